This is an optimization exercise on Yosys and OpenROAD, whose aim is small area, a short achievable clock period and few clock cycles per item, not a production implementation.
At most, simulation tests tie the RTL to the original design; equivalence was not proved.
Runs are listed by start time; runs that overlapped did not see each other's results, and the first one shown may already differ from the original design.
The series may have gaps, and a smaller design here may also do less where the tests do not look.
The RTL of runs 2 to 9, 13, 14, 16 to 18, 23 to 31 and 36 was laid out without a check of its function.
Power and IR drop assume default switching activity.

## design/flow/run.sh

```bash
#!/bin/bash
# synth_recipe.tcl (not shown) runs the flow's synth.tcl, then flattens the netlist and writes it again
# the make line also repeats each setting of config.mk as NAME=value (left out here)
make -C /OpenROAD-flow-scripts/flow DESIGN_CONFIG=/design/flow/config.mk WORK_HOME=/design/flow/orfs CLKGATE_MAP_FILE= SYNTH_SCRIPT=/design/flow/synth_recipe.tcl finish
```

## design/flow/config.mk

```make
export PLATFORM = sky130hd
export DESIGN_NAME = cordicTanh
export DESIGN_NICKNAME = cordicTanh
export VERILOG_FILES = /design/flow/design.v
export SDC_FILE = /design/flow/constraint.sdc
export NUM_CORES = 4
export LEC_CHECK = 0
export CAP_MARGIN = 20
export CORE_MARGIN = 2
export CORE_UTILIZATION = 40
export SLEW_MARGIN = 20
```

## design/flow/constraint.sdc

```tcl
create_clock -name core_clock -period 10.0 [get_ports {clk}]
set_input_delay 2.0000 -clock core_clock [delete_from_list [all_inputs] [get_ports {clk}]]
set_output_delay 2.0000 -clock core_clock [all_outputs]
set_load 0.01 [all_outputs]
```

## design/flow/design.v

```verilog
module cordicTanh(z0, clk, rst, out, flag);	
	input wire clk, rst;
	input wire signed [15:0] z0;
	output wire signed [15:0] out;
	output reg flag;
	reg [3:0] itr;
	reg signed [15:0] zj;
	wire signed [15:0] zn, zi, zval;
	reg signed [1:0] zsel;
	wire di;
	reg m;
	wire signed [15:0] tmpOut;
	reg [1:0] extreme;
	wire signed [15:0] extremeCheckN, extremeCheckP;
	reg signed [15:0] yj, xj;
	wire signed [15:0] yn, yi, yval, xn, xi, xval; 
	reg ysel, xsel;
	reg hold, clear;
	parameter [2:0] RST = 3'b000,
					TANH = 3'b001,
					REPEAT = 3'b010,
					DIVIDE = 3'b011,
					EXTR = 3'b100;
	reg [2:0] CS, NS;
	reg signed [15:0] ROM;
	always @(*)
		case(itr)
			4'b0001: ROM = 16'h08CA;
			4'b0010: ROM = 16'h0416;
			4'b0011: ROM = 16'h0203;
			4'b0100: ROM = 16'h0100;
			4'b0101: ROM = 16'h0080;
			4'b0110: ROM = 16'h0040;
			4'b0111: ROM = 16'h0020;
			4'b1000: ROM = 16'h0010;
			4'b1001: ROM = 16'h0008;
			4'b1010: ROM = 16'h0004;
			4'b1011: ROM = 16'h0002;
			4'b1100: ROM = 16'h0001;
			4'b1101: ROM = 16'h0001;
			default: ROM = 16'h0001;
		endcase
	assign zval = (zsel == 2'b00) ? z0 :  
				  (zsel == 2'b01) ? 16'h0000:
				  (zsel == 2'b10) ? zn : 16'h0000;
	always @(posedge clk) 
		if(rst)
			zj <= 16'h0000;
		else
			zj <= zval;
	assign di = (m == 1'b0) ? zj[15] : (~yj[15]);  
	assign zi = (m == 1'b0) ? ROM : (16'h1000 >>> itr);  
	assign zn = (di == 1'b0) ? zj - zi : zi + zj;
	assign yval = (ysel == 1'b0) ? 16'h0000 : yn;
	always @(posedge clk) 
		if(rst)
			yj <= 16'h0000;
		else
			yj <= yval;
	assign yi = xj >>> itr;
	assign yn = (di == 1'b0) ? yj + yi : yj - yi;
	assign xval = (xsel == 1'b0) ? 16'h1000 : xn;  
	always @(posedge clk) 
		if(rst)
			xj <= 16'h1000;
		else
			xj <= xval;
	assign xi = yj >>> itr;
	assign xn = ({di, m} == 2'b00) ? xj + xi : 
				({di, m} == 2'b10) ? xj - xi : xj;
	always@(posedge clk)
		if(clear || rst)
			itr <= 5'b0_0001;
		else if(~hold)
			itr <= itr + 5'b0_0001;
	assign extremeCheckP = z0 - 16'h4000;
	assign extremeCheckN = z0 - 16'hC000;
	always @(*)
	case(CS)
		RST:
		begin  
		if (extremeCheckP[15] == 1'b0 || extremeCheckN[15] == 1'b1) 
			begin
			extreme = 2'b00;
			m = 1'b0;
			ysel = 1'b0;
			xsel = 1'b0;
			zsel = 2'b00;
			hold = 1'b1;
			clear = 1'b1;
			flag = 1'b0;
			NS = EXTR;				
			end
		else 
			begin
			extreme = 2'b00;
			m = 1'b0;  
			ysel = 1'b0;
			xsel = 1'b0;
			zsel = 2'b00;
			hold = 1'b1;
			clear = 1'b1;
			flag = 1'b0;
			NS = TANH;
			end
		end
		EXTR:
			if(extremeCheckP[15] == 1'b0 && z0[15] == 1'b0)  
				begin
				extreme = 2'b01;
				m = 1'b0;		
				ysel = 1'b0;
				xsel = 1'b0;
				zsel = 2'b00;
				hold = 1'b1;
				clear = 1'b1;
				flag = 1'b1;
				NS = RST;
				end
			else if(extremeCheckN[15] == 1'b1 && z0[15] == 1'b1)  
				begin
				extreme = 2'b10;
				m = 1'b0;		
				ysel = 1'b0;
				xsel = 1'b0;
				zsel = 2'b00;
				hold = 1'b1;
				clear = 1'b1;
				flag = 1'b1;
				NS = RST;
				end
			else  
				begin
				extreme = 2'b00;
				m = 1'b0;
				ysel = 1'b0;
				xsel = 1'b0;
				zsel = 2'b00;
				hold = 1'b1;
				clear = 1'b1;
				flag = 1'b0;
				NS = RST;
				end
		TANH:
			if(itr == 5'b0_1110)  
				begin
				extreme = 2'b00;	
				m = 1'b1;
				ysel = 1'b1;
				xsel = 1'b1;
				zsel = 2'b01;
				hold = 1'b1;
				clear = 1'b1;
				NS = DIVIDE;
				flag = 1'b0;
				end
			else
				begin
				extreme = 2'b00;  
				m = 1'b0;
				ysel = 1'b1;
				xsel = 1'b1;
				zsel = 2'b10;
				hold = 1'b1;
				clear = 1'b0;
				NS = REPEAT;
				flag = 1'b0;
				end
		REPEAT:  
			begin
			extreme = 2'b00;	
			m = 1'b0;
			ysel = 1'b1;
			xsel = 1'b1;
			zsel = 2'b10;
			hold = 1'b0;
			clear = 1'b0;
			NS = TANH;
			flag = 1'b0;
			end
		DIVIDE: 
		if (itr == 5'b0_1110)  
			begin              
			extreme = 2'b00;
			m = 1'b0;
			ysel = 1'b0;
			xsel = 1'b0;
			zsel = 2'b00;
			hold = 1'b1;
			clear = 1'b1;
			NS = RST;
			flag = 1'b1;
			end
		else
			begin  
			extreme = 2'b00;
			m = 1'b1;
			ysel = 1'b1;
			xsel = 1'b1;
			zsel = 2'b10;
			hold = 1'b0;
			clear = 1'b0;
			flag = 1'b0;
			NS = DIVIDE;
			end
		default:  
			begin
			extreme = 2'b00;
			m = 1'b0;
			ysel = 1'b0;
			xsel = 1'b0;
			zsel = 2'b00;
			hold = 1'b1;
			clear = 1'b1;
			flag = 1'b0;
			NS = RST;
			end
	endcase 
	always@(posedge clk)  
		if(rst)
			CS <= RST;
		else
			CS <= NS;
	assign tmpOut = (extreme == 2'b00) ? zn : 
					(extreme == 2'b01) ? 16'h1000 :
					(extreme == 2'b10) ? 16'hF000 : zn;
	assign out = tmpOut;  
endmodule
```

==> run summary, run 1 <==
wire length per cell 17.1 µm; DR vias/cell 5.76; final routed wirelength across all metal layers 19700 µm; leading cell type in the layout, fill and taps excluded sky130_fd_sc_hd__nor2_1; power consumption 1230 µW; Hold Buf Count CTS 0; Yosys warnings 1; Clock Sinks 67; WP data required 8000 ps; most prevalent standard cell on the critical path sky130_fd_sc_hd__o21ai_0; net count reported at finish 997; leakage power of the design 0.00334 µW; final setup violating endpoints 0; RSZ-0062 raised after global routing no; sequential cell area fraction in the yosys report 0.185; most used flip-flop cell after synthesis sky130_fd_sc_hd__dfxtp_1; maximum ir drop on the vdd rail 0.104 mV; Slowest Stage Delay on Critical Path 1030 ps; series of cell instances along the critical path ha_1 > and3_1 > xor2_1 > nand2_1 > o21ai_2 > nor2_1 > xnor2_1 > ha_1 > nor2b_1 > o21ai_0 > a21o_1 > a21oi_1 > o21ai_0 > a21oi_1 > nor3_1 > nor4_1 > o21ai_0 > clkdlybuf4s50_1; post-synthesis average cell area 8.05 µm²; ys async rst share 0; Final Slew Violations 0; cells taking the most area after synthesis sky130_fd_sc_hd__dfxtp_1 18%, sky130_fd_sc_hd__ha_1 11%, sky130_fd_sc_hd__mux4_2 10%; antenna violations before repair 0; number of global-route vias before repair 6054; post-synthesis cell type count 77; Max Clock Freq 113 MHz; sum of net half-perimeters after detailed placement 15100 µm; post-route standard cell area excluding fillers 0.00805 mm²; top-level I/O count 35; Die Outline Area 0.0193 mm²; maximum number of pins on one net before global-route repair 43; width of the chip 139 µm; largest fanout of any net on the critical path 42; detailed-routing iteration count for the pre-antenna-repair pass 9; power per cell area 152 mW/mm²; DIE HEIGHT 139 µm; status no timing/DRC/antenna violations; maximum clock path buffer count 2; GRT Total Usage 0.203; Starting Density 0.406; total vias in the final route 6608; Final Critical Period 8860 ps; Max-slew headroom 0.352; CTS Root Cell sky130_fd_sc_hd__clkbuf_16; #FFs+latches synth 67; placed cell area 0.00776 mm²; synth-to-layout area growth 10.8%; top library cells by usage in the layout, fill and taps aside 94 x sky130_fd_sc_hd__nor2_1, 91 x sky130_fd_sc_hd__nand2_1, 68 x sky130_fd_sc_hd__a21oi_1, 65 x sky130_fd_sc_hd__dfxtp_1, 63 x sky130_fd_sc_hd__ha_1; number of nets with antenna violations after detailed routing 0; placement row count 49; remaining design rule violation count 0; register clock-pin slew on the reported worst setup and hold paths 50 ps; final core occ 0.450; transition time of the tightest slew-check pin 972 ps; final worst-path cycle share 0.886; summed negative setup slack over all endpoints 0 ps; dominant cell type by area after synthesis sky130_fd_sc_hd__dfxtp_1; Data arrival, critical path 6860 ps; Cell Count, Final, Fillers Out 1147; placeable core region 0.0179 mm²; post-CTS sizing 0; summed instance area of the synthesized netlist 0.00727 mm²; detailed router's first-iteration violation count 425; syn_nets 987; aggregate global routing overflow 0; H-tree depth 3; clock network latency to the later pin of the worst-skew pair 350 ps; Antenna diodes 0; area share of the largest cell type after synthesis 0.185; Placed Cells 1131; number of filler cells placed in the layout 1803; worst clock skew on the final layout 11.9 ps; total clock buffers created by CTS 9; buffer count from post-CTS setup fixing 0; number of instances in the synthesized netlist 903; wire length of the first global-routing pass 31800 µm; number of synthesized flops with an enable pin 0; clock tree from TritonCTS done; type of the worst setup path reg2out; internal reg-to-reg setup slack 3740 ps; Buf/Inv on CP 1; kind of cell with the highest combined delay on the critical path compound AO/OA/AOI/OAI gates; routability cong. 0.895; Critical Path Slowest Stage Cell sky130_fd_sc_hd__o21ai_2; Setup crit end kind output port; share of post-route cells with drive strength above 1 0.0937; number of hold violations in the final report 0; kind of start point of the critical path register; class of the most critical hold timing path reg2reg; total of max-cap violations 0; I/O Buffers 34
[logic make-up (layout without fill, tap and decap cells)]
family                     after synthesis  in the layout  synth area share
xor gates and xnor gates                74             74            0.0911
AOI/OAI and AO/OA                      237            237             0.212
buffers and inverters                   81             96            0.0477
and+or+nand+nor                        321            321             0.211
DFF                                     67             67             0.185
muxes                                   57             57             0.137
adders and majority gates               66             66             0.117
[per-stage QoR]
step	hold slack, ps	setup WS, ps
final	478	1140
after global routing	515	534
after CTS	477	1180
after detailed placement	469	1560
after global placement	465	1780
after floorplan	446	3190
[synth_stat cells, types with 9 or more instances]
library cell               count
sky130_fd_sc_hd__nor2_1       95
sky130_fd_sc_hd__xor2_1       32
sky130_fd_sc_hd__a21oi_1      68
sky130_fd_sc_hd__mux2i_1      15
sky130_fd_sc_hd__inv_1        36
sky130_fd_sc_hd__nand2b_1     12
sky130_fd_sc_hd__dfxtp_1      67
sky130_fd_sc_hd__xnor2_1      41
sky130_fd_sc_hd__a31oi_1      11
sky130_fd_sc_hd__nand2_1      91
sky130_fd_sc_hd__o21ai_0      46
sky130_fd_sc_hd__nor2b_1      25
sky130_fd_sc_hd__a22oi_1      13
sky130_fd_sc_hd__ha_1         63
sky130_fd_sc_hd__a211oi_1      9
sky130_fd_sc_hd__clkbuf_1     31
sky130_fd_sc_hd__mux4_2       33
sky130_fd_sc_hd__nand3_1      19
sky130_fd_sc_hd__and3_1       10
sky130_fd_sc_hd__and2_1       11
sky130_fd_sc_hd__nor3_1       26
sky130_fd_sc_hd__a21o_1       15
[routing by layer]
metal | wire length [µm] | vias up | global-route usage
met5 | 0 | - | 0
met4 | 345 | 0 | 0.0633
met3 | 942 | 22 | 0.0394
met2 | 8880 | 172 | 0.322
met1 | 9490 | 3121 | 0.281
li1 | - | 3293 | -
[cell type report]
class | count | area, µm² | share of cell area
inverter | 37 | 139 | 0.0172
tap | 229 | 287 | 0.0356
clock buffer | 11 | 233 | 0.0289
multi-input combinational | 755 | 5590 | 0.694
timing repair buffer | 43 | 408 | 0.0507
sequential | 67 | 1340 | 0.167
clock inverter | 5 | 53.8 | 0.00668
[state kept, by name (all words and copies together), names as in the netlist]
signal,count
yj,16
zj,16
itr,4
ROM,12
xj,16
CS,3
[worst min-delay path, stage by stage (launching register included)]
cell and delay [ps]:
sky130_fd_sc_hd__dfxtp_1 320, sky130_fd_sc_hd__nand2_1 60, sky130_fd_sc_hd__a21oi_1 50
[worst paths after layout]
check,startpoint,end,cells past startpoint
hold reg to reg,xj[0],xj[0],2
setup reg to reg,itr[1],yj[14],17
hold / removal,xj[0],xj[0],2
setup / recovery,itr[1],out[14],18
[where the power goes]
part	total [µW]	switching (µW)	internal, µW
sequential	306	20.9	285
combinational	600	316	284
clock	320	128	192
Testbench counts, summed over its fixed seeds: cycles 80,976, items 2,048.
==> inputs of run 2 (changes only) <==
==> design/flow/design.v (replaced) <==
module cordicTanh(z0, clk, rst, out, flag);
	input wire clk, rst;
	input wire signed [15:0] z0;
	output wire signed [15:0] out;
	output reg flag;
	reg [5:0] cnt;
	reg [3:0] sh;                
	reg rot;                     
	reg signed [14:0] z;         
	reg signed [14:0] y;
	reg [13:0] x;                
	wire ext = z0[15] ^ z0[14];            
	wire load = (cnt == 6'd0);
	wire last = (cnt == 6'd38);
	wire s = rot ? z[14] : ~y[14];
	reg [14:0] K;
	always @(*)
		if (rot)
			case (sh)
				4'd1:  K = 15'h08CA;
				4'd2:  K = 15'h0416;
				4'd3:  K = 15'h0203;
				4'd4:  K = 15'h0100;
				4'd5:  K = 15'h0080;
				4'd6:  K = 15'h0040;
				4'd7:  K = 15'h0020;
				4'd8:  K = 15'h0010;
				4'd9:  K = 15'h0008;
				4'd10: K = 15'h0004;
				4'd11: K = 15'h0002;
				default: K = 15'h0001;
			endcase
		else if (sh == 4'd12)
			K = (z[14] ^ y[14]) ? 15'h0002 : 15'h0000;
		else
			K = 15'h1000 >> sh;
	wire [13:0] xs = x >> sh;
	wire signed [14:0] ys = y >>> sh;
	wire [14:0] xs15 = {1'b0, xs};
	wire [14:0] zn = s ? z + K : z - K;
	wire [14:0] yn = s ? y - xs15 : y + xs15;
	wire [13:0] xn = s ? x - ys[13:0] : x + ys[13:0];
	reg [3:0] sh_n;
	always @(*)
		if (cnt <= 6'd25)
			sh_n = (cnt[4:0] + 5'd2) >> 1;
		else if (cnt <= 6'd37)
			sh_n = cnt - 6'd25;
		else
			sh_n = 4'd1;
	always @(posedge clk) begin
		if (rst) begin
			cnt <= 6'd0;
			flag <= 1'b0;
		end else if (load) begin
			cnt <= ext ? 6'd39 : 6'd1;
			flag <= ext;
		end else if (cnt == 6'd39) begin
			cnt <= 6'd0;
			flag <= 1'b0;
		end else begin
			cnt <= cnt + 6'd1;
			flag <= last;
		end
	end
	always @(posedge clk) begin
		sh <= sh_n;
		rot <= (cnt <= 6'd25);
		if (load) begin
			z <= ext ? (z0[15] ? 15'h7000 : 15'h1000) : z0[14:0];
			x <= 14'h1000;
			y <= 15'h0000;
		end else begin
			z <= (cnt == 6'd26) ? 15'h0000 : zn;
			y <= yn;
			if (rot)
				x <= xn;
		end
	end
	assign out = {z[14], z};
endmodule
==> run summary, run 2 <==
total vias in the final route 5583 (-16%); leading cell type in the layout, fill and taps excluded sky130_fd_sc_hd__nor2_1; detailed-routing iteration count for the pre-antenna-repair pass 5 (-4); post-synthesis average cell area 8.45 µm² (+5.0%); number of synthesized flops with an enable pin 0 (unchanged); Setup crit end kind register; #FFs+latches synth 68 (+1.5%); transition time of the tightest slew-check pin 1000 ps (+28.5 ps); syn_nets 842 (-15%); area share of the largest cell type after synthesis 0.211 (+0.0265); worst clock skew on the final layout 6.75 ps (-5.14 ps); type of the worst setup path reg2reg; most used flip-flop cell after synthesis sky130_fd_sc_hd__dfxtp_1; final routed wirelength across all metal layers 16000 µm (-19%); wire length of the first global-routing pass 25900 µm (-19%); summed negative setup slack over all endpoints 0 ps (unchanged); detailed router's first-iteration violation count 397 (-6.6%); remaining design rule violation count 0 (unchanged); final worst-path cycle share 0.528 (-0.358); share of post-route cells with drive strength above 1 0.0823 (-0.0114); Starting Density 0.407 (+0.00157); wire length per cell 16.1 µm (-6.0%); DR vias/cell 5.62 (-2.5%); Placed Cells 978 (-14%); H-tree depth 3 (unchanged); antenna violations before repair 0 (unchanged); summed instance area of the synthesized netlist 0.00645 mm² (-11%); Critical Path Slowest Stage Cell sky130_fd_sc_hd__dfxtp_2; net count reported at finish 852 (-15%); routability cong. 0.862 (-3.8%); RSZ-0062 raised after global routing no; Final Critical Period 5280 ps (-3580 ps); Clock Sinks 68 (+1.5%); number of hold violations in the final report 0 (unchanged); number of instances in the synthesized netlist 763 (-16%); I/O Buffers 34 (unchanged); Slowest Stage Delay on Critical Path 980 ps (-50 ps); clock network latency to the later pin of the worst-skew pair 350 ps (about the same); series of cell instances along the critical path mux4_2 > mux4_2 > inv_1 > ha_1 > a21oi_1 > ha_1 > nor2b_1 > o31a_1 > o41a_1 > o41ai_1 > o21ai_0 > a31oi_1 > xnor2_1 > a21oi_1 > a31o_1; buffer count from post-CTS setup fixing 0 (unchanged); top library cells by usage in the layout, fill and taps aside 76 x sky130_fd_sc_hd__nor2_1, 66 x sky130_fd_sc_hd__dfxtp_1, 65 x sky130_fd_sc_hd__nand2_1, 60 x sky130_fd_sc_hd__a21oi_1, 58 x sky130_fd_sc_hd__ha_1; Yosys warnings 1 (unchanged); placement row count 46 (-6.1%); Antenna diodes 0 (unchanged); Max-slew headroom 0.333 (-0.0189); dominant cell type by area after synthesis sky130_fd_sc_hd__dfxtp_1; clock tree from TritonCTS done; total clock buffers created by CTS 9 (unchanged); most numerous cell in the Yosys netlist sky130_fd_sc_hd__nor2_1; Data arrival, critical path 5520 ps (-1340 ps); Hold Buf Count CTS 0 (unchanged); sequential cell area fraction in the yosys report 0.211 (+0.0265); maximum clock path buffer count 2 (unchanged); number of global-route vias before repair 5202 (-14%); placeable core region 0.0158 mm² (-12%); synth-to-layout area growth 10.8% (about the same); cells taking the most area after synthesis sky130_fd_sc_hd__dfxtp_1 21%, sky130_fd_sc_hd__ha_1 11%, sky130_fd_sc_hd__mux4_2 8.4%; post-synthesis cell type count 72 (-6.5%); maximum number of pins on one net before global-route repair 52 (+21%); status no timing/DRC/antenna violations; GRT Total Usage 0.192 (-0.0106); class of the most critical hold timing path reg2reg; register clock-pin slew on the reported worst setup and hold paths 60 ps (about the same); largest fanout of any net on the critical path 40 (-4.8%); number of nets with antenna violations after detailed routing 0 (unchanged); top-level I/O count 35 (unchanged); final setup violating endpoints 0 (unchanged); CTS Root Cell sky130_fd_sc_hd__clkbuf_16; final core occ 0.451 (+0.00163); Die Outline Area 0.0172 mm² (-11%); post-CTS sizing 0 (unchanged); Buf/Inv on CP 1 (unchanged); minimum hold slack 529 ps (+50.8 ps); sum of net half-perimeters after detailed placement 12200 µm (-19%); kind of cell with the highest combined delay on the critical path compound AO/OA/AOI/OAI gates; Max Clock Freq 190 MHz (+68%); ys async rst share 0 (unchanged); Final Slew Violations 0 (unchanged); DIE HEIGHT 131 µm (-5.6%); total of max-cap violations 0 (unchanged); kind of start point of the critical path register; width of the chip 131 µm (-5.6%); Cell Count, Final, Fillers Out 994 (-13%); aggregate global routing overflow 0 (unchanged); top post-synthesis cells by count 76 x sky130_fd_sc_hd__nor2_1, 68 x sky130_fd_sc_hd__dfxtp_1, 65 x sky130_fd_sc_hd__nand2_1, 60 x sky130_fd_sc_hd__a21oi_1, 58 x sky130_fd_sc_hd__ha_1; WP data required 10240 ps (+2240 ps)
## run 2: cell types whose count changed after synthesis, moves of 10 or more
| cell | before | now |
|---|---|---|
| sky130_fd_sc_hd__clkbuf_1 | 31 | 21 |
| sky130_fd_sc_hd__nand2_1 | 91 | 65 |
| sky130_fd_sc_hd__a22oi_1 | 13 | 3 |
| sky130_fd_sc_hd__nor2_1 | 95 | 76 |
| sky130_fd_sc_hd__nand3_1 | 19 | 9 |
| sky130_fd_sc_hd__nor2b_1 | 25 | 7 |
## run 2: cell families (layout without fill, tap and decap cells)
family / after synthesis / after routing / synth area share
DFF: 68 / 68 / 0.211
muxes: 51 / 51 / 0.134
xor gates and xnor gates: 78 / 78 / 0.106
AOI/OAI and AO/OA: 193 / 193 / 0.192
buffers and inverters: 81 / 96 / 0.0648
adders and majority gates: 61 / 61 / 0.122
and+or+nand+nor: 231 / 231 / 0.171
## run 2: path summary, 6_finish.rpt
kind	start	end	slack (ps)	cells after the start
max	sh[0]	x[13]	4720	15
min	x[0]	x[0]	530	2
max reg2reg	sh[0]	x[13]	4720	15
min reg2reg	x[0]	x[0]	530	2
## run 2: tightest hold or removal path, delay by kind of cell (launching register included)
| kind | cells | cell delay (ps) |
|---|---|---|
| DFF | 1 | 340 |
| AOI/OAI and AO/OA | 1 | 50 |
| and+or+nand+nor | 1 | 90 |
## run 2: area by class of cell
cell class	count	area [µm²]
clock buffer	11	243
clock inverter	5	61.3
fill	1525	8680
inverter	41	154
multi-input combinational	614	4670
sequential	68	1360
tap	216	270
timing repair buffer	39	378
## run 2: metal layers
| metal | up-vias | GRT usage | share of wire | wire length (µm) |
|---|---|---|---|---|
| met1 | 2658 | 0.266 | 0.48 | 7710 |
| met4 | 0 | 0.0826 | 0.025 | 403 |
| met5 | - | 0 | 0 | 0 |
| met3 | 26 | 0.0212 | 0.045 | 724 |
| li1 | 2756 | - | - | - |
| met2 | 143 | 0.305 | 0.45 | 7180 |
## run 2: metrics by stage
stage                     setup slack, ps  instance area (µm²)
after CTS                            4680                 7140
final                                4720                 7140
after detailed placement             4680                 6840
after global placement               4900                 6840
after global routing                 4290                 7140
after floorplan                      5640                 6450
Power of run 2 is not shown: default switching activity piles up to over one toggle a cycle in this logic, so the estimate is an artifact.
==> inputs of run 3 (changes only) <==
--- a/design/flow/design.v
+++ b/design/flow/design.v
@@ -13,33 +13,28 @@
 	wire load = (cnt == 6'd0);
 	wire last = (cnt == 6'd38);
 	wire s = rot ? z[14] : ~y[14];
-	reg [14:0] K;
-	always @(*)
-		if (rot)
-			case (sh)
-				4'd1:  K = 15'h08CA;
-				4'd2:  K = 15'h0416;
-				4'd3:  K = 15'h0203;
-				4'd4:  K = 15'h0100;
-				4'd5:  K = 15'h0080;
-				4'd6:  K = 15'h0040;
-				4'd7:  K = 15'h0020;
-				4'd8:  K = 15'h0010;
-				4'd9:  K = 15'h0008;
-				4'd10: K = 15'h0004;
-				4'd11: K = 15'h0002;
-				default: K = 15'h0001;
-			endcase
-		else if (sh == 4'd12)
-			K = (z[14] ^ y[14]) ? 15'h0002 : 15'h0000;
-		else
-			K = 15'h1000 >> sh;
+	wire [14:0] K =
+		!rot ? ((sh == 4'd12) ? {13'd0, z[14] ^ y[14], 1'b0} : (15'h1000 >> sh)) :
+		(sh == 4'd1)  ? 15'h08CA :
+		(sh == 4'd2)  ? 15'h0416 :
+		(sh == 4'd3)  ? 15'h0203 :
+		(sh == 4'd4)  ? 15'h0100 :
+		(sh == 4'd5)  ? 15'h0080 :
+		(sh == 4'd6)  ? 15'h0040 :
+		(sh == 4'd7)  ? 15'h0020 :
+		(sh == 4'd8)  ? 15'h0010 :
+		(sh == 4'd9)  ? 15'h0008 :
+		(sh == 4'd10) ? 15'h0004 :
+		(sh == 4'd11) ? 15'h0002 : 15'h0001;
 	wire [13:0] xs = x >> sh;
 	wire signed [14:0] ys = y >>> sh;
 	wire [14:0] xs15 = {1'b0, xs};
-	wire [14:0] zn = s ? z + K : z - K;
-	wire [14:0] yn = s ? y - xs15 : y + xs15;
-	wire [13:0] xn = s ? x - ys[13:0] : x + ys[13:0];
+	wire [15:0] zsum = {z, 1'b1} + {K ^ {15{~s}}, ~s};
+	wire [15:0] ysum = {y, 1'b1} + {xs15 ^ {15{s}}, s};
+	wire [14:0] xsum = {x, 1'b1} + {ys[13:0] ^ {14{s}}, s};
+	wire [14:0] zn = zsum[15:1];
+	wire [14:0] yn = ysum[15:1];
+	wire [13:0] xn = xsum[14:1];
 	reg [3:0] sh_n;
 	always @(*)
 		if (cnt <= 6'd25)
--- a/design/flow/config.mk
+++ b/design/flow/config.mk
@@ -5,7 +5,9 @@
 export SDC_FILE = /design/flow/constraint.sdc
 export NUM_CORES = 4
 export LEC_CHECK = 0
+export ABC_CLOCK_PERIOD_IN_PS = 2500
 export CAP_MARGIN = 20
 export CORE_MARGIN = 2
 export CORE_UTILIZATION = 40
+export SETUP_SLACK_MARGIN = 5
 export SLEW_MARGIN = 20
==> run summary, run 3 <==
post-CTS sizing 0 (unchanged); post-synthesis cell type count 70 (-2.8%); Clock Sinks 56 (-18%); leading cell type in the layout, fill and taps excluded sky130_fd_sc_hd__nor2_1; RSZ-0062 raised after global routing no; placeable core region 0.0139 mm² (-12%); total of max-cap violations 0 (unchanged); class of the most critical hold timing path reg2reg; summed negative setup slack over all endpoints 0 ps (unchanged); placement row count 43 (-6.5%); Die Outline Area 0.0152 mm² (-11%); width of the chip 123 µm (-5.8%); synth-to-layout area growth 10.7% (about the same); syn_nets 768 (-8.8%); final routed wirelength across all metal layers 15400 µm (-3.9%); DIE HEIGHT 123 µm (-5.8%); Final Critical Period 4040 ps (-1230 ps); share of post-route cells with drive strength above 1 0.0831 (+0.000836); transition time of the tightest slew-check pin 759 ps (-242 ps); I/O Buffers 34 (unchanged); Max-slew headroom 0.492 (+0.159); Cell Count, Final, Fillers Out 890 (-10%); largest fanout of any net on the critical path 26 (-35%); net count reported at finish 777 (-8.8%); internal reg-to-reg setup slack 5960 ps (+1230 ps); dominant cell type by area after synthesis sky130_fd_sc_hd__dfxtp_1; DR vias/cell 5.80 (+3.2%); Data arrival, critical path 4230 ps (-1290 ps); cells taking the most area after synthesis sky130_fd_sc_hd__dfxtp_1 20%, sky130_fd_sc_hd__ha_1 11%, sky130_fd_sc_hd__xnor2_1 8.9%; Setup crit end kind register; final core occ 0.454 (+0.00310); top library cells by usage in the layout, fill and taps aside 65 x sky130_fd_sc_hd__nor2_1, 58 x sky130_fd_sc_hd__nand2_1, 58 x sky130_fd_sc_hd__xnor2_1, 56 x sky130_fd_sc_hd__dfxtp_1, 50 x sky130_fd_sc_hd__ha_1; detailed router's first-iteration violation count 358 (-9.8%); wire length of the first global-routing pass 24900 µm (-3.7%); post-synthesis average cell area 8.14 µm² (-3.7%); number of instances in the synthesized netlist 700 (-8.3%); Yosys warnings 1 (unchanged); most used flip-flop cell after synthesis sky130_fd_sc_hd__dfxtp_1; H-tree depth 2 (-1); ys async rst share 0 (unchanged); pre-CTS WS 5990 ps (+1310 ps); Final Slew Violations 0 (unchanged); Hold Buf Count CTS 0 (unchanged); clock tree from TritonCTS done; number of global-route vias before repair 4857 (-6.6%); GRT Total Usage 0.209 (+0.0170); Max Clock Freq 247 MHz (+31%); number of synthesized flops with an enable pin 0 (unchanged); number of hold violations in the final report 0 (unchanged); number of nets with antenna violations after detailed routing 0 (unchanged); maximum number of pins on one net before global-route repair 46 (-12%); maximum clock path buffer count 2 (unchanged); summed instance area of the synthesized netlist 0.00570 mm² (-12%); detailed-routing iteration count for the pre-antenna-repair pass 5 (unchanged); Placed Cells 882 (-9.8%); total vias in the final route 5161 (-7.6%); worst clock skew on the final layout 11.9 ps (+5.14 ps); Antenna diodes 0 (unchanged); buffer count from post-CTS setup fixing 0 (unchanged); final setup violating endpoints 0 (unchanged); aggregate global routing overflow 0 (unchanged); kind of start point of the critical path register; register clock-pin slew on the reported worst setup and hold paths 90 ps (+30 ps); Starting Density 0.410 (+0.00306); registers with the most flip-flops y x15, z x15, x x14; top post-synthesis cells by count 65 x sky130_fd_sc_hd__nor2_1, 58 x sky130_fd_sc_hd__nand2_1, 58 x sky130_fd_sc_hd__xnor2_1, 56 x sky130_fd_sc_hd__dfxtp_1, 50 x sky130_fd_sc_hd__ha_1; routability cong. 0.929 (+7.8%); wire length per cell 17.3 µm (+7.4%); top-level I/O count 35 (unchanged); #FFs+latches synth 56 (-18%); total clock buffers created by CTS 5 (-4); sequential cell area fraction in the yosys report 0.197 (-0.0143); final worst-path cycle share 0.404 (-0.123); minimum setup slack in the final design 5960 ps (+1230 ps); status no timing/DRC/antenna violations; sum of net half-perimeters after detailed placement 11500 µm (-5.9%); antenna violations before repair 0 (unchanged); WP data required 10190 ps (-50 ps); most numerous cell in the Yosys netlist sky130_fd_sc_hd__nor2_1; remaining design rule violation count 0 (unchanged); CTS Root Cell sky130_fd_sc_hd__clkbuf_16; type of the worst setup path reg2reg; clock network latency to the later pin of the worst-skew pair 310 ps (-40 ps); area share of the largest cell type after synthesis 0.197 (-0.0143)
## run 3: cell count changes in the layout (fill, tap and decap cells not counted), sizes merged, moves of 7 or more
cell / previous run / this run
a21oi: 60 / 48
dfxtp: 68 / 56
ha: 58 / 50
inv: 40 / 19
mux2i: 20 / 31
mux4: 27 / 14
nand2: 65 / 58
nand3: 10 / 18
nor2: 76 / 65
nor3: 24 / 16
o21bai: 8 / 1
xnor2: 50 / 58
## run 3: routing by layer
layer  vias up  share of wire  track usage  routed length [µm]
met5         -              0            0                   0
met4         0          0.012       0.0575                 184
met3        12          0.056       0.0277                 865
met2       143           0.46        0.335                7020
met1      2472           0.48        0.295                7320
li1       2534              -            -                   -
## run 3: cell type report
| class | instances | area, µm² |
|---|---|---|
| multi-input cells | 587 | 4340 |
| fillers | 1401 | 7570 |
| inverters | 16 | 60.1 |
| well taps | 180 | 225 |
| clock inverters | 3 | 28.8 |
| clock buffers | 5 | 125 |
| repair buffers | 43 | 408 |
| flip-flops and latches | 56 | 1120 |
## run 3: worst max-delay path: stages (launching register included)
cell and delay [ps]:
sky130_fd_sc_hd__dfxtp_1 320, sky130_fd_sc_hd__buf_4 310, sky130_fd_sc_hd__inv_1 290, sky130_fd_sc_hd__nor2_1 210
sky130_fd_sc_hd__mux2i_1 90, sky130_fd_sc_hd__or3_1 340, sky130_fd_sc_hd__xnor2_1 150, sky130_fd_sc_hd__ha_1 390
sky130_fd_sc_hd__a21o_1 150, sky130_fd_sc_hd__a21oi_1 70, sky130_fd_sc_hd__a21boi_0 220, sky130_fd_sc_hd__a31oi_2 100
sky130_fd_sc_hd__nor4b_2 210, sky130_fd_sc_hd__o41ai_1 610, sky130_fd_sc_hd__a21o_1 200, sky130_fd_sc_hd__a21oi_1 70
sky130_fd_sc_hd__xnor2_1 130, sky130_fd_sc_hd__o21ai_1 70
## run 3: final timing paths
kind / start / endpoint / depth (start not counted)
max: rot / z[14] / 17
min: cnt[0] / cnt[0] / 1
max reg2reg: rot / z[14] / 17
min reg2reg: cnt[0] / cnt[0] / 1
## run 3: stage by stage
stage | hold WS, ps | area, µm²
floorplan | 478 | 5700
global placement | 514 | 6150
detailed placement | 542 | 6150
CTS | 560 | 6310
global route | 595 | 6310
finish | 559 | 6310
## run 3: cell families after synthesis
logic type	share of synthesized area
AO/OA/AOI/OAI	0.208
XOR/XNOR	0.132
adder cells (fa/ha/maj)	0.110
buffers and inverters	0.0424
flip-flops	0.197
multiplexers	0.128
AND/OR/NAND/NOR	0.184
Power of run 3 is left out for the same reason.
==> inputs of run 4 (changes only) <==
==> design/flow/config.mk (replaced) <==
export PLATFORM = sky130hd
export DESIGN_NAME = cordicTanh
export DESIGN_NICKNAME = cordicTanh
export VERILOG_FILES = /design/flow/design.v
export SDC_FILE = /design/flow/constraint.sdc
export NUM_CORES = 4
export LEC_CHECK = 0
export CAP_MARGIN = 20
export CORE_MARGIN = 2
export CORE_UTILIZATION = 40
export SLEW_MARGIN = 20
==> run summary, run 4 <==
net count reported at finish 777 (unchanged); post-synthesis average cell area 8.14 µm² (unchanged); ys async rst share 0 (unchanged); Setup crit end kind register; number of global-route vias before repair 4857 (unchanged); sum of net half-perimeters after detailed placement 11500 µm (unchanged); final worst-path cycle share 0.404 (unchanged); kind of start point of the critical path register; Hold Buf Count CTS 0 (unchanged); class of the most critical hold timing path reg2reg; most used flip-flop cell after synthesis sky130_fd_sc_hd__dfxtp_1; final routed wirelength across all metal layers 15400 µm (unchanged); top-level I/O count 35 (unchanged); Yosys warnings 1 (unchanged); final setup violating endpoints 0 (unchanged); most numerous cell in the Yosys netlist sky130_fd_sc_hd__nor2_1; buffer count from post-CTS setup fixing 0 (unchanged); CTS Root Cell sky130_fd_sc_hd__clkbuf_16; summed instance area of the synthesized netlist 0.00570 mm² (unchanged); Antenna diodes 0 (unchanged); DR vias/cell 5.80 (unchanged); register clock-pin slew on the reported worst setup and hold paths 90 ps (about the same); detailed-routing iteration count for the pre-antenna-repair pass 5 (unchanged); number of synthesized flops with an enable pin 0 (unchanged); #FFs+latches synth 56 (unchanged); area share of the largest cell type after synthesis 0.197 (unchanged); Cell Count, Final, Fillers Out 890 (unchanged); maximum clock path buffer count 2 (unchanged); worst clock skew on the final layout 11.9 ps (unchanged); Starting Density 0.410 (unchanged); registers with the most flip-flops y x15, z x15, x x14; Final Critical Period 4040 ps (unchanged); synth-to-layout area growth 10.7% (unchanged); detailed router's first-iteration violation count 358 (unchanged); wire length of the first global-routing pass 24900 µm (unchanged); minimum setup slack in the final design 5960 ps (unchanged); syn_nets 768 (unchanged); top library cells by usage in the layout, fill and taps aside 65 x sky130_fd_sc_hd__nor2_1, 58 x sky130_fd_sc_hd__nand2_1, 58 x sky130_fd_sc_hd__xnor2_1, 56 x sky130_fd_sc_hd__dfxtp_1, 50 x sky130_fd_sc_hd__ha_1; leading cell type in the layout, fill and taps excluded sky130_fd_sc_hd__nor2_1; number of nets with antenna violations after detailed routing 0 (unchanged); Max Clock Freq 247 MHz (unchanged); status no timing/DRC/antenna violations; Data arrival, critical path 4230 ps (about the same); placeable core region 0.0139 mm² (unchanged); routability cong. 0.929 (unchanged); pre-CTS WS 5990 ps (unchanged); total clock buffers created by CTS 5 (unchanged); DIE HEIGHT 123 µm (unchanged); wire length per cell 17.3 µm (unchanged); number of hold violations in the final report 0 (unchanged); aggregate global routing overflow 0 (unchanged); GRT Total Usage 0.209 (unchanged); top post-synthesis cells by count 65 x sky130_fd_sc_hd__nor2_1, 58 x sky130_fd_sc_hd__nand2_1, 58 x sky130_fd_sc_hd__xnor2_1, 56 x sky130_fd_sc_hd__dfxtp_1, 50 x sky130_fd_sc_hd__ha_1; share of post-route cells with drive strength above 1 0.0831 (unchanged); H-tree depth 2 (unchanged); Placed Cells 882 (unchanged); Die Outline Area 0.0152 mm² (unchanged); antenna violations before repair 0 (unchanged); dominant cell type by area after synthesis sky130_fd_sc_hd__dfxtp_1; Max-slew headroom 0.492 (unchanged); post-synthesis cell type count 70 (unchanged); total of max-cap violations 0 (unchanged); width of the chip 123 µm (unchanged); Clock Sinks 56 (unchanged); sequential cell area fraction in the yosys report 0.197 (unchanged); clock tree from TritonCTS done; final core occ 0.454 (unchanged); largest fanout of any net on the critical path 26 (unchanged); placement row count 43 (unchanged); WP data required 10190 ps (about the same); summed negative setup slack over all endpoints 0 ps (unchanged); total vias in the final route 5161 (unchanged); Final Slew Violations 0 (unchanged); remaining design rule violation count 0 (unchanged); cells taking the most area after synthesis sky130_fd_sc_hd__dfxtp_1 20%, sky130_fd_sc_hd__ha_1 11%, sky130_fd_sc_hd__xnor2_1 8.9%; clock network latency to the later pin of the worst-skew pair 310 ps (about the same); post-CTS sizing 0 (unchanged); type of the worst setup path reg2reg; maximum number of pins on one net before global-route repair 46 (unchanged); RSZ-0062 raised after global routing no; transition time of the tightest slew-check pin 759 ps (unchanged); number of instances in the synthesized netlist 700 (unchanged); I/O Buffers 34 (unchanged)
-- run 4: worst max-delay path, cell delays in order (launching register included) --
cell	delay (ps)
sky130_fd_sc_hd__dfxtp_1	320
sky130_fd_sc_hd__buf_4	310
sky130_fd_sc_hd__inv_1	290
sky130_fd_sc_hd__nor2_1	210
sky130_fd_sc_hd__mux2i_1	90
sky130_fd_sc_hd__or3_1	340
sky130_fd_sc_hd__xnor2_1	150
sky130_fd_sc_hd__ha_1	390
sky130_fd_sc_hd__a21o_1	150
sky130_fd_sc_hd__a21oi_1	70
sky130_fd_sc_hd__a21boi_0	220
sky130_fd_sc_hd__a31oi_2	100
sky130_fd_sc_hd__nor4b_2	210
sky130_fd_sc_hd__o41ai_1	610
sky130_fd_sc_hd__a21o_1	200
sky130_fd_sc_hd__a21oi_1	70
sky130_fd_sc_hd__xnor2_1	130
sky130_fd_sc_hd__o21ai_1	70
-- run 4: path summary, 6_finish.rpt --
kind              cells past startpoint  slack, ps     end  startpoint
setup / recovery                     17       5960   z[14]         rot
hold / removal                        1        560  cnt[0]      cnt[0]
setup reg to reg                     17       5960   z[14]         rot
hold reg to reg                       1        560  cnt[0]      cnt[0]
-- run 4: logic make-up after synthesis --
family,count (synthesis),share of synthesized area
simple gates,219,0.184
compound gates,178,0.208
flops,56,0.197
mux,54,0.128
buf+inv,57,0.0424
xor+xnor,86,0.132
fa+ha+maj,50,0.110
-- run 4: layer usage --
layer | up-vias | share of wire | wire (µm) | GRT usage
li1 | 2534 | - | - | -
met4 | 0 | 0.012 | 184 | 0.0575
met2 | 143 | 0.46 | 7020 | 0.335
met5 | - | 0 | 0 | 0
met1 | 2472 | 0.48 | 7320 | 0.295
met3 | 12 | 0.056 | 865 | 0.0277
-- run 4: through the flow --
stage / instance area, µm² / hold WS [ps]
floorplan: 5700 / 478
global placement: 6150 / 514
detailed placement: 6150 / 542
CTS: 6310 / 560
global route: 6310 / 595
finish: 6310 / 559
-- run 4: layout make-up --
class,count,area (µm²)
fillers,1401,7570
multi-input cells,587,4340
flip-flops and latches,56,1120
repair buffers,43,408
well taps,180,225
clock buffers,5,125
inverters,16,60.1
clock inverters,3,28.8
Power of run 4 is left out for the same reason.
==> inputs of run 5 (changes only) <==
--- a/design/flow/config.mk
+++ b/design/flow/config.mk
@@ -5,6 +5,7 @@
 export SDC_FILE = /design/flow/constraint.sdc
 export NUM_CORES = 4
 export LEC_CHECK = 0
+export ABC_AREA = 1
 export CAP_MARGIN = 20
 export CORE_MARGIN = 2
 export CORE_UTILIZATION = 40
==> run summary, run 5 <==
status no timing/DRC/antenna violations; reg2reg end z[12]; Antenna diodes 0 (unchanged); Clock Sinks 56 (unchanged); met1 track demand over resource 0.292 (-0.00313); wire length per cell 14.4 µm (-17%); Data arrival, critical path 4220 ps (about the same); cells taking the most area after synthesis sky130_fd_sc_hd__dfxtp_1 20%, sky130_fd_sc_hd__nand2_1 17%, sky130_fd_sc_hd__ha_1 11%; global routing's busiest layer met2; summed instance area of the synthesized netlist 0.00563 mm² (-1.2%); CTS Root Cell sky130_fd_sc_hd__clkbuf_16; most numerous cell in the Yosys netlist sky130_fd_sc_hd__nand2_1; met2 Usage GRT 0.350 (+0.0148); top-level I/O count 35 (unchanged); aggregate global routing overflow 0 (unchanged); final setup violating endpoints 0 (unchanged); #FFs+latches synth 56 (unchanged); net count reported at finish 979 (+26%); number of instances in the synthesized netlist 897 (+28%); transition time of the tightest slew-check pin 1020 ps (+262 ps); DIE HEIGHT 123 µm (-0.60%); H-tree depth 2 (unchanged); ys async rst share 0 (unchanged); share of post-route cells with drive strength above 1 0.0395 (-0.0436); Max-slew headroom 0.318 (-0.174); top library cells by usage in the layout, fill and taps aside 254 x sky130_fd_sc_hd__nand2_1, 79 x sky130_fd_sc_hd__o21ai_0, 78 x sky130_fd_sc_hd__a21oi_1, 75 x sky130_fd_sc_hd__inv_1, 59 x sky130_fd_sc_hd__nand3_1; Starting Density 0.407 (-0.00347); number of hold violations in the final report 0 (unchanged); I/O Buffers 34 (unchanged); number of cell instances on the worst register-to-register path 17 (unchanged); syn_nets 965 (+26%); placeable core region 0.0138 mm² (-0.39%); area share of the largest cell type after synthesis 0.199 (+0.00245); clock network latency to the later pin of the worst-skew pair 320 ps (about the same); detailed router's first-iteration violation count 356 (-0.56%); end point of the most critical hold path x[13]; number of synthesized flops with an enable pin 0 (unchanged); GRT Total Usage 0.215 (+0.00551); buffer count from post-CTS setup fixing 0 (unchanged); antenna violations before repair 0 (unchanged); final worst-path cycle share 0.401 (-0.00319); RSZ-0062 raised after global routing no; maximum clock path buffer count 2 (unchanged); post-synthesis average cell area 6.27 µm² (-23%); width of the chip 123 µm (-0.60%); Final Slew Violations 0 (unchanged); total of max-cap violations 0 (unchanged); DR vias/cell 5.26 (-9.3%); post-CTS sizing 0 (unchanged); register clock-pin slew on the reported worst setup and hold paths 90 ps (about the same); most used flip-flop cell after synthesis sky130_fd_sc_hd__dfxtp_1; Setup crit end kind register; WP data required 10210 ps (+20 ps); Max Clock Freq 249 MHz (+0.80%); sequential cell area fraction in the yosys report 0.199 (+0.00245); type of the worst setup path reg2reg; leading cell type in the layout, fill and taps excluded sky130_fd_sc_hd__nand2_1; maximum number of pins on one net before global-route repair 29 (-37%); min-delay src x[13]; registers with the most flip-flops y x15, z x15, x x14; synth-to-layout area growth 10.6% (about the same); class of the most critical hold timing path reg2reg; total clock buffers created by CTS 5 (unchanged); remaining design rule violation count 0 (unchanged); Yosys warnings 1 (unchanged); post-synthesis cell type count 47 (-33%); detailed-routing iteration count for the pre-antenna-repair pass 5 (unchanged); top post-synthesis cells by count 254 x sky130_fd_sc_hd__nand2_1, 80 x sky130_fd_sc_hd__o21ai_0, 78 x sky130_fd_sc_hd__a21oi_1, 75 x sky130_fd_sc_hd__inv_1, 59 x sky130_fd_sc_hd__nand3_1; routability cong. 0.906 (-2.4%); number of global-route vias before repair 5317 (+9.5%); worst clock skew on the final layout 13.6 ps (+1.67 ps); clock tree from TritonCTS done; Die Outline Area 0.0150 mm² (-1.2%); total vias in the final route 5744 (+11%); largest fanout of any net on the critical path 26 (unchanged); Critical R2R Launch rot; number of nets with antenna violations after detailed routing 0 (unchanged); hold path depth 2 (+1); wire length of the first global-routing pass 25700 µm (+3.2%); Hold Buf Count CTS 0 (unchanged); final routed wirelength across all metal layers 15700 µm (+1.9%); met3 global-route usage 0.0349 (+0.00718); sum of net half-perimeters after detailed placement 12200 µm (+5.5%); dominant cell type by area after synthesis sky130_fd_sc_hd__dfxtp_1; Final Critical Period 4010 ps (-31.9 ps); placement row count 43 (unchanged); summed negative setup slack over all endpoints 0 ps (unchanged); internal reg-to-reg setup slack 5990 ps (+30 ps); kind of start point of the critical path register
==> run 5: cell count changes after synthesis, moves of 11 or more <==
| cell | previous run | this run |
|---|---|---|
| sky130_fd_sc_hd__nand2_1 | 58 | 254 |
| sky130_fd_sc_hd__inv_1 | 16 | 75 |
| sky130_fd_sc_hd__xnor2_1 | 58 | 6 |
| sky130_fd_sc_hd__o21ai_0 | 35 | 80 |
| sky130_fd_sc_hd__nand3_1 | 18 | 59 |
| sky130_fd_sc_hd__a21oi_1 | 48 | 78 |
| sky130_fd_sc_hd__mux2i_1 | 31 | 1 |
| sky130_fd_sc_hd__xor2_1 | 28 | 48 |
| sky130_fd_sc_hd__mux4_2 | 14 | 0 |
| sky130_fd_sc_hd__nand2b_1 | 14 | 0 |
| sky130_fd_sc_hd__a21o_1 | 17 | 5 |
| sky130_fd_sc_hd__nor3_1 | 16 | 5 |
==> run 5: critical path, cell delays in order, from the launching register on <==
cell                       delay, ps
sky130_fd_sc_hd__dfxtp_1        1000
sky130_fd_sc_hd__inv_2           350
sky130_fd_sc_hd__o21ai_2         510
sky130_fd_sc_hd__buf_4           320
sky130_fd_sc_hd__nand2_1          80
sky130_fd_sc_hd__nand2_1          50
sky130_fd_sc_hd__inv_1            40
sky130_fd_sc_hd__ha_1            290
sky130_fd_sc_hd__nand2_1          50
sky130_fd_sc_hd__o21bai_1        270
sky130_fd_sc_hd__a21o_1          230
sky130_fd_sc_hd__nand3_1         100
sky130_fd_sc_hd__o21bai_1        240
sky130_fd_sc_hd__nand3_1         130
sky130_fd_sc_hd__nand2_1          80
sky130_fd_sc_hd__nand2_1          40
sky130_fd_sc_hd__nand3_1          60
sky130_fd_sc_hd__nand2_1          50
==> run 5: cell type report <==
class                   instances  area (µm²)
fillers                      1500        7600
multi-input cells             727        4040
flip-flops and latches         56        1120
repair buffers                 39         378
inverters                      82         310
well taps                     180         225
clock buffers                   5         125
clock inverters                 3        27.5
==> run 5: cell families after synthesis <==
family,share of synthesized area
AO/OA/AOI/OAI,0.235
XOR/XNOR,0.0840
adder cells (fa/ha/maj),0.111
buffers and inverters,0.0838
flip-flops,0.199
multiplexers,0.00178
AND/OR/NAND/NOR,0.285
==> run 5: worst max path at each step <==
| stage | from | to | slack (ps) | depth (start not counted) |
|---|---|---|---|---|
| 6_report | rot | z[12] | 5990 | 17 |
| 5_1_grt | rot | z[12] | 5650 | 17 |
| 4_1_cts | rot | z[12] | 6010 | 17 |
| 3_5_place_dp | z0[14] | z[13] | 5970 | 7 |
| 3_3_place_gp | z0[14] | z[13] | 5980 | 7 |
| 2_1_floorplan | z0[14] | z[7] | 6920 | 7 |
==> run 5: metrics by stage <==
step	worst slack, ps	cells	hold slack (ps)	util	area [µm²]
2_1_floorplan	6920	897	472	-	5630
3_3_place_gp	5980	1084	525	0.439	6070
3_5_place_dp	5970	1084	519	0.439	6070
4_1_cts	6010	1092	533	0.450	6230
5_1_grt	5650	1092	557	0.450	6230
6_report	5990	1092	540	0.450	6230
==> run 5: layer usage <==
metal	vias to the layer above	routed length, µm
met4	0	298
met5	-	0
met3	20	645
li1	3042	-
met1	2557	7690
met2	125	7050
Power of run 5 is left out for the same reason.
==> inputs of run 6 (changes only) <==
--- a/design/flow/config.mk
+++ b/design/flow/config.mk
@@ -6,7 +6,7 @@
 export NUM_CORES = 4
 export LEC_CHECK = 0
 export ABC_AREA = 1
-export CAP_MARGIN = 20
+export CAP_MARGIN = 70
 export CORE_MARGIN = 2
 export CORE_UTILIZATION = 40
-export SLEW_MARGIN = 20
+export SLEW_MARGIN = 70
==> run summary, run 6 <==
detailed router's first-iteration violation count 421 (+18%); wire length of the first global-routing pass 25600 µm (-0.21%); WP data required 10250 ps (+40 ps); status no timing/DRC/antenna violations; detailed-routing iteration count for the pre-antenna-repair pass 6 (+1); buffer count from post-CTS setup fixing 0 (unchanged); I/O Buffers 34 (unchanged); top-level I/O count 35 (unchanged); net count reported at finish 982 (+0.31%); placed cell area 0.00611 mm² (+0.64%); reg2reg end y[8]; top library cells by usage in the layout, fill and taps aside 253 x sky130_fd_sc_hd__nand2_1, 78 x sky130_fd_sc_hd__a21oi_1, 78 x sky130_fd_sc_hd__o21ai_0, 75 x sky130_fd_sc_hd__inv_1, 59 x sky130_fd_sc_hd__nand3_1; clock network latency to the later pin of the worst-skew pair 320 ps (about the same); total vias in the final route 5819 (+1.3%); Antenna diodes 0 (unchanged); area share of the largest cell type after synthesis 0.199 (unchanged); synth-to-layout area growth 11.4%; aggregate global routing overflow 0 (unchanged); ys async rst share 0 (unchanged); Final Critical Period 3480 ps (-533 ps); Die Outline Area 0.0150 mm² (unchanged); Critical R2R Launch sh[0]; largest fanout of any net on the critical path 27 (+3.8%); class of the most critical hold timing path reg2reg; number of cell instances on the worst register-to-register path 19 (+2); Final Slew Violations 0 (unchanged); Max-slew headroom 0.697 (+0.378); dominant cell type by area after synthesis sky130_fd_sc_hd__dfxtp_1; Setup crit end kind register; syn_nets 965 (unchanged); H-tree depth 2 (unchanged); Max Clock Freq 288 MHz (+15%); kind of start point of the critical path register; sequential cell area fraction in the yosys report 0.199 (unchanged); summed instance area of the synthesized netlist 0.00563 mm² (unchanged); sum of net half-perimeters after detailed placement 12100 µm (-0.48%); Clock Sinks 56 (unchanged); routability cong. 0.906 (unchanged); register clock-pin slew on the reported worst setup and hold paths 90 ps (about the same); min-delay src x[13]; Critical Path Slowest Stage Cell sky130_fd_sc_hd__o21ai_0; number of instances in the synthesized netlist 897 (unchanged); final setup violating endpoints 0 (unchanged); post-synthesis average cell area 6.27 µm² (unchanged); total of max-cap violations 0 (unchanged); transition time of the tightest slew-check pin 455 ps (-566 ps); leading cell type in the layout, fill and taps excluded sky130_fd_sc_hd__nand2_1; number of hold violations in the final report 0 (unchanged); width of the chip 123 µm (unchanged); post-route standard cell area excluding fillers 0.00627 mm² (+0.74%); internal reg-to-reg setup slack 6520 ps (+530 ps); remaining design rule violation count 0 (unchanged); Yosys warnings 1 (unchanged); Hold Buf Count CTS 0 (unchanged); cells taking the most area after synthesis sky130_fd_sc_hd__dfxtp_1 20%, sky130_fd_sc_hd__nand2_1 17%, sky130_fd_sc_hd__ha_1 11%; maximum number of pins on one net before global-route repair 29 (unchanged); number of nets with antenna violations after detailed routing 0 (unchanged); final worst-path cycle share 0.348 (-0.0533); maximum clock path buffer count 2 (unchanged); most used flip-flop cell after synthesis sky130_fd_sc_hd__dfxtp_1; number of filler cells placed in the layout 1463 (-2.5%); most prevalent standard cell on the critical path sky130_fd_sc_hd__nand2_1; registers with the most flip-flops y x15, z x15, x x14; DR vias/cell 5.31 (+1.0%); GRT Total Usage 0.215 (-0.000411); #FFs+latches synth 56 (unchanged); summed negative setup slack over all endpoints 0 ps (unchanged); post-CTS sizing 0 (unchanged); antenna violations before repair 0 (unchanged); clock tree from TritonCTS done; share of post-route cells with drive strength above 1 0.0481 (+0.00861); Starting Density 0.407 (unchanged); number of global-route vias before repair 5290 (-0.51%); end point of the most critical hold path x[13]; hold path depth 2 (unchanged); final routed wirelength across all metal layers 15800 µm (+0.45%); wire length per cell 14.4 µm (+0.17%); number of synthesized flops with an enable pin 0 (unchanged); placement row count 43 (unchanged); Data arrival, critical path 3730 ps (-490 ps); CTS Root Cell sky130_fd_sc_hd__clkbuf_16; DIE HEIGHT 123 µm (unchanged); series of cell instances along the critical path buf_4 > inv_4 > nand2_1 > nand2_1 > o21ai_0 > o21ai_0 > nand2_1 > nand3_1 > xor2_1 > ha_1 > a21oi_1 > nand2_1 > nand2_1 > nand2_1 > a21oi_1 > o21ai_1 > a21boi_0 > o21ai_0 > a21oi_1; worst clock skew on the final layout 12.0 ps (-1.59 ps); post-synthesis cell type count 47 (unchanged); final core occ 0.454 (+0.00335); placeable core region 0.0138 mm² (unchanged); top post-synthesis cells by count 254 x sky130_fd_sc_hd__nand2_1, 80 x sky130_fd_sc_hd__o21ai_0, 78 x sky130_fd_sc_hd__a21oi_1, 75 x sky130_fd_sc_hd__inv_1, 59 x sky130_fd_sc_hd__nand3_1; most numerous cell in the Yosys netlist sky130_fd_sc_hd__nand2_1; type of the worst setup path reg2reg; RSZ-0062 raised after global routing no; Slowest Stage Delay on Critical Path 340 ps (-660 ps); total clock buffers created by CTS 5 (unchanged)
## run 6: logic make-up after synthesis
logic type	after synthesis	share of synthesized area
AO/OA/AOI/OAI	230	0.235
flip-flops	56	0.199
AND/OR/NAND/NOR	392	0.285
buffers and inverters	114	0.0838
XOR/XNOR	54	0.0840
adder cells (fa/ha/maj)	50	0.111
multiplexers	1	0.00178
## run 6: through the flow
| step | setup slack (ps) | instances | hold slack, ps |
|---|---|---|---|
| 6_report | 6520 | 1095 | 530 |
| 2_1_floorplan | 6920 | 897 | 472 |
| 3_5_place_dp | 6440 | 1086 | 512 |
| 5_1_grt | 6150 | 1095 | 556 |
| 4_1_cts | 6540 | 1094 | 526 |
| 3_3_place_gp | 5980 | 1084 | 525 |
## run 6: final cells by class
type | count | area [µm²] | area share
Multi-Input combinational cell | 727 | 4060 | 0.647
Sequential cell | 56 | 1130 | 0.180
Timing Repair Buffer | 42 | 400 | 0.0638
Inverter | 82 | 310 | 0.0495
Tap cell | 180 | 225 | 0.0359
Clock buffer | 5 | 125 | 0.0199
Clock inverter | 3 | 27.5 | 0.00439
## run 6: worst max-delay path by stage
stage,from,end,slack [ps],cells past startpoint
5_1_grt,sh[0],y[8],6150,19
6_report,sh[0],y[8],6520,19
3_5_place_dp,z0[14],z[13],6440,7
3_3_place_gp,z0[14],z[13],5980,7
2_1_floorplan,z0[14],z[7],6920,7
4_1_cts,z[14],out[15],6540,1
## run 6: metal layers
layer  wire [µm]  share of wire  GRT usage  vias up
met5           0              0          0        -
li1            -              -          -     3047
met1        7680           0.49      0.291     2597
met4         362          0.023     0.0733        0
met2        7020           0.45      0.345      141
met3         696          0.044     0.0335       34
## run 6: worst max-delay path: cells and delay by family (launching register included)
kind	cells	cell delay (ps)
flops	1	310
xor+xnor	1	160
buf+inv	2	460
compound gates	8	1510
simple gates	7	600
fa+ha+maj	1	340
Power of run 6 is left out for the same reason.
==> inputs of run 7 (changes only) <==
==> design/flow/design.v (replaced) <==
module cordicTanh(z0, clk, rst, out, flag);
	input wire clk, rst;
	input wire signed [15:0] z0;
	output wire signed [15:0] out;
	output reg flag;
	reg ld;                      
	reg rot;                     
	reg half;                    
	reg [3:0] sh;                
	reg signed [14:0] z;         
	reg signed [14:0] y;
	reg [13:0] x;                
	wire ext = z0[15] ^ z0[14];            
	wire div = ~(ld | rot | flag);
	wire rot_end = rot & half & (sh == 4'd13);
	wire s = rot ? z[14] : ~y[14];
	wire [14:0] K =
		!rot ? ((sh == 4'd12) ? {13'd0, z[14] ^ y[14], 1'b0} : (15'h1000 >> sh)) :
		(sh == 4'd1)  ? 15'h08CA :
		(sh == 4'd2)  ? 15'h0416 :
		(sh == 4'd3)  ? 15'h0203 :
		(sh == 4'd4)  ? 15'h0100 :
		(sh == 4'd5)  ? 15'h0080 :
		(sh == 4'd6)  ? 15'h0040 :
		(sh == 4'd7)  ? 15'h0020 :
		(sh == 4'd8)  ? 15'h0010 :
		(sh == 4'd9)  ? 15'h0008 :
		(sh == 4'd10) ? 15'h0004 :
		(sh == 4'd11) ? 15'h0002 : 15'h0001;
	wire [13:0] xs = x >> sh;
	wire signed [14:0] ys = y >>> sh;
	wire [15:0] zsum = {z, 1'b1} + {K ^ {15{~s}}, ~s};
	wire [15:0] ysum = {y, 1'b1} + {{1'b0, xs} ^ {15{s}}, s};
	wire [14:0] xsum = {x, 1'b1} + {ys[13:0] ^ {14{s}}, s};
	always @(posedge clk) begin
		if (rst) begin
			ld <= 1'b1;
			rot <= 1'b0;
			flag <= 1'b0;
		end else begin
			ld <= flag;
			rot <= (ld & ~ext) | (rot & ~rot_end);
			flag <= (ld & ext) | (div & (sh == 4'd12));
		end
	end
	always @(posedge clk) begin
		half <= rot & ~half;
		if (ld | rot_end)
			sh <= 4'd1;
		else if (~rot | half)
			sh <= sh + 4'd1;
	end
	always @(posedge clk) begin
		if (ld) begin
			z <= ext ? {z0[15], z0[15], 13'h1000} : z0[14:0];
			x <= 14'h1000;
			y <= 15'h0000;
		end else begin
			z <= rot_end ? 15'h0000 : zsum[15:1];
			y <= ysum[15:1];
			if (rot)
				x <= xsum[14:1];
		end
	end
	assign out = {z[14], z};
endmodule
==> run summary, run 7 <==
maximum number of pins on one net before global-route repair 44 (+52%); clock tree from TritonCTS done; Antenna diodes 0 (unchanged); internal reg-to-reg setup slack 6360 ps (-170 ps); DR vias/cell 5.34 (+0.49%); clock network latency to the later pin of the worst-skew pair 320 ps (about the same); synth-to-layout area growth 11.8%; final setup violating endpoints 0 (unchanged); top library cells by usage in the layout, fill and taps aside 229 x sky130_fd_sc_hd__nand2_1, 88 x sky130_fd_sc_hd__a21oi_1, 67 x sky130_fd_sc_hd__o21ai_0, 66 x sky130_fd_sc_hd__nand3_1, 62 x sky130_fd_sc_hd__inv_1; number of nets with antenna violations after detailed routing 0 (unchanged); Sequential cell area 0.00105 mm² (-6.8%); CTS Root Cell sky130_fd_sc_hd__clkbuf_16; RSZ-0062 raised after global routing no; buffer count from post-CTS setup fixing 0 (unchanged); Data arrival, critical path 3850 ps (+120 ps); status no timing/DRC/antenna violations; most used flip-flop cell after synthesis sky130_fd_sc_hd__dfxtp_1; sum of net half-perimeters after detailed placement 11700 µm (-3.1%); kind of start point of the critical path register; routability cong. 0.945 (+4.3%); Critical R2R Launch sh[1]; hold path depth 1 (-1); number of synthesized flops with an enable pin 0 (unchanged); largest fanout of any net on the critical path 32 (+19%); width of the chip 120 µm (-2.0%); series of cell instances along the critical path inv_4 > ha_1 > nand2_2 > nand2_1 > inv_2 > nand2_2 > o31ai_1 > xor2_1 > ha_1 > nand2_1 > o21bai_1 > a21o_1 > nand3_1 > o21bai_1 > nand3_1 > nand2_1 > nand2_1 > nand3_1 > nand2_1; Critical Path Slowest Stage Cell sky130_fd_sc_hd__dfxtp_4; number of filler cells placed in the layout 1418 (-3.1%); remaining design rule violation count 0 (unchanged); Max-slew headroom 0.706 (+0.00918); Final Slew Violations 0 (unchanged); end point of the most critical hold path ld; post-synthesis average cell area 6.24 µm² (-0.57%); dominant cell type by area after synthesis sky130_fd_sc_hd__dfxtp_1; number of cell instances on the worst register-to-register path 19 (unchanged); min-delay src flag; post-synthesis cell type count 47 (unchanged); leading cell type in the layout, fill and taps excluded sky130_fd_sc_hd__nand2_1; transition time of the tightest slew-check pin 437 ps (-18.4 ps); GRT Total Usage 0.225 (+0.0109); number of global-route vias before repair 5311 (+0.40%); reg2reg end z[12]; #FFs+latches synth 52 (-7.1%); maximum clock path buffer count 2 (unchanged); top-level I/O count 35 (unchanged); placeable core region 0.0132 mm² (-4.6%); most prevalent standard cell on the critical path sky130_fd_sc_hd__nand2_1; top post-synthesis cells by count 230 x sky130_fd_sc_hd__nand2_1, 88 x sky130_fd_sc_hd__a21oi_1, 71 x sky130_fd_sc_hd__o21ai_0, 66 x sky130_fd_sc_hd__inv_1, 66 x sky130_fd_sc_hd__nand3_1; Starting Density 0.409 (+0.00210); net count reported at finish 945 (-3.8%); Yosys warnings 1 (unchanged); H-tree depth 2 (unchanged); Setup crit end kind register; sequential cell area fraction in the yosys report 0.193 (-0.00629); final worst-path cycle share 0.364 (+0.0166); Cell Count, Final, Fillers Out 1055 (-3.7%); cells taking the most area after synthesis sky130_fd_sc_hd__dfxtp_1 19%, sky130_fd_sc_hd__nand2_1 16%, sky130_fd_sc_hd__ha_1 11%; wire length of the first global-routing pass 26200 µm (+2.2%); ys async rst share 0 (unchanged); total clock buffers created by CTS 5 (unchanged); I/O Buffers 34 (unchanged); Clock Sinks 52 (-7.1%); most numerous cell in the Yosys netlist sky130_fd_sc_hd__nand2_1; detailed-routing iteration count for the pre-antenna-repair pass 7 (+1); share of post-route cells with drive strength above 1 0.0592 (+0.0111); total vias in the final route 5634 (-3.2%); area share of the largest cell type after synthesis 0.193 (-0.00629); wire length per cell 14.8 µm (+3.2%); registers with the most flip-flops y x15, z x15, x x14; Slowest Stage Delay on Critical Path 570 ps (+230 ps); WP data required 10210 ps (-40 ps); summed negative setup slack over all endpoints 0 ps (unchanged); summed instance area of the synthesized netlist 0.00540 mm² (-4.1%); number of hold violations in the final report 0 (unchanged); Hold Buf Count CTS 0 (unchanged); syn_nets 932 (-3.4%); Final Critical Period 3640 ps (+166 ps); worst clock skew on the final layout 11.2 ps (-0.767 ps); class of the most critical hold timing path reg2reg; Max Clock Freq 274 MHz (-4.6%); final routed wirelength across all metal layers 15700 µm (-0.62%); total of max-cap violations 0 (unchanged); Placed Cells 1046 (-3.7%); number of instances in the synthesized netlist 865 (-3.6%); DIE HEIGHT 120 µm (-2.0%); detailed router's first-iteration violation count 466 (+11%); Die Outline Area 0.0144 mm² (-4.0%); aggregate global routing overflow 0 (unchanged); post-CTS sizing 0 (unchanged); placement row count 42 (-2.3%); antenna violations before repair 0 (unchanged); area of the multi-input gates 0.00394 mm² (-2.9%); type of the worst setup path reg2reg; register clock-pin slew on the reported worst setup and hold paths 80 ps (about the same)
==> run 7: kinds of logic (layout without fill, tap and decap cells) <==
logic type                 after synthesis  in the layout  synth area share
buffers and inverters                  108            122            0.0812
DFF                                     52             52             0.193
xor gates and xnor gates                46             46            0.0747
AOI/OAI and AO/OA                      223            223             0.230
and+or+nand+nor                        384            384             0.302
adders and majority gates               49             49             0.114
muxes                                    3              3           0.00556
==> run 7: final cells by class <==
class,count,share of cell area
multi-input combinational,705,0.653
clock buffer,6,0.0230
sequential,52,0.174
tap,176,0.0365
clock inverter,2,0.00166
timing repair buffer,39,0.0633
inverter,75,0.0483
==> run 7: routing by layer <==
metal	routed length, µm	track usage
met2	6550	0.352
met1	7880	0.322
met5	0	0
met4	263	0.0544
met3	964	0.0385
==> run 7: worst max-delay path by stage <==
stage | start | endpoint | slack, ps | cells past startpoint
floorplan | sh[1] | z[12] | 6370 | 22
CTS | sh[1] | z[12] | 6320 | 19
detailed placement | sh[1] | z[12] | 6330 | 19
global placement | sh[1] | z[12] | 5620 | 19
finish | sh[1] | z[12] | 6360 | 19
global route | sh[1] | z[12] | 6000 | 19
==> run 7: worst max-delay path, delay by kind of cell, from the launching register on <==
family,cells,cell delay [ps]
xor gates and xnor gates,1,110
buffers and inverters,2,310
adders and majority gates,2,690
DFF,1,570
AOI/OAI and AO/OA,4,1030
and+or+nand+nor,10,860
==> run 7: per-stage QoR <==
| step | setup slack [ps] | hold WS, ps | utilization | cell area [µm²] |
|---|---|---|---|---|
| after floorplan | 6370 | 444 | - | 5400 |
| after global placement | 5620 | 464 | 0.443 | 5850 |
| after detailed placement | 6330 | 465 | 0.445 | 5870 |
| after CTS | 6320 | 485 | 0.457 | 6020 |
| after global routing | 6000 | 520 | 0.457 | 6030 |
| final | 6360 | 481 | 0.457 | 6030 |
Power of run 7 is not shown: the default activity estimate is doubtful for this run.
==> inputs of run 8 (changes only) <==
==> design/flow/design.v (replaced) <==
module cordicTanh(z0, clk, rst, out, flag);
	input wire clk, rst;
	input wire signed [15:0] z0;
	output wire signed [15:0] out;
	output reg flag;
	reg [5:0] cnt;
	reg [3:0] sh;                
	reg rot;                     
	reg signed [14:0] z;         
	reg signed [14:0] y;
	reg [13:0] x;                
	wire ext = z0[15] ^ z0[14];            
	wire load = (cnt == 6'd0);
	wire last = (cnt == 6'd38);
	wire s = rot ? z[14] : ~y[14];
	wire [14:0] K =
		!rot ? ((sh == 4'd12) ? {13'd0, z[14] ^ y[14], 1'b0} : (15'h1000 >> sh)) :
		(sh == 4'd1)  ? 15'h08CA :
		(sh == 4'd2)  ? 15'h0416 :
		(sh == 4'd3)  ? 15'h0203 :
		(sh == 4'd4)  ? 15'h0100 :
		(sh == 4'd5)  ? 15'h0080 :
		(sh == 4'd6)  ? 15'h0040 :
		(sh == 4'd7)  ? 15'h0020 :
		(sh == 4'd8)  ? 15'h0010 :
		(sh == 4'd9)  ? 15'h0008 :
		(sh == 4'd10) ? 15'h0004 :
		(sh == 4'd11) ? 15'h0002 : 15'h0001;
	wire [13:0] xs = x >> sh;
	wire signed [14:0] ys = y >>> sh;
	wire [14:0] xs15 = {1'b0, xs};
	wire [15:0] zsum = {z, 1'b1} + {K ^ {15{~s}}, ~s};
	wire [15:0] ysum = {y, 1'b1} + {xs15 ^ {15{s}}, s};
	wire [14:0] xsum = {x, 1'b1} + {ys[13:0] ^ {14{s}}, s};
	wire [14:0] zn = zsum[15:1];
	wire [14:0] yn = ysum[15:1];
	wire [13:0] xn = xsum[14:1];
	reg [3:0] sh_n;
	always @(*)
		if (cnt <= 6'd25)
			sh_n = (cnt[4:0] + 5'd2) >> 1;
		else if (cnt <= 6'd37)
			sh_n = cnt - 6'd25;
		else
			sh_n = 4'd1;
	always @(posedge clk) begin
		if (rst) begin
			cnt <= 6'd0;
			flag <= 1'b0;
		end else if (load) begin
			cnt <= ext ? 6'd39 : 6'd1;
			flag <= ext;
		end else if (cnt == 6'd39) begin
			cnt <= 6'd0;
			flag <= 1'b0;
		end else begin
			cnt <= cnt + 6'd1;
			flag <= last;
		end
	end
	always @(posedge clk) begin
		sh <= sh_n;
		rot <= (cnt <= 6'd25);
		if (load) begin
			z <= ext ? (z0[15] ? 15'h7000 : 15'h1000) : z0[14:0];
			x <= 14'h1000;
			y <= 15'h0000;
		end else begin
			z <= (cnt == 6'd26) ? 15'h0000 : zn;
			y <= yn;
			if (rot)
				x <= xn;
		end
	end
	assign out = {z[14], z};
endmodule
--- a/design/flow/config.mk
+++ b/design/flow/config.mk
@@ -6,7 +6,7 @@
 export NUM_CORES = 4
 export LEC_CHECK = 0
 export ABC_AREA = 1
-export CAP_MARGIN = 70
+export CAP_MARGIN = 90
 export CORE_MARGIN = 2
 export CORE_UTILIZATION = 40
-export SLEW_MARGIN = 70
+export SLEW_MARGIN = 90
==> run summary, run 8 <==
status aborted with a tool error; stage reached global routing; Run Error [ERROR GRT-0232] Routing congestion too high. Check the congestion heatmap in the GUI.; area share of the largest cell type after synthesis 0.199 (+0.00629); most numerous cell in the Yosys netlist sky130_fd_sc_hd__nand2_1; maximum number of pins on one net before global-route repair 21; post-synthesis cell type count 47 (unchanged); H-tree depth 2 (unchanged); maximum clock path buffer count 2 (unchanged); sum of net half-perimeters after detailed placement 21200 µm (+81%); number of synthesized flops with an enable pin 0 (unchanged); summed instance area of the synthesized netlist 0.00563 mm² (+4.3%); sequential cell area fraction in the yosys report 0.199 (+0.00629); width of the chip 123 µm (+2.1%); Clock Sinks 56 (+7.7%); Hold Buf Count CTS 0 (unchanged); total clock buffers created by CTS 5 (unchanged); syn_nets 965 (+3.5%); aggregate global routing overflow 15; Starting Density 0.407 (-0.00210); post-synthesis average cell area 6.27 µm² (+0.57%); ys async rst share 0 (unchanged); DIE HEIGHT 123 µm (+2.1%); I/O Buffers 34 (unchanged); placement row count 43 (+2.4%); most used flip-flop cell after synthesis sky130_fd_sc_hd__dfxtp_1; Yosys warnings 1 (unchanged); #FFs+latches synth 56 (+7.7%); top post-synthesis cells by count 254 x sky130_fd_sc_hd__nand2_1, 80 x sky130_fd_sc_hd__o21ai_0, 78 x sky130_fd_sc_hd__a21oi_1, 75 x sky130_fd_sc_hd__inv_1, 59 x sky130_fd_sc_hd__nand3_1; cells taking the most area after synthesis sky130_fd_sc_hd__dfxtp_1 20%, sky130_fd_sc_hd__nand2_1 17%, sky130_fd_sc_hd__ha_1 11%; top-level I/O count 35 (unchanged); routability cong. 0.906 (-4.1%); number of instances in the synthesized netlist 897 (+3.7%); GRT Total Usage 0.706; dominant cell type by area after synthesis sky130_fd_sc_hd__dfxtp_1; CTS Root Cell sky130_fd_sc_hd__clkbuf_16; pre-CTS WS -2410 ps (-8750 ps)
## run 8: cell count changes after synthesis, sizes merged, moves of 4 or more
cell / delta
a21oi: -10
buf: +4
clkbuf: -5
dfxtp: +4
inv: +8
nand2: +17
nand3: -7
nor2: +6
o21bai: +4
o22ai: +4
xor2: +7
## run 8: worst max-delay path by stage
stage | start | to | slack (ps) | cells after the start
2_1_floorplan | z0[14] | z[7] | 6920 | 7
4_1_cts | sh[0] | x[13] | 140 | 37
3_5_place_dp | sh[2] | x[13] | -2410 | 45
3_3_place_gp | z0[14] | z[13] | 5980 | 7
## run 8: repair_timing
action / CTS
setup buffers: 1
pin swaps: 1
endpoints found under the setup margin: 12
resized for setup: 4
## run 8: cell families after synthesis
family	count (synthesis)	synth area share
DFF	56	0.199
buffers and inverters	114	0.0838
muxes	1	0.00178
xor gates and xnor gates	54	0.0840
and+or+nand+nor	392	0.285
AOI/OAI and AO/OA	230	0.235
adders and majority gates	50	0.111
## run 8: layer usage
layer / global-route usage / GRT overflow
met5: 0.153 / 0
met4: 0.742 / 6
met3: 0.539 / 0
met2: 0.908 / 9
met1: 0.674 / 0
## run 8: per-stage QoR
| stage | util | instances | cell area [µm²] |
|---|---|---|---|
| 2_1_floorplan | - | 897 | 5630 |
| 3_3_place_gp | 0.439 | 1084 | 6070 |
| 3_5_place_dp | 0.781 | 1332 | 10800 |
| 4_1_cts | 0.787 | 1328 | 10900 |
==> inputs of run 9 (changes only) <==
==> design/flow/flow/run.sh (new file) <==
#!/bin/bash
# Standard synthesis, then the standard layout steps with repair_timing
# asked for a larger setup margin (the SDC and clock period are unchanged).
set -eo pipefail
bash standard.sh synth > synth.log 2>&1
bash standard.sh SETUP_SLACK_MARGIN=7 finish > layout.log 2>&1
==> design/flow/standard.sh (new file) <==
#!/bin/bash
# synth_recipe.tcl (not shown) runs the flow's synth.tcl, then flattens the netlist and writes it again
# the make line also repeats each setting of config.mk as NAME=value (left out here)
make -C /OpenROAD-flow-scripts/flow DESIGN_CONFIG=/design/flow/config.mk WORK_HOME=/design/flow/orfs CLKGATE_MAP_FILE= SYNTH_SCRIPT=/design/flow/synth_recipe.tcl "${@:-finish}"
--- a/design/flow/config.mk
+++ b/design/flow/config.mk
@@ -6,7 +6,7 @@
 export NUM_CORES = 4
 export LEC_CHECK = 0
 export ABC_AREA = 1
-export CAP_MARGIN = 90
+export CAP_MARGIN = 70
 export CORE_MARGIN = 2
 export CORE_UTILIZATION = 40
-export SLEW_MARGIN = 90
+export SLEW_MARGIN = 70
removed: design/flow/run.sh
==> run summary, run 9 <==
type of the worst setup path reg2out; sum of net half-perimeters after detailed placement 12500 µm (-41%); dominant cell type by area after synthesis sky130_fd_sc_hd__dfxtp_1; antenna violations before repair 0; area share of the largest cell type after synthesis 0.199 (unchanged); top post-synthesis cells by count 254 x sky130_fd_sc_hd__nand2_1, 80 x sky130_fd_sc_hd__o21ai_0, 78 x sky130_fd_sc_hd__a21oi_1, 75 x sky130_fd_sc_hd__inv_1, 59 x sky130_fd_sc_hd__nand3_1; transition time of the tightest slew-check pin 410 ps; Routed met1 length 8260 µm; WP data required 8000 ps; post-synthesis average cell area 6.27 µm² (unchanged); end point of the most critical hold path x[13]; final setup violating endpoints 0; Final Critical Period 2960 ps; Placed Cells 1086 (-18%); DIE HEIGHT 123 µm (unchanged); Clock Sinks 56 (unchanged); sequential cell area fraction in the yosys report 0.199 (unchanged); clock tree from TritonCTS done; Max-slew headroom 0.726; min-delay src x[13]; GRT Total Usage 0.233; total of max-cap violations 0; Max Clock Freq 338 MHz; number of nets with antenna violations after detailed routing 0; share of the synthesized netlist area taken by xor and xnor gates 0.0840 (unchanged); DR vias/cell 5.39; remaining design rule violation count 0; number of filler cells placed in the layout 1383; wire length on met3 883 µm; detailed-routing iteration count for the pre-antenna-repair pass 5; Critical R2R Launch sh[0]; synth-to-layout area growth 26.8%; status no timing/DRC/antenna violations; reg2reg end x[13]; routability cong. 0.940 (+3.7%); synthesized-area fraction occupied by adder cells 0.111 (unchanged); top-level I/O count 35 (unchanged); number of global-route vias before repair 5588; Data arrival, critical path 960 ps; Hold Buf Count CTS 0 (unchanged); I/O Buffers 34 (unchanged); largest fanout of any net on the critical path 5; combinational family with the most area after synthesis simple AND/OR/NAND/NOR gates; Cell Count, Final, Fillers Out 1135; top library cells by usage in the layout, fill and taps aside 234 x sky130_fd_sc_hd__nand2_1, 72 x sky130_fd_sc_hd__inv_1, 61 x sky130_fd_sc_hd__a21oi_1, 59 x sky130_fd_sc_hd__o21ai_0; Die Outline Area 0.0150 mm²; summed negative setup slack over all endpoints 0 ps; #FFs+latches synth 56 (unchanged); class of the most critical hold timing path reg2reg; number of cell instances on the worst register-to-register path 19; wire length on met2 8220 µm; aggregate global routing overflow 0; total clock buffers created by CTS 5 (unchanged); number of hold violations in the final report 0; syn_nets 965 (unchanged); ys async rst share 0 (unchanged); series of cell instances along the critical path clkdlybuf4s15_1; placement row count 43 (unchanged); number of synthesized flops with an enable pin 0 (unchanged); uppermost layer routed met4; width of the chip 123 µm (unchanged); Final Slew Violations 0; most numerous cell in the Yosys netlist sky130_fd_sc_hd__nand2_1; final worst-path cycle share 0.296; Slowest Stage Delay on Critical Path 400 ps; kind of cell with the highest combined delay on the critical path flip-flops; multiplexer share of the synthesized area 0.00178 (unchanged); detailed router's first-iteration violation count 444; CTS Root Cell sky130_fd_sc_hd__clkbuf_16; leading cell type in the layout, fill and taps excluded sky130_fd_sc_hd__nand2_1; net count reported at finish 1022; post-synthesis share of cell area spent on and, or, nand and nor gates 0.285 (unchanged); final routed wirelength across all metal layers 17700 µm; Starting Density 0.407 (unchanged); summed instance area of the synthesized netlist 0.00563 mm² (unchanged); registers with the most flip-flops y x15, z x15, x x14; most used flip-flop cell after synthesis sky130_fd_sc_hd__dfxtp_1; share of post-route cells with drive strength above 1 0.184; hold path depth 2; maximum clock path buffer count 2 (unchanged); Setup crit end kind output port; total vias in the final route 6121; clock network latency to the later pin of the worst-skew pair 320 ps; post-synthesis cell type count 47 (unchanged); internal reg-to-reg setup slack 7090 ps; Critical Path Slowest Stage Cell sky130_fd_sc_hd__dfxtp_4; worst clock skew on the final layout 7.61 ps; cells taking the most area after synthesis sky130_fd_sc_hd__dfxtp_1 20%, sky130_fd_sc_hd__nand2_1 17%, sky130_fd_sc_hd__ha_1 11%; wire length per cell 15.6 µm; RSZ-0062 raised after global routing yes; number of instances in the synthesized netlist 897 (unchanged); maximum number of pins on one net before global-route repair 29; Buf/Inv on CP 1; placeable core region 0.0138 mm²; wire length of the first global-routing pass 27800 µm; H-tree depth 2 (unchanged); Antenna diodes 0; area fraction in compound gates after synthesis 0.235 (unchanged); kind of start point of the critical path register; register clock-pin slew on the reported worst setup and hold paths 80 ps; Yosys warnings 1 (unchanged)
## run 9: cell families (layout without fill, tap and decap cells)
group / after synthesis / count (layout)
simple gates: 392 / 392
buf+inv: 114 / 172
mux: 1 / 1
fa+ha+maj: 50 / 50
compound gates: 230 / 230
flops: 56 / 56
xor+xnor: 54 / 54
## run 9: timing repair
action | in CTS | in global routing
gates cloned | 2 | 1
resized for setup | 47 | 126
endpoints found under the setup margin | 48 | 28
setup buffers | 10 | 28
pin swaps | 8 | 51
## run 9: worst max path at each step
stage | startpoint | end | slack (ps) | cells after the start
CTS | z[14] | out[15] | 6990 | 1
finish | z[14] | out[14] | 7040 | 1
detailed placement | z0[14] | z[11] | 6450 | 7
global route | sh[0] | x[9] | 6900 | 16
global placement | rot | z[12] | 6000 | 17
floorplan | z0[14] | cnt[2] | 7070 | 6
## run 9: through the flow
step                hold slack (ps)  utilization  setup slack (ps)  instance area (µm²)
floorplan                       472            -              7070                 5630
global placement                503        0.439              6000                 6070
finish                          536        0.516              7040                 7130
detailed placement              509        0.443              6450                 6120
CTS                             521        0.469              6990                 6480
global route                    553        0.516              6900                 7130
## run 9: cell type report
type | instances | area [µm²] | share of cell area
Timing Repair Buffer | 81 | 795 | 0.111
Inverter | 82 | 339 | 0.0475
Clock buffer | 5 | 125 | 0.0175
Sequential cell | 56 | 1150 | 0.161
Tap cell | 180 | 225 | 0.0316
Clock inverter | 3 | 27.5 | 0.00386
Timing Repair inverter | 1 | 16.3 | 0.00228
Multi-Input combinational cell | 727 | 4460 | 0.625
## run 9: routing by layer
metal,vias up,track usage
li1,3138,-
met4,0,0.0611
met3,24,0.0362
met2,165,0.386
met1,2794,0.316
met5,-,0
Power of run 9 is left out: the tool's default activity adds up to more than one toggle a clock period on the data nets, which glitch-free logic cannot reach.
==> inputs of run 10 (changes only) <==
==> design/flow/design.v (replaced) <==
module cordicTanh(z0, clk, rst, out, flag);
	input wire clk, rst;
	input wire signed [15:0] z0;
	output wire signed [15:0] out;
	output reg flag;
	reg ld;                      
	reg rot;                     
	reg half;                    
	reg [3:0] sh;                
	reg signed [14:0] z;         
	reg signed [14:0] y;
	reg [13:0] x;                
	wire ext = z0[15] ^ z0[14];            
	wire div = ~(ld | rot | flag);
	wire rot_end = rot & half & (sh == 4'd13);
	wire s = rot ? z[14] : ~y[14];
	wire [13:1] d;
	genvar n;
	generate
		for (n = 1; n <= 13; n = n + 1) begin : dec
			assign d[n] = (sh == n);
		end
	endgenerate
	wire [14:0] K;
	assign K[14:12] = 3'b000;
	assign K[11] = d[1];
	assign K[10] = d[2];
	assign K[9]  = d[3];
	assign K[8]  = d[4];
	assign K[7]  = d[5] | (rot & d[1]);
	assign K[6]  = d[6] | (rot & d[1]);
	assign K[5]  = d[7];
	assign K[4]  = d[8] | (rot & d[2]);
	assign K[3]  = d[9] | (rot & d[1]);
	assign K[2]  = d[10] | (rot & d[2]);
	assign K[1]  = d[11] | (rot & (d[1] | d[2] | d[3])) | (~rot & d[12] & (z[14] ^ y[14]));
	assign K[0]  = rot & (d[3] | d[12] | d[13]);
	wire [13:0] xs = x >> sh;
	wire signed [14:0] ys = y >>> sh;
	wire [15:0] zsum = {z, 1'b1} + {K ^ {15{~s}}, ~s};
	wire [15:0] ysum = {y, 1'b1} + {{1'b0, xs} ^ {15{s}}, s};
	wire [14:0] xsum = {x, 1'b1} + {ys[13:0] ^ {14{s}}, s};
	always @(posedge clk) begin
		if (rst) begin
			ld <= 1'b1;
			rot <= 1'b0;
			flag <= 1'b0;
		end else begin
			ld <= flag;
			rot <= (ld & ~ext) | (rot & ~rot_end);
			flag <= (ld & ext) | (div & (sh == 4'd12));
		end
	end
	always @(posedge clk) begin
		half <= rot & ~half;
		if (ld | rot_end)
			sh <= 4'd1;
		else if (~rot | half)
			sh <= sh + 4'd1;
	end
	always @(posedge clk) begin
		if (ld) begin
			z <= ext ? {z0[15], z0[15], 13'h1000} : z0[14:0];
			x <= 14'h1000;
			y <= 15'h0000;
		end else begin
			z <= rot_end ? 15'h0000 : zsum[15:1];
			y <= ysum[15:1];
			if (rot)
				x <= xsum[14:1];
		end
	end
	assign out = {z[14], z};
endmodule
--- a/design/flow/config.mk
+++ b/design/flow/config.mk
@@ -5,7 +5,7 @@
 export SDC_FILE = /design/flow/constraint.sdc
 export NUM_CORES = 4
 export LEC_CHECK = 0
-export ABC_AREA = 1
+export ABC_AREA = 0
 export CAP_MARGIN = 70
 export CORE_MARGIN = 2
 export CORE_UTILIZATION = 40
==> run summary, run 10 <==
number of nets with antenna violations after detailed routing 0 (unchanged); hold path depth 1 (-1); final routed wirelength across all metal layers 18900 µm (+6.8%); routability cong. 0.848 (-9.7%); top-level I/O count 35 (unchanged); final worst-path cycle share 0.363 (+0.0665); series of cell instances along the critical path buf_12 > mux4_2 > mux4_2 > xnor2_2 > ha_4 > a21oi_2 > nor2b_2 > o31ai_4 > and2_4 > o21a_4 > o211ai_2 > mux2_4; clock network latency to the later pin of the worst-skew pair 320 ps (about the same); number of instances in the synthesized netlist 712 (-21%); most prevalent standard cell on the critical path sky130_fd_sc_hd__mux4_2; wire length per cell 19.5 µm (+25%); share of post-route cells with drive strength above 1 0.301 (+0.117); end point of the most critical hold path ld; #FFs+latches synth 52 (-7.1%); Yosys warnings 1 (unchanged); internal reg-to-reg setup slack 6370 ps (-720 ps); top library cells by usage in the layout, fill and taps aside 64 x sky130_fd_sc_hd__nand2_1, 55 x sky130_fd_sc_hd__nor2_1, 49 x sky130_fd_sc_hd__buf_4, 48 x sky130_fd_sc_hd__xnor2_1, 46 x sky130_fd_sc_hd__dfxtp_1; detailed router's first-iteration violation count 664 (+50%); GRT Total Usage 0.233 (-0.000716); dominant cell type by area after synthesis sky130_fd_sc_hd__dfxtp_1; maximum number of pins on one net before global-route repair 53 (+83%); area of the multi-input gates 0.00499 mm² (+12%); placeable core region 0.0137 mm² (-0.78%); number of cell instances on the worst register-to-register path 12 (-7); kind of start point of the critical path register; Max Clock Freq 276 MHz (-18%); aggregate global routing overflow 0 (unchanged); DIE HEIGHT 122 µm (-0.60%); Max-slew headroom 0.687 (-0.0392); DR vias/cell 6.02 (+12%); RSZ-0062 raised after global routing yes; number of synthesized flops with an enable pin 0 (unchanged); sequential cell area fraction in the yosys report 0.187 (-0.0119); type of the worst setup path reg2reg; Critical Path Slowest Stage Cell sky130_fd_sc_hd__mux4_2; Data arrival, critical path 3830 ps (+2870 ps); clock tree from TritonCTS done; summed negative setup slack over all endpoints 0 ps (unchanged); area share of the largest cell type after synthesis 0.187 (-0.0119); total clock buffers created by CTS 5 (unchanged); antenna violations before repair 0 (unchanged); Final Critical Period 3630 ps (+665 ps); I/O Buffers 34 (unchanged); most used flip-flop cell after synthesis sky130_fd_sc_hd__dfxtp_1; H-tree depth 2 (unchanged); reg2reg end x[13]; width of the chip 122 µm (-0.60%); Critical R2R Launch sh[0]; CTS Root Cell sky130_fd_sc_hd__clkbuf_16; Clock Sinks 52 (-7.1%); registers with the most flip-flops y x15, z x15, x x14; top post-synthesis cells by count 74 x sky130_fd_sc_hd__nand2_1, 65 x sky130_fd_sc_hd__nor2_1, 58 x sky130_fd_sc_hd__a21oi_1, 55 x sky130_fd_sc_hd__xnor2_1, 52 x sky130_fd_sc_hd__dfxtp_1; total vias in the final route 5842 (-4.6%); largest fanout of any net on the critical path 7 (+2); worst clock skew on the final layout 7.60 ps (-0.0150 ps); most numerous cell in the Yosys netlist sky130_fd_sc_hd__nand2_1; number of global-route vias before repair 5262 (-5.8%); syn_nets 777 (-19%); number of filler cells placed in the layout 1167 (-16%); ys async rst share 0 (unchanged); summed instance area of the synthesized netlist 0.00556 mm² (-1.2%); detailed-routing iteration count for the pre-antenna-repair pass 5 (unchanged); Slowest Stage Delay on Critical Path 560 ps (+160 ps); min-delay src flag; class of the most critical hold timing path reg2reg; cells taking the most area after synthesis sky130_fd_sc_hd__dfxtp_1 19%, sky130_fd_sc_hd__ha_1 11%, sky130_fd_sc_hd__xnor2_1 8.7%; sum of net half-perimeters after detailed placement 11200 µm (-10%); WP data required 10200 ps (+2200 ps); transition time of the tightest slew-check pin 465 ps (+54.4 ps); Starting Density 0.405 (-0.00191); status no timing/DRC/antenna violations; maximum clock path buffer count 2 (unchanged); wire length of the first global-routing pass 27400 µm (-1.5%); Die Outline Area 0.0149 mm² (-1.2%); Setup crit end kind register; total of max-cap violations 0 (unchanged); placement row count 43 (unchanged); leading cell type in the layout, fill and taps excluded sky130_fd_sc_hd__nand2_1; net count reported at finish 855 (-16%); post-synthesis average cell area 7.81 µm² (+24%); number of hold violations in the final report 0 (unchanged); final setup violating endpoints 0 (unchanged); register clock-pin slew on the reported worst setup and hold paths 80 ps (about the same); Final Slew Violations 0 (unchanged); Sequential cell area 0.00106 mm² (-7.6%); post-synthesis cell type count 71 (+51%); Antenna diodes 0 (unchanged); remaining design rule violation count 0 (unchanged); synth-to-layout area growth 38.4%
run 10: how the worst max path moves through the flow:
stage	from	endpoint	cells after the start
after detailed placement	sh[1]	x[12]	16
after floorplan	sh[0]	x[12]	15
final	sh[0]	x[13]	12
after global routing	sh[1]	x[12]	16
after global placement	y[14]	y[14]	13
after CTS	sh[0]	x[12]	14
run 10: cell type report:
type / instances / area share
clock buffer: 5 / 0.0163
clock inverter: 3 / 0.00277
inverter: 26 / 0.0159
multi-input combinational: 596 / 0.649
sequential: 52 / 0.138
tap: 180 / 0.0293
timing repair buffer: 109 / 0.150
run 10: logic make-up after synthesis:
| kind of cell | after synthesis | share of synthesized area |
|---|---|---|
| flip-flops | 52 | 0.187 |
| AND/OR/NAND/NOR | 235 | 0.198 |
| buffers and inverters | 65 | 0.0493 |
| adder cells (fa/ha/maj) | 47 | 0.106 |
| XOR/XNOR | 70 | 0.110 |
| multiplexers | 50 | 0.126 |
| AO/OA/AOI/OAI | 193 | 0.223 |
run 10: what timing repair did:
item,in CTS,in global routing
endpoints found under the setup margin,58,37
pin swaps,21,69
resized for setup,75,139
hold buffers,0,0
buffers inserted,26,37
cloned,5,2
run 10: metal layers:
| layer | track usage | up-vias | routed length, µm | part of all wire |
|---|---|---|---|---|
| li1 | - | 2727 | - | - |
| met4 | 0.0690 | 0 | 551 | 0.029 |
| met3 | 0.0389 | 45 | 1290 | 0.068 |
| met5 | 0 | - | 0 | 0 |
| met1 | 0.327 | 2834 | 8160 | 0.43 |
| met2 | 0.366 | 236 | 8930 | 0.47 |
run 10: metrics by stage:
stage / util / area (µm²) / std cells / hold slack, ps / worst slack (ps)
finish: 0.561 / 7690 / 971 / 496 / 6370
global route: 0.561 / 7690 / 971 / 528 / 6230
CTS: 0.491 / 6740 / 932 / 501 / 6410
detailed placement: 0.443 / 6080 / 893 / 487 / 6090
global placement: 0.439 / 6020 / 892 / 463 / 5730
floorplan: - / 5630 / 712 / 470 / 6410
run 10: worst max-delay path: cells and delay by family (launching register included):
| family | cells | cell delay, ps |
|---|---|---|
| muxes | 3 | 1430 |
| buffers and inverters | 1 | 150 |
| xor gates and xnor gates | 1 | 180 |
| DFF | 1 | 420 |
| adders and majority gates | 1 | 320 |
| AOI/OAI and AO/OA | 4 | 570 |
| and+or+nand+nor | 2 | 450 |
Testbench counts for the RTL of run 10, summed over its fixed seeds: cycles 77,132, items 2,048.
Power of run 10 is not shown: the default activity estimate is doubtful for this run.
==> inputs of run 11 (changes only) <==
--- a/design/flow/config.mk
+++ b/design/flow/config.mk
@@ -5,7 +5,7 @@
 export SDC_FILE = /design/flow/constraint.sdc
 export NUM_CORES = 4
 export LEC_CHECK = 0
-export ABC_AREA = 0
+export ABC_AREA = 1
 export CAP_MARGIN = 70
 export CORE_MARGIN = 2
 export CORE_UTILIZATION = 40
==> run summary, run 11 <==
detailed router's first-iteration violation count 437 (-34%); post-synthesis average cell area 6.46 µm² (-17%); most numerous cell in the Yosys netlist sky130_fd_sc_hd__nand2_1; DR vias/cell 5.44 (-9.5%); WP data required 8000 ps (-2200 ps); Buf/Inv on CP 1 (unchanged); area share of the largest cell type after synthesis 0.188 (+0.00106); final setup violating endpoints 0 (unchanged); H-tree depth 2 (unchanged); synth-to-layout area growth 23.1%; Max-slew headroom 0.743 (+0.0556); GRT Total Usage 0.232 (-0.000465); reg2reg end x[5]; sum of net half-perimeters after detailed placement 12300 µm (+10%); pre-CTS WS 6440 ps (+355 ps); Antenna diodes 0 (unchanged); remaining design rule violation count 0 (unchanged); placement row count 42 (-2.3%); registers with the most flip-flops y x15, z x15, x x14; Yosys warnings 1 (unchanged); ys async rst share 0 (unchanged); number of hold violations in the final report 0 (unchanged); maximum clock path buffer count 2 (unchanged); kind of start point of the critical path register; share of post-route cells with drive strength above 1 0.180 (-0.121); kind of cell with the highest combined delay on the critical path flip-flops; Max Clock Freq 336 MHz (+22%); Slowest Stage Delay on Critical Path 410 ps (-150 ps); top post-synthesis cells by count 196 x sky130_fd_sc_hd__nand2_1, 83 x sky130_fd_sc_hd__a21oi_1, 72 x sky130_fd_sc_hd__inv_1, 69 x sky130_fd_sc_hd__nor2_1, 59 x sky130_fd_sc_hd__nand3_1; cells taking the most area after synthesis sky130_fd_sc_hd__dfxtp_1 19%, sky130_fd_sc_hd__nand2_1 13%, sky130_fd_sc_hd__ha_1 11%; placeable core region 0.0133 mm² (-2.7%); total of max-cap violations 0 (unchanged); end point of the most critical hold path half; Data arrival, critical path 970 ps (-2860 ps); leading cell type in the layout, fill and taps excluded sky130_fd_sc_hd__nand2_1; width of the chip 122 µm (-0.27%); Clock Sinks 52 (unchanged); transition time of the tightest slew-check pin 384 ps (-80.9 ps); status no timing/DRC/antenna violations; wire length on met3 984 µm (-24%); largest fanout of any net on the critical path 5 (-2); sequential cell area fraction in the yosys report 0.188 (+0.00106); clock network latency to the later pin of the worst-skew pair 310 ps (about the same); min-delay src half; number of nets with antenna violations after detailed routing 0 (unchanged); clock tree from TritonCTS done; I/O Buffers 34 (unchanged); RSZ-0062 raised after global routing yes; net count reported at finish 972 (+14%); register clock-pin slew on the reported worst setup and hold paths 70 ps (about the same); uppermost layer routed met4; total clock buffers created by CTS 5 (unchanged); number of global-route vias before repair 5230 (-0.61%); total vias in the final route 5900 (+0.99%); most used flip-flop cell after synthesis sky130_fd_sc_hd__dfxtp_1; hold path depth 1 (unchanged); top-level I/O count 35 (unchanged); antenna violations before repair 0 (unchanged); Starting Density 0.414 (+0.00893); series of cell instances along the critical path clkdlybuf4s15_1; Critical R2R Launch sh[0]; top library cells by usage in the layout, fill and taps aside 191 x sky130_fd_sc_hd__nand2_1, 69 x sky130_fd_sc_hd__a21oi_1, 67 x sky130_fd_sc_hd__inv_1, 64 x sky130_fd_sc_hd__nor2_1, 57 x sky130_fd_sc_hd__nand3_1; worst clock skew on the final layout 5.79 ps (-1.81 ps); Critical Path Slowest Stage Cell sky130_fd_sc_hd__dfxtp_4; number of cell instances on the worst register-to-register path 17 (+5); wire length on met2 7380 µm (-17%); Routed met1 length 8870 µm (+8.7%); final routed wirelength across all metal layers 17600 µm (-7.2%); Final Critical Period 2970 ps (-652 ps); Hold Buf Count CTS 0 (unchanged); type of the worst setup path reg2out; post-synthesis cell type count 53 (-25%); summed negative setup slack over all endpoints 0 ps (unchanged); maximum number of pins on one net before global-route repair 32 (-40%); routability cong. 0.910 (+7.2%); number of filler cells placed in the layout 1370 (+17%); class of the most critical hold timing path reg2reg; dominant cell type by area after synthesis sky130_fd_sc_hd__dfxtp_1; Final Slew Violations 0 (unchanged); final worst-path cycle share 0.297 (-0.0652); syn_nets 921 (+19%); DIE HEIGHT 122 µm (-0.27%); Cell Count, Final, Fillers Out 1084 (+12%); summed instance area of the synthesized netlist 0.00553 mm² (-0.56%); Placed Cells 1040 (+16%); number of synthesized flops with an enable pin 0 (unchanged); #FFs+latches synth 52 (unchanged); aggregate global routing overflow 0 (unchanged); internal reg-to-reg setup slack 7040 ps (+670 ps); Setup crit end kind output port; CTS Root Cell sky130_fd_sc_hd__clkbuf_16; detailed-routing iteration count for the pre-antenna-repair pass 7 (+2); number of instances in the synthesized netlist 856 (+20%); Die Outline Area 0.0148 mm² (-0.54%); minimum setup slack in the final design 7030 ps (+652 ps); wire length of the first global-routing pass 27000 µm (-1.4%); wire length per cell 16.2 µm (-17%)
==> run 11: cell count changes after synthesis, sizes merged, moves of 23 or more <==
| cell | before | now |
|---|---|---|
| nand2 | 74 | 215 |
| nand3 | 11 | 69 |
| inv | 25 | 77 |
| xnor2 | 55 | 11 |
| a21oi | 58 | 84 |
| o21ai | 51 | 76 |
| mux2i | 28 | 4 |
| xor2 | 15 | 38 |
==> run 11: cell type report <==
class / count / area [µm²] / share of cell area
multi-input cells: 693 / 4270 / 0.628
flip-flops and latches: 52 / 1060 / 0.156
repair buffers: 72 / 702 / 0.103
inverters: 81 / 363 / 0.0533
well taps: 176 / 220 / 0.0324
clock buffers: 5 / 125 / 0.0184
clock inverters: 3 / 42.5 / 0.00625
repair inverters: 2 / 17.5 / 0.00257
==> run 11: repair_timing <==
item,4_1_cts,5_1_grt
endpoints found under the setup margin,50,34
gates resized for setup,53,69
pin swaps,3,24
gates cloned,2,3
setup buffers,11,20
==> run 11: stage by stage <==
step	hold slack, ps	util	instance area, µm²
5_1_grt	489	0.510	6800
3_5_place_dp	449	0.446	5960
6_report	459	0.510	6800
3_3_place_gp	444	0.445	5940
4_1_cts	459	0.475	6340
2_1_floorplan	427	-	5540
==> run 11: kinds of logic (layout without fill, tap and decap cells) <==
kind of cell | Yosys count | in the layout | share of synthesized area
AND/OR/NAND/NOR | 375 | 375 | 0.300
buffers and inverters | 111 | 163 | 0.0897
multiplexers | 4 | 4 | 0.00725
AO/OA/AOI/OAI | 218 | 218 | 0.231
adder cells (fa/ha/maj) | 47 | 47 | 0.106
XOR/XNOR | 49 | 49 | 0.0777
flip-flops | 52 | 52 | 0.188
==> run 11: worst max path at each step <==
stage                 from       to  cells after the start
floorplan            sh[0]    z[14]                     21
global placement     sh[1]    z[14]                     18
detailed placement   sh[1]    z[14]                     18
CTS                 z0[14]    z[13]                      7
global route         sh[0]    z[10]                     20
finish               z[14]  out[15]                      1
==> run 11: routing by layer <==
metal,GRT usage,up-vias
met1,0.355,2695
met5,0,-
met2,0.338,171
met3,0.0281,24
met4,0.0690,0
li1,-,3010
Power of run 11 is not shown: the default activity estimate is doubtful for this run.
==> inputs of run 12 (changes only) <==
==> design/flow/flow/run.sh (replaced) <==
#!/bin/bash
# Standard synthesis, then the standard layout steps with repair_timing
# asked for a larger setup margin and plain buffers on the ports (the SDC
# and clock period are unchanged).
set -eo pipefail
bash standard.sh synth > synth.log 2>&1
bash standard.sh SETUP_SLACK_MARGIN=7 "BUFFER_PORTS_ARGS=-buffer_cell sky130_fd_sc_hd__buf_1" finish > layout.log 2>&1
--- a/design/flow/config.mk
+++ b/design/flow/config.mk
@@ -8,5 +8,5 @@
 export ABC_AREA = 1
 export CAP_MARGIN = 70
 export CORE_MARGIN = 2
-export CORE_UTILIZATION = 40
+export CORE_UTILIZATION = 60
 export SLEW_MARGIN = 70
==> run summary, run 12 <==
dominant cell type by area after synthesis sky130_fd_sc_hd__dfxtp_1; worst clock skew on the final layout 12.4 ps (+6.64 ps); most prevalent standard cell on the critical path sky130_fd_sc_hd__o21ai_1; Max-slew headroom 0.666 (-0.0764); sequential cell area fraction in the yosys report 0.188 (unchanged); most numerous cell in the Yosys netlist sky130_fd_sc_hd__nand2_1; placeable core region 0.00906 mm² (-32%); area share of the largest cell type after synthesis 0.188 (unchanged); Antenna diodes 0 (unchanged); WP data required 10210 ps (+2210 ps); detailed-routing iteration count for the pre-antenna-repair pass 6 (-1); placement row count 35 (-17%); Final Slew Violations 0 (unchanged); largest fanout of any net on the critical path 25 (+20); wire length of the first global-routing pass 27300 µm (+1.1%); wire length per cell 17.4 µm (+7.7%); class of the most critical hold timing path reg2reg; Final Critical Period 3020 ps (+40.9 ps); cells taking the most area after synthesis sky130_fd_sc_hd__dfxtp_1 19%, sky130_fd_sc_hd__nand2_1 13%, sky130_fd_sc_hd__ha_1 11%; type of the worst setup path reg2reg; ys async rst share 0 (unchanged); CTS Root Cell sky130_fd_sc_hd__clkbuf_8; maximum number of pins on one net before global-route repair 33 (+3.1%); series of cell instances along the critical path buf_12 > inv_16 > nand2_2 > o21ai_4 > mux2i_2 > o21ai_2 > nand2_1 > nand3_1 > xor2_1 > ha_1 > a21oi_2 > o21ai_1 > a21oi_2 > buf_4 > o21ai_1 > xor2_1 > o21ai_1 > inv_1; number of nets with antenna violations after detailed routing 0 (unchanged); post-synthesis average cell area 6.46 µm² (unchanged); total of max-cap violations 0 (unchanged); remaining design rule violation count 0 (unchanged); total clock buffers created by CTS 5 (unchanged); top post-synthesis cells by count 196 x sky130_fd_sc_hd__nand2_1, 83 x sky130_fd_sc_hd__a21oi_1, 72 x sky130_fd_sc_hd__inv_1, 69 x sky130_fd_sc_hd__nor2_1, 59 x sky130_fd_sc_hd__nand3_1; number of hold violations in the final report 0 (unchanged); sum of net half-perimeters after detailed placement 12300 µm (-0.53%); most used flip-flop cell after synthesis sky130_fd_sc_hd__dfxtp_1; DIE HEIGHT 100 µm (-18%); summed instance area of the synthesized netlist 0.00553 mm² (unchanged); maximum clock path buffer count 2 (unchanged); number of filler cells placed in the layout 770 (-44%); Slowest Stage Delay on Critical Path 430 ps (+20 ps); GRT Total Usage 0.336 (+0.103); kind of start point of the critical path register; top library cells by usage in the layout, fill and taps aside 187 x sky130_fd_sc_hd__nand2_1, 72 x sky130_fd_sc_hd__a21oi_1, 67 x sky130_fd_sc_hd__inv_1, 65 x sky130_fd_sc_hd__nor2_1, 56 x sky130_fd_sc_hd__nand3_1; final worst-path cycle share 0.302 (+0.00409); Data arrival, critical path 3230 ps (+2260 ps); summed negative setup slack over all endpoints 0 ps (unchanged); kind of cell with the highest combined delay on the critical path compound AO/OA/AOI/OAI gates; leading cell type in the layout, fill and taps excluded sky130_fd_sc_hd__nand2_1; final routed wirelength across all metal layers 17700 µm (+0.92%); number of synthesized flops with an enable pin 0 (unchanged); aggregate global routing overflow 0 (unchanged); synth-to-layout area growth 17.5%; Starting Density 0.610 (+0.196); Hold Buf Count CTS 0 (unchanged); Max Clock Freq 332 MHz (-1.4%); register clock-pin slew on the reported worst setup and hold paths 110 ps (+40 ps); total vias in the final route 6195 (+5.0%); DR vias/cell 6.10 (+12%); clock tree from TritonCTS done; routability cong. 1.01 (+11%); RSZ-0062 raised after global routing yes; Critical Path Slowest Stage Cell sky130_fd_sc_hd__dfxtp_4; Buf/Inv on CP 4 (+3); final core occ 0.716 (+0.206); syn_nets 921 (unchanged); status no timing/DRC/antenna violations; minimum hold slack 492 ps (+33.2 ps); Clock Sinks 52 (unchanged); detailed router's first-iteration violation count 680 (+56%); final setup violating endpoints 0 (unchanged); transition time of the tightest slew-check pin 495 ps (+112 ps); share of post-route cells with drive strength above 1 0.183 (+0.00391); antenna violations before repair 0 (unchanged); clock network latency to the later pin of the worst-skew pair 320 ps (about the same); number of instances in the synthesized netlist 856 (unchanged); width of the chip 100 µm (-18%); post-synthesis cell type count 53 (unchanged); top-level I/O count 35 (unchanged); Yosys warnings 1 (unchanged); H-tree depth 2 (unchanged); I/O Buffers 34 (unchanged); Die Outline Area 0.0100 mm² (-32%); #FFs+latches synth 52 (unchanged); Setup crit end kind register; registers with the most flip-flops y x15, z x15, x x14; number of global-route vias before repair 5751 (+10%); net count reported at finish 969 (-0.31%)
[run 12: cell counts after synthesis]
Identical to the previous run, type by type.
[run 12: stage by stage]
stage | instances | setup slack [ps] | instance area [µm²]
2_1_floorplan | 856 | 7000 | 5540
3_3_place_gp | 975 | 6290 | 5650
3_5_place_dp | 975 | 6420 | 5660
4_1_cts | 992 | 6990 | 5960
5_1_grt | 1016 | 6840 | 6490
6_report | 1016 | 6980 | 6490
[run 12: timing repair]
item | 4_1_cts | 5_1_grt
endpoints found under the setup margin | 36 | 30
pin swaps | 3 | 24
cloned | 3 | 2
buffers inserted | 6 | 22
gates resized for setup | 28 | 82
[run 12: path summary, 6_finish.rpt]
kind	from	to	slack, ps	cells past startpoint
setup / recovery	sh[0]	x[6]	6980	18
hold / removal	half	half	490	1
setup reg to reg	sh[0]	x[6]	6980	18
hold reg to reg	half	half	490	1
[run 12: final cells by class]
| class | count | area [µm²] | area share |
|---|---|---|---|
| Multi-Input combinational cell | 693 | 4320 | 0.666 |
| Clock buffer | 5 | 68.8 | 0.0106 |
| Tap cell | 111 | 139 | 0.0214 |
| Timing Repair inverter | 1 | 7.51 | 0.00116 |
| Clock inverter | 3 | 21.3 | 0.00328 |
| Timing Repair Buffer | 70 | 523 | 0.0806 |
| Sequential cell | 52 | 1060 | 0.163 |
| Inverter | 81 | 350 | 0.0540 |
[run 12: metal layers]
| metal | global-route usage | vias to the layer above | share of wire |
|---|---|---|---|
| met3 | 0.0620 | 59 | 0.074 |
| met1 | 0.456 | 2838 | 0.44 |
| met2 | 0.552 | 296 | 0.46 |
| met4 | 0.0843 | 0 | 0.022 |
| met5 | 0 | - | 0 |
| li1 | - | 3002 | - |
[run 12: cells by family after synthesis]
group | count (synthesis) | synth area share
compound gates | 218 | 0.231
xor+xnor | 49 | 0.0777
fa+ha+maj | 47 | 0.106
buf+inv | 111 | 0.0897
flops | 52 | 0.188
mux | 4 | 0.00725
simple gates | 375 | 0.300
Power of run 12 is not shown: the default activity estimate is doubtful for this run.
==> inputs of run 13 (changes only) <==
==> design/flow/design.v (replaced) <==
module cordicTanh(z0, clk, rst, out, flag);
	input wire clk, rst;
	input wire signed [15:0] z0;
	output wire signed [15:0] out;
	output reg flag;
	reg ld;                      
	reg rot;                     
	reg half;                    
	reg [13:1] d;                
	reg signed [14:0] z;         
	reg signed [14:0] y;
	reg [13:0] x;                
	wire ext = z0[15] ^ z0[14];            
	wire div = ~(ld | rot | flag);
	wire rot_end = rot & half & d[13];
	wire s = rot ? z[14] : ~y[14];
	wire [14:0] K;
	assign K[14:12] = 3'b000;
	assign K[11] = d[1];
	assign K[10] = d[2];
	assign K[9]  = d[3];
	assign K[8]  = d[4];
	assign K[7]  = d[5] | (rot & d[1]);
	assign K[6]  = d[6] | (rot & d[1]);
	assign K[5]  = d[7];
	assign K[4]  = d[8] | (rot & d[2]);
	assign K[3]  = d[9] | (rot & d[1]);
	assign K[2]  = d[10] | (rot & d[2]);
	assign K[1]  = d[11] | (rot & (d[1] | d[2] | d[3])) | (~rot & d[12] & (z[14] ^ y[14]));
	assign K[0]  = rot & (d[3] | d[12] | d[13]);
	reg [13:0] xs;
	reg [14:0] ys;
	integer i, j;
	always @(*) begin
		for (j = 0; j < 14; j = j + 1) begin
			xs[j] = 1'b0;
			for (i = 1; i <= 13; i = i + 1)
				if (j + i <= 13)
					xs[j] = xs[j] | (d[i] & x[j + i]);
		end
		for (j = 0; j < 15; j = j + 1) begin
			ys[j] = 1'b0;
			for (i = 1; i <= 13; i = i + 1)
				ys[j] = ys[j] | (d[i] & y[(j + i <= 14) ? j + i : 14]);
		end
	end
	wire [14:0] zn, yn; wire [13:0] xn;
	padd #(15,1) uz(z, K ^ {15{~s}}, ~s, zn);
	padd #(15,1) uy(y, {1'b0, xs} ^ {15{s}}, s, yn);
	padd #(14,1) ux(x, ys[13:0] ^ {14{s}}, s, xn);
	wire [15:0] zsum = {zn, 1'b0};
	wire [15:0] ysum = {yn, 1'b0};
	wire [14:0] xsum = {xn, 1'b0};
	always @(posedge clk) begin
		if (rst) begin
			ld <= 1'b1;
			rot <= 1'b0;
			flag <= 1'b0;
		end else begin
			ld <= flag;
			rot <= (ld & ~ext) | (rot & ~rot_end);
			flag <= (ld & ext) | (div & d[12]);
		end
	end
	always @(posedge clk) begin
		half <= rot & ~half;
		if (ld | rot_end)
			d <= 13'd1;
		else if (~rot | half)
			d <= {d[12:1], 1'b0};
	end
	always @(posedge clk) begin
		if (ld) begin
			z <= ext ? {z0[15], z0[15], 13'h1000} : z0[14:0];
			x <= 14'h1000;
			y <= 15'h0000;
		end else begin
			z <= rot_end ? 15'h0000 : zsum[15:1];
			y <= ysum[15:1];
			if (rot)
				x <= xsum[14:1];
		end
	end
	assign out = {z[14], z};
endmodule
module padd #(parameter N = 15, parameter KIND = 0) (input [N-1:0] a, input [N-1:0] b, input cin, output [N-1:0] sum);
	wire [N-1:0] p = a ^ b;
	wire [N-1:0] g0 = a & b;
	reg [N:0] G, P;
	reg [N:0] Gn, Pn;
	integer l, i, st;
	always @(*) begin
		G = {g0, cin};
		P = {p, 1'b0};
		if (KIND == 3) begin
			for (i = 1; i <= N; i = i + 1) begin
				G[i] = G[i] | (P[i] & G[i-1]);
			end
		end else if (KIND == 2) begin
			for (st = 1; st <= N; st = st * 2)
				for (i = 2*st - 1; i <= N; i = i + 2*st) begin
					G[i] = G[i] | (P[i] & G[i-st]);
					P[i] = P[i] & P[i-st];
				end
			for (st = st / 2; st >= 1; st = st / 2)
				for (i = 3*st - 1; i <= N; i = i + 2*st) begin
					G[i] = G[i] | (P[i] & G[i-st]);
					P[i] = P[i] & P[i-st];
				end
		end else begin
			for (l = 1; l <= N; l = l * 2) begin
				Gn = G; Pn = P;
				for (i = 0; i <= N; i = i + 1) begin
					if (KIND == 0) begin
						if (i >= l) begin
							Gn[i] = G[i] | (P[i] & G[i-l]);
							Pn[i] = P[i] & P[i-l];
						end
					end else begin
						if ((i / l) % 2 == 1) begin
							Gn[i] = G[i] | (P[i] & G[(i / l) * l - 1]);
							Pn[i] = P[i] & P[(i / l) * l - 1];
						end
					end
				end
				G = Gn; P = Pn;
			end
		end
	end
	assign sum = p ^ G[N-1:0];
endmodule
--- a/design/flow/config.mk
+++ b/design/flow/config.mk
@@ -8,5 +8,5 @@
 export ABC_AREA = 1
 export CAP_MARGIN = 70
 export CORE_MARGIN = 2
-export CORE_UTILIZATION = 60
+export CORE_UTILIZATION = 45
 export SLEW_MARGIN = 70
==> run summary, run 13 <==
status no timing/DRC/antenna violations; sequential cell area fraction in the yosys report 0.224 (+0.0357); H-tree depth 3 (+1); number of synthesized flops with an enable pin 0 (unchanged); register clock-pin slew on the reported worst setup and hold paths 60 ps (-50 ps); GRT Total Usage 0.289 (-0.0467); clock tree from TritonCTS done; placement row count 40 (+14%); I/O Buffers 34 (unchanged); detailed-routing iteration count for the pre-antenna-repair pass 7 (+1); worst clock skew on the final layout 9.79 ps (-2.64 ps); wire length of the first global-routing pass 28800 µm (+5.7%); net count reported at finish 955 (-1.4%); top library cells by usage in the layout, fill and taps aside 183 x sky130_fd_sc_hd__nand2_1, 76 x sky130_fd_sc_hd__inv_1, 75 x sky130_fd_sc_hd__a21oi_1, 55 x sky130_fd_sc_hd__nor2_1; Die Outline Area 0.0130 mm² (+30%); Final Critical Period 3040 ps (+20.1 ps); maximum clock path buffer count 2 (unchanged); remaining design rule violation count 0 (unchanged); ys async rst share 0 (unchanged); top post-synthesis cells by count 194 x sky130_fd_sc_hd__nand2_1, 90 x sky130_fd_sc_hd__inv_1, 80 x sky130_fd_sc_hd__a21oi_1, 61 x sky130_fd_sc_hd__dfxtp_1, 56 x sky130_fd_sc_hd__nor2_1; Yosys warnings 3 (+2); final setup violating endpoints 0 (unchanged); RSZ-0062 raised after global routing yes; post-synthesis cell type count 45 (-15%); number of nets with antenna violations after detailed routing 0 (unchanged); minimum hold slack 464 ps (-27.4 ps); DR vias/cell 5.80 (-4.9%); width of the chip 114 µm (+14%); registers with the most flip-flops y x15, z x15, x x14; number of global-route vias before repair 5428 (-5.6%); routability cong. 0.962 (-4.8%); summed negative setup slack over all endpoints 0 ps (unchanged); placeable core region 0.0119 mm² (+31%); cells taking the most area after synthesis sky130_fd_sc_hd__dfxtp_1 22%, sky130_fd_sc_hd__nand2_1 13%, sky130_fd_sc_hd__ha_1 8.7%; CTS Root Cell sky130_fd_sc_hd__clkbuf_16; kind of start point of the critical path register; Setup crit end kind register; power per cell area 320 mW/mm²; number of instances in the synthesized netlist 825 (-3.6%); Critical Path Slowest Stage Cell sky130_fd_sc_hd__fa_2; most prevalent standard cell on the critical path sky130_fd_sc_hd__nand2_4; syn_nets 890 (-3.4%); area share of the largest cell type after synthesis 0.224 (+0.0357); leading cell type in the layout, fill and taps excluded sky130_fd_sc_hd__nand2_1; Clock Sinks 61 (+17%); synth-to-layout area growth 23.7%; number of filler cells placed in the layout 1163 (+51%); Antenna diodes 0 (unchanged); type of the worst setup path reg2reg; top-level I/O count 35 (unchanged); series of cell instances along the critical path nand2_4 > nand2_2 > inv_2 > nand2_4 > a2111oi_4 > nand4_1 > xor2_1 > ha_1 > nand2_1 > nor2_1 > a211oi_2 > nand2_4 > inv_2 > fa_2 > a21oi_2; final worst-path cycle share 0.304 (+0.00201); antenna violations before repair 0 (unchanged); summed instance area of the synthesized netlist 0.00545 mm² (-1.4%); maximum ir drop on the vdd rail 0.169 mV; Final Slew Violations 0 (unchanged); final routed wirelength across all metal layers 19200 µm (+8.3%); total clock buffers created by CTS 9 (+4); maximum number of pins on one net before global-route repair 23 (-30%); most numerous cell in the Yosys netlist sky130_fd_sc_hd__nand2_1; wire length per cell 18.4 µm (+5.7%); #FFs+latches synth 61 (+17%); aggregate global routing overflow 0 (unchanged); Slowest Stage Delay on Critical Path 430 ps (about the same); dominant cell type by area after synthesis sky130_fd_sc_hd__dfxtp_1; Max-slew headroom 0.705 (+0.0386); number of hold violations in the final report 0 (unchanged); largest fanout of any net on the critical path 7 (-72%); post-synthesis average cell area 6.61 µm² (+2.3%); sum of net half-perimeters after detailed placement 13000 µm (+5.9%); detailed router's first-iteration violation count 747 (+9.9%); total vias in the final route 6036 (-2.6%); total of max-cap violations 0 (unchanged); class of the most critical hold timing path reg2reg; DIE HEIGHT 114 µm (+14%); Max Clock Freq 329 MHz (-0.66%); Data arrival, critical path 3320 ps (+90 ps); share of post-route cells with drive strength above 1 0.202 (+0.0190); most used flip-flop cell after synthesis sky130_fd_sc_hd__dfxtp_1; Starting Density 0.458 (-0.152); leakage power of the design 0.00314 µW; WP data required 10280 ps (+70 ps); clock network latency to the later pin of the worst-skew pair 340 ps (+20 ps); transition time of the tightest slew-check pin 440 ps (-55.8 ps)
[run 13: cell count changes after synthesis, sizes merged, moves of 10 or more]
cell   change
inv       +20
nand2     -10
nand3     -15
nor2      -16
o21ai     -35
o22ai     +19
[run 13: worst max-delay path, delay by kind of cell (launching register included)]
kind | cells | cell delay [ps]
adders and majority gates | 2 | 760
and+or+nand+nor | 7 | 690
xor gates and xnor gates | 1 | 240
DFF | 1 | 390
buffers and inverters | 2 | 150
AOI/OAI and AO/OA | 3 | 710
[run 13: area by class of cell]
| cell class | count | area, µm² | share of cell area |
|---|---|---|---|
| clock buffer | 11 | 243 | 0.0360 |
| multi-input combinational | 622 | 3890 | 0.578 |
| inverter | 101 | 434 | 0.0644 |
| timing repair buffer | 95 | 632 | 0.0937 |
| tap | 147 | 184 | 0.0273 |
| sequential | 61 | 1280 | 0.190 |
| clock inverter | 4 | 72.6 | 0.0108 |
[run 13: final timing paths]
| check | startpoint | end | slack (ps) | depth (start not counted) |
|---|---|---|---|---|
| setup / recovery | y[14] | x[7] | 6960 | 15 |
| hold reg to reg | y[0] | y[0] | 460 | 2 |
| setup reg to reg | y[14] | x[7] | 6960 | 15 |
| hold / removal | y[0] | y[0] | 460 | 2 |
[run 13: power by group]
part / leakage (µW) / internal (µW) / switching, µW
Sequential: 0.000516 / 310 / 103
Clock: 0.000152 / 223 / 115
Combinational: 0.00247 / 568 / 839
Total: 0.00314 / 1100 / 1060
[run 13: layer usage]
metal  global-route usage  routed length, µm  up-vias
met5                    0                  0        -
met4                0.153                803        0
met3               0.0656               1790       71
met2                0.430               8340      344
met1                0.390               8270     2734
li1                     -                  -     2887
[run 13: repair_timing]
action	CTS	global route
setup buffers	13	41
cloned	0	1
endpoints found under the setup margin	28	16
pin swaps	7	26
hold buffers	0	0
gates resized for setup	37	68
[run 13: per-stage QoR]
step           power, µW  utilization  setup slack [ps]  std cells  area [µm²]
6_report            2160        0.566              6960       1041        6740
5_1_grt             2360        0.566              6860       1041        6740
4_1_cts             2010        0.518              7000        999        6170
3_5_place_dp        1620        0.473              6540        971        5640
3_3_place_gp        1580        0.470              6220        971        5600
2_1_floorplan       1340            -              7130        825        5450
[run 13: cell families (layout without fill, tap and decap cells)]
kind of cell / after synthesis / after routing / synth area share
AOI/OAI and AO/OA: 187 / 187 / 0.204
xor gates and xnor gates: 48 / 48 / 0.0785
adders and majority gates: 47 / 47 / 0.120
buffers and inverters: 142 / 211 / 0.107
DFF: 61 / 61 / 0.224
and+or+nand+nor: 340 / 340 / 0.266
==> inputs of run 14 (changes only) <==
--- a/design/flow/design.v
+++ b/design/flow/design.v
@@ -6,14 +6,21 @@
 	reg ld;                      
 	reg rot;                     
 	reg half;                    
-	reg [13:1] d;                
+	reg [3:0] sh;                
 	reg signed [14:0] z;         
 	reg signed [14:0] y;
 	reg [13:0] x;                
 	wire ext = z0[15] ^ z0[14];            
 	wire div = ~(ld | rot | flag);
-	wire rot_end = rot & half & d[13];
+	wire rot_end = rot & half & (sh == 4'd13);
 	wire s = rot ? z[14] : ~y[14];
+	wire [13:1] d;
+	genvar n;
+	generate
+		for (n = 1; n <= 13; n = n + 1) begin : dec
+			assign d[n] = (sh == n);
+		end
+	endgenerate
 	wire [14:0] K;
 	assign K[14:12] = 3'b000;
 	assign K[11] = d[1];
@@ -28,22 +35,8 @@
 	assign K[2]  = d[10] | (rot & d[2]);
 	assign K[1]  = d[11] | (rot & (d[1] | d[2] | d[3])) | (~rot & d[12] & (z[14] ^ y[14]));
 	assign K[0]  = rot & (d[3] | d[12] | d[13]);
-	reg [13:0] xs;
-	reg [14:0] ys;
-	integer i, j;
-	always @(*) begin
-		for (j = 0; j < 14; j = j + 1) begin
-			xs[j] = 1'b0;
-			for (i = 1; i <= 13; i = i + 1)
-				if (j + i <= 13)
-					xs[j] = xs[j] | (d[i] & x[j + i]);
-		end
-		for (j = 0; j < 15; j = j + 1) begin
-			ys[j] = 1'b0;
-			for (i = 1; i <= 13; i = i + 1)
-				ys[j] = ys[j] | (d[i] & y[(j + i <= 14) ? j + i : 14]);
-		end
-	end
+	wire [13:0] xs = x >> sh;
+	wire signed [14:0] ys = y >>> sh;
 	wire [14:0] zn, yn; wire [13:0] xn;
 	padd #(15,1) uz(z, K ^ {15{~s}}, ~s, zn);
 	padd #(15,1) uy(y, {1'b0, xs} ^ {15{s}}, s, yn);
@@ -59,15 +52,15 @@
 		end else begin
 			ld <= flag;
 			rot <= (ld & ~ext) | (rot & ~rot_end);
-			flag <= (ld & ext) | (div & d[12]);
+			flag <= (ld & ext) | (div & (sh == 4'd12));
 		end
 	end
 	always @(posedge clk) begin
 		half <= rot & ~half;
 		if (ld | rot_end)
-			d <= 13'd1;
+			sh <= 4'd1;
 		else if (~rot | half)
-			d <= {d[12:1], 1'b0};
+			sh <= sh + 4'd1;
 	end
 	always @(posedge clk) begin
 		if (ld) begin
@@ -97,16 +90,13 @@
 				G[i] = G[i] | (P[i] & G[i-1]);
 			end
 		end else if (KIND == 2) begin
-			for (st = 1; st <= N; st = st * 2)
-				for (i = 2*st - 1; i <= N; i = i + 2*st) begin
-					G[i] = G[i] | (P[i] & G[i-st]);
-					P[i] = P[i] & P[i-st];
-				end
-			for (st = st / 2; st >= 1; st = st / 2)
-				for (i = 3*st - 1; i <= N; i = i + 2*st) begin
-					G[i] = G[i] | (P[i] & G[i-st]);
-					P[i] = P[i] & P[i-st];
-				end
+			for (i = 1; i <= N; i = i + 2) begin G[i] = G[i] | (P[i] & G[i-1]); P[i] = P[i] & P[i-1]; end
+			for (i = 3; i <= N; i = i + 4) begin G[i] = G[i] | (P[i] & G[i-2]); P[i] = P[i] & P[i-2]; end
+			for (i = 7; i <= N; i = i + 8) begin G[i] = G[i] | (P[i] & G[i-4]); P[i] = P[i] & P[i-4]; end
+			for (i = 15; i <= N; i = i + 16) begin G[i] = G[i] | (P[i] & G[i-8]); P[i] = P[i] & P[i-8]; end
+			for (i = 11; i <= N; i = i + 8) begin G[i] = G[i] | (P[i] & G[i-4]); P[i] = P[i] & P[i-4]; end
+			for (i = 5; i <= N; i = i + 4) begin G[i] = G[i] | (P[i] & G[i-2]); P[i] = P[i] & P[i-2]; end
+			for (i = 2; i <= N; i = i + 2) begin G[i] = G[i] | (P[i] & G[i-1]); P[i] = P[i] & P[i-1]; end
 		end else begin
 			for (l = 1; l <= N; l = l * 2) begin
 				Gn = G; Pn = P;
==> run summary, run 14 <==
RSZ-0062 raised after global routing yes; antenna violations before repair 0 (unchanged); maximum number of pins on one net before global-route repair 25 (+8.7%); Slowest Stage Delay on Critical Path 380 ps (-50 ps); post-synthesis cell type count 45 (unchanged); reg2reg end x[8]; met2 Usage GRT 0.420 (-0.00952); Max Clock Freq 320 MHz (-2.8%); register clock-pin slew on the reported worst setup and hold paths 110 ps (+50 ps); leakage power of the design 0.00315 µW (+0.26%); top post-synthesis cells by count 178 x sky130_fd_sc_hd__nand2_1, 93 x sky130_fd_sc_hd__inv_1, 58 x sky130_fd_sc_hd__a21oi_1, 58 x sky130_fd_sc_hd__nand3_1, 54 x sky130_fd_sc_hd__nor2_1; final core occ 0.606 (+0.0395); DIE HEIGHT 110 µm (-3.7%); worst clock skew on the final layout 9.00 ps (-0.791 ps); met1 track demand over resource 0.359 (-0.0311); number of synthesized flops with an enable pin 0 (unchanged); dominant cell type by area after synthesis sky130_fd_sc_hd__dfxtp_1; summed negative setup slack over all endpoints 0 ps (unchanged); Cell Count, Final, Fillers Out 983 (-5.6%); sequential cell area fraction in the yosys report 0.207 (-0.0174); Final Critical Period 3120 ps (+88.8 ps); net count reported at finish 913 (-4.4%); Setup crit end kind register; series of cell instances along the critical path buf_6 > buf_8 > o21ai_4 > nor2_1 > a31oi_1 > a22oi_1 > nand2_1 > xor2_2 > inv_1 > ha_2 > nand2_1 > nor2_1 > nand2_2 > nand2_2 > inv_2 > fa_2 > xnor2_1 > o21ai_1 > inv_1; total clock buffers created by CTS 5 (-4); wire length of the first global-routing pass 24400 µm (-15%); maximum clock path buffer count 2 (unchanged); Buf/Inv on CP 5 (+3); GRT Total Usage 0.261 (-0.0281); top-level I/O count 35 (unchanged); routability cong. 0.914 (-5.0%); detailed-routing iteration count for the pre-antenna-repair pass 7 (unchanged); met3 global-route usage 0.0391 (-0.0265); class of the most critical hold timing path reg2reg; clock tree from TritonCTS done; power per cell area 333 mW/mm² (+4.0%); transition time of the tightest slew-check pin 431 ps (-8.26 ps); number of global-route vias before repair 4954 (-8.7%); clock network latency to the later pin of the worst-skew pair 320 ps (-20 ps); area share of the largest cell type after synthesis 0.207 (-0.0174); end point of the most critical hold path half; Starting Density 0.463 (+0.00509); number of instances in the synthesized netlist 759 (-8.0%); final routed wirelength across all metal layers 16000 µm (-17%); leading cell type in the layout, fill and taps excluded sky130_fd_sc_hd__nand2_1; global routing's busiest layer met2; DR vias/cell 5.42 (-6.5%); summed instance area of the synthesized netlist 0.00504 mm² (-7.6%); wire length per cell 16.3 µm (-12%); most used flip-flop cell after synthesis sky130_fd_sc_hd__dfxtp_1; registers with the most flip-flops y x15, z x15, x x14; final setup violating endpoints 0 (unchanged); share of post-route cells with drive strength above 1 0.259 (+0.0561); syn_nets 830 (-6.7%); type of the worst setup path reg2reg; top library cells by usage in the layout, fill and taps aside 163 x sky130_fd_sc_hd__nand2_1, 78 x sky130_fd_sc_hd__inv_1, 54 x sky130_fd_sc_hd__nand3_1, 53 x sky130_fd_sc_hd__buf_4, 47 x sky130_fd_sc_hd__dfxtp_1; Critical Path Slowest Stage Cell sky130_fd_sc_hd__dfxtp_4; Data arrival, critical path 3350 ps (+30 ps); number of nets with antenna violations after detailed routing 0 (unchanged); WP data required 10220 ps (-60 ps); placeable core region 0.0109 mm² (-8.6%); sum of net half-perimeters after detailed placement 10400 µm (-20%); final worst-path cycle share 0.312 (+0.00888); H-tree depth 2 (-1); Final Slew Violations 0 (unchanged); Clock Sinks 52 (-15%); number of hold violations in the final report 0 (unchanged); kind of start point of the critical path register; #FFs+latches synth 52 (-15%); Antenna diodes 0 (unchanged); cells taking the most area after synthesis sky130_fd_sc_hd__dfxtp_1 21%, sky130_fd_sc_hd__nand2_1 13%, sky130_fd_sc_hd__ha_1 11%; internal reg-to-reg setup slack 6880 ps (-90 ps); placement row count 38 (-5.0%); width of the chip 110 µm (-3.7%); Max-slew headroom 0.710 (+0.00540); maximum ir drop on the vdd rail 0.157 mV (-7.3%); post-synthesis average cell area 6.64 µm² (+0.46%); ys async rst share 0 (unchanged); total of max-cap violations 0 (unchanged); Placed Cells 907 (-6.6%); remaining design rule violation count 0 (unchanged); Yosys warnings 3 (unchanged); aggregate global routing overflow 0 (unchanged); status no timing/DRC/antenna violations; largest fanout of any net on the critical path 8 (+1); Hold Buf Count CTS 0 (unchanged); kind of cell with the highest combined delay on the critical path adder cells; hold path depth 1 (-1); number of cell instances on the worst register-to-register path 19 (+4); synth-to-layout area growth 30.9%; I/O Buffers 34 (unchanged); CTS Root Cell sky130_fd_sc_hd__clkbuf_8; total vias in the final route 5330 (-12%); min-delay src half; Die Outline Area 0.0121 mm² (-7.3%); most numerous cell in the Yosys netlist sky130_fd_sc_hd__nand2_1; detailed router's first-iteration violation count 401 (-46%); Critical R2R Launch sh[0]
## run 14: changes by cell type after synthesis, sizes merged, moves of 6 or more
cell    change
o22ai      -19
a211oi      -7
nand3       +7
dfxtp       -9
o21ai      +16
ha          +6
nand2      -17
a21oi      -21
clkbuf      -8
## run 14: repair_timing
item	CTS	global route
endpoints found under the setup margin	35	30
cloned	1	1
pin swaps	43	76
gates resized for setup	88	89
setup buffers	42	24
## run 14: kinds of logic (layout without fill, tap and decap cells)
group	Yosys count	count (layout)	synth area share
multiplexers	5	5	0.00994
flip-flops	52	52	0.207
adder cells (fa/ha/maj)	53	53	0.145
buffers and inverters	128	212	0.107
AND/OR/NAND/NOR	318	318	0.270
XOR/XNOR	51	51	0.0887
AO/OA/AOI/OAI	152	152	0.173
## run 14: worst max path at each step
stage | cells past startpoint | endpoint | start | slack [ps]
CTS | 21 | x[8] | sh[0] | 6930
floorplan | 23 | x[8] | sh[0] | 7000
global route | 20 | x[8] | sh[0] | 6680
detailed placement | 20 | x[13] | rot | 6060
global placement | 20 | x[13] | rot | 5770
finish | 19 | x[8] | sh[0] | 6880
## run 14: per-stage QoR
step           setup slack, ps  cell area (µm²)  hold slack (ps)  power [µW]
2_1_floorplan             7000             5070              427        1350
3_3_place_gp              5770             5210              454        1580
3_5_place_dp              6060             5250              473        1610
4_1_cts                   6930             6030              499        1950
5_1_grt                   6680             6590              492        2410
6_report                  6880             6590              481        2190
## run 14: metal layers
| layer | routed length, µm | share of wire |
|---|---|---|
| met1 | 7310 | 0.46 |
| met2 | 7370 | 0.46 |
| met3 | 948 | 0.059 |
| met4 | 395 | 0.025 |
| met5 | 0 | 0 |
## run 14: layout make-up
type                            instances  area, µm²
Multi-Input combinational cell        579       3990
Clock inverter                          3       42.5
Clock buffer                            5       68.8
Inverter                               98        429
Timing Repair Buffer                  106        827
Sequential cell                        52       1060
Tap cell                              140        175
Fill cell                             997       4290
## run 14: where the power goes
group | internal (µW) | total, µW | leakage [µW] | switching, µW
clock | 74.5 | 158 | 0.0000558 | 83.0
combinational | 725 | 1710 | 0.00266 | 985
sequential | 272 | 327 | 0.000434 | 54.6
total | 1070 | 2190 | 0.00315 | 1120
## run 14: worst register-to-register path, cell delays in order (launching register included)
cell and delay (ps):
sky130_fd_sc_hd__dfxtp_4 380, sky130_fd_sc_hd__buf_6 140, sky130_fd_sc_hd__buf_8 140, sky130_fd_sc_hd__o21ai_4 190, sky130_fd_sc_hd__nor2_1 80, sky130_fd_sc_hd__a31oi_1 210
sky130_fd_sc_hd__a22oi_1 130, sky130_fd_sc_hd__nand2_1 150, sky130_fd_sc_hd__xor2_2 190, sky130_fd_sc_hd__inv_1 70, sky130_fd_sc_hd__ha_2 300, sky130_fd_sc_hd__nand2_1 60
sky130_fd_sc_hd__nor2_1 150, sky130_fd_sc_hd__nand2_2 70, sky130_fd_sc_hd__nand2_2 90, sky130_fd_sc_hd__inv_2 40, sky130_fd_sc_hd__fa_2 350, sky130_fd_sc_hd__xnor2_1 130
sky130_fd_sc_hd__o21ai_1 120, sky130_fd_sc_hd__inv_1 50
==> inputs of run 15 (changes only) <==
==> design/flow/design.v (replaced) <==
module cordicTanh(z0, clk, rst, out, flag);
	input wire clk, rst;
	input wire signed [15:0] z0;
	output wire signed [15:0] out;
	output reg flag;
	reg ld;                      
	reg rot;                     
	reg half;                    
	reg [3:0] sh;                
	reg signed [14:0] z;         
	reg signed [14:0] y;
	reg [13:0] x;                
	wire ext = z0[15] ^ z0[14];            
	wire div = ~(ld | rot | flag);
	wire rot_end = rot & half & (sh == 4'd13);
	wire s = rot ? z[14] : ~y[14];
	wire [13:1] d;
	genvar n;
	generate
		for (n = 1; n <= 13; n = n + 1) begin : dec
			assign d[n] = (sh == n);
		end
	endgenerate
	wire [14:0] K;
	assign K[14:12] = 3'b000;
	assign K[11] = d[1];
	assign K[10] = d[2];
	assign K[9]  = d[3];
	assign K[8]  = d[4];
	assign K[7]  = d[5] | (rot & d[1]);
	assign K[6]  = d[6] | (rot & d[1]);
	assign K[5]  = d[7];
	assign K[4]  = d[8] | (rot & d[2]);
	assign K[3]  = d[9] | (rot & d[1]);
	assign K[2]  = d[10] | (rot & d[2]);
	assign K[1]  = d[11] | (rot & (d[1] | d[2] | d[3])) | (~rot & d[12] & (z[14] ^ y[14]));
	assign K[0]  = rot & (d[3] | d[12] | d[13]);
	wire [13:0] xs = x >> sh;
	wire signed [14:0] ys = y >>> sh;
	wire [15:0] zsum = {z, 1'b1} + {K ^ {15{~s}}, ~s};
	wire [15:0] ysum = {y, 1'b1} + {{1'b0, xs} ^ {15{s}}, s};
	wire [14:0] xsum = {x, 1'b1} + {ys[13:0] ^ {14{s}}, s};
	always @(posedge clk) begin
		if (rst) begin
			ld <= 1'b1;
			rot <= 1'b0;
			flag <= 1'b0;
		end else begin
			ld <= flag;
			rot <= (ld & ~ext) | (rot & ~rot_end);
			flag <= (ld & ext) | (div & (sh == 4'd12));
		end
	end
	always @(posedge clk) begin
		half <= rot & ~half;
		if (ld | rot_end)
			sh <= 4'd1;
		else if (~rot | half)
			sh <= sh + 4'd1;
	end
	always @(posedge clk) begin
		if (ld) begin
			z <= ext ? {z0[15], z0[15], 13'h1000} : z0[14:0];
			x <= 14'h1000;
			y <= 15'h0000;
		end else begin
			z <= rot_end ? 15'h0000 : zsum[15:1];
			y <= ysum[15:1];
			if (rot)
				x <= xsum[14:1];
		end
	end
	assign out = {z[14], z};
endmodule
--- a/design/flow/config.mk
+++ b/design/flow/config.mk
@@ -10,3 +10,4 @@
 export CORE_MARGIN = 2
 export CORE_UTILIZATION = 45
 export SLEW_MARGIN = 70
+export TNS_END_PERCENT = 5
==> run summary, run 15 <==
status no timing/DRC/antenna violations; transition time of the tightest slew-check pin 428 ps (-3.14 ps); aggregate global routing overflow 0 (unchanged); Max-slew headroom 0.714 (+0.00431); minimum hold slack 479 ps (-1.63 ps); top-level I/O count 35 (unchanged); number of instances in the synthesized netlist 856 (+13%); final routed wirelength across all metal layers 18500 µm (+16%); area share of the largest cell type after synthesis 0.188 (-0.0183); clock network latency to the later pin of the worst-skew pair 310 ps (about the same); met2 Usage GRT 0.432 (+0.0117); minimum setup slack in the final design 6950 ps (+77.9 ps); area of the multi-input gates 0.00427 mm² (+6.9%); share of post-route cells with drive strength above 1 0.179 (-0.0793); WP data required 10250 ps (+30 ps); Final Slew Violations 0 (unchanged); detailed-routing iteration count for the pre-antenna-repair pass 5 (-2); met1 track demand over resource 0.387 (+0.0277); DR vias/cell 5.79 (+6.7%); Sequential cell area 0.00106 mm² (+0.24%); kind of start point of the critical path register; Yosys warnings 1 (-2); final setup violating endpoints 0 (unchanged); pre-CTS WS 6470 ps (+408 ps); placement row count 40 (+5.3%); I/O Buffers 34 (unchanged); ys async rst share 0 (unchanged); number of synthesized flops with an enable pin 0 (unchanged); placed cell area 0.00571 mm² (+8.8%); H-tree depth 2 (unchanged); leading cell type in the layout, fill and taps excluded sky130_fd_sc_hd__nand2_1; #FFs+latches synth 52 (unchanged); CTS Root Cell sky130_fd_sc_hd__clkbuf_16; width of the chip 115 µm (+4.6%); detailed router's first-iteration violation count 452 (+13%); placeable core region 0.0120 mm² (+10%); top library cells by usage in the layout, fill and taps aside 191 x sky130_fd_sc_hd__nand2_1, 69 x sky130_fd_sc_hd__a21oi_1, 68 x sky130_fd_sc_hd__inv_1, 63 x sky130_fd_sc_hd__nor2_1, 57 x sky130_fd_sc_hd__nand3_1; dominant cell type by area after synthesis sky130_fd_sc_hd__dfxtp_1; final worst-path cycle share 0.305 (-0.00779); top post-synthesis cells by count 196 x sky130_fd_sc_hd__nand2_1, 83 x sky130_fd_sc_hd__a21oi_1, 72 x sky130_fd_sc_hd__inv_1, 69 x sky130_fd_sc_hd__nor2_1, 59 x sky130_fd_sc_hd__nand3_1; summed instance area of the synthesized netlist 0.00553 mm² (+9.7%); wire length per cell 17.5 µm (+7.6%); routability cong. 0.964 (+5.5%); clock tree from TritonCTS done; net count reported at finish 973 (+6.6%); Antenna diodes 0 (unchanged); RSZ-0062 raised after global routing yes; registers with the most flip-flops y x15, z x15, x x14; register clock-pin slew on the reported worst setup and hold paths 80 ps (-30 ps); maximum number of pins on one net before global-route repair 33 (+32%); DIE HEIGHT 115 µm (+4.6%); Clock Sinks 52 (unchanged); post-synthesis average cell area 6.46 µm² (-2.7%); number of filler cells placed in the layout 1206 (+21%); Max Clock Freq 328 MHz (+2.6%); post-route standard cell area excluding fillers 0.00661 mm² (+0.23%); total of max-cap violations 0 (unchanged); largest fanout of any net on the critical path 14 (+6); number of hold violations in the final report 0 (unchanged); Final Critical Period 3050 ps (-77.9 ps); Hold Buf Count CTS 0 (unchanged); number of nets with antenna violations after detailed routing 0 (unchanged); most used flip-flop cell after synthesis sky130_fd_sc_hd__dfxtp_1; met3 global-route usage 0.0464 (+0.00727); total clock buffers created by CTS 5 (unchanged); GRT Total Usage 0.272 (+0.0115); wire length of the first global-routing pass 28400 µm (+16%); Data arrival, critical path 3300 ps (-50 ps); type of the worst setup path reg2reg; Starting Density 0.460 (-0.00255); maximum clock path buffer count 2 (unchanged); sequential cell area fraction in the yosys report 0.188 (-0.0183); synth-to-layout area growth 19.6%; class of the most critical hold timing path reg2reg; remaining design rule violation count 0 (unchanged); Die Outline Area 0.0132 mm² (+9.4%); number of global-route vias before repair 5529 (+12%); summed negative setup slack over all endpoints 0 ps (unchanged); global routing's busiest layer met2; most numerous cell in the Yosys netlist sky130_fd_sc_hd__nand2_1; post-synthesis cell type count 53 (+18%); sum of net half-perimeters after detailed placement 13400 µm (+29%); Setup crit end kind register; antenna violations before repair 0 (unchanged); worst clock skew on the final layout 9.59 ps (+0.588 ps); syn_nets 921 (+11%); total vias in the final route 6111 (+15%); cells taking the most area after synthesis sky130_fd_sc_hd__dfxtp_1 19%, sky130_fd_sc_hd__nand2_1 13%, sky130_fd_sc_hd__ha_1 11%
==> run 15: per-stage QoR <==
stage                      util  cells
after floorplan               -    856
after global placement    0.474   1011
after detailed placement  0.475   1011
after CTS                 0.502   1025
after global routing      0.550   1056
final                     0.550   1056
==> run 15: worst max-delay path, stage by stage, from the launching register on <==
cell and delay [ps]:
sky130_fd_sc_hd__dfxtp_4 430, sky130_fd_sc_hd__nor2_4 170, sky130_fd_sc_hd__clkinvlp_4 200, sky130_fd_sc_hd__buf_4 190, sky130_fd_sc_hd__nor2_4 130, sky130_fd_sc_hd__nor2_2 60
sky130_fd_sc_hd__a21oi_2 150, sky130_fd_sc_hd__a221oi_2 60, sky130_fd_sc_hd__xor2_1 170, sky130_fd_sc_hd__ha_1 360, sky130_fd_sc_hd__a21o_1 210, sky130_fd_sc_hd__a31oi_4 190
sky130_fd_sc_hd__o21ai_4 110, sky130_fd_sc_hd__nand2_2 110, sky130_fd_sc_hd__nand2_4 60, sky130_fd_sc_hd__nand2_2 80, sky130_fd_sc_hd__nand2_2 60, sky130_fd_sc_hd__nand2_1 60
sky130_fd_sc_hd__nand2_1 50, sky130_fd_sc_hd__o21ai_1 110
==> run 15: layer usage <==
metal  wire length [µm]  share of wire
met1               8760           0.47
met2               8190           0.44
met4                334          0.018
met3               1240          0.067
met5                  0              0
==> run 15: path summary, 6_finish.rpt <==
path	start	to	slack, ps	cells past startpoint
max	sh[3]	z[10]	6950	19
min reg2reg	half	half	480	1
max reg2reg	sh[3]	z[10]	6950	19
min	half	half	480	1
==> run 15: layout make-up <==
type	count	share of cell area
Multi-Input combinational cell	693	0.646
Sequential cell	52	0.161
Timing Repair Buffer	74	0.0841
Inverter	81	0.0532
Tap cell	147	0.0278
Clock buffer	6	0.0210
Clock inverter	2	0.00587
Timing Repair inverter	1	0.00170
==> run 15: kinds of logic after synthesis <==
group,count (synthesis),share of synthesized area
and+or+nand+nor,375,0.300
xor gates and xnor gates,49,0.0777
DFF,52,0.188
muxes,4,0.00725
AOI/OAI and AO/OA,218,0.231
buffers and inverters,111,0.0897
adders and majority gates,47,0.106
==> run 15: repair_timing <==
| item | in CTS | in global routing |
|---|---|---|
| endpoints found under the setup margin | 38 | 33 |
| buffers inserted | 5 | 27 |
| pin swaps | 2 | 21 |
| cloned | 1 | 4 |
| resized for setup | 23 | 71 |
Testbench counts for the RTL of run 15, summed over its fixed seeds: cycles 77,132, items 2,048.
Power of run 15 is not shown: the default activity estimate is doubtful for this run.
==> inputs of run 16 (changes only) <==
--- a/design/flow/design.v
+++ b/design/flow/design.v
@@ -37,9 +37,13 @@
 	assign K[0]  = rot & (d[3] | d[12] | d[13]);
 	wire [13:0] xs = x >> sh;
 	wire signed [14:0] ys = y >>> sh;
-	wire [15:0] zsum = {z, 1'b1} + {K ^ {15{~s}}, ~s};
-	wire [15:0] ysum = {y, 1'b1} + {{1'b0, xs} ^ {15{s}}, s};
-	wire [14:0] xsum = {x, 1'b1} + {ys[13:0] ^ {14{s}}, s};
+	wire [14:0] zn, yn; wire [13:0] xn;
+	padd #(15,1) uz(z, K ^ {15{~s}}, ~s, zn);
+	padd #(15,1) uy(y, {1'b0, xs} ^ {15{s}}, s, yn);
+	padd #(14,1) ux(x, ys[13:0] ^ {14{s}}, s, xn);
+	wire [15:0] zsum = {zn, 1'b0};
+	wire [15:0] ysum = {yn, 1'b0};
+	wire [14:0] xsum = {xn, 1'b0};
 	always @(posedge clk) begin
 		if (rst) begin
 			ld <= 1'b1;
@@ -72,3 +76,46 @@
 	end
 	assign out = {z[14], z};
 endmodule
+module padd #(parameter N = 15, parameter KIND = 0) (input [N-1:0] a, input [N-1:0] b, input cin, output [N-1:0] sum);
+	wire [N-1:0] p = a ^ b;
+	wire [N-1:0] g0 = a & b;
+	reg [N:0] G, P;
+	reg [N:0] Gn, Pn;
+	integer l, i, st;
+	always @(*) begin
+		G = {g0, cin};
+		P = {p, 1'b0};
+		if (KIND == 3) begin
+			for (i = 1; i <= N; i = i + 1) begin
+				G[i] = G[i] | (P[i] & G[i-1]);
+			end
+		end else if (KIND == 2) begin
+			for (i = 1; i <= N; i = i + 2) begin G[i] = G[i] | (P[i] & G[i-1]); P[i] = P[i] & P[i-1]; end
+			for (i = 3; i <= N; i = i + 4) begin G[i] = G[i] | (P[i] & G[i-2]); P[i] = P[i] & P[i-2]; end
+			for (i = 7; i <= N; i = i + 8) begin G[i] = G[i] | (P[i] & G[i-4]); P[i] = P[i] & P[i-4]; end
+			for (i = 15; i <= N; i = i + 16) begin G[i] = G[i] | (P[i] & G[i-8]); P[i] = P[i] & P[i-8]; end
+			for (i = 11; i <= N; i = i + 8) begin G[i] = G[i] | (P[i] & G[i-4]); P[i] = P[i] & P[i-4]; end
+			for (i = 5; i <= N; i = i + 4) begin G[i] = G[i] | (P[i] & G[i-2]); P[i] = P[i] & P[i-2]; end
+			for (i = 2; i <= N; i = i + 2) begin G[i] = G[i] | (P[i] & G[i-1]); P[i] = P[i] & P[i-1]; end
+		end else begin
+			for (l = 1; l <= N; l = l * 2) begin
+				Gn = G; Pn = P;
+				for (i = 0; i <= N; i = i + 1) begin
+					if (KIND == 0) begin
+						if (i >= l) begin
+							Gn[i] = G[i] | (P[i] & G[i-l]);
+							Pn[i] = P[i] & P[i-l];
+						end
+					end else begin
+						if ((i / l) % 2 == 1) begin
+							Gn[i] = G[i] | (P[i] & G[(i / l) * l - 1]);
+							Pn[i] = P[i] & P[(i / l) * l - 1];
+						end
+					end
+				end
+				G = Gn; P = Pn;
+			end
+		end
+	end
+	assign sum = p ^ G[N-1:0];
+endmodule
==> run summary, run 16 <==
detailed-routing iteration count for the pre-antenna-repair pass 5 (unchanged); final routed wirelength across all metal layers 15700 µm (-15%); final worst-path cycle share 0.310 (+0.00486); summed instance area of the synthesized netlist 0.00504 mm² (-8.9%); clock network latency to the later pin of the worst-skew pair 340 ps (+30 ps); #FFs+latches synth 52 (unchanged); leakage power of the design 0.00312 µW; sequential cell area fraction in the yosys report 0.207 (+0.0183); WP data required 10270 ps (+20 ps); registers with the most flip-flops y x15, z x15, x x14; wire length per cell 16.1 µm (-8.4%); Critical R2R Launch sh[0]; Final Critical Period 3100 ps (+48.6 ps); maximum ir drop on the vdd rail 0.176 mV; power per cell area 330 mW/mm²; antenna violations before repair 0 (unchanged); total of max-cap violations 0 (unchanged); Clock Sinks 52 (unchanged); Final Slew Violations 0 (unchanged); class of the most critical hold timing path reg2reg; area of the multi-input gates 0.00391 mm² (-8.3%); placeable core region 0.0109 mm² (-9.4%); number of hold violations in the final report 0 (unchanged); leading cell type in the layout, fill and taps excluded sky130_fd_sc_hd__nand2_1; summed negative setup slack over all endpoints 0 ps (unchanged); Cell Count, Final, Fillers Out 979 (-7.3%); number of global-route vias before repair 4771 (-14%); dominant cell type by area after synthesis sky130_fd_sc_hd__dfxtp_1; transition time of the tightest slew-check pin 388 ps (-39.8 ps); syn_nets 830 (-9.9%); sum of net half-perimeters after detailed placement 10400 µm (-23%); synth-to-layout area growth 29.0%; detailed router's first-iteration violation count 343 (-24%); wire length of the first global-routing pass 24000 µm (-16%); top library cells by usage in the layout, fill and taps aside 167 x sky130_fd_sc_hd__nand2_1, 84 x sky130_fd_sc_hd__inv_1, 56 x sky130_fd_sc_hd__buf_4, 55 x sky130_fd_sc_hd__nand3_1, 47 x sky130_fd_sc_hd__dfxtp_1; Antenna diodes 0 (unchanged); Placed Cells 907 (-10%); maximum clock path buffer count 2 (unchanged); total clock buffers created by CTS 5 (unchanged); top-level I/O count 35 (unchanged); Setup crit end kind register; Die Outline Area 0.0121 mm² (-8.6%); routability cong. 0.897 (-7.0%); I/O Buffers 34 (unchanged); GRT Total Usage 0.260 (-0.0120); post-synthesis cell type count 45 (-15%); net count reported at finish 909 (-6.6%); min-delay src half; share of post-route cells with drive strength above 1 0.236 (+0.0567); Starting Density 0.463 (+0.00255); total vias in the final route 5267 (-14%); CTS Root Cell sky130_fd_sc_hd__clkbuf_8; final setup violating endpoints 0 (unchanged); cells taking the most area after synthesis sky130_fd_sc_hd__dfxtp_1 21%, sky130_fd_sc_hd__nand2_1 13%, sky130_fd_sc_hd__ha_1 11%; most numerous cell in the Yosys netlist sky130_fd_sc_hd__nand2_1; top post-synthesis cells by count 178 x sky130_fd_sc_hd__nand2_1, 93 x sky130_fd_sc_hd__inv_1, 58 x sky130_fd_sc_hd__a21oi_1, 58 x sky130_fd_sc_hd__nand3_1, 54 x sky130_fd_sc_hd__nor2_1; CP Launch Point sh[0]; maximum number of pins on one net before global-route repair 25 (-24%); most used flip-flop cell after synthesis sky130_fd_sc_hd__dfxtp_1; kind of start point of the critical path register; Sequential cell area 0.00106 mm² (-0.24%); minimum hold slack 494 ps (+14.8 ps); register clock-pin slew on the reported worst setup and hold paths 110 ps (+30 ps); Max Clock Freq 323 MHz (-1.6%); Yosys warnings 3 (+2); remaining design rule violation count 0 (unchanged); Data arrival, critical path 3370 ps (+70 ps); placement row count 38 (-5.0%); H-tree depth 2 (unchanged); status no timing/DRC/antenna violations; DIE HEIGHT 110 µm (-4.4%); post-synthesis average cell area 6.64 µm² (+2.8%); final core occ 0.597 (+0.0464); pre-CTS WS 6170 ps (-295 ps); number of synthesized flops with an enable pin 0 (unchanged); area share of the largest cell type after synthesis 0.207 (+0.0183); Hold Buf Count CTS 0 (unchanged); number of filler cells placed in the layout 1029 (-15%); aggregate global routing overflow 0 (unchanged); number of instances in the synthesized netlist 759 (-11%); worst clock skew on the final layout 13.7 ps (+4.10 ps); Max-slew headroom 0.741 (+0.0262); type of the worst setup path reg2reg; ys async rst share 0 (unchanged); DR vias/cell 5.38 (-7.0%); width of the chip 110 µm (-4.4%); minimum setup slack in the final design 6900 ps (-48.6 ps); number of nets with antenna violations after detailed routing 0 (unchanged); largest fanout of any net on the critical path 6 (-8); RSZ-0062 raised after global routing yes; clock tree from TritonCTS done
run 16: metrics by stage:
stage,cell area (µm²),total power [µW]
after floorplan,5070,1350
after detailed placement,5250,1610
after CTS,5980,1980
after global routing,6500,2350
final,6500,2150
after global placement,5210,1580
run 16: worst paths after layout:
check               to  slack (ps)  cells after the start
setup / recovery  y[7]        6900                     16
hold / removal    half         490                      1
setup reg to reg  y[7]        6900                     16
hold reg to reg   half         490                      1
run 16: cell type report:
type,count,area share
Sequential cell,52,0.163
Timing Repair inverter,1,0.000770
Timing Repair Buffer,101,0.122
Multi-Input combinational cell,579,0.602
Clock inverter,2,0.00924
Clock buffer,6,0.0112
Tap cell,140,0.0270
Inverter,98,0.0643
run 16: critical path, stage by stage, from the launching register on:
cell and delay, ps:
sky130_fd_sc_hd__dfxtp_4 400, sky130_fd_sc_hd__buf_4 150, sky130_fd_sc_hd__bufbuf_16 270, sky130_fd_sc_hd__nand2_2 60, sky130_fd_sc_hd__o21ai_2 70, sky130_fd_sc_hd__o211ai_1 320
sky130_fd_sc_hd__o221ai_2 200, sky130_fd_sc_hd__xor2_2 230, sky130_fd_sc_hd__inv_1 70, sky130_fd_sc_hd__ha_2 180, sky130_fd_sc_hd__a21oi_2 140, sky130_fd_sc_hd__nor2_1 60
sky130_fd_sc_hd__nor3b_2 240, sky130_fd_sc_hd__nand2_4 80, sky130_fd_sc_hd__inv_2 50, sky130_fd_sc_hd__fa_2 410, sky130_fd_sc_hd__nor2_1 100
run 16: cells by family (layout without fill, tap and decap cells):
family,Yosys count,in the layout,synth area share
simple gates,318,318,0.270
compound gates,152,152,0.173
buf+inv,128,208,0.107
fa+ha+maj,53,53,0.145
flops,52,52,0.207
xor+xnor,51,51,0.0887
mux,5,5,0.00994
run 16: report_power, final:
part | internal (µW) | switching, µW | total, µW
Clock | 100 | 83.7 | 184
Sequential | 272 | 56.7 | 329
Combinational | 697 | 936 | 1630
Total | 1070 | 1080 | 2150
run 16: what timing repair did:
action / in CTS / in global routing
pin swaps: 27 / 54
gates resized for setup: 61 / 81
hold endpoints to repair: 0 / 0
gates cloned: 4 / 0
buffers inserted: 35 / 25
setup endpoints to repair: 35 / 32
run 16: per-layer routing:
metal / global-route usage / wire length (µm)
met5: 0 / 0
met4: 0.0976 / 401
met3: 0.0368 / 841
met2: 0.396 / 7060
met1: 0.371 / 7430
==> inputs of run 17 (changes only) <==
==> design/flow/design.v (replaced) <==
module cordicTanh(z0, clk, rst, out, flag);
	input wire clk, rst;
	input wire signed [15:0] z0;
	output wire signed [15:0] out;
	output reg flag;
	reg ld;                      
	reg rot;                     
	reg half;                    
	reg [3:0] sh;                
	reg signed [14:0] z;         
	reg signed [14:0] y;
	reg [13:0] x;                
	wire ext = z0[15] ^ z0[14];            
	wire div = ~(ld | rot | flag);
	wire rot_end = rot & half & (sh == 4'd13);
	wire s = rot ? z[14] : ~y[14];
	wire [13:1] d;
	genvar n;
	generate
		for (n = 1; n <= 13; n = n + 1) begin : dec
			assign d[n] = (sh == n);
		end
	endgenerate
	wire [14:0] K;
	assign K[14:12] = 3'b000;
	assign K[11] = d[1];
	assign K[10] = d[2];
	assign K[9]  = d[3];
	assign K[8]  = d[4];
	assign K[7]  = d[5] | (rot & d[1]);
	assign K[6]  = d[6] | (rot & d[1]);
	assign K[5]  = d[7];
	assign K[4]  = d[8] | (rot & d[2]);
	assign K[3]  = d[9] | (rot & d[1]);
	assign K[2]  = d[10] | (rot & d[2]);
	assign K[1]  = d[11] | (rot & (d[1] | d[2] | d[3])) | (~rot & d[12] & (z[14] ^ y[14]));
	assign K[0]  = rot & (d[3] | d[12] | d[13]);
	wire [13:0] xs = x >> sh;
	wire signed [14:0] ys = y >>> sh;
	wire [14:0] zn, yn;
	wire [13:0] xn;
	addsub #(15, 2) uz(z, K, ~s, zn);
	addsub #(15, 2) uy(y, {1'b0, xs}, s, yn);
	addsub #(14, 2) ux(x, ys[13:0], s, xn);
	always @(posedge clk) begin
		if (rst) begin
			ld <= 1'b1;
			rot <= 1'b0;
			flag <= 1'b0;
		end else begin
			ld <= flag;
			rot <= (ld & ~ext) | (rot & ~rot_end);
			flag <= (ld & ext) | (div & (sh == 4'd12));
		end
	end
	always @(posedge clk) begin
		half <= rot & ~half;
		if (ld | rot_end)
			sh <= 4'd1;
		else if (~rot | half)
			sh <= sh + 4'd1;
	end
	always @(posedge clk) begin
		if (ld) begin
			z <= ext ? {z0[15], z0[15], 13'h1000} : z0[14:0];
			x <= 14'h1000;
			y <= 15'h0000;
		end else begin
			z <= rot_end ? 15'h0000 : zn;
			y <= yn;
			if (rot)
				x <= xn;
		end
	end
	assign out = {z[14], z};
endmodule
module addsub #(parameter N = 15, parameter KIND = 1) (input [N-1:0] a, input [N-1:0] b, input sub, output [N-1:0] out);
	wire [N-1:0] ai = a ^ {N{sub}};
	reg [N-1:0] G, P, Gn, Pn;
	integer l, i;
	always @(*) begin
		G = ai & b;
		P = ai ^ b;
		if (KIND == 3) begin
			for (i = 1; i < N; i = i + 1)
				G[i] = G[i] | (P[i] & G[i-1]);
		end else if (KIND == 2) begin
			for (i = 1; i < N; i = i + 2) begin G[i] = G[i] | (P[i] & G[i-1]); P[i] = P[i] & P[i-1]; end
			for (i = 3; i < N; i = i + 4) begin G[i] = G[i] | (P[i] & G[i-2]); P[i] = P[i] & P[i-2]; end
			for (i = 7; i < N; i = i + 8) begin G[i] = G[i] | (P[i] & G[i-4]); P[i] = P[i] & P[i-4]; end
			for (i = 11; i < N; i = i + 8) begin G[i] = G[i] | (P[i] & G[i-4]); P[i] = P[i] & P[i-4]; end
			for (i = 5; i < N; i = i + 4) begin G[i] = G[i] | (P[i] & G[i-2]); P[i] = P[i] & P[i-2]; end
			for (i = 2; i < N; i = i + 2) begin G[i] = G[i] | (P[i] & G[i-1]); P[i] = P[i] & P[i-1]; end
		end else begin
			for (l = 1; l < N; l = l * 2) begin
				Gn = G; Pn = P;
				for (i = 0; i < N; i = i + 1)
					if ((i / l) % 2 == 1) begin
						Gn[i] = G[i] | (P[i] & G[(i / l) * l - 1]);
						Pn[i] = P[i] & P[(i / l) * l - 1];
					end
				G = Gn; P = Pn;
			end
		end
	end
	assign out = a ^ b ^ {G[N-2:0], 1'b0};
endmodule
==> design/flow/flow/run.sh (replaced) <==
#!/bin/bash
# Standard synthesis, then the standard layout steps with repair_timing
# asked for a larger setup margin and plain buffers on the ports (the SDC
# and clock period are unchanged).
set -eo pipefail
bash standard.sh synth > synth.log 2>&1
bash standard.sh SETUP_SLACK_MARGIN=5 "BUFFER_PORTS_ARGS=-buffer_cell sky130_fd_sc_hd__buf_1" finish > layout.log 2>&1
==> run summary, run 17 <==
top post-synthesis cells by count 192 x sky130_fd_sc_hd__nand2_1, 73 x sky130_fd_sc_hd__inv_1, 69 x sky130_fd_sc_hd__xor2_1, 59 x sky130_fd_sc_hd__nor2_1, 55 x sky130_fd_sc_hd__a21oi_1; total of max-cap violations 0 (unchanged); number of synthesized flops with an enable pin 0 (unchanged); DIE HEIGHT 112 µm (+1.6%); total clock buffers created by CTS 5 (unchanged); Critical R2R Launch sh[1]; switching power summed over all nets 844 µW (-22%); post-synthesis cell type count 48 (+6.7%); internal power consumption 800 µW (-25%); CP Launch Point sh[1]; Critical Path Slowest Stage Cell sky130_fd_sc_hd__clkinv_2; Data arrival, critical path 3690 ps (+320 ps); WP data required 10210 ps (-60 ps); Final Critical Period 3490 ps (+393 ps); number of global-route vias before repair 4927 (+3.3%); antenna violations before repair 0 (unchanged); cells taking the most area after synthesis sky130_fd_sc_hd__dfxtp_1 20%, sky130_fd_sc_hd__nand2_1 14%, sky130_fd_sc_hd__xor2_1 12%; syn_nets 845 (+1.8%); clock tree from TritonCTS done; summed instance area of the synthesized netlist 0.00521 mm² (+3.4%); ys async rst share 0 (unchanged); placed cell area 0.00545 mm² (+3.8%); clock network latency to the later pin of the worst-skew pair 310 ps (-30 ps); most numerous cell in the Yosys netlist sky130_fd_sc_hd__nand2_1; detailed-routing iteration count for the pre-antenna-repair pass 5 (unchanged); post-synthesis share of cell area spent on and, or, nand and nor gates 0.301 (+0.0310); share of post-route cells with drive strength above 1 0.0977 (-0.138); width of the chip 112 µm (+1.6%); worst clock skew on the final layout 10.7 ps (-2.98 ps); wire length per cell 13.9 µm (-14%); Hold Buf Count CTS 0 (unchanged); H-tree depth 2 (unchanged); #FFs+latches synth 52 (unchanged); leakage power of the design 0.00262 µW (-16%); power per cell area 292 mW/mm² (-12%); Slowest Stage Delay on Critical Path 410 ps (about the same); CTS Root Cell sky130_fd_sc_hd__clkbuf_16; kind of start point of the critical path register; RSZ-0062 raised after global routing no; registers with the most flip-flops y x15, z x15, x x14; portion of total power attributed to combinational logic 0.679 (-0.082); synthesized-area fraction occupied by adder cells 0.0961 (-0.0490); post-CTS sizing 0 (-100%); minimum hold slack 472 ps (-22.2 ps); combinational family with the most area after synthesis simple AND/OR/NAND/NOR gates; number of hold violations in the final report 0 (unchanged); area fraction in compound gates after synthesis 0.176 (+0.00369); I/O Buffers 34 (unchanged); aggregate global routing overflow 0 (unchanged); area share of the largest cell type after synthesis 0.200 (-0.00680); synth-to-layout area growth 7.95%; type of the worst setup path reg2reg; Buf/Inv on CP 4 (unchanged); largest fanout of any net on the critical path 33 (+27); net count reported at finish 866 (-4.7%); number of instances in the synthesized netlist 787 (+3.7%); switching share of power 0.513 (+0.0118); register clock-pin slew on the reported worst setup and hold paths 80 ps (-30 ps); remaining design rule violation count 0 (unchanged); detailed router's first-iteration violation count 325 (-5.2%); clock network fraction of design power 0.127 (+0.041); most used flip-flop cell after synthesis sky130_fd_sc_hd__dfxtp_1; sum of net half-perimeters after detailed placement 10100 µm (-2.4%); share of the synthesized netlist area taken by xor and xnor gates 0.135 (+0.0458); Antenna diodes 0 (unchanged); post-synthesis average cell area 6.62 µm² (-0.28%); DR vias/cell 5.26 (-2.2%); Starting Density 0.458 (-0.00453); placeable core region 0.0114 mm² (+4.4%); total vias in the final route 5009 (-4.9%); maximum ir drop on the vdd rail 0.179 mV (+1.6%); min-delay src half; multiplexer share of the synthesized area 0.00384 (-0.00609); Max-slew headroom 0.726 (-0.0148); maximum clock path buffer count 2 (unchanged); final setup violating endpoints 0 (unchanged); sequential cell area fraction in the yosys report 0.200 (-0.00680); GRT Total Usage 0.219 (-0.0415); series of cell instances along the critical path buf_4 > clkinv_2 > ha_1 > inv_1 > nor2_1 > o21ai_0 > o2111ai_1 > ha_1 > inv_1 > o21ai_4 > nand3_2 > nand2_2 > a21o_4 > nand2_2 > o21ai_4 > nand3_1 > nand3_1 > nand2_1; power consumption 1640 µW (-23%); final core occ 0.495 (-0.102); Max Clock Freq 287 MHz (-11%); final worst-path cycle share 0.349 (+0.0393); post-route standard cell area excluding fillers 0.00562 mm² (-13%); Setup crit end kind register; dominant cell type by area after synthesis sky130_fd_sc_hd__dfxtp_1; wire length of the first global-routing pass 22600 µm (-5.7%); Clock Sinks 52 (unchanged); placement row count 39 (+2.6%); number of nets with antenna violations after detailed routing 0 (unchanged); transition time of the tightest slew-check pin 410 ps (+21.7 ps); final routed wirelength across all metal layers 13200 µm (-16%); Sequential Power Share 0.194 (+0.041); Final Slew Violations 0 (unchanged); status no timing/DRC/antenna violations; summed negative setup slack over all endpoints 0 ps (unchanged); routability cong. 0.903 (+0.77%); maximum number of pins on one net before global-route repair 53 (+110%); kind of cell with the highest combined delay on the critical path buffers and inverters; class of the most critical hold timing path reg2reg; top-level I/O count 35 (unchanged); Yosys warnings 3 (unchanged); top library cells by usage in the layout, fill and taps aside 192 x sky130_fd_sc_hd__nand2_1, 71 x sky130_fd_sc_hd__inv_1, 69 x sky130_fd_sc_hd__xor2_1, 57 x sky130_fd_sc_hd__nor2_1, 55 x sky130_fd_sc_hd__a21oi_1; buffer count from post-CTS setup fixing 0 (-100%); leading cell type in the layout, fill and taps excluded sky130_fd_sc_hd__nand2_1; Die Outline Area 0.0125 mm² (+3.3%)
## run 17: cell types whose count changed after synthesis, moves of 5 or more
cell and change:
sky130_fd_sc_hd__nor2_1 +5, sky130_fd_sc_hd__xor2_1 +27, sky130_fd_sc_hd__nand2_4 +5, sky130_fd_sc_hd__nand2_2 +14, sky130_fd_sc_hd__inv_1 -20, sky130_fd_sc_hd__nand2_1 +14
sky130_fd_sc_hd__o21ai_0 -9, sky130_fd_sc_hd__nand3_1 -10, sky130_fd_sc_hd__fa_1 -9, sky130_fd_sc_hd__o21ai_1 +18
## run 17: power groups by stage
stage               logic, µW  clock network [µW]  registers [µW]
floorplan                 900                   0             315
global placement         1060                   0             322
detailed placement       1100                   0             324
CTS                      1110                 216             320
global route             1280                 220             329
finish                   1120                 209             320
## run 17: path summary, 6_finish.rpt
path / slack (ps) / to / cells past startpoint
max: 6510 / z[13] / 18
min reg2reg: 470 / half / 1
max reg2reg: 6510 / z[13] / 18
min: 470 / half / 1
## run 17: worst register-to-register path, delay by kind of cell, from the launching register on
kind | cells | cell delay (ps)
AOI/OAI and AO/OA | 5 | 890
adders and majority gates | 2 | 690
buffers and inverters | 4 | 890
DFF | 1 | 310
and+or+nand+nor | 7 | 600
## run 17: final cells by class
type                    count  area (µm²)
fillers                  1176        5750
repair buffers             41         184
clock inverters             3        46.3
inverters                  80         307
clock buffers               5         125
well taps                 143         179
multi-input cells         628        3730
flip-flops and latches     52        1050
## run 17: kinds of logic after synthesis
family                   count (synthesis)
flip-flops                              52
AND/OR/NAND/NOR                        350
AO/OA/AOI/OAI                          156
multiplexers                             2
adder cells (fa/ha/maj)                 40
XOR/XNOR                                80
buffers and inverters                  107
## run 17: metal layers
layer,GRT usage,part of all wire,wire length [µm],vias up
li1,-,-,-,2607
met1,0.273,0.47,6180,2284
met5,0,0,0,-
met3,0.0272,0.030,402,24
met2,0.385,0.48,6290,94
met4,0.0848,0.026,347,0
## run 17: through the flow
| stage | std cells | worst slack, ps |
|---|---|---|
| 2_1_floorplan | 787 | 7120 |
| 3_5_place_dp | 944 | 6600 |
| 4_1_cts | 952 | 6570 |
| 3_3_place_gp | 941 | 6380 |
| 6_report | 952 | 6510 |
| 5_1_grt | 952 | 6110 |
==> inputs of run 18 (changes only) <==
==> design/flow/flow/run.sh (replaced) <==
#!/bin/bash
# Standard synthesis, then the standard layout steps with repair_timing
# asked for a larger setup margin and plain buffers on the ports (the SDC
# and clock period are unchanged).
set -eo pipefail
bash standard.sh synth > synth.log 2>&1
bash standard.sh SETUP_SLACK_MARGIN=7 "BUFFER_PORTS_ARGS=-buffer_cell sky130_fd_sc_hd__buf_1" finish > layout.log 2>&1
==> run summary, run 18 <==
synth-to-layout area growth 15.3%; WP data required 10210 ps (about the same); number of hold violations in the final report 0 (unchanged); maximum number of pins on one net before global-route repair 34 (-36%); wire length per cell 14.5 µm (+4.4%); transition time of the tightest slew-check pin 426 ps (+15.8 ps); area share of the largest cell type after synthesis 0.200 (unchanged); final core occ 0.528 (+0.0336); total clock buffers created by CTS 5 (unchanged); remaining design rule violation count 0 (unchanged); Max-slew headroom 0.713 (-0.0129); most numerous cell in the Yosys netlist sky130_fd_sc_hd__nand2_1; Antenna diodes 0 (unchanged); H-tree depth 2 (unchanged); net count reported at finish 882 (+1.8%); leading cell type in the layout, fill and taps excluded sky130_fd_sc_hd__nand2_1; registers with the most flip-flops y x15, z x15, x x14; total vias in the final route 5147 (+2.8%); summed negative setup slack over all endpoints 0 ps (unchanged); Hold Buf Count CTS 0 (unchanged); wire length of the first global-routing pass 23300 µm (+2.8%); number of filler cells placed in the layout 1143 (-2.8%); clock tree from TritonCTS done; sequential cell area fraction in the yosys report 0.200 (unchanged); final setup violating endpoints 0 (unchanged); Slowest Stage Delay on Critical Path 370 ps (-40 ps); placement row count 39 (unchanged); share of post-route cells with drive strength above 1 0.152 (+0.0539); Data arrival, critical path 3150 ps (-540 ps); DIE HEIGHT 112 µm (unchanged); top post-synthesis cells by count 192 x sky130_fd_sc_hd__nand2_1, 73 x sky130_fd_sc_hd__inv_1, 69 x sky130_fd_sc_hd__xor2_1, 59 x sky130_fd_sc_hd__nor2_1, 55 x sky130_fd_sc_hd__a21oi_1; Die Outline Area 0.0125 mm² (unchanged); Yosys warnings 3 (unchanged); post-synthesis cell type count 48 (unchanged); detailed-routing iteration count for the pre-antenna-repair pass 6 (+1); Starting Density 0.458 (unchanged); worst clock skew on the final layout 10.5 ps (-0.198 ps); kind of start point of the critical path register; final routed wirelength across all metal layers 14000 µm (+6.2%); number of global-route vias before repair 5007 (+1.6%); minimum hold slack 476 ps (+3.95 ps); sum of net half-perimeters after detailed placement 10100 µm (unchanged); placeable core region 0.0114 mm² (unchanged); most used flip-flop cell after synthesis sky130_fd_sc_hd__dfxtp_1; Final Slew Violations 0 (unchanged); total of max-cap violations 0 (unchanged); final worst-path cycle share 0.293 (-0.0554); ys async rst share 0 (unchanged); syn_nets 845 (unchanged); routability cong. 0.903 (unchanged); power per cell area 289 mW/mm² (-1.3%); largest fanout of any net on the critical path 13 (-61%); Setup crit end kind register; post-synthesis average cell area 6.62 µm² (unchanged); detailed router's first-iteration violation count 404 (+24%); #FFs+latches synth 52 (unchanged); Critical Path Slowest Stage Cell sky130_fd_sc_hd__dfxtp_4; leakage power of the design 0.00278 µW (+6.2%); series of cell instances along the critical path buf_12 > o21ai_1 > o21ai_1 > o21ai_0 > o21ai_1 > ha_1 > a21oi_1 > nor2_1 > a211oi_1 > nand2_2 > nand2_2 > nand2_1 > nand2_1 > nand3_1 > nand2_1 > inv_1; antenna violations before repair 0 (unchanged); Max Clock Freq 341 MHz (+19%); CTS Root Cell sky130_fd_sc_hd__clkbuf_16; GRT Total Usage 0.226 (+0.00705); summed instance area of the synthesized netlist 0.00521 mm² (unchanged); aggregate global routing overflow 0 (unchanged); I/O Buffers 34 (unchanged); DR vias/cell 5.32 (+1.1%); clock network latency to the later pin of the worst-skew pair 310 ps (about the same); width of the chip 112 µm (unchanged); number of synthesized flops with an enable pin 0 (unchanged); register clock-pin slew on the reported worst setup and hold paths 70 ps (about the same); number of instances in the synthesized netlist 787 (unchanged); dominant cell type by area after synthesis sky130_fd_sc_hd__dfxtp_1; RSZ-0062 raised after global routing yes; top library cells by usage in the layout, fill and taps aside 189 x sky130_fd_sc_hd__nand2_1, 69 x sky130_fd_sc_hd__xor2_1, 68 x sky130_fd_sc_hd__inv_1, 54 x sky130_fd_sc_hd__nor2_1, 53 x sky130_fd_sc_hd__a21oi_1; cells taking the most area after synthesis sky130_fd_sc_hd__dfxtp_1 20%, sky130_fd_sc_hd__nand2_1 14%, sky130_fd_sc_hd__xor2_1 12%; type of the worst setup path reg2reg; class of the most critical hold timing path reg2reg; maximum ir drop on the vdd rail 0.179 mV (about the same); maximum clock path buffer count 2 (unchanged); number of nets with antenna violations after detailed routing 0 (unchanged); top-level I/O count 35 (unchanged); Final Critical Period 2930 ps (-554 ps); Clock Sinks 52 (unchanged); status no timing/DRC/antenna violations
run 18: changes by cell type in the layout (fill, tap and decap cells not counted), sizes merged:
cell,previous run,this run
bufbuf,0,2
inv,79,80
clkinv,2,1
clkbuf,5,6
buf,41,54
run 18: per-layer routing:
layer,up-vias,share of wire,GRT usage
li1,2652,-,-
met1,2340,0.45,0.282
met2,126,0.48,0.398
met3,29,0.046,0.0272
met4,0,0.027,0.0864
met5,-,0,0
run 18: timing repair:
| item | 4_1_cts | 5_1_grt |
|---|---|---|
| setup buffers | 5 | 8 |
| cloned | 2 | 1 |
| gates resized for setup | 15 | 42 |
| endpoints found under the setup margin | 17 | 22 |
| pin swaps | 3 | 9 |
run 18: through the flow:
step / setup WS [ps] / area [µm²] / power [µW] / instances
global placement: 6380 / 5390 / 1380 / 941
finish: 7070 / 6000 / 1730 / 968
global route: 6940 / 6000 / 1920 / 968
CTS: 7010 / 5770 / 1680 / 959
floorplan: 7120 / 5210 / 1220 / 787
detailed placement: 6600 / 5450 / 1430 / 944
run 18: cell type report:
type                            instances  area (µm²)  area share
Timing Repair Buffer                   57         400      0.0667
Multi-Input combinational cell        628        3870       0.645
Tap cell                              143         179      0.0298
Clock buffer                            5         125      0.0208
Inverter                               80         323      0.0538
Clock inverter                          3        46.3     0.00771
Sequential cell                        52        1060       0.177
run 18: path summary, 6_finish.rpt:
| kind | slack (ps) | cells past startpoint | end | from |
|---|---|---|---|---|
| worst max-delay path | 7070 | 16 | x[13] | sh[0] |
| worst min-delay path | 480 | 1 | half | half |
| worst max register to register | 7070 | 16 | x[13] | sh[0] |
| worst min register to register | 480 | 1 | half | half |
run 18: cells by family (layout without fill, tap and decap cells):
logic type / count (synthesis) / count (layout) / synth area share
AND/OR/NAND/NOR: 350 / 350 / 0.301
AO/OA/AOI/OAI: 156 / 156 / 0.176
buffers and inverters: 107 / 145 / 0.0886
XOR/XNOR: 80 / 80 / 0.135
flip-flops: 52 / 52 / 0.200
adder cells (fa/ha/maj): 40 / 40 / 0.0961
multiplexers: 2 / 2 / 0.00384
run 18: report_power, final:
part	switching, µW	total [µW]	internal [µW]	leakage, µW
logic	731	1200	472	0.00227
clock network	89.7	209	119	0.0000804
registers	60.6	321	260	0.000433
total	881	1730	852	0.00278
run 18: worst max-delay path, delay by kind of cell, from the launching register on:
kind	cells	cell delay, ps
flops	1	370
fa+ha+maj	1	350
compound gates	6	1420
buf+inv	2	180
simple gates	7	520
==> inputs of run 19 (changes only) <==
--- a/design/flow/design.v
+++ b/design/flow/design.v
@@ -41,7 +41,7 @@
 	wire [13:0] xn;
 	addsub #(15, 2) uz(z, K, ~s, zn);
 	addsub #(15, 2) uy(y, {1'b0, xs}, s, yn);
-	addsub #(14, 2) ux(x, ys[13:0], s, xn);
+	addsub #(14, 2) ux(x, ys[13:0] & {14{rot}}, s, xn);    
 	always @(posedge clk) begin
 		if (rst) begin
 			ld <= 1'b1;
@@ -68,8 +68,7 @@
 		end else begin
 			z <= rot_end ? 15'h0000 : zn;
 			y <= yn;
-			if (rot)
-				x <= xn;
+			x <= xn;
 		end
 	end
 	assign out = {z[14], z};
--- a/design/flow/config.mk
+++ b/design/flow/config.mk
@@ -9,5 +9,7 @@
 export CAP_MARGIN = 70
 export CORE_MARGIN = 2
 export CORE_UTILIZATION = 45
+export CTS_CLUSTER_DIAMETER = 300
+export CTS_CLUSTER_SIZE = 64
 export SLEW_MARGIN = 70
 export TNS_END_PERCENT = 5
==> run summary, run 19 <==
status no timing/DRC/antenna violations; DR vias/cell 5.38 (+1.1%); kind of start point of the critical path register; number of nets with antenna violations after detailed routing 0 (unchanged); number of cell instances on the worst register-to-register path 19 (+3); minimum setup slack in the final design 7050 ps (-19.2 ps); Antenna diodes 0 (unchanged); summed instance area of the synthesized netlist 0.00498 mm² (-4.4%); transition time of the tightest slew-check pin 408 ps (-17.9 ps); logic depth of the worst setup path including buffers 1 (-15); sequential cell area fraction in the yosys report 0.209 (+0.00919); DIE HEIGHT 109 µm (-2.1%); pre-CTS WS 6730 ps (+125 ps); summed negative setup slack over all endpoints 0 ps (unchanged); minimum hold slack 489 ps (+13.1 ps); ys async rst share 0 (unchanged); H-tree depth 2 (unchanged); CTS Root Cell sky130_fd_sc_hd__clkbuf_8; number of global-route vias before repair 4572 (-8.7%); Slowest Stage Delay on Critical Path 440 ps (+70 ps); Sequential cell area 0.00106 mm² (+0.24%); leakage power of the design 0.00268 µW (-3.7%); Max Clock Freq 339 MHz (-0.65%); net count reported at finish 848 (-3.9%); global routing's busiest layer met2; Setup crit end kind output port; internal reg-to-reg setup slack 7130 ps (+60 ps); reg2reg end z[12]; Max-slew headroom 0.728 (+0.0149); Critical Path Slowest Stage Cell sky130_fd_sc_hd__dfxtp_1; final routed wirelength across all metal layers 14200 µm (+1.2%); RSZ-0062 raised after global routing yes; top library cells by usage in the layout, fill and taps aside 185 x sky130_fd_sc_hd__nand2_1, 63 x sky130_fd_sc_hd__xor2_1, 57 x sky130_fd_sc_hd__inv_1, 56 x sky130_fd_sc_hd__a21oi_1, 52 x sky130_fd_sc_hd__nand3_1; clock network latency to the later pin of the worst-skew pair 340 ps (+30 ps); GRT Total Usage 0.235 (+0.00868); WP data required 8000 ps (-2210 ps); most numerous cell in the Yosys netlist sky130_fd_sc_hd__nand2_1; placeable core region 0.0108 mm² (-4.7%); most used flip-flop cell after synthesis sky130_fd_sc_hd__dfxtp_1; #FFs+latches synth 52 (unchanged); dominant cell type by area after synthesis sky130_fd_sc_hd__dfxtp_1; hold path depth 1 (unchanged); Buf/Inv on CP 1 (-1); wire length per cell 15.3 µm (+5.2%); met1 track demand over resource 0.291 (+0.00915); Final Slew Violations 0 (unchanged); Placed Cells 905 (-4.1%); I/O Buffers 34 (unchanged); number of instances in the synthesized netlist 752 (-4.4%); register clock-pin slew on the reported worst setup and hold paths 110 ps (+40 ps); total vias in the final route 5006 (-2.7%); top-level I/O count 35 (unchanged); aggregate global routing overflow 0 (unchanged); registers with the most flip-flops y x15, z x15, x x14; area share of the largest cell type after synthesis 0.209 (+0.00919); number of filler cells placed in the layout 1100 (-3.8%); Cell Count, Final, Fillers Out 931 (-3.8%); synth-to-layout area growth 15.1%; width of the chip 109 µm (-2.1%); number of synthesized flops with an enable pin 0 (unchanged); Data arrival, critical path 950 ps (-2200 ps); post-synthesis share of cell area spent on and, or, nand and nor gates 0.278 (-0.0229); share of post-route cells with drive strength above 1 0.135 (-0.0162); maximum ir drop on the vdd rail 0.115 mV (-36%); Die Outline Area 0.0119 mm² (-4.2%); antenna violations before repair 0 (unchanged); share of the synthesized netlist area taken by xor and xnor gates 0.151 (+0.0165); series of cell instances along the critical path buf_1; met2 Usage GRT 0.420 (+0.0217); cells taking the most area after synthesis sky130_fd_sc_hd__dfxtp_1 21%, sky130_fd_sc_hd__nand2_1 14%, sky130_fd_sc_hd__xor2_1 11%; post-synthesis average cell area 6.62 µm² (about the same); Hold Buf Count CTS 0 (unchanged); detailed-routing iteration count for the pre-antenna-repair pass 5 (-1); number of hold violations in the final report 0 (unchanged); end point of the critical path out[13]; clock tree from TritonCTS done; wire length of the first global-routing pass 21900 µm (-5.7%); power per cell area 262 mW/mm² (-9.3%); maximum clock path buffer count 2 (unchanged); total clock buffers created by CTS 5 (unchanged); syn_nets 810 (-4.1%); routability cong. 0.904 (about the same); area fraction in compound gates after synthesis 0.172 (-0.00395); remaining design rule violation count 0 (unchanged); post-synthesis cell type count 42 (-13%); combinational family with the most area after synthesis simple AND/OR/NAND/NOR gates; worst clock skew on the final layout 13.8 ps (+3.32 ps); leading cell type in the layout, fill and taps excluded sky130_fd_sc_hd__nand2_1; sum of net half-perimeters after detailed placement 10300 µm (+1.5%); multiplexer share of the synthesized area 0.00603 (+0.00219); Final Critical Period 2950 ps (+19.2 ps); type of the worst setup path reg2out; class of the most critical hold timing path reg2reg; final worst-path cycle share 0.295 (+0.00192); placement row count 38 (-2.6%); met3 global-route usage 0.0347 (+0.00745); final core occ 0.529 (about the same); Yosys warnings 3 (unchanged); CP Launch Point z[13]; final setup violating endpoints 0 (unchanged); kind of cell with the highest combined delay on the critical path flip-flops; Clock Sinks 52 (unchanged); detailed router's first-iteration violation count 269 (-33%); Starting Density 0.459 (+0.00125); maximum number of pins on one net before global-route repair 44 (+29%); total of max-cap violations 0 (unchanged); top post-synthesis cells by count 188 x sky130_fd_sc_hd__nand2_1, 63 x sky130_fd_sc_hd__xor2_1, 62 x sky130_fd_sc_hd__inv_1, 59 x sky130_fd_sc_hd__a21oi_1, 55 x sky130_fd_sc_hd__o21ai_0; Critical R2R Launch sh[0]; largest fanout of any net on the critical path 5 (-8); synthesized-area fraction occupied by adder cells 0.101 (+0.00442); area of the multi-input gates 0.00369 mm² (-4.6%)
==> run 19: cell count changes after synthesis, moves of 8 or more <==
cell,change
sky130_fd_sc_hd__inv_1,-11
sky130_fd_sc_hd__nand2_2,-8
sky130_fd_sc_hd__nor2_1,-10
sky130_fd_sc_hd__o21ai_0,+15
sky130_fd_sc_hd__o21ai_1,-16
sky130_fd_sc_hd__xnor2_1,+10
==> run 19: per-stage QoR <==
step / area (µm²) / power, µW
global route: 5730 / 1670
global placement: 5160 / 1250
detailed placement: 5210 / 1280
finish: 5730 / 1500
CTS: 5340 / 1430
floorplan: 4980 / 1090
==> run 19: what timing repair did <==
| action | 4_1_cts | 5_1_grt |
|---|---|---|
| pin swaps | 0 | 6 |
| cloned | 0 | 4 |
| setup buffers | 0 | 14 |
| endpoints found under the setup margin | 26 | 29 |
| gates resized for setup | 11 | 58 |
==> run 19: cell type report <==
type,instances,share of cell area
timing repair buffer,57,0.0727
inverter,70,0.0502
sequential,52,0.186
clock buffer,5,0.0120
tap,140,0.0306
multi-input combinational,604,0.644
clock inverter,3,0.00459
==> run 19: cell families after synthesis <==
family / after synthesis
and+or+nand+nor: 324
AOI/OAI and AO/OA: 152
buffers and inverters: 96
xor gates and xnor gates: 85
DFF: 52
adders and majority gates: 40
muxes: 3
==> run 19: per-layer routing <==
layer / up-vias / part of all wire
met5: - / 0
met4: 0 / 0.017
met3: 17 / 0.026
met2: 80 / 0.50
met1: 2361 / 0.46
li1: 2548 / -
==> run 19: worst min-delay path by stage <==
stage | slack [ps] | start | to
finish | 490 | flag | ld
global route | 510 | flag | ld
CTS | 490 | flag | ld
detailed placement | 470 | flag | ld
global placement | 450 | flag | ld
floorplan | 440 | half | half
==> run 19: power breakdown <==
group | switching (µW) | internal (µW)
Sequential | 76.8 | 272
Clock | 85.6 | 51.3
Combinational | 607 | 407
Testbench counts for the RTL of run 19, summed over its fixed seeds: cycles 77,132, items 2,048.
==> inputs of run 20 (changes only) <==
--- a/design/flow/config.mk
+++ b/design/flow/config.mk
@@ -9,7 +9,5 @@
 export CAP_MARGIN = 70
 export CORE_MARGIN = 2
 export CORE_UTILIZATION = 45
-export CTS_CLUSTER_DIAMETER = 300
-export CTS_CLUSTER_SIZE = 64
 export SLEW_MARGIN = 70
 export TNS_END_PERCENT = 5
==> run summary, run 20 <==
leading cell type in the layout, fill and taps excluded sky130_fd_sc_hd__nand2_1; net count reported at finish 848 (unchanged); Clock Sinks 52 (unchanged); maximum clock path buffer count 2 (unchanged); status no timing/DRC/antenna violations; Die Outline Area 0.0119 mm² (unchanged); DIE HEIGHT 109 µm (unchanged); Final Slew Violations 0 (unchanged); share of post-route cells with drive strength above 1 0.135 (unchanged); aggregate global routing overflow 0 (unchanged); total of max-cap violations 0 (unchanged); final routed wirelength across all metal layers 14200 µm (unchanged); minimum setup slack in the final design 7050 ps (unchanged); cells taking the most area after synthesis sky130_fd_sc_hd__dfxtp_1 21%, sky130_fd_sc_hd__nand2_1 14%, sky130_fd_sc_hd__xor2_1 11%; Sequential cell area 0.00106 mm² (unchanged); most numerous cell in the Yosys netlist sky130_fd_sc_hd__nand2_1; I/O Buffers 34 (unchanged); kind of cell with the highest combined delay on the critical path flip-flops; register clock-pin slew on the reported worst setup and hold paths 110 ps (about the same); registers with the most flip-flops y x15, z x15, x x14; largest fanout of any net on the critical path 5 (unchanged); WP data required 8000 ps (about the same); series of cell instances along the critical path buf_1; Setup crit end kind output port; placement row count 38 (unchanged); width of the chip 109 µm (unchanged); dominant cell type by area after synthesis sky130_fd_sc_hd__dfxtp_1; number of instances in the synthesized netlist 752 (unchanged); placeable core region 0.0108 mm² (unchanged); Max Clock Freq 339 MHz (unchanged); RSZ-0062 raised after global routing yes; synth-to-layout area growth 15.1% (unchanged); routability cong. 0.904 (unchanged); Critical Path Slowest Stage Cell sky130_fd_sc_hd__dfxtp_1; Slowest Stage Delay on Critical Path 440 ps (about the same); Starting Density 0.459 (unchanged); remaining design rule violation count 0 (unchanged); H-tree depth 2 (unchanged); post-synthesis average cell area 6.62 µm² (unchanged); number of nets with antenna violations after detailed routing 0 (unchanged); Cell Count, Final, Fillers Out 931 (unchanged); Yosys warnings 3 (unchanged); wire length per cell 15.3 µm (unchanged); DR vias/cell 5.38 (unchanged); ys async rst share 0 (unchanged); number of hold violations in the final report 0 (unchanged); power per cell area 262 mW/mm² (unchanged); summed negative setup slack over all endpoints 0 ps (unchanged); Buf/Inv on CP 1 (unchanged); number of global-route vias before repair 4572 (unchanged); total clock buffers created by CTS 5 (unchanged); class of the most critical hold timing path reg2reg; post-synthesis cell type count 42 (unchanged); Antenna diodes 0 (unchanged); Final Critical Period 2950 ps (unchanged); final core occ 0.529 (unchanged); most used flip-flop cell after synthesis sky130_fd_sc_hd__dfxtp_1; wire length of the first global-routing pass 21900 µm (unchanged); clock network latency to the later pin of the worst-skew pair 340 ps (about the same); transition time of the tightest slew-check pin 408 ps (unchanged); type of the worst setup path reg2out; maximum ir drop on the vdd rail 0.115 mV (unchanged); maximum number of pins on one net before global-route repair 44 (unchanged); top post-synthesis cells by count 188 x sky130_fd_sc_hd__nand2_1, 63 x sky130_fd_sc_hd__xor2_1, 62 x sky130_fd_sc_hd__inv_1, 59 x sky130_fd_sc_hd__a21oi_1, 55 x sky130_fd_sc_hd__o21ai_0; top-level I/O count 35 (unchanged); detailed-routing iteration count for the pre-antenna-repair pass 5 (unchanged); clock tree from TritonCTS done; summed instance area of the synthesized netlist 0.00498 mm² (unchanged); Placed Cells 905 (unchanged); number of filler cells placed in the layout 1100 (unchanged); Data arrival, critical path 950 ps (about the same); #FFs+latches synth 52 (unchanged); pre-CTS WS 6730 ps (unchanged); kind of start point of the critical path register; sum of net half-perimeters after detailed placement 10300 µm (unchanged); final setup violating endpoints 0 (unchanged); detailed router's first-iteration violation count 269 (unchanged); top library cells by usage in the layout, fill and taps aside 185 x sky130_fd_sc_hd__nand2_1, 63 x sky130_fd_sc_hd__xor2_1, 57 x sky130_fd_sc_hd__inv_1, 56 x sky130_fd_sc_hd__a21oi_1, 52 x sky130_fd_sc_hd__nand3_1; area share of the largest cell type after synthesis 0.209 (unchanged); total vias in the final route 5006 (unchanged); antenna violations before repair 0 (unchanged); worst clock skew on the final layout 13.8 ps (unchanged); leakage power of the design 0.00268 µW (unchanged); GRT Total Usage 0.235 (unchanged); sequential cell area fraction in the yosys report 0.209 (unchanged); Max-slew headroom 0.728 (unchanged); CTS Root Cell sky130_fd_sc_hd__clkbuf_8; area of the multi-input gates 0.00369 mm² (unchanged); final worst-path cycle share 0.295 (unchanged); syn_nets 810 (unchanged); number of synthesized flops with an enable pin 0 (unchanged)
run 20: cell counts after synthesis:
Identical to the previous run, type by type.
run 20: cell type report:
type | instances | area share
timing repair buffer | 57 | 0.0727
multi-input combinational | 604 | 0.644
inverter | 70 | 0.0502
clock buffer | 5 | 0.0120
clock inverter | 3 | 0.00459
tap | 140 | 0.0306
sequential | 52 | 0.186
run 20: metal layers:
| layer | track usage | vias up | part of all wire |
|---|---|---|---|
| li1 | - | 2548 | - |
| met1 | 0.291 | 2361 | 0.46 |
| met2 | 0.420 | 80 | 0.50 |
| met3 | 0.0347 | 17 | 0.026 |
| met4 | 0.0651 | 0 | 0.017 |
| met5 | 0 | - | 0 |
run 20: what timing repair did:
action	in CTS	in global routing
gates cloned	0	4
hold endpoints to repair	0	0
pin swaps	0	6
hold buffers	0	0
buffers inserted	0	14
resized for setup	11	58
setup endpoints to repair	26	29
run 20: stage by stage:
step	power, µW	hold WS (ps)	instance area, µm²
final	1500	489	5730
after global routing	1670	507	5730
after CTS	1430	493	5340
after detailed placement	1280	467	5210
after global placement	1250	450	5160
after floorplan	1090	437	4980
run 20: power by group:
part	internal [µW]	leakage (µW)	switching [µW]
clock network	51.3	0.0000487	85.6
logic	407	0.00220	607
registers	272	0.000434	76.8
run 20: cells by family (layout without fill, tap and decap cells):
logic type                 after synthesis  after routing  synth area share
buffers and inverters                   96            135            0.0832
xor gates and xnor gates                85             85             0.151
and+or+nand+nor                        324            324             0.278
AOI/OAI and AO/OA                      152            152             0.172
adders and majority gates               40             40             0.101
muxes                                    3              3           0.00603
DFF                                     52             52             0.209
run 20: worst paths after layout:
kind          from       to  slack [ps]  cells after the start
max          z[13]  out[13]        7050                      1
min           flag       ld         490                      1
min reg2reg   flag       ld         490                      1
max reg2reg  sh[0]    z[12]        7130                     19
==> inputs of run 21 (changes only) <==
==> design/flow/flow/run.sh (replaced) <==
#!/bin/bash
# Standard synthesis, then the standard layout steps with repair_timing
# asked for a larger setup margin and plain buffers on the ports (the SDC
# and clock period are unchanged).
set -eo pipefail
bash standard.sh synth > synth.log 2>&1
bash standard.sh SETUP_SLACK_MARGIN=7.15 "BUFFER_PORTS_ARGS=-buffer_cell sky130_fd_sc_hd__buf_1" finish > layout.log 2>&1
==> run summary, run 21 <==
status no timing/DRC/antenna violations; ys async rst share 0 (unchanged); placeable core region 0.0108 mm² (unchanged); worst clock skew on the final layout 13.9 ps (+0.0445 ps); Clock Sinks 52 (unchanged); total clock buffers created by CTS 5 (unchanged); total vias in the final route 5153 (+2.9%); Buf/Inv on CP 1 (unchanged); share of post-route cells with drive strength above 1 0.255 (+0.120); sum of net half-perimeters after detailed placement 9750 µm (-4.9%); routability cong. 0.953 (+5.5%); maximum ir drop on the vdd rail 0.116 mV (+1.1%); Final Slew Violations 0 (unchanged); power consumption 1660 µW (+11%); aggregate global routing overflow 0 (unchanged); wire length of the first global-routing pass 22100 µm (+0.76%); kind of start point of the critical path register; width of the chip 109 µm (unchanged); logic depth of the worst setup path including buffers 1 (unchanged); RSZ-0062 raised after global routing yes; Data arrival, critical path 870 ps (-80 ps); Starting Density 0.459 (unchanged); Final Critical Period 2870 ps (-87.4 ps); number of cell instances on the worst register-to-register path 16 (-3); GRT Total Usage 0.239 (+0.00414); hold path depth 1 (unchanged); Hold Buf Count CTS 0 (unchanged); detailed-routing iteration count for the pre-antenna-repair pass 5 (unchanged); final setup violating endpoints 0 (unchanged); minimum setup slack in the final design 7130 ps (+87.4 ps); reg2reg end x[10]; number of global-route vias before repair 4616 (+0.96%); end point of the most critical hold path half; post-route standard cell area excluding fillers 0.00634 mm² (+11%); number of filler cells placed in the layout 1036 (-5.8%); WP data required 8000 ps (about the same); placement row count 38 (unchanged); most used flip-flop cell after synthesis sky130_fd_sc_hd__dfxtp_1; register clock-pin slew on the reported worst setup and hold paths 120 ps (about the same); CTS Root Cell sky130_fd_sc_hd__clkbuf_8; registers with the most flip-flops y x15, z x15, x x14; net count reported at finish 881 (+3.9%); top-level I/O count 35 (unchanged); wire length per cell 15.3 µm (+0.42%); Die Outline Area 0.0119 mm² (unchanged); Max-slew headroom 0.709 (-0.0185); Yosys warnings 3 (unchanged); maximum clock path buffer count 2 (unchanged); Critical R2R Launch sh[0]; most numerous cell in the Yosys netlist sky130_fd_sc_hd__nand2_1; final routed wirelength across all metal layers 14800 µm (+4.0%); type of the worst setup path reg2out; Critical Path Slowest Stage Cell sky130_fd_sc_hd__dfxtp_4; number of hold violations in the final report 0 (unchanged); min-delay src half; H-tree depth 2 (unchanged); top library cells by usage in the layout, fill and taps aside 174 x sky130_fd_sc_hd__nand2_1, 63 x sky130_fd_sc_hd__xor2_1, 55 x sky130_fd_sc_hd__inv_1, 51 x sky130_fd_sc_hd__nand3_1, 49 x sky130_fd_sc_hd__a21oi_1; Slowest Stage Delay on Critical Path 380 ps (-60 ps); final worst-path cycle share 0.287 (-0.00874); Setup crit end kind output port; class of the most critical hold timing path reg2reg; number of nets with antenna violations after detailed routing 0 (unchanged); series of cell instances along the critical path buf_2; placed cell area 0.00519 mm² (-0.24%); summed negative setup slack over all endpoints 0 ps (unchanged); total of max-cap violations 0 (unchanged); post-synthesis cell type count 42 (unchanged); number of synthesized flops with an enable pin 0 (unchanged); synth-to-layout area growth 27.4%; detailed router's first-iteration violation count 390 (+45%); syn_nets 810 (unchanged); Max Clock Freq 349 MHz (+3.0%); post-synthesis average cell area 6.62 µm² (unchanged); kind of cell with the highest combined delay on the critical path flip-flops; remaining design rule violation count 0 (unchanged); dominant cell type by area after synthesis sky130_fd_sc_hd__dfxtp_1; internal reg-to-reg setup slack 7180 ps (+50 ps); summed instance area of the synthesized netlist 0.00498 mm² (unchanged); DIE HEIGHT 109 µm (unchanged); top post-synthesis cells by count 188 x sky130_fd_sc_hd__nand2_1, 63 x sky130_fd_sc_hd__xor2_1, 62 x sky130_fd_sc_hd__inv_1, 59 x sky130_fd_sc_hd__a21oi_1, 55 x sky130_fd_sc_hd__o21ai_0; clock tree from TritonCTS done; largest fanout of any net on the critical path 5 (unchanged); maximum number of pins on one net before global-route repair 26 (-41%); transition time of the tightest slew-check pin 435 ps (+27.3 ps); I/O Buffers 34 (unchanged); leading cell type in the layout, fill and taps excluded sky130_fd_sc_hd__nand2_1; number of instances in the synthesized netlist 752 (unchanged); sequential cell area fraction in the yosys report 0.209 (unchanged); leakage power of the design 0.00297 µW (+11%); area share of the largest cell type after synthesis 0.209 (unchanged); #FFs+latches synth 52 (unchanged); power per cell area 262 mW/mm² (about the same); cells taking the most area after synthesis sky130_fd_sc_hd__dfxtp_1 21%, sky130_fd_sc_hd__nand2_1 14%, sky130_fd_sc_hd__xor2_1 11%; pre-CTS WS 6720 ps (-5.25 ps); clock network latency to the later pin of the worst-skew pair 350 ps (about the same); Antenna diodes 0 (unchanged); antenna violations before repair 0 (unchanged); DR vias/cell 5.35 (-0.59%)
==> run 21: cell types whose count changed in the layout (fill, tap and decap cells not counted), moves of 10 or more <==
cell	before	now
sky130_fd_sc_hd__buf_1	35	18
sky130_fd_sc_hd__nand2_1	185	174
sky130_fd_sc_hd__dfxtp_1	44	34
sky130_fd_sc_hd__buf_4	14	43
sky130_fd_sc_hd__buf_2	0	12
==> run 21: worst max path at each step <==
| stage | startpoint | to | slack (ps) |
|---|---|---|---|
| floorplan | sh[1] | z[11] | 7150 |
| global placement | sh[1] | z[11] | 6500 |
| detailed placement | sh[1] | z[11] | 6720 |
| CTS | sh[3] | z[11] | 7120 |
| global route | sh[0] | x[10] | 7030 |
| finish | z[12] | out[12] | 7130 |
==> run 21: logic make-up after synthesis <==
kind of cell               count (synthesis)  synth area share
buffers and inverters                     96            0.0832
AOI/OAI and AO/OA                        152             0.172
adders and majority gates                 40             0.101
xor gates and xnor gates                  85             0.151
muxes                                      3           0.00603
DFF                                       52             0.209
and+or+nand+nor                          324             0.278
==> run 21: metal layers <==
layer	global-route usage	vias to the layer above	wire length, µm
met2	0.414	122	7230
met1	0.291	2372	6560
met3	0.0406	34	550
met5	0	-	0
li1	-	2625	-
met4	0.0967	0	427
==> run 21: report_power, final <==
part           switching (µW)  leakage [µW]  internal, µW
combinational             680       0.00248           492
clock                    87.9     0.0000487          51.3
sequential               74.2      0.000437           275
total                     842       0.00297           818
==> run 21: cell type report <==
| type | instances | area [µm²] | share of cell area |
|---|---|---|---|
| multi-input combinational | 605 | 3940 | 0.621 |
| sequential | 52 | 1090 | 0.171 |
| timing repair buffer | 89 | 731 | 0.115 |
| inverter | 70 | 317 | 0.0499 |
| tap | 140 | 175 | 0.0276 |
| clock buffer | 5 | 68.8 | 0.0109 |
| clock inverter | 3 | 26.3 | 0.00414 |
==> run 21: what timing repair did <==
item	CTS	global route
gates resized for setup	59	108
endpoints found under the setup margin	45	46
gates cloned	2	3
buffers inserted	7	40
pin swaps	5	39
==> run 21: through the flow <==
| stage | util | hold WS [ps] | instances |
|---|---|---|---|
| after floorplan | - | 437 | 752 |
| after CTS | 0.511 | 490 | 921 |
| after global placement | 0.476 | 454 | 904 |
| final | 0.585 | 497 | 964 |
| after detailed placement | 0.479 | 466 | 904 |
| after global routing | 0.585 | 518 | 964 |
==> inputs of run 22 (changes only) <==
==> design/flow/flow/run.sh (replaced) <==
#!/bin/bash
# Standard synthesis, then the standard layout steps with repair_timing
# asked for a larger setup margin and plain buffers on the ports (the SDC
# and clock period are unchanged).
set -eo pipefail
bash standard.sh synth > synth.log 2>&1
bash standard.sh SETUP_SLACK_MARGIN=7 "BUFFER_PORTS_ARGS=-buffer_cell sky130_fd_sc_hd__buf_1" finish > layout.log 2>&1
--- a/design/flow/config.mk
+++ b/design/flow/config.mk
@@ -9,5 +9,6 @@
 export CAP_MARGIN = 70
 export CORE_MARGIN = 2
 export CORE_UTILIZATION = 45
+export CTS_BUF_LIST = sky130_fd_sc_hd__clkbuf_16
 export SLEW_MARGIN = 70
 export TNS_END_PERCENT = 5
==> run summary, run 22 <==
RSZ-0062 raised after global routing yes; Critical R2R Launch z[14]; series of cell instances along the critical path buf_1; aggregate global routing overflow 0 (unchanged); number of nets with antenna violations after detailed routing 0 (unchanged); total vias in the final route 4966 (-3.6%); DR vias/cell 5.36 (+0.22%); Data arrival, critical path 970 ps (+100 ps); summed negative setup slack over all endpoints 0 ps (unchanged); worst clock skew on the final layout 9.04 ps (-4.84 ps); hold path depth 1 (unchanged); reg2reg end z[12]; registers with the most flip-flops y x15, z x15, x x14; number of hold violations in the final report 0 (unchanged); #FFs+latches synth 52 (unchanged); remaining design rule violation count 0 (unchanged); combinational family with the most area after synthesis simple AND/OR/NAND/NOR gates; power per cell area 269 mW/mm² (+2.7%); leading cell type in the layout, fill and taps excluded sky130_fd_sc_hd__nand2_1; routability cong. 0.904 (-5.2%); Sequential cell area 0.00106 mm² (-2.3%); CTS Root Cell sky130_fd_sc_hd__clkbuf_16; Critical Path Slowest Stage Cell sky130_fd_sc_hd__dfxtp_1; post-synthesis share of cell area spent on and, or, nand and nor gates 0.278 (unchanged); summed instance area of the synthesized netlist 0.00498 mm² (unchanged); net count reported at finish 844 (-4.2%); ys async rst share 0 (unchanged); number of global-route vias before repair 4583 (-0.71%); placement row count 38 (unchanged); number of filler cells placed in the layout 1097 (+5.9%); detailed router's first-iteration violation count 308 (-21%); maximum ir drop on the vdd rail 0.115 mV (-1.2%); maximum clock path buffer count 2 (unchanged); register clock-pin slew on the reported worst setup and hold paths 80 ps (-40 ps); number of instances in the synthesized netlist 752 (unchanged); internal reg-to-reg setup slack 7140 ps (-40 ps); share of the synthesized netlist area taken by xor and xnor gates 0.151 (unchanged); Setup crit end kind output port; number of synthesized flops with an enable pin 0 (unchanged); Slowest Stage Delay on Critical Path 470 ps (+90 ps); wire length per cell 15.2 µm (-0.71%); area share of the largest cell type after synthesis 0.209 (unchanged); final worst-path cycle share 0.297 (+0.0104); dominant cell type by area after synthesis sky130_fd_sc_hd__dfxtp_1; top post-synthesis cells by count 188 x sky130_fd_sc_hd__nand2_1, 63 x sky130_fd_sc_hd__xor2_1, 62 x sky130_fd_sc_hd__inv_1, 59 x sky130_fd_sc_hd__a21oi_1, 55 x sky130_fd_sc_hd__o21ai_0; top library cells by usage in the layout, fill and taps aside 186 x sky130_fd_sc_hd__nand2_1, 63 x sky130_fd_sc_hd__xor2_1, 58 x sky130_fd_sc_hd__a21oi_1, 57 x sky130_fd_sc_hd__inv_1, 52 x sky130_fd_sc_hd__nand3_1; Buf/Inv on CP 1 (unchanged); wire length of the first global-routing pass 22000 µm (-0.50%); width of the chip 109 µm (unchanged); kind of start point of the critical path register; GRT Total Usage 0.234 (-0.00426); clock tree from TritonCTS done; share of post-route cells with drive strength above 1 0.123 (-0.132); transition time of the tightest slew-check pin 408 ps (-27.1 ps); largest fanout of any net on the critical path 7 (+2); Yosys warnings 3 (unchanged); min-delay src flag; class of the most critical hold timing path reg2reg; clock network latency to the later pin of the worst-skew pair 310 ps (-40 ps); area fraction in compound gates after synthesis 0.172 (unchanged); leakage power of the design 0.00268 µW (-9.8%); minimum hold slack 481 ps (-16.6 ps); antenna violations before repair 0 (unchanged); Clock Sinks 52 (unchanged); Die Outline Area 0.0119 mm² (unchanged); status no timing/DRC/antenna violations; cells taking the most area after synthesis sky130_fd_sc_hd__dfxtp_1 21%, sky130_fd_sc_hd__nand2_1 14%, sky130_fd_sc_hd__xor2_1 11%; Final Critical Period 2970 ps (+104 ps); area of the multi-input gates 0.00367 mm² (-6.8%); most numerous cell in the Yosys netlist sky130_fd_sc_hd__nand2_1; H-tree depth 2 (unchanged); final routed wirelength across all metal layers 14100 µm (-4.5%); sum of net half-perimeters after detailed placement 10300 µm (+5.2%); Max Clock Freq 337 MHz (-3.5%); detailed-routing iteration count for the pre-antenna-repair pass 5 (unchanged); type of the worst setup path reg2out; kind of cell with the highest combined delay on the critical path flip-flops; multiplexer share of the synthesized area 0.00603 (unchanged); WP data required 8000 ps (about the same); total of max-cap violations 0 (unchanged); Starting Density 0.459 (unchanged); I/O Buffers 34 (unchanged); synth-to-layout area growth 14.8%; synthesized-area fraction occupied by adder cells 0.101 (unchanged); post-synthesis average cell area 6.62 µm² (unchanged); Antenna diodes 0 (unchanged); post-synthesis cell type count 42 (unchanged); most used flip-flop cell after synthesis sky130_fd_sc_hd__dfxtp_1; total clock buffers created by CTS 5 (unchanged); sequential cell area fraction in the yosys report 0.209 (unchanged); placeable core region 0.0108 mm² (unchanged); number of cell instances on the worst register-to-register path 14 (-2); syn_nets 810 (unchanged); maximum number of pins on one net before global-route repair 44 (+69%); Max-slew headroom 0.728 (+0.0184); Final Slew Violations 0 (unchanged); end point of the most critical hold path ld; final setup violating endpoints 0 (unchanged); DIE HEIGHT 109 µm (unchanged); top-level I/O count 35 (unchanged)
run 22: cell counts after synthesis:
Identical to the previous run, type by type.
run 22: cell type report:
cell class                 instances  area share
tap                              140      0.0306
multi-input combinational        604       0.642
timing repair buffer              53      0.0645
clock buffer                       5      0.0219
sequential                        52       0.186
clock inverter                     3     0.00459
inverter                          70      0.0508
run 22: where the power goes:
part	internal (µW)	total (µW)	switching, µW	leakage, µW
combinational	400	1000	602	0.00217
clock	95.0	186	91.3	0.0000744
sequential	272	349	77.0	0.000434
run 22: worst max path at each step:
stage | depth (start not counted) | slack [ps] | from | endpoint
after global routing | 21 | 6950 | sh[1] | z[13]
after CTS | 19 | 6990 | sh[0] | y[10]
final | 1 | 7030 | z[14] | out[15]
after floorplan | 19 | 7070 | rot | z[11]
after global placement | 19 | 6340 | sh[1] | z[11]
after detailed placement | 21 | 6730 | sh[0] | z[13]
run 22: cells by family after synthesis:
logic type,after synthesis
AOI/OAI and AO/OA,152
xor gates and xnor gates,85
adders and majority gates,40
buffers and inverters,96
DFF,52
muxes,3
and+or+nand+nor,324
run 22: per-layer routing:
metal,part of all wire,track usage,vias to the layer above
li1,-,-,2538
met1,0.46,0.292,2322
met2,0.49,0.420,91
met3,0.031,0.0347,15
met4,0.017,0.0624,0
met5,0,0,-
run 22: repair_timing:
item                       in CTS  in global routing
setup endpoints to repair      24                 28
gates resized for setup        13                 52
pin swaps                       0                  5
buffers inserted                0                 11
hold buffers                    0                  0
cloned                          0                  3
run 22: per-stage QoR:
step / instance area (µm²) / cells / power, µW / utilization / worst slack, ps
2_1_floorplan: 4980 / 752 / 1090 / - / 7070
5_1_grt: 5720 / 927 / 1700 / 0.528 / 6950
3_5_place_dp: 5210 / 905 / 1280 / 0.480 / 6730
4_1_cts: 5410 / 913 / 1480 / 0.499 / 6990
6_report: 5720 / 927 / 1540 / 0.528 / 7030
3_3_place_gp: 5160 / 904 / 1250 / 0.476 / 6340
==> inputs of run 23 (changes only) <==
--- a/design/flow/design.v
+++ b/design/flow/design.v
@@ -35,13 +35,15 @@
 	assign K[2]  = d[10] | (rot & d[2]);
 	assign K[1]  = d[11] | (rot & (d[1] | d[2] | d[3])) | (~rot & d[12] & (z[14] ^ y[14]));
 	assign K[0]  = rot & (d[3] | d[12] | d[13]);
-	wire [13:0] xs = x >> sh;
-	wire signed [14:0] ys = y >>> sh;
+	wire [14:0] xneg = {1'b0, x} ^ {15{s}};
+	wire [14:0] yneg = (y ^ {15{s}}) & {15{rot}};
+	wire [14:0] xs = $signed(xneg) >>> sh;
+	wire [14:0] ys = $signed(yneg) >>> sh;
 	wire [14:0] zn, yn;
 	wire [13:0] xn;
-	addsub #(15, 2) uz(z, K, ~s, zn);
-	addsub #(15, 2) uy(y, {1'b0, xs}, s, yn);
-	addsub #(14, 2) ux(x, ys[13:0] & {14{rot}}, s, xn);    
+	padd #(15, 2) uz(z, K ^ {15{~s}}, ~s, zn);
+	padd #(15, 2) uy(y, xs, s, yn);
+	padd #(14, 2) ux(x, ys[13:0], s & rot, xn);
 	always @(posedge clk) begin
 		if (rst) begin
 			ld <= 1'b1;
@@ -73,34 +75,46 @@
 	end
 	assign out = {z[14], z};
 endmodule
-module addsub #(parameter N = 15, parameter KIND = 1) (input [N-1:0] a, input [N-1:0] b, input sub, output [N-1:0] out);
-	wire [N-1:0] ai = a ^ {N{sub}};
-	reg [N-1:0] G, P, Gn, Pn;
-	integer l, i;
+module padd #(parameter N = 15, parameter KIND = 0) (input [N-1:0] a, input [N-1:0] b, input cin, output [N-1:0] sum);
+	wire [N-1:0] p = a ^ b;
+	wire [N-1:0] g0 = a & b;
+	reg [N:0] G, P;
+	reg [N:0] Gn, Pn;
+	integer l, i, st;
 	always @(*) begin
-		G = ai & b;
-		P = ai ^ b;
+		G = {g0, cin};
+		P = {p, 1'b0};
 		if (KIND == 3) begin
-			for (i = 1; i < N; i = i + 1)
+			for (i = 1; i <= N; i = i + 1) begin
 				G[i] = G[i] | (P[i] & G[i-1]);
+			end
 		end else if (KIND == 2) begin
-			for (i = 1; i < N; i = i + 2) begin G[i] = G[i] | (P[i] & G[i-1]); P[i] = P[i] & P[i-1]; end
-			for (i = 3; i < N; i = i + 4) begin G[i] = G[i] | (P[i] & G[i-2]); P[i] = P[i] & P[i-2]; end
-			for (i = 7; i < N; i = i + 8) begin G[i] = G[i] | (P[i] & G[i-4]); P[i] = P[i] & P[i-4]; end
-			for (i = 11; i < N; i = i + 8) begin G[i] = G[i] | (P[i] & G[i-4]); P[i] = P[i] & P[i-4]; end
-			for (i = 5; i < N; i = i + 4) begin G[i] = G[i] | (P[i] & G[i-2]); P[i] = P[i] & P[i-2]; end
-			for (i = 2; i < N; i = i + 2) begin G[i] = G[i] | (P[i] & G[i-1]); P[i] = P[i] & P[i-1]; end
+			for (i = 1; i <= N; i = i + 2) begin G[i] = G[i] | (P[i] & G[i-1]); P[i] = P[i] & P[i-1]; end
+			for (i = 3; i <= N; i = i + 4) begin G[i] = G[i] | (P[i] & G[i-2]); P[i] = P[i] & P[i-2]; end
+			for (i = 7; i <= N; i = i + 8) begin G[i] = G[i] | (P[i] & G[i-4]); P[i] = P[i] & P[i-4]; end
+			for (i = 15; i <= N; i = i + 16) begin G[i] = G[i] | (P[i] & G[i-8]); P[i] = P[i] & P[i-8]; end
+			for (i = 11; i <= N; i = i + 8) begin G[i] = G[i] | (P[i] & G[i-4]); P[i] = P[i] & P[i-4]; end
+			for (i = 5; i <= N; i = i + 4) begin G[i] = G[i] | (P[i] & G[i-2]); P[i] = P[i] & P[i-2]; end
+			for (i = 2; i <= N; i = i + 2) begin G[i] = G[i] | (P[i] & G[i-1]); P[i] = P[i] & P[i-1]; end
 		end else begin
-			for (l = 1; l < N; l = l * 2) begin
+			for (l = 1; l <= N; l = l * 2) begin
 				Gn = G; Pn = P;
-				for (i = 0; i < N; i = i + 1)
-					if ((i / l) % 2 == 1) begin
-						Gn[i] = G[i] | (P[i] & G[(i / l) * l - 1]);
-						Pn[i] = P[i] & P[(i / l) * l - 1];
+				for (i = 0; i <= N; i = i + 1) begin
+					if (KIND == 0) begin
+						if (i >= l) begin
+							Gn[i] = G[i] | (P[i] & G[i-l]);
+							Pn[i] = P[i] & P[i-l];
+						end
+					end else begin
+						if ((i / l) % 2 == 1) begin
+							Gn[i] = G[i] | (P[i] & G[(i / l) * l - 1]);
+							Pn[i] = P[i] & P[(i / l) * l - 1];
+						end
 					end
+				end
 				G = Gn; P = Pn;
 			end
 		end
 	end
-	assign out = a ^ b ^ {G[N-2:0], 1'b0};
+	assign sum = p ^ G[N-1:0];
 endmodule
--- a/design/flow/config.mk
+++ b/design/flow/config.mk
@@ -9,6 +9,5 @@
 export CAP_MARGIN = 70
 export CORE_MARGIN = 2
 export CORE_UTILIZATION = 45
-export CTS_BUF_LIST = sky130_fd_sc_hd__clkbuf_16
 export SLEW_MARGIN = 70
 export TNS_END_PERCENT = 5
==> run summary, run 23 <==
type of the worst setup path reg2reg; width of the chip 108 µm (-0.64%); synthesized-area fraction occupied by adder cells 0.197 (+0.0961); Hold Buf Count CTS 0 (unchanged); Max Clock Freq 303 MHz (-9.9%); cells taking the most area after synthesis sky130_fd_sc_hd__dfxtp_1 21%, sky130_fd_sc_hd__nand2_1 13%, sky130_fd_sc_hd__ha_1 11%; maximum number of pins on one net before global-route repair 46 (+4.5%); number of filler cells placed in the layout 1042 (-5.0%); GRT Total Usage 0.247 (+0.0128); post-synthesis average cell area 6.95 µm² (+4.9%); transition time of the tightest slew-check pin 427 ps (+19.0 ps); total clock buffers created by CTS 5 (unchanged); top library cells by usage in the layout, fill and taps aside 154 x sky130_fd_sc_hd__nand2_1, 69 x sky130_fd_sc_hd__inv_1, 58 x sky130_fd_sc_hd__nor2_1, 45 x sky130_fd_sc_hd__dfxtp_1, 38 x sky130_fd_sc_hd__nand3_1; sum of net half-perimeters after detailed placement 10000 µm (-2.5%); Final Critical Period 3300 ps (+325 ps); top-level I/O count 35 (unchanged); sequential cell area fraction in the yosys report 0.212 (+0.00282); minimum hold slack 490 ps (+9.61 ps); WP data required 10230 ps (+2230 ps); class of the most critical hold timing path reg2reg; RSZ-0062 raised after global routing yes; placement row count 38 (unchanged); post-synthesis cell type count 43 (+2.4%); routability cong. 0.904 (about the same); area of the multi-input gates 0.00376 mm² (+2.3%); uppermost layer routed met4; number of hold violations in the final report 0 (unchanged); number of nets with antenna violations after detailed routing 0 (unchanged); total of max-cap violations 0 (unchanged); Data arrival, critical path 3530 ps (+2560 ps); CP Launch Point y[14]; synth-to-layout area growth 21.7%; Starting Density 0.457 (-0.00211); register clock-pin slew on the reported worst setup and hold paths 110 ps (+30 ps); remaining design rule violation count 0 (unchanged); Max-slew headroom 0.714 (-0.0137); Critical R2R Launch y[14]; Antenna diodes 0 (unchanged); top post-synthesis cells by count 164 x sky130_fd_sc_hd__nand2_1, 76 x sky130_fd_sc_hd__inv_1, 64 x sky130_fd_sc_hd__nor2_1, 56 x sky130_fd_sc_hd__o21ai_0, 52 x sky130_fd_sc_hd__dfxtp_1; placeable core region 0.0107 mm² (-0.88%); min-delay src flag; most numerous cell in the Yosys netlist sky130_fd_sc_hd__nand2_1; Sequential cell area 0.00107 mm² (+0.59%); detailed router's first-iteration violation count 526 (+71%); Setup crit end kind register; worst clock skew on the final layout 7.00 ps (-2.04 ps); clock network latency to the later pin of the worst-skew pair 340 ps (+30 ps); final routed wirelength across all metal layers 14000 µm (-0.40%); post-synthesis share of cell area spent on and, or, nand and nor gates 0.237 (-0.0408); H-tree depth 2 (unchanged); CTS Root Cell sky130_fd_sc_hd__clkbuf_8; kind of start point of the critical path register; share of the synthesized netlist area taken by xor and xnor gates 0.0871 (-0.0639); number of global-route vias before repair 4578 (-0.11%); most used flip-flop cell after synthesis sky130_fd_sc_hd__dfxtp_1; net count reported at finish 839 (-0.59%); ys async rst share 0 (unchanged); number of instances in the synthesized netlist 707 (-6.0%); Final Slew Violations 0 (unchanged); wire length of the first global-routing pass 22600 µm (+2.6%); final setup violating endpoints 0 (unchanged); #FFs+latches synth 52 (unchanged); Die Outline Area 0.0118 mm² (-1.3%); area fraction in compound gates after synthesis 0.170 (-0.00277); combinational family with the most area after synthesis simple AND/OR/NAND/NOR gates; summed instance area of the synthesized netlist 0.00491 mm² (-1.3%); largest fanout of any net on the critical path 5 (-2); summed negative setup slack over all endpoints 0 ps (unchanged); maximum clock path buffer count 2 (unchanged); DR vias/cell 5.46 (+2.0%); wire length on met3 919 µm (+110%); antenna violations before repair 1 (+1); detailed-routing iteration count for the pre-antenna-repair pass 5 (unchanged); syn_nets 789 (-2.6%); status no timing/DRC/antenna violations; registers with the most flip-flops y x15, z x15, x x14; Clock Sinks 52 (unchanged); dominant cell type by area after synthesis sky130_fd_sc_hd__dfxtp_1; final core occ 0.557 (+0.0290); multiplexer share of the synthesized area 0.00204 (-0.00399); wire length per cell 15.6 µm (+2.8%); final worst-path cycle share 0.330 (+0.0325); total vias in the final route 4906 (-1.2%); Yosys warnings 3 (unchanged); I/O Buffers 34 (unchanged); number of synthesized flops with an enable pin 0 (unchanged); area share of the largest cell type after synthesis 0.212 (+0.00282); share of post-route cells with drive strength above 1 0.193 (+0.0694); Routed met1 length 6380 µm (-1.6%); wire length on met2 6540 µm (-5.7%); DIE HEIGHT 108 µm (-0.64%); clock tree from TritonCTS done; leading cell type in the layout, fill and taps excluded sky130_fd_sc_hd__nand2_1; aggregate global routing overflow 0 (unchanged)
run 23: cell count changes after synthesis, sizes merged, moves of 6 or more:
cell	previous run	this run
o221ai	7	0
fa	0	22
buf	22	16
a21oi	60	35
nand2	204	165
clkbuf	4	17
nor2	53	67
nand3	56	43
o21ai	65	73
inv	69	79
a32o	0	7
xor2	64	30
run 23: worst paths after layout:
check	slack [ps]	cells after the start	to
max	6700	18	y[9]
min	490	1	ld
max reg2reg	6700	18	y[9]
min reg2reg	490	1	ld
run 23: worst max-delay path, cell delays in order (launching register included):
cell	delay [ps]
sky130_fd_sc_hd__dfxtp_4	390
sky130_fd_sc_hd__o21ai_4	250
sky130_fd_sc_hd__buf_12	190
sky130_fd_sc_hd__xor2_4	90
sky130_fd_sc_hd__mux2i_2	220
sky130_fd_sc_hd__nand2_1	100
sky130_fd_sc_hd__o21ai_2	100
sky130_fd_sc_hd__nand2_2	90
sky130_fd_sc_hd__nand3_2	80
sky130_fd_sc_hd__nand3_2	70
sky130_fd_sc_hd__fa_2	370
sky130_fd_sc_hd__inv_2	80
sky130_fd_sc_hd__nand3_2	70
sky130_fd_sc_hd__nand3_2	80
sky130_fd_sc_hd__a221o_1	200
sky130_fd_sc_hd__inv_2	60
sky130_fd_sc_hd__o21a_1	190
sky130_fd_sc_hd__fa_2	530
sky130_fd_sc_hd__nor2_1	40
run 23: through the flow:
stage	std cells	cell area [µm²]	setup WS, ps
2_1_floorplan	707	4950	6990
3_3_place_gp	851	5090	5740
3_5_place_dp	854	5140	6190
4_1_cts	887	5640	6670
5_1_grt	898	5980	6500
6_report	898	5980	6700
run 23: cell families (layout without fill, tap and decap cells):
kind of cell	count (synthesis)	in the layout
muxes	1	1
buffers and inverters	113	164
AOI/OAI and AO/OA	143	143
adders and majority gates	64	64
xor gates and xnor gates	48	48
and+or+nand+nor	286	286
DFF	52	52
run 23: layout make-up:
cell class / count / share of cell area
inverters: 80 / 0.0556
multi-input cells: 542 / 0.628
repair buffers: 76 / 0.0883
clock buffers: 6 / 0.0138
clock inverters: 2 / 0.00649
flip-flops and latches: 52 / 0.178
well taps: 140 / 0.0293
run 23: timing repair:
action	in CTS	in global routing
pin swaps	16	25
gates resized for setup	60	59
buffers inserted	25	10
endpoints found under the setup margin	40	39
gates cloned	0	1
run 23: routing by layer:
layer | vias to the layer above | global-route usage
li1 | 2401 | -
met1 | 2311 | 0.333
met2 | 174 | 0.396
met3 | 20 | 0.0549
met4 | 0 | 0.0733
met5 | - | 0
Power of run 23 is not shown: the default activity estimate is doubtful for this run.
==> inputs of run 24 (changes only) <==
==> design/flow/design.v (replaced) <==
module cordicTanh(z0, clk, rst, out, flag);
	input wire clk, rst;
	input wire signed [15:0] z0;
	output wire signed [15:0] out;
	output reg flag;
	reg ld;                      
	reg rot;                     
	reg half;                    
	reg [3:0] sh;                
	reg signed [14:0] z;         
	reg signed [14:0] y;
	reg [13:0] x;                
	wire ext = z0[15] ^ z0[14];            
	wire div = ~(ld | rot | flag);
	wire rot_end = rot & half & (sh == 4'd13);
	wire s = rot ? z[14] : ~y[14];
	wire [13:1] d;
	genvar n;
	generate
		for (n = 1; n <= 13; n = n + 1) begin : dec
			assign d[n] = (sh == n);
		end
	endgenerate
	wire [14:0] K;
	assign K[14:12] = 3'b000;
	assign K[11] = d[1];
	assign K[10] = d[2];
	assign K[9]  = d[3];
	assign K[8]  = d[4];
	assign K[7]  = d[5] | (rot & d[1]);
	assign K[6]  = d[6] | (rot & d[1]);
	assign K[5]  = d[7];
	assign K[4]  = d[8] | (rot & d[2]);
	assign K[3]  = d[9] | (rot & d[1]);
	assign K[2]  = d[10] | (rot & d[2]);
	assign K[1]  = d[11] | (rot & (d[1] | d[2] | d[3])) | (~rot & d[12] & (z[14] ^ y[14]));
	assign K[0]  = rot & (d[3] | d[12] | d[13]);
	wire [13:0] xs1 = sh[0] ? {1'd0, x[13:1]} : x;
	wire [13:0] xs2 = sh[1] ? {2'd0, xs1[13:2]} : xs1;
	wire [13:0] xs4 = sh[2] ? {4'd0, xs2[13:4]} : xs2;
	wire [13:0] xs  = sh[3] ? {8'd0, xs4[13:8]} : xs4;
	wire [14:0] ys1 = sh[0] ? {y[14], y[14:1]} : y;
	wire [14:0] ys2 = sh[1] ? {{2{ys1[14]}}, ys1[14:2]} : ys1;
	wire [14:0] ys4 = sh[2] ? {{4{ys2[14]}}, ys2[14:4]} : ys2;
	wire [14:0] ys  = sh[3] ? {{8{ys4[14]}}, ys4[14:8]} : ys4;
	wire [14:0] zn, yn;
	wire [13:0] xn;
	addsub #(15, 2) uz(z, K, ~s, zn);
	addsub #(15, 2) uy(y, {1'b0, xs}, s, yn);
	addsub #(14, 2) ux(x, ys[13:0] & {14{rot}}, s, xn);    
	always @(posedge clk) begin
		if (rst) begin
			ld <= 1'b1;
			rot <= 1'b0;
			flag <= 1'b0;
		end else begin
			ld <= flag;
			rot <= (ld & ~ext) | (rot & ~rot_end);
			flag <= (ld & ext) | (div & (sh == 4'd12));
		end
	end
	always @(posedge clk) begin
		half <= rot & ~half;
		if (ld | rot_end)
			sh <= 4'd1;
		else if (~rot | half)
			sh <= sh + 4'd1;
	end
	always @(posedge clk) begin
		if (ld) begin
			z <= ext ? {z0[15], z0[15], 13'h1000} : z0[14:0];
			x <= 14'h1000;
			y <= 15'h0000;
		end else begin
			z <= rot_end ? 15'h0000 : zn;
			y <= yn;
			x <= xn;
		end
	end
	assign out = {z[14], z};
endmodule
module addsub #(parameter N = 15, parameter KIND = 1) (input [N-1:0] a, input [N-1:0] b, input sub, output [N-1:0] out);
	wire [N-1:0] ai = a ^ {N{sub}};
	reg [N-1:0] G, P, Gn, Pn;
	integer l, i;
	always @(*) begin
		G = ai & b;
		P = ai ^ b;
		if (KIND == 3) begin
			for (i = 1; i < N; i = i + 1)
				G[i] = G[i] | (P[i] & G[i-1]);
		end else if (KIND == 2) begin
			for (i = 1; i < N; i = i + 2) begin G[i] = G[i] | (P[i] & G[i-1]); P[i] = P[i] & P[i-1]; end
			for (i = 3; i < N; i = i + 4) begin G[i] = G[i] | (P[i] & G[i-2]); P[i] = P[i] & P[i-2]; end
			for (i = 7; i < N; i = i + 8) begin G[i] = G[i] | (P[i] & G[i-4]); P[i] = P[i] & P[i-4]; end
			for (i = 11; i < N; i = i + 8) begin G[i] = G[i] | (P[i] & G[i-4]); P[i] = P[i] & P[i-4]; end
			for (i = 5; i < N; i = i + 4) begin G[i] = G[i] | (P[i] & G[i-2]); P[i] = P[i] & P[i-2]; end
			for (i = 2; i < N; i = i + 2) begin G[i] = G[i] | (P[i] & G[i-1]); P[i] = P[i] & P[i-1]; end
		end else begin
			for (l = 1; l < N; l = l * 2) begin
				Gn = G; Pn = P;
				for (i = 0; i < N; i = i + 1)
					if ((i / l) % 2 == 1) begin
						Gn[i] = G[i] | (P[i] & G[(i / l) * l - 1]);
						Pn[i] = P[i] & P[(i / l) * l - 1];
					end
				G = Gn; P = Pn;
			end
		end
	end
	assign out = a ^ b ^ {G[N-2:0], 1'b0};
endmodule
==> run summary, run 24 <==
Max-slew headroom 0.723 (+0.00846); detailed router's first-iteration violation count 287 (-45%); area of the multi-input gates 0.00364 mm² (-3.2%); Buf/Inv on CP 1 (-2); H-tree depth 2 (unchanged); Die Outline Area 0.0119 mm² (+1.2%); Final Slew Violations 0 (unchanged); wire length of the first global-routing pass 22400 µm (-0.92%); DIE HEIGHT 109 µm (+0.61%); width of the chip 109 µm (+0.61%); series of cell instances along the critical path buf_1; Critical Path Slowest Stage Cell sky130_fd_sc_hd__dfxtp_1; hold path depth 1 (unchanged); syn_nets 808 (+2.4%); total clock buffers created by CTS 5 (unchanged); placement row count 38 (unchanged); min-delay src flag; register clock-pin slew on the reported worst setup and hold paths 120 ps (about the same); status no timing/DRC/antenna violations; area share of the largest cell type after synthesis 0.209 (-0.00266); WP data required 8000 ps (-2230 ps); cells taking the most area after synthesis sky130_fd_sc_hd__dfxtp_1 21%, sky130_fd_sc_hd__nand2_1 14%, sky130_fd_sc_hd__xor2_1 11%; ys async rst share 0 (unchanged); largest fanout of any net on the critical path 6 (+1); CTS Root Cell sky130_fd_sc_hd__clkbuf_8; final worst-path cycle share 0.295 (-0.0342); kind of start point of the critical path register; end point of the most critical hold path ld; sequential cell area fraction in the yosys report 0.209 (-0.00266); Clock Sinks 52 (unchanged); CP Launch Point z[12]; kind of cell with the highest combined delay on the critical path flip-flops; worst clock skew on the final layout 15.7 ps (+8.74 ps); Starting Density 0.461 (+0.00378); Max Clock Freq 339 MHz (+12%); Yosys warnings 3 (unchanged); leading cell type in the layout, fill and taps excluded sky130_fd_sc_hd__nand2_1; synth-to-layout area growth 13.7%; maximum ir drop on the vdd rail 0.130 mV; number of global-route vias before repair 4625 (+1.0%); Slowest Stage Delay on Critical Path 430 ps (-100 ps); Setup crit end kind output port; share of post-route cells with drive strength above 1 0.130 (-0.0622); post-synthesis average cell area 6.63 µm² (-4.5%); number of filler cells placed in the layout 1089 (+4.5%); dominant cell type by area after synthesis sky130_fd_sc_hd__dfxtp_1; top post-synthesis cells by count 187 x sky130_fd_sc_hd__nand2_1, 63 x sky130_fd_sc_hd__xor2_1, 61 x sky130_fd_sc_hd__inv_1, 59 x sky130_fd_sc_hd__a21oi_1, 52 x sky130_fd_sc_hd__dfxtp_1; I/O Buffers 34 (unchanged); number of instances in the synthesized netlist 750 (+6.1%); antenna violations before repair 0 (-1); summed instance area of the synthesized netlist 0.00498 mm² (+1.3%); #FFs+latches synth 52 (unchanged); sum of net half-perimeters after detailed placement 10200 µm (+2.1%); most used flip-flop cell after synthesis sky130_fd_sc_hd__dfxtp_1; Cell Count, Final, Fillers Out 930 (+3.6%); Antenna diodes 0 (unchanged); placeable core region 0.0108 mm² (+0.44%); summed negative setup slack over all endpoints 0 ps (unchanged); maximum number of pins on one net before global-route repair 35 (-24%); internal reg-to-reg setup slack 7160 ps (+460 ps); routability cong. 0.892 (-1.3%); detailed-routing iteration count for the pre-antenna-repair pass 5 (unchanged); number of nets with antenna violations after detailed routing 0 (unchanged); post-synthesis cell type count 41 (-4.7%); final setup violating endpoints 0 (unchanged); type of the worst setup path reg2out; Sequential cell area 0.00106 mm² (-0.35%); clock tree from TritonCTS done; top library cells by usage in the layout, fill and taps aside 185 x sky130_fd_sc_hd__nand2_1, 63 x sky130_fd_sc_hd__xor2_1, 56 x sky130_fd_sc_hd__inv_1, 55 x sky130_fd_sc_hd__a21oi_1, 50 x sky130_fd_sc_hd__nand3_1; most numerous cell in the Yosys netlist sky130_fd_sc_hd__nand2_1; reg2reg end z[13]; final routed wirelength across all metal layers 14300 µm (+1.6%); transition time of the tightest slew-check pin 416 ps (-11.1 ps); clock network latency to the later pin of the worst-skew pair 350 ps (about the same); wire length per cell 15.3 µm (-1.9%); DR vias/cell 5.34 (-2.3%); Final Critical Period 2950 ps (-342 ps); power per cell area 263 mW/mm²; total vias in the final route 4964 (+1.2%); aggregate global routing overflow 0 (unchanged); leakage power of the design 0.00266 µW; top-level I/O count 35 (unchanged); maximum clock path buffer count 2 (unchanged); registers with the most flip-flops y x15, z x15, x x14; net count reported at finish 847 (+0.95%); number of cell instances on the worst register-to-register path 21 (+3); Placed Cells 903 (+5.7%); total of max-cap violations 0 (unchanged); Data arrival, critical path 950 ps (-2580 ps); number of hold violations in the final report 0 (unchanged); RSZ-0062 raised after global routing yes; class of the most critical hold timing path reg2reg; Critical R2R Launch sh[0]; remaining design rule violation count 0 (unchanged); number of synthesized flops with an enable pin 0 (unchanged); GRT Total Usage 0.241 (-0.00593)
-- run 24: how the worst max path moves through the flow --
stage | endpoint | slack [ps] | cells after the start
CTS | z[11] | 6950 | 16
finish | out[12] | 7050 | 1
floorplan | z[1] | 7140 | 5
detailed placement | z[13] | 6580 | 21
global route | x[10] | 6910 | 21
global placement | z[13] | 6360 | 21
-- run 24: stage by stage --
stage               hold slack (ps)  cell area, µm²  power [µW]  setup slack (ps)   util
floorplan                       436            4980        1080              7140      -
global placement                447            5160        1250              6360  0.478
detailed placement              462            5200        1280              6580  0.482
CTS                             491            5390        1440              6950  0.499
global route                    518            5660        1650              6910  0.524
finish                          497            5660        1490              7050  0.524
-- run 24: power breakdown --
| group | total [µW] | switching [µW] | internal (µW) |
|---|---|---|---|
| registers | 348 | 76.3 | 272 |
| clock network | 137 | 87.5 | 49.9 |
| logic | 1000 | 606 | 398 |
| total | 1490 | 770 | 720 |
-- run 24: logic make-up after synthesis --
group / synth area share
muxes: 0.00603
and+or+nand+nor: 0.277
adders and majority gates: 0.101
xor gates and xnor gates: 0.150
buffers and inverters: 0.0835
AOI/OAI and AO/OA: 0.174
DFF: 0.209
-- run 24: cell type report --
class	instances	share of cell area
inverters	69	0.0507
well taps	140	0.0310
repair buffers	58	0.0712
flip-flops and latches	52	0.188
clock inverters	3	0.00420
multi-input cells	603	0.643
clock buffers	5	0.0122
-- run 24: routing by layer --
metal | GRT usage | share of wire | routed length, µm | vias to the layer above
met5 | 0 | 0 | 0 | -
met4 | 0.0806 | 0.020 | 286 | 0
met3 | 0.0424 | 0.044 | 633 | 16
met2 | 0.436 | 0.50 | 7130 | 119
met1 | 0.286 | 0.44 | 6220 | 2280
li1 | - | - | - | 2549
-- run 24: repair_timing --
| item | CTS | global route |
|---|---|---|
| setup endpoints to repair | 30 | 26 |
| gates cloned | 1 | 2 |
| buffers inserted | 0 | 15 |
| hold buffers | 0 | 0 |
| pin swaps | 1 | 11 |
| gates resized for setup | 19 | 39 |
==> inputs of run 25 (changes only) <==
==> design/flow/flow/run.sh (replaced) <==
#!/bin/bash
# Standard synthesis, then the standard layout steps with repair_timing
# asked for a larger setup margin and plain buffers on the ports (the SDC
# and clock period are unchanged).
set -eo pipefail
bash standard.sh synth > synth.log 2>&1
bash standard.sh SETUP_SLACK_MARGIN=7  "BUFFER_PORTS_ARGS=-buffer_cell sky130_fd_sc_hd__buf_1" finish > layout.log 2>&1
--- a/design/flow/config.mk
+++ b/design/flow/config.mk
@@ -8,6 +8,7 @@
 export ABC_AREA = 1
 export CAP_MARGIN = 70
 export CORE_MARGIN = 2
-export CORE_UTILIZATION = 45
+export CORE_UTILIZATION = 55
+export GPL_TIMING_DRIVEN = 0
 export SLEW_MARGIN = 70
 export TNS_END_PERCENT = 5
==> run summary, run 25 <==
Final Critical Period 2980 ps (+27.9 ps); number of global-route vias before repair 4975 (+7.6%); sum of net half-perimeters after detailed placement 11500 µm (+12%); DR vias/cell 5.70 (+6.8%); hold path depth 1 (unchanged); final routed wirelength across all metal layers 15700 µm (+10%); number of instances in the synthesized netlist 750 (unchanged); status no timing/DRC/antenna violations; DIE HEIGHT 99.1 µm (-9.2%); total clock buffers created by CTS 5 (unchanged); pre-CTS WS 6280 ps (-300 ps); top-level I/O count 35 (unchanged); Antenna diodes 0 (unchanged); routability cong. 1.11 (+25%); detailed router's first-iteration violation count 325 (+13%); class of the most critical hold timing path reg2reg; remaining design rule violation count 0 (unchanged); maximum number of pins on one net before global-route repair 18 (-49%); final worst-path cycle share 0.298 (+0.00279); share of post-route cells with drive strength above 1 0.197 (+0.0667); minimum setup slack in the final design 7020 ps (-27.9 ps); Clock Sinks 52 (unchanged); cells taking the most area after synthesis sky130_fd_sc_hd__dfxtp_1 21%, sky130_fd_sc_hd__nand2_1 14%, sky130_fd_sc_hd__xor2_1 11%; RSZ-0062 raised after global routing yes; synth-to-layout area growth 20.9%; width of the chip 99.1 µm (-9.2%); number of nets with antenna violations after detailed routing 0 (unchanged); WP data required 8000 ps (about the same); aggregate global routing overflow 0 (unchanged); total of max-cap violations 0 (unchanged); transition time of the tightest slew-check pin 441 ps (+24.4 ps); Starting Density 0.568 (+0.107); total vias in the final route 5301 (+6.8%); clock network latency to the later pin of the worst-skew pair 330 ps (-20 ps); wire length of the first global-routing pass 24400 µm (+9.3%); area share of the largest cell type after synthesis 0.209 (unchanged); syn_nets 808 (unchanged); number of synthesized flops with an enable pin 0 (unchanged); top library cells by usage in the layout, fill and taps aside 182 x sky130_fd_sc_hd__nand2_1, 63 x sky130_fd_sc_hd__xor2_1, 56 x sky130_fd_sc_hd__inv_1, 50 x sky130_fd_sc_hd__nand3_1, 48 x sky130_fd_sc_hd__a21oi_1; H-tree depth 2 (unchanged); summed instance area of the synthesized netlist 0.00498 mm² (unchanged); ys async rst share 0 (unchanged); leakage power of the design 0.00282 µW (+6.1%); summed negative setup slack over all endpoints 0 ps (unchanged); register clock-pin slew on the reported worst setup and hold paths 110 ps (about the same); Setup crit end kind output port; Yosys warnings 3 (unchanged); maximum ir drop on the vdd rail 0.168 mV (+29%); CTS Root Cell sky130_fd_sc_hd__clkbuf_8; final setup violating endpoints 0 (unchanged); placeable core region 0.00876 mm² (-19%); leading cell type in the layout, fill and taps excluded sky130_fd_sc_hd__nand2_1; post-synthesis average cell area 6.63 µm² (unchanged); registers with the most flip-flops y x15, z x15, x x14; maximum clock path buffer count 2 (unchanged); Final Slew Violations 0 (unchanged); number of cell instances on the worst register-to-register path 17 (-19%); Data arrival, critical path 980 ps (+30 ps); most used flip-flop cell after synthesis sky130_fd_sc_hd__dfxtp_1; antenna violations before repair 0 (unchanged); type of the worst setup path reg2out; clock tree from TritonCTS done; power per cell area 268 mW/mm² (+1.8%); GRT Total Usage 0.311 (+0.0696); kind of start point of the critical path register; most numerous cell in the Yosys netlist sky130_fd_sc_hd__nand2_1; worst clock skew on the final layout 11.9 ps (-3.81 ps); top post-synthesis cells by count 187 x sky130_fd_sc_hd__nand2_1, 63 x sky130_fd_sc_hd__xor2_1, 61 x sky130_fd_sc_hd__inv_1, 59 x sky130_fd_sc_hd__a21oi_1, 52 x sky130_fd_sc_hd__dfxtp_1; #FFs+latches synth 52 (unchanged); dominant cell type by area after synthesis sky130_fd_sc_hd__dfxtp_1; detailed-routing iteration count for the pre-antenna-repair pass 5 (unchanged); post-synthesis cell type count 41 (unchanged); Max-slew headroom 0.704 (-0.0183); net count reported at finish 879 (+3.8%); I/O Buffers 34 (unchanged); wire length per cell 16.9 µm (+10%); placement row count 34 (-11%); final core occ 0.686 (+0.162); largest fanout of any net on the critical path 7 (+1); Die Outline Area 0.00982 mm² (-18%); number of hold violations in the final report 0 (unchanged); Max Clock Freq 335 MHz (-0.93%); power consumption 1610 µW (+8.3%); sequential cell area fraction in the yosys report 0.209 (unchanged); minimum hold slack 483 ps (-13.7 ps)
==> run 25: cell counts after synthesis <==
Identical to the previous run, type by type.
==> run 25: metrics by stage <==
stage          std cells  instance area (µm²)
2_1_floorplan        750                 4980
3_3_place_gp         892                 5240
3_5_place_dp         893                 5270
4_1_cts              905                 5480
5_1_grt              930                 6020
6_report             930                 6020
==> run 25: worst max-delay path, stage by stage, from the launching register on <==
cell and delay [ps]:
sky130_fd_sc_hd__dfxtp_2 400, sky130_fd_sc_hd__buf_4 120, sky130_fd_sc_hd__buf_1 140
==> run 25: report_power, final <==
group | switching (µW) | internal, µW | total (µW) | leakage [µW]
combinational | 683 | 450 | 1130 | 0.00235
clock | 85.6 | 49.9 | 136 | 0.0000404
sequential | 73.2 | 271 | 345 | 0.000432
total | 842 | 772 | 1610 | 0.00282
==> run 25: repair_timing <==
action / 4_1_cts / 5_1_grt
gates resized for setup: 28 / 91
cloned: 0 / 1
pin swaps: 1 / 29
hold buffers: 0 / 0
setup buffers: 4 / 24
setup endpoints to repair: 32 / 28
==> run 25: metal layers <==
metal | vias up | GRT usage | routed length [µm]
met5 | - | 0 | 0
li1 | 2616 | - | -
met4 | 0 | 0.150 | 791
met1 | 2431 | 0.377 | 6520
met3 | 54 | 0.0436 | 794
met2 | 200 | 0.541 | 7620
==> run 25: final timing paths <==
kind               from  endpoint  slack [ps]
hold reg to reg    half      half         480
hold / removal     half      half         480
setup reg to reg  sh[2]     x[10]        7070
setup / recovery  z[14]   out[15]        7020
==> run 25: cell type report <==
class	count	area, µm²
clock buffer	5	68.8
fill	786	2750
multi-input combinational	603	3820
buffer	26	264
clock inverter	3	23.8
inverter	69	279
tap	108	135
timing repair buffer	64	368
sequential	52	1050
==> run 25: cells by family (layout without fill, tap and decap cells) <==
group / Yosys count / after routing / share of synthesized area
mux: 3 / 3 / 0.00603
compound gates: 153 / 153 / 0.174
xor+xnor: 85 / 85 / 0.150
buf+inv: 95 / 167 / 0.0835
flops: 52 / 52 / 0.209
simple gates: 322 / 322 / 0.277
fa+ha+maj: 40 / 40 / 0.101
==> inputs of run 26 (changes only) <==
==> design/flow/flow/run.sh (replaced) <==
#!/bin/bash
# Standard synthesis, then the standard layout steps with repair_timing
# asked for a larger setup margin and plain buffers on the ports (the SDC
# and clock period are unchanged).
set -eo pipefail
bash standard.sh synth > synth.log 2>&1
bash standard.sh SETUP_SLACK_MARGIN=7 SKIP_GATE_CLONING=1 "BUFFER_PORTS_ARGS=-buffer_cell sky130_fd_sc_hd__buf_1" finish > layout.log 2>&1
--- a/design/flow/config.mk
+++ b/design/flow/config.mk
@@ -8,7 +8,6 @@
 export ABC_AREA = 1
 export CAP_MARGIN = 70
 export CORE_MARGIN = 2
-export CORE_UTILIZATION = 55
-export GPL_TIMING_DRIVEN = 0
+export CORE_UTILIZATION = 45
 export SLEW_MARGIN = 70
 export TNS_END_PERCENT = 5
==> run summary, run 26 <==
power per cell area 266 mW/mm² (-0.84%); Final Slew Violations 0 (unchanged); Slowest Stage Delay on Critical Path 420 ps (+20 ps); share of post-route cells with drive strength above 1 0.137 (-0.0598); post-synthesis cell type count 41 (unchanged); wire length of the first global-routing pass 22300 µm (-8.8%); Max-slew headroom 0.724 (+0.0201); transition time of the tightest slew-check pin 413 ps (-27.2 ps); area share of the largest cell type after synthesis 0.209 (unchanged); Antenna diodes 0 (unchanged); Critical R2R Launch sh[0]; number of synthesized flops with an enable pin 0 (unchanged); min-delay src flag; final worst-path cycle share 0.295 (-0.00354); registers with the most flip-flops y x15, z x15, x x14; Max Clock Freq 339 MHz (+1.2%); series of cell instances along the critical path buf_1; Setup crit end kind output port; RSZ-0062 raised after global routing yes; number of filler cells placed in the layout 1085 (+38%); switching share of power 0.514 (-0.00799); #FFs+latches synth 52 (unchanged); WP data required 8000 ps (about the same); Critical Path Slowest Stage Cell sky130_fd_sc_hd__dfxtp_2; worst clock skew on the final layout 16.7 ps (+4.77 ps); placeable core region 0.0108 mm² (+23%); switching power summed over all nets 772 µW (-8.2%); Final Critical Period 2950 ps (-35.4 ps); portion of total power attributed to combinational logic 0.678 (-0.024); Data arrival, critical path 950 ps (-30 ps); leading cell type in the layout, fill and taps excluded sky130_fd_sc_hd__nand2_1; internal reg-to-reg setup slack 7160 ps (+90 ps); cells taking the most area after synthesis sky130_fd_sc_hd__dfxtp_1 21%, sky130_fd_sc_hd__nand2_1 14%, sky130_fd_sc_hd__xor2_1 11%; largest fanout of any net on the critical path 7 (unchanged); sum of net half-perimeters after detailed placement 10200 µm (-11%); summed instance area of the synthesized netlist 0.00498 mm² (unchanged); antenna violations before repair 0 (unchanged); total vias in the final route 4949 (-6.6%); top library cells by usage in the layout, fill and taps aside 182 x sky130_fd_sc_hd__nand2_1, 63 x sky130_fd_sc_hd__xor2_1, 57 x sky130_fd_sc_hd__inv_1, 56 x sky130_fd_sc_hd__a21oi_1, 50 x sky130_fd_sc_hd__nand3_1; Placed Cells 903 (+1.1%); final setup violating endpoints 0 (unchanged); clock network fraction of design power 0.091 (+0.007); Die Outline Area 0.0119 mm² (+21%); total of max-cap violations 0 (unchanged); maximum clock path buffer count 2 (unchanged); Cell Count, Final, Fillers Out 934 (+0.43%); clock tree from TritonCTS done; ys async rst share 0 (unchanged); most used flip-flop cell after synthesis sky130_fd_sc_hd__dfxtp_1; CP Launch Point z[14]; DR vias/cell 5.30 (-7.0%); top post-synthesis cells by count 187 x sky130_fd_sc_hd__nand2_1, 63 x sky130_fd_sc_hd__xor2_1, 61 x sky130_fd_sc_hd__inv_1, 59 x sky130_fd_sc_hd__a21oi_1, 52 x sky130_fd_sc_hd__dfxtp_1; remaining design rule violation count 0 (unchanged); top-level I/O count 35 (unchanged); number of nets with antenna violations after detailed routing 0 (unchanged); Yosys warnings 3 (unchanged); kind of start point of the critical path register; detailed-routing iteration count for the pre-antenna-repair pass 5 (unchanged); Starting Density 0.461 (-0.107); placement row count 38 (+12%); I/O Buffers 34 (unchanged); aggregate global routing overflow 0 (unchanged); kind of cell with the highest combined delay on the critical path flip-flops; internal power consumption 731 µW (-5.2%); H-tree depth 2 (unchanged); Buf/Inv on CP 1 (-1); synth-to-layout area growth 13.6%; status no timing/DRC/antenna violations; Clock Sinks 52 (unchanged); CTS Root Cell sky130_fd_sc_hd__clkbuf_8; maximum number of pins on one net before global-route repair 35 (+17); routability cong. 0.892 (-20%); clock network latency to the later pin of the worst-skew pair 350 ps (+20 ps); leakage power of the design 0.00265 µW (-6.0%); most numerous cell in the Yosys netlist sky130_fd_sc_hd__nand2_1; summed negative setup slack over all endpoints 0 ps (unchanged); GRT Total Usage 0.240 (-0.0708); post-synthesis average cell area 6.63 µm² (unchanged); type of the worst setup path reg2out; class of the most critical hold timing path reg2reg; detailed router's first-iteration violation count 243 (-25%); dominant cell type by area after synthesis sky130_fd_sc_hd__dfxtp_1; number of instances in the synthesized netlist 750 (unchanged); register clock-pin slew on the reported worst setup and hold paths 120 ps (about the same); number of global-route vias before repair 4640 (-6.7%); final routed wirelength across all metal layers 14000 µm (-11%); maximum ir drop on the vdd rail 0.133 mV (-21%); syn_nets 808 (unchanged); wire length per cell 15.0 µm (-11%); total clock buffers created by CTS 5 (unchanged); DIE HEIGHT 109 µm (+10%); width of the chip 109 µm (+10%); sequential cell area fraction in the yosys report 0.209 (unchanged); net count reported at finish 851 (-3.2%); number of hold violations in the final report 0 (unchanged); Sequential Power Share 0.230 (+0.016)
-- run 26: cell counts after synthesis --
Identical to the previous run, type by type.
-- run 26: worst paths after layout --
path | endpoint | cells after the start
hold / removal | ld | 1
setup / recovery | out[14] | 1
hold reg to reg | ld | 1
setup reg to reg | y[14] | 21
-- run 26: logic make-up after synthesis --
logic type / count (synthesis) / synth area share
AO/OA/AOI/OAI: 153 / 0.174
buffers and inverters: 95 / 0.0835
adder cells (fa/ha/maj): 40 / 0.101
AND/OR/NAND/NOR: 322 / 0.277
multiplexers: 3 / 0.00603
XOR/XNOR: 85 / 0.150
flip-flops: 52 / 0.209
-- run 26: area by class of cell --
class                      instances  area (µm²)  area share
sequential                        52        1060       0.187
inverter                          69         287      0.0507
tap                              140         175      0.0310
timing repair buffer              62         397      0.0701
clock inverter                     3        23.8     0.00420
multi-input combinational        603        3640       0.644
clock buffer                       5        68.8      0.0122
-- run 26: routing by layer --
| layer | up-vias | part of all wire | GRT usage |
|---|---|---|---|
| met5 | - | 0 | 0 |
| met4 | 0 | 0.025 | 0.0833 |
| met3 | 18 | 0.038 | 0.0400 |
| met2 | 95 | 0.49 | 0.433 |
| met1 | 2289 | 0.44 | 0.285 |
| li1 | 2547 | - | - |
-- run 26: per-stage QoR --
stage          hold slack (ps)  utilization  total power, µW  area [µm²]  worst slack, ps
2_1_floorplan              436            -             1080        4980             7140
5_1_grt                    518        0.524             1670        5650             6960
6_report                   493        0.524             1500        5650             7050
3_3_place_gp               447        0.478             1250        5160             6360
3_5_place_dp               462        0.482             1280        5200             6580
4_1_cts                    491        0.497             1440        5370             6950
-- run 26: timing repair --
| action | 4_1_cts | 5_1_grt |
|---|---|---|
| gates resized for setup | 16 | 46 |
| gates cloned | 0 | 0 |
| buffers inserted | 1 | 21 |
| pin swaps | 0 | 15 |
| hold buffers | 0 | 0 |
| setup endpoints to repair | 30 | 28 |
-- run 26: power by group through the flow --
stage               Combinational (µW)  Clock (µW)  Sequential (µW)
floorplan                          746           0              338
global placement                   900           0              350
detailed placement                 927           0              352
CTS                                945         143              348
global route                      1160         149              357
finish                            1020         137              346
==> inputs of run 27 (changes only) <==
--- a/design/flow/design.v
+++ b/design/flow/design.v
@@ -39,15 +39,16 @@
 	wire [13:0] xs2 = sh[1] ? {2'd0, xs1[13:2]} : xs1;
 	wire [13:0] xs4 = sh[2] ? {4'd0, xs2[13:4]} : xs2;
 	wire [13:0] xs  = sh[3] ? {8'd0, xs4[13:8]} : xs4;
-	wire [14:0] ys1 = sh[0] ? {y[14], y[14:1]} : y;
+	wire [14:0] yneg = (y ^ {15{z[14]}}) & {15{rot}};
+	wire [14:0] ys1 = sh[0] ? {yneg[14], yneg[14:1]} : yneg;
 	wire [14:0] ys2 = sh[1] ? {{2{ys1[14]}}, ys1[14:2]} : ys1;
 	wire [14:0] ys4 = sh[2] ? {{4{ys2[14]}}, ys2[14:4]} : ys2;
 	wire [14:0] ys  = sh[3] ? {{8{ys4[14]}}, ys4[14:8]} : ys4;
 	wire [14:0] zn, yn;
 	wire [13:0] xn;
-	addsub #(15, 2) uz(z, K, ~s, zn);
+	padd #(15, 2) uz(z, K ^ {15{~s}}, ~s, zn);
 	addsub #(15, 2) uy(y, {1'b0, xs}, s, yn);
-	addsub #(14, 2) ux(x, ys[13:0] & {14{rot}}, s, xn);    
+	padd #(14, 2) ux(x, ys[13:0], z[14] & rot, xn);
 	always @(posedge clk) begin
 		if (rst) begin
 			ld <= 1'b1;
@@ -110,3 +111,46 @@
 	end
 	assign out = a ^ b ^ {G[N-2:0], 1'b0};
 endmodule
+module padd #(parameter N = 15, parameter KIND = 0) (input [N-1:0] a, input [N-1:0] b, input cin, output [N-1:0] sum);
+	wire [N-1:0] p = a ^ b;
+	wire [N-1:0] g0 = a & b;
+	reg [N:0] G, P;
+	reg [N:0] Gn, Pn;
+	integer l, i, st;
+	always @(*) begin
+		G = {g0, cin};
+		P = {p, 1'b0};
+		if (KIND == 3) begin
+			for (i = 1; i <= N; i = i + 1) begin
+				G[i] = G[i] | (P[i] & G[i-1]);
+			end
+		end else if (KIND == 2) begin
+			for (i = 1; i <= N; i = i + 2) begin G[i] = G[i] | (P[i] & G[i-1]); P[i] = P[i] & P[i-1]; end
+			for (i = 3; i <= N; i = i + 4) begin G[i] = G[i] | (P[i] & G[i-2]); P[i] = P[i] & P[i-2]; end
+			for (i = 7; i <= N; i = i + 8) begin G[i] = G[i] | (P[i] & G[i-4]); P[i] = P[i] & P[i-4]; end
+			for (i = 15; i <= N; i = i + 16) begin G[i] = G[i] | (P[i] & G[i-8]); P[i] = P[i] & P[i-8]; end
+			for (i = 11; i <= N; i = i + 8) begin G[i] = G[i] | (P[i] & G[i-4]); P[i] = P[i] & P[i-4]; end
+			for (i = 5; i <= N; i = i + 4) begin G[i] = G[i] | (P[i] & G[i-2]); P[i] = P[i] & P[i-2]; end
+			for (i = 2; i <= N; i = i + 2) begin G[i] = G[i] | (P[i] & G[i-1]); P[i] = P[i] & P[i-1]; end
+		end else begin
+			for (l = 1; l <= N; l = l * 2) begin
+				Gn = G; Pn = P;
+				for (i = 0; i <= N; i = i + 1) begin
+					if (KIND == 0) begin
+						if (i >= l) begin
+							Gn[i] = G[i] | (P[i] & G[i-l]);
+							Pn[i] = P[i] & P[i-l];
+						end
+					end else begin
+						if ((i / l) % 2 == 1) begin
+							Gn[i] = G[i] | (P[i] & G[(i / l) * l - 1]);
+							Pn[i] = P[i] & P[(i / l) * l - 1];
+						end
+					end
+				end
+				G = Gn; P = Pn;
+			end
+		end
+	end
+	assign sum = p ^ G[N-1:0];
+endmodule
==> design/flow/flow/run.sh (replaced) <==
#!/bin/bash
# Standard synthesis, then the standard layout steps with repair_timing
# asked for a larger setup margin and plain buffers on the ports (the SDC
# and clock period are unchanged).
set -eo pipefail
bash standard.sh synth > synth.log 2>&1
bash standard.sh SETUP_SLACK_MARGIN=7 "BUFFER_PORTS_ARGS=-buffer_cell sky130_fd_sc_hd__buf_1" finish > layout.log 2>&1
==> run summary, run 27 <==
Final Slew Violations 0 (unchanged); DR vias/cell 5.41 (+2.2%); Hold Buf Count CTS 0 (unchanged); top library cells by usage in the layout, fill and taps aside 144 x sky130_fd_sc_hd__nand2_1, 61 x sky130_fd_sc_hd__nor2_1, 57 x sky130_fd_sc_hd__inv_1, 45 x sky130_fd_sc_hd__dfxtp_1, 42 x sky130_fd_sc_hd__o21ai_0; power consumption 1670 µW (+11%); post-synthesis average cell area 6.92 µm² (+4.4%); combinational family with the most area after synthesis simple AND/OR/NAND/NOR gates; clock network latency to the later pin of the worst-skew pair 340 ps (about the same); Antenna diodes 0 (unchanged); final setup violating endpoints 0 (unchanged); area share of the largest cell type after synthesis 0.214 (+0.00468); #FFs+latches synth 52 (unchanged); RSZ-0062 raised after global routing yes; wire length per cell 15.7 µm (+4.5%); GRT Total Usage 0.243 (+0.00331); H-tree depth 2 (unchanged); CTS Root Cell sky130_fd_sc_hd__clkbuf_8; Data arrival, critical path 3710 ps (+2760 ps); Die Outline Area 0.0117 mm² (-2.1%); Yosys warnings 4 (+1); DIE HEIGHT 108 µm (-1.1%); ys async rst share 0 (unchanged); maximum clock path buffer count 2 (unchanged); clock tree from TritonCTS done; final routed wirelength across all metal layers 13600 µm (-2.8%); number of nets with antenna violations after detailed routing 0 (unchanged); routability cong. 0.939 (+5.2%); transition time of the tightest slew-check pin 436 ps (+23.1 ps); aggregate global routing overflow 0 (unchanged); multiplexer share of the synthesized area 0.00411 (-0.00192); width of the chip 108 µm (-1.1%); register clock-pin slew on the reported worst setup and hold paths 120 ps (about the same); placement row count 37 (-2.6%); share of post-route cells with drive strength above 1 0.149 (+0.0114); total clock buffers created by CTS 5 (unchanged); number of synthesized flops with an enable pin 0 (unchanged); minimum setup slack in the final design 6570 ps (-489 ps); Cell Count, Final, Fillers Out 869 (-7.0%); maximum number of pins on one net before global-route repair 36 (+2.9%); antenna violations before repair 0 (unchanged); summed instance area of the synthesized netlist 0.00487 mm² (-2.2%); share of the synthesized netlist area taken by xor and xnor gates 0.0954 (-0.0542); worst clock skew on the final layout 13.2 ps (-3.54 ps); sum of net half-perimeters after detailed placement 9970 µm (-2.5%); post-synthesis share of cell area spent on and, or, nand and nor gates 0.253 (-0.0234); Setup crit end kind register; leakage power of the design 0.00250 µW (-5.7%); number of hold violations in the final report 0 (unchanged); registers with the most flip-flops y x15, z x15, x x14; leading cell type in the layout, fill and taps excluded sky130_fd_sc_hd__nand2_1; power per cell area 302 mW/mm² (+13%); placeable core region 0.0104 mm² (-3.5%); post-synthesis cell type count 48 (+17%); most used flip-flop cell after synthesis sky130_fd_sc_hd__dfxtp_1; Final Critical Period 3430 ps (+489 ps); Starting Density 0.467 (+0.00622); Max Clock Freq 291 MHz (-14%); detailed-routing iteration count for the pre-antenna-repair pass 5 (unchanged); Clock Sinks 52 (unchanged); sequential cell area fraction in the yosys report 0.214 (+0.00468); total vias in the final route 4705 (-4.9%); Placed Cells 847 (-6.2%); remaining design rule violation count 0 (unchanged); wire length of the first global-routing pass 22000 µm (-1.1%); total of max-cap violations 0 (unchanged); status no timing/DRC/antenna violations; number of global-route vias before repair 4423 (-4.7%); final worst-path cycle share 0.343 (+0.0489); maximum ir drop on the vdd rail 0.113 mV (-15%); net count reported at finish 807 (-5.2%); top post-synthesis cells by count 153 x sky130_fd_sc_hd__nand2_1, 69 x sky130_fd_sc_hd__nor2_1, 63 x sky130_fd_sc_hd__inv_1, 57 x sky130_fd_sc_hd__o21ai_0, 52 x sky130_fd_sc_hd__dfxtp_1; pre-CTS WS 5990 ps (-584 ps); number of filler cells placed in the layout 1084 (-0.092%); detailed router's first-iteration violation count 285 (+17%); largest fanout of any net on the critical path 8 (+1); summed negative setup slack over all endpoints 0 ps (unchanged); type of the worst setup path reg2reg; cells taking the most area after synthesis sky130_fd_sc_hd__dfxtp_1 21%, sky130_fd_sc_hd__nand2_1 12%, sky130_fd_sc_hd__ha_1 11%; most numerous cell in the Yosys netlist sky130_fd_sc_hd__nand2_1; I/O Buffers 34 (unchanged); synthesized-area fraction occupied by adder cells 0.168 (+0.0675); class of the most critical hold timing path reg2reg; final core occ 0.531 (+0.00669); synth-to-layout area growth 13.5% (about the same); syn_nets 778 (-3.7%); kind of start point of the critical path register; WP data required 10270 ps (+2270 ps); dominant cell type by area after synthesis sky130_fd_sc_hd__dfxtp_1; number of instances in the synthesized netlist 703 (-6.3%); top-level I/O count 35 (unchanged); area fraction in compound gates after synthesis 0.178 (+0.00415); Max-slew headroom 0.706 (-0.0185)
run 27: area by class of cell:
| class | count | area [µm²] | area share |
|---|---|---|---|
| tap | 136 | 170 | 0.0308 |
| multi-input combinational | 548 | 3610 | 0.652 |
| clock buffer | 6 | 72.6 | 0.0131 |
| timing repair buffer | 53 | 307 | 0.0555 |
| sequential | 52 | 1060 | 0.192 |
| inverter | 72 | 293 | 0.0530 |
| clock inverter | 2 | 16.3 | 0.00294 |
run 27: metal layers:
layer	wire length, µm	GRT usage	up-vias
met5	0	0	-
met4	354	0.0897	0
met3	577	0.0392	23
met2	6260	0.405	105
met1	6440	0.318	2199
li1	-	-	2378
run 27: worst paths after layout:
kind,slack (ps),startpoint,to,cells after the start
max,6570,z[14],x[11],22
min,490,flag,ld,1
max reg2reg,6570,z[14],x[11],22
min reg2reg,490,flag,ld,1
run 27: logic make-up after synthesis:
logic type / after synthesis
simple gates: 291
compound gates: 145
buf+inv: 103
fa+ha+maj: 57
xor+xnor: 53
flops: 52
mux: 2
run 27: critical path, stage by stage (launching register included):
cell	delay, ps
sky130_fd_sc_hd__dfxtp_4	400
sky130_fd_sc_hd__buf_8	150
sky130_fd_sc_hd__nand2_2	60
sky130_fd_sc_hd__inv_2	40
sky130_fd_sc_hd__nor3_2	150
sky130_fd_sc_hd__inv_1	80
sky130_fd_sc_hd__o21ai_1	120
sky130_fd_sc_hd__inv_1	60
sky130_fd_sc_hd__nand2_1	50
sky130_fd_sc_hd__o21a_1	130
sky130_fd_sc_hd__nor2_1	50
sky130_fd_sc_hd__a221oi_2	240
sky130_fd_sc_hd__ha_1	330
sky130_fd_sc_hd__nand2_1	100
sky130_fd_sc_hd__nand2_2	60
sky130_fd_sc_hd__a31oi_4	160
sky130_fd_sc_hd__inv_2	50
sky130_fd_sc_hd__a221o_1	370
sky130_fd_sc_hd__nand2_1	110
sky130_fd_sc_hd__nand2_2	60
sky130_fd_sc_hd__inv_2	70
sky130_fd_sc_hd__fa_1	390
sky130_fd_sc_hd__nor2_1	120
run 27: report_power, final:
part           leakage (µW)  internal, µW  switching (µW)
registers          0.000435           290            88.9
clock network     0.0000414          50.2            83.9
logic               0.00202           468             687
run 27: repair_timing:
item                       4_1_cts  5_1_grt
gates resized for setup         45       20
setup endpoints to repair       33       32
buffers inserted                13        1
pin swaps                       17       14
run 27: through the flow:
| step | hold WS (ps) | instance area [µm²] |
|---|---|---|
| after floorplan | 427 | 4980 |
| after global placement | 455 | 5110 |
| after detailed placement | 465 | 5140 |
| after CTS | 497 | 5450 |
| after global routing | 509 | 5530 |
| final | 490 | 5530 |
==> inputs of run 28 (changes only) <==
--- a/design/flow/design.v
+++ b/design/flow/design.v
@@ -21,6 +21,11 @@
 			assign d[n] = (sh == n);
 		end
 	endgenerate
+	wire [6:0] y12 = {y[5:0], 1'b1} + {{3'd0, x[13:11]} ^ {6{s}}, s};
+	wire b12 = ~y12[6];
+	wire b1 = ~z[14];
+	wire b12_eq_b1 = ~(b12 ^ b1);
+	wire e_up = s ? (b12 & ~b1) : (b1 & ~b12);
 	wire [14:0] K;
 	assign K[14:12] = 3'b000;
 	assign K[11] = d[1];
@@ -32,23 +37,22 @@
 	assign K[5]  = d[7];
 	assign K[4]  = d[8] | (rot & d[2]);
 	assign K[3]  = d[9] | (rot & d[1]);
-	assign K[2]  = d[10] | (rot & d[2]);
-	assign K[1]  = d[11] | (rot & (d[1] | d[2] | d[3])) | (~rot & d[12] & (z[14] ^ y[14]));
+	assign K[2]  = d[10] | (rot & d[2]) | (~rot & d[11] & e_up);
+	assign K[1]  = (d[11] & (rot | b12_eq_b1)) | (rot & (d[1] | d[2] | d[3]));
 	assign K[0]  = rot & (d[3] | d[12] | d[13]);
 	wire [13:0] xs1 = sh[0] ? {1'd0, x[13:1]} : x;
 	wire [13:0] xs2 = sh[1] ? {2'd0, xs1[13:2]} : xs1;
 	wire [13:0] xs4 = sh[2] ? {4'd0, xs2[13:4]} : xs2;
 	wire [13:0] xs  = sh[3] ? {8'd0, xs4[13:8]} : xs4;
-	wire [14:0] yneg = (y ^ {15{z[14]}}) & {15{rot}};
-	wire [14:0] ys1 = sh[0] ? {yneg[14], yneg[14:1]} : yneg;
+	wire [14:0] ys1 = sh[0] ? {y[14], y[14:1]} : y;
 	wire [14:0] ys2 = sh[1] ? {{2{ys1[14]}}, ys1[14:2]} : ys1;
 	wire [14:0] ys4 = sh[2] ? {{4{ys2[14]}}, ys2[14:4]} : ys2;
 	wire [14:0] ys  = sh[3] ? {{8{ys4[14]}}, ys4[14:8]} : ys4;
 	wire [14:0] zn, yn;
 	wire [13:0] xn;
-	padd #(15, 2) uz(z, K ^ {15{~s}}, ~s, zn);
+	addsub #(15, 2) uz(z, K, ~s, zn);
 	addsub #(15, 2) uy(y, {1'b0, xs}, s, yn);
-	padd #(14, 2) ux(x, ys[13:0], z[14] & rot, xn);
+	addsub #(14, 2) ux(x, ys[13:0] & {14{rot}}, s, xn);    
 	always @(posedge clk) begin
 		if (rst) begin
 			ld <= 1'b1;
@@ -57,7 +61,7 @@
 		end else begin
 			ld <= flag;
 			rot <= (ld & ~ext) | (rot & ~rot_end);
-			flag <= (ld & ext) | (div & (sh == 4'd12));
+			flag <= (ld & ext) | (div & (sh == 4'd11));
 		end
 	end
 	always @(posedge clk) begin
@@ -111,46 +115,3 @@
 	end
 	assign out = a ^ b ^ {G[N-2:0], 1'b0};
 endmodule
-module padd #(parameter N = 15, parameter KIND = 0) (input [N-1:0] a, input [N-1:0] b, input cin, output [N-1:0] sum);
-	wire [N-1:0] p = a ^ b;
-	wire [N-1:0] g0 = a & b;
-	reg [N:0] G, P;
-	reg [N:0] Gn, Pn;
-	integer l, i, st;
-	always @(*) begin
-		G = {g0, cin};
-		P = {p, 1'b0};
-		if (KIND == 3) begin
-			for (i = 1; i <= N; i = i + 1) begin
-				G[i] = G[i] | (P[i] & G[i-1]);
-			end
-		end else if (KIND == 2) begin
-			for (i = 1; i <= N; i = i + 2) begin G[i] = G[i] | (P[i] & G[i-1]); P[i] = P[i] & P[i-1]; end
-			for (i = 3; i <= N; i = i + 4) begin G[i] = G[i] | (P[i] & G[i-2]); P[i] = P[i] & P[i-2]; end
-			for (i = 7; i <= N; i = i + 8) begin G[i] = G[i] | (P[i] & G[i-4]); P[i] = P[i] & P[i-4]; end
-			for (i = 15; i <= N; i = i + 16) begin G[i] = G[i] | (P[i] & G[i-8]); P[i] = P[i] & P[i-8]; end
-			for (i = 11; i <= N; i = i + 8) begin G[i] = G[i] | (P[i] & G[i-4]); P[i] = P[i] & P[i-4]; end
-			for (i = 5; i <= N; i = i + 4) begin G[i] = G[i] | (P[i] & G[i-2]); P[i] = P[i] & P[i-2]; end
-			for (i = 2; i <= N; i = i + 2) begin G[i] = G[i] | (P[i] & G[i-1]); P[i] = P[i] & P[i-1]; end
-		end else begin
-			for (l = 1; l <= N; l = l * 2) begin
-				Gn = G; Pn = P;
-				for (i = 0; i <= N; i = i + 1) begin
-					if (KIND == 0) begin
-						if (i >= l) begin
-							Gn[i] = G[i] | (P[i] & G[i-l]);
-							Pn[i] = P[i] & P[i-l];
-						end
-					end else begin
-						if ((i / l) % 2 == 1) begin
-							Gn[i] = G[i] | (P[i] & G[(i / l) * l - 1]);
-							Pn[i] = P[i] & P[(i / l) * l - 1];
-						end
-					end
-				end
-				G = Gn; P = Pn;
-			end
-		end
-	end
-	assign sum = p ^ G[N-1:0];
-endmodule
==> run summary, run 28 <==
status no timing/DRC/antenna violations; DR vias/cell 5.27 (-2.6%); Die Outline Area 0.0123 mm² (+5.6%); portion of total power attributed to combinational logic 0.677 (-0.015); I/O Buffers 34 (unchanged); RSZ-0062 raised after global routing yes; number of nets with antenna violations after detailed routing 0 (unchanged); pre-CTS WS 5680 ps (-313 ps); final setup violating endpoints 0 (unchanged); summed negative setup slack over all endpoints 0 ps (unchanged); post-synthesis average cell area 6.68 µm² (-3.5%); register clock-pin slew on the reported worst setup and hold paths 70 ps (-50 ps); class of the most critical hold timing path reg2reg; detailed-routing iteration count for the pre-antenna-repair pass 5 (unchanged); clock tree from TritonCTS done; switching share of power 0.498 (-0.0176); #FFs+latches synth 52 (unchanged); Yosys warnings 3 (-1); Data arrival, critical path 3820 ps (+110 ps); power per cell area 299 mW/mm² (-0.85%); leading cell type in the layout, fill and taps excluded sky130_fd_sc_hd__nand2_1; remaining design rule violation count 0 (unchanged); Final Slew Violations 0 (unchanged); Starting Density 0.457 (-0.0102); Cell Count, Final, Fillers Out 955 (+9.9%); synth-to-layout area growth 14.3%; number of instances in the synthesized netlist 771 (+9.7%); sum of net half-perimeters after detailed placement 10400 µm (+4.6%); CTS Root Cell sky130_fd_sc_hd__clkbuf_16; total of max-cap violations 0 (unchanged); Setup crit end kind register; Sequential Power Share 0.193 (-0.034); syn_nets 835 (+7.3%); clock network latency to the later pin of the worst-skew pair 310 ps (-30 ps); area share of the largest cell type after synthesis 0.202 (-0.0118); number of hold violations in the final report 0 (unchanged); clock network fraction of design power 0.130 (+0.050); top post-synthesis cells by count 181 x sky130_fd_sc_hd__nand2_1, 69 x sky130_fd_sc_hd__inv_1, 65 x sky130_fd_sc_hd__xor2_1, 62 x sky130_fd_sc_hd__a21oi_1, 55 x sky130_fd_sc_hd__o21ai_0; number of synthesized flops with an enable pin 0 (unchanged); WP data required 10200 ps (-70 ps); switching power summed over all nets 877 µW (+2.1%); type of the worst setup path reg2reg; Max Clock Freq 276 MHz (-5.2%); final core occ 0.523 (-0.00798); Placed Cells 925 (+9.2%); maximum ir drop on the vdd rail 0.155 mV (+37%); most used flip-flop cell after synthesis sky130_fd_sc_hd__dfxtp_1; maximum clock path buffer count 2 (unchanged); aggregate global routing overflow 0 (unchanged); final routed wirelength across all metal layers 14500 µm (+6.6%); wire length per cell 15.2 µm (-3.0%); kind of start point of the critical path register; registers with the most flip-flops y x15, z x15, x x14; internal power consumption 885 µW (+9.5%); min-delay src half; width of the chip 111 µm (+2.8%); summed instance area of the synthesized netlist 0.00515 mm² (+5.9%); cells taking the most area after synthesis sky130_fd_sc_hd__dfxtp_1 20%, sky130_fd_sc_hd__nand2_1 13%, sky130_fd_sc_hd__ha_1 11%; wire length of the first global-routing pass 23800 µm (+8.1%); placeable core region 0.0113 mm² (+8.2%); transition time of the tightest slew-check pin 435 ps (-1.92 ps); routability cong. 0.992 (+5.7%); detailed router's first-iteration violation count 350 (+23%); largest fanout of any net on the critical path 5 (-3); maximum number of pins on one net before global-route repair 43 (+19%); Critical R2R Launch rot; GRT Total Usage 0.240 (-0.00323); Final Critical Period 3620 ps (+187 ps); placement row count 39 (+5.4%); share of post-route cells with drive strength above 1 0.131 (-0.0182); DIE HEIGHT 111 µm (+2.8%); Antenna diodes 0 (unchanged); total clock buffers created by CTS 5 (unchanged); worst clock skew on the final layout 5.47 ps (-7.68 ps); top library cells by usage in the layout, fill and taps aside 177 x sky130_fd_sc_hd__nand2_1, 65 x sky130_fd_sc_hd__inv_1, 63 x sky130_fd_sc_hd__xor2_1, 60 x sky130_fd_sc_hd__a21oi_1; final worst-path cycle share 0.362 (+0.0187); leakage power of the design 0.00282 µW (+13%); dominant cell type by area after synthesis sky130_fd_sc_hd__dfxtp_1; post-synthesis cell type count 42 (-13%); most numerous cell in the Yosys netlist sky130_fd_sc_hd__nand2_1; minimum hold slack 498 ps (+7.39 ps); top-level I/O count 35 (unchanged); H-tree depth 2 (unchanged); ys async rst share 0 (unchanged); Max-slew headroom 0.707 (+0.00129); total vias in the final route 5037 (+7.1%); number of global-route vias before repair 4857 (+9.8%); net count reported at finish 876 (+8.6%); CP Launch Point rot; Clock Sinks 52 (unchanged); sequential cell area fraction in the yosys report 0.202 (-0.0118); minimum setup slack in the final design 6380 ps (-187 ps); antenna violations before repair 0 (unchanged)
run 28: cell types whose count changed after synthesis, moves of 7 or more:
cell                       before  now
sky130_fd_sc_hd__a21oi_1       42   62
sky130_fd_sc_hd__clkbuf_1      12    5
sky130_fd_sc_hd__fa_1          14    0
sky130_fd_sc_hd__nand2_1      153  181
sky130_fd_sc_hd__nand2_2       10   19
sky130_fd_sc_hd__nand3_1       35   48
sky130_fd_sc_hd__nor2_1        69   52
sky130_fd_sc_hd__o21ai_1        5   12
sky130_fd_sc_hd__o221ai_1       2    9
sky130_fd_sc_hd__xor2_1        33   65
run 28: repair_timing:
action / CTS / global route
buffers inserted: 12 / 9
pin swaps: 12 / 19
hold buffers: 0 / 0
gates cloned: 2 / 0
gates resized for setup: 17 / 15
setup endpoints to repair: 30 / 34
run 28: per-stage QoR:
stage | cell area [µm²] | total power [µW]
4_1_cts | 5740 | 1710
5_1_grt | 5890 | 1950
3_3_place_gp | 5320 | 1350
3_5_place_dp | 5370 | 1390
2_1_floorplan | 5180 | 1180
6_report | 5890 | 1760
run 28: kinds of logic (layout without fill, tap and decap cells):
family | Yosys count | after routing | share of synthesized area
flops | 52 | 52 | 0.202
xor+xnor | 84 | 84 | 0.143
buf+inv | 106 | 145 | 0.0882
fa+ha+maj | 46 | 46 | 0.112
mux | 4 | 4 | 0.00777
simple gates | 322 | 324 | 0.276
compound gates | 157 | 157 | 0.171
run 28: power by group through the flow:
stage	sequential [µW]	combinational, µW	clock (µW)
after floorplan	328	849	0
after global placement	340	1010	0
after detailed placement	342	1040	0
after CTS	339	1130	235
after global routing	348	1360	240
final	340	1190	229
run 28: cell type report:
class | count | area [µm²]
clock buffers | 5 | 125
clock inverters | 2 | 60.1
fillers | 1109 | 5380
inverters | 80 | 323
multi-input cells | 615 | 3840
flip-flops and latches | 52 | 1050
well taps | 143 | 179
repair buffers | 58 | 312
run 28: worst paths after layout:
check	end	slack, ps	cells past startpoint
max reg2reg	z[12]	6380	24
min reg2reg	half	500	1
min	half	500	1
max	z[12]	6380	24
run 28: critical path, stage by stage, from the launching register on:
cell and delay, ps:
sky130_fd_sc_hd__dfxtp_4 430, sky130_fd_sc_hd__clkinv_8 80, sky130_fd_sc_hd__nand2_8 70, sky130_fd_sc_hd__nand2_8 70, sky130_fd_sc_hd__xor2_2 150, sky130_fd_sc_hd__ha_1 300, sky130_fd_sc_hd__a21oi_2 160, sky130_fd_sc_hd__o221ai_2 130
sky130_fd_sc_hd__xnor2_2 250, sky130_fd_sc_hd__buf_4 150, sky130_fd_sc_hd__buf_4 90, sky130_fd_sc_hd__buf_4 110, sky130_fd_sc_hd__ha_4 120, sky130_fd_sc_hd__nor2_2 40, sky130_fd_sc_hd__o31ai_2 280, sky130_fd_sc_hd__ha_1 330
sky130_fd_sc_hd__nand3_4 80, sky130_fd_sc_hd__nand2_4 70, sky130_fd_sc_hd__nand2_4 70, sky130_fd_sc_hd__nand2_4 60, sky130_fd_sc_hd__nand2_4 110, sky130_fd_sc_hd__o21ai_4 70, sky130_fd_sc_hd__buf_4 150, sky130_fd_sc_hd__nor2_1 70
sky130_fd_sc_hd__o21ai_1 70
run 28: metal layers:
layer	wire (µm)	GRT usage	up-vias
met5	0	0	-
met1	6470	0.299	2259
met3	539	0.0350	39
li1	-	-	2621
met4	622	0.119	0
met2	6900	0.405	118
==> inputs of run 29 (changes only) <==
--- a/design/flow/design.v
+++ b/design/flow/design.v
@@ -21,11 +21,12 @@
 			assign d[n] = (sh == n);
 		end
 	endgenerate
-	wire [6:0] y12 = {y[5:0], 1'b1} + {{3'd0, x[13:11]} ^ {6{s}}, s};
+	wire sd = ~y[14];             
+	wire [6:0] y12 = {y[5:0], 1'b1} + {{3'd0, x[13:11]} ^ {6{sd}}, sd};
 	wire b12 = ~y12[6];
 	wire b1 = ~z[14];
 	wire b12_eq_b1 = ~(b12 ^ b1);
-	wire e_up = s ? (b12 & ~b1) : (b1 & ~b12);
+	wire e_up = sd ? (b12 & ~b1) : (b1 & ~b12);
 	wire [14:0] K;
 	assign K[14:12] = 3'b000;
 	assign K[11] = d[1];
==> run summary, run 29 <==
maximum clock path buffer count 2 (unchanged); leading cell type in the layout, fill and taps excluded sky130_fd_sc_hd__nand2_1; Buf/Inv on CP 2 (-3); share of the synthesized netlist area taken by xor and xnor gates 0.155 (+0.0119); top-level I/O count 35 (unchanged); Final Critical Period 3400 ps (-217 ps); Clock Sinks 52 (unchanged); maximum number of pins on one net before global-route repair 44 (+2.3%); routability cong. 0.923 (-7.0%); Die Outline Area 0.0122 mm² (-1.1%); final routed wirelength across all metal layers 14000 µm (-3.6%); maximum ir drop on the vdd rail 0.148 mV (-4.9%); final core occ 0.519 (-0.00360); internal reg-to-reg setup slack 6600 ps (+220 ps); top post-synthesis cells by count 185 x sky130_fd_sc_hd__nand2_1, 66 x sky130_fd_sc_hd__a21oi_1, 65 x sky130_fd_sc_hd__inv_1, 62 x sky130_fd_sc_hd__xor2_1, 56 x sky130_fd_sc_hd__o21ai_0; syn_nets 827 (-0.96%); wire length of the first global-routing pass 23400 µm (-2.0%); transition time of the tightest slew-check pin 435 ps (+0.121 ps); Critical Path Slowest Stage Cell sky130_fd_sc_hd__dfxtp_4; DIE HEIGHT 110 µm (-0.54%); Data arrival, critical path 3600 ps (-220 ps); number of synthesized flops with an enable pin 0 (unchanged); H-tree depth 2 (unchanged); ys async rst share 0 (unchanged); Max Clock Freq 294 MHz (+6.4%); Setup crit end kind register; met1 track demand over resource 0.299 (about the same); placed cell area 0.00534 mm² (-0.44%); width of the chip 110 µm (-0.54%); CTS Root Cell sky130_fd_sc_hd__clkbuf_16; WP data required 10190 ps (about the same); minimum hold slack 483 ps (-15.0 ps); DR vias/cell 5.36 (+1.6%); I/O Buffers 34 (unchanged); Hold Buf Count CTS 0 (unchanged); aggregate global routing overflow 0 (unchanged); met2 Usage GRT 0.403 (-0.00164); total clock buffers created by CTS 5 (unchanged); post-route standard cell area excluding fillers 0.00568 mm² (-3.7%); total vias in the final route 5002 (-0.69%); synthesized-area fraction occupied by adder cells 0.113 (+0.00126); detailed-routing iteration count for the pre-antenna-repair pass 5 (unchanged); power per cell area 299 mW/mm² (about the same); combinational family with the most area after synthesis simple AND/OR/NAND/NOR gates; sum of net half-perimeters after detailed placement 10500 µm (+0.97%); RSZ-0062 raised after global routing yes; remaining design rule violation count 0 (unchanged); status no timing/DRC/antenna violations; summed negative setup slack over all endpoints 0 ps (unchanged); number of hold violations in the final report 0 (unchanged); area fraction in compound gates after synthesis 0.189 (+0.0177); kind of start point of the critical path register; Slowest Stage Delay on Critical Path 380 ps (-50 ps); Starting Density 0.466 (+0.00881); largest fanout of any net on the critical path 5 (unchanged); type of the worst setup path reg2reg; multiplexer share of the synthesized area 0.00589 (-0.00188); Antenna diodes 0 (unchanged); sequential cell area fraction in the yosys report 0.204 (+0.00228); clock network latency to the later pin of the worst-skew pair 310 ps (about the same); met3 global-route usage 0.0351 (+0.000134); series of cell instances along the critical path xnor2_2 > ha_1 > nand2_1 > nor2_1 > o211ai_1 > o211ai_1 > xnor2_1 > inv_1 > ha_2 > or2_4 > o2111ai_2 > o211ai_1 > ha_2 > a21oi_2 > nand2_4 > buf_4 > nand3_1 > nand2_1 > a21oi_1 > xor2_1 > o21ai_1; dominant cell type by area after synthesis sky130_fd_sc_hd__dfxtp_1; Final Slew Violations 0 (unchanged); kind of cell with the highest combined delay on the critical path compound AO/OA/AOI/OAI gates; Max-slew headroom 0.707 (about the same); net count reported at finish 856 (-2.3%); clock tree from TritonCTS done; synth-to-layout area growth 11.4%; post-synthesis average cell area 6.68 µm² (about the same); antenna violations before repair 0 (unchanged); registers with the most flip-flops y x15, z x15, x x14; #FFs+latches synth 52 (unchanged); leakage power of the design 0.00267 µW (-5.3%); number of instances in the synthesized netlist 763 (-1.0%); register clock-pin slew on the reported worst setup and hold paths 80 ps (about the same); global routing's busiest layer met2; cells taking the most area after synthesis sky130_fd_sc_hd__dfxtp_1 20%, sky130_fd_sc_hd__nand2_1 14%, sky130_fd_sc_hd__ha_1 11%; most prevalent standard cell on the critical path sky130_fd_sc_hd__o211ai_1; final worst-path cycle share 0.340 (-0.0217); most used flip-flop cell after synthesis sky130_fd_sc_hd__dfxtp_1; class of the most critical hold timing path reg2reg; share of post-route cells with drive strength above 1 0.103 (-0.0271); number of global-route vias before repair 4751 (-2.2%); Yosys warnings 3 (unchanged); post-synthesis cell type count 45 (+7.1%); final setup violating endpoints 0 (unchanged); most numerous cell in the Yosys netlist sky130_fd_sc_hd__nand2_1; GRT Total Usage 0.232 (-0.00783); power consumption 1700 µW (-3.7%); top library cells by usage in the layout, fill and taps aside 183 x sky130_fd_sc_hd__nand2_1, 65 x sky130_fd_sc_hd__a21oi_1, 62 x sky130_fd_sc_hd__xor2_1, 59 x sky130_fd_sc_hd__inv_1, 51 x sky130_fd_sc_hd__o21ai_0; area share of the largest cell type after synthesis 0.204 (+0.00228); placement row count 38 (-2.6%); post-synthesis share of cell area spent on and, or, nand and nor gates 0.250 (-0.0268); summed instance area of the synthesized netlist 0.00509 mm² (-1.1%); detailed router's first-iteration violation count 382 (+9.1%); worst clock skew on the final layout 8.39 ps (+2.92 ps); wire length per cell 15.0 µm (-1.3%); placeable core region 0.0109 mm² (-3.0%); total of max-cap violations 0 (unchanged); number of nets with antenna violations after detailed routing 0 (unchanged)
[run 29: cell count changes after synthesis, moves of 4 or more]
cell                       before  now
sky130_fd_sc_hd__nand2_2       19    8
sky130_fd_sc_hd__xnor2_1       19   28
sky130_fd_sc_hd__nor2_1        52   44
sky130_fd_sc_hd__clkbuf_1       5   11
sky130_fd_sc_hd__nand2_4        6    1
sky130_fd_sc_hd__o211ai_1       4    9
sky130_fd_sc_hd__o21ai_1       12    7
sky130_fd_sc_hd__a21oi_1       62   66
sky130_fd_sc_hd__inv_1         69   65
sky130_fd_sc_hd__nand2_1      181  185
[run 29: cell type report]
type                       instances  area, µm²
tap                              140        175
clock inverter                     2       38.8
fill                            1120       5260
inverter                          73        282
multi-input combinational        608       3720
clock buffer                       6        139
timing repair buffer              52        267
sequential                        52       1060
[run 29: worst paths after layout]
| check | startpoint | to | depth (start not counted) |
|---|---|---|---|
| max | y[14] | z[7] | 21 |
| min | half | half | 1 |
| max reg2reg | y[14] | z[7] | 21 |
| min reg2reg | half | half | 1 |
[run 29: per-layer routing]
metal | vias to the layer above | wire, µm
li1 | 2576 | -
met1 | 2315 | 6530
met2 | 93 | 6820
met3 | 18 | 456
met4 | 0 | 209
met5 | - | 0
[run 29: metrics by stage]
stage	worst slack (ps)	cells
floorplan	6770	763
detailed placement	6430	914
CTS	6650	929
finish	6600	933
global placement	6340	910
global route	6410	933
[run 29: cell families after synthesis]
logic type               Yosys count
XOR/XNOR                          90
AND/OR/NAND/NOR                  303
buffers and inverters            103
multiplexers                       3
AO/OA/AOI/OAI                    166
flip-flops                        52
adder cells (fa/ha/maj)           46
[run 29: repair_timing]
action / in CTS / in global routing
cloned: 0 / 0
setup endpoints to repair: 32 / 36
endpoints found under the hold margin: 0 / 0
pin swaps: 14 / 15
gates resized for setup: 12 / 8
buffers inserted: 7 / 4
[run 29: report_power, final]
part	leakage, µW	switching (µW)	internal (µW)
clock	0.0000871	87.7	126
sequential	0.000433	86.5	272
combinational	0.00215	669	457
total	0.00267	843	855
==> inputs of run 30 (changes only) <==
==> design/flow/design.v (replaced) <==
module cordicTanh(z0, clk, rst, out, flag);
	input wire clk, rst;
	input wire signed [15:0] z0;
	output wire signed [15:0] out;
	output reg flag;
	reg ld;                      
	reg rot;                     
	reg half;                    
	reg [3:0] sh;                
	reg signed [14:0] z;         
	reg signed [14:0] y;
	reg [13:0] x;                
	wire ext = z0[15] ^ z0[14];            
	wire div = ~(ld | rot | flag);
	wire rot_end = rot & half & (sh == 4'd13);
	wire s = rot ? z[14] : ~y[14];
	wire [13:1] d;
	genvar n;
	generate
		for (n = 1; n <= 13; n = n + 1) begin : dec
			assign d[n] = (sh == n);
		end
	endgenerate
	wire [14:0] K;
	assign K[14:12] = 3'b000;
	assign K[11] = d[1];
	assign K[10] = d[2];
	assign K[9]  = d[3];
	assign K[8]  = d[4];
	assign K[7]  = d[5] | (rot & d[1]);
	assign K[6]  = d[6] | (rot & d[1]);
	assign K[5]  = d[7];
	assign K[4]  = d[8] | (rot & d[2]);
	assign K[3]  = d[9] | (rot & d[1]);
	assign K[2]  = d[10] | (rot & d[2]);
	assign K[1]  = d[11] | (rot & (d[1] | d[2] | d[3])) | (~rot & d[12] & (z[14] ^ y[14]));
	assign K[0]  = rot & (d[3] | d[12] | d[13]);
	wire [13:0] xs = x >> sh;
	wire signed [14:0] ys = y >>> sh;
	wire [14:0] zn, yn; wire [13:0] xn;
	padd #(15,2) uz(z, K ^ {15{~s}}, ~s, zn);
	padd #(15,2) uy(y, {1'b0, xs} ^ {15{s}}, s, yn);
	padd #(14,2) ux(x, (ys[13:0] ^ {14{s}}) & {14{rot}}, s & rot, xn);    
	wire [15:0] zsum = {zn, 1'b0};
	wire [15:0] ysum = {yn, 1'b0};
	wire [14:0] xsum = {xn, 1'b0};
	always @(posedge clk) begin
		if (rst) begin
			ld <= 1'b1;
			rot <= 1'b0;
			flag <= 1'b0;
		end else begin
			ld <= flag;
			rot <= (ld & ~ext) | (rot & ~rot_end);
			flag <= (ld & ext) | (div & (sh == 4'd12));
		end
	end
	always @(posedge clk) begin
		half <= rot & ~half;
		if (ld | rot_end)
			sh <= 4'd1;
		else if (~rot | half)
			sh <= sh + 4'd1;
	end
	always @(posedge clk) begin
		if (ld) begin
			z <= ext ? {z0[15], z0[15], 13'h1000} : z0[14:0];
			x <= 14'h1000;
			y <= 15'h0000;
		end else begin
			z <= rot_end ? 15'h0000 : zsum[15:1];
			y <= ysum[15:1];
			x <= xsum[14:1];
		end
	end
	assign out = {z[14], z};
endmodule
module padd #(parameter N = 15, parameter KIND = 0) (input [N-1:0] a, input [N-1:0] b, input cin, output [N-1:0] sum);
	wire [N-1:0] p = a ^ b;
	wire [N-1:0] g0 = a & b;
	reg [N:0] G, P;
	reg [N:0] Gn, Pn;
	integer l, i, st;
	always @(*) begin
		G = {g0, cin};
		P = {p, 1'b0};
		if (KIND == 3) begin
			for (i = 1; i <= N; i = i + 1) begin
				G[i] = G[i] | (P[i] & G[i-1]);
			end
		end else if (KIND == 2) begin
			for (i = 1; i <= N; i = i + 2) begin G[i] = G[i] | (P[i] & G[i-1]); P[i] = P[i] & P[i-1]; end
			for (i = 3; i <= N; i = i + 4) begin G[i] = G[i] | (P[i] & G[i-2]); P[i] = P[i] & P[i-2]; end
			for (i = 7; i <= N; i = i + 8) begin G[i] = G[i] | (P[i] & G[i-4]); P[i] = P[i] & P[i-4]; end
			for (i = 15; i <= N; i = i + 16) begin G[i] = G[i] | (P[i] & G[i-8]); P[i] = P[i] & P[i-8]; end
			for (i = 11; i <= N; i = i + 8) begin G[i] = G[i] | (P[i] & G[i-4]); P[i] = P[i] & P[i-4]; end
			for (i = 5; i <= N; i = i + 4) begin G[i] = G[i] | (P[i] & G[i-2]); P[i] = P[i] & P[i-2]; end
			for (i = 2; i <= N; i = i + 2) begin G[i] = G[i] | (P[i] & G[i-1]); P[i] = P[i] & P[i-1]; end
		end else begin
			for (l = 1; l <= N; l = l * 2) begin
				Gn = G; Pn = P;
				for (i = 0; i <= N; i = i + 1) begin
					if (KIND == 0) begin
						if (i >= l) begin
							Gn[i] = G[i] | (P[i] & G[i-l]);
							Pn[i] = P[i] & P[i-l];
						end
					end else begin
						if ((i / l) % 2 == 1) begin
							Gn[i] = G[i] | (P[i] & G[(i / l) * l - 1]);
							Pn[i] = P[i] & P[(i / l) * l - 1];
						end
					end
				end
				G = Gn; P = Pn;
			end
		end
	end
	assign sum = p ^ G[N-1:0];
endmodule
==> run summary, run 30 <==
status no timing/DRC/antenna violations; type of the worst setup path reg2reg; remaining design rule violation count 0 (unchanged); ys async rst share 0 (unchanged); power per cell area 333 mW/mm² (+11%); Clock Sinks 52 (unchanged); leakage power of the design 0.00281 µW (+5.4%); class of the most critical hold timing path reg2reg; Final Critical Period 3210 ps (-199 ps); final setup violating endpoints 0 (unchanged); series of cell instances along the critical path buf_6 > buf_4 > nand2_1 > o21ai_1 > o21ai_1 > o21ai_1 > nand2_1 > nand3_1 > nand2_1 > o21ai_1 > inv_1 > ha_1 > a21o_1 > nand2_1 > nand3_2 > nand2_1 > nand2_2 > nand2_2 > nand2_2 > fa_2 > inv_1 > nor2_1; Yosys warnings 3 (unchanged); Slowest Stage Delay on Critical Path 520 ps (+140 ps); GRT Total Usage 0.246 (+0.0134); net count reported at finish 829 (-3.2%); Antenna diodes 0 (unchanged); I/O Buffers 34 (unchanged); sequential cell area fraction in the yosys report 0.220 (+0.0160); share of post-route cells with drive strength above 1 0.247 (+0.144); DR vias/cell 5.45 (+1.6%); post-synthesis cell type count 44 (-2.2%); sum of net half-perimeters after detailed placement 9350 µm (-11%); placeable core region 0.0103 mm² (-6.0%); final worst-path cycle share 0.321 (-0.0199); Critical Path Slowest Stage Cell sky130_fd_sc_hd__fa_2; number of synthesized flops with an enable pin 0 (unchanged); top post-synthesis cells by count 170 x sky130_fd_sc_hd__nand2_1, 61 x sky130_fd_sc_hd__inv_1, 52 x sky130_fd_sc_hd__dfxtp_1, 52 x sky130_fd_sc_hd__nor2_1, 49 x sky130_fd_sc_hd__o21ai_0; post-synthesis average cell area 7.14 µm² (+6.9%); WP data required 10270 ps (+80 ps); most numerous cell in the Yosys netlist sky130_fd_sc_hd__nand2_1; Max Clock Freq 312 MHz (+6.2%); total of max-cap violations 0 (unchanged); most used flip-flop cell after synthesis sky130_fd_sc_hd__dfxtp_1; detailed-routing iteration count for the pre-antenna-repair pass 6 (+1); largest fanout of any net on the critical path 5 (unchanged); number of instances in the synthesized netlist 662 (-13%); clock tree from TritonCTS done; wire length per cell 15.8 µm (+5.5%); total clock buffers created by CTS 5 (unchanged); number of filler cells placed in the layout 990 (-12%); summed negative setup slack over all endpoints 0 ps (unchanged); placement row count 37 (-2.6%); registers with the most flip-flops y x15, z x15, x x14; number of global-route vias before repair 4489 (-5.5%); H-tree depth 2 (unchanged); Max-slew headroom 0.699 (-0.00860); Die Outline Area 0.0113 mm² (-7.0%); area share of the largest cell type after synthesis 0.220 (+0.0160); clock network latency to the later pin of the worst-skew pair 340 ps (+30 ps); maximum number of pins on one net before global-route repair 45 (+2.3%); internal reg-to-reg setup slack 6790 ps (+200 ps); cells taking the most area after synthesis sky130_fd_sc_hd__dfxtp_1 22%, sky130_fd_sc_hd__nand2_1 14%, sky130_fd_sc_hd__ha_1 11%; Starting Density 0.460 (-0.00620); Data arrival, critical path 3480 ps (-120 ps); maximum ir drop on the vdd rail 0.171 mV (+16%); Hold Buf Count CTS 0 (unchanged); CTS Root Cell sky130_fd_sc_hd__clkbuf_8; aggregate global routing overflow 0 (unchanged); kind of start point of the critical path register; kind of cell with the highest combined delay on the critical path simple AND/OR/NAND/NOR gates; leading cell type in the layout, fill and taps excluded sky130_fd_sc_hd__nand2_1; Setup crit end kind register; antenna violations before repair 0 (unchanged); power consumption 1990 µW (+17%); summed instance area of the synthesized netlist 0.00472 mm² (-7.3%); Buf/Inv on CP 4 (+2); routability cong. 0.969 (+5.0%); number of nets with antenna violations after detailed routing 0 (unchanged); #FFs+latches synth 52 (unchanged); dominant cell type by area after synthesis sky130_fd_sc_hd__dfxtp_1; wire length of the first global-routing pass 22000 µm (-5.7%); register clock-pin slew on the reported worst setup and hold paths 90 ps (about the same); synth-to-layout area growth 26.6%; number of hold violations in the final report 0 (unchanged); DIE HEIGHT 106 µm (-3.6%); final routed wirelength across all metal layers 14000 µm (about the same); detailed router's first-iteration violation count 508 (+33%); total vias in the final route 4816 (-3.7%); maximum clock path buffer count 2 (unchanged); top-level I/O count 35 (unchanged); Final Slew Violations 0 (unchanged); width of the chip 106 µm (-3.6%); most prevalent standard cell on the critical path sky130_fd_sc_hd__nand2_1; RSZ-0062 raised after global routing yes; worst clock skew on the final layout 15.0 ps (+6.57 ps); transition time of the tightest slew-check pin 447 ps (+12.8 ps); top library cells by usage in the layout, fill and taps aside 155 x sky130_fd_sc_hd__nand2_1, 59 x sky130_fd_sc_hd__buf_4, 50 x sky130_fd_sc_hd__inv_1, 46 x sky130_fd_sc_hd__dfxtp_1, 44 x sky130_fd_sc_hd__nor2_1; syn_nets 743 (-10%)
-- run 30: cell count changes after synthesis, moves of 8 or more --
cell / before / now
sky130_fd_sc_hd__xor2_1: 62 / 29
sky130_fd_sc_hd__fa_1: 0 / 21
sky130_fd_sc_hd__a21oi_1: 66 / 28
sky130_fd_sc_hd__nand2_1: 185 / 170
sky130_fd_sc_hd__xnor2_1: 28 / 16
sky130_fd_sc_hd__nor2_1: 44 / 52
-- run 30: area by class of cell --
type	instances	area, µm²	area share
Clock buffer	6	72.6	0.0121
Clock inverter	1	30.0	0.00502
Inverter	67	294	0.0492
Multi-Input combinational cell	514	3600	0.602
Sequential cell	52	1060	0.177
Tap cell	136	170	0.0285
Timing Repair Buffer	106	734	0.123
Timing Repair inverter	2	20.0	0.00335
-- run 30: final timing paths --
| path | to | start | cells after the start |
|---|---|---|---|
| hold / removal | half | half | 1 |
| setup reg to reg | x[11] | sh[0] | 22 |
| hold reg to reg | half | half | 1 |
| setup / recovery | x[11] | sh[0] | 22 |
-- run 30: what timing repair did --
| item | in CTS | in global routing |
|---|---|---|
| setup endpoints to repair | 35 | 32 |
| pin swaps | 32 | 49 |
| setup buffers | 40 | 27 |
| cloned | 0 | 2 |
| resized for setup | 85 | 38 |
-- run 30: cell families (layout without fill, tap and decap cells) --
family                   after synthesis  count (layout)  share of synthesized area
AND/OR/NAND/NOR                      284             284                      0.249
AO/OA/AOI/OAI                        120             120                      0.155
buffers and inverters                 96             182                     0.0877
adder cells (fa/ha/maj)               63              63                      0.200
flip-flops                            52              52                      0.220
XOR/XNOR                              45              45                     0.0834
multiplexers                           2               2                    0.00424
-- run 30: worst register-to-register path, delay by kind of cell (launching register included) --
family | cells | cell delay [ps]
buf+inv | 4 | 400
compound gates | 5 | 800
simple gates | 11 | 860
flops | 1 | 400
fa+ha+maj | 2 | 710
-- run 30: power breakdown --
group,internal [µW],leakage (µW),switching (µW)
Clock,73.6,0.0000513,77.9
Sequential,289,0.000435,82.8
Combinational,653,0.00233,817
-- run 30: stage by stage --
step	hold WS [ps]	cells	area (µm²)	util	setup WS (ps)
2_1_floorplan	427	662	4810	-	6840
3_3_place_gp	460	805	4950	0.481	5890
3_5_place_dp	465	808	4990	0.485	6270
4_1_cts	479	855	5650	0.550	6870
5_1_grt	506	884	5980	0.582	6680
6_report	489	884	5980	0.582	6790
-- run 30: metal layers --
metal / share of wire / vias to the layer above / GRT usage
met5: 0 / - / 0
met4: 0.026 / 0 / 0.0631
met3: 0.072 / 38 / 0.0380
met2: 0.48 / 191 / 0.424
met1: 0.42 / 2233 / 0.321
li1: - / 2354 / -
==> inputs of run 31 (changes only) <==
--- a/design/flow/design.v
+++ b/design/flow/design.v
@@ -38,9 +38,9 @@
 	wire [13:0] xs = x >> sh;
 	wire signed [14:0] ys = y >>> sh;
 	wire [14:0] zn, yn; wire [13:0] xn;
-	padd #(15,2) uz(z, K ^ {15{~s}}, ~s, zn);
-	padd #(15,2) uy(y, {1'b0, xs} ^ {15{s}}, s, yn);
-	padd #(14,2) ux(x, (ys[13:0] ^ {14{s}}) & {14{rot}}, s & rot, xn);    
+	padd #(15,1) uz(z, K ^ {15{~s}}, ~s, zn);
+	padd #(15,1) uy(y, {1'b0, xs} ^ {15{s}}, s, yn);
+	padd #(14,1) ux(x, (ys[13:0] ^ {14{s}}) & {14{rot}}, s & rot, xn);    
 	wire [15:0] zsum = {zn, 1'b0};
 	wire [15:0] ysum = {yn, 1'b0};
 	wire [14:0] xsum = {xn, 1'b0};
==> run summary, run 31 <==
status no timing/DRC/antenna violations; Critical Path Slowest Stage Cell sky130_fd_sc_hd__dfxtp_4; RSZ-0062 raised after global routing yes; Buf/Inv on CP 5 (+1); area of the multi-input gates 0.00350 mm² (-2.7%); clock network latency to the later pin of the worst-skew pair 340 ps (about the same); power per cell area 330 mW/mm² (-0.95%); total of max-cap violations 0 (unchanged); Final Critical Period 3140 ps (-66.9 ps); DIE HEIGHT 107 µm (+0.57%); placement row count 37 (unchanged); detailed router's first-iteration violation count 364 (-28%); number of nets with antenna violations after detailed routing 0 (unchanged); #FFs+latches synth 52 (unchanged); routability cong. 0.917 (-5.4%); remaining design rule violation count 0 (unchanged); leakage power of the design 0.00266 µW (-5.5%); dominant cell type by area after synthesis sky130_fd_sc_hd__dfxtp_1; antenna violations before repair 0 (unchanged); net count reported at finish 851 (+2.7%); switching share of power 0.527 (+0.0368); placed cell area 0.00502 mm² (+0.73%); total clock buffers created by CTS 5 (unchanged); Antenna diodes 0 (unchanged); top library cells by usage in the layout, fill and taps aside 187 x sky130_fd_sc_hd__nand2_1, 71 x sky130_fd_sc_hd__inv_1, 53 x sky130_fd_sc_hd__nor2_1, 53 x sky130_fd_sc_hd__nand3_1, 46 x sky130_fd_sc_hd__dfxtp_1; total vias in the final route 4857 (+0.85%); kind of start point of the critical path register; Starting Density 0.463 (+0.00339); WP data required 10230 ps (-40 ps); H-tree depth 2 (unchanged); sequential cell area fraction in the yosys report 0.218 (-0.00259); type of the worst setup path reg2reg; Sequential cell area 0.00106 mm² (-0.24%); largest fanout of any net on the critical path 15 (+10); summed instance area of the synthesized netlist 0.00478 mm² (+1.2%); series of cell instances along the critical path buf_6 > buf_12 > buf_4 > nand2_1 > nand3_1 > nand3_1 > o221ai_1 > xor2_1 > ha_1 > nand2_1 > inv_1 > nand3_2 > nand2_2 > nand2_1 > nand2_4 > inv_1 > fa_1 > xor2_1 > nor2_1; Max Clock Freq 319 MHz (+2.1%); share of post-route cells with drive strength above 1 0.160 (-0.0871); top-level I/O count 35 (unchanged); clock network fraction of design power 0.072 (-0.004); number of hold violations in the final report 0 (unchanged); clock tree from TritonCTS done; maximum number of pins on one net before global-route repair 30 (-33%); wire length of the first global-routing pass 22300 µm (+1.4%); post-synthesis cell type count 46 (+4.5%); post-synthesis average cell area 6.54 µm² (-8.4%); final routed wirelength across all metal layers 13400 µm (-4.3%); register clock-pin slew on the reported worst setup and hold paths 110 ps (+20 ps); final setup violating endpoints 0 (unchanged); aggregate global routing overflow 0 (unchanged); registers with the most flip-flops y x15, z x15, x x14; sum of net half-perimeters after detailed placement 9880 µm (+5.7%); placeable core region 0.0103 mm² (+0.45%); ys async rst share 0 (unchanged); top post-synthesis cells by count 193 x sky130_fd_sc_hd__nand2_1, 76 x sky130_fd_sc_hd__inv_1, 61 x sky130_fd_sc_hd__o21ai_0, 58 x sky130_fd_sc_hd__nor2_1, 55 x sky130_fd_sc_hd__nand3_1; detailed-routing iteration count for the pre-antenna-repair pass 5 (-1); number of synthesized flops with an enable pin 0 (unchanged); Data arrival, critical path 3360 ps (-120 ps); syn_nets 803 (+8.1%); portion of total power attributed to combinational logic 0.728 (-0.009); I/O Buffers 34 (unchanged); leading cell type in the layout, fill and taps excluded sky130_fd_sc_hd__nand2_1; GRT Total Usage 0.246 (+0.000716); maximum ir drop on the vdd rail 0.138 mV (-19%); switching power summed over all nets 975 µW (-0.26%); Final Slew Violations 0 (unchanged); maximum clock path buffer count 2 (unchanged); kind of cell with the highest combined delay on the critical path simple AND/OR/NAND/NOR gates; synth-to-layout area growth 17.2%; wire length per cell 14.6 µm (-7.6%); summed negative setup slack over all endpoints 0 ps (unchanged); Die Outline Area 0.0115 mm² (+1.1%); Clock Sinks 52 (unchanged); CTS Root Cell sky130_fd_sc_hd__clkbuf_8; internal power consumption 875 µW (-14%); DR vias/cell 5.30 (-2.7%); worst clock skew on the final layout 10.1 ps (-4.91 ps); cells taking the most area after synthesis sky130_fd_sc_hd__dfxtp_1 22%, sky130_fd_sc_hd__nand2_1 15%, sky130_fd_sc_hd__ha_1 12%; number of filler cells placed in the layout 1024 (+3.4%); most used flip-flop cell after synthesis sky130_fd_sc_hd__dfxtp_1; class of the most critical hold timing path reg2reg; width of the chip 107 µm (+0.57%); transition time of the tightest slew-check pin 386 ps (-61.6 ps); Max-slew headroom 0.740 (+0.0415); final worst-path cycle share 0.314 (-0.00669); area share of the largest cell type after synthesis 0.218 (-0.00259); number of global-route vias before repair 4551 (+1.4%); Slowest Stage Delay on Critical Path 420 ps (-100 ps); post-route standard cell area excluding fillers 0.00560 mm² (-6.3%); number of instances in the synthesized netlist 731 (+10%); most numerous cell in the Yosys netlist sky130_fd_sc_hd__nand2_1; internal reg-to-reg setup slack 6860 ps (+70 ps); most prevalent standard cell on the critical path sky130_fd_sc_hd__nand2_1; Yosys warnings 3 (unchanged); Setup crit end kind register; Sequential Power Share 0.200 (+0.013)
run 31: cell count changes in the layout (fill, tap and decap cells not counted), sizes merged, moves of 4 or more:
cell    change
nor2        +6
nand3       +9
a21oi      +11
nor3        +6
o211ai      -4
nand4       +4
a32o        -7
inv        +20
o21ai      +12
nand2      +25
xnor2      -11
buf        -37
fa         -11
run 31: per-stage QoR:
stage	cells	power [µW]	setup slack [ps]	hold WS, ps	utilization
final	916	1850	6860	469	0.543
after global routing	916	2070	6650	502	0.543
after floorplan	731	1340	6930	427	-
after detailed placement	876	1600	6360	453	0.487
after CTS	908	1800	6860	470	0.526
after global placement	876	1560	5940	449	0.485
run 31: metal layers:
metal / share of wire / track usage / vias to the layer above
met5: 0 / 0 / -
li1: - / - / 2501
met3: 0.047 / 0.0365 / 20
met1: 0.49 / 0.349 / 2226
met2: 0.44 / 0.377 / 110
met4: 0.023 / 0.0918 / 0
run 31: path summary, 6_finish.rpt:
path,from,endpoint,cells after the start
max,sh[0],y[8],19
min,half,half,1
max reg2reg,sh[0],y[8],19
min reg2reg,half,half,1
run 31: power by group through the flow:
stage / combinational, µW / sequential, µW / clock [µW]
after floorplan: 983 / 352 / 0
after global placement: 1180 / 378 / 0
after detailed placement: 1220 / 380 / 0
after CTS: 1290 / 367 / 142
after global routing: 1550 / 379 / 148
final: 1350 / 370 / 134
run 31: area by class of cell:
| class | count | area share |
|---|---|---|
| flip-flops and latches | 52 | 0.189 |
| multi-input cells | 567 | 0.625 |
| clock inverters | 3 | 0.00402 |
| well taps | 136 | 0.0304 |
| repair buffers | 69 | 0.0800 |
| inverters | 84 | 0.0596 |
| clock buffers | 5 | 0.0123 |
run 31: kinds of logic after synthesis:
| kind of cell | after synthesis | synth area share |
|---|---|---|
| AOI/OAI and AO/OA | 139 | 0.165 |
| xor gates and xnor gates | 35 | 0.0641 |
| adders and majority gates | 54 | 0.157 |
| buffers and inverters | 112 | 0.0963 |
| DFF | 52 | 0.218 |
| muxes | 1 | 0.00209 |
| and+or+nand+nor | 338 | 0.298 |
run 31: repair_timing:
action / 4_1_cts / 5_1_grt
hold buffers: 0 / 0
resized for setup: 40 / 31
endpoints found under the setup margin: 32 / 30
setup buffers: 24 / 8
pin swaps: 10 / 12
==> inputs of run 32 (changes only) <==
==> design/flow/design.v: back to that of run 19 <==
--- a/design/flow/config.mk
+++ b/design/flow/config.mk
@@ -7,6 +7,8 @@
 export LEC_CHECK = 0
 export ABC_AREA = 1
 export CAP_MARGIN = 70
+export CELL_PAD_IN_SITES_DETAIL_PLACEMENT = 0
+export CELL_PAD_IN_SITES_GLOBAL_PLACEMENT = 0
 export CORE_MARGIN = 2
 export CORE_UTILIZATION = 45
 export SLEW_MARGIN = 70
==> run summary, run 32 <==
Max-slew headroom 0.728 (-0.0121); GRT Total Usage 0.235 (-0.0118); detailed router's first-iteration violation count 269 (-26%); ys async rst share 0 (unchanged); hold path depth 1 (unchanged); remaining design rule violation count 0 (unchanged); area of the multi-input gates 0.00369 mm² (+5.5%); clock network latency to the later pin of the worst-skew pair 340 ps (about the same); largest fanout of any net on the critical path 5 (-10); syn_nets 810 (+0.87%); area share of the largest cell type after synthesis 0.209 (-0.00870); wire length on met2 7070 µm (+20%); placement row count 38 (+2.7%); Antenna diodes 0 (unchanged); maximum number of pins on one net before global-route repair 44 (+47%); top-level I/O count 35 (unchanged); Slowest Stage Delay on Critical Path 440 ps (+20 ps); width of the chip 109 µm (+2.0%); placeable core region 0.0108 mm² (+5.0%); total of max-cap violations 0 (unchanged); DIE HEIGHT 109 µm (+2.0%); post-synthesis cell type count 42 (-8.7%); top library cells by usage in the layout, fill and taps aside 185 x sky130_fd_sc_hd__nand2_1, 63 x sky130_fd_sc_hd__xor2_1, 57 x sky130_fd_sc_hd__inv_1, 56 x sky130_fd_sc_hd__a21oi_1, 52 x sky130_fd_sc_hd__nand3_1; transition time of the tightest slew-check pin 408 ps (+22.2 ps); Data arrival, critical path 950 ps (-2410 ps); number of synthesized flops with an enable pin 0 (unchanged); number of nets with antenna violations after detailed routing 0 (unchanged); net count reported at finish 848 (-0.35%); Hold Buf Count CTS 0 (unchanged); summed instance area of the synthesized netlist 0.00498 mm² (+4.2%); Final Critical Period 2950 ps (-186 ps); wire length on met3 372 µm (-41%); final core occ 0.529 (-0.0141); total vias in the final route 5006 (+3.1%); DR vias/cell 5.38 (+1.4%); power consumption 1500 µW (-19%); final routed wirelength across all metal layers 14200 µm (+5.9%); antenna violations before repair 0 (unchanged); clock tree from TritonCTS done; Die Outline Area 0.0119 mm² (+4.0%); minimum hold slack 489 ps (+19.8 ps); total clock buffers created by CTS 5 (unchanged); reg2reg end z[12]; Critical R2R Launch sh[0]; final setup violating endpoints 0 (unchanged); aggregate global routing overflow 0 (unchanged); most used flip-flop cell after synthesis sky130_fd_sc_hd__dfxtp_1; leading cell type in the layout, fill and taps excluded sky130_fd_sc_hd__nand2_1; detailed-routing iteration count for the pre-antenna-repair pass 5 (unchanged); Starting Density 0.459 (-0.00372); maximum clock path buffer count 2 (unchanged); Setup crit end kind output port; Buf/Inv on CP 1 (-4); internal reg-to-reg setup slack 7130 ps (+270 ps); register clock-pin slew on the reported worst setup and hold paths 110 ps (about the same); registers with the most flip-flops y x15, z x15, x x14; final worst-path cycle share 0.295 (-0.0186); Routed met1 length 6520 µm (-0.72%); uppermost layer routed met4; #FFs+latches synth 52 (unchanged); sequential cell area fraction in the yosys report 0.209 (-0.00870); Max Clock Freq 339 MHz (+6.3%); end point of the most critical hold path ld; wire length per cell 15.3 µm (+4.2%); min-delay src flag; Sequential cell area 0.00106 mm² (+0.47%); I/O Buffers 34 (unchanged); power per cell area 262 mW/mm² (-21%); cells taking the most area after synthesis sky130_fd_sc_hd__dfxtp_1 21%, sky130_fd_sc_hd__nand2_1 14%, sky130_fd_sc_hd__xor2_1 11%; CTS Root Cell sky130_fd_sc_hd__clkbuf_8; synth-to-layout area growth 15.1%; Clock Sinks 52 (unchanged); status no timing/DRC/antenna violations; leakage power of the design 0.00268 µW (+0.90%); number of global-route vias before repair 4572 (+0.46%); wire length of the first global-routing pass 21900 µm (-1.7%); kind of start point of the critical path register; routability cong. 0.904 (-1.4%); maximum ir drop on the vdd rail 0.115 mV (-17%); H-tree depth 2 (unchanged); class of the most critical hold timing path reg2reg; sum of net half-perimeters after detailed placement 10300 µm (+3.8%); Final Slew Violations 0 (unchanged); series of cell instances along the critical path buf_1; worst clock skew on the final layout 13.8 ps (+3.78 ps); share of post-route cells with drive strength above 1 0.135 (-0.0250); post-synthesis average cell area 6.62 µm² (+1.3%); most numerous cell in the Yosys netlist sky130_fd_sc_hd__nand2_1; type of the worst setup path reg2out; summed negative setup slack over all endpoints 0 ps (unchanged); Critical Path Slowest Stage Cell sky130_fd_sc_hd__dfxtp_1; number of instances in the synthesized netlist 752 (+2.9%); number of filler cells placed in the layout 1100 (+7.4%); Yosys warnings 3 (unchanged); number of hold violations in the final report 0 (unchanged); number of cell instances on the worst register-to-register path 19 (unchanged); dominant cell type by area after synthesis sky130_fd_sc_hd__dfxtp_1; WP data required 8000 ps (-2230 ps); kind of cell with the highest combined delay on the critical path flip-flops; top post-synthesis cells by count 188 x sky130_fd_sc_hd__nand2_1, 63 x sky130_fd_sc_hd__xor2_1, 62 x sky130_fd_sc_hd__inv_1, 59 x sky130_fd_sc_hd__a21oi_1, 55 x sky130_fd_sc_hd__o21ai_0; RSZ-0062 raised after global routing yes
[run 32: changes by cell type in the layout (fill, tap and decap cells not counted), sizes merged, moves of 5 or more]
cell and delta:
xnor2 +16, nand4 -5, nor3 -5, inv -14, a21oi +20, nor2 -8
a211oi +5, fa -10, xor2 +34, buf -16
[run 32: metal layers]
layer | vias up | GRT usage
met4 | 0 | 0.0651
met2 | 80 | 0.420
li1 | 2548 | -
met3 | 17 | 0.0347
met1 | 2361 | 0.291
met5 | - | 0
[run 32: worst max path at each step]
stage | from | end | slack (ps) | cells after the start
3_3_place_gp | sh[1] | z[11] | 6340 | 19
6_report | z[13] | out[13] | 7050 | 1
3_5_place_dp | sh[0] | z[13] | 6730 | 21
2_1_floorplan | rot | z[11] | 7070 | 19
5_1_grt | sh[0] | x[11] | 6950 | 18
4_1_cts | sh[0] | x[10] | 6960 | 15
[run 32: logic make-up (layout without fill, tap and decap cells)]
group / count (synthesis) / count (layout) / share of synthesized area
buf+inv: 96 / 135 / 0.0832
compound gates: 152 / 152 / 0.172
xor+xnor: 85 / 85 / 0.151
simple gates: 324 / 324 / 0.278
flops: 52 / 52 / 0.209
fa+ha+maj: 40 / 40 / 0.101
mux: 3 / 3 / 0.00603
[run 32: through the flow]
| stage | cell area [µm²] | cells | setup WS [ps] |
|---|---|---|---|
| 3_3_place_gp | 5160 | 904 | 6340 |
| 5_1_grt | 5730 | 931 | 6950 |
| 2_1_floorplan | 4980 | 752 | 7070 |
| 3_5_place_dp | 5210 | 905 | 6730 |
| 6_report | 5730 | 931 | 7050 |
| 4_1_cts | 5340 | 913 | 6960 |
[run 32: area by class of cell]
cell class / count / area share
clock inverter: 3 / 0.00459
multi-input combinational: 604 / 0.644
inverter: 70 / 0.0502
sequential: 52 / 0.186
clock buffer: 5 / 0.0120
timing repair buffer: 57 / 0.0727
tap: 140 / 0.0306
[run 32: power breakdown]
part / leakage [µW] / internal (µW) / total (µW) / switching (µW)
clock: 0.0000487 / 51.3 / 137 / 85.6
combinational: 0.00220 / 407 / 1010 / 607
sequential: 0.000434 / 272 / 349 / 76.8
[run 32: timing repair]
item | in CTS | in global routing
gates resized for setup | 11 | 58
setup buffers | 0 | 14
setup endpoints to repair | 26 | 29
pin swaps | 0 | 6
cloned | 0 | 4
Testbench counts for the RTL of run 32, summed over its fixed seeds: cycles 77,132, items 2,048.
==> inputs of run 33 (changes only) <==
--- a/design/flow/config.mk
+++ b/design/flow/config.mk
@@ -7,9 +7,8 @@
 export LEC_CHECK = 0
 export ABC_AREA = 1
 export CAP_MARGIN = 70
-export CELL_PAD_IN_SITES_DETAIL_PLACEMENT = 0
-export CELL_PAD_IN_SITES_GLOBAL_PLACEMENT = 0
 export CORE_MARGIN = 2
-export CORE_UTILIZATION = 45
+export CORE_UTILIZATION = 55
+export PLACE_DENSITY = 0.75
 export SLEW_MARGIN = 70
 export TNS_END_PERCENT = 5
==> run summary, run 33 <==
end point of the critical path out[15]; Sequential Power Share 0.230 (-0.002); top library cells by usage in the layout, fill and taps aside 188 x sky130_fd_sc_hd__nand2_1, 63 x sky130_fd_sc_hd__xor2_1, 59 x sky130_fd_sc_hd__inv_1, 58 x sky130_fd_sc_hd__a21oi_1, 53 x sky130_fd_sc_hd__nand3_1; GRT Total Usage 0.269 (+0.0340); internal power consumption 746 µW (+2.2%); number of instances in the synthesized netlist 752 (unchanged); series of cell instances along the critical path buf_1; number of cell instances on the worst register-to-register path 21 (+2); portion of total power attributed to combinational logic 0.663 (-0.013); logic depth of the worst setup path including buffers 1 (unchanged); minimum setup slack in the final design 7060 ps (+18.1 ps); number of filler cells placed in the layout 817 (-26%); post-synthesis cell type count 42 (unchanged); Max-slew headroom 0.724 (-0.00446); Clock Sinks 52 (unchanged); antenna violations before repair 0 (unchanged); DIE HEIGHT 99.2 µm (-9.2%); final setup violating endpoints 0 (unchanged); synth-to-layout area growth 11.3%; DR vias/cell 5.72 (+6.3%); minimum hold slack 490 ps (+1.28 ps); Data arrival, critical path 940 ps (about the same); maximum ir drop on the vdd rail 0.117 mV (+1.5%); total of max-cap violations 0 (unchanged); detailed router's first-iteration violation count 400 (+49%); area share of the largest cell type after synthesis 0.209 (unchanged); largest fanout of any net on the critical path 7 (+2); Max Clock Freq 341 MHz (+0.62%); wire length of the first global-routing pass 21700 µm (-1.3%); Setup crit end kind output port; Critical Path Slowest Stage Cell sky130_fd_sc_hd__dfxtp_2; sequential cell area fraction in the yosys report 0.209 (unchanged); placed cell area 0.00515 mm² (-1.0%); maximum clock path buffer count 2 (unchanged); switching share of power 0.511 (-0.00269); maximum number of pins on one net before global-route repair 44 (unchanged); placement row count 34 (-11%); total vias in the final route 5058 (+1.0%); cells taking the most area after synthesis sky130_fd_sc_hd__dfxtp_1 21%, sky130_fd_sc_hd__nand2_1 14%, sky130_fd_sc_hd__xor2_1 11%; WP data required 8000 ps (about the same); internal reg-to-reg setup slack 7110 ps (-20 ps); Antenna diodes 0 (unchanged); RSZ-0062 raised after global routing yes; total clock buffers created by CTS 5 (unchanged); #FFs+latches synth 52 (unchanged); worst clock skew on the final layout 6.97 ps (-6.87 ps); registers with the most flip-flops y x15, z x15, x x14; Final Critical Period 2940 ps (-18.1 ps); power per cell area 275 mW/mm² (+5.1%); net count reported at finish 834 (-1.7%); I/O Buffers 34 (unchanged); final worst-path cycle share 0.294 (-0.00181); final routed wirelength across all metal layers 13500 µm (-4.9%); Slowest Stage Delay on Critical Path 440 ps (about the same); pre-CTS WS 6630 ps (-98.9 ps); Hold Buf Count CTS 0 (unchanged); clock network latency to the later pin of the worst-skew pair 320 ps (-20 ps); summed instance area of the synthesized netlist 0.00498 mm² (unchanged); Starting Density 0.568 (+0.109); kind of start point of the critical path register; remaining design rule violation count 0 (unchanged); H-tree depth 2 (unchanged); Critical R2R Launch sh[0]; class of the most critical hold timing path reg2reg; aggregate global routing overflow 0 (unchanged); switching power summed over all nets 778 µW (+1.1%); Final Slew Violations 0 (unchanged); register clock-pin slew on the reported worst setup and hold paths 110 ps (about the same); top-level I/O count 35 (unchanged); type of the worst setup path reg2out; number of global-route vias before repair 4706 (+2.9%); CP Launch Point z[14]; number of synthesized flops with an enable pin 0 (unchanged); Yosys warnings 3 (unchanged); post-synthesis average cell area 6.62 µm² (unchanged); routability cong. 0.942 (+4.2%); dominant cell type by area after synthesis sky130_fd_sc_hd__dfxtp_1; most numerous cell in the Yosys netlist sky130_fd_sc_hd__nand2_1; detailed-routing iteration count for the pre-antenna-repair pass 5 (unchanged); placeable core region 0.00876 mm² (-19%); summed negative setup slack over all endpoints 0 ps (unchanged); clock network fraction of design power 0.107 (+0.016); Die Outline Area 0.00983 mm² (-18%); clock tree from TritonCTS done; ys async rst share 0 (unchanged); width of the chip 99.2 µm (-9.2%); most used flip-flop cell after synthesis sky130_fd_sc_hd__dfxtp_1; wire length per cell 15.3 µm (about the same); status no timing/DRC/antenna violations; number of hold violations in the final report 0 (unchanged); number of nets with antenna violations after detailed routing 0 (unchanged); post-route standard cell area excluding fillers 0.00554 mm² (-3.3%); sum of net half-perimeters after detailed placement 9820 µm (-4.3%); CTS Root Cell sky130_fd_sc_hd__clkbuf_8; kind of cell with the highest combined delay on the critical path flip-flops; power consumption 1520 µW (+1.6%); share of post-route cells with drive strength above 1 0.108 (-0.0272); leakage power of the design 0.00260 µW (-2.9%); top post-synthesis cells by count 188 x sky130_fd_sc_hd__nand2_1, 63 x sky130_fd_sc_hd__xor2_1, 62 x sky130_fd_sc_hd__inv_1, 59 x sky130_fd_sc_hd__a21oi_1, 55 x sky130_fd_sc_hd__o21ai_0; syn_nets 810 (unchanged); Buf/Inv on CP 1 (unchanged); leading cell type in the layout, fill and taps excluded sky130_fd_sc_hd__nand2_1; reg2reg end x[10]; transition time of the tightest slew-check pin 415 ps (+6.70 ps)
run 33: cell counts after synthesis:
Identical to the previous run, type by type.
run 33: final cells by class:
type | count | area [µm²] | share of cell area
inverter | 70 | 288 | 0.0519
multi-input combinational | 604 | 3670 | 0.662
clock inverter | 2 | 38.8 | 0.00700
clock buffer | 6 | 82.6 | 0.0149
sequential | 52 | 1060 | 0.192
tap | 108 | 135 | 0.0244
timing repair buffer | 43 | 268 | 0.0483
run 33: worst min path at each step:
stage	slack (ps)	from	cells after the start	to
finish	490	half	1	half
global route	530	half	1	half
CTS	490	half	1	half
detailed placement	460	flag	1	ld
global placement	450	flag	1	ld
floorplan	440	half	1	half
run 33: power groups by stage:
stage	Sequential (µW)	Clock [µW]	Combinational (µW)
3_5_place_dp	351	0	933
5_1_grt	360	174	1150
4_1_cts	346	165	948
3_3_place_gp	347	0	892
2_1_floorplan	338	0	749
6_report	351	163	1010
run 33: cells by family (layout without fill, tap and decap cells):
family / after synthesis / in the layout / synth area share
flops: 52 / 52 / 0.209
simple gates: 324 / 324 / 0.278
xor+xnor: 85 / 85 / 0.151
compound gates: 152 / 152 / 0.172
fa+ha+maj: 40 / 40 / 0.101
buf+inv: 96 / 121 / 0.0832
mux: 3 / 3 / 0.00603
run 33: per-layer routing:
| metal | global-route usage | vias up | routed length, µm |
|---|---|---|---|
| met2 | 0.475 | 177 | 6560 |
| li1 | - | 2531 | - |
| met1 | 0.332 | 2307 | 5790 |
| met3 | 0.0323 | 43 | 699 |
| met4 | 0.105 | 0 | 450 |
| met5 | 0 | - | 0 |
run 33: through the flow:
stage,util,std cells
finish,0.632,885
global route,0.632,885
CTS,0.606,879
detailed placement,0.588,871
global placement,0.584,871
floorplan,-,752
run 33: timing repair:
item | CTS | global route
pin swaps | 0 | 2
cloned | 0 | 2
setup endpoints to repair | 27 | 29
gates resized for setup | 10 | 45
setup buffers | 0 | 4
==> inputs of run 34 (changes only) <==
==> design/flow/config.mk (replaced) <==
export PLATFORM = sky130hd
export DESIGN_NAME = cordicTanh
export DESIGN_NICKNAME = cordicTanh
export VERILOG_FILES = /design/flow/design.v
export SDC_FILE = /design/flow/constraint.sdc
export NUM_CORES = 4
export LEC_CHECK = 0
export ABC_AREA = 1
export CAP_MARGIN = 40
export CORE_MARGIN = 2
export CORE_UTILIZATION = 50
export PLACE_DENSITY = 0.65
export SLEW_MARGIN = 40
export TNS_END_PERCENT = 5
==> run summary, run 34 <==
kind of start point of the critical path register; Routed met1 length 6080 µm (+5.0%); clock tree from TritonCTS done; Final Critical Period 2920 ps (-10.7 ps); wire length per cell 15.0 µm (-1.5%); antenna violations before repair 0 (unchanged); summed instance area of the synthesized netlist 0.00498 mm² (unchanged); WP data required 10260 ps (+2260 ps); placed cell area 0.00515 mm² (about the same); Critical Path Slowest Stage Cell sky130_fd_sc_hd__dfxtp_4; CTS Root Cell sky130_fd_sc_hd__clkbuf_8; switching power summed over all nets 796 µW (+2.2%); clock network fraction of design power 0.103 (-0.004); #FFs+latches synth 52 (unchanged); portion of total power attributed to combinational logic 0.678 (+0.015); Cell Count, Final, Fillers Out 940 (+6.2%); summed negative setup slack over all endpoints 0 ps (unchanged); placeable core region 0.00973 mm² (+11%); routability cong. 0.920 (-2.2%); total vias in the final route 5092 (+0.67%); placement row count 36 (+5.9%); wire length on met3 757 µm (+8.3%); ys async rst share 0 (unchanged); top library cells by usage in the layout, fill and taps aside 180 x sky130_fd_sc_hd__nand2_1, 63 x sky130_fd_sc_hd__xor2_1, 58 x sky130_fd_sc_hd__inv_1, 57 x sky130_fd_sc_hd__a21oi_1, 52 x sky130_fd_sc_hd__nand3_1; net count reported at finish 864 (+3.6%); H-tree depth 2 (unchanged); internal power consumption 787 µW (+5.5%); Clock Sinks 52 (unchanged); synth-to-layout area growth 18.7%; series of cell instances along the critical path buf_12 > clkinvlp_4 > mux2i_4 > buf_4 > o22ai_2 > inv_1 > a21oi_4 > ha_4 > a21oi_2 > nor2_1 > a211oi_2 > nand2_2 > nand2_2 > nand2_2 > or2_1 > a21oi_1; largest fanout of any net on the critical path 6 (-1); leading cell type in the layout, fill and taps excluded sky130_fd_sc_hd__nand2_1; Sequential Power Share 0.219 (-0.011); maximum clock path buffer count 2 (unchanged); number of global-route vias before repair 4776 (+1.5%); maximum number of pins on one net before global-route repair 44 (unchanged); most used flip-flop cell after synthesis sky130_fd_sc_hd__dfxtp_1; top-level I/O count 35 (unchanged); most prevalent standard cell on the critical path sky130_fd_sc_hd__nand2_2; post-synthesis average cell area 6.62 µm² (unchanged); total clock buffers created by CTS 5 (unchanged); Final Slew Violations 0 (unchanged); type of the worst setup path reg2reg; sum of net half-perimeters after detailed placement 9730 µm (-0.84%); Yosys warnings 3 (unchanged); width of the chip 104 µm (+4.7%); dominant cell type by area after synthesis sky130_fd_sc_hd__dfxtp_1; register clock-pin slew on the reported worst setup and hold paths 110 ps (about the same); share of post-route cells with drive strength above 1 0.162 (+0.0542); Data arrival, critical path 3180 ps (+2240 ps); DIE HEIGHT 104 µm (+4.7%); Max-slew headroom 0.535 (-0.188); Max Clock Freq 342 MHz (+0.37%); area share of the largest cell type after synthesis 0.209 (unchanged); wire length of the first global-routing pass 22600 µm (+4.4%); pre-CTS WS 6330 ps (-297 ps); detailed router's first-iteration violation count 362 (-9.5%); Die Outline Area 0.0108 mm² (+9.6%); number of hold violations in the final report 0 (unchanged); detailed-routing iteration count for the pre-antenna-repair pass 5 (unchanged); Slowest Stage Delay on Critical Path 370 ps (-70 ps); post-synthesis cell type count 42 (unchanged); GRT Total Usage 0.253 (-0.0153); number of instances in the synthesized netlist 752 (unchanged); sequential cell area fraction in the yosys report 0.209 (unchanged); Antenna diodes 0 (unchanged); final setup violating endpoints 0 (unchanged); number of nets with antenna violations after detailed routing 0 (unchanged); Hold Buf Count CTS 0 (unchanged); power per cell area 268 mW/mm² (-2.6%); top post-synthesis cells by count 188 x sky130_fd_sc_hd__nand2_1, 63 x sky130_fd_sc_hd__xor2_1, 62 x sky130_fd_sc_hd__inv_1, 59 x sky130_fd_sc_hd__a21oi_1, 55 x sky130_fd_sc_hd__o21ai_0; most numerous cell in the Yosys netlist sky130_fd_sc_hd__nand2_1; class of the most critical hold timing path reg2reg; final core occ 0.608 (-0.0250); final worst-path cycle share 0.292 (-0.00107); wire length on met2 6960 µm (+6.1%); minimum setup slack in the final design 7080 ps (+10.7 ps); maximum ir drop on the vdd rail 0.122 mV (+4.5%); uppermost layer routed met4; worst clock skew on the final layout 6.68 ps (-0.283 ps); RSZ-0062 raised after global routing yes; registers with the most flip-flops y x15, z x15, x x14; switching share of power 0.503 (-0.00797); Setup crit end kind register; remaining design rule violation count 0 (unchanged); cells taking the most area after synthesis sky130_fd_sc_hd__dfxtp_1 21%, sky130_fd_sc_hd__nand2_1 14%, sky130_fd_sc_hd__xor2_1 11%; DR vias/cell 5.42 (-5.2%); clock network latency to the later pin of the worst-skew pair 320 ps (about the same); post-route standard cell area excluding fillers 0.00591 mm² (+6.6%); Starting Density 0.512 (-0.0564); status no timing/DRC/antenna violations; syn_nets 810 (unchanged); final routed wirelength across all metal layers 14100 µm (+4.7%); Placed Cells 896 (+2.9%); total of max-cap violations 0 (unchanged); number of synthesized flops with an enable pin 0 (unchanged); transition time of the tightest slew-check pin 696 ps (+282 ps); I/O Buffers 34 (unchanged); leakage power of the design 0.00276 µW (+6.0%); aggregate global routing overflow 0 (unchanged)
==> run 34: stage by stage <==
step	total power, µW	hold slack, ps
after global placement	1250	446
after CTS	1470	491
after floorplan	1090	437
after global routing	1740	507
final	1580	489
after detailed placement	1270	463
==> run 34: metal layers <==
metal | track usage | vias to the layer above
li1 | - | 2578
met1 | 0.317 | 2341
met2 | 0.446 | 147
met3 | 0.0334 | 26
met4 | 0.0907 | 0
met5 | 0 | -
==> run 34: power groups by stage <==
stage,registers [µW],logic (µW),clock network (µW)
6_report,347,1070,164
5_1_grt,357,1210,175
4_1_cts,348,960,167
3_5_place_dp,350,921,0
3_3_place_gp,348,899,0
2_1_floorplan,338,749,0
==> run 34: worst paths after layout <==
kind                            cells after the start     to   from  slack [ps]
worst max register to register                     16  x[10]  sh[1]        7080
worst max-delay path                               16  x[10]  sh[1]        7080
worst min-delay path                                1     ld   flag         490
worst min register to register                      1     ld   flag         490
==> run 34: repair_timing <==
action                                  CTS  global route
endpoints found under the setup margin   35            25
gates resized for setup                  27            65
buffers inserted                          8            24
pin swaps                                 2            21
cloned                                    2             2
==> run 34: critical path, delay by kind of cell (launching register included) <==
family / cells / cell delay [ps]
AOI/OAI and AO/OA: 5 / 820
adders and majority gates: 1 / 240
buffers and inverters: 4 / 600
DFF: 1 / 370
muxes: 1 / 280
and+or+nand+nor: 5 / 530
==> run 34: logic make-up after synthesis <==
| family | count (synthesis) | synth area share |
|---|---|---|
| simple gates | 324 | 0.278 |
| mux | 3 | 0.00603 |
| fa+ha+maj | 40 | 0.101 |
| xor+xnor | 85 | 0.151 |
| buf+inv | 96 | 0.0832 |
| flops | 52 | 0.209 |
| compound gates | 152 | 0.172 |
==> run 34: layout make-up <==
type | count | area [µm²]
timing repair buffer | 71 | 495
timing repair inverter | 2 | 15.0
inverter | 70 | 283
multi-input combinational | 604 | 3770
sequential | 52 | 1060
clock inverter | 2 | 38.8
tap | 133 | 166
fill | 941 | 3820
clock buffer | 6 | 82.6
==> inputs of run 35 (changes only) <==
==> design/flow/config.mk (replaced) <==
export PLATFORM = sky130hd
export DESIGN_NAME = cordicTanh
export DESIGN_NICKNAME = cordicTanh
export VERILOG_FILES = /design/flow/design.v
export SDC_FILE = /design/flow/constraint.sdc
export NUM_CORES = 4
export LEC_CHECK = 0
export ABC_AREA = 1
export CAP_MARGIN = 70
export CORE_MARGIN = 2
export CORE_UTILIZATION = 65
export PLACE_DENSITY = 0.85
export SLEW_MARGIN = 70
export TNS_END_PERCENT = 5
==> run summary, run 35 <==
top post-synthesis cells by count 188 x sky130_fd_sc_hd__nand2_1, 63 x sky130_fd_sc_hd__xor2_1, 62 x sky130_fd_sc_hd__inv_1, 59 x sky130_fd_sc_hd__a21oi_1, 55 x sky130_fd_sc_hd__o21ai_0; power per cell area 268 mW/mm² (-0.12%); post-synthesis average cell area 6.62 µm² (unchanged); Clock Sinks 52 (unchanged); leading cell type in the layout, fill and taps excluded sky130_fd_sc_hd__nand2_1; maximum ir drop on the vdd rail 0.154 mV (+26%); GRT Total Usage 0.316 (+0.0627); routability cong. 0.995 (+8.1%); final core occ 0.770 (+0.163); kind of start point of the critical path register; #FFs+latches synth 52 (unchanged); antenna violations before repair 0 (unchanged); remaining design rule violation count 0 (unchanged); share of post-route cells with drive strength above 1 0.127 (-0.0350); combinational family with the most area after synthesis simple AND/OR/NAND/NOR gates; clock tree from TritonCTS done; placeable core region 0.00733 mm² (-25%); status no timing/DRC/antenna violations; largest fanout of any net on the critical path 7 (+1); sum of net half-perimeters after detailed placement 9620 µm (-1.1%); kind of cell with the highest combined delay on the critical path flip-flops; Antenna diodes 0 (unchanged); cells taking the most area after synthesis sky130_fd_sc_hd__dfxtp_1 21%, sky130_fd_sc_hd__nand2_1 14%, sky130_fd_sc_hd__xor2_1 11%; placed cell area 0.00514 mm² (-0.12%); final worst-path cycle share 0.293 (about the same); H-tree depth 2 (unchanged); number of synthesized flops with an enable pin 0 (unchanged); net count reported at finish 850 (-1.6%); Critical Path Slowest Stage Cell sky130_fd_sc_hd__dfxtp_2; final routed wirelength across all metal layers 13400 µm (-5.0%); number of instances in the synthesized netlist 752 (unchanged); width of the chip 91.5 µm (-12%); Max Clock Freq 342 MHz (about the same); total of max-cap violations 0 (unchanged); series of cell instances along the critical path buf_1; number of filler cells placed in the layout 547 (-42%); Slowest Stage Delay on Critical Path 440 ps (+70 ps); aggregate global routing overflow 0 (unchanged); share of the synthesized netlist area taken by xor and xnor gates 0.151 (unchanged); summed instance area of the synthesized netlist 0.00498 mm² (unchanged); transition time of the tightest slew-check pin 425 ps (-271 ps); Final Critical Period 2930 ps (+2.35 ps); CTS Root Cell sky130_fd_sc_hd__clkbuf_8; dominant cell type by area after synthesis sky130_fd_sc_hd__dfxtp_1; clock network latency to the later pin of the worst-skew pair 310 ps (about the same); DR vias/cell 5.70 (+5.2%); placement row count 31 (-14%); RSZ-0062 raised after global routing yes; class of the most critical hold timing path reg2reg; registers with the most flip-flops y x15, z x15, x x14; top-level I/O count 35 (unchanged); top library cells by usage in the layout, fill and taps aside 186 x sky130_fd_sc_hd__nand2_1, 63 x sky130_fd_sc_hd__xor2_1, 59 x sky130_fd_sc_hd__a21oi_1, 58 x sky130_fd_sc_hd__inv_1, 52 x sky130_fd_sc_hd__nand3_1; area fraction in compound gates after synthesis 0.172 (unchanged); Yosys warnings 3 (unchanged); wire length of the first global-routing pass 21800 µm (-3.5%); detailed-routing iteration count for the pre-antenna-repair pass 5 (unchanged); Setup crit end kind output port; Buf/Inv on CP 1 (-3); final setup violating endpoints 0 (unchanged); maximum number of pins on one net before global-route repair 44 (unchanged); Data arrival, critical path 930 ps (-2250 ps); most used flip-flop cell after synthesis sky130_fd_sc_hd__dfxtp_1; DIE HEIGHT 91.5 µm (-12%); syn_nets 810 (unchanged); synthesized-area fraction occupied by adder cells 0.101 (unchanged); ys async rst share 0 (unchanged); post-route standard cell area excluding fillers 0.00565 mm² (-4.5%); multiplexer share of the synthesized area 0.00603 (unchanged); sequential cell area fraction in the yosys report 0.209 (unchanged); area share of the largest cell type after synthesis 0.209 (unchanged); number of global-route vias before repair 4868 (+1.9%); register clock-pin slew on the reported worst setup and hold paths 110 ps (about the same); WP data required 8000 ps (-2260 ps); I/O Buffers 34 (unchanged); number of nets with antenna violations after detailed routing 0 (unchanged); Die Outline Area 0.00838 mm² (-22%); wire length per cell 15.0 µm (about the same); most numerous cell in the Yosys netlist sky130_fd_sc_hd__nand2_1; worst clock skew on the final layout 6.74 ps (+0.0590 ps); detailed router's first-iteration violation count 388 (+7.2%); Final Slew Violations 0 (unchanged); leakage power of the design 0.00268 µW (-2.9%); Max-slew headroom 0.713 (+0.178); synth-to-layout area growth 13.4%; summed negative setup slack over all endpoints 0 ps (unchanged); total clock buffers created by CTS 5 (unchanged); post-synthesis share of cell area spent on and, or, nand and nor gates 0.278 (unchanged); Starting Density 0.679 (+0.167); type of the worst setup path reg2out; post-synthesis cell type count 42 (unchanged); number of hold violations in the final report 0 (unchanged); total vias in the final route 5081 (-0.22%); power consumption 1510 µW (-4.6%); maximum clock path buffer count 2 (unchanged)
-- run 35: cell types whose count changed in the layout (fill, tap and decap cells not counted), moves of 3 or more --
cell | before | now
sky130_fd_sc_hd__buf_4 | 30 | 17
sky130_fd_sc_hd__nand2_2 | 20 | 15
sky130_fd_sc_hd__ha_1 | 37 | 40
sky130_fd_sc_hd__o21ai_0 | 41 | 44
sky130_fd_sc_hd__nand2_1 | 180 | 186
sky130_fd_sc_hd__ha_4 | 3 | 0
sky130_fd_sc_hd__o21ai_2 | 8 | 4
-- run 35: final cells by class --
cell class                      count  area [µm²]  share of cell area
Timing Repair Buffer               59         400              0.0709
Clock buffer                        5        68.8              0.0122
Inverter                           70         287              0.0507
Tap cell                           99         124              0.0219
Clock inverter                      3        46.3             0.00820
Multi-Input combinational cell    604        3660               0.648
Sequential cell                    52        1060               0.188
-- run 35: timing repair --
| item | CTS | global route |
|---|---|---|
| resized for setup | 12 | 44 |
| hold endpoints to repair | 0 | 0 |
| setup endpoints to repair | 25 | 31 |
| hold buffers | 0 | 0 |
| setup buffers | 3 | 14 |
| gates cloned | 0 | 3 |
| pin swaps | 0 | 9 |
-- run 35: routing by layer --
metal	wire length (µm)	part of all wire	global-route usage	up-vias
li1	-	-	-	2555
met1	5520	0.41	0.358	2314
met2	6720	0.50	0.578	177
met3	769	0.057	0.0581	35
met4	415	0.031	0.126	0
met5	0	0	0	-
-- run 35: report_power, final --
group          total [µW]  internal, µW  switching [µW]
logic                1010           399             609
registers             347           272            75.9
clock network         155          75.6            79.9
total                1510           746             765
-- run 35: path summary, 6_finish.rpt --
path         startpoint      end  slack (ps)  cells past startpoint
max               z[14]  out[15]        7070                      1
min                flag       ld         490                      1
max reg2reg         rot    y[10]        7170                     14
min reg2reg        flag       ld         490                      1
-- run 35: logic make-up (layout without fill, tap and decap cells) --
group | after synthesis | after routing
AND/OR/NAND/NOR | 324 | 324
AO/OA/AOI/OAI | 152 | 152
buffers and inverters | 96 | 137
XOR/XNOR | 85 | 85
flip-flops | 52 | 52
adder cells (fa/ha/maj) | 40 | 40
multiplexers | 3 | 3
-- run 35: per-stage QoR --
stage	setup WS (ps)	cells	hold slack (ps)
2_1_floorplan	7070	752	437
3_3_place_gp	6430	863	454
3_5_place_dp	6680	863	464
4_1_cts	6950	874	491
5_1_grt	6960	892	523
6_report	7070	892	488
==> inputs of run 36 (changes only) <==
--- a/design/flow/design.v
+++ b/design/flow/design.v
@@ -36,12 +36,13 @@
 	assign K[1]  = d[11] | (rot & (d[1] | d[2] | d[3])) | (~rot & d[12] & (z[14] ^ y[14]));
 	assign K[0]  = rot & (d[3] | d[12] | d[13]);
 	wire [13:0] xs = x >> sh;
-	wire signed [14:0] ys = y >>> sh;
+	wire signed [14:0] yr = y & {15{rot}};    
+	wire signed [14:0] ys = yr >>> sh;
 	wire [14:0] zn, yn;
 	wire [13:0] xn;
 	addsub #(15, 2) uz(z, K, ~s, zn);
 	addsub #(15, 2) uy(y, {1'b0, xs}, s, yn);
-	addsub #(14, 2) ux(x, ys[13:0] & {14{rot}}, s, xn);    
+	addsub #(14, 2) ux(x, ys[13:0], s, xn);
 	always @(posedge clk) begin
 		if (rst) begin
 			ld <= 1'b1;
--- a/design/flow/config.mk
+++ b/design/flow/config.mk
@@ -8,7 +8,7 @@
 export ABC_AREA = 1
 export CAP_MARGIN = 70
 export CORE_MARGIN = 2
-export CORE_UTILIZATION = 65
-export PLACE_DENSITY = 0.85
+export CORE_UTILIZATION = 50
+export PLACE_DENSITY = 0.65
 export SLEW_MARGIN = 70
 export TNS_END_PERCENT = 5
==> run summary, run 36 <==
most numerous cell in the Yosys netlist sky130_fd_sc_hd__nand2_1; #FFs+latches synth 52 (unchanged); wire length on met2 6610 µm (-1.6%); leading cell type in the layout, fill and taps excluded sky130_fd_sc_hd__nand2_1; top post-synthesis cells by count 176 x sky130_fd_sc_hd__nand2_1, 65 x sky130_fd_sc_hd__inv_1, 60 x sky130_fd_sc_hd__xor2_1, 58 x sky130_fd_sc_hd__a21oi_1, 57 x sky130_fd_sc_hd__nand3_1; syn_nets 811 (+0.12%); DR vias/cell 5.44 (-4.6%); DIE HEIGHT 105 µm (+14%); Data arrival, critical path 940 ps (about the same); number of hold violations in the final report 0 (unchanged); ys async rst share 0 (unchanged); maximum clock path buffer count 2 (unchanged); worst clock skew on the final layout 4.73 ps (-2.01 ps); total of max-cap violations 0 (unchanged); wire length on met3 716 µm (-6.9%); largest fanout of any net on the critical path 6 (-1); H-tree depth 2 (unchanged); total clock buffers created by CTS 5 (unchanged); Hold Buf Count CTS 0 (unchanged); maximum ir drop on the vdd rail 0.130 mV (-15%); wire length per cell 14.5 µm (-3.4%); Final Critical Period 2940 ps (+10.2 ps); transition time of the tightest slew-check pin 470 ps (+45.1 ps); number of nets with antenna violations after detailed routing 0 (unchanged); placement row count 36 (+16%); Die Outline Area 0.0109 mm² (+30%); routability cong. 0.949 (-4.6%); Max-slew headroom 0.683 (-0.0304); class of the most critical hold timing path reg2reg; Setup crit end kind output port; summed instance area of the synthesized netlist 0.00505 mm² (+1.5%); placed cell area 0.00523 mm² (+1.7%); Clock Sinks 52 (unchanged); Slowest Stage Delay on Critical Path 430 ps (about the same); total vias in the final route 4985 (-1.9%); registers with the most flip-flops y x15, z x15, x x14; maximum number of pins on one net before global-route repair 40 (-9.1%); post-synthesis cell type count 47 (+12%); Routed met1 length 5750 µm (+4.2%); register clock-pin slew on the reported worst setup and hold paths 110 ps (about the same); placeable core region 0.00977 mm² (+33%); top-level I/O count 35 (unchanged); sequential cell area fraction in the yosys report 0.206 (-0.00310); post-route standard cell area excluding fillers 0.00557 mm² (-1.3%); detailed router's first-iteration violation count 300 (-23%); area share of the largest cell type after synthesis 0.206 (-0.00310); Final Slew Violations 0 (unchanged); leakage power of the design 0.00262 µW (-2.2%); antenna violations before repair 0 (unchanged); CTS Root Cell sky130_fd_sc_hd__clkbuf_8; Antenna diodes 0 (unchanged); uppermost layer routed met4; Buf/Inv on CP 1 (unchanged); RSZ-0062 raised after global routing yes; series of cell instances along the critical path buf_1; net count reported at finish 841 (-1.1%); GRT Total Usage 0.240 (-0.0764); type of the worst setup path reg2out; number of global-route vias before repair 4718 (-3.1%); post-synthesis average cell area 6.71 µm² (+1.4%); number of synthesized flops with an enable pin 0 (unchanged); width of the chip 105 µm (+14%); cells taking the most area after synthesis sky130_fd_sc_hd__dfxtp_1 21%, sky130_fd_sc_hd__nand2_1 13%, sky130_fd_sc_hd__xor2_1 10%; WP data required 8000 ps (about the same); Cell Count, Final, Fillers Out 917 (+2.8%); Yosys warnings 3 (unchanged); status no timing/DRC/antenna violations; kind of cell with the highest combined delay on the critical path flip-flops; number of filler cells placed in the layout 982 (+80%); final routed wirelength across all metal layers 13300 µm (-0.66%); Max Clock Freq 340 MHz (-0.35%); final setup violating endpoints 0 (unchanged); clock tree from TritonCTS done; Critical Path Slowest Stage Cell sky130_fd_sc_hd__dfxtp_1; number of instances in the synthesized netlist 753 (+0.13%); I/O Buffers 34 (unchanged); final worst-path cycle share 0.294 (+0.00102); detailed-routing iteration count for the pre-antenna-repair pass 7 (+2); clock network latency to the later pin of the worst-skew pair 320 ps (about the same); synth-to-layout area growth 10.2%; most used flip-flop cell after synthesis sky130_fd_sc_hd__dfxtp_1; sum of net half-perimeters after detailed placement 9810 µm (+2.0%); kind of start point of the critical path register; top library cells by usage in the layout, fill and taps aside 176 x sky130_fd_sc_hd__nand2_1, 62 x sky130_fd_sc_hd__inv_1, 60 x sky130_fd_sc_hd__xor2_1, 57 x sky130_fd_sc_hd__nand3_1, 57 x sky130_fd_sc_hd__a21oi_1; wire length of the first global-routing pass 21700 µm (-0.28%); power per cell area 274 mW/mm² (+2.3%); summed negative setup slack over all endpoints 0 ps (unchanged); dominant cell type by area after synthesis sky130_fd_sc_hd__dfxtp_1; remaining design rule violation count 0 (unchanged); Placed Cells 894 (+3.6%); Starting Density 0.517 (-0.162); share of post-route cells with drive strength above 1 0.115 (-0.0126); aggregate global routing overflow 0 (unchanged)
==> run 36: changes by cell type after synthesis, moves of 4 or more <==
cell / change
sky130_fd_sc_hd__buf_4: -4
sky130_fd_sc_hd__inv_2: -4
sky130_fd_sc_hd__nand3_1: +4
sky130_fd_sc_hd__nand2_1: -12
sky130_fd_sc_hd__xnor2_1: +4
sky130_fd_sc_hd__buf_6: +5
sky130_fd_sc_hd__nor2_1: +5
sky130_fd_sc_hd__o21ai_1: -4
==> run 36: metrics by stage <==
stage          hold WS, ps  setup WS (ps)  total power, µW   util
2_1_floorplan          436           7140             1140      -
3_3_place_gp           461           6040             1290  0.531
3_5_place_dp           472           6810             1330  0.535
4_1_cts                488           6940             1480  0.546
5_1_grt                510           6930             1690  0.570
6_report               493           7060             1530  0.570
==> run 36: area by class of cell <==
type,instances,area [µm²],share of cell area
multi-input combinational,602,3650,0.655
sequential,52,1060,0.190
timing repair buffer,52,322,0.0577
inverter,70,284,0.0510
tap,133,166,0.0299
clock buffer,5,68.8,0.0124
clock inverter,3,25.0,0.00449
==> run 36: worst paths after layout <==
kind | from | endpoint | slack (ps) | depth (start not counted)
worst min register to register | half | half | 490 | 1
worst min-delay path | half | half | 490 | 1
worst max register to register | sh[0] | y[7] | 7130 | 17
worst max-delay path | z[12] | out[12] | 7060 | 1
==> run 36: what timing repair did <==
action                                  4_1_cts  5_1_grt
cloned                                        0        2
resized for setup                             6       23
setup buffers                                 0       13
pin swaps                                     0        5
endpoints found under the setup margin       20       28
==> run 36: cells by family after synthesis <==
family	count (synthesis)	synth area share
XOR/XNOR	85	0.147
AND/OR/NAND/NOR	323	0.276
adder cells (fa/ha/maj)	40	0.0990
multiplexers	3	0.00594
buffers and inverters	99	0.0899
flip-flops	52	0.206
AO/OA/AOI/OAI	151	0.175
==> run 36: worst register-to-register path: cells and delay by family (launching register included) <==
kind	cells	cell delay, ps
AOI/OAI and AO/OA	6	1160
and+or+nand+nor	6	400
DFF	1	390
buffers and inverters	3	360
adders and majority gates	1	270
muxes	1	190
==> run 36: routing by layer <==
| metal | global-route usage | up-vias |
|---|---|---|
| li1 | - | 2540 |
| met1 | 0.292 | 2245 |
| met2 | 0.434 | 175 |
| met3 | 0.0324 | 25 |
| met4 | 0.0743 | 0 |
| met5 | 0 | - |
==> run 36: where the power goes <==
group | leakage [µW] | internal [µW] | total (µW) | switching (µW)
registers | 0.000434 | 272 | 354 | 81.6
logic | 0.00214 | 414 | 1040 | 623
clock network | 0.0000452 | 51.4 | 135 | 83.8
total | 0.00262 | 737 | 1530 | 788
==> inputs of run 37 (changes only) <==
--- a/design/flow/design.v
+++ b/design/flow/design.v
@@ -36,13 +36,12 @@
 	assign K[1]  = d[11] | (rot & (d[1] | d[2] | d[3])) | (~rot & d[12] & (z[14] ^ y[14]));
 	assign K[0]  = rot & (d[3] | d[12] | d[13]);
 	wire [13:0] xs = x >> sh;
-	wire signed [14:0] yr = y & {15{rot}};    
-	wire signed [14:0] ys = yr >>> sh;
+	wire signed [14:0] ys = y >>> sh;
 	wire [14:0] zn, yn;
 	wire [13:0] xn;
 	addsub #(15, 2) uz(z, K, ~s, zn);
 	addsub #(15, 2) uy(y, {1'b0, xs}, s, yn);
-	addsub #(14, 2) ux(x, ys[13:0], s, xn);
+	addsub #(14, 2) ux(x, ys[13:0] & {14{rot}}, s, xn);    
 	always @(posedge clk) begin
 		if (rst) begin
 			ld <= 1'b1;
==> run summary, run 37 <==
status no timing/DRC/antenna violations; series of cell instances along the critical path buf_1; met3 global-route usage 0.0327 (+0.000286); Max-slew headroom 0.716 (+0.0330); placement row count 36 (unchanged); worst clock skew on the final layout 7.77 ps (+3.04 ps); H-tree depth 2 (unchanged); summed negative setup slack over all endpoints 0 ps (unchanged); summed instance area of the synthesized netlist 0.00498 mm² (-1.5%); number of synthesized flops with an enable pin 0 (unchanged); Starting Density 0.512 (-0.00532); GRT Total Usage 0.244 (+0.00458); met2 Usage GRT 0.430 (-0.00371); Buf/Inv on CP 1 (unchanged); number of nets with antenna violations after detailed routing 0 (unchanged); Data arrival, critical path 920 ps (-20 ps); I/O Buffers 34 (unchanged); leading cell type in the layout, fill and taps excluded sky130_fd_sc_hd__nand2_1; top-level I/O count 35 (unchanged); power per cell area 266 mW/mm² (-2.8%); total clock buffers created by CTS 5 (unchanged); WP data required 8000 ps (about the same); global routing's busiest layer met2; maximum ir drop on the vdd rail 0.111 mV (-15%); clock network latency to the later pin of the worst-skew pair 330 ps (about the same); final routed wirelength across all metal layers 13500 µm (+1.1%); Die Outline Area 0.0108 mm² (-1.4%); kind of cell with the highest combined delay on the critical path flip-flops; detailed-routing iteration count for the pre-antenna-repair pass 5 (-2); #FFs+latches synth 52 (unchanged); DR vias/cell 5.41 (-0.48%); final setup violating endpoints 0 (unchanged); largest fanout of any net on the critical path 7 (+1); Cell Count, Final, Fillers Out 914 (-0.33%); internal reg-to-reg setup slack 7180 ps (+50 ps); clock tree from TritonCTS done; sum of net half-perimeters after detailed placement 9710 µm (-1.1%); min-delay src half; hold path depth 1 (unchanged); type of the worst setup path reg2out; total vias in the final route 4945 (-0.80%); width of the chip 104 µm (-0.72%); post-synthesis cell type count 42 (-11%); final worst-path cycle share 0.292 (-0.00213); area share of the largest cell type after synthesis 0.209 (+0.00310); number of cell instances on the worst register-to-register path 17 (unchanged); class of the most critical hold timing path reg2reg; net count reported at finish 838 (-0.36%); ys async rst share 0 (unchanged); minimum setup slack in the final design 7080 ps (+21.3 ps); Critical R2R Launch sh[0]; registers with the most flip-flops y x15, z x15, x x14; antenna violations before repair 0 (unchanged); transition time of the tightest slew-check pin 426 ps (-44.5 ps); CTS Root Cell sky130_fd_sc_hd__clkbuf_8; routability cong. 0.920 (-3.0%); aggregate global routing overflow 0 (unchanged); synth-to-layout area growth 13.0%; Max Clock Freq 343 MHz (+0.73%); DIE HEIGHT 104 µm (-0.72%); wire length per cell 14.8 µm (+1.5%); Critical Path Slowest Stage Cell sky130_fd_sc_hd__dfxtp_2; number of hold violations in the final report 0 (unchanged); leakage power of the design 0.00263 µW (+0.36%); post-synthesis average cell area 6.62 µm² (-1.4%); Final Slew Violations 0 (unchanged); number of instances in the synthesized netlist 752 (-0.13%); number of global-route vias before repair 4741 (+0.49%); detailed router's first-iteration violation count 393 (+31%); Slowest Stage Delay on Critical Path 420 ps (about the same); Antenna diodes 0 (unchanged); maximum clock path buffer count 2 (unchanged); share of post-route cells with drive strength above 1 0.118 (+0.00300); Final Critical Period 2920 ps (-21.3 ps); reg2reg end y[14]; dominant cell type by area after synthesis sky130_fd_sc_hd__dfxtp_1; Placed Cells 896 (+0.22%); total of max-cap violations 0 (unchanged); remaining design rule violation count 0 (unchanged); top library cells by usage in the layout, fill and taps aside 186 x sky130_fd_sc_hd__nand2_1, 63 x sky130_fd_sc_hd__xor2_1, 57 x sky130_fd_sc_hd__inv_1, 57 x sky130_fd_sc_hd__a21oi_1, 52 x sky130_fd_sc_hd__nand3_1; wire length of the first global-routing pass 21900 µm (+0.89%); cells taking the most area after synthesis sky130_fd_sc_hd__dfxtp_1 21%, sky130_fd_sc_hd__nand2_1 14%, sky130_fd_sc_hd__xor2_1 11%; met1 track demand over resource 0.307 (+0.0155); syn_nets 810 (-0.12%); Clock Sinks 52 (unchanged); sequential cell area fraction in the yosys report 0.209 (+0.00310); RSZ-0062 raised after global routing yes; register clock-pin slew on the reported worst setup and hold paths 100 ps (about the same); Yosys warnings 3 (unchanged); maximum number of pins on one net before global-route repair 44 (+10%); top post-synthesis cells by count 188 x sky130_fd_sc_hd__nand2_1, 63 x sky130_fd_sc_hd__xor2_1, 62 x sky130_fd_sc_hd__inv_1, 59 x sky130_fd_sc_hd__a21oi_1, 55 x sky130_fd_sc_hd__o21ai_0; pre-CTS WS 6620 ps (-196 ps); Setup crit end kind output port; kind of start point of the critical path register; end point of the most critical hold path half; most used flip-flop cell after synthesis sky130_fd_sc_hd__dfxtp_1; placeable core region 0.00973 mm² (-0.46%); most numerous cell in the Yosys netlist sky130_fd_sc_hd__nand2_1
-- run 37: logic make-up after synthesis --
| logic type | count (synthesis) | share of synthesized area |
|---|---|---|
| mux | 3 | 0.00603 |
| simple gates | 324 | 0.278 |
| flops | 52 | 0.209 |
| fa+ha+maj | 40 | 0.101 |
| compound gates | 152 | 0.172 |
| buf+inv | 96 | 0.0832 |
| xor+xnor | 85 | 0.151 |
-- run 37: metrics by stage --
stage / utilization / cell area (µm²) / power, µW / hold WS [ps]
after floorplan: - / 4980 / 1090 / 437
final: 0.578 / 5630 / 1500 / 489
after global placement: 0.529 / 5150 / 1250 / 446
after CTS: 0.549 / 5340 / 1440 / 482
after global routing: 0.578 / 5630 / 1660 / 514
after detailed placement: 0.533 / 5190 / 1270 / 456
-- run 37: worst max-delay path by stage --
stage	cells past startpoint	end	startpoint
floorplan	19	z[11]	rot
global placement	19	z[11]	sh[1]
detailed placement	19	z[11]	sh[1]
CTS	21	z[13]	sh[0]
global route	23	x[11]	sh[0]
finish	1	out[14]	z[14]
-- run 37: routing by layer --
| layer | vias up | part of all wire | wire length, µm |
|---|---|---|---|
| li1 | 2539 | - | - |
| met1 | 2256 | 0.46 | 6150 |
| met2 | 127 | 0.49 | 6540 |
| met3 | 23 | 0.039 | 525 |
| met4 | 0 | 0.019 | 261 |
| met5 | - | 0 | 0 |
-- run 37: what timing repair did --
| action | in CTS | in global routing |
|---|---|---|
| hold endpoints to repair | 0 | 0 |
| pin swaps | 1 | 5 |
| buffers inserted | 1 | 6 |
| hold buffers | 0 | 0 |
| setup endpoints to repair | 28 | 28 |
| gates resized for setup | 10 | 53 |
| gates cloned | 0 | 3 |
-- run 37: where the power goes --
part / leakage, µW / internal [µW] / switching [µW] / total [µW]
clock network: 0.0000541 / 74.3 / 79.3 / 154
logic: 0.00215 / 392 / 604 / 996
registers: 0.000434 / 272 / 76.2 / 348
-- run 37: cell type report --
class                      instances  area (µm²)
clock buffer                       5        68.8
clock inverter                     3        42.5
fill                             963        4100
inverter                          70         290
multi-input combinational        604        3680
sequential                        52        1060
tap                              133         166
timing repair buffer              47         315
Testbench counts for the RTL of run 37, summed over its fixed seeds: cycles 77,132, items 2,048.
==> inputs of run 38 (changes only) <==
==> design/flow/flow/run.sh (replaced) <==
#!/bin/bash
# Standard synthesis, then the standard layout steps with repair_timing
# asked for a larger setup margin and plain buffers on the ports (the SDC
# and clock period are unchanged).
set -eo pipefail
bash standard.sh synth > synth.log 2>&1
bash standard.sh SETUP_SLACK_MARGIN=7.05 "BUFFER_PORTS_ARGS=-buffer_cell sky130_fd_sc_hd__buf_1" finish > layout.log 2>&1
==> run summary, run 38 <==
Max Clock Freq 343 MHz (about the same); post-synthesis cell type count 42 (unchanged); Yosys warnings 3 (unchanged); total vias in the final route 4978 (+0.67%); Antenna diodes 0 (unchanged); remaining design rule violation count 0 (unchanged); net count reported at finish 845 (+0.84%); number of nets with antenna violations after detailed routing 0 (unchanged); register clock-pin slew on the reported worst setup and hold paths 110 ps (about the same); most used flip-flop cell after synthesis sky130_fd_sc_hd__dfxtp_1; CTS Root Cell sky130_fd_sc_hd__clkbuf_8; aggregate global routing overflow 0 (unchanged); WP data required 8000 ps (about the same); share of post-route cells with drive strength above 1 0.146 (+0.0281); dominant cell type by area after synthesis sky130_fd_sc_hd__dfxtp_1; maximum clock path buffer count 2 (unchanged); Final Slew Violations 0 (unchanged); Data arrival, critical path 920 ps (about the same); H-tree depth 2 (unchanged); summed negative setup slack over all endpoints 0 ps (unchanged); total of max-cap violations 0 (unchanged); worst clock skew on the final layout 8.31 ps (+0.546 ps); power per cell area 266 mW/mm² (about the same); clock network latency to the later pin of the worst-skew pair 320 ps (about the same); detailed router's first-iteration violation count 374 (-4.8%); number of global-route vias before repair 4753 (+0.25%); total clock buffers created by CTS 5 (unchanged); ys async rst share 0 (unchanged); leading cell type in the layout, fill and taps excluded sky130_fd_sc_hd__nand2_1; largest fanout of any net on the critical path 7 (unchanged); maximum ir drop on the vdd rail 0.112 mV (+0.91%); Cell Count, Final, Fillers Out 921 (+0.77%); class of the most critical hold timing path reg2reg; kind of start point of the critical path register; DR vias/cell 5.40 (about the same); Clock Sinks 52 (unchanged); maximum number of pins on one net before global-route repair 44 (unchanged); kind of cell with the highest combined delay on the critical path flip-flops; cells taking the most area after synthesis sky130_fd_sc_hd__dfxtp_1 21%, sky130_fd_sc_hd__nand2_1 14%, sky130_fd_sc_hd__xor2_1 11%; final routed wirelength across all metal layers 13800 µm (+2.7%); Starting Density 0.512 (unchanged); number of hold violations in the final report 0 (unchanged); number of instances in the synthesized netlist 752 (unchanged); status no timing/DRC/antenna violations; synth-to-layout area growth 15.8%; Die Outline Area 0.0108 mm² (unchanged); series of cell instances along the critical path buf_1; top post-synthesis cells by count 188 x sky130_fd_sc_hd__nand2_1, 63 x sky130_fd_sc_hd__xor2_1, 62 x sky130_fd_sc_hd__inv_1, 59 x sky130_fd_sc_hd__a21oi_1, 55 x sky130_fd_sc_hd__o21ai_0; Buf/Inv on CP 1 (unchanged); routability cong. 0.920 (unchanged); placeable core region 0.00973 mm² (unchanged); #FFs+latches synth 52 (unchanged); post-synthesis average cell area 6.62 µm² (unchanged); Max-slew headroom 0.707 (-0.00868); area share of the largest cell type after synthesis 0.209 (unchanged); Critical Path Slowest Stage Cell sky130_fd_sc_hd__dfxtp_2; summed instance area of the synthesized netlist 0.00498 mm² (unchanged); transition time of the tightest slew-check pin 439 ps (+13.0 ps); number of synthesized flops with an enable pin 0 (unchanged); detailed-routing iteration count for the pre-antenna-repair pass 5 (unchanged); width of the chip 104 µm (unchanged); GRT Total Usage 0.245 (+0.000663); I/O Buffers 34 (unchanged); leakage power of the design 0.00268 µW (+1.7%); Slowest Stage Delay on Critical Path 420 ps (about the same); wire length of the first global-routing pass 22000 µm (+0.19%); top library cells by usage in the layout, fill and taps aside 180 x sky130_fd_sc_hd__nand2_1, 63 x sky130_fd_sc_hd__xor2_1, 57 x sky130_fd_sc_hd__inv_1, 56 x sky130_fd_sc_hd__a21oi_1, 52 x sky130_fd_sc_hd__nand3_1; RSZ-0062 raised after global routing yes; final core occ 0.593 (+0.0145); placement row count 36 (unchanged); clock tree from TritonCTS done; sequential cell area fraction in the yosys report 0.209 (unchanged); type of the worst setup path reg2out; most numerous cell in the Yosys netlist sky130_fd_sc_hd__nand2_1; Setup crit end kind output port; sum of net half-perimeters after detailed placement 9710 µm (unchanged); DIE HEIGHT 104 µm (unchanged); wire length per cell 15.0 µm (+1.9%); final setup violating endpoints 0 (unchanged); antenna violations before repair 0 (unchanged); top-level I/O count 35 (unchanged); registers with the most flip-flops y x15, z x15, x x14; syn_nets 810 (unchanged); final worst-path cycle share 0.292 (about the same); Final Critical Period 2920 ps (-0.0600 ps); Placed Cells 896 (unchanged)
-- run 38: cell counts after synthesis --
No cell type changed its count.
-- run 38: through the flow --
stage / area [µm²] / setup slack, ps / hold slack [ps] / total power, µW
after floorplan: 4980 / 7070 / 437 / 1090
after CTS: 5350 / 7000 / 482 / 1450
after detailed placement: 5190 / 6620 / 456 / 1270
final: 5770 / 7080 / 487 / 1540
after global placement: 5150 / 6360 / 446 / 1250
after global routing: 5770 / 6960 / 514 / 1700
-- run 38: final cells by class --
| cell class | instances | area [µm²] |
|---|---|---|
| Inverter | 70 | 290 |
| Fill cell | 948 | 3960 |
| Clock buffer | 5 | 68.8 |
| Sequential cell | 52 | 1060 |
| Multi-Input combinational cell | 604 | 3730 |
| Clock inverter | 3 | 42.5 |
| Timing Repair Buffer | 54 | 402 |
| Tap cell | 133 | 166 |
-- run 38: repair_timing --
action	CTS	global route
hold buffers	0	0
resized for setup	12	69
setup buffers	1	11
pin swaps	1	15
setup endpoints to repair	31	33
gates cloned	0	5
-- run 38: final timing paths --
kind | startpoint | endpoint | slack [ps] | cells after the start
max | z[14] | out[14] | 7080 | 1
max reg2reg | sh[0] | x[10] | 7210 | 21
min | flag | ld | 490 | 1
min reg2reg | flag | ld | 490 | 1
-- run 38: logic make-up after synthesis --
group / Yosys count / share of synthesized area
compound gates: 152 / 0.172
buf+inv: 96 / 0.0832
fa+ha+maj: 40 / 0.101
flops: 52 / 0.209
simple gates: 324 / 0.278
xor+xnor: 85 / 0.151
mux: 3 / 0.00603
-- run 38: layer usage --
layer  track usage  vias to the layer above  share of wire
li1              -                     2550              -
met1         0.309                     2268           0.44
met2         0.431                      132           0.49
met3        0.0327                       28          0.044
met4        0.0801                        0          0.021
met5             0                        -              0
-- run 38: report_power, final --
part	internal (µW)	total [µW]	switching, µW
registers	272	351	78.8
logic	413	1030	619
clock network	74.3	154	79.3
total	759	1540	777
==> inputs of run 39 (changes only) <==
==> design/flow/flow/run.sh (replaced) <==
#!/bin/bash
# Standard synthesis, then the standard layout steps with repair_timing
# asked for a larger setup margin and plain buffers on the ports (the SDC
# and clock period are unchanged).
set -eo pipefail
bash standard.sh synth > synth.log 2>&1
bash standard.sh SETUP_SLACK_MARGIN=7 "BUFFER_PORTS_ARGS=-buffer_cell sky130_fd_sc_hd__buf_1" finish > layout.log 2>&1
--- a/design/flow/config.mk
+++ b/design/flow/config.mk
@@ -6,9 +6,9 @@
 export NUM_CORES = 4
 export LEC_CHECK = 0
 export ABC_AREA = 1
-export CAP_MARGIN = 70
+export CAP_MARGIN = 20
 export CORE_MARGIN = 2
 export CORE_UTILIZATION = 50
 export PLACE_DENSITY = 0.65
-export SLEW_MARGIN = 70
+export SLEW_MARGIN = 20
 export TNS_END_PERCENT = 5
==> run summary, run 39 <==
minimum hold slack 483 ps (-4.20 ps); final setup violating endpoints 0 (unchanged); leading cell type in the layout, fill and taps excluded sky130_fd_sc_hd__nand2_1; placement row count 36 (unchanged); Sequential cell area 0.00106 mm² (-0.23%); H-tree depth 2 (unchanged); register clock-pin slew on the reported worst setup and hold paths 110 ps (about the same); routability cong. 0.920 (unchanged); Antenna diodes 0 (unchanged); total clock buffers created by CTS 5 (unchanged); Critical Path Slowest Stage Cell sky130_fd_sc_hd__dfxtp_2; final worst-path cycle share 0.293 (+0.00126); power per cell area 267 mW/mm² (about the same); clock tree from TritonCTS done; RSZ-0062 raised after global routing yes; wire length of the first global-routing pass 21900 µm (-0.35%); total of max-cap violations 0 (unchanged); class of the most critical hold timing path reg2reg; DIE HEIGHT 104 µm (unchanged); detailed router's first-iteration violation count 478 (+28%); Data arrival, critical path 930 ps (about the same); series of cell instances along the critical path buf_1; I/O Buffers 34 (unchanged); Final Critical Period 2930 ps (+12.6 ps); number of hold violations in the final report 0 (unchanged); DR vias/cell 5.45 (+0.84%); summed instance area of the synthesized netlist 0.00498 mm² (unchanged); #FFs+latches synth 52 (unchanged); type of the worst setup path reg2out; kind of start point of the critical path register; sequential cell area fraction in the yosys report 0.209 (unchanged); maximum ir drop on the vdd rail 0.107 mV (-4.5%); sum of net half-perimeters after detailed placement 9650 µm (-0.64%); Max Clock Freq 341 MHz (-0.43%); number of instances in the synthesized netlist 752 (unchanged); final routed wirelength across all metal layers 13800 µm (-0.48%); Buf/Inv on CP 1 (unchanged); maximum clock path buffer count 2 (unchanged); placeable core region 0.00973 mm² (unchanged); leakage power of the design 0.00269 µW (+0.57%); CTS Root Cell sky130_fd_sc_hd__clkbuf_8; post-synthesis average cell area 6.62 µm² (unchanged); kind of cell with the highest combined delay on the critical path flip-flops; total vias in the final route 5069 (+1.8%); largest fanout of any net on the critical path 7 (unchanged); transition time of the tightest slew-check pin 930 ps (+492 ps); detailed-routing iteration count for the pre-antenna-repair pass 6 (+1); Final Slew Violations 0 (unchanged); post-synthesis cell type count 42 (unchanged); Placed Cells 896 (unchanged); summed negative setup slack over all endpoints 0 ps (unchanged); number of nets with antenna violations after detailed routing 0 (unchanged); Starting Density 0.512 (unchanged); Clock Sinks 52 (unchanged); top-level I/O count 35 (unchanged); syn_nets 810 (unchanged); Max-slew headroom 0.379 (-0.328); width of the chip 104 µm (unchanged); most numerous cell in the Yosys netlist sky130_fd_sc_hd__nand2_1; ys async rst share 0 (unchanged); remaining design rule violation count 0 (unchanged); Die Outline Area 0.0108 mm² (unchanged); cells taking the most area after synthesis sky130_fd_sc_hd__dfxtp_1 21%, sky130_fd_sc_hd__nand2_1 14%, sky130_fd_sc_hd__xor2_1 11%; Cell Count, Final, Fillers Out 930 (+0.98%); number of synthesized flops with an enable pin 0 (unchanged); dominant cell type by area after synthesis sky130_fd_sc_hd__dfxtp_1; most used flip-flop cell after synthesis sky130_fd_sc_hd__dfxtp_1; registers with the most flip-flops y x15, z x15, x x14; Hold Buf Count CTS 0 (unchanged); top library cells by usage in the layout, fill and taps aside 184 x sky130_fd_sc_hd__nand2_1, 63 x sky130_fd_sc_hd__xor2_1, 60 x sky130_fd_sc_hd__inv_1, 59 x sky130_fd_sc_hd__a21oi_1, 52 x sky130_fd_sc_hd__nand3_1; power consumption 1520 µW (-0.96%); number of global-route vias before repair 4701 (-1.1%); Slowest Stage Delay on Critical Path 430 ps (about the same); area share of the largest cell type after synthesis 0.209 (unchanged); antenna violations before repair 0 (unchanged); clock network latency to the later pin of the worst-skew pair 320 ps (about the same); net count reported at finish 854 (+1.1%); GRT Total Usage 0.245 (about the same); synth-to-layout area growth 14.6%; top post-synthesis cells by count 188 x sky130_fd_sc_hd__nand2_1, 63 x sky130_fd_sc_hd__xor2_1, 62 x sky130_fd_sc_hd__inv_1, 59 x sky130_fd_sc_hd__a21oi_1, 55 x sky130_fd_sc_hd__o21ai_0; status no timing/DRC/antenna violations; aggregate global routing overflow 0 (unchanged); number of filler cells placed in the layout 968 (+2.1%); wire length per cell 14.8 µm (-1.4%); maximum number of pins on one net before global-route repair 44 (unchanged); worst clock skew on the final layout 10.9 ps (+2.60 ps); area of the multi-input gates 0.00364 mm² (-2.4%); WP data required 8000 ps (about the same); Setup crit end kind output port; Yosys warnings 3 (unchanged); share of post-route cells with drive strength above 1 0.125 (-0.0205)
run 39: changes by cell type in the layout (fill, tap and decap cells not counted), sizes merged:
| cell | before | now |
|---|---|---|
| inv | 69 | 67 |
| buf | 50 | 59 |
| clkinvlp | 1 | 3 |
run 39: repair_timing:
action / CTS / global route
endpoints found under the setup margin: 39 / 30
gates cloned: 1 / 3
pin swaps: 1 / 7
hold endpoints to repair: 0 / 0
gates resized for setup: 18 / 46
buffers inserted: 6 / 16
run 39: power by group:
part / internal (µW) / total, µW / switching (µW) / leakage [µW]
logic: 401 / 1010 / 609 / 0.00220
registers: 272 / 346 / 74.9 / 0.000434
clock network: 82.2 / 165 / 82.7 / 0.0000614
run 39: final timing paths:
kind	startpoint	endpoint	slack, ps	cells past startpoint
max	z[14]	out[15]	7070	1
min reg2reg	flag	ld	480	1
min	flag	ld	480	1
max reg2reg	sh[1]	y[13]	7140	18
run 39: cell families after synthesis:
logic type	after synthesis	synth area share
adder cells (fa/ha/maj)	40	0.101
AO/OA/AOI/OAI	152	0.172
XOR/XNOR	85	0.151
AND/OR/NAND/NOR	324	0.278
buffers and inverters	96	0.0832
multiplexers	3	0.00603
flip-flops	52	0.209
run 39: cell type report:
class | instances | area share
tap | 133 | 0.0292
inverter | 70 | 0.0491
clock buffer | 6 | 0.0145
clock inverter | 2 | 0.00680
timing repair inverter | 1 | 0.00132
timing repair buffer | 62 | 0.0745
sequential | 52 | 0.186
multi-input combinational | 604 | 0.638
run 39: per-layer routing:
layer / part of all wire / vias up / track usage
met2: 0.48 / 161 / 0.433
met1: 0.45 / 2313 / 0.309
met5: 0 / - / 0
met4: 0.030 / 0 / 0.0840
met3: 0.046 / 32 / 0.0277
li1: - / 2563 / -
run 39: stage by stage:
step	cell area (µm²)	worst slack, ps	util
2_1_floorplan	4980	7070	-
3_3_place_gp	5150	6360	0.529
3_5_place_dp	5150	6350	0.529
4_1_cts	5380	6940	0.552
5_1_grt	5710	6930	0.587
6_report	5710	7070	0.587
==> inputs of run 40 (changes only) <==
==> design/flow/config.mk (replaced) <==
export PLATFORM = sky130hd
export DESIGN_NAME = cordicTanh
export DESIGN_NICKNAME = cordicTanh
export VERILOG_FILES = /design/flow/design.v
export SDC_FILE = /design/flow/constraint.sdc
export NUM_CORES = 4
export LEC_CHECK = 0
export ABC_AREA = 0
export CAP_MARGIN = 70
export CORE_MARGIN = 2
export CORE_UTILIZATION = 50
export PLACE_DENSITY = 0.65
export SLEW_MARGIN = 70
export TNS_END_PERCENT = 5
==> run summary, run 40 <==
status no timing/DRC/antenna violations; final worst-path cycle share 0.359 (+0.0663); summed negative setup slack over all endpoints 0 ps (unchanged); Clock Sinks 52 (unchanged); maximum number of pins on one net before global-route repair 42 (-4.5%); kind of start point of the critical path register; most used flip-flop cell after synthesis sky130_fd_sc_hd__dfxtp_1; maximum ir drop on the vdd rail 0.162 mV (+52%); total vias in the final route 4550 (-10%); Critical Path Slowest Stage Cell sky130_fd_sc_hd__dfxtp_4; synth-to-layout area growth 14.0%; number of synthesized flops with an enable pin 0 (unchanged); CP Launch Point sh[1]; Max Clock Freq 278 MHz (-18%); hold path depth 1 (unchanged); number of global-route vias before repair 4317 (-8.2%); largest fanout of any net on the critical path 11 (+4); worst clock skew on the final layout 13.6 ps (+2.72 ps); H-tree depth 2 (unchanged); post-synthesis average cell area 8.23 µm² (+24%); Slowest Stage Delay on Critical Path 380 ps (-50 ps); total of max-cap violations 0 (unchanged); clock tree from TritonCTS done; top library cells by usage in the layout, fill and taps aside 85 x sky130_fd_sc_hd__xnor2_1, 64 x sky130_fd_sc_hd__nor2_1, 58 x sky130_fd_sc_hd__nand2_1, 46 x sky130_fd_sc_hd__dfxtp_1; WP data required 10210 ps (+2210 ps); number of cell instances on the worst register-to-register path 15 (-3); Final Slew Violations 0 (unchanged); DR vias/cell 5.80 (+6.5%); most prevalent standard cell on the critical path sky130_fd_sc_hd__buf_16; share of post-route cells with drive strength above 1 0.158 (+0.0327); final routed wirelength across all metal layers 13400 µm (-3.0%); kind of cell with the highest combined delay on the critical path compound AO/OA/AOI/OAI gates; number of instances in the synthesized netlist 622 (-17%); net count reported at finish 708 (-17%); end point of the most critical hold path ld; top-level I/O count 35 (unchanged); leading cell type in the layout, fill and taps excluded sky130_fd_sc_hd__xnor2_1; width of the chip 105 µm (+1.3%); transition time of the tightest slew-check pin 418 ps (-512 ps); final core occ 0.592 (+0.00503); dominant cell type by area after synthesis sky130_fd_sc_hd__dfxtp_1; logic depth of the worst setup path including buffers 15 (+14); ys async rst share 0 (unchanged); antenna violations before repair 0 (unchanged); post-synthesis cell type count 62 (+48%); I/O Buffers 34 (unchanged); wire length of the first global-routing pass 21500 µm (-2.0%); Data arrival, critical path 3810 ps (+2880 ps); placement row count 36 (unchanged); leakage power of the design 0.00240 µW (-11%); wire length per cell 17.0 µm (+15%); most numerous cell in the Yosys netlist sky130_fd_sc_hd__xnor2_1; power consumption 1650 µW (+8.3%); Setup crit end kind register; class of the most critical hold timing path reg2reg; Yosys warnings 3 (unchanged); number of hold violations in the final report 0 (unchanged); internal reg-to-reg setup slack 6410 ps (-730 ps); area share of the largest cell type after synthesis 0.203 (-0.00572); power per cell area 282 mW/mm² (+5.9%); Antenna diodes 0 (unchanged); reg2reg end x[13]; sum of net half-perimeters after detailed placement 9660 µm (+0.15%); min-delay src flag; Hold Buf Count CTS 0 (unchanged); detailed-routing iteration count for the pre-antenna-repair pass 5 (-1); Placed Cells 762 (-15%); clock network latency to the later pin of the worst-skew pair 330 ps (about the same); RSZ-0062 raised after global routing yes; summed instance area of the synthesized netlist 0.00512 mm² (+2.8%); total clock buffers created by CTS 5 (unchanged); DIE HEIGHT 105 µm (+1.3%); Cell Count, Final, Fillers Out 784 (-16%); Critical R2R Launch sh[1]; detailed router's first-iteration violation count 328 (-31%); Final Critical Period 3590 ps (+663 ps); sequential cell area fraction in the yosys report 0.203 (-0.00572); #FFs+latches synth 52 (unchanged); CTS Root Cell sky130_fd_sc_hd__clkbuf_8; minimum hold slack 528 ps (+45.3 ps); Die Outline Area 0.0111 mm² (+2.7%); Buf/Inv on CP 2 (+1); maximum clock path buffer count 2 (unchanged); GRT Total Usage 0.243 (-0.00239); number of nets with antenna violations after detailed routing 0 (unchanged); placeable core region 0.00986 mm² (+1.4%); routability cong. 0.886 (-3.7%); syn_nets 680 (-16%); aggregate global routing overflow 0 (unchanged); type of the worst setup path reg2reg; top post-synthesis cells by count 85 x sky130_fd_sc_hd__xnor2_1, 65 x sky130_fd_sc_hd__nor2_1, 60 x sky130_fd_sc_hd__nand2_1, 52 x sky130_fd_sc_hd__dfxtp_1, 44 x sky130_fd_sc_hd__a21oi_1; register clock-pin slew on the reported worst setup and hold paths 100 ps (about the same); series of cell instances along the critical path buf_16 > buf_16 > mux2_2 > or2_2 > a311oi_2 > a211oi_2 > ha_1 > a21oi_4 > o221ai_2 > a21o_1 > a31o_4 > a211o_4 > a21oi_2 > xnor2_1 > nor2_1; remaining design rule violation count 0 (unchanged); Max-slew headroom 0.721 (+0.342); cells taking the most area after synthesis sky130_fd_sc_hd__dfxtp_1 20%, sky130_fd_sc_hd__xnor2_1 15%, sky130_fd_sc_hd__ha_1 9.8%; final setup violating endpoints 0 (unchanged); Starting Density 0.519 (+0.00719); registers with the most flip-flops y x15, z x15, x x14
==> run 40: worst max path at each step <==
stage          slack [ps]    end
6_report             6410  x[13]
5_1_grt              6270  x[13]
4_1_cts              6450  x[13]
3_5_place_dp         6240  x[13]
3_3_place_gp         5690  x[13]
2_1_floorplan        6720  x[12]
==> run 40: report_power, final <==
group | internal (µW) | switching, µW | leakage [µW] | total (µW)
Clock | 49.4 | 76.0 | 0.0000422 | 125
Sequential | 269 | 101 | 0.000432 | 370
Combinational | 561 | 591 | 0.00193 | 1150
==> run 40: kinds of logic after synthesis <==
logic type | count (synthesis) | synth area share
simple gates | 182 | 0.159
mux | 40 | 0.107
fa+ha+maj | 40 | 0.0978
flops | 52 | 0.203
xor+xnor | 122 | 0.211
buf+inv | 49 | 0.0393
compound gates | 137 | 0.182
==> run 40: through the flow <==
stage          cell area [µm²]  setup WS, ps
2_1_floorplan             5250          6720
3_3_place_gp              5380          5690
3_5_place_dp              5480          6240
4_1_cts                   5700          6450
5_1_grt                   5840          6270
6_report                  5840          6410
==> run 40: layout make-up <==
class / count / area (µm²)
multi-input combinational: 521 / 4090
fill: 885 / 4030
timing repair buffer: 53 / 373
clock inverter: 1 / 5.00
clock buffer: 7 / 76.3
inverter: 17 / 71.3
sequential: 52 / 1060
tap: 133 / 166
==> run 40: repair_timing <==
action | CTS | global route
setup endpoints to repair | 31 | 33
pin swaps | 4 | 11
resized for setup | 10 | 16
buffers inserted | 8 | 4
cloned | 1 | 1
==> run 40: routing by layer <==
layer	up-vias	GRT usage	part of all wire
met1	2158	0.337	0.48
li1	2239	-	-
met3	22	0.0374	0.046
met2	131	0.381	0.45
met4	0	0.0829	0.019
met5	-	0	0
==> inputs of run 41 (changes only) <==
--- a/design/flow/config.mk
+++ b/design/flow/config.mk
@@ -5,10 +5,10 @@
 export SDC_FILE = /design/flow/constraint.sdc
 export NUM_CORES = 4
 export LEC_CHECK = 0
-export ABC_AREA = 0
+export ABC_AREA = 1
 export CAP_MARGIN = 70
 export CORE_MARGIN = 2
 export CORE_UTILIZATION = 50
 export PLACE_DENSITY = 0.65
 export SLEW_MARGIN = 70
-export TNS_END_PERCENT = 5
+export TNS_END_PERCENT = 100
==> run summary, run 41 <==
RSZ-0062 raised after global routing yes; number of global-route vias before repair 4783 (+11%); status no timing/DRC/antenna violations; net count reported at finish 843 (+19%); Buf/Inv on CP 1 (-1); Setup crit end kind output port; power per cell area 266 mW/mm² (-5.8%); number of instances in the synthesized netlist 752 (+21%); Clock Sinks 52 (unchanged); syn_nets 810 (+19%); Final Slew Violations 0 (unchanged); post-synthesis cell type count 42 (-32%); summed instance area of the synthesized netlist 0.00498 mm² (-2.7%); Final Critical Period 2920 ps (-673 ps); leakage power of the design 0.00266 µW (+11%); minimum setup slack in the final design 7080 ps (+673 ps); remaining design rule violation count 0 (unchanged); most used flip-flop cell after synthesis sky130_fd_sc_hd__dfxtp_1; total vias in the final route 4981 (+9.5%); H-tree depth 2 (unchanged); final core occ 0.583 (-0.00902); most numerous cell in the Yosys netlist sky130_fd_sc_hd__nand2_1; aggregate global routing overflow 0 (unchanged); post-synthesis share of cell area spent on and, or, nand and nor gates 0.278 (+0.119); type of the worst setup path reg2out; top library cells by usage in the layout, fill and taps aside 184 x sky130_fd_sc_hd__nand2_1, 63 x sky130_fd_sc_hd__xor2_1, 57 x sky130_fd_sc_hd__inv_1, 57 x sky130_fd_sc_hd__a21oi_1, 52 x sky130_fd_sc_hd__nand3_1; Critical Path Slowest Stage Cell sky130_fd_sc_hd__dfxtp_2; clock tree from TritonCTS done; final setup violating endpoints 0 (unchanged); post-route standard cell area excluding fillers 0.00567 mm² (-2.9%); Antenna diodes 0 (unchanged); top-level I/O count 35 (unchanged); final worst-path cycle share 0.292 (-0.0673); Max-slew headroom 0.718 (-0.00264); Data arrival, critical path 920 ps (-2890 ps); pre-CTS WS 6620 ps (+376 ps); register clock-pin slew on the reported worst setup and hold paths 100 ps (about the same); placed cell area 0.00519 mm² (-5.4%); CTS Root Cell sky130_fd_sc_hd__clkbuf_8; dominant cell type by area after synthesis sky130_fd_sc_hd__dfxtp_1; leading cell type in the layout, fill and taps excluded sky130_fd_sc_hd__nand2_1; placeable core region 0.00973 mm² (-1.4%); Starting Density 0.512 (-0.00719); summed negative setup slack over all endpoints 0 ps (unchanged); ys async rst share 0 (unchanged); clock network latency to the later pin of the worst-skew pair 320 ps (about the same); DIE HEIGHT 104 µm (-1.3%); synth-to-layout area growth 13.8%; routability cong. 0.920 (+3.9%); kind of cell with the highest combined delay on the critical path flip-flops; class of the most critical hold timing path reg2reg; wire length of the first global-routing pass 22300 µm (+3.6%); Hold Buf Count CTS 0 (unchanged); Placed Cells 896 (+18%); Slowest Stage Delay on Critical Path 430 ps (+50 ps); WP data required 8000 ps (-2210 ps); maximum ir drop on the vdd rail 0.114 mV (-30%); detailed-routing iteration count for the pre-antenna-repair pass 5 (unchanged); Yosys warnings 3 (unchanged); total clock buffers created by CTS 5 (unchanged); detailed router's first-iteration violation count 392 (+20%); transition time of the tightest slew-check pin 423 ps (+4.54 ps); sequential cell area fraction in the yosys report 0.209 (+0.00572); worst clock skew on the final layout 8.73 ps (-4.90 ps); kind of start point of the critical path register; #FFs+latches synth 52 (unchanged); GRT Total Usage 0.249 (+0.00626); series of cell instances along the critical path buf_1; I/O Buffers 34 (unchanged); width of the chip 104 µm (-1.3%); area share of the largest cell type after synthesis 0.209 (+0.00572); number of hold violations in the final report 0 (unchanged); Max Clock Freq 343 MHz (+23%); area fraction in compound gates after synthesis 0.172 (-0.00970); maximum clock path buffer count 2 (unchanged); DR vias/cell 5.42 (-6.6%); sum of net half-perimeters after detailed placement 9710 µm (+0.49%); multiplexer share of the synthesized area 0.00603 (-0.101); cells taking the most area after synthesis sky130_fd_sc_hd__dfxtp_1 21%, sky130_fd_sc_hd__nand2_1 14%, sky130_fd_sc_hd__xor2_1 11%; Cell Count, Final, Fillers Out 919 (+17%); combinational family with the most area after synthesis simple AND/OR/NAND/NOR gates; maximum number of pins on one net before global-route repair 35 (-17%); antenna violations before repair 0 (unchanged); post-synthesis average cell area 6.62 µm² (-20%); final routed wirelength across all metal layers 13700 µm (+2.6%); synthesized-area fraction occupied by adder cells 0.101 (+0.00275); number of nets with antenna violations after detailed routing 0 (unchanged); top post-synthesis cells by count 188 x sky130_fd_sc_hd__nand2_1, 63 x sky130_fd_sc_hd__xor2_1, 62 x sky130_fd_sc_hd__inv_1, 59 x sky130_fd_sc_hd__a21oi_1, 55 x sky130_fd_sc_hd__o21ai_0; total of max-cap violations 0 (unchanged); largest fanout of any net on the critical path 7 (-4); share of post-route cells with drive strength above 1 0.126 (-0.0323); registers with the most flip-flops y x15, z x15, x x14; Die Outline Area 0.0108 mm² (-2.6%); share of the synthesized netlist area taken by xor and xnor gates 0.151 (-0.0604); number of synthesized flops with an enable pin 0 (unchanged); wire length per cell 14.9 µm (-12%); placement row count 36 (unchanged)
[run 41: cell types whose count changed in the layout (fill, tap and decap cells not counted), moves of 28 or more]
cell,change
sky130_fd_sc_hd__nand3_1,+42
sky130_fd_sc_hd__inv_1,+45
sky130_fd_sc_hd__xnor2_1,-64
sky130_fd_sc_hd__xor2_1,+28
sky130_fd_sc_hd__nand2_1,+126
[run 41: kinds of logic after synthesis]
| kind of cell | count (synthesis) |
|---|---|
| mux | 3 |
| buf+inv | 96 |
| simple gates | 324 |
| fa+ha+maj | 40 |
| xor+xnor | 85 |
| compound gates | 152 |
| flops | 52 |
[run 41: area by class of cell]
cell class	instances	area [µm²]
fillers	952	4060
multi-input cells	604	3670
flip-flops and latches	52	1060
repair buffers	52	360
inverters	70	295
well taps	133	166
clock buffers	5	68.8
clock inverters	3	42.5
[run 41: worst paths after layout]
kind | start | to | slack [ps] | cells past startpoint
worst max-delay path | z[14] | out[14] | 7080 | 1
worst min-delay path | flag | ld | 480 | 1
worst max register to register | sh[0] | y[14] | 7180 | 17
worst min register to register | flag | ld | 480 | 1
[run 41: routing by layer]
| layer | global-route usage | share of wire | up-vias |
|---|---|---|---|
| met1 | 0.312 | 0.44 | 2249 |
| met2 | 0.438 | 0.48 | 151 |
| met5 | 0 | 0 | - |
| met4 | 0.0840 | 0.026 | 0 |
| met3 | 0.0340 | 0.048 | 36 |
| li1 | - | - | 2545 |
[run 41: what timing repair did]
action,in CTS,in global routing
resized for setup,13,54
setup buffers,1,11
gates cloned,1,2
pin swaps,1,7
setup endpoints to repair,28,25
[run 41: where the power goes]
part,switching (µW),internal [µW],leakage [µW]
logic,605,400,0.00217
clock network,78.9,74.3,0.0000541
registers,77.1,272,0.000434
[run 41: stage by stage]
stage	hold WS, ps	total power, µW
finish	484	1510
global route	514	1670
CTS	482	1450
detailed placement	456	1270
global placement	446	1250
floorplan	437	1090

## afterwards: timing with drivers on the ports
The flow's constraints put no driver on any port. The routed layouts listed below were extracted and timed again, unchanged, in two steps.
Step 1 (the two cells are an assumption about what drives the block):
set clk [get_ports {clk}]
set_driving_cell -lib_cell sky130_fd_sc_hd__clkbuf_16 $clk
set_driving_cell -lib_cell sky130_fd_sc_hd__buf_2 [delete_from_list [all_inputs] $clk]
Step 2 also shifts input and output timing later by t, the mid clock arrival at the registers, as if the neighbouring blocks saw the same clock.
Three values: ideal, step 1, step 2; two values: the first two.
| run | shift t [ns] | setup WS [ns] | worst hold slack (ns) |
|---|---|---|---|
| run 1 | 0.386 | 1.144 / 1.104 / 1.490 | 0.478 / 0.478 / 0.478 |
| run 2 | 0.380 | 4.725 / 4.725 / 4.725 | 0.529 / 0.529 / 0.529 |
| run 3 | 0.350 | 5.958 / 5.958 / 5.958 | 0.559 / 0.559 / 0.559 |
| run 4 | 0.350 | 5.958 / 5.958 / 5.958 | 0.559 / 0.559 / 0.559 |
| run 5 | 0.356 | 5.990 / 5.990 / 5.990 | 0.540 / 0.540 / 0.540 |
| run 6 | 0.358 | 6.523 / 6.509 / 6.477 | 0.530 / 0.530 / 0.530 |
| run 7 | 0.350 | 6.357 / 6.357 / 6.357 | 0.481 / 0.481 / 0.481 |
| run 9 | 0.354 | 7.037 / 6.996 / 6.756 | 0.536 / 0.536 / 0.536 |
| run 10 | 0.356 | 6.373 / 6.373 / 6.373 | 0.496 / 0.496 / 0.496 |
| run 11 | 0.345 | 7.025 / 6.986 / 6.915 | 0.459 / 0.459 / 0.459 |
| run 12 | 0.352 | 6.984 / 6.984 / 6.926 | 0.492 / 0.492 / 0.492 |
| run 13 | 0.383 | 6.964 / 6.964 / 6.964 | 0.464 / 0.464 / 0.464 |
| run 14 | 0.355 | 6.875 / 6.875 / 6.875 | 0.481 / 0.481 / 0.481 |
| run 15 | 0.350 | 6.953 / 6.953 / 6.886 | 0.479 / 0.479 / 0.479 |
| run 16 | 0.370 | 6.905 / 6.905 / 6.905 | 0.494 / 0.494 / 0.494 |
| run 17 | 0.348 | 6.512 / 6.512 / 6.512 | 0.472 / 0.472 / 0.472 |
| run 18 | 0.349 | 7.066 / 7.036 / 7.045 | 0.476 / 0.476 / 0.476 |
| run 19 | 0.372 | 7.047 / 7.013 / 7.062 | 0.489 / 0.489 / 0.489 |
| run 20 | 0.372 | 7.047 / 7.013 / 7.062 | 0.489 / 0.489 / 0.489 |
| run 21 | 0.381 | 7.134 / 7.101 / 7.093 | 0.497 / 0.497 / 0.497 |
| run 22 | 0.344 | 7.030 / 6.991 / 7.059 | 0.481 / 0.481 / 0.481 |
| run 23 | 0.372 | 6.705 / 6.705 / 6.705 | 0.490 / 0.490 / 0.490 |
| run 24 | 0.372 | 7.046 / 7.014 / 7.089 | 0.497 / 0.497 / 0.497 |
| run 25 | 0.363 | 7.018 / 6.983 / 6.922 | 0.483 / 0.483 / 0.483 |
| run 26 | 0.371 | 7.054 / 7.021 / 7.102 | 0.493 / 0.493 / 0.493 |
| run 27 | 0.368 | 6.565 / 6.565 / 6.565 | 0.490 / 0.490 / 0.490 |
| run 28 | 0.346 | 6.379 / 6.379 / 6.379 | 0.498 / 0.498 / 0.498 |
| run 29 | 0.348 | 6.596 / 6.596 / 6.596 | 0.483 / 0.483 / 0.483 |
| run 30 | 0.362 | 6.794 / 6.794 / 6.794 | 0.489 / 0.489 / 0.489 |
| run 31 | 0.367 | 6.861 / 6.861 / 6.861 | 0.469 / 0.469 / 0.469 |
| run 32 | 0.372 | 7.047 / 7.013 / 7.062 | 0.489 / 0.489 / 0.489 |
| run 33 | 0.348 | 7.065 / 7.035 / 7.098 | 0.490 / 0.490 / 0.490 |
| run 34 | 0.350 | 7.075 / 7.044 / 6.915 | 0.489 / 0.489 / 0.489 |
| run 35 | 0.344 | 7.073 / 7.039 / 7.064 | 0.488 / 0.488 / 0.488 |
| run 36 | 0.355 | 7.063 / 7.028 / 7.062 | 0.493 / 0.493 / 0.493 |
| run 37 | 0.356 | 7.084 / 7.050 / 7.104 | 0.489 / 0.489 / 0.489 |
| run 38 | 0.351 | 7.084 / 7.050 / 7.100 | 0.487 / 0.487 / 0.487 |
| run 39 | 0.352 | 7.072 / 7.035 / 6.896 | 0.483 / 0.483 / 0.483 |
| run 40 | 0.359 | 6.408 / 6.408 / 6.408 | 0.528 / 0.528 / 0.528 |
| run 41 | 0.354 | 7.082 / 7.045 / 7.104 | 0.484 / 0.484 / 0.484 |
After both steps setup and hold are still met in every run listed. The setup slack of run 9, which loses most, moves by -0.041 ns with the drivers and by -0.281 ns with both steps.
